Source: an optimization exercise on an open RTL-to-GDS flow (aim: small area and a short achievable clock period). Production flows keep margins and buffers that such runs may drop. At most, simulation tests tie the RTL to the original design; equivalence was not proved. Order is by start time. A run may have started before the one above it ended, and the first run may already hold edits. Some runs may be left out. An edit can pass the tests and still lose a function that they never use. Function not checked in runs 1 to 6 and 9 to 12: the RTL went through the layout flow alone.

[flow/run.sh]
#!/bin/bash
# synth_recipe.tcl (not shown) runs the flow's synth.tcl, then flattens the netlist and writes it again
# the make line also repeats each setting of config.mk as NAME=value (left out here)
make -C /OpenROAD-flow-scripts/flow DESIGN_CONFIG=/design/flow/config.mk WORK_HOME=/design/flow/orfs CLKGATE_MAP_FILE= SYNTH_SCRIPT=/design/flow/synth_recipe.tcl finish
[flow/config.mk]
export PLATFORM = sky130hd
export DESIGN_NAME = ntt_block_radix2_pipelined
export DESIGN_NICKNAME = ntt_block_radix2_pipelined
export VERILOG_FILES = /design/flow/design.v
export SDC_FILE = /design/flow/constraint.sdc
export NUM_CORES = 4
export LEC_CHECK = 0
export CAP_MARGIN = 20
export CORE_MARGIN = 2
export CORE_UTILIZATION = 45
export SLEW_MARGIN = 20
[flow/constraint.sdc]
create_clock -name core_clock -period 65.0 [get_ports {clk}]
set_input_delay 13.0000 -clock core_clock [delete_from_list [all_inputs] [get_ports {clk}]]
set_output_delay 13.0000 -clock core_clock [all_outputs]
set_load 0.01 [all_outputs]
[flow/design.v]
module ntt_butterfly_2stage #(
    parameter W = 32,     
    parameter logic [2*W-1:0] Q = 64'd40961   
) (
    input  logic clk,
    input  logic reset,
    input  logic iNTT_mode,       
    input  logic [W-1:0] A_in,
    input  logic [W-1:0] B_in,
    input  logic [W-1:0] Wk_fwd,
    input  logic [W-1:0] Wk_inv,
    output logic [W-1:0] A_out,
    output logic [W-1:0] B_out
);
    logic [W-1:0]   Wk_selected;
    logic [2*W-1:0] pipe_mult_prod;    
    logic [W-1:0]   pipe_A_reg;        
    assign Wk_selected = iNTT_mode ? Wk_inv : Wk_fwd;
    always_ff @(posedge clk or posedge reset) begin
        if (reset) begin
            pipe_mult_prod <= '0;
            pipe_A_reg     <= '0;
        end else begin
            pipe_mult_prod <= B_in * Wk_selected;
            pipe_A_reg     <= A_in;
        end
    end
    logic [W-1:0] P_mod;   
    logic [W-1:0] B_term;  
    logic [W:0]   sum;     
    logic [W:0]   diff;    
    always_comb begin
        P_mod = pipe_mult_prod % Q;
    end
    assign B_term = P_mod;
    always_comb begin
        sum = pipe_A_reg + B_term;
        if (sum >= Q)
            A_out = sum - Q;
        else
            A_out = sum;
    end
    always_comb begin
        if (pipe_A_reg < B_term)
            diff = pipe_A_reg - B_term + Q;
        else
            diff = pipe_A_reg - B_term;
        B_out = diff[W-1:0];
    end
endmodule
module ntt_block_radix2_pipelined #(
    parameter W           = 32,
    parameter N           = 4,
    parameter logic [2*W-1:0] Modulus_Q   = 64'd2147483777,
    parameter OMEGA       = 1021707020,   
    parameter OMEGA_INV   = 1125776757    
) (
    input  logic clk,
    input  logic reset,
    input  logic data_valid_in,  
    input  logic iNTT_mode,      
    input  logic [N*W-1:0] Data_in,
    output logic [N*W-1:0] Data_out,
    output logic           data_valid_out,  
    output logic           mode_out         
);
    localparam LOG2_N = $clog2(N);
    logic [N*W-1:0] stage_regs [0:LOG2_N];
    logic [N*W-1:0] butterfly_out_wires [0:LOG2_N-1];
    logic [LOG2_N:0] valid_pipe;
    logic [LOG2_N:0] mode_pipe;
    function automatic [W-1:0] twiddle (
        input [2*W-1:0] base,
        input [2*W-1:0] mod,
        input integer   k
    );
        reg [2*W-1:0] twiddle_factor;
        integer i;
        begin
            twiddle_factor = 1;
            for (i = 0; i < k; i = i + 1)
                twiddle_factor = (twiddle_factor * base) % mod;
            twiddle = twiddle_factor[W-1:0];
        end
    endfunction
    function automatic integer bit_reverse_func (
        input integer addr_in
    );
        integer i;
        begin
            bit_reverse_func = 0;
            for (i = 0; i < LOG2_N; i = i + 1)
                if (addr_in & (1 << (LOG2_N - 1 - i)))
                    bit_reverse_func = bit_reverse_func | (1 << i);
        end
    endfunction
    always_ff @(posedge clk or posedge reset) begin
        if (reset) begin
            stage_regs[0] <= '0;
            valid_pipe[0] <= 1'b0;
            mode_pipe[0]  <= 1'b0;
        end else begin
            for (int i = 0; i < N; i++) begin
                stage_regs[0][i*W +: W] <= Data_in[bit_reverse_func(i)*W +: W];
            end
            valid_pipe[0] <= data_valid_in;
            mode_pipe[0]  <= iNTT_mode;
        end
    end
    genvar s, g, b;
    generate
        for (s = 0; s < LOG2_N; s = s + 1) begin : STAGE_LOOP
            localparam stride     = 1 << s;
            localparam num_groups = N / (stride * 2);
            for (g = 0; g < num_groups; g = g + 1) begin : GROUP_LOOP
                for (b = 0; b < stride; b = b + 1) begin : BFLY_LOOP
                    localparam top_idx     = (g * stride * 2) + b;
                    localparam bot_idx     = (g * stride * 2) + b + stride;
                    localparam twiddle_idx = b * num_groups;
                    localparam [W-1:0] WK_FWD = twiddle(OMEGA,     Modulus_Q, twiddle_idx);
                    localparam [W-1:0] WK_INV = twiddle(OMEGA_INV, Modulus_Q, twiddle_idx);
                    ntt_butterfly_2stage #(
                        .W(W),
                        .Q(Modulus_Q)
                    ) ntt_bfly_inst (
                        .clk(clk),
                        .reset(reset),
                        .iNTT_mode(mode_pipe[s]),
                        .A_in(stage_regs[s][top_idx*W +: W]),
                        .B_in(stage_regs[s][bot_idx*W +: W]),
                        .Wk_fwd(WK_FWD),
                        .Wk_inv(WK_INV),
                        .A_out(butterfly_out_wires[s][top_idx*W +: W]),
                        .B_out(butterfly_out_wires[s][bot_idx*W +: W])
                    );
                end
            end
            always_ff @(posedge clk or posedge reset) begin
                if (reset) begin
                    stage_regs[s+1] <= '0;
                end else begin
                    stage_regs[s+1] <= butterfly_out_wires[s];
                end
            end
            reg valid_mid_delay;
            reg mode_mid_delay;
            always_ff @(posedge clk or posedge reset) begin
                if (reset) begin
                    valid_mid_delay <= 1'b0;
                    valid_pipe[s+1] <= 1'b0;
                    mode_mid_delay  <= 1'b0;
                    mode_pipe[s+1]  <= 1'b0;
                end else begin
                    valid_mid_delay <= valid_pipe[s];
                    mode_mid_delay  <= mode_pipe[s];
                    valid_pipe[s+1] <= valid_mid_delay;
                    mode_pipe[s+1]  <= mode_mid_delay;
                end
            end
        end  
    endgenerate
    assign Data_out       = stage_regs[LOG2_N];
    assign data_valid_out = valid_pipe[LOG2_N];
    assign mode_out       = mode_pipe[LOG2_N];  
endmodule
==> results of run 1 <==
## final cells by class
class | count | area (µm²)
inverter | 1244 | 4705
clock inverter | 45 | 596.8
antenna | 2 | 5.005
tap | 3533 | 4420
timing repair buffer | 1616 | 13110
clock buffer | 95 | 2093
multi-input combinational | 11480 | 95850
fill | 25550 | 127500
sequential | 682 | 17070
## path summary, 6_finish.rpt
kind	startpoint	to	slack, ns	depth (start not counted)
setup reg to reg	flip-flop	stage_regs[2][62]	1.87	228
hold / removal	stage_regs[0][79]	flip-flop	0.34	0
min in group asynchronous	reset	async pin	12.85	2
setup / recovery	flip-flop	stage_regs[2][62]	1.87	228
hold reg to reg	stage_regs[0][79]	flip-flop	0.34	0
max in group asynchronous	reset	stage_regs[2][117]	49.00	5
## cell usage after synthesis (76+ instances only)
cell type  count  share of area
xor2_1       541          0.039
dfrtp_1      682           0.14
xnor2_1     1002          0.073
xnor2_2       76          0.010
o21bai_1     134         0.0084
o21ai_1       96         0.0040
o21a_1        84         0.0053
a21oi_1      502          0.021
or4_1         84         0.0053
inv_1       1231          0.039
nor4_1       189         0.0099
or2_2        101         0.0053
nand2b_1     153         0.0080
and3_1        92         0.0048
o211ai_1     100         0.0063
o31ai_1      127         0.0079
o21ai_0      387          0.016
nand4_1      203          0.011
nor2_1      1056          0.033
a31oi_1      161         0.0084
nor3_1       424          0.018
nand3_1      380          0.016
fa_1         749           0.12
buf_6        117          0.011
a211oi_1      88         0.0055
nand2_1     1039          0.032
and2_2        77         0.0048
and2_1       107         0.0056
or3_1        174         0.0091
ha_1         746          0.078
a21o_1       158         0.0099
clkbuf_1     152         0.0048
## routing by layer
| layer | global-route usage | part of all wire | up-vias |
|---|---|---|---|
| met5 | 0 | 0.000058 | - |
| met4 | 0.1439 | 0.051 | 4 |
| met3 | 0.05107 | 0.064 | 950 |
| met2 | 0.5526 | 0.47 | 4200 |
| met1 | 0.4275 | 0.42 | 54910 |
| li1 | - | - | 51990 |
## timing repair
| item | in CTS | in global routing |
|---|---|---|
| pin swaps | 3 | 62 |
| gates cloned | 0 | 7 |
| resized for setup | 25 | 213 |
| hold buffers | 0 | 0 |
| endpoints found under the setup margin | 62 | 64 |
| buffers inserted | 6 | 83 |
## stage by stage
stage	util	area (µm²)	hold WS, ns	worst slack (ns)
global placement	0.5006	132800	0.3312	-1.023
CTS	0.5115	135700	0.3301	0.03563
floorplan	-	120000	0.3312	3.200
finish	0.5195	137800	0.3355	1.872
detailed placement	0.5006	132800	0.3347	-1.061
global route	0.5195	137800	0.3468	-0.2358
## worst max-delay path: cells and delay by family (launching register included)
family                     cells  cell delay [ns]
AOI/OAI and AO/OA             99            25.36
xor gates and xnor gates      14             3.50
adders and majority gates      2             0.66
buffers and inverters         34             6.30
DFF                            1             0.48
muxes                          3             0.89
and+or+nand+nor               76            25.53
## kinds of logic after synthesis
kind of cell,share of synthesized area
and+or+nand+nor,0.2414
AOI/OAI and AO/OA,0.2017
buffers and inverters,0.07328
xor gates and xnor gates,0.1266
adders and majority gates,0.2045
DFF,0.1422
muxes,0.01032
other,0.00003125
==> metrics.md, run 1 <==
| Metric | Value |
|---|---|
| Worst skew pair latency | 0.74 ns |
| Max-slew violations | 0 |
| CTS root buffer | clkbuf_16 |
| MaxCap Viol Count | 0 |
| Post-Layout Cell Count | 18,700 |
| Setup TNS | 0 ns |
| GR Overflow Total | 0 |
| Total iterations of the first detailed-routing run | 6 |
| Max Fclk | 15.84 MHz |
| Sequential area share after synthesis | 0.1422 |
| Clk sink count | 682 |
| CTS clock-pin slew for the worst setup and hold paths | 0.07 ns |
| DRT antenna net count | 0 |
| Core area | 265,300 µm² |
| Critical Path Max Stage Delay | 0.62 ns |
| Final Hold Fails | 0 |
| Worst EP required | 65.55 ns |
| Port Buffers | 261 |
| CP Launch Type | flip-flop |
| Layout area overhead | 14.86% |
| Outcome | timing/DRC/antenna clean |
| Final Critical Period | 63.13 ns |
| Final setup fails | 0 |
| CP Max Fanout | 30 |
| Total CTS buffers | 76 |
| Largest register FFs | 384 |
| Die area | 270,800 µm² |
| Drt total wl | 464.3 mm |
| Vias | 112,100 |
| Post-Syn Area | 120,000 µm² |
| Core Rows | 189 |
| Die width | 520.4 µm |
| Yosys reg bits | 682 |
| DR WL/cell | 24.84 µm |
| Yosys cell types | 226 |
| GRT Total Usage | 0.3325 |
| Synth Instances | 13,860 |
| CP max stage cell | or4_4 |
| Vias in the first global route | 109,600 |
| Worst setup path category | flip-flop to flip-flop |
| IO Pins | 262 |
| CP Capture Type | flip-flop |
| Inst Count DP | 18,460 |
| Warnings from Yosys | 5 |
| Remaining routing DRC violations | 0 |
| CTS Buffer Depth | 3 |
| Most common cell after layout, fill and taps aside | buf_4 |
| Worst Hold Class | flip-flop to flip-flop |
| Synth Area per Inst | 8.659 µm² |
| Die Ht | 520.4 µm |
| Antenna violations before repair | 30 |
| Fin crit share | 0.9712 |
| Most frequent cells in the layout | buf_4 (1,327), inv_1 (1,230), nor2_1 (1,053) |
| Critical path arrival | 63.67 ns |
| Starting Density | 0.4523 |
| H-Tree Depth | 3 |
| Clk_skew | 0.08301 ns |
| Post-synth EDFFs | 0 |
| CP dominant cell by count | buf_4 |
| Starting DRT DRC Count | 10,420 |
| Nets | 16,730 |
| Share of layout cells above drive strength 1 | 0.2046 |
| Worst slew margin | 0.1721 |
| Final HPWL DP | 392.6 mm |
| Worst-margin pin slew | 1.233 ns |
| Asr flop ratio synth | 1.000 |
| Via-to-Cell Ratio | 5.994 |
| Gp weighted congestion | 1.028 |
| First-pass GRT wire length | 695.2 mm |
| Largest net degree at the start of global routing | 174 |
| CTS tree | yes |
| Main synth FF type | dfrtp_1 |
Power of run 1 is not shown: default switching activity piles up to over one toggle a cycle in this logic, so the estimate is an artifact.
--- run 2: outline of the changes from run 1 ---
flow/design.v: 165 -> 2976 lines; modules unchanged: 0
  ntt_block_radix2_pipelined: edited, 115 -> 2976 lines, shown in part
  removed: ntt_butterfly_2stage
==> module ntt_block_radix2_pipelined, changes in run 2, first 53 of 3088 lines <==
@@ -1,115 +1,2976 @@
-module ntt_block_radix2_pipelined #(
-    parameter W           = 32,
-    parameter N           = 4,
-    parameter logic [2*W-1:0] Modulus_Q   = 64'd2147483777,
-    parameter OMEGA       = 1021707020,   
-    parameter OMEGA_INV   = 1125776757    
-) (
-    input  logic clk,
-    input  logic reset,
-    input  logic data_valid_in,  
-    input  logic iNTT_mode,      
-    input  logic [N*W-1:0] Data_in,
-    output logic [N*W-1:0] Data_out,
-    output logic           data_valid_out,  
-    output logic           mode_out         
+module ntt_block_radix2_pipelined (
+    input  logic         clk,
+    input  logic         reset,
+    input  logic         data_valid_in,
+    input  logic         iNTT_mode,
+    input  logic [127:0] Data_in,
+    output logic [127:0] Data_out,
+    output logic         data_valid_out,
+    output logic         mode_out
 );
-    localparam LOG2_N = $clog2(N);
-    logic [N*W-1:0] stage_regs [0:LOG2_N];
-    logic [N*W-1:0] butterfly_out_wires [0:LOG2_N-1];
-    logic [LOG2_N:0] valid_pipe;
-    logic [LOG2_N:0] mode_pipe;
-    function automatic [W-1:0] twiddle (
-        input [2*W-1:0] base,
-        input [2*W-1:0] mod,
-        input integer   k
-    );
-        reg [2*W-1:0] twiddle_factor;
-        integer i;
-        begin
-            twiddle_factor = 1;
-            for (i = 0; i < k; i = i + 1)
-                twiddle_factor = (twiddle_factor * base) % mod;
-            twiddle = twiddle_factor[W-1:0];
-        end
-    endfunction
-    function automatic integer bit_reverse_func (
-        input integer addr_in
-    );
-        integer i;
-        begin
-            bit_reverse_func = 0;
-            for (i = 0; i < LOG2_N; i = i + 1)
-                if (addr_in & (1 << (LOG2_N - 1 - i)))
==> run 2 against run 1 <==
Worst hold slack got worse by 0.010 ns. Sequential share of layout area rose by 17 points. Count of clock-buffer cells in the layout fell by 19. Routed wire length fell by 83%. Critical path depth fell by 169. Critical path type unchanged. Maximum frequency rose to 4.2 times the previous value. Cell area fell by 74%. Critical endpoint is now r2489. Utilization rose by 0.68 points. Non-clock buffer count fell by 1340. Setup slack improved by 48 ns. Flip-flop and latch count fell by 145. Register-to-register slack improved by 48 ns.
==> metrics.md, run 2 <==
| Metric | Value |
|---|---|
| Pre-CTS WS | 49.85 ns |
| Final WS setup | 49.93 ns |
| Gp weighted congestion | 0.8881 |
| Post-CTS Setup Bufs | 0 |
| DRT antenna net count | 0 |
| Most common cell after layout, fill and taps aside | inv_1 |
| Worst slew margin | 0.3190 |
| CP Capture Type | flip-flop |
| Most frequent cells in the layout | inv_1 (757), fa_1 (644), dfxtp_1 (532) |
| Vias | 15,960 |
| Critical path arrival | 15.58 ns |
| Worst skew pair latency | 0.64 ns |
| Worst Hold Class | flip-flop to flip-flop |
| Drt total wl | 76.81 mm |
| Post-CTS Resized | 0 |
| Layout area overhead | 15.42% |
| Final Hold Fails | 0 |
| Yosys top cell area share | 0.4108 |
| Largest net degree at the start of global routing | 35 |
| R2R Setup Slk | 49.93 ns |
| Worst EP required | 65.51 ns |
| Area contributors post-synth | fa_1 (41%), dfxtp_1 (34%), inv_1 (9.1%) |
| Critical Path Max Stage Delay | 0.79 ns |
| Max-slew violations | 0 |
| Final Critical Period | 15.07 ns |
| Post-synth EDFFs | 0 |
| Worst setup path category | flip-flop to flip-flop |
| R2R cell count | 59 |
| Top-count cell post-synth | inv_1 |
| Total iterations of the first detailed-routing run | 5 |
| CTS tree | yes |
| Count of hold-fix buffers inserted at cts | 0 |
| Sequential area share after synthesis | 0.3432 |
| CP Max Fanout | 8 |
| Top cells by count, synth | inv_1 (757), fa_1 (644), dfxtp_1 (533), ha_1 (188), buf_4 (128) |
| Core Rows | 96 |
| RSZ-0062 raised after global routing | false |
| Antenna violations before repair | 2 |
| H-Tree Depth | 2 |
| CTS root buffer | clkbuf_16 |
| CP bufs+invs | 20 |
| Starting DRT DRC Count | 566 |
| Share of layout cells above drive strength 1 | 0.05385 |
| Synth Area per Inst | 12.65 µm² |
| Asr flop ratio synth | 0.007449 |
| Die Ht | 268.1 µm |
| Max Fclk | 66.37 MHz |
| Port Buffers | 261 |
| Setup TNS | 0 ns |
| Largest register FFs | 4 |
| CP max stage cell | dfxtp_1 |
| Final HPWL DP | 66.16 mm |
| Die area | 71,870 µm² |
| Kind of cell adding the most delay to the critical path | adder cells |
| Total CTS buffers | 58 |
| CTS Buffer Depth | 3 |
| Starting Density | 0.4560 |
| MaxCap Viol Count | 0 |
| GR Overflow Total | 0 |
| Nets | 3,629 |
| Layout Utilization | 0.5263 |
| Outcome | timing/DRC/antenna clean |
| First-pass GRT wire length | 116.9 mm |
| GRT Total Usage | 0.2268 |
| Main synth FF type | dfxtp_1 |
| Synth Instances | 2,481 |
| Post-Syn Area | 31,390 µm² |
| Remaining routing DRC violations | 0 |
| Fin crit share | 0.2318 |
| CTS clock-pin slew for the worst setup and hold paths | 0.07 ns |
| Clk_skew | 0.03828 ns |
| Worst path depth | 59 |
| CP Launch Type | flip-flop |
| DR WL/cell | 21.08 µm |
| Synth area leader | fa_1 |
| CP dominant cell by count | fa_1 |
| Biggest register | valid_pipe |
| Die width | 268.1 µm |
| Warnings from Yosys | 1 |
| Via-to-Cell Ratio | 4.382 |
| Yosys cell types | 33 |
| Core area | 68,830 µm² |
| Final setup fails | 0 |
| IO Pins | 262 |
| Yosys reg bits | 537 |
| Hold path depth | 0 |
| Vias in the first global route | 18,770 |
| Clk sink count | 537 |
| Worst-margin pin slew | 1.019 ns |
-- run 2: cell count changes in the layout (fill, tap and decap cells not counted), moves of 507 or more --
cell,before,now
buf_4,1327,15
xnor2_1,988,6
dfrtp_1,680,4
nand2_1,1038,16
nor2_1,1053,6
dfxtp_1,0,532
ha_1,746,188
xor2_1,539,32
-- run 2: final timing paths --
kind,to,startpoint
worst max-delay path,r2489,r509
worst min-delay path,r2780,r2779
worst max register to register,r2489,r509
worst min register to register,r2780,r2779
max in group asynchronous,valid_pipe[1],reset
min in group asynchronous,valid_pipe[3],reset
-- run 2: area by class of cell --
class	instances	area [µm²]
diodes	1	2.502
clock buffers	76	1629
clock inverters	30	382.9
fillers	5901	32600
inverters	758	2845
multi-input cells	1034	16700
flip-flops and latches	537	10770
well taps	931	1165
repair buffers	276	2725
-- run 2: per-stage QoR --
step | hold WS (ns) | cells | instance area, µm²
after floorplan | 0.3096 | 2481 | 31390
after global placement | 0.3360 | 3534 | 34200
after detailed placement | 0.3189 | 3535 | 34200
after CTS | 0.3273 | 3641 | 36210
after global routing | 0.3336 | 3642 | 36220
final | 0.3253 | 3643 | 36220
-- run 2: cells by family (layout without fill, tap and decap cells) --
kind of cell / Yosys count / in the layout / share of synthesized area
other: 0 / 1 / 0
AND/OR/NAND/NOR: 48 / 48 / 0.008332
buffers and inverters: 910 / 1140 / 0.1246
flip-flops: 537 / 537 / 0.3432
XOR/XNOR: 38 / 38 / 0.01060
AO/OA/AOI/OAI: 84 / 84 / 0.01635
adder cells (fa/ha/maj): 832 / 832 / 0.4857
multiplexers: 32 / 32 / 0.01120
-- run 2: routing by layer --
| layer | share of wire | global-route usage | vias up |
|---|---|---|---|
| li1 | - | - | 7265 |
| met1 | 0.45 | 0.3159 | 8321 |
| met2 | 0.48 | 0.3773 | 292 |
| met3 | 0.042 | 0.03656 | 85 |
| met4 | 0.019 | 0.04696 | 0 |
| met5 | 0 | 0 | - |
Power of run 2 is left out for the same reason.
## Run 3: large edit since run 2, in outline
flow/design.v: 2976 -> 2964 lines; modules unchanged: 0
  ntt_block_radix2_pipelined: edited, 2976 -> 2964 lines, shown in part
==> module ntt_block_radix2_pipelined as of run 3, first 23 of 2964 lines <==
module ntt_block_radix2_pipelined (
    input  logic         clk,
    input  logic         reset,
    input  logic         data_valid_in,
    input  logic         iNTT_mode,
    input  logic [127:0] Data_in,
    output logic [127:0] Data_out,
    output logic         data_valid_out,
    output logic         mode_out
);
    logic n130, n131, n132, n133, n134, n135, n136, n137, n138, n139, n140, n141, n142, n143, n144, n145;
    logic n146, n147, n148, n149, n150, n151, n152, n153, n154, n155, n156, n157, n158, n159, n160, n161;
    logic n162, n163, n164, n165, n166, n167, n168, n169, n170, n171, n172, n173, n174, n175, n176, n177;
    logic n178, n179, n180, n181, n182, n183, n184, n185, n186, n187, n188, n189, n190, n191, n192, n193;
    logic n194, n195, n196, n197, n198, n199, n200, n201, n202, n203, n204, n205, n206, n207, n208, n209;
    logic n210, n211, n212, n213, n214, n215, n216, n217, n218, n219, n220, n221, n222, n223, n224, n225;
    logic n226, n227, n228, n229, n230, n231, n232, n233, n234, n235, n236, n237, n238, n239, n240, n241;
    logic n242, n243, n244, n245, n246, n247, n248, n249, n250, n251, n252, n253, n254, n255, n256, n257;
    logic n258, n259, n260, n261, n262, n263, n264, n265, n266, n267, n268, n269, n270, n271, n272, n273;
    logic n274, n275, n276, n277, n278, n279, n280, n281, n282, n283, n284, n285, n286, n287, n288, n289;
    logic n290, n291, n292, n293, n294, n295, n296, n297, n298, n299, n300, n301, n302, n303, n304, n305;
    logic n306, n307, n308, n309, n310, n311, n312, n313, n314, n315, n316, n317, n318, n319, n320, n321;
    logic n322, n323, n324, n325, n326, n327, n328, n329, n330, n331, n332, n333, n334, n335, n336, n337;
removed: flow/run.sh
==> flow/flow/run.sh (new file) <==
#!/bin/bash
# Standard ORFS layout (standard synthesis unchanged); only the cell used to buffer the ports differs.
set -o pipefail
bash standard.sh "BUFFER_PORTS_ARGS=-buffer_cell sky130_fd_sc_hd__buf_2" finish > standard.log 2>&1
==> flow/standard.sh (new file) <==
#!/bin/bash
# synth_recipe.tcl (not shown) runs the flow's synth.tcl, then flattens the netlist and writes it again
# the make line also repeats each setting of config.mk as NAME=value (left out here)
make -C /OpenROAD-flow-scripts/flow DESIGN_CONFIG=/design/flow/config.mk WORK_HOME=/design/flow/orfs CLKGATE_MAP_FILE= SYNTH_SCRIPT=/design/flow/synth_recipe.tcl "${@:-finish}"
==> run 3 against run 2 <==
Still clean on timing, DRC and antenna. Global-route usage fell by 2.0 points. Routed wire length fell by 6.6%. Via count rose by 2.1%. Setup slack improved by 0.95 ns. Register-to-register slack improved by 1.3 ns. Critical endpoint is now data_valid_out.
==> metrics.md, run 3 <==
| Metric | Value |
|---|---|
| Main synth FF type | dfxtp_1 |
| Core area | 69,910 µm² |
| Clk sink count | 537 |
| Max-slew violations | 0 |
| R2R Setup Slk | 51.27 ns |
| Core Rows | 97 |
| Fin crit share | 0.2172 |
| DR WL/cell | 19.29 µm |
| Largest family of logic cells by synthesized area | adder cells |
| Layout Utilization | 0.5042 |
| CTS root buffer | clkbuf_16 |
| Final Hold Fails | 0 |
| H-Tree Depth | 2 |
| Post-Synth XOR/XNOR Area | 0.01325 |
| Critical path arrival | 1.12 ns |
| Final WS setup | 50.88 ns |
| Post-route cell area | 35,250 µm² |
| Starting DRT DRC Count | 841 |
| Die width | 269.5 µm |
| Setup TNS | 0 ns |
| Share of layout cells above drive strength 1 | 0.1418 |
| Hold Path End | r2767 |
| Gp weighted congestion | 0.9343 |
| Worst EP required | 52.00 ns |
| Grt met3 use | 0.04123 |
| Final HPWL DP | 61.29 mm |
| Warnings from Yosys | 1 |
| Post-CTS Resized | 0 |
| Worst setup path category | flip-flop to primary output |
| Crit-path cells | buf_2 |
| Vias in the first global route | 19,130 |
| Final Critical Period | 14.12 ns |
| Largest register FFs | 4 |
| First-pass GRT wire length | 111.9 mm |
| Synth Area per Inst | 12.44 µm² |
| Hold path depth | 0 |
| Compound-cell area share of the yosys netlist | 0.02201 |
| Worst path depth | 1 |
| Post-synthesis simple-gate area fraction | 0.01452 |
| Synth Instances | 2,550 |
| CP max stage cell | dfrtp_1 |
| Hold Startpoint | r2766 |
| Port Buffers | 261 |
| Post-synth EDFFs | 0 |
| Die Ht | 269.5 µm |
| M1 GR Usage | 0.2721 |
| Remaining routing DRC violations | 0 |
| Top-count cell post-synth | inv_1 |
| CP bufs+invs | 1 |
| Outcome | timing/DRC/antenna clean |
| Critical Path Max Stage Delay | 0.36 ns |
| Most frequent cells in the layout | inv_1 (749), fa_1 (633), dfxtp_1 (532) |
| GR Util met2 | 0.3487 |
| Kind of cell adding the most delay to the critical path | flip-flops |
| Area contributors post-synth | fa_1 (40%), dfxtp_1 (34%), inv_1 (8.9%) |
| Post-CTS Setup Bufs | 0 |
| Clk_skew | 0.02971 ns |
| DP Area | 33,220 µm² |
| Count of hold-fix buffers inserted at cts | 0 |
| Number of fill cells in the layout | 6,220 |
| Worst-margin pin slew | 0.9509 ns |
| Total iterations of the first detailed-routing run | 5 |
| Synth area leader | fa_1 |
| Ant diodes | 0 |
| Starting Density | 0.4538 |
| Worst skew pair latency | 0.63 ns |
| Die area | 72,630 µm² |
| CTS clock-pin slew for the worst setup and hold paths | 0.06 ns |
| RSZ-0062 raised after global routing | false |
| Post-Synth Adder-Cell Area | 0.4800 |
| Total CTS buffers | 57 |
| Mux cell area share after synthesis | 0.008244 |
| GRT Total Usage | 0.2072 |
| CP Capture Type | primary output |
| GR Overflow Total | 0 |
| Drt total wl | 71.72 mm |
| Layout area overhead | 11.11% |
| Yosys top cell area share | 0.3995 |
| CTS tree | yes |
| Top cells by count, synth | inv_1 (749), fa_1 (633), dfxtp_1 (533), ha_1 (204), buf_4 (130) |
| Vias | 16,300 |
| Largest net degree at the start of global routing | 37 |
| Post-Syn Area | 31,720 µm² |
| RR Endpoint | r2214 |
| Antenna violations before repair | 0 |
| Worst Hold Class | flip-flop to flip-flop |
| Pre-CTS WS | 51.11 ns |
| Nets | 3,699 |
| IO Pins | 262 |
| CTS Buffer Depth | 3 |
| CP Max Fanout | 1 |
| Asr flop ratio synth | 0.007449 |
| Max Fclk | 70.83 MHz |
| Yosys cell types | 45 |
| CP Launch Type | flip-flop |
| Worst slew margin | 0.3661 |
| Sequential area share after synthesis | 0.3395 |
| GRT busiest layer | met2 |
| MaxCap Viol Count | 0 |
| Via-to-Cell Ratio | 4.384 |
| Biggest register | valid_pipe |
| Final setup fails | 0 |
| R2R cell count | 35 |
| Most common cell after layout, fill and taps aside | inv_1 |
| DRT antenna net count | 0 |
| Yosys reg bits | 537 |
| Worst r2r src | r1174 |
run 3: kinds of logic (layout without fill, tap and decap cells):
kind of cell | count (synthesis) | count (layout)
simple gates | 89 | 89
flops | 537 | 537
mux | 24 | 24
xor+xnor | 48 | 48
compound gates | 114 | 114
buf+inv | 901 | 1129
fa+ha+maj | 837 | 837
run 3: metal layers:
metal	wire, µm	share of wire	vias up
li1	-	-	7517
met1	31000	0.43	8319
met2	34860	0.49	369
met3	3828	0.053	95
met4	2026	0.028	0
met5	0	0	-
run 3: final cells by class:
type	instances	area, µm²	share of cell area
Clock buffer	81	1657	0.04700
Clock inverter	26	371.6	0.01054
Inverter	750	2815	0.07987
Multi-Input combinational cell	1112	17070	0.4842
Sequential cell	537	10770	0.3056
Tap cell	940	1176	0.03337
Timing Repair Buffer	272	1389	0.03940
run 3: worst max-delay path by stage:
stage          slack (ns)        endpoint          start
2_1_floorplan       51.60     Data_out[0]          r2638
3_3_place_gp        51.22           r2214          r1174
3_5_place_dp        51.11           r2214          r1174
4_1_cts             50.84  data_valid_out  valid_pipe[3]
5_1_grt             50.72           r2214          r1174
6_report            50.88  data_valid_out  valid_pipe[3]
run 3: per-stage QoR:
step | hold WS [ns] | cells
floorplan | 0.3096 | 2550
global placement | 0.3355 | 3611
detailed placement | 0.3479 | 3611
CTS | 0.3522 | 3718
global route | 0.3643 | 3718
finish | 0.3496 | 3718
Power of run 3 is left out for the same reason.
==> run 4: changes to the inputs <==
==> flow/run.sh (new file) <==
#!/bin/bash
# synth_recipe.tcl (not shown) runs the flow's synth.tcl, then flattens the netlist and writes it again
# the make line also repeats each setting of config.mk as NAME=value (left out here)
make -C /OpenROAD-flow-scripts/flow DESIGN_CONFIG=/design/flow/config.mk WORK_HOME=/design/flow/orfs CLKGATE_MAP_FILE= SYNTH_SCRIPT=/design/flow/synth_recipe.tcl finish
--- a/flow/config.mk
+++ b/flow/config.mk
@@ -9,3 +9,4 @@
 export CORE_MARGIN = 2
 export CORE_UTILIZATION = 45
+export CTS_BUF_LIST = sky130_fd_sc_hd__clkbuf_4 sky130_fd_sc_hd__clkbuf_8
 export SLEW_MARGIN = 20
removed: flow/flow/run.sh
removed: flow/standard.sh
==> run 4 against run 3 <==
Clock skew up 0.022 ns. Setup slack worse by 0.46 ns. Cell area up 3.8%. Critical path type unchanged. Highest routed layer unchanged.
==> metrics.md, run 4 <==
| Metric | Value |
|---|---|
| Outcome | timing/DRC/antenna clean |
| Worst skew pair latency | 0.71 ns |
| Area contributors post-synth | fa_1 (40%), dfxtp_1 (34%), inv_1 (8.9%) |
| Die Ht | 269.5 µm |
| Clk sink count | 537 |
| Final setup fails | 0 |
| GR Overflow Total | 0 |
| Yosys reg bits | 537 |
| CTS clock-pin slew for the worst setup and hold paths | 0.07 ns |
| Via-to-Cell Ratio | 4.345 |
| CTS root buffer | clkbuf_8 |
| Nets | 3,734 |
| Synth Area per Inst | 12.44 µm² |
| Grt met3 use | 0.05504 |
| Largest register FFs | 4 |
| DRT antenna net count | 0 |
| M1 GR Usage | 0.2691 |
| RSZ-0062 raised after global routing | false |
| Starting Density | 0.4538 |
| Fin crit share | 0.2242 |
| Vias | 16,410 |
| Top-count cell post-synth | inv_1 |
| Core area | 69,910 µm² |
| Vias in the first global route | 19,230 |
| Yosys top cell area share | 0.3995 |
| Antenna violations before repair | 5 |
| CTS Buffer Depth | 3 |
| Kind of cell adding the most delay to the critical path | buffers and inverters |
| GRT Total Usage | 0.2114 |
| Final HPWL DP | 62.39 mm |
| Die area | 72,630 µm² |
| CP bufs+invs | 1 |
| MaxCap Viol Count | 0 |
| Critical Path Max Stage Delay | 0.54 ns |
| Post-CTS Setup Bufs | 0 |
| Top cells by count, synth | inv_1 (749), fa_1 (633), dfxtp_1 (533), ha_1 (204), buf_4 (130) |
| Max-slew violations | 0 |
| Worst setup path category | flip-flop to primary output |
| Area of the multi-input gates | 17,070 µm² |
| Most frequent cells in the layout | inv_1 (749), fa_1 (633), dfxtp_1 (532) |
| Count of hold-fix buffers inserted at cts | 0 |
| Max Fclk | 68.61 MHz |
| Most common cell after layout, fill and taps aside | inv_1 |
| Main synth FF type | dfxtp_1 |
| Biggest register | valid_pipe |
| Largest net degree at the start of global routing | 37 |
| Number of fill cells in the layout | 6,074 |
| Synth area leader | fa_1 |
| Crit-path cells | clkdlybuf4s50_1 |
| Starting DRT DRC Count | 764 |
| Layout Utilization | 0.5232 |
| Setup TNS | 0 ns |
| CP Capture Type | primary output |
| CP Max Fanout | 1 |
| CP Launch Type | flip-flop |
| Core Rows | 97 |
| Asr flop ratio synth | 0.007449 |
| Drt total wl | 73.63 mm |
| Remaining routing DRC violations | 0 |
| Total iterations of the first detailed-routing run | 4 |
| Pre-CTS WS | 51.15 ns |
| CP max stage cell | clkdlybuf4s50_1 |
| Share of layout cells above drive strength 1 | 0.07022 |
| Post-CTS Resized | 0 |
| Port Buffers | 261 |
| Gp weighted congestion | 0.9432 |
| Final Critical Period | 14.57 ns |
| Worst EP required | 52.00 ns |
| Critical path arrival | 1.57 ns |
| DR WL/cell | 19.50 µm |
| Synth Instances | 2,550 |
| Worst Hold Class | flip-flop to flip-flop |
| Total CTS buffers | 90 |
| GR Util met2 | 0.3521 |
| DP Area | 34,540 µm² |
| Die width | 269.5 µm |
| Warnings from Yosys | 1 |
| GRT busiest layer | met2 |
| Layout area overhead | 15.30% |
| Sequential area share after synthesis | 0.3395 |
| IO Pins | 262 |
| Post-route cell area | 36,570 µm² |
| H-Tree Depth | 3 |
| Final WS setup | 50.43 ns |
| Clk_skew | 0.05180 ns |
| First-pass GRT wire length | 113.0 mm |
| CTS tree | yes |
| Yosys cell types | 45 |
| Post-synth EDFFs | 0 |
| Post-Syn Area | 31,720 µm² |
| Sequential Area | 10,770 µm² |
| Worst-margin pin slew | 0.9760 ns |
| Worst slew margin | 0.3494 |
| Final Hold Fails | 0 |
## run 4: final timing paths
check                      cells after the start           from  slack (ns)            end
max                                            1          r2725       50.43   Data_out[87]
min                                            0  valid_pipe[0]        0.35  valid_pipe[1]
max reg2reg                                   55           r513       51.33          r2476
min reg2reg                                    0  valid_pipe[0]        0.35  valid_pipe[1]
max in group asynchronous                      2          reset       52.37  valid_pipe[3]
min in group asynchronous                      2          reset       12.49  valid_pipe[2]
## run 4: stage by stage
| stage | instances | hold slack, ns |
|---|---|---|
| after global routing | 3776 | 0.3672 |
| after detailed placement | 3613 | 0.3363 |
| after global placement | 3613 | 0.3351 |
| after floorplan | 2550 | 0.3096 |
| after CTS | 3774 | 0.3519 |
| final | 3776 | 0.3484 |
## run 4: final cells by class
cell class	instances	area share
Timing Repair Buffer	274	0.07410
Clock inverter	30	0.009613
Antenna cell	2	0.0001368
Inverter	750	0.07698
Sequential cell	537	0.2945
Multi-Input combinational cell	1112	0.4666
Clock buffer	131	0.04588
Tap cell	940	0.03216
## run 4: layer usage
metal / wire length (µm) / share of wire
met2: 35470 / 0.48
met4: 2240 / 0.030
met5: 0 / 0
met1: 30850 / 0.42
met3: 5070 / 0.069
## run 4: cell families (layout without fill, tap and decap cells)
family,after synthesis,in the layout,synth area share
muxes,24,24,0.008244
other,0,2,0
AOI/OAI and AO/OA,114,114,0.02201
buffers and inverters,901,1185,0.1225
adders and majority gates,837,837,0.4800
and+or+nand+nor,89,89,0.01452
DFF,537,537,0.3395
xor gates and xnor gates,48,48,0.01325
Power of run 4 is left out for the same reason.
==> run 5: changes to the inputs <==
--- a/flow/design.v
+++ b/flow/design.v
@@ -113,7 +113,7 @@
     logic n1931, n1932, n1933, n1934, n1935, n1936, n1937, n1938, n1939, n1940, n1941, n1942, n1943, n1944, n1945, n1946;
     logic n1947, n1948, n1949, n1950, n1951, n1952, n1953, n1954, n1955, n1956, n1957, n1958, n1959, n1960, n1961, n1962;
-    logic n2000, n2001, n2002, n2003, n2004, n2005, n2006, n2007, n2008, n2009, n2010, n2011, n2012, n2013, n2014, n2015;
-    logic n2016, n2017, n2018, n2019, n2020, n2021, n2022, n2023, n2024, n2025, n2026, n2027, n2028, n2029, n2030, n2031;
-    logic n2032, n2033, n2034, n2035, n2036, n2037, n2038, n2039, n2040, n2041, n2042, n2043, n2044, n2045, n2046, n2047;
+    logic n1963, n1964, n1965, n1966, n1967, n1968, n1969, n1970, n1971, n1972, n1973, n1974, n1975, n1976, n1977, n1978;
+    logic n1979, n1980, n1981, n1982, n1983, n1984, n1985, n1986, n1987, n1988, n1989, n1990, n1991, n1992, n1993, n1994;
+    logic n1995, n1996, n2034, n2035, n2036, n2037, n2038, n2039, n2040, n2041, n2042, n2043, n2044, n2045, n2046, n2047;
     logic n2048, n2049, n2050, n2051, n2052, n2053, n2054, n2055, n2056, n2057, n2058, n2059, n2060, n2061, n2062, n2063;
     logic n2064, n2065, n2066, n2067, n2068, n2069, n2070, n2071, n2072, n2073, n2074, n2075, n2076, n2077, n2078, n2079;
@@ -124,5 +124,5 @@
     logic n2144, n2145, n2146, n2147, n2148, n2149, n2150, n2151, n2152, n2153, n2154, n2155, n2156, n2157, n2158, n2159;
     logic n2160, n2161, n2162, n2163, n2164, n2165, n2166, n2167, n2168, n2169, n2170, n2171, n2172, n2173, n2174, n2175;
-    logic n2176, n2177, n2178, n2179, n2180, n2181, n2216, n2217, n2218, n2219, n2220, n2221, n2222, n2223, n2224, n2225;
+    logic n2176, n2177, n2178, n2179, n2180, n2181, n2182, n2183, n2184, n2185, n2186, n2187, n2188, n2189, n2190, n2191;
     logic n2226, n2227, n2228, n2229, n2230, n2231, n2232, n2233, n2234, n2235, n2236, n2237, n2238, n2239, n2240, n2241;
     logic n2242, n2243, n2244, n2245, n2246, n2247, n2248, n2249, n2250, n2251, n2252, n2253, n2254, n2255, n2256, n2257;
@@ -138,6 +138,6 @@
     logic n2402, n2403, n2404, n2405, n2406, n2407, n2408, n2409, n2410, n2411, n2412, n2413, n2414, n2415, n2416, n2417;
     logic n2418, n2419, n2420, n2421, n2422, n2423, n2424, n2425, n2426, n2427, n2428, n2429, n2430, n2431, n2432, n2433;
-    logic n2434, n2435, n2436, n2437, n2438, n2439, n2479, n2480, n2481, n2482, n2483, n2484, n2485, n2486, n2487, n2488;
-    logic n2489, n2490, n2491, n2492, n2493, n2494, n2495, n2496, n2497, n2498, n2499, n2500, n2501, n2502, n2503, n2504;
+    logic n2434, n2435, n2436, n2437, n2438, n2439, n2440, n2441, n2442, n2443, n2444, n2445, n2446, n2447, n2448, n2449;
+    logic n2450, n2490, n2491, n2492, n2493, n2494, n2495, n2496, n2497, n2498, n2499, n2500, n2501, n2502, n2503, n2504;
     logic n2505, n2506, n2507, n2508, n2509, n2510, n2511, n2512, n2513, n2514, n2515, n2516, n2517, n2518, n2519, n2520;
     logic n2521, n2522, n2523, n2524, n2525, n2526, n2527, n2528, n2529, n2530, n2531, n2532, n2533, n2534, n2535, n2536;
@@ -148,5 +148,7 @@
     logic n2601, n2602, n2603, n2604, n2605, n2606, n2607, n2608, n2609, n2610, n2611, n2612, n2613, n2614, n2615, n2616;
     logic n2617, n2618, n2619, n2620, n2621, n2622, n2623, n2624, n2625, n2626, n2627, n2628, n2629, n2630, n2631, n2632;
-    logic n2633, n2634, n2635, n2636, n2637;
+    logic n2633, n2634, n2635, n2636, n2637, n2638, n2639, n2640, n2641, n2642, n2643, n2644, n2645, n2646, n2647, n2648;
+    logic n2649, n2650, n2651, n2652, n2653, n2654, n2655, n2656, n2657, n2658, n2659, n2660, n2661, n2662, n2663, n2664;
+    logic n2665, n2666, n2667, n2668, n2669, n2670;
     logic r1, r2, r3, r4, r5, r6, r7, r8, r9, r10, r11, r12, r13, r14, r15, r16;
     logic r17, r18, r19, r20, r21, r22, r23, r24, r25, r26, r27, r28, r29, r30, r31, r32;
@@ -167,20 +169,20 @@
     logic r1609, r1610, r1611, r1612, r1613, r1614, r1781, r1782, r1783, r1784, r1785, r1786, r1787, r1788, r1789, r1790;
     logic r1791, r1792, r1793, r1794, r1795, r1796, r1797, r1798, r1799, r1800, r1801, r1802, r1803, r1804, r1805, r1806;
-    logic r1807, r1808, r1809, r1810, r1811, r1812, r1813, r1814, r1963, r1964, r1965, r1966, r1967, r1968, r1969, r1970;
-    logic r1971, r1972, r1973, r1974, r1975, r1976, r1977, r1978, r1979, r1980, r1981, r1982, r1983, r1984, r1985, r1986;
-    logic r1987, r1988, r1989, r1990, r1991, r1992, r1993, r1994, r1995, r1996, r1997, r1998, r1999, r2182, r2183, r2184;
-    logic r2185, r2186, r2187, r2188, r2189, r2190, r2191, r2192, r2193, r2194, r2195, r2196, r2197, r2198, r2199, r2200;
-    logic r2201, r2202, r2203, r2204, r2205, r2206, r2207, r2208, r2209, r2210, r2211, r2212, r2213, r2214, r2215, r2440;
-    logic r2441, r2442, r2443, r2444, r2445, r2446, r2447, r2448, r2449, r2450, r2451, r2452, r2453, r2454, r2455, r2456;
-    logic r2457, r2458, r2459, r2460, r2461, r2462, r2463, r2464, r2465, r2466, r2467, r2468, r2469, r2470, r2471, r2472;
-    logic r2473, r2474, r2475, r2476, r2477, r2478, r2638, r2639, r2640, r2641, r2642, r2643, r2644, r2645, r2646, r2647;
-    logic r2648, r2649, r2650, r2651, r2652, r2653, r2654, r2655, r2656, r2657, r2658, r2659, r2660, r2661, r2662, r2663;
-    logic r2664, r2665, r2666, r2667, r2668, r2669, r2670, r2671, r2672, r2673, r2674, r2675, r2676, r2677, r2678, r2679;
-    logic r2680, r2681, r2682, r2683, r2684, r2685, r2686, r2687, r2688, r2689, r2690, r2691, r2692, r2693, r2694, r2695;
-    logic r2696, r2697, r2698, r2699, r2700, r2701, r2702, r2703, r2704, r2705, r2706, r2707, r2708, r2709, r2710, r2711;
-    logic r2712, r2713, r2714, r2715, r2716, r2717, r2718, r2719, r2720, r2721, r2722, r2723, r2724, r2725, r2726, r2727;
-    logic r2728, r2729, r2730, r2731, r2732, r2733, r2734, r2735, r2736, r2737, r2738, r2739, r2740, r2741, r2742, r2743;
-    logic r2744, r2745, r2746, r2747, r2748, r2749, r2750, r2751, r2752, r2753, r2754, r2755, r2756, r2757, r2758, r2759;
-    logic r2760, r2761, r2762, r2763, r2764, r2765, r2766, r2767;
+    logic r1807, r1808, r1809, r1810, r1811, r1812, r1813, r1814, r1997, r1998, r1999, r2000, r2001, r2002, r2003, r2004;
+    logic r2005, r2006, r2007, r2008, r2009, r2010, r2011, r2012, r2013, r2014, r2015, r2016, r2017, r2018, r2019, r2020;
+    logic r2021, r2022, r2023, r2024, r2025, r2026, r2027, r2028, r2029, r2030, r2031, r2032, r2033, r2192, r2193, r2194;
+    logic r2195, r2196, r2197, r2198, r2199, r2200, r2201, r2202, r2203, r2204, r2205, r2206, r2207, r2208, r2209, r2210;
+    logic r2211, r2212, r2213, r2214, r2215, r2216, r2217, r2218, r2219, r2220, r2221, r2222, r2223, r2224, r2225, r2451;
+    logic r2452, r2453, r2454, r2455, r2456, r2457, r2458, r2459, r2460, r2461, r2462, r2463, r2464, r2465, r2466, r2467;
+    logic r2468, r2469, r2470, r2471, r2472, r2473, r2474, r2475, r2476, r2477, r2478, r2479, r2480, r2481, r2482, r2483;
+    logic r2484, r2485, r2486, r2487, r2488, r2489, r2671, r2672, r2673, r2674, r2675, r2676, r2677, r2678, r2679, r2680;
+    logic r2681, r2682, r2683, r2684, r2685, r2686, r2687, r2688, r2689, r2690, r2691, r2692, r2693, r2694, r2695, r2696;
+    logic r2697, r2698, r2699, r2700, r2701, r2702, r2703, r2704, r2705, r2706, r2707, r2708, r2709, r2710, r2711, r2712;
+    logic r2713, r2714, r2715, r2716, r2717, r2718, r2719, r2720, r2721, r2722, r2723, r2724, r2725, r2726, r2727, r2728;
+    logic r2729, r2730, r2731, r2732, r2733, r2734, r2735, r2736, r2737, r2738, r2739, r2740, r2741, r2742, r2743, r2744;
+    logic r2745, r2746, r2747, r2748, r2749, r2750, r2751, r2752, r2753, r2754, r2755, r2756, r2757, r2758, r2759, r2760;
+    logic r2761, r2762, r2763, r2764, r2765, r2766, r2767, r2768, r2769, r2770, r2771, r2772, r2773, r2774, r2775, r2776;
+    logic r2777, r2778, r2779, r2780, r2781, r2782, r2783, r2784, r2785, r2786, r2787, r2788, r2789, r2790, r2791, r2792;
+    logic r2793, r2794, r2795, r2796, r2797, r2798, r2799, r2800;
     logic [8:0] n1345;
     assign n1345 = {1'b0, n1173, n1289, n1287, n1285, n1283, n1281, n1279, n1277} + {1'b0, n1290, n1288, n1286, n1284, n1282, n1280, n1278, n1275} + n1344;
@@ -1734,686 +1736,719 @@
     assign n1844 = r1790 ^ n1820 ^ n1843;
     assign n1845 = (r1790 & n1820) | (n1843 & (r1790 ^ n1820));
-    assign n1846 = r1791 ^ n1845;
-    assign n1847 = ~n1846;
-    assign n1848 = r1791 | n1845;
-    assign n1849 = r1792 ^ n1848;
-    assign n1850 = ~n1849;
-    assign n1851 = r1792 | n1848;
-    assign n1852 = r1793 ^ n1851;
-    assign n1853 = ~n1852;
-    assign n1854 = r1793 | n1851;
-    assign n1855 = r1794 ^ n1854;
-    assign n1856 = ~n1855;
-    assign n1857 = r1794 | n1854;
-    assign n1858 = r1795 ^ n1857;
-    assign n1859 = ~n1858;
-    assign n1860 = r1795 | n1857;
-    assign n1861 = r1796 ^ n1860;
-    assign n1862 = ~n1861;
-    assign n1863 = r1796 | n1860;
-    assign n1864 = r1797 ^ n1863;
-    assign n1865 = ~n1864;
-    assign n1866 = r1797 | n1863;
-    assign n1867 = r1798 ^ n1866;
-    assign n1868 = ~n1867;
-    assign n1869 = r1798 | n1866;
-    assign n1870 = r1799 ^ n1869;
-    assign n1871 = ~n1870;
-    assign n1872 = r1799 | n1869;
-    assign n1873 = r1800 ^ n1872;
-    assign n1874 = ~n1873;
-    assign n1875 = r1800 | n1872;
-    assign n1876 = r1801 ^ n1875;
-    assign n1877 = ~n1876;
-    assign n1878 = r1801 | n1875;
-    assign n1879 = r1802 ^ n1878;
-    assign n1880 = ~n1879;
-    assign n1881 = r1802 | n1878;
-    assign n1882 = r1803 ^ n1881;
-    assign n1883 = ~n1882;
-    assign n1884 = r1803 | n1881;
-    assign n1885 = r1804 ^ n1884;
-    assign n1886 = ~n1885;
-    assign n1887 = r1804 | n1884;
-    assign n1888 = r1805 ^ n1887;
-    assign n1889 = ~n1888;
-    assign n1890 = r1805 | n1887;
-    assign n1891 = r1806 ^ n1890;
-    assign n1892 = ~n1891;
-    assign n1893 = r1806 | n1890;
-    assign n1894 = r1807 ^ n1893;
-    assign n1895 = ~n1894;
-    assign n1896 = r1807 | n1893;
-    assign n1897 = r1808 ^ n1896;
-    assign n1898 = ~n1897;
-    assign n1899 = r1808 | n1896;
-    assign n1900 = r1809 ^ n1899;
-    assign n1901 = ~n1900;
-    assign n1902 = r1809 | n1899;
-    assign n1903 = r1810 ^ n1902;
-    assign n1904 = ~n1903;
-    assign n1905 = r1810 | n1902;
-    assign n1906 = r1811 ^ n1905;
-    assign n1907 = ~n1906;
-    assign n1908 = r1811 | n1905;
-    assign n1909 = ~n1908;
-    assign n1910 = ~n1908;
-    assign n1911 = n1824 ^ n1822;
-    assign n1912 = n1824 & n1822;
-    assign n1913 = n1826 ^ n1912;
-    assign n1914 = n1826 & n1912;
-    assign n1915 = n1829 ^ n1914;
-    assign n1916 = n1829 & n1914;
-    assign n1917 = n1832 ^ n1916;
-    assign n1918 = n1832 & n1916;
-    assign n1919 = n1835 ^ n1918;
-    assign n1920 = n1835 & n1918;
-    assign n1921 = n1838 ^ n1920;
-    assign n1922 = n1838 & n1920;
-    assign n1923 = n1840 ^ n1922;
-    assign n1924 = ~n1923;
-    assign n1925 = n1840 | n1922;
-    assign n1926 = n1842 ^ n1925;
-    assign n1927 = n1842 & n1925;
-    assign n1928 = n1844 ^ n1927;
-    assign n1929 = n1844 & n1927;
-    assign n1930 = ~n1929;
-    assign n1931 = n1910 ? n1821 : n1822;
-    assign n1932 = n1910 ? n1911 : n1824;
-    assign n1933 = n1910 ? n1913 : n1826;
-    assign n1934 = n1910 ? n1915 : n1829;
-    assign n1935 = n1910 ? n1917 : n1832;
-    assign n1936 = n1910 ? n1919 : n1835;
-    assign n1937 = n1910 ? n1921 : n1838;
-    assign n1938 = n1910 ? n1924 : n1840;
-    assign n1939 = n1910 ? n1926 : n1842;
-    assign n1940 = n1910 ? n1928 : n1844;
-    assign n1941 = n1910 ? n1930 : n1847;
-    assign n1942 = n1910 ? n1930 : n1850;
-    assign n1943 = n1910 ? n1930 : n1853;
-    assign n1944 = n1910 ? n1930 : n1856;
-    assign n1945 = n1910 ? n1930 : n1859;
-    assign n1946 = n1910 ? n1930 : n1862;
-    assign n1947 = n1910 ? n1930 : n1865;
-    assign n1948 = n1910 ? n1930 : n1868;
-    assign n1949 = n1910 ? n1930 : n1871;
-    assign n1950 = n1910 ? n1930 : n1874;
-    assign n1951 = n1910 ? n1930 : n1877;
-    assign n1952 = n1910 ? n1930 : n1880;
-    assign n1953 = n1910 ? n1930 : n1883;
-    assign n1954 = n1910 ? n1930 : n1886;
-    assign n1955 = n1910 ? n1930 : n1889;
-    assign n1956 = n1910 ? n1930 : n1892;
-    assign n1957 = n1910 ? n1930 : n1895;
-    assign n1958 = n1910 ? n1930 : n1898;
-    assign n1959 = n1910 ? n1930 : n1901;
-    assign n1960 = n1910 ? n1930 : n1904;
-    assign n1961 = n1910 ? n1930 : n1907;
-    assign n1962 = n1910 ? n1929 : n1909;
-    assign n2000 = ~r1994;
-    assign n2001 = ~r1995;
-    assign n2002 = ~r1996;
-    assign n2003 = ~r1997;
-    assign n2004 = ~r1998;
-    assign n2005 = ~r1999;
-    assign n2006 = n2001 ^ n2000;
-    assign n2007 = n2001 & n2000;
-    assign n2008 = n2002 ^ n2007;
-    assign n2009 = ~n2008;
-    assign n2010 = n2002 | n2007;
-    assign n2011 = n2003 ^ n2010;
-    assign n2012 = n2003 & n2010;
-    assign n2013 = n2004 ^ n2012;
-    assign n2014 = n2004 & n2012;
-    assign n2015 = n2005 ^ n2014;
-    assign n2016 = n2005 & n2014;
-    assign n2017 = r1963 ^ r1994;
-    assign n2018 = r1963 & r1994;
-    assign n2019 = r1964 ^ n2006 ^ n2018;
-    assign n2020 = (r1964 & n2006) | (n2018 & (r1964 ^ n2006));
-    assign n2021 = r1965 ^ n2009 ^ n2020;
-    assign n2022 = (r1965 & n2009) | (n2020 & (r1965 ^ n2009));
-    assign n2023 = r1966 ^ n2011 ^ n2022;
-    assign n2024 = (r1966 & n2011) | (n2022 & (r1966 ^ n2011));
-    assign n2025 = r1967 ^ n2013 ^ n2024;
-    assign n2026 = (r1967 & n2013) | (n2024 & (r1967 ^ n2013));
-    assign n2027 = r1968 ^ n2015 ^ n2026;
-    assign n2028 = (r1968 & n2015) | (n2026 & (r1968 ^ n2015));
-    assign n2029 = r1969 ^ n2016 ^ n2028;
-    assign n2030 = (r1969 & n2016) | (n2028 & (r1969 ^ n2016));
-    assign n2031 = r1970 ^ r1994 ^ n2030;
-    assign n2032 = (r1970 & r1994) | (n2030 & (r1970 ^ r1994));
-    assign n2033 = r1971 ^ n2006 ^ n2032;
-    assign n2034 = (r1971 & n2006) | (n2032 & (r1971 ^ n2006));
-    assign n2035 = r1972 ^ n2009 ^ n2034;
-    assign n2036 = (r1972 & n2009) | (n2034 & (r1972 ^ n2009));
-    assign n2037 = r1973 ^ n2011 ^ n2036;
-    assign n2038 = (r1973 & n2011) | (n2036 & (r1973 ^ n2011));
-    assign n2039 = r1974 ^ n2013 ^ n2038;
-    assign n2040 = (r1974 & n2013) | (n2038 & (r1974 ^ n2013));
-    assign n2041 = r1975 ^ n2015 ^ n2040;
-    assign n2042 = (r1975 & n2015) | (n2040 & (r1975 ^ n2015));
-    assign n2043 = r1976 ^ n2016 ^ n2042;
-    assign n2044 = (r1976 & n2016) | (n2042 & (r1976 ^ n2016));
-    assign n2045 = r1977 ^ n2044;
-    assign n2046 = r1977 & n2044;
-    assign n2047 = r1978 ^ n2046;
-    assign n2048 = r1978 & n2046;
-    assign n2049 = r1979 ^ n2048;
-    assign n2050 = r1979 & n2048;
-    assign n2051 = r1980 ^ n2050;
-    assign n2052 = r1980 & n2050;
-    assign n2053 = r1981 ^ n2052;
-    assign n2054 = r1981 & n2052;
-    assign n2055 = r1982 ^ n2054;
-    assign n2056 = r1982 & n2054;
-    assign n2057 = r1983 ^ n2056;
-    assign n2058 = r1983 & n2056;
-    assign n2059 = r1984 ^ n2058;
-    assign n2060 = r1984 & n2058;
-    assign n2061 = r1985 ^ n2060;
-    assign n2062 = r1985 & n2060;
-    assign n2063 = r1986 ^ n2062;
-    assign n2064 = r1986 & n2062;
-    assign n2065 = r1987 ^ n2064;
-    assign n2066 = r1987 & n2064;
-    assign n2067 = r1988 ^ n2066;
-    assign n2068 = r1988 & n2066;
-    assign n2069 = r1989 ^ n2068;
-    assign n2070 = r1989 & n2068;
-    assign n2071 = r1990 ^ n2070;
-    assign n2072 = r1990 & n2070;
-    assign n2073 = r1991 ^ n2072;
-    assign n2074 = r1991 & n2072;
-    assign n2075 = r1992 ^ n2074;
-    assign n2076 = r1992 & n2074;
-    assign n2077 = r1993 ^ n2076;
-    assign n2078 = r1993 & n2076;
-    assign n2079 = n2033 | n2035;
-    assign n2080 = n2079 | n2037;
-    assign n2081 = n2080 | n2039;
-    assign n2082 = n2081 | n2041;
-    assign n2083 = n2082 | n2043;
-    assign n2084 = n2017 | n2019;
-    assign n2085 = n2084 | n2021;
-    assign n2086 = n2085 | n2023;
-    assign n2087 = n2086 | n2025;
-    assign n2088 = n2087 | n2027;
-    assign n2089 = n2088 | n2029;
-    assign n2090 = n2031 & n2089;
-    assign n2091 = n2083 | n2090;
-    assign n2092 = n2078 & n2091;
-    assign n2093 = ~n2017;
-    assign n2094 = n2019 ^ n2017;
-    assign n2095 = ~n2094;
-    assign n2096 = n2019 | n2017;
-    assign n2097 = n2021 ^ n2096;
-    assign n2098 = ~n2097;
-    assign n2099 = n2021 | n2096;
-    assign n2100 = n2023 ^ n2099;
-    assign n2101 = ~n2100;
-    assign n2102 = n2023 | n2099;
-    assign n2103 = n2025 ^ n2102;
-    assign n2104 = ~n2103;
-    assign n2105 = n2025 | n2102;
-    assign n2106 = n2027 ^ n2105;
-    assign n2107 = ~n2106;
-    assign n2108 = n2027 | n2105;
-    assign n2109 = n2029 ^ n2108;
-    assign n2110 = ~n2109;
-    assign n2111 = n2029 | n2108;
-    assign n2112 = n2031 ^ n2111;
-    assign n2113 = n2031 & n2111;
-    assign n2114 = n2033 ^ n2113;
-    assign n2115 = ~n2114;
-    assign n2116 = n2033 | n2113;
-    assign n2117 = n2035 ^ n2116;
-    assign n2118 = ~n2117;
-    assign n2119 = n2035 | n2116;
-    assign n2120 = n2037 ^ n2119;
-    assign n2121 = ~n2120;
-    assign n2122 = n2037 | n2119;
-    assign n2123 = n2039 ^ n2122;
-    assign n2124 = ~n2123;
-    assign n2125 = n2039 | n2122;
-    assign n2126 = n2041 ^ n2125;
-    assign n2127 = ~n2126;
-    assign n2128 = n2041 | n2125;
-    assign n2129 = n2043 ^ n2128;
-    assign n2130 = ~n2129;
-    assign n2131 = n2043 | n2128;
-    assign n2132 = n2092 ? n2093 : n2017;
-    assign n2133 = n2092 ? n2095 : n2019;
-    assign n2134 = n2092 ? n2098 : n2021;
-    assign n2135 = n2092 ? n2101 : n2023;
-    assign n2136 = n2092 ? n2104 : n2025;
-    assign n2137 = n2092 ? n2107 : n2027;
-    assign n2138 = n2092 ? n2110 : n2029;
-    assign n2139 = n2092 ? n2112 : n2031;
-    assign n2140 = n2092 ? n2115 : n2033;
-    assign n2141 = n2092 ? n2118 : n2035;
-    assign n2142 = n2092 ? n2121 : n2037;
-    assign n2143 = n2092 ? n2124 : n2039;
-    assign n2144 = n2092 ? n2127 : n2041;
-    assign n2145 = n2092 ? n2130 : n2043;
-    assign n2146 = ~n2092;
-    assign n2147 = n2146 & n2045;
-    assign n2148 = ~n2092;
-    assign n2149 = n2148 & n2047;
-    assign n2150 = ~n2092;
-    assign n2151 = n2150 & n2049;
-    assign n2152 = ~n2092;
-    assign n2153 = n2152 & n2051;
-    assign n2154 = ~n2092;
-    assign n2155 = n2154 & n2053;
-    assign n2156 = ~n2092;
-    assign n2157 = n2156 & n2055;
-    assign n2158 = ~n2092;
-    assign n2159 = n2158 & n2057;
-    assign n2160 = ~n2092;
-    assign n2161 = n2160 & n2059;
-    assign n2162 = ~n2092;
-    assign n2163 = n2162 & n2061;
-    assign n2164 = ~n2092;
-    assign n2165 = n2164 & n2063;
-    assign n2166 = ~n2092;
-    assign n2167 = n2166 & n2065;
-    assign n2168 = ~n2092;
-    assign n2169 = n2168 & n2067;
-    assign n2170 = ~n2092;
-    assign n2171 = n2170 & n2069;
-    assign n2172 = ~n2092;
-    assign n2173 = n2172 & n2071;
-    assign n2174 = ~n2092;
-    assign n2175 = n2174 & n2073;
-    assign n2176 = ~n2092;
-    assign n2177 = n2176 & n2075;
-    assign n2178 = ~n2092;
-    assign n2179 = n2178 & n2077;
-    assign n2180 = ~n2092;
-    assign n2181 = n2180 & n2078;
-    assign n2216 = ~r2213;
-    assign n2217 = ~r2214;
-    assign n2218 = ~r2215;
-    assign n2219 = n2217 ^ n2216;
-    assign n2220 = n2217 & n2216;
-    assign n2221 = n2218 ^ n2220;
-    assign n2222 = ~n2221;
-    assign n2223 = n2218 | n2220;
-    assign n2224 = ~n2223;
-    assign n2225 = n2222 ^ r2213;
-    assign n2226 = n2222 & r2213;
-    assign n2227 = n2222 ^ n2219 ^ n2226;
-    assign n2228 = (n2222 & n2219) | (n2226 & (n2222 ^ n2219));
-    assign n2229 = n2222 ^ n2222 ^ n2228;
-    assign n2230 = (n2222 & n2222) | (n2228 & (n2222 ^ n2222));
-    assign n2231 = n2222 ^ n2222 ^ n2230;
-    assign n2232 = (n2222 & n2222) | (n2230 & (n2222 ^ n2222));
-    assign n2233 = r2182 ^ r2213;
-    assign n2234 = r2182 & r2213;
-    assign n2235 = r2183 ^ n2219 ^ n2234;
-    assign n2236 = (r2183 & n2219) | (n2234 & (r2183 ^ n2219));
-    assign n2237 = r2184 ^ n2222 ^ n2236;
-    assign n2238 = (r2184 & n2222) | (n2236 & (r2184 ^ n2222));
-    assign n2239 = r2185 ^ n2222 ^ n2238;
-    assign n2240 = (r2185 & n2222) | (n2238 & (r2185 ^ n2222));
-    assign n2241 = r2186 ^ n2222 ^ n2240;
-    assign n2242 = (r2186 & n2222) | (n2240 & (r2186 ^ n2222));
-    assign n2243 = r2187 ^ n2222 ^ n2242;
-    assign n2244 = (r2187 & n2222) | (n2242 & (r2187 ^ n2222));
-    assign n2245 = r2188 ^ n2222 ^ n2244;
-    assign n2246 = (r2188 & n2222) | (n2244 & (r2188 ^ n2222));
-    assign n2247 = r2189 ^ n2225 ^ n2246;
-    assign n2248 = (r2189 & n2225) | (n2246 & (r2189 ^ n2225));
-    assign n2249 = r2190 ^ n2227 ^ n2248;
-    assign n2250 = (r2190 & n2227) | (n2248 & (r2190 ^ n2227));
-    assign n2251 = r2191 ^ n2229 ^ n2250;
-    assign n2252 = (r2191 & n2229) | (n2250 & (r2191 ^ n2229));
-    assign n2253 = r2192 ^ n2231 ^ n2252;
-    assign n2254 = (r2192 & n2231) | (n2252 & (r2192 ^ n2231));
-    assign n2255 = r2193 ^ n2231 ^ n2254;
-    assign n2256 = (r2193 & n2231) | (n2254 & (r2193 ^ n2231));
-    assign n2257 = r2194 ^ n2231 ^ n2256;
-    assign n2258 = (r2194 & n2231) | (n2256 & (r2194 ^ n2231));
-    assign n2259 = r2195 ^ n2231 ^ n2258;
-    assign n2260 = (r2195 & n2231) | (n2258 & (r2195 ^ n2231));
-    assign n2261 = r2196 ^ n2231 ^ n2260;
-    assign n2262 = (r2196 & n2231) | (n2260 & (r2196 ^ n2231));
-    assign n2263 = r2197 ^ n2231 ^ n2262;
-    assign n2264 = (r2197 & n2231) | (n2262 & (r2197 ^ n2231));
-    assign n2265 = r2198 ^ n2231 ^ n2264;
-    assign n2266 = (r2198 & n2231) | (n2264 & (r2198 ^ n2231));
-    assign n2267 = r2199 ^ n2231 ^ n2266;
-    assign n2268 = (r2199 & n2231) | (n2266 & (r2199 ^ n2231));
-    assign n2269 = r2200 ^ n2231 ^ n2268;
-    assign n2270 = (r2200 & n2231) | (n2268 & (r2200 ^ n2231));
-    assign n2271 = r2201 ^ n2231 ^ n2270;
-    assign n2272 = (r2201 & n2231) | (n2270 & (r2201 ^ n2231));
-    assign n2273 = r2202 ^ n2231 ^ n2272;
-    assign n2274 = (r2202 & n2231) | (n2272 & (r2202 ^ n2231));
-    assign n2275 = r2203 ^ n2231 ^ n2274;
-    assign n2276 = (r2203 & n2231) | (n2274 & (r2203 ^ n2231));
-    assign n2277 = r2204 ^ n2231 ^ n2276;
-    assign n2278 = (r2204 & n2231) | (n2276 & (r2204 ^ n2231));
-    assign n2279 = r2205 ^ n2231 ^ n2278;
-    assign n2280 = (r2205 & n2231) | (n2278 & (r2205 ^ n2231));
-    assign n2281 = r2206 ^ n2231 ^ n2280;
-    assign n2282 = (r2206 & n2231) | (n2280 & (r2206 ^ n2231));
-    assign n2283 = r2207 ^ n2231 ^ n2282;
-    assign n2284 = (r2207 & n2231) | (n2282 & (r2207 ^ n2231));
-    assign n2285 = r2208 ^ n2231 ^ n2284;
-    assign n2286 = (r2208 & n2231) | (n2284 & (r2208 ^ n2231));
-    assign n2287 = r2209 ^ n2231 ^ n2286;
-    assign n2288 = (r2209 & n2231) | (n2286 & (r2209 ^ n2231));
-    assign n2289 = r2210 ^ n2231 ^ n2288;
-    assign n2290 = (r2210 & n2231) | (n2288 & (r2210 ^ n2231));
-    assign n2291 = r2211 ^ n2231 ^ n2290;
-    assign n2292 = (r2211 & n2231) | (n2290 & (r2211 ^ n2231));
-    assign n2293 = r2212 ^ n2231 ^ n2292;
-    assign n2294 = (r2212 & n2231) | (n2292 & (r2212 ^ n2231));
-    assign n2295 = n2231 ^ n2294;
-    assign n2296 = n2231 & n2294;
-    assign n2297 = n2231 ^ n2296;
-    assign n2298 = n2231 & n2296;
-    assign n2299 = n2233 | n2235;
-    assign n2300 = n2299 | n2237;
-    assign n2301 = n2300 | n2239;
-    assign n2302 = n2301 | n2241;
-    assign n2303 = n2302 | n2243;
-    assign n2304 = n2303 | n2245;
-    assign n2305 = ~n2297;
-    assign n2306 = n2295 & n2305;
-    assign n2307 = n2247 & n2304;
-    assign n2308 = n2249 | n2307;
-    assign n2309 = n2306 & n2308;
-    assign n2310 = ~n2233;
-    assign n2311 = n2235 ^ n2233;
-    assign n2312 = n2235 & n2233;
-    assign n2313 = n2237 ^ n2312;
-    assign n2314 = n2237 & n2312;
-    assign n2315 = n2239 ^ n2314;
-    assign n2316 = n2239 & n2314;
-    assign n2317 = n2241 ^ n2316;
-    assign n2318 = n2241 & n2316;
-    assign n2319 = n2243 ^ n2318;
-    assign n2320 = n2243 & n2318;
-    assign n2321 = n2245 ^ n2320;
-    assign n2322 = n2245 & n2320;
-    assign n2323 = n2247 ^ n2322;
-    assign n2324 = ~n2323;
-    assign n2325 = n2247 | n2322;
-    assign n2326 = n2249 ^ n2325;
-    assign n2327 = n2249 & n2325;
-    assign n2328 = ~n2327;
-    assign n2329 = ~n2233;
-    assign n2330 = n2235 ^ n2233;
-    assign n2331 = ~n2330;
-    assign n2332 = n2235 | n2233;
-    assign n2333 = n2237 ^ n2332;
-    assign n2334 = ~n2333;
-    assign n2335 = n2237 | n2332;
-    assign n2336 = n2239 ^ n2335;
-    assign n2337 = ~n2336;
-    assign n2338 = n2239 | n2335;
-    assign n2339 = n2241 ^ n2338;
-    assign n2340 = ~n2339;
-    assign n2341 = n2241 | n2338;
-    assign n2342 = n2243 ^ n2341;
-    assign n2343 = ~n2342;
-    assign n2344 = n2243 | n2341;
-    assign n2345 = n2245 ^ n2344;
-    assign n2346 = ~n2345;
-    assign n2347 = n2245 | n2344;
-    assign n2348 = n2247 ^ n2347;
-    assign n2349 = n2247 & n2347;
-    assign n2350 = n2249 ^ n2349;
-    assign n2351 = ~n2350;
-    assign n2352 = n2249 | n2349;
-    assign n2353 = n2309 ? n2329 : n2233;
-    assign n2354 = n2297 ? n2310 : n2353;
-    assign n2355 = n2309 ? n2331 : n2235;
-    assign n2356 = n2297 ? n2311 : n2355;
-    assign n2357 = n2309 ? n2334 : n2237;
-    assign n2358 = n2297 ? n2313 : n2357;
-    assign n2359 = n2309 ? n2337 : n2239;
-    assign n2360 = n2297 ? n2315 : n2359;
-    assign n2361 = n2309 ? n2340 : n2241;
-    assign n2362 = n2297 ? n2317 : n2361;
-    assign n2363 = n2309 ? n2343 : n2243;
-    assign n2364 = n2297 ? n2319 : n2363;
-    assign n2365 = n2309 ? n2346 : n2245;
-    assign n2366 = n2297 ? n2321 : n2365;
-    assign n2367 = n2309 ? n2348 : n2247;
-    assign n2368 = n2297 ? n2324 : n2367;
-    assign n2369 = n2309 ? n2351 : n2249;
-    assign n2370 = n2297 ? n2326 : n2369;
-    assign n2371 = ~n2309;
-    assign n2372 = n2371 & n2251;
-    assign n2373 = n2297 ? n2328 : n2372;
-    assign n2374 = ~n2309;
-    assign n2375 = n2374 & n2253;
-    assign n2376 = n2297 ? n2328 : n2375;
-    assign n2377 = ~n2309;
-    assign n2378 = n2377 & n2255;
-    assign n2379 = n2297 ? n2328 : n2378;
-    assign n2380 = ~n2309;
-    assign n2381 = n2380 & n2257;
-    assign n2382 = n2297 ? n2328 : n2381;
-    assign n2383 = ~n2309;
-    assign n2384 = n2383 & n2259;
-    assign n2385 = n2297 ? n2328 : n2384;
-    assign n2386 = ~n2309;
-    assign n2387 = n2386 & n2261;
-    assign n2388 = n2297 ? n2328 : n2387;
-    assign n2389 = ~n2309;
-    assign n2390 = n2389 & n2263;
-    assign n2391 = n2297 ? n2328 : n2390;
-    assign n2392 = ~n2309;
-    assign n2393 = n2392 & n2265;
-    assign n2394 = n2297 ? n2328 : n2393;
-    assign n2395 = ~n2309;
-    assign n2396 = n2395 & n2267;
-    assign n2397 = n2297 ? n2328 : n2396;
-    assign n2398 = ~n2309;
-    assign n2399 = n2398 & n2269;
-    assign n2400 = n2297 ? n2328 : n2399;
-    assign n2401 = ~n2309;
-    assign n2402 = n2401 & n2271;
-    assign n2403 = n2297 ? n2328 : n2402;
-    assign n2404 = ~n2309;
-    assign n2405 = n2404 & n2273;
-    assign n2406 = n2297 ? n2328 : n2405;
-    assign n2407 = ~n2309;
-    assign n2408 = n2407 & n2275;
-    assign n2409 = n2297 ? n2328 : n2408;
-    assign n2410 = ~n2309;
-    assign n2411 = n2410 & n2277;
-    assign n2412 = n2297 ? n2328 : n2411;
-    assign n2413 = ~n2309;
-    assign n2414 = n2413 & n2279;
-    assign n2415 = n2297 ? n2328 : n2414;
-    assign n2416 = ~n2309;
-    assign n2417 = n2416 & n2281;
-    assign n2418 = n2297 ? n2328 : n2417;
-    assign n2419 = ~n2309;
-    assign n2420 = n2419 & n2283;
-    assign n2421 = n2297 ? n2328 : n2420;
-    assign n2422 = ~n2309;
-    assign n2423 = n2422 & n2285;
-    assign n2424 = n2297 ? n2328 : n2423;
-    assign n2425 = ~n2309;
-    assign n2426 = n2425 & n2287;
-    assign n2427 = n2297 ? n2328 : n2426;
-    assign n2428 = ~n2309;
-    assign n2429 = n2428 & n2289;
-    assign n2430 = n2297 ? n2328 : n2429;
-    assign n2431 = ~n2309;
-    assign n2432 = n2431 & n2291;
-    assign n2433 = n2297 ? n2328 : n2432;
-    assign n2434 = ~n2309;
-    assign n2435 = n2434 & n2293;
-    assign n2436 = n2297 ? n2328 : n2435;
-    assign n2437 = ~n2309;
-    assign n2438 = n2437 & n2295;
-    assign n2439 = n2297 ? n2327 : n2438;
-    assign n2479 = ~r2477;
-    assign n2480 = r2478 ^ r2477;
-    assign n2481 = ~n2480;
-    assign n2482 = r2478 | r2477;
-    assign n2483 = ~n2482;
-    assign n2484 = ~r2471;
-    assign n2485 = ~r2472;
-    assign n2486 = ~r2473;
-    assign n2487 = ~r2474;
-    assign n2488 = ~r2475;
-    assign n2489 = ~r2476;
-    assign n2490 = ~r2471;
-    assign n2491 = ~r2472;
-    assign n2492 = ~r2473;
-    assign n2493 = ~r2474;
-    assign n2494 = ~r2475;
-    assign n2495 = ~r2476;
-    assign n2496 = r2440 ^ n2484;
-    assign n2497 = ~n2496;
-    assign n2498 = r2440 | n2484;
-    assign n2499 = r2441 ^ n2485 ^ n2498;
-    assign n2500 = (r2441 & n2485) | (n2498 & (r2441 ^ n2485));
-    assign n2501 = r2442 ^ n2486 ^ n2500;
-    assign n2502 = (r2442 & n2486) | (n2500 & (r2442 ^ n2486));
-    assign n2503 = r2443 ^ n2487 ^ n2502;
-    assign n2504 = (r2443 & n2487) | (n2502 & (r2443 ^ n2487));
-    assign n2505 = r2444 ^ n2488 ^ n2504;
-    assign n2506 = (r2444 & n2488) | (n2504 & (r2444 ^ n2488));
-    assign n2507 = r2445 ^ n2489 ^ n2506;
-    assign n2508 = (r2445 & n2489) | (n2506 & (r2445 ^ n2489));
-    assign n2509 = r2446 ^ r2477 ^ n2508;
-    assign n2510 = (r2446 & r2477) | (n2508 & (r2446 ^ r2477));
-    assign n2511 = r2447 ^ n2490 ^ n2510;
-    assign n2512 = (r2447 & n2490) | (n2510 & (r2447 ^ n2490));
-    assign n2513 = r2448 ^ n2491 ^ n2512;
-    assign n2514 = (r2448 & n2491) | (n2512 & (r2448 ^ n2491));
-    assign n2515 = r2449 ^ n2492 ^ n2514;
-    assign n2516 = (r2449 & n2492) | (n2514 & (r2449 ^ n2492));
-    assign n2517 = r2450 ^ n2493 ^ n2516;
-    assign n2518 = (r2450 & n2493) | (n2516 & (r2450 ^ n2493));
-    assign n2519 = r2451 ^ n2494 ^ n2518;
-    assign n2520 = (r2451 & n2494) | (n2518 & (r2451 ^ n2494));
-    assign n2521 = r2452 ^ n2495 ^ n2520;
-    assign n2522 = (r2452 & n2495) | (n2520 & (r2452 ^ n2495));
-    assign n2523 = r2453 ^ r2477 ^ n2522;
-    assign n2524 = (r2453 & r2477) | (n2522 & (r2453 ^ r2477));
-    assign n2525 = r2454 ^ n2524;
-    assign n2526 = ~n2525;
-    assign n2527 = r2454 | n2524;
-    assign n2528 = r2455 ^ n2527;
-    assign n2529 = ~n2528;
-    assign n2530 = r2455 | n2527;
-    assign n2531 = r2456 ^ n2530;
-    assign n2532 = ~n2531;
-    assign n2533 = r2456 | n2530;
-    assign n2534 = r2457 ^ n2533;
-    assign n2535 = ~n2534;
-    assign n2536 = r2457 | n2533;
-    assign n2537 = r2458 ^ n2536;
-    assign n2538 = ~n2537;
-    assign n2539 = r2458 | n2536;
-    assign n2540 = r2459 ^ n2539;
-    assign n2541 = ~n2540;
-    assign n2542 = r2459 | n2539;
-    assign n2543 = r2460 ^ n2542;
-    assign n2544 = ~n2543;
-    assign n2545 = r2460 | n2542;
-    assign n2546 = r2461 ^ n2545;
-    assign n2547 = ~n2546;
-    assign n2548 = r2461 | n2545;
-    assign n2549 = r2462 ^ n2548;
-    assign n2550 = ~n2549;
-    assign n2551 = r2462 | n2548;
-    assign n2552 = r2463 ^ n2551;
-    assign n2553 = ~n2552;
-    assign n2554 = r2463 | n2551;
-    assign n2555 = r2464 ^ n2554;
-    assign n2556 = ~n2555;
-    assign n2557 = r2464 | n2554;
-    assign n2558 = r2465 ^ n2557;
-    assign n2559 = ~n2558;
-    assign n2560 = r2465 | n2557;
-    assign n2561 = r2466 ^ n2560;
-    assign n2562 = ~n2561;
-    assign n2563 = r2466 | n2560;
-    assign n2564 = r2467 ^ n2563;
-    assign n2565 = ~n2564;
-    assign n2566 = r2467 | n2563;
-    assign n2567 = r2468 ^ n2566;
-    assign n2568 = ~n2567;
-    assign n2569 = r2468 | n2566;
-    assign n2570 = r2469 ^ n2569;
-    assign n2571 = ~n2570;
-    assign n2572 = r2469 | n2569;
-    assign n2573 = r2470 ^ n2572;
-    assign n2574 = ~n2573;
-    assign n2575 = r2470 | n2572;
-    assign n2576 = ~n2575;
-    assign n2577 = ~n2575;
-    assign n2578 = n2499 ^ n2497;
-    assign n2579 = n2499 & n2497;
-    assign n2580 = n2501 ^ n2579;
-    assign n2581 = n2501 & n2579;
-    assign n2582 = n2503 ^ n2581;
-    assign n2583 = n2503 & n2581;
-    assign n2584 = n2505 ^ n2583;
-    assign n2585 = n2505 & n2583;
-    assign n2586 = n2507 ^ n2585;
-    assign n2587 = n2507 & n2585;
-    assign n2588 = n2509 ^ n2587;
-    assign n2589 = n2509 & n2587;
-    assign n2590 = n2511 ^ n2589;
-    assign n2591 = ~n2590;
-    assign n2592 = n2511 | n2589;
-    assign n2593 = n2513 ^ n2592;
-    assign n2594 = n2513 & n2592;
-    assign n2595 = n2515 ^ n2594;
-    assign n2596 = n2515 & n2594;
-    assign n2597 = n2517 ^ n2596;
-    assign n2598 = n2517 & n2596;
-    assign n2599 = n2519 ^ n2598;
-    assign n2600 = n2519 & n2598;
-    assign n2601 = n2521 ^ n2600;
-    assign n2602 = n2521 & n2600;
-    assign n2603 = n2523 ^ n2602;
-    assign n2604 = n2523 & n2602;
+    assign n1846 = ~n1845;
+    assign n1847 = r1791 ^ n1846;
+    assign n1848 = ~r1791;
+    assign n1849 = n1846 & n1848;
+    assign n1850 = r1792 ^ n1849;
+    assign n1851 = ~r1792;
+    assign n1852 = n1849 & n1851;
+    assign n1853 = r1793 ^ n1852;
+    assign n1854 = ~r1793;
+    assign n1855 = n1852 & n1854;
+    assign n1856 = r1794 ^ n1855;
+    assign n1857 = ~r1794;
+    assign n1858 = n1855 & n1857;
+    assign n1859 = r1795 ^ n1858;
+    assign n1860 = ~r1795;
+    assign n1861 = n1858 & n1860;
+    assign n1862 = r1796 ^ n1861;
+    assign n1863 = ~r1796;
+    assign n1864 = n1861 & n1863;
+    assign n1865 = r1797 ^ n1864;
+    assign n1866 = ~r1797;
+    assign n1867 = n1864 & n1866;
+    assign n1868 = r1798 ^ n1867;
+    assign n1869 = ~r1798;
+    assign n1870 = n1867 & n1869;
+    assign n1871 = r1799 ^ n1870;
+    assign n1872 = ~r1799;
+    assign n1873 = n1870 & n1872;
+    assign n1874 = r1800 ^ n1873;
+    assign n1875 = ~r1800;
+    assign n1876 = n1873 & n1875;
+    assign n1877 = r1801 ^ n1876;
+    assign n1878 = ~r1801;
+    assign n1879 = n1876 & n1878;
+    assign n1880 = r1802 ^ n1879;
+    assign n1881 = ~r1802;
+    assign n1882 = n1879 & n1881;
+    assign n1883 = r1803 ^ n1882;
+    assign n1884 = ~r1803;
+    assign n1885 = n1882 & n1884;
+    assign n1886 = r1804 ^ n1885;
+    assign n1887 = ~r1804;
+    assign n1888 = n1885 & n1887;
+    assign n1889 = r1805 ^ n1888;
+    assign n1890 = ~r1805;
+    assign n1891 = n1888 & n1890;
+    assign n1892 = r1806 ^ n1891;
+    assign n1893 = ~r1806;
+    assign n1894 = n1891 & n1893;
+    assign n1895 = r1807 ^ n1894;
+    assign n1896 = ~r1807;
+    assign n1897 = n1894 & n1896;
+    assign n1898 = r1808 ^ n1897;
+    assign n1899 = ~r1808;
+    assign n1900 = n1897 & n1899;
+    assign n1901 = r1809 ^ n1900;
+    assign n1902 = ~r1809;
+    assign n1903 = n1900 & n1902;
+    assign n1904 = r1810 ^ n1903;
+    assign n1905 = ~r1810;
+    assign n1906 = n1903 & n1905;
+    assign n1907 = r1811 ^ n1906;
+    assign n1908 = ~r1811;
+    assign n1909 = n1906 & n1908;
+    assign n1910 = ~n1845;
+    assign n1911 = r1791 | r1792;
+    assign n1912 = r1793 | r1794;
+    assign n1913 = r1795 | r1796;
+    assign n1914 = r1797 | r1798;
+    assign n1915 = r1799 | r1800;
+    assign n1916 = r1801 | r1802;
+    assign n1917 = r1803 | r1804;
+    assign n1918 = r1805 | r1806;
+    assign n1919 = r1807 | r1808;
+    assign n1920 = r1809 | r1810;
+    assign n1921 = n1911 | n1912;
+    assign n1922 = n1913 | n1914;
+    assign n1923 = n1915 | n1916;
+    assign n1924 = n1917 | n1918;
+    assign n1925 = n1919 | n1920;
+    assign n1926 = n1921 | n1922;
+    assign n1927 = n1923 | n1924;
+    assign n1928 = n1925 | r1811;
+    assign n1929 = n1926 | n1927;
+    assign n1930 = n1929 | n1928;
+    assign n1931 = ~n1930;
+    assign n1932 = n1910 & n1931;
+    assign n1933 = n1822 ^ n1932;
+    assign n1934 = n1822 & n1932;
+    assign n1935 = n1824 ^ n1934;
+    assign n1936 = n1824 & n1934;
+    assign n1937 = n1826 ^ n1936;
+    assign n1938 = n1826 & n1936;
+    assign n1939 = n1829 ^ n1938;
+    assign n1940 = n1829 & n1938;
+    assign n1941 = n1832 ^ n1940;
+    assign n1942 = n1832 & n1940;
+    assign n1943 = n1835 ^ n1942;
+    assign n1944 = n1835 & n1942;
+    assign n1945 = n1838 ^ n1944;
+    assign n1946 = n1838 & n1944;
+    assign n1947 = n1840 ^ n1932 ^ n1946;
+    assign n1948 = (n1840 & n1932) | (n1946 & (n1840 ^ n1932));
+    assign n1949 = n1842 ^ n1948;
+    assign n1950 = n1842 & n1948;
+    assign n1951 = n1844 ^ n1950;
+    assign n1952 = n1844 & n1950;
+    assign n1953 = n1932 & n1952;
+    assign n1954 = ~n1953;
+    assign n1955 = n1847 & n1954;
+    assign n1956 = ~n1953;
+    assign n1957 = n1850 & n1956;
+    assign n1958 = ~n1953;
+    assign n1959 = n1853 & n1958;
+    assign n1960 = ~n1953;
+    assign n1961 = n1856 & n1960;
+    assign n1962 = ~n1953;
+    assign n1963 = n1859 & n1962;
+    assign n1964 = ~n1953;
+    assign n1965 = n1862 & n1964;
+    assign n1966 = ~n1953;
+    assign n1967 = n1865 & n1966;
+    assign n1968 = ~n1953;
+    assign n1969 = n1868 & n1968;
+    assign n1970 = ~n1953;
+    assign n1971 = n1871 & n1970;
+    assign n1972 = ~n1953;
+    assign n1973 = n1874 & n1972;
+    assign n1974 = ~n1953;
+    assign n1975 = n1877 & n1974;
+    assign n1976 = ~n1953;
+    assign n1977 = n1880 & n1976;
+    assign n1978 = ~n1953;
+    assign n1979 = n1883 & n1978;
+    assign n1980 = ~n1953;
+    assign n1981 = n1886 & n1980;
+    assign n1982 = ~n1953;
+    assign n1983 = n1889 & n1982;
+    assign n1984 = ~n1953;
+    assign n1985 = n1892 & n1984;
+    assign n1986 = ~n1953;
+    assign n1987 = n1895 & n1986;
+    assign n1988 = ~n1953;
+    assign n1989 = n1898 & n1988;
+    assign n1990 = ~n1953;
+    assign n1991 = n1901 & n1990;
+    assign n1992 = ~n1953;
+    assign n1993 = n1904 & n1992;
+    assign n1994 = ~n1953;
+    assign n1995 = n1907 & n1994;
+    assign n1996 = n1932 & n1952;
+    assign n2034 = ~r2028;
+    assign n2035 = ~r2029;
+    assign n2036 = ~r2030;
+    assign n2037 = ~r2031;
+    assign n2038 = ~r2032;
+    assign n2039 = ~r2033;
+    assign n2040 = n2035 ^ n2034;
+    assign n2041 = n2035 & n2034;
+    assign n2042 = n2036 ^ n2041;
+    assign n2043 = ~n2042;
+    assign n2044 = n2036 | n2041;
+    assign n2045 = n2037 ^ n2044;
+    assign n2046 = n2037 & n2044;
+    assign n2047 = n2038 ^ n2046;
+    assign n2048 = n2038 & n2046;
+    assign n2049 = n2039 ^ n2048;
+    assign n2050 = n2039 & n2048;
+    assign n2051 = r1997 ^ r2028;
+    assign n2052 = r1997 & r2028;
+    assign n2053 = r1998 ^ n2040 ^ n2052;
+    assign n2054 = (r1998 & n2040) | (n2052 & (r1998 ^ n2040));
+    assign n2055 = r1999 ^ n2043 ^ n2054;
+    assign n2056 = (r1999 & n2043) | (n2054 & (r1999 ^ n2043));
+    assign n2057 = r2000 ^ n2045 ^ n2056;
+    assign n2058 = (r2000 & n2045) | (n2056 & (r2000 ^ n2045));
+    assign n2059 = r2001 ^ n2047 ^ n2058;
+    assign n2060 = (r2001 & n2047) | (n2058 & (r2001 ^ n2047));
+    assign n2061 = r2002 ^ n2049 ^ n2060;
+    assign n2062 = (r2002 & n2049) | (n2060 & (r2002 ^ n2049));
+    assign n2063 = r2003 ^ n2050 ^ n2062;
+    assign n2064 = (r2003 & n2050) | (n2062 & (r2003 ^ n2050));
+    assign n2065 = r2004 ^ r2028 ^ n2064;
+    assign n2066 = (r2004 & r2028) | (n2064 & (r2004 ^ r2028));
+    assign n2067 = r2005 ^ n2040 ^ n2066;
+    assign n2068 = (r2005 & n2040) | (n2066 & (r2005 ^ n2040));
+    assign n2069 = r2006 ^ n2043 ^ n2068;
+    assign n2070 = (r2006 & n2043) | (n2068 & (r2006 ^ n2043));
+    assign n2071 = r2007 ^ n2045 ^ n2070;
+    assign n2072 = (r2007 & n2045) | (n2070 & (r2007 ^ n2045));
+    assign n2073 = r2008 ^ n2047 ^ n2072;
+    assign n2074 = (r2008 & n2047) | (n2072 & (r2008 ^ n2047));
+    assign n2075 = r2009 ^ n2049 ^ n2074;
+    assign n2076 = (r2009 & n2049) | (n2074 & (r2009 ^ n2049));
+    assign n2077 = r2010 ^ n2050 ^ n2076;
+    assign n2078 = (r2010 & n2050) | (n2076 & (r2010 ^ n2050));
+    assign n2079 = r2011 ^ n2078;
+    assign n2080 = r2011 & n2078;
+    assign n2081 = r2012 ^ n2080;
+    assign n2082 = r2012 & n2080;
+    assign n2083 = r2013 ^ n2082;
+    assign n2084 = r2013 & n2082;
+    assign n2085 = r2014 ^ n2084;
+    assign n2086 = r2014 & n2084;
+    assign n2087 = r2015 ^ n2086;
+    assign n2088 = r2015 & n2086;
+    assign n2089 = r2016 ^ n2088;
+    assign n2090 = r2016 & n2088;
+    assign n2091 = r2017 ^ n2090;
+    assign n2092 = r2017 & n2090;
+    assign n2093 = r2018 ^ n2092;
+    assign n2094 = r2018 & n2092;
+    assign n2095 = r2019 ^ n2094;
+    assign n2096 = r2019 & n2094;
+    assign n2097 = r2020 ^ n2096;
+    assign n2098 = r2020 & n2096;
+    assign n2099 = r2021 ^ n2098;
+    assign n2100 = r2021 & n2098;
+    assign n2101 = r2022 ^ n2100;
+    assign n2102 = r2022 & n2100;
+    assign n2103 = r2023 ^ n2102;
+    assign n2104 = r2023 & n2102;
+    assign n2105 = r2024 ^ n2104;
+    assign n2106 = r2024 & n2104;
+    assign n2107 = r2025 ^ n2106;
+    assign n2108 = r2025 & n2106;
+    assign n2109 = r2026 ^ n2108;
+    assign n2110 = r2026 & n2108;
+    assign n2111 = r2027 ^ n2110;
+    assign n2112 = r2027 & n2110;
+    assign n2113 = ~r2011;
+    assign n2114 = ~r2012;
+    assign n2115 = ~r2013;
+    assign n2116 = ~r2014;
+    assign n2117 = ~r2015;
+    assign n2118 = ~r2016;
+    assign n2119 = ~r2017;
+    assign n2120 = ~r2018;
+    assign n2121 = ~r2019;
+    assign n2122 = ~r2020;
+    assign n2123 = ~r2021;
+    assign n2124 = ~r2022;
+    assign n2125 = ~r2023;
+    assign n2126 = ~r2024;
+    assign n2127 = ~r2025;
+    assign n2128 = ~r2026;
+    assign n2129 = ~r2027;
+    assign n2130 = n2113 | n2114;
+    assign n2131 = n2115 | n2116;
+    assign n2132 = n2117 | n2118;
+    assign n2133 = n2119 | n2120;
+    assign n2134 = n2121 | n2122;
+    assign n2135 = n2123 | n2124;
+    assign n2136 = n2125 | n2126;
+    assign n2137 = n2127 | n2128;
+    assign n2138 = n2130 | n2131;
+    assign n2139 = n2132 | n2133;
+    assign n2140 = n2134 | n2135;
+    assign n2141 = n2136 | n2137;
+    assign n2142 = n2138 | n2139;
+    assign n2143 = n2140 | n2141;
+    assign n2144 = n2142 | n2143;
+    assign n2145 = n2144 | n2129;
+    assign n2146 = ~n2145;
+    assign n2147 = n2078 & n2146;
+    assign n2148 = n2067 | n2069;
+    assign n2149 = n2071 | n2073;
+    assign n2150 = n2075 | n2077;
+    assign n2151 = n2148 | n2149;
+    assign n2152 = n2151 | n2150;
+    assign n2153 = n2051 | n2053;
+    assign n2154 = n2055 | n2057;
+    assign n2155 = n2059 | n2061;
+    assign n2156 = n2153 | n2154;
+    assign n2157 = n2155 | n2063;
+    assign n2158 = n2156 | n2157;
+    assign n2159 = n2065 & n2158;
+    assign n2160 = n2152 | n2159;
+    assign n2161 = n2147 & n2160;
+    assign n2162 = n2051 ^ n2161;
+    assign n2163 = n2051 & n2161;
+    assign n2164 = n2053 ^ n2161 ^ n2163;
+    assign n2165 = (n2053 & n2161) | (n2163 & (n2053 ^ n2161));
+    assign n2166 = n2055 ^ n2161 ^ n2165;
+    assign n2167 = (n2055 & n2161) | (n2165 & (n2055 ^ n2161));
+    assign n2168 = n2057 ^ n2161 ^ n2167;
+    assign n2169 = (n2057 & n2161) | (n2167 & (n2057 ^ n2161));
+    assign n2170 = n2059 ^ n2161 ^ n2169;
+    assign n2171 = (n2059 & n2161) | (n2169 & (n2059 ^ n2161));
+    assign n2172 = n2061 ^ n2161 ^ n2171;
+    assign n2173 = (n2061 & n2161) | (n2171 & (n2061 ^ n2161));
+    assign n2174 = n2063 ^ n2161 ^ n2173;
+    assign n2175 = (n2063 & n2161) | (n2173 & (n2063 ^ n2161));
+    assign n2176 = n2065 ^ n2175;
+    assign n2177 = n2065 & n2175;
+    assign n2178 = n2067 ^ n2161 ^ n2177;
+    assign n2179 = (n2067 & n2161) | (n2177 & (n2067 ^ n2161));
+    assign n2180 = n2069 ^ n2161 ^ n2179;
+    assign n2181 = (n2069 & n2161) | (n2179 & (n2069 ^ n2161));
+    assign n2182 = n2071 ^ n2161 ^ n2181;
+    assign n2183 = (n2071 & n2161) | (n2181 & (n2071 ^ n2161));
+    assign n2184 = n2073 ^ n2161 ^ n2183;
+    assign n2185 = (n2073 & n2161) | (n2183 & (n2073 ^ n2161));
+    assign n2186 = n2075 ^ n2161 ^ n2185;
+    assign n2187 = (n2075 & n2161) | (n2185 & (n2075 ^ n2161));
+    assign n2188 = n2077 ^ n2161 ^ n2187;
+    assign n2189 = (n2077 & n2161) | (n2187 & (n2077 ^ n2161));
+    assign n2190 = ~n2161;
+    assign n2191 = n2147 & n2190;
+    assign n2226 = ~r2223;
+    assign n2227 = ~r2224;
+    assign n2228 = ~r2225;
+    assign n2229 = n2227 ^ n2226;
+    assign n2230 = n2227 & n2226;
+    assign n2231 = n2228 ^ n2230;
+    assign n2232 = ~n2231;
+    assign n2233 = n2228 | n2230;
+    assign n2234 = ~n2233;
+    assign n2235 = n2232 ^ r2223;
+    assign n2236 = n2232 & r2223;
+    assign n2237 = n2232 ^ n2229 ^ n2236;
+    assign n2238 = (n2232 & n2229) | (n2236 & (n2232 ^ n2229));
+    assign n2239 = n2232 ^ n2232 ^ n2238;
+    assign n2240 = (n2232 & n2232) | (n2238 & (n2232 ^ n2232));
+    assign n2241 = n2232 ^ n2232 ^ n2240;
+    assign n2242 = (n2232 & n2232) | (n2240 & (n2232 ^ n2232));
+    assign n2243 = r2192 ^ r2223;
+    assign n2244 = r2192 & r2223;
+    assign n2245 = r2193 ^ n2229 ^ n2244;
+    assign n2246 = (r2193 & n2229) | (n2244 & (r2193 ^ n2229));
+    assign n2247 = r2194 ^ n2232 ^ n2246;
+    assign n2248 = (r2194 & n2232) | (n2246 & (r2194 ^ n2232));
+    assign n2249 = r2195 ^ n2232 ^ n2248;
+    assign n2250 = (r2195 & n2232) | (n2248 & (r2195 ^ n2232));
+    assign n2251 = r2196 ^ n2232 ^ n2250;
+    assign n2252 = (r2196 & n2232) | (n2250 & (r2196 ^ n2232));
+    assign n2253 = r2197 ^ n2232 ^ n2252;
+    assign n2254 = (r2197 & n2232) | (n2252 & (r2197 ^ n2232));
+    assign n2255 = r2198 ^ n2232 ^ n2254;
+    assign n2256 = (r2198 & n2232) | (n2254 & (r2198 ^ n2232));
+    assign n2257 = r2199 ^ n2235 ^ n2256;
+    assign n2258 = (r2199 & n2235) | (n2256 & (r2199 ^ n2235));
+    assign n2259 = r2200 ^ n2237 ^ n2258;
+    assign n2260 = (r2200 & n2237) | (n2258 & (r2200 ^ n2237));
+    assign n2261 = r2201 ^ n2239 ^ n2260;
+    assign n2262 = (r2201 & n2239) | (n2260 & (r2201 ^ n2239));
+    assign n2263 = r2202 ^ n2241 ^ n2262;
+    assign n2264 = (r2202 & n2241) | (n2262 & (r2202 ^ n2241));
+    assign n2265 = r2203 ^ n2241 ^ n2264;
+    assign n2266 = (r2203 & n2241) | (n2264 & (r2203 ^ n2241));
+    assign n2267 = r2204 ^ n2241 ^ n2266;
+    assign n2268 = (r2204 & n2241) | (n2266 & (r2204 ^ n2241));
+    assign n2269 = r2205 ^ n2241 ^ n2268;
+    assign n2270 = (r2205 & n2241) | (n2268 & (r2205 ^ n2241));
+    assign n2271 = r2206 ^ n2241 ^ n2270;
+    assign n2272 = (r2206 & n2241) | (n2270 & (r2206 ^ n2241));
+    assign n2273 = r2207 ^ n2241 ^ n2272;
+    assign n2274 = (r2207 & n2241) | (n2272 & (r2207 ^ n2241));
+    assign n2275 = r2208 ^ n2241 ^ n2274;
+    assign n2276 = (r2208 & n2241) | (n2274 & (r2208 ^ n2241));
+    assign n2277 = r2209 ^ n2241 ^ n2276;
+    assign n2278 = (r2209 & n2241) | (n2276 & (r2209 ^ n2241));
+    assign n2279 = r2210 ^ n2241 ^ n2278;
+    assign n2280 = (r2210 & n2241) | (n2278 & (r2210 ^ n2241));
+    assign n2281 = r2211 ^ n2241 ^ n2280;
+    assign n2282 = (r2211 & n2241) | (n2280 & (r2211 ^ n2241));
+    assign n2283 = r2212 ^ n2241 ^ n2282;
+    assign n2284 = (r2212 & n2241) | (n2282 & (r2212 ^ n2241));
+    assign n2285 = r2213 ^ n2241 ^ n2284;
+    assign n2286 = (r2213 & n2241) | (n2284 & (r2213 ^ n2241));
+    assign n2287 = r2214 ^ n2241 ^ n2286;
+    assign n2288 = (r2214 & n2241) | (n2286 & (r2214 ^ n2241));
+    assign n2289 = r2215 ^ n2241 ^ n2288;
+    assign n2290 = (r2215 & n2241) | (n2288 & (r2215 ^ n2241));
+    assign n2291 = r2216 ^ n2241 ^ n2290;
+    assign n2292 = (r2216 & n2241) | (n2290 & (r2216 ^ n2241));
+    assign n2293 = r2217 ^ n2241 ^ n2292;
+    assign n2294 = (r2217 & n2241) | (n2292 & (r2217 ^ n2241));
+    assign n2295 = r2218 ^ n2241 ^ n2294;
+    assign n2296 = (r2218 & n2241) | (n2294 & (r2218 ^ n2241));
+    assign n2297 = r2219 ^ n2241 ^ n2296;
+    assign n2298 = (r2219 & n2241) | (n2296 & (r2219 ^ n2241));
+    assign n2299 = r2220 ^ n2241 ^ n2298;
+    assign n2300 = (r2220 & n2241) | (n2298 & (r2220 ^ n2241));
+    assign n2301 = r2221 ^ n2241 ^ n2300;
+    assign n2302 = (r2221 & n2241) | (n2300 & (r2221 ^ n2241));
+    assign n2303 = r2222 ^ n2241 ^ n2302;
+    assign n2304 = (r2222 & n2241) | (n2302 & (r2222 ^ n2241));
+    assign n2305 = ~n2262;
+    assign n2306 = n2241 & n2305;
+    assign n2307 = r2202 | r2203;
+    assign n2308 = r2204 | r2205;
+    assign n2309 = r2206 | r2207;
+    assign n2310 = r2208 | r2209;
+    assign n2311 = r2210 | r2211;
+    assign n2312 = r2212 | r2213;
+    assign n2313 = r2214 | r2215;
+    assign n2314 = r2216 | r2217;
+    assign n2315 = r2218 | r2219;
+    assign n2316 = r2220 | r2221;
+    assign n2317 = n2307 | n2308;
+    assign n2318 = n2309 | n2310;
+    assign n2319 = n2311 | n2312;
+    assign n2320 = n2313 | n2314;
+    assign n2321 = n2315 | n2316;
+    assign n2322 = n2317 | n2318;
+    assign n2323 = n2319 | n2320;
+    assign n2324 = n2321 | r2222;
+    assign n2325 = n2322 | n2323;
+    assign n2326 = n2325 | n2324;
+    assign n2327 = ~n2326;
+    assign n2328 = n2306 & n2327;
+    assign n2329 = ~n2241;
+    assign n2330 = n2329 & n2262;
+    assign n2331 = ~r2202;
+    assign n2332 = ~r2203;
+    assign n2333 = ~r2204;
+    assign n2334 = ~r2205;
+    assign n2335 = ~r2206;
+    assign n2336 = ~r2207;
+    assign n2337 = ~r2208;
+    assign n2338 = ~r2209;
+    assign n2339 = ~r2210;
+    assign n2340 = ~r2211;
+    assign n2341 = ~r2212;
+    assign n2342 = ~r2213;
+    assign n2343 = ~r2214;
+    assign n2344 = ~r2215;
+    assign n2345 = ~r2216;
+    assign n2346 = ~r2217;
+    assign n2347 = ~r2218;
+    assign n2348 = ~r2219;
+    assign n2349 = ~r2220;
+    assign n2350 = ~r2221;
+    assign n2351 = ~r2222;
+    assign n2352 = n2331 | n2332;
+    assign n2353 = n2333 | n2334;
+    assign n2354 = n2335 | n2336;
+    assign n2355 = n2337 | n2338;
+    assign n2356 = n2339 | n2340;
+    assign n2357 = n2341 | n2342;
+    assign n2358 = n2343 | n2344;
+    assign n2359 = n2345 | n2346;
+    assign n2360 = n2347 | n2348;
+    assign n2361 = n2349 | n2350;
+    assign n2362 = n2352 | n2353;
+    assign n2363 = n2354 | n2355;
+    assign n2364 = n2356 | n2357;
+    assign n2365 = n2358 | n2359;
+    assign n2366 = n2360 | n2361;
+    assign n2367 = n2362 | n2363;
+    assign n2368 = n2364 | n2365;
+    assign n2369 = n2366 | n2351;
+    assign n2370 = n2367 | n2368;
+    assign n2371 = n2370 | n2369;
+    assign n2372 = ~n2371;
+    assign n2373 = n2330 & n2372;
+    assign n2374 = n2243 | n2245;
+    assign n2375 = n2247 | n2249;
+    assign n2376 = n2251 | n2253;
+    assign n2377 = n2374 | n2375;
+    assign n2378 = n2376 | n2255;
+    assign n2379 = n2377 | n2378;
+    assign n2380 = n2257 & n2379;
+    assign n2381 = n2259 | n2380;
+    assign n2382 = n2373 & n2381;
+    assign n2383 = n2328 | n2382;
+    assign n2384 = n2243 ^ n2383;
+    assign n2385 = n2243 & n2383;
+    assign n2386 = n2245 ^ n2382 ^ n2385;
+    assign n2387 = (n2245 & n2382) | (n2385 & (n2245 ^ n2382));
+    assign n2388 = n2247 ^ n2382 ^ n2387;
+    assign n2389 = (n2247 & n2382) | (n2387 & (n2247 ^ n2382));
+    assign n2390 = n2249 ^ n2382 ^ n2389;
+    assign n2391 = (n2249 & n2382) | (n2389 & (n2249 ^ n2382));
+    assign n2392 = n2251 ^ n2382 ^ n2391;
+    assign n2393 = (n2251 & n2382) | (n2391 & (n2251 ^ n2382));
+    assign n2394 = n2253 ^ n2382 ^ n2393;
+    assign n2395 = (n2253 & n2382) | (n2393 & (n2253 ^ n2382));
+    assign n2396 = n2255 ^ n2382 ^ n2395;
+    assign n2397 = (n2255 & n2382) | (n2395 & (n2255 ^ n2382));
+    assign n2398 = n2257 ^ n2328 ^ n2397;
+    assign n2399 = (n2257 & n2328) | (n2397 & (n2257 ^ n2328));
+    assign n2400 = n2259 ^ n2382 ^ n2399;
+    assign n2401 = (n2259 & n2382) | (n2399 & (n2259 ^ n2382));
+    assign n2402 = n2328 & n2401;
+    assign n2403 = ~n2402;
+    assign n2404 = n2261 & n2403;
+    assign n2405 = ~n2402;
+    assign n2406 = n2263 & n2405;
+    assign n2407 = ~n2402;
+    assign n2408 = n2265 & n2407;
+    assign n2409 = ~n2402;
+    assign n2410 = n2267 & n2409;
+    assign n2411 = ~n2402;
+    assign n2412 = n2269 & n2411;
+    assign n2413 = ~n2402;
+    assign n2414 = n2271 & n2413;
+    assign n2415 = ~n2402;
+    assign n2416 = n2273 & n2415;
+    assign n2417 = ~n2402;
+    assign n2418 = n2275 & n2417;
+    assign n2419 = ~n2402;
+    assign n2420 = n2277 & n2419;
+    assign n2421 = ~n2402;
+    assign n2422 = n2279 & n2421;
+    assign n2423 = ~n2402;
+    assign n2424 = n2281 & n2423;
+    assign n2425 = ~n2402;
+    assign n2426 = n2283 & n2425;
+    assign n2427 = ~n2402;
+    assign n2428 = n2285 & n2427;
+    assign n2429 = ~n2402;
+    assign n2430 = n2287 & n2429;
+    assign n2431 = ~n2402;
+    assign n2432 = n2289 & n2431;
+    assign n2433 = ~n2402;
+    assign n2434 = n2291 & n2433;
+    assign n2435 = ~n2402;
+    assign n2436 = n2293 & n2435;
+    assign n2437 = ~n2402;
+    assign n2438 = n2295 & n2437;
+    assign n2439 = ~n2402;
+    assign n2440 = n2297 & n2439;
+    assign n2441 = ~n2402;
+    assign n2442 = n2299 & n2441;
+    assign n2443 = ~n2402;
+    assign n2444 = n2301 & n2443;
+    assign n2445 = ~n2402;
+    assign n2446 = n2303 & n2445;
+    assign n2447 = ~n2382;
+    assign n2448 = n2373 & n2447;
+    assign n2449 = n2328 & n2401;
+    assign n2450 = n2448 | n2449;
+    assign n2490 = ~r2488;
+    assign n2491 = r2489 ^ r2488;
+    assign n2492 = ~n2491;
+    assign n2493 = r2489 | r2488;
+    assign n2494 = ~n2493;
+    assign n2495 = ~r2482;
+    assign n2496 = ~r2483;
+    assign n2497 = ~r2484;
+    assign n2498 = ~r2485;
+    assign n2499 = ~r2486;
+    assign n2500 = ~r2487;
+    assign n2501 = ~r2482;
+    assign n2502 = ~r2483;
+    assign n2503 = ~r2484;
+    assign n2504 = ~r2485;
+    assign n2505 = ~r2486;
+    assign n2506 = ~r2487;
+    assign n2507 = r2451 ^ n2495;
+    assign n2508 = ~n2507;
+    assign n2509 = r2451 | n2495;
+    assign n2510 = r2452 ^ n2496 ^ n2509;
+    assign n2511 = (r2452 & n2496) | (n2509 & (r2452 ^ n2496));
+    assign n2512 = r2453 ^ n2497 ^ n2511;
+    assign n2513 = (r2453 & n2497) | (n2511 & (r2453 ^ n2497));
+    assign n2514 = r2454 ^ n2498 ^ n2513;
+    assign n2515 = (r2454 & n2498) | (n2513 & (r2454 ^ n2498));
+    assign n2516 = r2455 ^ n2499 ^ n2515;
+    assign n2517 = (r2455 & n2499) | (n2515 & (r2455 ^ n2499));
+    assign n2518 = r2456 ^ n2500 ^ n2517;
+    assign n2519 = (r2456 & n2500) | (n2517 & (r2456 ^ n2500));
+    assign n2520 = r2457 ^ r2488 ^ n2519;
+    assign n2521 = (r2457 & r2488) | (n2519 & (r2457 ^ r2488));
+    assign n2522 = r2458 ^ n2501 ^ n2521;
+    assign n2523 = (r2458 & n2501) | (n2521 & (r2458 ^ n2501));
+    assign n2524 = r2459 ^ n2502 ^ n2523;
+    assign n2525 = (r2459 & n2502) | (n2523 & (r2459 ^ n2502));
+    assign n2526 = r2460 ^ n2503 ^ n2525;
+    assign n2527 = (r2460 & n2503) | (n2525 & (r2460 ^ n2503));
+    assign n2528 = r2461 ^ n2504 ^ n2527;
+    assign n2529 = (r2461 & n2504) | (n2527 & (r2461 ^ n2504));
+    assign n2530 = r2462 ^ n2505 ^ n2529;
+    assign n2531 = (r2462 & n2505) | (n2529 & (r2462 ^ n2505));
+    assign n2532 = r2463 ^ n2506 ^ n2531;
+    assign n2533 = (r2463 & n2506) | (n2531 & (r2463 ^ n2506));
+    assign n2534 = r2464 ^ r2488 ^ n2533;
+    assign n2535 = (r2464 & r2488) | (n2533 & (r2464 ^ r2488));
+    assign n2536 = ~n2535;
+    assign n2537 = r2465 ^ n2536;
+    assign n2538 = ~r2465;
+    assign n2539 = n2536 & n2538;
+    assign n2540 = r2466 ^ n2539;
+    assign n2541 = ~r2466;
+    assign n2542 = n2539 & n2541;
+    assign n2543 = r2467 ^ n2542;
+    assign n2544 = ~r2467;
+    assign n2545 = n2542 & n2544;
+    assign n2546 = r2468 ^ n2545;
+    assign n2547 = ~r2468;
+    assign n2548 = n2545 & n2547;
+    assign n2549 = r2469 ^ n2548;
+    assign n2550 = ~r2469;
+    assign n2551 = n2548 & n2550;
+    assign n2552 = r2470 ^ n2551;
+    assign n2553 = ~r2470;
+    assign n2554 = n2551 & n2553;
+    assign n2555 = r2471 ^ n2554;
+    assign n2556 = ~r2471;
+    assign n2557 = n2554 & n2556;
+    assign n2558 = r2472 ^ n2557;
+    assign n2559 = ~r2472;
+    assign n2560 = n2557 & n2559;
+    assign n2561 = r2473 ^ n2560;
+    assign n2562 = ~r2473;
+    assign n2563 = n2560 & n2562;
+    assign n2564 = r2474 ^ n2563;
+    assign n2565 = ~r2474;
+    assign n2566 = n2563 & n2565;
+    assign n2567 = r2475 ^ n2566;
+    assign n2568 = ~r2475;
+    assign n2569 = n2566 & n2568;
+    assign n2570 = r2476 ^ n2569;
+    assign n2571 = ~r2476;
+    assign n2572 = n2569 & n2571;
+    assign n2573 = r2477 ^ n2572;
+    assign n2574 = ~r2477;
+    assign n2575 = n2572 & n2574;
+    assign n2576 = r2478 ^ n2575;
+    assign n2577 = ~r2478;
+    assign n2578 = n2575 & n2577;
+    assign n2579 = r2479 ^ n2578;
+    assign n2580 = ~r2479;
+    assign n2581 = n2578 & n2580;
+    assign n2582 = r2480 ^ n2581;
+    assign n2583 = ~r2480;
+    assign n2584 = n2581 & n2583;
+    assign n2585 = r2481 ^ n2584;
+    assign n2586 = ~r2481;
+    assign n2587 = n2584 & n2586;
+    assign n2588 = ~n2535;
+    assign n2589 = r2465 | r2466;
+    assign n2590 = r2467 | r2468;
+    assign n2591 = r2469 | r2470;
+    assign n2592 = r2471 | r2472;
+    assign n2593 = r2473 | r2474;
+    assign n2594 = r2475 | r2476;
+    assign n2595 = r2477 | r2478;
+    assign n2596 = r2479 | r2480;
+    assign n2597 = n2589 | n2590;
+    assign n2598 = n2591 | n2592;
+    assign n2599 = n2593 | n2594;
+    assign n2600 = n2595 | n2596;
+    assign n2601 = n2597 | n2598;
+    assign n2602 = n2599 | n2600;
+    assign n2603 = n2601 | n2602;
+    assign n2604 = n2603 | r2481;
     assign n2605 = ~n2604;
-    assign n2606 = n2577 ? n2496 : n2497;
-    assign n2607 = n2577 ? n2578 : n2499;
-    assign n2608 = n2577 ? n2580 : n2501;
-    assign n2609 = n2577 ? n2582 : n2503;
-    assign n2610 = n2577 ? n2584 : n2505;
-    assign n2611 = n2577 ? n2586 : n2507;
-    assign n2612 = n2577 ? n2588 : n2509;
-    assign n2613 = n2577 ? n2591 : n2511;
-    assign n2614 = n2577 ? n2593 : n2513;
-    assign n2615 = n2577 ? n2595 : n2515;
-    assign n2616 = n2577 ? n2597 : n2517;
-    assign n2617 = n2577 ? n2599 : n2519;
-    assign n2618 = n2577 ? n2601 : n2521;
-    assign n2619 = n2577 ? n2603 : n2523;
-    assign n2620 = n2577 ? n2605 : n2526;
-    assign n2621 = n2577 ? n2605 : n2529;
-    assign n2622 = n2577 ? n2605 : n2532;
-    assign n2623 = n2577 ? n2605 : n2535;
-    assign n2624 = n2577 ? n2605 : n2538;
-    assign n2625 = n2577 ? n2605 : n2541;
-    assign n2626 = n2577 ? n2605 : n2544;
-    assign n2627 = n2577 ? n2605 : n2547;
-    assign n2628 = n2577 ? n2605 : n2550;
-    assign n2629 = n2577 ? n2605 : n2553;
-    assign n2630 = n2577 ? n2605 : n2556;
-    assign n2631 = n2577 ? n2605 : n2559;
-    assign n2632 = n2577 ? n2605 : n2562;
-    assign n2633 = n2577 ? n2605 : n2565;
-    assign n2634 = n2577 ? n2605 : n2568;
-    assign n2635 = n2577 ? n2605 : n2571;
-    assign n2636 = n2577 ? n2605 : n2574;
-    assign n2637 = n2577 ? n2604 : n2576;
+    assign n2606 = n2588 & n2605;
+    assign n2607 = n2508 ^ n2606;
+    assign n2608 = n2508 & n2606;
+    assign n2609 = n2510 ^ n2608;
+    assign n2610 = n2510 & n2608;
+    assign n2611 = n2512 ^ n2610;
+    assign n2612 = n2512 & n2610;
+    assign n2613 = n2514 ^ n2612;
+    assign n2614 = n2514 & n2612;
+    assign n2615 = n2516 ^ n2614;
+    assign n2616 = n2516 & n2614;
+    assign n2617 = n2518 ^ n2616;
+    assign n2618 = n2518 & n2616;
+    assign n2619 = n2520 ^ n2618;
+    assign n2620 = n2520 & n2618;
+    assign n2621 = n2522 ^ n2606 ^ n2620;
+    assign n2622 = (n2522 & n2606) | (n2620 & (n2522 ^ n2606));
+    assign n2623 = n2524 ^ n2622;
+    assign n2624 = n2524 & n2622;
+    assign n2625 = n2526 ^ n2624;
+    assign n2626 = n2526 & n2624;
+    assign n2627 = n2528 ^ n2626;
+    assign n2628 = n2528 & n2626;
+    assign n2629 = n2530 ^ n2628;
+    assign n2630 = n2530 & n2628;
+    assign n2631 = n2532 ^ n2630;
+    assign n2632 = n2532 & n2630;
+    assign n2633 = n2534 ^ n2632;
+    assign n2634 = n2534 & n2632;
+    assign n2635 = n2606 & n2634;
+    assign n2636 = ~n2635;
+    assign n2637 = n2537 & n2636;
+    assign n2638 = ~n2635;
+    assign n2639 = n2540 & n2638;
+    assign n2640 = ~n2635;
+    assign n2641 = n2543 & n2640;
+    assign n2642 = ~n2635;
+    assign n2643 = n2546 & n2642;
+    assign n2644 = ~n2635;
+    assign n2645 = n2549 & n2644;
+    assign n2646 = ~n2635;
+    assign n2647 = n2552 & n2646;
+    assign n2648 = ~n2635;
+    assign n2649 = n2555 & n2648;
+    assign n2650 = ~n2635;
+    assign n2651 = n2558 & n2650;
+    assign n2652 = ~n2635;
+    assign n2653 = n2561 & n2652;
+    assign n2654 = ~n2635;
+    assign n2655 = n2564 & n2654;
+    assign n2656 = ~n2635;
+    assign n2657 = n2567 & n2656;
+    assign n2658 = ~n2635;
+    assign n2659 = n2570 & n2658;
+    assign n2660 = ~n2635;
+    assign n2661 = n2573 & n2660;
+    assign n2662 = ~n2635;
+    assign n2663 = n2576 & n2662;
+    assign n2664 = ~n2635;
+    assign n2665 = n2579 & n2664;
+    assign n2666 = ~n2635;
+    assign n2667 = n2582 & n2666;
+    assign n2668 = ~n2635;
+    assign n2669 = n2585 & n2668;
+    assign n2670 = n2606 & n2634;
     always_ff @(posedge clk) begin
         r1 <= Data_in[0];
@@ -2713,244 +2748,244 @@
         r1813 <= n1679;
         r1814 <= n1680;
-        r1963 <= n1207;
-        r1964 <= n1291;
-        r1965 <= n1293;
-        r1966 <= n1295;
-        r1967 <= n1297;
-        r1968 <= n1299;
-        r1969 <= n1301;
-        r1970 <= n1303;
-        r1971 <= n1305;
-        r1972 <= n1307;
-        r1973 <= n1309;
-        r1974 <= n1311;
-        r1975 <= n1313;
-        r1976 <= n1315;
-        r1977 <= n1317;
-        r1978 <= n1319;
-        r1979 <= n1321;
-        r1980 <= n1323;
-        r1981 <= n1325;
-        r1982 <= n1327;
-        r1983 <= n1329;
-        r1984 <= n1331;
-        r1985 <= n1333;
-        r1986 <= n1335;
-        r1987 <= n1337;
-        r1988 <= n1339;
-        r1989 <= n1341;
-        r1990 <= n1343;
-        r1991 <= n1346;
-        r1992 <= n1347;
-        r1993 <= n1348;
-        r1994 <= n1349;
-        r1995 <= n1350;
-        r1996 <= n1351;
-        r1997 <= n1352;
-        r1998 <= n1353;
-        r1999 <= n1354;
-        r2182 <= n1715;
-        r2183 <= n1717;
-        r2184 <= n1719;
-        r2185 <= n1721;
-        r2186 <= n1723;
-        r2187 <= n1725;
-        r2188 <= n1727;
-        r2189 <= n1729;
-        r2190 <= n1731;
-        r2191 <= n1733;
-        r2192 <= n1735;
-        r2193 <= n1737;
-        r2194 <= n1739;
-        r2195 <= n1741;
-        r2196 <= n1743;
-        r2197 <= n1745;
-        r2198 <= n1747;
-        r2199 <= n1749;
-        r2200 <= n1751;
-        r2201 <= n1753;
-        r2202 <= n1755;
-        r2203 <= n1757;
-        r2204 <= n1759;
-        r2205 <= n1761;
-        r2206 <= n1763;
-        r2207 <= n1765;
-        r2208 <= n1767;
-        r2209 <= n1769;
-        r2210 <= n1771;
-        r2211 <= n1773;
-        r2212 <= n1775;
-        r2213 <= n1777;
-        r2214 <= n1779;
-        r2215 <= n1780;
-        r2440 <= n1357;
-        r2441 <= n1483;
-        r2442 <= n1485;
-        r2443 <= n1487;
-        r2444 <= n1489;
-        r2445 <= n1491;
-        r2446 <= n1493;
-        r2447 <= n1495;
-        r2448 <= n1497;
-        r2449 <= n1499;
-        r2450 <= n1501;
-        r2451 <= n1503;
-        r2452 <= n1505;
-        r2453 <= n1507;
-        r2454 <= n1509;
-        r2455 <= n1511;
-        r2456 <= n1513;
-        r2457 <= n1515;
-        r2458 <= n1517;
-        r2459 <= n1519;
-        r2460 <= n1521;
-        r2461 <= n1523;
-        r2462 <= n1525;
-        r2463 <= n1527;
-        r2464 <= n1529;
-        r2465 <= n1531;
-        r2466 <= n1533;
-        r2467 <= n1535;
-        r2468 <= n1538;
-        r2469 <= n1539;
-        r2470 <= n1540;
-        r2471 <= n1541;
-        r2472 <= n1542;
-        r2473 <= n1543;
-        r2474 <= n1544;
-        r2475 <= n1545;
-        r2476 <= n1546;
-        r2477 <= n1547;
-        r2478 <= n1548;
-        r2638 <= n1931;
-        r2639 <= n1932;
-        r2640 <= n1933;
-        r2641 <= n1934;
-        r2642 <= n1935;
-        r2643 <= n1936;
-        r2644 <= n1937;
-        r2645 <= n1938;
-        r2646 <= n1939;
-        r2647 <= n1940;
-        r2648 <= n1941;
-        r2649 <= n1942;
-        r2650 <= n1943;
-        r2651 <= n1944;
-        r2652 <= n1945;
-        r2653 <= n1946;
-        r2654 <= n1947;
-        r2655 <= n1948;
-        r2656 <= n1949;
-        r2657 <= n1950;
-        r2658 <= n1951;
-        r2659 <= n1952;
-        r2660 <= n1953;
-        r2661 <= n1954;
-        r2662 <= n1955;
-        r2663 <= n1956;
-        r2664 <= n1957;
-        r2665 <= n1958;
-        r2666 <= n1959;
-        r2667 <= n1960;
-        r2668 <= n1961;
-        r2669 <= n1962;
-        r2670 <= n2132;
-        r2671 <= n2133;
-        r2672 <= n2134;
-        r2673 <= n2135;
-        r2674 <= n2136;
-        r2675 <= n2137;
-        r2676 <= n2138;
-        r2677 <= n2139;
-        r2678 <= n2140;
-        r2679 <= n2141;
-        r2680 <= n2142;
-        r2681 <= n2143;
-        r2682 <= n2144;
-        r2683 <= n2145;
-        r2684 <= n2147;
-        r2685 <= n2149;
-        r2686 <= n2151;
-        r2687 <= n2153;
-        r2688 <= n2155;
-        r2689 <= n2157;
-        r2690 <= n2159;
-        r2691 <= n2161;
-        r2692 <= n2163;
-        r2693 <= n2165;
-        r2694 <= n2167;
-        r2695 <= n2169;
-        r2696 <= n2171;
-        r2697 <= n2173;
-        r2698 <= n2175;
-        r2699 <= n2177;
-        r2700 <= n2179;
-        r2701 <= n2181;
-        r2702 <= n2354;
-        r2703 <= n2356;
-        r2704 <= n2358;
-        r2705 <= n2360;
-        r2706 <= n2362;
-        r2707 <= n2364;
-        r2708 <= n2366;
-        r2709 <= n2368;
-        r2710 <= n2370;
-        r2711 <= n2373;
-        r2712 <= n2376;
-        r2713 <= n2379;
-        r2714 <= n2382;
-        r2715 <= n2385;
-        r2716 <= n2388;
-        r2717 <= n2391;
-        r2718 <= n2394;
-        r2719 <= n2397;
-        r2720 <= n2400;
-        r2721 <= n2403;
-        r2722 <= n2406;
-        r2723 <= n2409;
-        r2724 <= n2412;
-        r2725 <= n2415;
-        r2726 <= n2418;
-        r2727 <= n2421;
-        r2728 <= n2424;
-        r2729 <= n2427;
-        r2730 <= n2430;
-        r2731 <= n2433;
-        r2732 <= n2436;
-        r2733 <= n2439;
-        r2734 <= n2606;
-        r2735 <= n2607;
-        r2736 <= n2608;
-        r2737 <= n2609;
-        r2738 <= n2610;
-        r2739 <= n2611;
-        r2740 <= n2612;
-        r2741 <= n2613;
-        r2742 <= n2614;
-        r2743 <= n2615;
-        r2744 <= n2616;
-        r2745 <= n2617;
-        r2746 <= n2618;
-        r2747 <= n2619;
-        r2748 <= n2620;
-        r2749 <= n2621;
-        r2750 <= n2622;
-        r2751 <= n2623;
-        r2752 <= n2624;
-        r2753 <= n2625;
-        r2754 <= n2626;
-        r2755 <= n2627;
-        r2756 <= n2628;
-        r2757 <= n2629;
-        r2758 <= n2630;
-        r2759 <= n2631;
-        r2760 <= n2632;
-        r2761 <= n2633;
-        r2762 <= n2634;
-        r2763 <= n2635;
-        r2764 <= n2636;
-        r2765 <= n2637;
-        r2766 <= r517;
-        r2767 <= r2766;
+        r1997 <= n1207;
+        r1998 <= n1291;
+        r1999 <= n1293;
+        r2000 <= n1295;
+        r2001 <= n1297;
+        r2002 <= n1299;
+        r2003 <= n1301;
+        r2004 <= n1303;
+        r2005 <= n1305;
+        r2006 <= n1307;
+        r2007 <= n1309;
+        r2008 <= n1311;
+        r2009 <= n1313;
+        r2010 <= n1315;
+        r2011 <= n1317;
+        r2012 <= n1319;
+        r2013 <= n1321;
+        r2014 <= n1323;
+        r2015 <= n1325;
+        r2016 <= n1327;
+        r2017 <= n1329;
+        r2018 <= n1331;
+        r2019 <= n1333;
+        r2020 <= n1335;
+        r2021 <= n1337;
+        r2022 <= n1339;
+        r2023 <= n1341;
+        r2024 <= n1343;
+        r2025 <= n1346;
+        r2026 <= n1347;
+        r2027 <= n1348;
+        r2028 <= n1349;
+        r2029 <= n1350;
+        r2030 <= n1351;
+        r2031 <= n1352;
+        r2032 <= n1353;
+        r2033 <= n1354;
+        r2192 <= n1715;
+        r2193 <= n1717;
+        r2194 <= n1719;
+        r2195 <= n1721;
+        r2196 <= n1723;
+        r2197 <= n1725;
+        r2198 <= n1727;
+        r2199 <= n1729;
+        r2200 <= n1731;
+        r2201 <= n1733;
+        r2202 <= n1735;
+        r2203 <= n1737;
+        r2204 <= n1739;
+        r2205 <= n1741;
+        r2206 <= n1743;
+        r2207 <= n1745;
+        r2208 <= n1747;
+        r2209 <= n1749;
+        r2210 <= n1751;
+        r2211 <= n1753;
+        r2212 <= n1755;
+        r2213 <= n1757;
+        r2214 <= n1759;
+        r2215 <= n1761;
+        r2216 <= n1763;
+        r2217 <= n1765;
+        r2218 <= n1767;
+        r2219 <= n1769;
+        r2220 <= n1771;
+        r2221 <= n1773;
+        r2222 <= n1775;
+        r2223 <= n1777;
+        r2224 <= n1779;
+        r2225 <= n1780;
+        r2451 <= n1357;
+        r2452 <= n1483;
+        r2453 <= n1485;
+        r2454 <= n1487;
+        r2455 <= n1489;
+        r2456 <= n1491;
+        r2457 <= n1493;
+        r2458 <= n1495;
+        r2459 <= n1497;
+        r2460 <= n1499;
+        r2461 <= n1501;
+        r2462 <= n1503;
+        r2463 <= n1505;
+        r2464 <= n1507;
+        r2465 <= n1509;
+        r2466 <= n1511;
+        r2467 <= n1513;
+        r2468 <= n1515;
+        r2469 <= n1517;
+        r2470 <= n1519;
+        r2471 <= n1521;
+        r2472 <= n1523;
+        r2473 <= n1525;
+        r2474 <= n1527;
+        r2475 <= n1529;
+        r2476 <= n1531;
+        r2477 <= n1533;
+        r2478 <= n1535;
+        r2479 <= n1538;
+        r2480 <= n1539;
+        r2481 <= n1540;
+        r2482 <= n1541;
+        r2483 <= n1542;
+        r2484 <= n1543;
+        r2485 <= n1544;
+        r2486 <= n1545;
+        r2487 <= n1546;
+        r2488 <= n1547;
+        r2489 <= n1548;
+        r2671 <= n1933;
+        r2672 <= n1935;
+        r2673 <= n1937;
+        r2674 <= n1939;
+        r2675 <= n1941;
+        r2676 <= n1943;
+        r2677 <= n1945;
+        r2678 <= n1947;
+        r2679 <= n1949;
+        r2680 <= n1951;
+        r2681 <= n1955;
+        r2682 <= n1957;
+        r2683 <= n1959;
+        r2684 <= n1961;
+        r2685 <= n1963;
+        r2686 <= n1965;
+        r2687 <= n1967;
+        r2688 <= n1969;
+        r2689 <= n1971;
+        r2690 <= n1973;
+        r2691 <= n1975;
+        r2692 <= n1977;
+        r2693 <= n1979;
+        r2694 <= n1981;
+        r2695 <= n1983;
+        r2696 <= n1985;
+        r2697 <= n1987;
+        r2698 <= n1989;
+        r2699 <= n1991;
+        r2700 <= n1993;
+        r2701 <= n1995;
+        r2702 <= n1996;
+        r2703 <= n2162;
+        r2704 <= n2164;
+        r2705 <= n2166;
+        r2706 <= n2168;
+        r2707 <= n2170;
+        r2708 <= n2172;
+        r2709 <= n2174;
+        r2710 <= n2176;
+        r2711 <= n2178;
+        r2712 <= n2180;
+        r2713 <= n2182;
+        r2714 <= n2184;
+        r2715 <= n2186;
+        r2716 <= n2188;
+        r2717 <= n2079;
+        r2718 <= n2081;
+        r2719 <= n2083;
+        r2720 <= n2085;
+        r2721 <= n2087;
+        r2722 <= n2089;
+        r2723 <= n2091;
+        r2724 <= n2093;
+        r2725 <= n2095;
+        r2726 <= n2097;
+        r2727 <= n2099;
+        r2728 <= n2101;
+        r2729 <= n2103;
+        r2730 <= n2105;
+        r2731 <= n2107;
+        r2732 <= n2109;
+        r2733 <= n2111;
+        r2734 <= n2191;
+        r2735 <= n2384;
+        r2736 <= n2386;
+        r2737 <= n2388;
+        r2738 <= n2390;
+        r2739 <= n2392;
+        r2740 <= n2394;
+        r2741 <= n2396;
+        r2742 <= n2398;
+        r2743 <= n2400;
+        r2744 <= n2404;
+        r2745 <= n2406;
+        r2746 <= n2408;
+        r2747 <= n2410;
+        r2748 <= n2412;
+        r2749 <= n2414;
+        r2750 <= n2416;
+        r2751 <= n2418;
+        r2752 <= n2420;
+        r2753 <= n2422;
+        r2754 <= n2424;
+        r2755 <= n2426;
+        r2756 <= n2428;
+        r2757 <= n2430;
+        r2758 <= n2432;
+        r2759 <= n2434;
+        r2760 <= n2436;
+        r2761 <= n2438;
+        r2762 <= n2440;
+        r2763 <= n2442;
+        r2764 <= n2444;
+        r2765 <= n2446;
+        r2766 <= n2450;
+        r2767 <= n2607;
+        r2768 <= n2609;
+        r2769 <= n2611;
+        r2770 <= n2613;
+        r2771 <= n2615;
+        r2772 <= n2617;
+        r2773 <= n2619;
+        r2774 <= n2621;
+        r2775 <= n2623;
+        r2776 <= n2625;
+        r2777 <= n2627;
+        r2778 <= n2629;
+        r2779 <= n2631;
+        r2780 <= n2633;
+        r2781 <= n2637;
+        r2782 <= n2639;
+        r2783 <= n2641;
+        r2784 <= n2643;
+        r2785 <= n2645;
+        r2786 <= n2647;
+        r2787 <= n2649;
+        r2788 <= n2651;
+        r2789 <= n2653;
+        r2790 <= n2655;
+        r2791 <= n2657;
+        r2792 <= n2659;
+        r2793 <= n2661;
+        r2794 <= n2663;
+        r2795 <= n2665;
+        r2796 <= n2667;
+        r2797 <= n2669;
+        r2798 <= n2670;
+        r2799 <= r517;
+        r2800 <= r2799;
     end
     logic [3:0] valid_pipe;
@@ -2960,5 +2995,5 @@
     end
     assign data_valid_out = valid_pipe[3];
-    assign mode_out = r2767;
-    assign Data_out = {r2765, r2764, r2763, r2762, r2761, r2760, r2759, r2758, r2757, r2756, r2755, r2754, r2753, r2752, r2751, r2750, r2749, r2748, r2747, r2746, r2745, r2744, r2743, r2742, r2741, r2740, r2739, r2738, r2737, r2736, r2735, r2734, r2733, r2732, r2731, r2730, r2729, r2728, r2727, r2726, r2725, r2724, r2723, r2722, r2721, r2720, r2719, r2718, r2717, r2716, r2715, r2714, r2713, r2712, r2711, r2710, r2709, r2708, r2707, r2706, r2705, r2704, r2703, r2702, r2701, r2700, r2699, r2698, r2697, r2696, r2695, r2694, r2693, r2692, r2691, r2690, r2689, r2688, r2687, r2686, r2685, r2684, r2683, r2682, r2681, r2680, r2679, r2678, r2677, r2676, r2675, r2674, r2673, r2672, r2671, r2670, r2669, r2668, r2667, r2666, r2665, r2664, r2663, r2662, r2661, r2660, r2659, r2658, r2657, r2656, r2655, r2654, r2653, r2652, r2651, r2650, r2649, r2648, r2647, r2646, r2645, r2644, r2643, r2642, r2641, r2640, r2639, r2638};
+    assign mode_out = r2800;
+    assign Data_out = {r2798, r2797, r2796, r2795, r2794, r2793, r2792, r2791, r2790, r2789, r2788, r2787, r2786, r2785, r2784, r2783, r2782, r2781, r2780, r2779, r2778, r2777, r2776, r2775, r2774, r2773, r2772, r2771, r2770, r2769, r2768, r2767, r2766, r2765, r2764, r2763, r2762, r2761, r2760, r2759, r2758, r2757, r2756, r2755, r2754, r2753, r2752, r2751, r2750, r2749, r2748, r2747, r2746, r2745, r2744, r2743, r2742, r2741, r2740, r2739, r2738, r2737, r2736, r2735, r2734, r2733, r2732, r2731, r2730, r2729, r2728, r2727, r2726, r2725, r2724, r2723, r2722, r2721, r2720, r2719, r2718, r2717, r2716, r2715, r2714, r2713, r2712, r2711, r2710, r2709, r2708, r2707, r2706, r2705, r2704, r2703, r2702, r2701, r2700, r2699, r2698, r2697, r2696, r2695, r2694, r2693, r2692, r2691, r2690, r2689, r2688, r2687, r2686, r2685, r2684, r2683, r2682, r2681, r2680, r2679, r2678, r2677, r2676, r2675, r2674, r2673, r2672, r2671};
 endmodule
==> flow/flow/run.sh (new file) <==
#!/bin/bash
# Standard ORFS layout with the standard synthesis; only placement/CTS options differ.
set -o pipefail
bash standard.sh  "BUFFER_PORTS_ARGS=-buffer_cell sky130_fd_sc_hd__buf_2" "CTS_CLUSTER_SIZE=30" "CTS_CLUSTER_DIAMETER=150" finish > standard.log 2>&1
==> flow/standard.sh (new file) <==
#!/bin/bash
# synth_recipe.tcl (not shown) runs the flow's synth.tcl, then flattens the netlist and writes it again
# the make line also repeats each setting of config.mk as NAME=value (left out here)
make -C /OpenROAD-flow-scripts/flow DESIGN_CONFIG=/design/flow/config.mk WORK_HOME=/design/flow/orfs CLKGATE_MAP_FILE= SYNTH_SCRIPT=/design/flow/synth_recipe.tcl "${@:-finish}"
--- a/flow/config.mk
+++ b/flow/config.mk
@@ -9,4 +9,3 @@
 export CORE_MARGIN = 2
 export CORE_UTILIZATION = 45
-export CTS_BUF_LIST = sky130_fd_sc_hd__clkbuf_4 sky130_fd_sc_hd__clkbuf_8
 export SLEW_MARGIN = 20
removed: flow/run.sh
==> run 5 against run 4 <==
Critical path type unchanged. Cell area fell by 8.7%. Clock skew fell by 0.013 ns. Setup slack improved by 0.48 ns. Maximum frequency is 3.4% higher. Largest cell class unchanged. Still clean. Global-route usage shrank 0.18 points. Routed wire length fell by 2.4%. Synthesized cell count fell by 2.4%. Critical endpoint is now data_valid_out.
==> metrics.md, run 5 <==
| Metric | Value |
|---|---|
| Outcome | timing/DRC/antenna clean |
| Sequential area share after synthesis | 0.3444 |
| H-Tree Depth | 1 |
| RSZ-0062 raised after global routing | false |
| Worst path depth | 1 |
| Die area | 71,620 µm² |
| Post-CTS Setup Bufs | 0 |
| CTS tree | yes |
| MaxCap Viol Count | 0 |
| CTS Buffer Depth | 3 |
| Crit-path cells | buf_2 |
| Worst Hold Class | flip-flop to flip-flop |
| GRT busiest layer | met2 |
| Largest register FFs | 4 |
| Critical Path Max Stage Delay | 0.37 ns |
| Area contributors post-synth | fa_1 (42%), dfxtp_1 (34%), inv_1 (9.2%) |
| Synth area leader | fa_1 |
| DRT antenna net count | 0 |
| Main synth FF type | dfxtp_1 |
| Yosys cell types | 47 |
| Number of fill cells in the layout | 6,195 |
| Final Critical Period | 14.09 ns |
| Antenna violations before repair | 2 |
| Max Fclk | 70.95 MHz |
| Die Ht | 267.6 µm |
| Starting Density | 0.4552 |
| CP Capture Type | primary output |
| CTS root buffer | clkbuf_16 |
| Setup TNS | 0 ns |
| Clk_skew | 0.03926 ns |
| Worst setup path category | flip-flop to primary output |
| Drt total wl | 71.84 mm |
| Worst hold slack | 0.3484 ns |
| Inst Count DP | 3,548 |
| CP Max Fanout | 1 |
| Clk sink count | 537 |
| Die width | 267.6 µm |
| Largest net degree at the start of global routing | 35 |
| Yosys reg bits | 537 |
| Vias in the first global route | 18,410 |
| Post-Syn Area | 31,270 µm² |
| GR Overflow Total | 0 |
| GR Util met2 | 0.3512 |
| Layout area overhead | 6.782% |
| Vias | 15,980 |
| Share of layout cells above drive strength 1 | 0.1135 |
| Via-to-Cell Ratio | 4.469 |
| Total iterations of the first detailed-routing run | 4 |
| Top-count cell post-synth | inv_1 |
| CP Launch Type | flip-flop |
| Grt met3 use | 0.03071 |
| Worst skew pair latency | 0.60 ns |
| CTS clock-pin slew for the worst setup and hold paths | 0.11 ns |
| Gp weighted congestion | 0.9440 |
| First-pass GRT wire length | 109.6 mm |
| R2R cell count | 35 |
| Top cells by count, synth | inv_1 (764), fa_1 (652), dfxtp_1 (533), ha_1 (175), buf_4 (128) |
| Critical path arrival | 1.10 ns |
| Asr flop ratio synth | 0.007449 |
| Worst-margin pin slew | 1.037 ns |
| Synth Area per Inst | 12.57 µm² |
| Most common cell after layout, fill and taps aside | inv_1 |
| M1 GR Usage | 0.2909 |
| Post-route cell area | 33,390 µm² |
| DR WL/cell | 20.10 µm |
| Worst slew margin | 0.3082 |
| Yosys top cell area share | 0.4174 |
| CP max stage cell | dfrtp_1 |
| Fin crit share | 0.2168 |
| Remaining routing DRC violations | 0 |
| Kind of cell adding the most delay to the critical path | flip-flops |
| Biggest register | valid_pipe |
| Core Rows | 96 |
| Post-Layout Cell Count | 3,575 |
| Post-CTS Resized | 0 |
| Nets | 3,600 |
| Port Buffers | 261 |
| Final setup fails | 0 |
| Most frequent cells in the layout | inv_1 (764), fa_1 (652), dfxtp_1 (532) |
| Core area | 68,710 µm² |
| Hold path depth | 0 |
| Warnings from Yosys | 1 |
| Final Hold Fails | 0 |
| Starting DRT DRC Count | 792 |
| Count of hold-fix buffers inserted at cts | 0 |
| Final HPWL DP | 62.53 mm |
| Synth Instances | 2,488 |
| Post-synth EDFFs | 0 |
| GRT Total Usage | 0.2096 |
| DP Area | 32,770 µm² |
| Max-slew violations | 0 |
| CP bufs+invs | 1 |
| IO Pins | 262 |
| Total CTS buffers | 22 |
| Worst EP required | 52.00 ns |
| Ant diodes | 0 |
[run 5: cells by family after synthesis]
group / after synthesis / synth area share
multiplexers: 2 / 0.0007201
AND/OR/NAND/NOR: 139 / 0.02189
AO/OA/AOI/OAI: 29 / 0.006401
buffers and inverters: 902 / 0.1244
flip-flops: 537 / 0.3444
XOR/XNOR: 52 / 0.01480
adder cells (fa/ha/maj): 827 / 0.4874
[run 5: worst paths after layout]
check,startpoint,slack (ns),to
worst max register to register,r1174,51.26,r2224
worst max-delay path,valid_pipe[3],50.91,data_valid_out
max in group asynchronous,reset,52.60,valid_pipe[0]
min in group asynchronous,reset,12.26,valid_pipe[3]
worst min register to register,r2799,0.35,r2800
worst min-delay path,r2799,0.35,r2800
[run 5: stage by stage]
step | utilization | setup WS [ns]
finish | 0.4860 | 50.91
global route | 0.4860 | 50.76
CTS | 0.4859 | 50.87
detailed placement | 0.4770 | 51.14
global placement | 0.4770 | 51.42
floorplan | - | 51.60
[run 5: cell type report]
cell class                 instances  area, µm²  area share
clock buffer                      23      554.3     0.01660
clock inverter                     4      60.06    0.001798
inverter                         764       2868     0.08588
multi-input combinational       1049      16620      0.4978
sequential                       537      10770      0.3226
tap                              931       1165     0.03488
timing repair buffer             267       1351     0.04047
[run 5: layer usage]
metal	routed length, µm	vias to the layer above
met3	3434	63
met1	32220	8395
met2	34570	368
met5	0	-
li1	-	7151
met4	1610	0
Power of run 5 is left out for the same reason.
==> run 6: changes to the inputs <==
==> flow/flow/run.sh (replaced) <==
#!/bin/bash
# Standard ORFS layout with the standard synthesis; only placement/CTS options differ.
set -o pipefail
bash standard.sh  "BUFFER_PORTS_ARGS=-buffer_cell sky130_fd_sc_hd__buf_2" finish > standard.log 2>&1
==> run 6 against run 5 <==
Still clean. Maximum frequency shrank 0.17%. Utilization is 2.1 points higher. Flip-flop and latch count unchanged. Highest routed layer unchanged.
==> metrics.md, run 6 <==
| Metric | Value |
|---|---|
| Synth area leader | fa_1 |
| Total CTS buffers | 57 |
| CP bufs+invs | 1 |
| Drt total wl | 73.15 mm |
| Kind of cell adding the most delay to the critical path | flip-flops |
| Vias in the first global route | 18,940 |
| Largest net degree at the start of global routing | 35 |
| Worst Hold Class | flip-flop to flip-flop |
| Layout area overhead | 11.37% |
| CP Max Fanout | 1 |
| Share of layout cells above drive strength 1 | 0.1384 |
| Main synth FF type | dfxtp_1 |
| Max Fclk | 70.83 MHz |
| Remaining routing DRC violations | 0 |
| Warnings from Yosys | 1 |
| Yosys top cell area share | 0.4174 |
| Post-CTS Resized | 0 |
| Compound-cell area share of the yosys netlist | 0.006402 |
| Yosys reg bits | 537 |
| Most frequent cells in the layout | inv_1 (764), fa_1 (652), dfxtp_1 (532) |
| CTS tree | yes |
| Clk_skew | 0.03410 ns |
| Area contributors post-synth | fa_1 (42%), dfxtp_1 (34%), inv_1 (9.2%) |
| Final Critical Period | 14.12 ns |
| Top-count cell post-synth | inv_1 |
| Synth Area per Inst | 12.57 µm² |
| GR Overflow Total | 0 |
| Max-slew violations | 0 |
| Die Ht | 267.6 µm |
| Crit-path cells | buf_2 |
| Outcome | timing/DRC/antenna clean |
| Largest family of logic cells by synthesized area | adder cells |
| Count of hold-fix buffers inserted at cts | 0 |
| Post-Syn Area | 31,270 µm² |
| CTS clock-pin slew for the worst setup and hold paths | 0.06 ns |
| Post-Synth XOR/XNOR Area | 0.01480 |
| Hold path depth | 0 |
| Final Hold Fails | 0 |
| Post-synthesis simple-gate area fraction | 0.02189 |
| Die width | 267.6 µm |
| DRT antenna net count | 0 |
| IO Pins | 262 |
| Number of fill cells in the layout | 6,060 |
| Worst hold slack | 0.3391 ns |
| H-Tree Depth | 2 |
| Nets | 3,635 |
| First-pass GRT wire length | 111.9 mm |
| Starting Density | 0.4552 |
| CTS root buffer | clkbuf_16 |
| Yosys cell types | 47 |
| CP Launch Type | flip-flop |
| Post-Synth Adder-Cell Area | 0.4874 |
| GRT Total Usage | 0.2148 |
| Final setup fails | 0 |
| Antenna violations before repair | 2 |
| Critical Path Max Stage Delay | 0.35 ns |
| R2R cell count | 35 |
| Synth Instances | 2,488 |
| Total iterations of the first detailed-routing run | 6 |
| Largest register FFs | 4 |
| Gp weighted congestion | 0.9440 |
| Fin crit share | 0.2172 |
| Mux cell area share after synthesis | 0.0007202 |
| Post-route cell area | 34,830 µm² |
| MaxCap Viol Count | 0 |
| Worst slew margin | 0.3113 |
| Ant diodes | 0 |
| Core Rows | 96 |
| CTS Buffer Depth | 3 |
| Post-synth EDFFs | 0 |
| Top cells by count, synth | inv_1 (764), fa_1 (652), dfxtp_1 (533), ha_1 (175), buf_4 (128) |
| Critical path arrival | 1.12 ns |
| CP Capture Type | primary output |
| Core area | 68,710 µm² |
| DP Area | 32,770 µm² |
| Die area | 71,620 µm² |
| Worst path depth | 1 |
| Worst EP required | 52.00 ns |
| Worst setup path category | flip-flop to primary output |
| Most common cell after layout, fill and taps aside | inv_1 |
| RSZ-0062 raised after global routing | false |
| Sequential area share after synthesis | 0.3444 |
| DR WL/cell | 20.01 µm |
| Biggest register | valid_pipe |
| Worst skew pair latency | 0.65 ns |
| Vias | 16,290 |
| Final HPWL DP | 62.53 mm |
| Post-CTS Setup Bufs | 0 |
| Asr flop ratio synth | 0.007449 |
| Starting DRT DRC Count | 698 |
| Clk sink count | 537 |
| Setup TNS | 0 ns |
| Worst-margin pin slew | 1.032 ns |
| Port Buffers | 261 |
| CP max stage cell | dfrtp_1 |
| Via-to-Cell Ratio | 4.456 |
run 6: path summary, 6_finish.rpt:
| check | startpoint | end | slack, ns |
|---|---|---|---|
| setup / recovery | valid_pipe[3] | data_valid_out | 50.88 |
| hold / removal | r2799 | r2800 | 0.34 |
| setup reg to reg | r1174 | r2224 | 51.29 |
| hold reg to reg | r2799 | r2800 | 0.34 |
| max in group asynchronous | reset | valid_pipe[0] | 52.63 |
| min in group asynchronous | reset | valid_pipe[3] | 12.23 |
run 6: logic make-up after synthesis:
logic type | Yosys count
compound gates | 29
xor+xnor | 52
fa+ha+maj | 827
buf+inv | 902
flops | 537
mux | 2
simple gates | 139
run 6: layer usage:
layer | GRT usage | vias up | part of all wire
met5 | 0 | - | 0
met4 | 0.06281 | 0 | 0.029
met3 | 0.03549 | 105 | 0.050
met2 | 0.3541 | 395 | 0.48
met1 | 0.2933 | 8507 | 0.44
li1 | - | 7279 | -
run 6: per-stage QoR:
| stage | instances | utilization | setup slack [ns] |
|---|---|---|---|
| 6_report | 3655 | 0.5069 | 50.88 |
| 5_1_grt | 3655 | 0.5069 | 50.75 |
| 4_1_cts | 3655 | 0.5068 | 50.84 |
| 3_5_place_dp | 3548 | 0.4770 | 51.14 |
| 3_3_place_gp | 3548 | 0.4770 | 51.42 |
| 2_1_floorplan | 2488 | - | 51.60 |
run 6: final cells by class:
class | instances | area [µm²] | area share
Multi-Input combinational cell | 1049 | 16620 | 0.4773
Sequential cell | 537 | 10770 | 0.3093
Inverter | 764 | 2868 | 0.08234
Clock buffer | 68 | 1549 | 0.04448
Timing Repair Buffer | 267 | 1351 | 0.03880
Tap cell | 931 | 1165 | 0.03345
Clock inverter | 39 | 499.2 | 0.01433
Power of run 6 is left out for the same reason.
--- run 7: outline of the changes from run 6 ---
flow/design.v: 2999 -> 2365 lines; modules unchanged: 0
  ntt_fa: new, 10 lines
  ntt_ha: new, 9 lines
  ntt_block_radix2_pipelined: edited, 2999 -> 2346 lines, shown in part
==> module ntt_fa as of run 7 <==
module ntt_fa (
    input  logic a,
    input  logic b,
    input  logic c,
    output logic s,
    output logic co
);
    assign s  = a ^ b ^ c;
    assign co = (a & b) | (c & (a ^ b));
endmodule
==> module ntt_ha as of run 7 <==
module ntt_ha (
    input  logic a,
    input  logic b,
    output logic s,
    output logic co
);
    assign s  = a ^ b;
    assign co = a & b;
endmodule
==> module ntt_block_radix2_pipelined as of run 7, first 24 of 2346 lines <==
module ntt_block_radix2_pipelined (
    input  logic         clk,
    input  logic         reset,
    input  logic         data_valid_in,
    input  logic         iNTT_mode,
    input  logic [127:0] Data_in,
    output logic [127:0] Data_out,
    output logic         data_valid_out,
    output logic         mode_out
);
    logic n1, n2, n3, n4, n5, n6, n7, n8, n9, n10, n11, n12, n13, n14, n15, n16;
    logic n17, n18, n19, n20, n21, n22, n23, n24, n25, n26, n27, n28, n29, n30, n31, n32;
    logic n33, n34, n35, n36, n37, n38, n39, n40, n41, n42, n43, n44, n45, n46, n47, n48;
    logic n49, n50, n51, n52, n53, n54, n55, n56, n57, n58, n59, n60, n61, n62, n63, n64;
    logic n65, n66, n67, n68, n69, n70, n71, n72, n73, n74, n75, n76, n77, n78, n79, n80;
    logic n81, n82, n83, n84, n85, n86, n87, n88, n89, n90, n91, n92, n93, n94, n95, n96;
    logic n97, n98, n99, n100, n101, n102, n103, n104, n105, n106, n107, n108, n109, n110, n111, n112;
    logic n113, n114, n115, n116, n117, n118, n119, n120, n121, n122, n123, n124, n125, n126, n127, n128;
    logic n129, n130, n131, n132, n133, n134, n135, n136, n137, n138, n139, n140, n141, n142, n143, n144;
    logic n145, n146, n147, n148, n149, n150, n151, n152, n153, n154, n155, n156, n157, n158, n159, n160;
    logic n161, n162, n163, n164, n165, n166, n167, n168, n169, n170, n171, n172, n173, n174, n175, n176;
    logic n177, n178, n179, n180, n181, n182, n183, n184, n185, n186, n187, n188, n189, n190, n191, n192;
    logic n193, n194, n195, n196, n197, n198, n199, n200, n201, n202, n203, n204, n205, n206, n207, n208;
    logic n209, n210, n211, n212, n213, n214, n215, n216, n217, n218, n219, n220, n221, n222, n223, n224;
==> flow/flow/run.sh (replaced) <==
#!/bin/bash
# Standard ORFS layout with the standard synthesis; only placement/CTS options differ.
set -o pipefail
bash standard.sh  "BUFFER_PORTS_ARGS=-buffer_cell sky130_fd_sc_hd__buf_2" "CTS_CLUSTER_SIZE=24" "CTS_CLUSTER_DIAMETER=120" finish > standard.log 2>&1
--- a/flow/config.mk
+++ b/flow/config.mk
@@ -10,2 +10,4 @@
 export CORE_UTILIZATION = 45
 export SLEW_MARGIN = 20
+export SYNTH_HIERARCHICAL = 1
+export SYNTH_MINIMUM_KEEP_SIZE = 0
==> run 7 against run 6 <==
Sequential share of layout area rose by 2.4 points. Register-to-register slack improved by 0.29 ns. Critical path depth did not move. Via count fell by 7.8%. Area after synthesis fell by 3.7%. Final cell count fell by 13%. Count of clock-buffer cells in the layout fell by 40. Critical endpoint unchanged. Setup slack improved by 0.0055 ns. Critical path type unchanged. Maximum frequency barely moved. Synthesized cell count fell by 14%. Global-route usage fell by 0.065 points.
==> metrics.md, run 7 <==
| Metric | Value |
|---|---|
| Starting Density | 0.4564 |
| Sequential area share after synthesis | 0.3576 |
| Most frequent cells in the layout | fa_1 (641), dfxtp_1 (532), inv_1 (322) |
| CP Launch Type | flip-flop |
| RSZ-0062 raised after global routing | false |
| Core Rows | 94 |
| Top cells by count, synth | fa_1 (641), dfxtp_1 (533), inv_1 (322), ha_1 (186), buf_4 (128) |
| Final Hold Fails | 0 |
| Vias | 15,020 |
| DR WL/cell | 22.37 µm |
| Worst path depth | 1 |
| Final setup fails | 0 |
| Starting DRT DRC Count | 635 |
| Main synth FF type | dfxtp_1 |
| Worst Hold Class | flip-flop to flip-flop |
| Most common cell after layout, fill and taps aside | fa_1 |
| First-pass GRT wire length | 107.8 mm |
| Post-synth EDFFs | 0 |
| Kind of cell adding the most delay to the critical path | flip-flops |
| DRT antenna net count | 0 |
| R2R cell count | 33 |
| Post-CTS Resized | 0 |
| Area of the multi-input gates | 17,130 µm² |
| Die width | 262.7 µm |
| Worst slew margin | 0.3230 |
| Post-Syn Area | 30,120 µm² |
| MaxCap Viol Count | 0 |
| Port Buffers | 261 |
| CTS clock-pin slew for the worst setup and hold paths | 0.09 ns |
| CP max stage cell | dfrtp_1 |
| CP Capture Type | primary output |
| Crit-path cells | buf_2 |
| Clk_skew | 0.03140 ns |
| Final HPWL DP | 60.14 mm |
| IO Pins | 262 |
| Critical path arrival | 1.11 ns |
| CTS Buffer Depth | 3 |
| Final Critical Period | 14.11 ns |
| GR Overflow Total | 0 |
| Critical Path Max Stage Delay | 0.36 ns |
| Worst skew pair latency | 0.63 ns |
| Synth Instances | 2,135 |
| Yosys cell types | 59 |
| Vias in the first global route | 17,650 |
| Yosys top cell area share | 0.4261 |
| Post-CTS Setup Bufs | 0 |
| CP Max Fanout | 1 |
| Max-slew violations | 0 |
| Worst-margin pin slew | 1.016 ns |
| Warnings from Yosys | 7 |
| Top-count cell post-synth | fa_1 |
| Layout area overhead | 7.391% |
| CTS root buffer | clkbuf_16 |
| Nets | 3,253 |
| Share of layout cells above drive strength 1 | 0.1366 |
| Count of hold-fix buffers inserted at cts | 0 |
| Drt total wl | 70.75 mm |
| Setup TNS | 0 ns |
| Synth Area per Inst | 14.11 µm² |
| Synth area leader | fa_1 |
| H-Tree Depth | 1 |
| Worst setup path category | flip-flop to primary output |
| Total iterations of the first detailed-routing run | 5 |
| Layout Utilization | 0.4902 |
| GRT Total Usage | 0.2141 |
| Sequential Area | 10,770 µm² |
| Fin crit share | 0.2171 |
| Clk sink count | 537 |
| CP bufs+invs | 1 |
| Max Fclk | 70.86 MHz |
| Via-to-Cell Ratio | 4.749 |
| Number of fill cells in the layout | 5,728 |
| Total CTS buffers | 27 |
| Area contributors post-synth | fa_1 (43%), dfxtp_1 (35%), ha_1 (7.7%) |
| Worst EP required | 52.00 ns |
| Hold path depth | 0 |
| CTS tree | yes |
| Yosys reg bits | 537 |
| Largest register FFs | 4 |
| Asr flop ratio synth | 0.007449 |
| Gp weighted congestion | 0.9459 |
| Remaining routing DRC violations | 0 |
| Die Ht | 262.7 µm |
| Biggest register | valid_pipe |
| Outcome | timing/DRC/antenna clean |
| Core area | 65,980 µm² |
| Die area | 69,010 µm² |
| Antenna violations before repair | 1 |
| Largest net degree at the start of global routing | 35 |
-- run 7: cell types whose count changed after synthesis, sizes merged, moves of 5 or more --
cell,delta
ha,+11
nor2,-9
a21oi,+21
nor2b,+19
xnor2,+8
nand2,+5
a21o,+11
inv,-442
fa,-11
o21ai,+6
nand2b,+5
and3,+5
-- run 7: layout make-up --
| class | instances | area share |
|---|---|---|
| multi-input cells | 1136 | 0.5296 |
| flip-flops and latches | 537 | 0.3331 |
| repair buffers | 270 | 0.04248 |
| inverters | 322 | 0.03737 |
| well taps | 864 | 0.03343 |
| clock buffers | 28 | 0.02101 |
| clock inverters | 5 | 0.003018 |
| diodes | 1 | 0.00007738 |
-- run 7: cell families (layout without fill, tap and decap cells) --
family          count (synthesis)  count (layout)  share of synthesized area
simple gates                  162             162                    0.02792
compound gates                 83              83                    0.01849
other cells                     0               1                          0
flops                         537             537                     0.3576
fa+ha+maj                     827             827                     0.5034
xor+xnor                       64              64                    0.01861
buf+inv                       462             625                    0.07395
-- run 7: final timing paths --
path / start / end / slack, ns
min in group asynchronous: reset / valid_pipe[0] / 12.24
hold reg to reg: valid_pipe[0] / valid_pipe[1] / 0.35
setup reg to reg: q365 / q501 / 51.58
max in group asynchronous: reset / valid_pipe[2] / 52.61
hold / removal: valid_pipe[0] / valid_pipe[1] / 0.35
setup / recovery: valid_pipe[3] / data_valid_out / 50.89
-- run 7: per-module statistics from Yosys, one instance, submodules excluded --
module | flops+latches | cells inside | copies in the design | cell area [µm²]
ntt_block_radix2_pipelined | 537 | 1499 | 1 | 17380
ntt_fa | 0 | 1 | 636 | 20.02
-- run 7: worst reg2reg max path, delay by kind of cell (launching register included) --
| family | cells | cell delay [ns] |
|---|---|---|
| AND/OR/NAND/NOR | 1 | 0.15 |
| adder cells (fa/ha/maj) | 31 | 12.50 |
| buffers and inverters | 1 | 0.08 |
| flip-flops | 1 | 0.54 |
-- run 7: stage by stage --
step           hold slack (ns)  std cells  area [µm²]  setup WS (ns)
2_1_floorplan           0.3096       2135       30120          51.60
3_3_place_gp            0.3379       3129       31560          51.54
3_5_place_dp            0.3347       3129       31560          51.54
4_1_cts                 0.3571       3162       32330          50.83
5_1_grt                 0.3668       3162       32340          50.83
6_report                0.3540       3163       32340          50.89
-- run 7: layer usage --
metal  share of wire  GRT usage  vias to the layer above
li1                -          -                     6653
met1            0.42     0.2820                     7937
met2            0.50     0.3692                      346
met3           0.050    0.03430                       86
met4           0.027    0.05669                        0
met5               0          0                        -
Power of run 7 is left out for the same reason.
==> run 8: changes to the inputs <==
==> flow/flow/run.sh (replaced) <==
#!/bin/bash
# Standard ORFS layout with the standard synthesis; only placement/CTS options differ.
set -o pipefail
bash standard.sh  "BUFFER_PORTS_ARGS=-buffer_cell sky130_fd_sc_hd__buf_2" "CTS_CLUSTER_SIZE=30" "CTS_CLUSTER_DIAMETER=150" finish > standard.log 2>&1
==> run 8 against run 7 <==
Cell area shrank 0.52%. Clock skew grew 0.013 ns. Die area is the same. Critical path type unchanged. Critical endpoint unchanged. Largest cell class unchanged.
==> metrics.md, run 8 <==
| Metric | Value |
|---|---|
| Post-route cell area | 32,170 µm² |
| Vias in the first global route | 17,570 |
| Layout area overhead | 6.835% |
| Worst slew margin | 0.3160 |
| Post-synth EDFFs | 0 |
| Largest register FFs | 4 |
| Most common cell after layout, fill and taps aside | fa_1 |
| Synth Instances | 2,135 |
| Setup TNS | 0 ns |
| Fin crit share | 0.2169 |
| Final setup fails | 0 |
| Vias | 14,920 |
| Worst setup path category | flip-flop to primary output |
| Asr flop ratio synth | 0.007449 |
| Area contributors post-synth | fa_1 (43%), dfxtp_1 (35%), ha_1 (7.7%) |
| Die Ht | 262.7 µm |
| Worst-margin pin slew | 1.026 ns |
| Share of layout cells above drive strength 1 | 0.1340 |
| Sequential Area | 10,770 µm² |
| CP bufs+invs | 1 |
| Clk sink count | 537 |
| Most frequent cells in the layout | fa_1 (641), dfxtp_1 (532), inv_1 (322) |
| GRT Total Usage | 0.2133 |
| Yosys top cell area share | 0.4261 |
| Worst EP required | 52.00 ns |
| Top cells by count, synth | fa_1 (641), dfxtp_1 (533), inv_1 (322), ha_1 (186), buf_4 (128) |
| Clk_skew | 0.04458 ns |
| MaxCap Viol Count | 0 |
| Critical Path Max Stage Delay | 0.37 ns |
| Post-Syn Area | 30,120 µm² |
| Largest net degree at the start of global routing | 35 |
| GR Overflow Total | 0 |
| Main synth FF type | dfxtp_1 |
| Post-CTS Resized | 0 |
| First-pass GRT wire length | 107.5 mm |
| Total iterations of the first detailed-routing run | 5 |
| Area of the multi-input gates | 17,130 µm² |
| Number of fill cells in the layout | 5,737 |
| Outcome | timing/DRC/antenna clean |
| Starting Density | 0.4564 |
| DR WL/cell | 22.28 µm |
| CTS tree | yes |
| DRT antenna net count | 0 |
| H-Tree Depth | 1 |
| Synth Area per Inst | 14.11 µm² |
| Port Buffers | 261 |
| Crit-path cells | buf_2 |
| Yosys cell types | 59 |
| Max Fclk | 70.92 MHz |
| Ant diodes | 0 |
| Max-slew violations | 0 |
| RSZ-0062 raised after global routing | false |
| Nets | 3,248 |
| Final Critical Period | 14.10 ns |
| CTS clock-pin slew for the worst setup and hold paths | 0.11 ns |
| Top-count cell post-synth | fa_1 |
| DP Area | 31,560 µm² |
| CP max stage cell | dfrtp_1 |
| Remaining routing DRC violations | 0 |
| CP Max Fanout | 1 |
| Via-to-Cell Ratio | 4.728 |
| IO Pins | 262 |
| CTS Buffer Depth | 3 |
| Kind of cell adding the most delay to the critical path | flip-flops |
| CTS root buffer | clkbuf_16 |
| Count of hold-fix buffers inserted at cts | 0 |
| Warnings from Yosys | 7 |
| Post-CTS Setup Bufs | 0 |
| Starting DRT DRC Count | 721 |
| Worst Hold Class | flip-flop to flip-flop |
| Core Rows | 94 |
| Core area | 65,980 µm² |
| Gp weighted congestion | 0.9459 |
| CP Capture Type | primary output |
| Critical path arrival | 1.10 ns |
| Die area | 69,010 µm² |
| Final Hold Fails | 0 |
| Final HPWL DP | 60.14 mm |
| Die width | 262.7 µm |
| Sequential area share after synthesis | 0.3576 |
| Biggest register | valid_pipe |
| Drt total wl | 70.30 mm |
| Total CTS buffers | 22 |
| Worst skew pair latency | 0.61 ns |
| Antenna violations before repair | 1 |
| Synth area leader | fa_1 |
| CP Launch Type | flip-flop |
| Yosys reg bits | 537 |
## run 8: changes by cell type in the layout (fill, tap and decap cells not counted), sizes merged
| cell | before | now |
|---|---|---|
| inv | 325 | 323 |
| diode | 1 | 0 |
| clkinv | 1 | 2 |
| bufinv | 1 | 0 |
| clkbuf | 28 | 23 |
## run 8: path summary, 6_finish.rpt
path | startpoint | endpoint | slack (ns) | cells after the start
worst max-delay path | valid_pipe[3] | data_valid_out | 50.90 | 1
worst min-delay path | valid_pipe[0] | valid_pipe[1] | 0.36 | 0
worst max register to register | q365 | q501 | 51.59 | 33
worst min register to register | valid_pipe[0] | valid_pipe[1] | 0.36 | 0
max in group asynchronous | reset | valid_pipe[1] | 52.60 | 2
min in group asynchronous | reset | valid_pipe[3] | 12.25 | 2
## run 8: modules after synthesis (local to each module, per instance)
module	area [µm²]	cells inside	flops+latches	copies in the design
ntt_fa	20.02	1	0	636
ntt_block_radix2_pipelined	17380	1499	537	1
## run 8: cell families after synthesis
logic type,Yosys count,synth area share
adders and majority gates,827,0.5034
DFF,537,0.3576
buffers and inverters,462,0.07395
and+or+nand+nor,162,0.02792
AOI/OAI and AO/OA,83,0.01849
xor gates and xnor gates,64,0.01861
## run 8: metal layers
layer	track usage	share of wire	vias to the layer above
met2	0.3683	0.50	301
li1	-	-	6633
met1	0.2826	0.43	7912
met4	0.05157	0.025	0
met5	0	0	-
met3	0.03411	0.048	72
## run 8: layout make-up
type                            instances  share of cell area
Clock buffer                           23             0.01723
Clock inverter                          3            0.001789
Inverter                              322             0.03757
Multi-Input combinational cell       1136              0.5323
Sequential cell                       537              0.3348
Tap cell                              864             0.03360
Timing Repair Buffer                  270             0.04270
## run 8: per-stage QoR
step | util | std cells | setup slack, ns | hold slack (ns)
2_1_floorplan | - | 2135 | 51.60 | 0.3096
3_3_place_gp | 0.4782 | 3129 | 51.54 | 0.3379
3_5_place_dp | 0.4782 | 3129 | 51.54 | 0.3347
4_1_cts | 0.4875 | 3155 | 50.85 | 0.3609
5_1_grt | 0.4876 | 3155 | 50.86 | 0.3698
6_report | 0.4876 | 3155 | 50.90 | 0.3585
Power of run 8 is left out for the same reason.
==> run 9: too many edits to list; what changed since run 8 <==
flow/design.v: 2365 -> 2328 lines; modules unchanged: 2
  ntt_block_radix2_pipelined: edited, 2346 -> 2309 lines, shown in part
==> module ntt_block_radix2_pipelined as of run 9, first 24 of 2309 lines <==
module ntt_block_radix2_pipelined (
    input  logic         clk,
    input  logic         reset,
    input  logic         data_valid_in,
    input  logic         iNTT_mode,
    input  logic [127:0] Data_in,
    output logic [127:0] Data_out,
    output logic         data_valid_out,
    output logic         mode_out
);
    logic n1, n2, n3, n4, n5, n6, n7, n8, n9, n10, n11, n12, n13, n14, n15, n16;
    logic n17, n18, n19, n20, n21, n22, n23, n24, n25, n26, n27, n28, n29, n30, n31, n32;
    logic n33, n34, n35, n36, n37, n38, n39, n40, n41, n42, n43, n44, n45, n46, n47, n48;
    logic n49, n50, n51, n52, n53, n54, n55, n56, n57, n58, n59, n60, n61, n62, n63, n64;
    logic n65, n66, n67, n68, n69, n70, n71, n72, n73, n74, n75, n76, n77, n78, n79, n80;
    logic n81, n82, n83, n84, n85, n86, n87, n88, n89, n90, n91, n92, n93, n94, n95, n96;
    logic n97, n98, n99, n100, n101, n102, n103, n104, n105, n106, n107, n108, n109, n110, n111, n112;
    logic n113, n114, n115, n116, n117, n118, n119, n120, n121, n122, n123, n124, n125, n126, n127, n128;
    logic n129, n130, n131, n132, n133, n134, n135, n136, n137, n138, n139, n140, n141, n142, n143, n144;
    logic n145, n146, n147, n148, n149, n150, n151, n152, n153, n154, n155, n156, n157, n158, n159, n160;
    logic n161, n162, n163, n164, n165, n166, n167, n168, n169, n170, n171, n172, n173, n174, n175, n176;
    logic n177, n178, n179, n180, n181, n182, n183, n184, n185, n186, n187, n188, n189, n190, n191, n192;
    logic n193, n194, n195, n196, n197, n198, n199, n200, n201, n202, n203, n204, n205, n206, n207, n208;
    logic n209, n210, n211, n212, n213, n214, n215, n216, n217, n218, n219, n220, n221, n222, n223, n224;
==> run 9 against run 8 <==
Still clean on timing, DRC and antenna. Register-to-register slack lost 0.18 ns. Non-clock buffer count up 1. Worst hold slack worse by 0.021 ns. Sequential share of layout area grew 0.54 points. Clock skew fell by 0.026 ns. Routed wire length grew 1.2%. Highest routed layer unchanged.
==> metrics.md, run 9 <==
| Metric | Value |
|---|---|
| Yosys cell types | 62 |
| CP bufs+invs | 1 |
| Die Ht | 260.8 µm |
| Worst skew pair latency | 0.59 ns |
| Most common cell after layout, fill and taps aside | fa_1 |
| Yosys top cell area share | 0.4134 |
| Final Critical Period | 14.10 ns |
| CP Max Fanout | 1 |
| CTS clock-pin slew for the worst setup and hold paths | 0.11 ns |
| Die width | 260.8 µm |
| Clk_skew | 0.01837 ns |
| Synth Area per Inst | 13.90 µm² |
| Layout area overhead | 6.672% |
| Port Buffers | 261 |
| Synth Instances | 2,136 |
| Top-count cell post-synth | fa_1 |
| Critical path arrival | 1.10 ns |
| Via-to-Cell Ratio | 4.819 |
| Fin crit share | 0.2169 |
| Yosys reg bits | 537 |
| CTS root buffer | clkbuf_16 |
| MaxCap Viol Count | 0 |
| Final Hold Fails | 0 |
| Total iterations of the first detailed-routing run | 5 |
| Setup TNS | 0 ns |
| Worst-margin pin slew | 1.120 ns |
| Synth area leader | fa_1 |
| CP max stage cell | dfrtp_1 |
| Area contributors post-synth | fa_1 (41%), dfxtp_1 (36%), ha_1 (7.4%) |
| First-pass GRT wire length | 106.0 mm |
| RSZ-0062 raised after global routing | false |
| Max Fclk | 70.92 MHz |
| Post-synth EDFFs | 0 |
| DR WL/cell | 22.56 µm |
| Worst slew margin | 0.2465 |
| Biggest register | valid_pipe |
| Worst EP required | 52.00 ns |
| Core Rows | 94 |
| Share of layout cells above drive strength 1 | 0.1346 |
| Most frequent cells in the layout | fa_1 (613), dfxtp_1 (532), inv_1 (274) |
| Gp weighted congestion | 0.9321 |
| Post-CTS Setup Bufs | 0 |
| DRT antenna net count | 0 |
| Warnings from Yosys | 7 |
| Worst Hold Class | flip-flop to flip-flop |
| Max-slew violations | 0 |
| Worst path depth | 1 |
| Hold path depth | 0 |
| Count of hold-fix buffers inserted at cts | 0 |
| Largest register FFs | 4 |
| Final HPWL DP | 61.42 mm |
| CP Capture Type | primary output |
| IO Pins | 262 |
| Drt total wl | 71.12 mm |
| Total CTS buffers | 21 |
| GRT Total Usage | 0.2171 |
| Remaining routing DRC violations | 0 |
| Die area | 68,040 µm² |
| Sequential area share after synthesis | 0.3628 |
| DP Area | 31,120 µm² |
| CP Launch Type | flip-flop |
| Core area | 65,510 µm² |
| Vias in the first global route | 17,680 |
| H-Tree Depth | 1 |
| Pre-CTS WS | 51.50 ns |
| Starting Density | 0.4531 |
| Largest net degree at the start of global routing | 35 |
| CTS Buffer Depth | 3 |
| Vias | 15,190 |
| Crit-path cells | buf_2 |
| Worst setup path category | flip-flop to primary output |
| Nets | 3,208 |
| Clk sink count | 537 |
| Outcome | timing/DRC/antenna clean |
| Post-route cell area | 31,670 µm² |
| Final setup fails | 0 |
| Kind of cell adding the most delay to the critical path | flip-flops |
| Top cells by count, synth | fa_1 (613), dfxtp_1 (533), inv_1 (274), ha_1 (176), buf_4 (129) |
| Final WS setup | 50.90 ns |
| Post-Syn Area | 29,680 µm² |
| R2R cell count | 33 |
| Number of fill cells in the layout | 5,740 |
| Main synth FF type | dfxtp_1 |
| CTS tree | yes |
| Starting DRT DRC Count | 719 |
| GR Overflow Total | 0 |
| Asr flop ratio synth | 0.007449 |
| Antenna violations before repair | 2 |
| Critical Path Max Stage Delay | 0.38 ns |
| Post-CTS Resized | 0 |
run 9: cell count changes after synthesis, moves of 10 or more:
cell / previous run / this run
nand2_1: 14 / 48
o21ai_0: 11 / 39
nor3_1: 2 / 12
ha_1: 186 / 176
inv_1: 322 / 274
fa_1: 641 / 613
run 9: final cells by class:
| type | count | area (µm²) | area share |
|---|---|---|---|
| inverter | 274 | 1028 | 0.03248 |
| tap | 864 | 1081 | 0.03414 |
| multi-input combinational | 1182 | 16860 | 0.5324 |
| clock inverter | 2 | 13.76 | 0.0004346 |
| antenna | 1 | 2.502 | 0.00007903 |
| clock buffer | 22 | 529.3 | 0.01671 |
| sequential | 537 | 10770 | 0.3402 |
| timing repair buffer | 271 | 1381 | 0.04362 |
run 9: through the flow:
stage,cells,hold WS [ns],utilization
after detailed placement,3128,0.3157,0.4750
final,3153,0.3380,0.4834
after global routing,3152,0.3470,0.4833
after global placement,3128,0.3111,0.4750
after CTS,3152,0.3406,0.4833
after floorplan,2136,0.3096,-
run 9: cell families (layout without fill, tap and decap cells):
| logic type | after synthesis | count (layout) | synth area share |
|---|---|---|---|
| flip-flops | 537 | 537 | 0.3628 |
| AO/OA/AOI/OAI | 122 | 122 | 0.02774 |
| AND/OR/NAND/NOR | 211 | 211 | 0.03469 |
| multiplexers | 1 | 1 | 0.0003372 |
| other | 0 | 1 | 0 |
| adder cells (fa/ha/maj) | 790 | 790 | 0.4879 |
| XOR/XNOR | 58 | 58 | 0.01711 |
| buffers and inverters | 417 | 569 | 0.06938 |
run 9: worst paths after layout:
check / from / end / slack (ns)
max: valid_pipe[3] / data_valid_out / 50.90
min: q535 / q536 / 0.34
max reg2reg: q366 / q501 / 51.41
min reg2reg: q535 / q536 / 0.34
max in group asynchronous: reset / valid_pipe[0] / 52.59
min in group asynchronous: reset / valid_pipe[2] / 12.26
run 9: Yosys stat by module, one instance, submodules excluded:
module	area, µm²	copies in the design	flops+latches	cells inside
ntt_block_radix2_pipelined	17510	1	537	1528
ntt_fa	20.02	608	0	1
run 9: routing by layer:
metal	track usage	vias up	wire length (µm)
met5	0	-	0
met4	0.06270	0	2351
met3	0.02642	83	3014
met2	0.3757	337	36160
met1	0.2876	8029	29600
li1	-	6745	-
Power of run 9 is left out for the same reason.
==> run 10: changes to the inputs <==
==> flow/flow/run.sh (replaced) <==
#!/bin/bash
# Standard ORFS layout with the standard synthesis; only port-buffer cells and CTS clustering differ.
set -o pipefail
bash standard.sh "PRE_GLOBAL_PLACE_TCL=$PWD/flow/pre_gpl.tcl" "BUFFER_PORTS_ARGS=-inputs -buffer_cell sky130_fd_sc_hd__buf_1" "CTS_CLUSTER_SIZE=30" "CTS_CLUSTER_DIAMETER=150" finish > standard.log 2>&1
==> flow/flow/pre_gpl.tcl (new file) <==
# Buffer the outputs with buf_2 before the standard flow buffers the (remaining) input ports.
buffer_ports -outputs -buffer_cell sky130_fd_sc_hd__buf_2
==> run 10 against run 9 <==
Critical path type unchanged. Clock skew is 0.0090 ns higher. Sequential share of layout area grew 0.81 points. Via count shrank 3.4%. Maximum frequency grew 0.59%. Area after synthesis unchanged. Routed wire length is 1.6% lower. Critical endpoint unchanged. Global-route usage shrank 0.47 points. Count of clock-buffer cells in the layout rose by 1. Utilization fell by 1.1 points. Cell area fell by 2.3%. Synthesized cell count stayed put. Register-to-register slack hardly changed.
==> metrics.md, run 10 <==
| Metric | Value |
|---|---|
| Via-to-Cell Ratio | 4.846 |
| Met2 WL | 35.45 mm |
| Final setup fails | 0 |
| Sequential area share after synthesis | 0.3628 |
| Largest family of logic cells by synthesized area | adder cells |
| IO Pins | 262 |
| Largest register FFs | 4 |
| DRT antenna net count | 0 |
| RSZ-0062 raised after global routing | false |
| Die width | 260.8 µm |
| H-Tree Depth | 1 |
| Warnings from Yosys | 7 |
| Share of layout cells above drive strength 1 | 0.02404 |
| Met3 wire length | 2.567 mm |
| Outcome | timing/DRC/antenna clean |
| Post-Synth Adder-Cell Area | 0.4879 |
| Nets | 3,081 |
| Final HPWL DP | 60.07 mm |
| Final Hold Fails | 0 |
| Worst setup path category | flip-flop to primary output |
| Synth area leader | fa_1 |
| Top cells by count, synth | fa_1 (613), dfxtp_1 (533), inv_1 (274), ha_1 (176), buf_4 (129) |
| Antenna violations before repair | 2 |
| Post-Syn Area | 29,680 µm² |
| Critical path arrival | 1.02 ns |
| Post-synthesis simple-gate area fraction | 0.03469 |
| DR WL/cell | 23.12 µm |
| CTS root buffer | clkbuf_16 |
| Area contributors post-synth | fa_1 (41%), dfxtp_1 (36%), ha_1 (7.4%) |
| CP Capture Type | primary output |
| Worst skew pair latency | 0.62 ns |
| Biggest register | valid_pipe |
| Hold path depth | 0 |
| Worst r2r src | q366 |
| Setup TNS | 0 ns |
| Mux cell area share after synthesis | 0.0003372 |
| Top layer reached by signal wires | met4 |
| Asr flop ratio synth | 0.007449 |
| Hold Path End | q535 |
| Fin crit share | 0.2157 |
| Synth Instances | 2,136 |
| Count of hold-fix buffers inserted at cts | 0 |
| Gp weighted congestion | 0.9240 |
| Core area | 65,510 µm² |
| Layout area overhead | 4.202% |
| Hold Startpoint | q164 |
| CTS tree | yes |
| Remaining routing DRC violations | 0 |
| Worst Hold Class | flip-flop to flip-flop |
| Post-Synth XOR/XNOR Area | 0.01711 |
| CTS clock-pin slew for the worst setup and hold paths | 0.11 ns |
| Die Ht | 260.8 µm |
| Most frequent cells in the layout | fa_1 (613), dfxtp_1 (532), inv_1 (274) |
| Synth Area per Inst | 13.90 µm² |
| Worst EP required | 52.00 ns |
| GRT Total Usage | 0.2124 |
| Post-CTS Setup Bufs | 0 |
| Top-count cell post-synth | fa_1 |
| Worst slew margin | 0.2924 |
| Met1 Routed Length | 30.16 mm |
| Pre-CTS WS | 51.45 ns |
| DP Area | 30,320 µm² |
| RR Endpoint | q501 |
| MaxCap Viol Count | 0 |
| Final Critical Period | 14.02 ns |
| Worst-margin pin slew | 1.052 ns |
| Ant diodes | 0 |
| Vias | 14,670 |
| Drt total wl | 69.99 mm |
| Total iterations of the first detailed-routing run | 5 |
| GR Overflow Total | 0 |
| Total CTS buffers | 22 |
| Largest net degree at the start of global routing | 35 |
| Clk sink count | 537 |
| Main synth FF type | dfxtp_1 |
| R2R cell count | 33 |
| Yosys reg bits | 537 |
| Die area | 68,040 µm² |
| CP Max Fanout | 1 |
| Yosys cell types | 62 |
| Max Fclk | 71.34 MHz |
| Port Buffers | 261 |
| Clk_skew | 0.02741 ns |
| Post-CTS Resized | 0 |
| Post-route cell area | 30,930 µm² |
| Yosys top cell area share | 0.4134 |
| Most common cell after layout, fill and taps aside | fa_1 |
| Vias in the first global route | 16,850 |
| R2R Setup Slk | 51.42 ns |
| CTS Buffer Depth | 3 |
| CP Launch Type | flip-flop |
| First-pass GRT wire length | 103.6 mm |
| Final WS setup | 50.98 ns |
| Core Rows | 94 |
| Max-slew violations | 0 |
| Starting Density | 0.4531 |
| Compound-cell area share of the yosys netlist | 0.02773 |
| Starting DRT DRC Count | 721 |
| Post-synth EDFFs | 0 |
==> run 10: cell counts after synthesis <==
Identical to the previous run, type by type.
==> run 10: kinds of logic (layout without fill, tap and decap cells) <==
| group | after synthesis | count (layout) |
|---|---|---|
| adder cells (fa/ha/maj) | 790 | 790 |
| AND/OR/NAND/NOR | 211 | 211 |
| AO/OA/AOI/OAI | 122 | 122 |
| multiplexers | 1 | 1 |
| flip-flops | 537 | 537 |
| buffers and inverters | 417 | 444 |
| XOR/XNOR | 58 | 58 |
==> run 10: area by class of cell <==
cell class	count	area, µm²
clock buffers	23	554.3
clock inverters	4	57.56
fillers	5798	34580
inverters	274	1028
multi-input cells	1182	16860
flip-flops and latches	537	10770
well taps	864	1081
repair buffers	143	581.8
==> run 10: how the worst max path moves through the flow <==
stage	from	end	slack [ns]	depth (start not counted)
2_1_floorplan	q407	Data_out[0]	51.60	1
3_3_place_gp	valid_pipe[3]	data_valid_out	51.62	0
3_5_place_dp	q366	q501	51.45	33
4_1_cts	valid_pipe[3]	data_valid_out	50.94	0
5_1_grt	valid_pipe[3]	data_valid_out	50.94	0
6_report	valid_pipe[3]	data_valid_out	50.98	0
==> run 10: per-module statistics from Yosys, one instance, submodules excluded <==
module,cells,flops+latches
ntt_block_radix2_pipelined,1528,537
ntt_fa,1,0
==> run 10: through the flow <==
step	utilization	cells	hold WS (ns)
after global placement	0.4628	3000	0.3123
after global routing	0.4722	3027	0.3466
after floorplan	-	2136	0.3096
after CTS	0.4722	3027	0.3381
final	0.4722	3027	0.3353
after detailed placement	0.4628	3000	0.3132
==> run 10: routing by layer <==
layer  vias to the layer above  global-route usage
li1                       6495                   -
met1                      7782              0.2881
met2                       322              0.3644
met3                        71             0.02137
met4                         0             0.05873
met5                         -                   0
Power of run 10 is left out for the same reason.
==> run 11: changes to the inputs <==
==> flow/flow/run.sh (replaced) <==
#!/bin/bash
# Standard ORFS layout with the standard synthesis; only placement/CTS options differ.
set -o pipefail
bash standard.sh  "BUFFER_PORTS_ARGS=-buffer_cell sky130_fd_sc_hd__buf_1" "CTS_CLUSTER_SIZE=30" "CTS_CLUSTER_DIAMETER=150" finish > standard.log 2>&1
--- a/flow/config.mk
+++ b/flow/config.mk
@@ -10,4 +10,2 @@
 export CORE_UTILIZATION = 45
 export SLEW_MARGIN = 20
-export SYNTH_HIERARCHICAL = 1
-export SYNTH_MINIMUM_KEEP_SIZE = 0
removed: flow/flow/pre_gpl.tcl
==> run 11 against run 10 <==
Still clean on timing, DRC and antenna. Routed wire length up 3.8%. Non-clock buffer count increased by 133. Clock skew is 0.0039 ns lower. Utilization is 0.96 points higher. First-iteration DRC count up 20%. Sequential share of layout area decreased by 2.9 points. Die area is 7.2% higher. Synthesized cell count increased by 25%. Area after synthesis increased by 7.3%. Largest cell class unchanged.
==> metrics.md, run 11 <==
| Metric | Value |
|---|---|
| Critical path arrival | 1.10 ns |
| R2R cell count | 35 |
| Synth Area per Inst | 11.95 µm² |
| H-Tree Depth | 1 |
| GRT Total Usage | 0.2093 |
| Core Rows | 97 |
| Die area | 72,940 µm² |
| Most frequent cells in the layout | inv_1 (840), fa_1 (629), dfxtp_1 (532) |
| Kind of cell adding the most delay to the critical path | flip-flops |
| Max Fclk | 70.91 MHz |
| GR Util met2 | 0.3688 |
| Largest net degree at the start of global routing | 35 |
| Asr flop ratio synth | 0.007449 |
| CP max stage cell | dfxtp_1 |
| Worst r2r src | q198 |
| Most common cell after layout, fill and taps aside | inv_1 |
| Main synth FF type | dfxtp_1 |
| Area contributors post-synth | fa_1 (40%), dfxtp_1 (33%), inv_1 (9.9%) |
| Count of hold-fix buffers inserted at cts | 0 |
| Worst EP required | 52.00 ns |
| First-pass GRT wire length | 114.3 mm |
| Warnings from Yosys | 1 |
| Final Critical Period | 14.10 ns |
| CTS tree | yes |
| Via-to-Cell Ratio | 4.475 |
| Starting DRT DRC Count | 867 |
| Antenna violations before repair | 2 |
| Remaining routing DRC violations | 0 |
| Outcome | timing/DRC/antenna clean |
| Top-count cell post-synth | inv_1 |
| Worst skew pair latency | 0.62 ns |
| Critical Path Max Stage Delay | 0.34 ns |
| Total iterations of the first detailed-routing run | 5 |
| RR Endpoint | q367 |
| CP bufs+invs | 1 |
| CP Max Fanout | 1 |
| Die width | 270.1 µm |
| Sequential area share after synthesis | 0.3381 |
| DRT antenna net count | 0 |
| Total CTS buffers | 22 |
| Hold Startpoint | q164 |
| Top cells by count, synth | inv_1 (840), fa_1 (629), dfxtp_1 (533), ha_1 (179), buf_4 (131) |
| Starting Density | 0.4549 |
| Final HPWL DP | 63.12 mm |
| Yosys top cell area share | 0.3952 |
| Hold Path End | q535 |
| DR WL/cell | 19.29 µm |
| IO Pins | 262 |
| Setup TNS | 0 ns |
| Die Ht | 270.1 µm |
| Number of fill cells in the layout | 6,479 |
| Largest register FFs | 4 |
| MaxCap Viol Count | 0 |
| Fin crit share | 0.2170 |
| M1 GR Usage | 0.2739 |
| Vias | 16,860 |
| Crit-path cells | buf_1 |
| CTS Buffer Depth | 3 |
| CP Capture Type | primary output |
| Post-synth EDFFs | 0 |
| Post-Syn Area | 31,860 µm² |
| Drt total wl | 72.69 mm |
| R2R Setup Slk | 51.45 ns |
| Grt met3 use | 0.02827 |
| Worst hold slack | 0.3377 ns |
| Final Hold Fails | 0 |
| Hold path depth | 0 |
| Post-CTS Resized | 0 |
| Biggest register | valid_pipe |
| Synth area leader | fa_1 |
| Final setup fails | 0 |
| Layout area overhead | 5.891% |
| Yosys cell types | 55 |
| Post-CTS Setup Bufs | 0 |
| CTS clock-pin slew for the worst setup and hold paths | 0.11 ns |
| Nets | 3,764 |
| CTS root buffer | clkbuf_16 |
| Core area | 70,030 µm² |
| RSZ-0062 raised after global routing | false |
| CP Launch Type | flip-flop |
| Worst slew margin | 0.2753 |
| Gp weighted congestion | 0.9149 |
| Port Buffers | 261 |
| Worst setup path category | flip-flop to primary output |
| Synth Instances | 2,665 |
| Worst Hold Class | flip-flop to flip-flop |
| Share of layout cells above drive strength 1 | 0.01910 |
| Yosys reg bits | 537 |
| Vias in the first global route | 19,700 |
| GR Overflow Total | 0 |
| Max-slew violations | 0 |
| Worst path depth | 1 |
| Worst-margin pin slew | 1.078 ns |
| GRT busiest layer | met2 |
| Clk_skew | 0.02351 ns |
| Clk sink count | 537 |
## run 11: cell count changes in the layout (fill, tap and decap cells not counted), sizes merged, moves of 9 or more
| cell | delta |
|---|---|
| inv | +568 |
| buf | +133 |
| nand2 | -32 |
| o21ai | -25 |
| nor2 | +21 |
| fa | +16 |
| nor2b | -14 |
| and2b | -10 |
| xnor2 | +9 |
## run 11: area by class of cell
cell class | instances | area [µm²] | area share
diodes | 1 | 2.502 | 0.00007418
clock buffers | 23 | 554.3 | 0.01643
clock inverters | 4 | 66.31 | 0.001966
inverters | 841 | 3157 | 0.09357
multi-input cells | 1146 | 16920 | 0.5014
flip-flops and latches | 537 | 10770 | 0.3193
well taps | 940 | 1176 | 0.03486
repair buffers | 276 | 1092 | 0.03238
## run 11: worst max path at each step
| stage | from | endpoint |
|---|---|---|
| 4_1_cts | valid_pipe[3] | data_valid_out |
| 5_1_grt | valid_pipe[3] | data_valid_out |
| 3_5_place_dp | q198 | q367 |
| 2_1_floorplan | q407 | Data_out[0] |
| 6_report | q411 | Data_out[4] |
| 3_3_place_gp | valid_pipe[3] | data_valid_out |
## run 11: metrics by stage
stage | worst slack, ns | util | area [µm²] | std cells
after floorplan | 51.60 | - | 31860 | 2665
after global placement | 51.53 | 0.4729 | 33110 | 3740
after detailed placement | 51.35 | 0.4729 | 33110 | 3740
after CTS | 50.85 | 0.4817 | 33730 | 3767
after global routing | 50.81 | 0.4817 | 33740 | 3768
final | 50.90 | 0.4817 | 33740 | 3768
## run 11: metal layers
metal  part of all wire  wire [µm]
met1               0.42      30720
met2               0.51      36780
met5                  0          0
met4              0.022       1600
met3              0.049       3578
## run 11: kinds of logic after synthesis
group / count (synthesis) / synth area share
xor+xnor: 61 / 0.01701
mux: 1 / 0.0003534
compound gates: 102 / 0.02125
simple gates: 174 / 0.02639
buf+inv: 982 / 0.1314
fa+ha+maj: 808 / 0.4655
flops: 537 / 0.3381
Power of run 11 is left out for the same reason.
==> run 12: changes to the inputs <==
==> flow/flow/run.sh (replaced) <==
#!/bin/bash
# Standard ORFS layout with the standard synthesis; only port-buffer cells and CTS clustering differ.
set -o pipefail
bash standard.sh "POST_GLOBAL_PLACE_TCL=$PWD/flow/post_gpl.tcl" "BUFFER_PORTS_ARGS=-buffer_cell sky130_fd_sc_hd__buf_1" "CTS_CLUSTER_SIZE=30" "CTS_CLUSTER_DIAMETER=150" finish > standard.log 2>&1
==> flow/flow/post_gpl.tcl (new file) <==
# The standard port buffering used buf_1 on every port; give the output ports a buf_2 instead.
foreach port [get_ports -quiet *] {
  if {[get_property $port direction] ne "output"} { continue }
  set net [get_nets -quiet -of_objects $port]
  if {$net eq ""} { continue }
  foreach pin [get_pins -quiet -of_objects $net -filter "direction==output"] {
    set inst [get_cells -of_objects $pin]
    if {[get_property $inst ref_name] eq "sky130_fd_sc_hd__buf_1"} {
      replace_cell $inst sky130_fd_sc_hd__buf_2
    }
  }
}
==> run 12 against run 11 <==
The flow now stops in global placement (3_3_place_gp). Synthesized cell count unchanged. Area after synthesis is the same.
==> metrics.md, run 12 <==
| Metric | Value |
|---|---|
| Outcome | did not finish |
| Failing step | global placement (3_3_place_gp) |
| Error msg | [ERROR STA-0100] unsupported object type Port. |
| Post-Syn Area | 31,860 µm² |
| Main synth FF type | dfxtp_1 |
| Mux cell area share after synthesis | 0.0003535 |
| Asr flop ratio synth | 0.007449 |
| Post-Synth Adder-Cell Area | 0.4655 |
| Synth Area per Inst | 11.95 µm² |
| Post-Synth XOR/XNOR Area | 0.01701 |
| Compound-cell area share of the yosys netlist | 0.02125 |
| Die width | 270.1 µm |
| Starting Density | 0.4549 |
| Core Rows | 97 |
| Yosys reg bits | 537 |
| Post-synthesis simple-gate area fraction | 0.02639 |
| Sequential area share after synthesis | 0.3381 |
| Largest family of logic cells by synthesized area | adder cells |
| Area contributors post-synth | fa_1 (40%), dfxtp_1 (33%), inv_1 (9.9%) |
| Post-synth EDFFs | 0 |
| Yosys top cell area share | 0.3952 |
| Die Ht | 270.1 µm |
| Top-count cell post-synth | inv_1 |
| Warnings from Yosys | 1 |
| Top cells by count, synth | inv_1 (840), fa_1 (629), dfxtp_1 (533), ha_1 (179), buf_4 (131) |
| Port Buffers | 261 |
| Synth Instances | 2,665 |
| Yosys cell types | 55 |
| Synth area leader | fa_1 |
| IO Pins | 262 |
[run 12: cell counts after synthesis]
No cell type changed its count.
[run 12: logic make-up after synthesis]
logic type,after synthesis
multiplexers,1
AO/OA/AOI/OAI,102
XOR/XNOR,61
flip-flops,537
adder cells (fa/ha/maj),808
buffers and inverters,982
AND/OR/NAND/NOR,174
## Run 13: large edit since run 12, in outline
flow/design.v: 2328 -> 2333 lines; modules unchanged: 2
  ntt_block_radix2_pipelined: edited, 2309 -> 2314 lines, shown in part
==> module ntt_block_radix2_pipelined, changes in run 13, first 16 of 3167 lines <==
@@ -77,6 +77,6 @@
     logic n1057, n1058, n1059, n1060, n1061, n1062, n1063, n1064, n1065, n1066, n1067, n1068, n1069, n1070, n1071, n1072;
     logic n1073, n1074, n1075, n1076, n1077, n1078, n1079, n1080, n1081, n1082, n1083, n1084, n1085, n1086, n1087, n1088;
-    logic n1089, n1090, n1091, n1092, n1093, n1094, n1096, n1097, n1098, n1099, n1100, n1101, n1102, n1103, n1104, n1105;
-    logic n1106, n1107, n1108, n1109, n1110, n1111, n1112, n1113, n1114, n1115, n1116, n1117, n1118, n1119, n1120, n1121;
+    logic n1089, n1090, n1091, n1092, n1093, n1094, n1095, n1096, n1097, n1098, n1099, n1100, n1101, n1102, n1103, n1104;
+    logic n1105, n1106, n1108, n1109, n1110, n1111, n1112, n1113, n1114, n1115, n1116, n1117, n1118, n1119, n1120, n1121;
     logic n1122, n1123, n1124, n1125, n1126, n1127, n1128, n1129, n1130, n1131, n1132, n1133, n1134, n1135, n1136, n1137;
     logic n1138, n1139, n1140, n1141, n1142, n1143, n1144, n1145, n1146, n1147, n1148, n1149, n1150, n1151, n1152, n1153;
@@ -86,6 +86,6 @@
     logic n1202, n1203, n1204, n1205, n1206, n1207, n1208, n1209, n1210, n1211, n1212, n1213, n1214, n1215, n1216, n1217;
     logic n1218, n1219, n1220, n1221, n1222, n1223, n1224, n1225, n1226, n1227, n1228, n1229, n1230, n1231, n1232, n1233;
-    logic n1234, n1235, n1236, n1237, n1238, n1239, n1240, n1241, n1242, n1243, n1244, n1245, n1246, n1247, n1248, n1250;
-    logic n1251, n1252, n1253, n1254, n1255, n1256, n1257, n1258, n1259, n1260, n1261, n1262, n1263, n1264, n1265, n1266;
+    logic n1234, n1235, n1236, n1237, n1238, n1239, n1240, n1241, n1242, n1243, n1244, n1245, n1246, n1247, n1248, n1249;
+    logic n1250, n1251, n1252, n1253, n1254, n1255, n1256, n1258, n1259, n1260, n1261, n1262, n1263, n1264, n1265, n1266;
removed: flow/flow/post_gpl.tcl
==> flow/flow/run.sh (replaced) <==
#!/bin/bash
# Standard ORFS layout with the standard synthesis; only placement/CTS options differ.
set -o pipefail
bash standard.sh  "BUFFER_PORTS_ARGS=-buffer_cell sky130_fd_sc_hd__buf_2" "CTS_CLUSTER_SIZE=30" "CTS_CLUSTER_DIAMETER=150" finish > standard.log 2>&1
--- a/flow/config.mk
+++ b/flow/config.mk
@@ -10,2 +10,4 @@
 export CORE_UTILIZATION = 45
 export SLEW_MARGIN = 20
+export SYNTH_HIERARCHICAL = 1
+export SYNTH_MINIMUM_KEEP_SIZE = 0
==> run 13 against run 12 <==
Now clean on timing, DRC and antenna. Area after synthesis decreased by 7.6%. Synthesized cell count decreased by 21%.
==> metrics.md, run 13 <==
| Metric | Value |
|---|---|
| Post-Syn Area | 29,440 µm² |
| Die width | 259.8 µm |
| Via-to-Cell Ratio | 4.748 |
| GR Overflow Total | 0 |
| Yosys top cell area share | 0.4134 |
| Outcome | timing/DRC/antenna clean |
| DRT antenna net count | 0 |
| Worst skew pair latency | 0.59 ns |
| Worst setup path category | flip-flop to primary output |
| Top cells by count, synth | fa_1 (608), dfxtp_1 (533), inv_1 (289), ha_1 (182), buf_4 (128) |
| Vias in the first global route | 17,120 |
| Critical Path Max Stage Delay | 0.34 ns |
| Most common cell after layout, fill and taps aside | fa_1 |
| Worst slew margin | 0.2315 |
| RSZ-0062 raised after global routing | false |
| CP max stage cell | dfxtp_1 |
| DR WL/cell | 22.20 µm |
| CTS clock-pin slew for the worst setup and hold paths | 0.11 ns |
| Final HPWL DP | 59.42 mm |
| CTS Buffer Depth | 3 |
| Worst EP required | 52.00 ns |
| CP Max Fanout | 1 |
| IO Pins | 262 |
| Top-count cell post-synth | fa_1 |
| Post-CTS Resized | 0 |
| Synth Area per Inst | 13.99 µm² |
| Most frequent cells in the layout | fa_1 (608), dfxtp_1 (532), inv_1 (289) |
| CP bufs+invs | 1 |
| Core area | 64,580 µm² |
| Starting DRT DRC Count | 752 |
| Core Rows | 93 |
| Yosys cell types | 54 |
| Nets | 3,183 |
| Remaining routing DRC violations | 0 |
| Main synth FF type | dfxtp_1 |
| Area contributors post-synth | fa_1 (41%), dfxtp_1 (36%), ha_1 (7.7%) |
| Die Ht | 259.8 µm |
| Kind of cell adding the most delay to the critical path | flip-flops |
| Number of fill cells in the layout | 5,633 |
| MaxCap Viol Count | 0 |
| Clk sink count | 536 |
| Starting Density | 0.4559 |
| Critical path arrival | 1.05 ns |
| Total iterations of the first detailed-routing run | 5 |
| Worst r2r src | q198 |
| CP Capture Type | primary output |
| Gp weighted congestion | 0.9170 |
| Vias | 14,800 |
| Post-CTS Setup Bufs | 0 |
| Worst-margin pin slew | 1.142 ns |
| CTS tree | yes |
| Layout area overhead | 6.799% |
| First-pass GRT wire length | 104.5 mm |
| GRT Total Usage | 0.2143 |
| Crit-path cells | buf_2 |
| Drt total wl | 69.23 mm |
| Port Buffers | 261 |
| Max-slew violations | 0 |
| Total CTS buffers | 21 |
| Fin crit share | 0.2162 |
| Biggest register | valid_pipe |
| Setup TNS | 0 ns |
| Die area | 67,490 µm² |
| Yosys reg bits | 536 |
| Largest register FFs | 3 |
| Asr flop ratio synth | 0.005597 |
| Worst Hold Class | flip-flop to flip-flop |
| Antenna violations before repair | 0 |
| Final Critical Period | 14.05 ns |
| Synth Instances | 2,104 |
| Sequential area share after synthesis | 0.3649 |
| Largest net degree at the start of global routing | 35 |
| CP Launch Type | flip-flop |
| Hold Startpoint | q164 |
| Synth area leader | fa_1 |
| Crit. Startpoint | q507 |
| Post-synth EDFFs | 0 |
| Share of layout cells above drive strength 1 | 0.1353 |
| CTS root buffer | clkbuf_16 |
| Warnings from Yosys | 7 |
| Count of hold-fix buffers inserted at cts | 0 |
| Max Fclk | 71.17 MHz |
| Final setup fails | 0 |
| Final Hold Fails | 0 |
| Clk_skew | 0.03091 ns |
| H-Tree Depth | 1 |
==> run 13: worst paths after layout <==
kind,endpoint,slack (ns),cells after the start
min in group asynchronous,valid_pipe[2],12.26,2
setup reg to reg,q367,51.56,35
max in group asynchronous,valid_pipe[0],52.61,2
hold reg to reg,q535,0.34,0
hold / removal,q535,0.34,0
setup / recovery,Data_out[100],50.95,1
==> run 13: final cells by class <==
| type | count | area [µm²] | share of cell area |
|---|---|---|---|
| diodes | 1 | 2.502 | 0.00007958 |
| clock buffers | 23 | 533.0 | 0.01695 |
| clock inverters | 1 | 5.005 | 0.0001592 |
| inverters | 289 | 1085 | 0.03450 |
| multi-input cells | 1140 | 16610 | 0.5281 |
| flip-flops and latches | 536 | 10750 | 0.3417 |
| well taps | 855 | 1070 | 0.03402 |
| repair buffers | 273 | 1396 | 0.04440 |
==> run 13: metrics by stage <==
step                      instance area [µm²]  setup slack [ns]  instances    util  hold slack, ns
after floorplan                         29440             51.60       2104       -          0.3096
after global placement                  30910             51.57       3093  0.4786          0.3109
after detailed placement                30910             51.50       3093  0.4786          0.3143
after CTS                               31440             50.90       3117  0.4869          0.3404
after global routing                    31440             50.89       3117  0.4869          0.3507
final                                   31450             50.95       3118  0.4869          0.3370
==> run 13: modules after synthesis, one instance, submodules excluded <==
module                      flip-flops and latches  copies in the design  area, µm²
ntt_fa                                           0                   603      20.02
ntt_block_radix2_pipelined                     536                     1      17370
==> run 13: logic make-up after synthesis <==
kind of cell / count (synthesis) / share of synthesized area
fa+ha+maj: 790 / 0.4907
flops: 536 / 0.3649
buf+inv: 428 / 0.07101
simple gates: 178 / 0.03081
compound gates: 110 / 0.02409
xor+xnor: 62 / 0.01844
==> run 13: layer usage <==
layer / GRT usage / part of all wire / up-vias
li1: - / - / 6625
met1: 0.2918 / 0.43 / 7713
met2: 0.3557 / 0.49 / 398
met3: 0.04211 / 0.063 / 68
met4: 0.04885 / 0.025 / 0
met5: 0 / 0 / -
Power of run 13 is left out for the same reason.
==> run 14: changes to the inputs <==
==> flow/flow/run.sh (replaced) <==
#!/bin/bash
# Standard ORFS layout with the standard synthesis; only port-buffer cells and CTS clustering differ.
set -o pipefail
bash standard.sh "POST_GLOBAL_PLACE_TCL=$PWD/flow/post_gpl.tcl" "BUFFER_PORTS_ARGS=-buffer_cell sky130_fd_sc_hd__buf_1" "CTS_CLUSTER_SIZE=30" "CTS_CLUSTER_DIAMETER=150" finish > standard.log 2>&1
==> flow/flow/post_gpl.tcl (new file) <==
# The standard port buffering used buf_1 on every port; give the output ports a buf_2 instead.
set block [ord::get_db_block]
foreach bterm [$block getBTerms] {
  if {[$bterm getIoType] ne "OUTPUT"} { continue }
  set net [$bterm getNet]
  if {$net eq "NULL"} { continue }
  foreach iterm [$net getITerms] {
    if {![$iterm isOutputSignal]} { continue }
    set inst [$iterm getInst]
    if {[[$inst getMaster] getName] eq "sky130_fd_sc_hd__buf_1"} {
      replace_cell [get_cells [$inst getName]] sky130_fd_sc_hd__buf_2
    }
  }
}
==> run 14 against run 13 <==
Clock skew down 0.010 ns. Die area unchanged. Routed wire length up 2.1%. Global-route usage up 0.25 points. Via count up 0.63%. Area after synthesis unchanged. Synthesized cell count unchanged. Cell area down 0.37%.
==> metrics.md, run 14 <==
| Metric | Value |
|---|---|
| Outcome | timing/DRC/antenna clean |
| Max Fclk | 71.19 MHz |
| Fin crit share | 0.2161 |
| Count of hold-fix buffers inserted at cts | 0 |
| CP bufs+invs | 1 |
| CTS tree | yes |
| Crit-path cells | buf_2 |
| Die Ht | 259.8 µm |
| GRT Total Usage | 0.2168 |
| Post-CTS Setup Bufs | 0 |
| Worst EP required | 52.00 ns |
| Final Hold Fails | 0 |
| Final Critical Period | 14.05 ns |
| Asr flop ratio synth | 0.005597 |
| Total iterations of the first detailed-routing run | 5 |
| Largest register FFs | 3 |
| Starting Density | 0.4559 |
| Remaining routing DRC violations | 0 |
| Critical Path Max Stage Delay | 0.35 ns |
| Setup TNS | 0 ns |
| Core area | 64,580 µm² |
| Synth Instances | 2,104 |
| H-Tree Depth | 1 |
| Warnings from Yosys | 7 |
| First-pass GRT wire length | 106.0 mm |
| CTS Buffer Depth | 3 |
| Post-synth EDFFs | 0 |
| Most common cell after layout, fill and taps aside | fa_1 |
| Share of layout cells above drive strength 1 | 0.07947 |
| Drt total wl | 70.66 mm |
| Most frequent cells in the layout | fa_1 (608), dfxtp_1 (532), inv_1 (289) |
| CP Capture Type | primary output |
| DRT antenna net count | 0 |
| Max-slew violations | 0 |
| DR WL/cell | 22.64 µm |
| Die width | 259.8 µm |
| Top cells by count, synth | fa_1 (608), dfxtp_1 (533), inv_1 (289), ha_1 (182), buf_4 (128) |
| IO Pins | 262 |
| Yosys top cell area share | 0.4134 |
| Clk sink count | 536 |
| Worst skew pair latency | 0.58 ns |
| Area contributors post-synth | fa_1 (41%), dfxtp_1 (36%), ha_1 (7.7%) |
| Synth Area per Inst | 13.99 µm² |
| CTS root buffer | clkbuf_16 |
| Vias in the first global route | 17,220 |
| Critical path arrival | 1.05 ns |
| Yosys cell types | 54 |
| Sequential area share after synthesis | 0.3649 |
| MaxCap Viol Count | 0 |
| Die area | 67,490 µm² |
| Port Buffers | 261 |
| Via-to-Cell Ratio | 4.773 |
| Largest net degree at the start of global routing | 35 |
| Biggest register | valid_pipe |
| Worst slew margin | 0.3243 |
| Kind of cell adding the most delay to the critical path | flip-flops |
| Worst Hold Class | flip-flop to flip-flop |
| RSZ-0062 raised after global routing | false |
| Worst-margin pin slew | 1.014 ns |
| Total CTS buffers | 21 |
| CP Launch Type | flip-flop |
| Clk_skew | 0.02061 ns |
| CP max stage cell | dfxtp_1 |
| Top-count cell post-synth | fa_1 |
| Starting DRT DRC Count | 700 |
| GR Overflow Total | 0 |
| Nets | 3,186 |
| Final setup fails | 0 |
| Synth area leader | fa_1 |
| Worst setup path category | flip-flop to primary output |
| Core Rows | 93 |
| Main synth FF type | dfxtp_1 |
| CP Max Fanout | 1 |
| Post-Syn Area | 29,440 µm² |
| Antenna violations before repair | 1 |
| Final HPWL DP | 60.09 mm |
| Layout area overhead | 6.404% |
| CTS clock-pin slew for the worst setup and hold paths | 0.11 ns |
| Post-CTS Resized | 0 |
| Yosys reg bits | 536 |
| Vias | 14,900 |
==> run 14: cell count changes in the layout (fill, tap and decap cells not counted) <==
cell,delta
buf_1,+131
clkinv_2,-1
buf_4,+3
buf_2,-131
nor4_2,+1
clkbuf_1,-1
clkbuf_8,+2
nor4_1,-1
==> run 14: worst paths after layout <==
path / startpoint / to / slack (ns) / depth (start not counted)
worst max-delay path: q422 / Data_out[15] / 50.95 / 1
worst min-delay path: q535 / q536 / 0.34 / 0
worst max register to register: q146 / q402 / 51.47 / 32
worst min register to register: q535 / q536 / 0.34 / 0
max in group asynchronous: reset / valid_pipe[0] / 52.60 / 2
min in group asynchronous: reset / valid_pipe[1] / 12.27 / 2
==> run 14: per-layer routing <==
layer	vias to the layer above	part of all wire	global-route usage
li1	6634	-	-
met1	7792	0.43	0.2913
met2	394	0.49	0.3627
met3	78	0.055	0.04405
met4	0	0.026	0.05093
met5	-	0	0
==> run 14: area by class of cell <==
type / instances / area (µm²)
clock buffer: 24 / 556.8
sequential: 536 / 10750
multi-input combinational: 1140 / 16610
inverter: 289 / 1085
fill: 5743 / 33250
antenna: 1 / 2.502
timing repair buffer: 276 / 1255
tap: 855 / 1070
==> run 14: per-stage QoR <==
| step | area [µm²] | worst slack [ns] | hold WS, ns | std cells | utilization |
|---|---|---|---|---|---|
| floorplan | 29440 | 51.60 | 0.3096 | 2104 | - |
| global placement | 30600 | 51.53 | 0.3112 | 3096 | 0.4739 |
| detailed placement | 30760 | 51.49 | 0.3181 | 3096 | 0.4764 |
| CTS | 31320 | 50.91 | 0.3446 | 3120 | 0.4850 |
| global route | 31330 | 50.89 | 0.3465 | 3120 | 0.4851 |
| finish | 31330 | 50.95 | 0.3403 | 3121 | 0.4851 |
==> run 14: cells by family after synthesis <==
| logic type | count (synthesis) | synth area share |
|---|---|---|
| XOR/XNOR | 62 | 0.01844 |
| buffers and inverters | 428 | 0.07101 |
| flip-flops | 536 | 0.3649 |
| AND/OR/NAND/NOR | 178 | 0.03081 |
| AO/OA/AOI/OAI | 110 | 0.02409 |
| adder cells (fa/ha/maj) | 790 | 0.4907 |
==> run 14: Yosys stat by module, one instance, submodules excluded <==
module                      flip-flops and latches  cells inside  cell area, µm²
ntt_block_radix2_pipelined                     536          1501           17370
ntt_fa                                           0             1           20.02
Power of run 14 is left out for the same reason.
==> run 15: changes to the inputs <==
==> flow/flow/run.sh (replaced) <==
#!/bin/bash
# Standard ORFS layout of the standard synthesis. Differences from the default flow:
# ports are buffered with buf_1 and the output-port buffers are then resized to buf_2
# (flow/post_gpl.tcl), and the CTS sink clustering is set explicitly.
set -o pipefail
bash standard.sh "POST_GLOBAL_PLACE_TCL=$PWD/flow/post_gpl.tcl" "BUFFER_PORTS_ARGS=-buffer_cell sky130_fd_sc_hd__buf_1"  "CTS_CLUSTER_SIZE=20" "CTS_CLUSTER_DIAMETER=100" finish > standard.log 2>&1
==> run 15 against run 14 <==
Still clean on timing, DRC and antenna. Synthesized cell count is the same. First-iteration DRC count grew 11%. Routed wire length grew 0.53%. Sequential share of layout area shrank 0.46 points. Global-route usage grew 0.29 points. Via count grew 0.42%. Cell area grew 1.4%. Register-to-register slack is essentially flat. Utilization grew 0.66 points. Flip-flop and latch count is the same. Final cell count grew 0.61%.
==> metrics.md, run 15 <==
| Metric | Value |
|---|---|
| Outcome | timing/DRC/antenna clean |
| Post-CTS Resized | 0 |
| CP Capture Type | primary output |
| Final HPWL DP | 60.09 mm |
| Largest register FFs | 3 |
| CTS root buffer | clkbuf_16 |
| Crit-path cells | buf_2 |
| Post-Syn Area | 29,440 µm² |
| Top cells by count, synth | fa_1 (608), dfxtp_1 (533), inv_1 (289), ha_1 (182), buf_4 (128) |
| CTS clock-pin slew for the worst setup and hold paths | 0.08 ns |
| Main synth FF type | dfxtp_1 |
| CP bufs+invs | 1 |
| Critical Path Max Stage Delay | 0.34 ns |
| Ant diodes | 0 |
| Antenna violations before repair | 0 |
| Worst-margin pin slew | 1.022 ns |
| Synth area leader | fa_1 |
| Port Buffers | 261 |
| CP max stage cell | dfxtp_1 |
| Most frequent cells in the layout | fa_1 (608), dfxtp_1 (532), inv_1 (289) |
| Synth Area per Inst | 13.99 µm² |
| Worst skew pair latency | 0.57 ns |
| Critical path arrival | 1.04 ns |
| Largest family of logic cells by synthesized area | adder cells |
| Core area | 64,580 µm² |
| CTS tree | yes |
| Post-CTS Setup Bufs | 0 |
| Post-synthesis simple-gate area fraction | 0.03081 |
| Number of fill cells in the layout | 5,698 |
| Starting DRT DRC Count | 778 |
| Vias | 14,960 |
| Biggest register | valid_pipe |
| Clk sink count | 536 |
| Yosys reg bits | 536 |
| Post-synth EDFFs | 0 |
| Via-to-Cell Ratio | 4.765 |
| Count of hold-fix buffers inserted at cts | 0 |
| First-pass GRT wire length | 106.8 mm |
| DR WL/cell | 22.62 µm |
| Warnings from Yosys | 7 |
| Kind of cell adding the most delay to the critical path | flip-flops |
| Clk_skew | 0.01870 ns |
| Worst slew margin | 0.3186 |
| Sequential area share after synthesis | 0.3649 |
| Starting Density | 0.4559 |
| Max Fclk | 71.24 MHz |
| Remaining routing DRC violations | 0 |
| Compound-cell area share of the yosys netlist | 0.02409 |
| Drt total wl | 71.03 mm |
| DRT antenna net count | 0 |
| Yosys top cell area share | 0.4134 |
| Mux cell area share after synthesis | 0 |
| Post-Synth XOR/XNOR Area | 0.01844 |
| Layout area overhead | 7.849% |
| Largest net degree at the start of global routing | 35 |
| Top-count cell post-synth | fa_1 |
| Asr flop ratio synth | 0.005597 |
| Post-Synth Adder-Cell Area | 0.4907 |
| Total CTS buffers | 34 |
| CP Launch Type | flip-flop |
| Vias in the first global route | 17,390 |
| Worst setup path category | flip-flop to primary output |
| Final setup fails | 0 |
| Die width | 259.8 µm |
| Fin crit share | 0.2159 |
| Yosys cell types | 54 |
| Max-slew violations | 0 |
| Die area | 67,490 µm² |
| H-Tree Depth | 2 |
| Core Rows | 93 |
| IO Pins | 262 |
| GR Overflow Total | 0 |
| Die Ht | 259.8 µm |
| Setup TNS | 0 ns |
| Final Critical Period | 14.04 ns |
| Most common cell after layout, fill and taps aside | fa_1 |
| CP Max Fanout | 1 |
| CTS Buffer Depth | 3 |
| Share of layout cells above drive strength 1 | 0.08753 |
| GRT Total Usage | 0.2197 |
| Area contributors post-synth | fa_1 (41%), dfxtp_1 (36%), ha_1 (7.7%) |
| Worst Hold Class | flip-flop to flip-flop |
| MaxCap Viol Count | 0 |
| Final Hold Fails | 0 |
| Worst EP required | 52.00 ns |
| Nets | 3,199 |
| Synth Instances | 2,104 |
| RSZ-0062 raised after global routing | false |
| Total iterations of the first detailed-routing run | 6 |
[run 15: kinds of logic (layout without fill, tap and decap cells)]
family                     count (synthesis)  in the layout
buffers and inverters                    428            609
AOI/OAI and AO/OA                        110            110
adders and majority gates                790            790
DFF                                      536            536
and+or+nand+nor                          178            178
xor gates and xnor gates                  62             62
[run 15: final cells by class]
type,count,area (µm²),area share
well taps,855,1070,0.03369
clock inverters,6,77.57,0.002443
repair buffers,276,1255,0.03952
clock buffers,38,907.1,0.02857
inverters,289,1085,0.03416
multi-input cells,1140,16610,0.5232
flip-flops and latches,536,10750,0.3384
[run 15: path summary, 6_finish.rpt]
| check | start | end | slack [ns] | cells past startpoint |
|---|---|---|---|---|
| min in group asynchronous | reset | valid_pipe[1] | 12.28 | 2 |
| min | q535 | q536 | 0.33 | 0 |
| min reg2reg | q535 | q536 | 0.33 | 0 |
| max reg2reg | q146 | q402 | 51.46 | 32 |
| max | q422 | Data_out[15] | 50.96 | 1 |
| max in group asynchronous | reset | valid_pipe[0] | 52.60 | 2 |
[run 15: routing by layer]
layer  GRT usage  vias to the layer above  part of all wire
met1      0.2924                     7810              0.42
li1            -                     6673                 -
met5           0                        -                 0
met4     0.05699                        0             0.025
met2      0.3644                      402              0.49
met3     0.04951                       76             0.059
[run 15: stage by stage]
step / cell area, µm² / utilization / setup slack (ns) / cells / hold slack [ns]
finish: 31760 / 0.4917 / 50.96 / 3140 / 0.3332
global route: 31760 / 0.4917 / 50.89 / 3140 / 0.3392
CTS: 31750 / 0.4916 / 50.92 / 3140 / 0.3377
detailed placement: 30760 / 0.4764 / 51.49 / 3096 / 0.3181
global placement: 30600 / 0.4739 / 51.53 / 3096 / 0.3112
floorplan: 29440 / - / 51.60 / 2104 / 0.3096
[run 15: modules after synthesis (local to each module, per instance)]
module / cells inside / cell area [µm²]
ntt_block_radix2_pipelined: 1501 / 17370
ntt_fa: 1 / 20.02
Power of run 15 is left out for the same reason.
==> run 16: changes to the inputs <==
==> flow/flow/run.sh (replaced) <==
#!/bin/bash
# Standard ORFS layout of the standard synthesis. Differences from the default flow:
# ports are buffered with buf_1 and the output-port buffers are then resized to buf_2
# (flow/post_gpl.tcl), and the CTS sink clustering is set explicitly.
set -o pipefail
bash standard.sh "POST_GLOBAL_PLACE_TCL=$PWD/flow/post_gpl.tcl" "BUFFER_PORTS_ARGS=-buffer_cell sky130_fd_sc_hd__buf_1"  "CTS_CLUSTER_SIZE=30" "CTS_CLUSTER_DIAMETER=150" finish > standard.log 2>&1
--- a/flow/config.mk
+++ b/flow/config.mk
@@ -8,5 +8,5 @@
 export CAP_MARGIN = 20
 export CORE_MARGIN = 2
-export CORE_UTILIZATION = 45
+export CORE_UTILIZATION = 60
 export SLEW_MARGIN = 20
 export SYNTH_HIERARCHICAL = 1
==> run 16 against run 15 <==
First-iteration DRC count grew 9.6%. Non-clock buffer count fell by 7. Register-to-register slack is essentially flat. Utilization grew 15 points. Area after synthesis unchanged. Clock skew increased by 0.028 ns. Synthesized cell count unchanged. Critical path type unchanged.
==> metrics.md, run 16 <==
| Metric | Value |
|---|---|
| Outcome | timing/DRC/antenna clean |
| CP bufs+invs | 1 |
| Starting Density | 0.6053 |
| IO Pins | 262 |
| Sequential Area | 10,750 µm² |
| Synth area leader | fa_1 |
| Worst slew margin | 0.3385 |
| Biggest register | valid_pipe |
| First-pass GRT wire length | 98.53 mm |
| Worst-margin pin slew | 0.9922 ns |
| Final HPWL DP | 55.27 mm |
| Top-count cell post-synth | fa_1 |
| Yosys cell types | 54 |
| Area of the multi-input gates | 16,610 µm² |
| Clk_skew | 0.04627 ns |
| Post-CTS Setup Bufs | 0 |
| Layout Utilization | 0.6370 |
| Worst skew pair latency | 0.60 ns |
| Total iterations of the first detailed-routing run | 7 |
| Vias | 14,820 |
| CTS tree | yes |
| Antenna violations before repair | 0 |
| Max-slew violations | 0 |
| Die area | 50,860 µm² |
| Most common cell after layout, fill and taps aside | fa_1 |
| Worst EP required | 52.00 ns |
| Layout area overhead | 5.244% |
| Asr flop ratio synth | 0.005597 |
| Sequential area share after synthesis | 0.3649 |
| Hold Startpoint | q164 |
| Largest net degree at the start of global routing | 35 |
| Main synth FF type | dfxtp_1 |
| Core Rows | 81 |
| Number of fill cells in the layout | 3,717 |
| Total CTS buffers | 21 |
| Drt total wl | 65.06 mm |
| Crit. Startpoint | q530 |
| Fin crit share | 0.2161 |
| Final Hold Fails | 0 |
| Setup TNS | 0 ns |
| Critical path arrival | 1.05 ns |
| Worst setup path category | flip-flop to primary output |
| Largest register FFs | 3 |
| DR WL/cell | 22.59 µm |
| CP Max Fanout | 1 |
| Synth Area per Inst | 13.99 µm² |
| Worst r2r src | q198 |
| Die width | 225.5 µm |
| Post-Syn Area | 29,440 µm² |
| CP Capture Type | primary output |
| Yosys reg bits | 536 |
| GRT Total Usage | 0.2706 |
| Remaining routing DRC violations | 0 |
| Area contributors post-synth | fa_1 (41%), dfxtp_1 (36%), ha_1 (7.7%) |
| Top cells by count, synth | fa_1 (608), dfxtp_1 (533), inv_1 (289), ha_1 (182), buf_4 (128) |
| Worst Hold Class | flip-flop to flip-flop |
| CTS clock-pin slew for the worst setup and hold paths | 0.12 ns |
| Final Critical Period | 14.05 ns |
| CTS root buffer | clkbuf_16 |
| Yosys top cell area share | 0.4134 |
| Core area | 48,650 µm² |
| Ant diodes | 0 |
| Post-CTS Resized | 0 |
| CTS Buffer Depth | 3 |
| Port Buffers | 261 |
| DRT antenna net count | 0 |
| Nets | 3,179 |
| Warnings from Yosys | 7 |
| Count of hold-fix buffers inserted at cts | 0 |
| Synth Instances | 2,104 |
| RSZ-0062 raised after global routing | false |
| CP Launch Type | flip-flop |
| Critical Path Max Stage Delay | 0.33 ns |
| Clk sink count | 536 |
| Crit-path cells | buf_2 |
| Via-to-Cell Ratio | 5.146 |
| Inst Count DP | 2,856 |
| Kind of cell adding the most delay to the critical path | flip-flops |
| Starting DRT DRC Count | 853 |
| Vias in the first global route | 16,650 |
| Final setup fails | 0 |
| MaxCap Viol Count | 0 |
| Most frequent cells in the layout | fa_1 (608), dfxtp_1 (532), inv_1 (289) |
| H-Tree Depth | 1 |
| Share of layout cells above drive strength 1 | 0.07617 |
| GR Overflow Total | 0 |
| Die Ht | 225.5 µm |
| Max Fclk | 71.18 MHz |
| Post-synth EDFFs | 0 |
| Post-Layout Cell Count | 2,880 |
| CP max stage cell | dfxtp_1 |
run 16: path summary, 6_finish.rpt:
kind	slack, ns	cells past startpoint	end
min	0.34	0	q535
max reg2reg	51.47	33	q296
min in group asynchronous	12.28	2	valid_pipe[0]
min reg2reg	0.34	0	q535
max in group asynchronous	52.59	2	valid_pipe[1]
max	50.95	1	Data_out[123]
run 16: kinds of logic (layout without fill, tap and decap cells):
| logic type | count (synthesis) | after routing | share of synthesized area |
|---|---|---|---|
| fa+ha+maj | 790 | 790 | 0.4907 |
| flops | 536 | 536 | 0.3649 |
| buf+inv | 428 | 582 | 0.07101 |
| simple gates | 178 | 178 | 0.03081 |
| compound gates | 110 | 110 | 0.02409 |
| xor+xnor | 62 | 62 | 0.01844 |
run 16: area by class of cell:
cell class | instances | area share
Sequential cell | 536 | 0.3468
Clock inverter | 2 | 0.001252
Clock buffer | 22 | 0.01708
Timing Repair Buffer | 269 | 0.03880
Inverter | 289 | 0.03501
Tap cell | 622 | 0.02511
Multi-Input combinational cell | 1140 | 0.5360
run 16: modules after synthesis, one instance, submodules excluded:
module	cell area (µm²)	copies in the design	flip-flops and latches
ntt_block_radix2_pipelined	17370	1	536
ntt_fa	20.02	603	0
run 16: through the flow:
stage          worst slack [ns]  cell area (µm²)  hold slack, ns
3_5_place_dp              51.46            30420          0.3132
5_1_grt                   50.90            30990          0.3550
4_1_cts                   50.91            30990          0.3378
2_1_floorplan             51.60            29440          0.3096
6_report                  50.95            30990          0.3399
3_3_place_gp              51.53            30260          0.3125
run 16: metal layers:
metal | global-route usage | part of all wire | wire length, µm
met1 | 0.3811 | 0.43 | 28230
met2 | 0.4362 | 0.48 | 31120
met3 | 0.05189 | 0.057 | 3712
met4 | 0.07199 | 0.031 | 1988
met5 | 0 | 0 | 0
Power of run 16 is left out for the same reason.
==> run 17: changes to the inputs <==
--- a/flow/config.mk
+++ b/flow/config.mk
@@ -8,5 +8,5 @@
 export CAP_MARGIN = 20
 export CORE_MARGIN = 2
-export CORE_UTILIZATION = 60
+export CORE_UTILIZATION = 55
 export SLEW_MARGIN = 20
 export SYNTH_HIERARCHICAL = 1
==> run 17 against run 16 <==
Worst hold slack got worse by 0.00066 ns. Still clean. First-iteration DRC count decreased by 17%. Utilization down 4.8 points. Sequential share of layout area decreased by 0.094 points. Maximum frequency hardly changed. Flip-flop and latch count did not move.
==> metrics.md, run 17 <==
| Metric | Value |
|---|---|
| Outcome | timing/DRC/antenna clean |
| Kind of cell adding the most delay to the critical path | flip-flops |
| Worst EP required | 52.00 ns |
| Worst slew margin | 0.3312 |
| Max-slew violations | 0 |
| Worst-margin pin slew | 1.003 ns |
| Synth Instances | 2,104 |
| H-Tree Depth | 1 |
| GR Overflow Total | 0 |
| Die area | 55,400 µm² |
| Top-count cell post-synth | fa_1 |
| DR WL/cell | 22.68 µm |
| Post-CTS Resized | 0 |
| Synth area leader | fa_1 |
| Post-Syn Area | 29,440 µm² |
| Most frequent cells in the layout | fa_1 (608), dfxtp_1 (532), inv_1 (289) |
| Total CTS buffers | 21 |
| Max Fclk | 71.22 MHz |
| Total iterations of the first detailed-routing run | 4 |
| MaxCap Viol Count | 0 |
| Clk_skew | 0.01397 ns |
| GRT Total Usage | 0.2523 |
| CTS Buffer Depth | 3 |
| CP Launch Type | flip-flop |
| Critical path arrival | 1.04 ns |
| Die width | 235.4 µm |
| CTS tree | yes |
| Clk sink count | 536 |
| Port Buffers | 261 |
| Count of hold-fix buffers inserted at cts | 0 |
| Fin crit share | 0.2160 |
| Largest register FFs | 3 |
| Area contributors post-synth | fa_1 (41%), dfxtp_1 (36%), ha_1 (7.7%) |
| Nets | 3,180 |
| Final HPWL DP | 57.20 mm |
| Sequential area share after synthesis | 0.3649 |
| Largest family of logic cells by synthesized area | adder cells |
| CP max stage cell | dfxtp_1 |
| Most common cell after layout, fill and taps aside | fa_1 |
| DRT antenna net count | 0 |
| Worst skew pair latency | 0.57 ns |
| Crit-path cells | buf_2 |
| Compound-cell area share of the yosys netlist | 0.02409 |
| Setup TNS | 0 ns |
| Vias | 14,770 |
| Yosys reg bits | 536 |
| Top cells by count, synth | fa_1 (608), dfxtp_1 (533), inv_1 (289), ha_1 (182), buf_4 (128) |
| CP bufs+invs | 1 |
| Asr flop ratio synth | 0.005597 |
| Worst Hold Class | flip-flop to flip-flop |
| Remaining routing DRC violations | 0 |
| Post-synthesis simple-gate area fraction | 0.03081 |
| DP Area | 30,510 µm² |
| Post-Synth Adder-Cell Area | 0.4907 |
| Post-synth EDFFs | 0 |
| First-pass GRT wire length | 102.0 mm |
| Critical Path Max Stage Delay | 0.34 ns |
| Share of layout cells above drive strength 1 | 0.07617 |
| RSZ-0062 raised after global routing | false |
| Synth Area per Inst | 13.99 µm² |
| CP Max Fanout | 1 |
| Mux cell area share after synthesis | 0 |
| Largest net degree at the start of global routing | 35 |
| Final setup fails | 0 |
| CP Capture Type | primary output |
| CTS root buffer | clkbuf_16 |
| Post-CTS Setup Bufs | 0 |
| Main synth FF type | dfxtp_1 |
| Post-Synth XOR/XNOR Area | 0.01844 |
| Drt total wl | 66.84 mm |
| Via-to-Cell Ratio | 5.011 |
| Core area | 52,760 µm² |
| Warnings from Yosys | 7 |
| Final Hold Fails | 0 |
| Starting Density | 0.5581 |
| Core Rows | 84 |
| Layout Utilization | 0.5889 |
| Die Ht | 235.4 µm |
| Biggest register | valid_pipe |
| Vias in the first global route | 16,720 |
| Yosys top cell area share | 0.4134 |
| Yosys cell types | 54 |
| Starting DRT DRC Count | 704 |
| Post-route cell area | 31,070 µm² |
| Antenna violations before repair | 1 |
| Worst setup path category | flip-flop to primary output |
| CTS clock-pin slew for the worst setup and hold paths | 0.11 ns |
| Layout area overhead | 5.528% |
| IO Pins | 262 |
| Final Critical Period | 14.04 ns |
-- run 17: Yosys stat by module (local to each module, per instance) --
module / cells / flops+latches / copies in the design
ntt_block_radix2_pipelined: 1501 / 536 / 1
ntt_fa: 1 / 0 / 603
-- run 17: final cells by class --
cell class / instances / area, µm²
tap: 688 / 860.8
fill: 4233 / 21690
clock inverter: 1 / 30.03
inverter: 289 / 1085
antenna: 1 / 2.502
clock buffer: 22 / 529.3
multi-input combinational: 1140 / 16610
timing repair buffer: 270 / 1210
sequential: 536 / 10750
-- run 17: cell families after synthesis --
family | count (synthesis)
buffers and inverters | 428
adders and majority gates | 790
AOI/OAI and AO/OA | 110
xor gates and xnor gates | 62
and+or+nand+nor | 178
DFF | 536
-- run 17: metal layers --
metal	track usage	routed length (µm)	vias to the layer above
met5	0	0	-
met4	0.04767	1337	0
met3	0.04139	3634	55
li1	-	-	6622
met1	0.3584	29400	7720
met2	0.4168	32480	369
-- run 17: worst paths after layout --
path                       cells past startpoint  slack, ns       endpoint  start
max                                            1      50.96   Data_out[19]   q426
min                                            0       0.34           q535   q164
max reg2reg                                   33      51.40           q296   q198
min reg2reg                                    0       0.34           q535   q164
max in group asynchronous                      2      52.60  valid_pipe[1]  reset
min in group asynchronous                      2      12.27  valid_pipe[0]  reset
-- run 17: metrics by stage --
stage               worst slack [ns]  hold WS (ns)  instances
floorplan                      51.60        0.3096       2104
global placement               51.54        0.3105       2923
detailed placement             51.40        0.3121       2923
CTS                            50.93        0.3387       2946
global route                   50.91        0.3462       2946
finish                         50.96        0.3393       2947
Power of run 17 is left out for the same reason.
==> run 18: changes to the inputs <==
==> flow/flow/run.sh (replaced) <==
#!/bin/bash
# Standard ORFS layout of the standard synthesis. Differences from the default flow:
# ports are buffered with buf_1 and the output-port buffers are then resized to buf_2
# (flow/post_gpl.tcl), and the CTS sink clustering is set explicitly.
set -o pipefail
bash standard.sh "POST_GLOBAL_PLACE_TCL=$PWD/flow/post_gpl.tcl" "BUFFER_PORTS_ARGS=-buffer_cell sky130_fd_sc_hd__buf_1"  "CTS_CLUSTER_SIZE=30" "CTS_CLUSTER_DIAMETER=150" "CTS_BUF_DISTANCE=400" finish > standard.log 2>&1
==> run 18 against run 17 <==
Cell area did not move. Global-route usage did not move. Synthesized cell count did not move. Critical path depth did not move. Critical path type unchanged. Critical endpoint unchanged.
==> metrics.md, run 18 <==
| Metric | Value |
|---|---|
| Outcome | timing/DRC/antenna clean |
| CP Max Fanout | 1 |
| Max Fclk | 71.22 MHz |
| Clk sink count | 536 |
| Total CTS buffers | 21 |
| GR Overflow Total | 0 |
| CP Launch Type | flip-flop |
| Count of hold-fix buffers inserted at cts | 0 |
| Layout area overhead | 5.528% |
| Max-slew violations | 0 |
| Die Ht | 235.4 µm |
| Setup TNS | 0 ns |
| CP Capture Type | primary output |
| Most frequent cells in the layout | fa_1 (608), dfxtp_1 (532), inv_1 (289) |
| Remaining routing DRC violations | 0 |
| Largest net degree at the start of global routing | 35 |
| Crit-path cells | buf_2 |
| Top-count cell post-synth | fa_1 |
| Die area | 55,400 µm² |
| Critical Path Max Stage Delay | 0.34 ns |
| Synth area leader | fa_1 |
| Biggest register | valid_pipe |
| Post-synth EDFFs | 0 |
| DR WL/cell | 22.68 µm |
| Antenna violations before repair | 1 |
| Final Hold Fails | 0 |
| Post-CTS Resized | 0 |
| Area contributors post-synth | fa_1 (41%), dfxtp_1 (36%), ha_1 (7.7%) |
| Worst EP required | 52.00 ns |
| Yosys reg bits | 536 |
| Final setup fails | 0 |
| R2R Setup Slk | 51.40 ns |
| Vias in the first global route | 16,720 |
| Fin crit share | 0.2160 |
| Final HPWL DP | 57.20 mm |
| Asr flop ratio synth | 0.005597 |
| Most common cell after layout, fill and taps aside | fa_1 |
| Largest register FFs | 3 |
| MaxCap Viol Count | 0 |
| CTS Buffer Depth | 3 |
| Synth Area per Inst | 13.99 µm² |
| Main synth FF type | dfxtp_1 |
| Starting Density | 0.5581 |
| Worst setup path category | flip-flop to primary output |
| Post-route cell area | 31,070 µm² |
| CTS root buffer | clkbuf_16 |
| Vias | 14,770 |
| CTS tree | yes |
| Post-CTS Setup Bufs | 0 |
| GRT Total Usage | 0.2523 |
| Worst Hold Class | flip-flop to flip-flop |
| Post-Syn Area | 29,440 µm² |
| Critical path arrival | 1.04 ns |
| Yosys top cell area share | 0.4134 |
| Port Buffers | 261 |
| Total iterations of the first detailed-routing run | 4 |
| Yosys cell types | 54 |
| Starting DRT DRC Count | 704 |
| Final Critical Period | 14.04 ns |
| Die width | 235.4 µm |
| H-Tree Depth | 1 |
| CTS clock-pin slew for the worst setup and hold paths | 0.11 ns |
| Warnings from Yosys | 7 |
| First-pass GRT wire length | 102.0 mm |
| DRT antenna net count | 0 |
| Sequential area share after synthesis | 0.3649 |
| CP bufs+invs | 1 |
| IO Pins | 262 |
| Core area | 52,760 µm² |
| Clk_skew | 0.01397 ns |
| Synth Instances | 2,104 |
| Share of layout cells above drive strength 1 | 0.07617 |
| RSZ-0062 raised after global routing | false |
| Via-to-Cell Ratio | 5.011 |
| Worst skew pair latency | 0.57 ns |
| Kind of cell adding the most delay to the critical path | flip-flops |
| Top cells by count, synth | fa_1 (608), dfxtp_1 (533), inv_1 (289), ha_1 (182), buf_4 (128) |
| Nets | 3,180 |
| Worst slew margin | 0.3312 |
| Worst-margin pin slew | 1.003 ns |
| Drt total wl | 66.84 mm |
| CP max stage cell | dfxtp_1 |
| Core Rows | 84 |
| DP Area | 30,510 µm² |
## run 18: final cells by class
class,count,area (µm²)
inverter,289,1085
multi-input combinational,1140,16610
clock buffer,22,529.3
clock inverter,1,30.03
sequential,536,10750
antenna,1,2.502
timing repair buffer,270,1210
tap,688,860.8
fill,4233,21690
## run 18: final timing paths
path,start,to,cells after the start
worst min-delay path,q164,q535,0
min in group asynchronous,reset,valid_pipe[0],2
worst min register to register,q164,q535,0
worst max-delay path,q426,Data_out[19],1
worst max register to register,q198,q296,33
max in group asynchronous,reset,valid_pipe[1],2
## run 18: through the flow
step | worst slack, ns | hold WS [ns] | cells | util
detailed placement | 51.40 | 0.3121 | 2923 | 0.5783
floorplan | 51.60 | 0.3096 | 2104 | -
global placement | 51.54 | 0.3105 | 2923 | 0.5752
global route | 50.91 | 0.3462 | 2946 | 0.5889
finish | 50.96 | 0.3393 | 2947 | 0.5889
CTS | 50.93 | 0.3387 | 2946 | 0.5889
## run 18: logic make-up after synthesis
group                      after synthesis  synth area share
xor gates and xnor gates                62           0.01844
and+or+nand+nor                        178           0.03081
adders and majority gates              790            0.4907
AOI/OAI and AO/OA                      110           0.02409
buffers and inverters                  428           0.07101
DFF                                    536            0.3649
## run 18: per-layer routing
metal | vias to the layer above | part of all wire | global-route usage
met3 | 55 | 0.054 | 0.04139
met4 | 0 | 0.020 | 0.04767
met5 | - | 0 | 0
li1 | 6622 | - | -
met2 | 369 | 0.49 | 0.4168
met1 | 7720 | 0.44 | 0.3584
## run 18: modules after synthesis, one instance, submodules excluded
module | cells inside | times used | flip-flops and latches
ntt_block_radix2_pipelined | 1501 | 1 | 536
ntt_fa | 1 | 603 | 0
Power of run 18 is left out for the same reason.
==> run 19: changes to the inputs <==
==> flow/flow/run.sh (replaced) <==
#!/bin/bash
# Standard ORFS layout of the standard synthesis. Differences from the default flow:
# ports are buffered with buf_1
# and the CTS sink clustering is set explicitly.
set -o pipefail
bash standard.sh "BUFFER_PORTS_ARGS=-buffer_cell sky130_fd_sc_hd__buf_1"  "CTS_CLUSTER_SIZE=30" "CTS_CLUSTER_DIAMETER=150" finish > standard.log 2>&1
removed: flow/flow/post_gpl.tcl
==> run 19 against run 18 <==
Die area unchanged. Area after synthesis unchanged. Critical path depth unchanged. Clock skew up 0.0052 ns. Flip-flop and latch count unchanged. Worst hold slack worse by 0.00087 ns. First-iteration DRC count up 9.2%. Non-clock buffer count unchanged. Critical path type unchanged.
==> metrics.md, run 19 <==
| Metric | Value |
|---|---|
| Layout area overhead | 4.976% |
| Vias in the first global route | 16,690 |
| Hold path depth | 0 |
| Starting Density | 0.5581 |
| Final HPWL DP | 57.11 mm |
| Area of the multi-input gates | 16,610 µm² |
| Worst-margin pin slew | 1.010 ns |
| Final Hold Fails | 0 |
| Core Rows | 84 |
| CP Capture Type | primary output |
| DP Area | 30,350 µm² |
| Post-route cell area | 30,910 µm² |
| Yosys cell types | 54 |
| Critical Path Max Stage Delay | 0.35 ns |
| Final Critical Period | 14.09 ns |
| MaxCap Viol Count | 0 |
| Crit-path cells | buf_1 |
| CTS root buffer | clkbuf_16 |
| Critical path arrival | 1.09 ns |
| H-Tree Depth | 1 |
| Vias | 14,780 |
| Synth area leader | fa_1 |
| Largest net degree at the start of global routing | 35 |
| Top-count cell post-synth | fa_1 |
| CTS tree | yes |
| Worst Hold Class | flip-flop to flip-flop |
| Worst skew pair latency | 0.57 ns |
| Yosys reg bits | 536 |
| Total CTS buffers | 21 |
| Area contributors post-synth | fa_1 (41%), dfxtp_1 (36%), ha_1 (7.7%) |
| GRT Total Usage | 0.2530 |
| Max-slew violations | 0 |
| Die width | 235.4 µm |
| Die Ht | 235.4 µm |
| Die area | 55,400 µm² |
| IO Pins | 262 |
| Clk_skew | 0.01919 ns |
| CTS Buffer Depth | 3 |
| First-pass GRT wire length | 102.2 mm |
| Count of hold-fix buffers inserted at cts | 0 |
| Antenna violations before repair | 1 |
| Final setup fails | 0 |
| Most common cell after layout, fill and taps aside | fa_1 |
| Number of fill cells in the layout | 4,304 |
| Kind of cell adding the most delay to the critical path | flip-flops |
| CP max stage cell | dfxtp_1 |
| Remaining routing DRC violations | 0 |
| DRT antenna net count | 0 |
| Fin crit share | 0.2167 |
| Outcome | timing/DRC/antenna clean |
| Worst EP required | 52.00 ns |
| Biggest register | valid_pipe |
| RSZ-0062 raised after global routing | false |
| Post-synth EDFFs | 0 |
| Worst setup path category | flip-flop to primary output |
| Synth Instances | 2,104 |
| Worst slew margin | 0.3267 |
| Post-Syn Area | 29,440 µm² |
| Port Buffers | 261 |
| Share of layout cells above drive strength 1 | 0.01860 |
| Warnings from Yosys | 7 |
| R2R cell count | 33 |
| Most frequent cells in the layout | fa_1 (608), dfxtp_1 (532), inv_1 (289) |
| Pre-CTS WS | 51.42 ns |
| Gp weighted congestion | 0.9302 |
| CTS clock-pin slew for the worst setup and hold paths | 0.11 ns |
| DR WL/cell | 22.68 µm |
| Worst path depth | 1 |
| Max Fclk | 70.99 MHz |
| Nets | 3,180 |
| Core area | 52,760 µm² |
| Clk sink count | 536 |
| GR Overflow Total | 0 |
| CP Max Fanout | 1 |
| Yosys top cell area share | 0.4134 |
| Drt total wl | 66.82 mm |
| CP Launch Type | flip-flop |
| Main synth FF type | dfxtp_1 |
| Post-CTS Resized | 0 |
| Starting DRT DRC Count | 769 |
| Post-CTS Setup Bufs | 0 |
| CP bufs+invs | 1 |
| Total iterations of the first detailed-routing run | 5 |
| Sequential area share after synthesis | 0.3649 |
| Via-to-Cell Ratio | 5.015 |
| Sequential Area | 10,750 µm² |
| Asr flop ratio synth | 0.005597 |
| Final WS setup | 50.91 ns |
| Synth Area per Inst | 13.99 µm² |
| Setup TNS | 0 ns |
| Top cells by count, synth | fa_1 (608), dfxtp_1 (533), inv_1 (289), ha_1 (182), buf_4 (128) |
| Largest register FFs | 3 |
[run 19: cell counts after synthesis]
No cell type changed its count.
[run 19: final timing paths]
path / start / endpoint / slack, ns
setup reg to reg: q198 / q296 / 51.40
max in group asynchronous: reset / valid_pipe[2] / 52.60
min in group asynchronous: reset / valid_pipe[0] / 12.27
setup / recovery: q426 / Data_out[19] / 50.91
hold / removal: q164 / q535 / 0.34
hold reg to reg: q164 / q535 / 0.34
[run 19: per-layer routing]
layer | routed length, µm | global-route usage
met5 | 0 | 0
met4 | 1580 | 0.05617
met2 | 32500 | 0.4142
met1 | 29900 | 0.3608
met3 | 2837 | 0.03928
[run 19: layout make-up]
type | count | share of cell area
clock buffers | 22 | 0.01712
well taps | 688 | 0.02785
repair buffers | 270 | 0.03388
flip-flops and latches | 536 | 0.3477
clock inverters | 1 | 0.0009715
inverters | 289 | 0.03510
multi-input cells | 1140 | 0.5373
diodes | 1 | 0.00008096
[run 19: through the flow]
stage | hold slack (ns) | utilization | instances
2_1_floorplan | 0.3096 | - | 2104
3_3_place_gp | 0.3105 | 0.5752 | 2923
3_5_place_dp | 0.3121 | 0.5752 | 2923
4_1_cts | 0.3389 | 0.5858 | 2946
5_1_grt | 0.3454 | 0.5858 | 2946
6_report | 0.3384 | 0.5858 | 2947
[run 19: kinds of logic (layout without fill, tap and decap cells)]
group,count (synthesis),after routing,share of synthesized area
other,0,1,0
buffers and inverters,428,582,0.07101
adder cells (fa/ha/maj),790,790,0.4907
flip-flops,536,536,0.3649
AND/OR/NAND/NOR,178,178,0.03081
XOR/XNOR,62,62,0.01844
AO/OA/AOI/OAI,110,110,0.02409
[run 19: modules after synthesis (local to each module, per instance)]
module	copies in the design	flip-flops and latches
ntt_block_radix2_pipelined	1	536
ntt_fa	603	0
Power of run 19 is left out for the same reason.
==> run 20: changes to the inputs <==
==> flow/flow/run.sh (replaced) <==
#!/bin/bash
# Standard ORFS layout of the standard synthesis. Differences from the default flow:
# ports are buffered with buf_1 and the output-port buffers are then resized to buf_2
# (flow/post_gpl.tcl), and the CTS sink clustering is set explicitly.
set -o pipefail
bash standard.sh "POST_GLOBAL_PLACE_TCL=$PWD/flow/post_gpl.tcl" "BUFFER_PORTS_ARGS=-buffer_cell sky130_fd_sc_hd__buf_1"  "CTS_ARGS=-sink_clustering_enable -repair_clock_nets -sink_clustering_size 30 -sink_clustering_max_diameter 150 -balance_levels" finish > standard.log 2>&1
==> flow/flow/post_gpl.tcl (new file) <==
# The standard port buffering used buf_1 on every port; give the output ports a buf_2 instead.
set block [ord::get_db_block]
foreach bterm [$block getBTerms] {
  if {[$bterm getIoType] ne "OUTPUT"} { continue }
  set net [$bterm getNet]
  if {$net eq "NULL"} { continue }
  foreach iterm [$net getITerms] {
    if {![$iterm isOutputSignal]} { continue }
    set inst [$iterm getInst]
    if {[[$inst getMaster] getName] eq "sky130_fd_sc_hd__buf_1"} {
      replace_cell [get_cells [$inst getName]] sky130_fd_sc_hd__buf_2
    }
  }
}
==> run 20 against run 19 <==
Still clean. Cell area is 0.53% higher. Worst hold slack better by 0.00087 ns. Critical path depth stayed put. Final cell count unchanged. Flip-flop and latch count stayed put. Non-clock buffer count unchanged. Register-to-register slack about the same.
==> metrics.md, run 20 <==
| Metric | Value |
|---|---|
| Outcome | timing/DRC/antenna clean |
| Starting DRT DRC Count | 704 |
| Number of fill cells in the layout | 4,233 |
| Via-to-Cell Ratio | 5.011 |
| Critical Path Max Stage Delay | 0.34 ns |
| Total iterations of the first detailed-routing run | 4 |
| Starting Density | 0.5581 |
| Die area | 55,400 µm² |
| Yosys cell types | 54 |
| Final HPWL DP | 57.20 mm |
| Total CTS buffers | 21 |
| Post-Synth Adder-Cell Area | 0.4907 |
| Mux cell area share after synthesis | 0 |
| GR Overflow Total | 0 |
| Post-CTS Resized | 0 |
| MaxCap Viol Count | 0 |
| Post-synth EDFFs | 0 |
| RSZ-0062 raised after global routing | false |
| Clk_skew | 0.01397 ns |
| Asr flop ratio synth | 0.005597 |
| Worst EP required | 52.00 ns |
| Synth Instances | 2,104 |
| Post-Synth XOR/XNOR Area | 0.01844 |
| H-Tree Depth | 1 |
| Max Fclk | 71.22 MHz |
| First-pass GRT wire length | 102.0 mm |
| Compound-cell area share of the yosys netlist | 0.02409 |
| Worst-margin pin slew | 1.003 ns |
| Largest register FFs | 3 |
| Drt total wl | 66.84 mm |
| CP bufs+invs | 1 |
| Layout area overhead | 5.528% |
| IO Pins | 262 |
| Post-synthesis simple-gate area fraction | 0.03081 |
| Max-slew violations | 0 |
| Setup TNS | 0 ns |
| Largest net degree at the start of global routing | 35 |
| DR WL/cell | 22.68 µm |
| DRT antenna net count | 0 |
| Yosys reg bits | 536 |
| Port Buffers | 261 |
| Synth Area per Inst | 13.99 µm² |
| CTS root buffer | clkbuf_16 |
| Sequential area share after synthesis | 0.3649 |
| Nets | 3,180 |
| Crit-path cells | buf_2 |
| Critical path arrival | 1.04 ns |
| Clk sink count | 536 |
| Top cells by count, synth | fa_1 (608), dfxtp_1 (533), inv_1 (289), ha_1 (182), buf_4 (128) |
| Yosys top cell area share | 0.4134 |
| CP max stage cell | dfxtp_1 |
| Die Ht | 235.4 µm |
| Core Rows | 84 |
| Final Critical Period | 14.04 ns |
| Fin crit share | 0.2160 |
| CP Capture Type | primary output |
| Most common cell after layout, fill and taps aside | fa_1 |
| CTS tree | yes |
| Die width | 235.4 µm |
| CTS Buffer Depth | 3 |
| Post-Syn Area | 29,440 µm² |
| Largest family of logic cells by synthesized area | adder cells |
| GRT Total Usage | 0.2523 |
| Antenna violations before repair | 1 |
| Count of hold-fix buffers inserted at cts | 0 |
| Biggest register | valid_pipe |
| Kind of cell adding the most delay to the critical path | flip-flops |
| CP Max Fanout | 1 |
| Area contributors post-synth | fa_1 (41%), dfxtp_1 (36%), ha_1 (7.7%) |
| Core area | 52,760 µm² |
| Share of layout cells above drive strength 1 | 0.07617 |
| Vias in the first global route | 16,720 |
| Worst skew pair latency | 0.57 ns |
| Most frequent cells in the layout | fa_1 (608), dfxtp_1 (532), inv_1 (289) |
| Vias | 14,770 |
| Worst setup path category | flip-flop to primary output |
| Synth area leader | fa_1 |
| Final Hold Fails | 0 |
| Worst Hold Class | flip-flop to flip-flop |
| Remaining routing DRC violations | 0 |
| Main synth FF type | dfxtp_1 |
| CP Launch Type | flip-flop |
| Warnings from Yosys | 7 |
| Post-CTS Setup Bufs | 0 |
| Top-count cell post-synth | fa_1 |
| Worst slew margin | 0.3312 |
| Final setup fails | 0 |
| CTS clock-pin slew for the worst setup and hold paths | 0.11 ns |
## run 20: kinds of logic (layout without fill, tap and decap cells)
kind of cell,Yosys count,in the layout
buffers and inverters,428,582
XOR/XNOR,62,62
flip-flops,536,536
AND/OR/NAND/NOR,178,178
AO/OA/AOI/OAI,110,110
adder cells (fa/ha/maj),790,790
other,0,1
## run 20: per-layer routing
metal	global-route usage	wire length, µm
met2	0.4168	32480
met1	0.3584	29400
met3	0.04139	3634
met4	0.04767	1337
met5	0	0
## run 20: layout make-up
type                       instances  area, µm²  area share
multi-input combinational       1140      16610      0.5345
inverter                         289       1085     0.03491
clock inverter                     1      30.03   0.0009664
clock buffer                      22      529.3     0.01703
sequential                       536      10750      0.3459
antenna                            1      2.502  0.00008053
timing repair buffer             270       1210     0.03894
tap                              688      860.8     0.02770
## run 20: path summary, 6_finish.rpt
path                       start  slack [ns]            end  cells past startpoint
max                         q426       50.96   Data_out[19]                      1
min                         q164        0.34           q535                      0
max reg2reg                 q198       51.40           q296                     33
min reg2reg                 q164        0.34           q535                      0
max in group asynchronous  reset       52.60  valid_pipe[1]                      2
min in group asynchronous  reset       12.27  valid_pipe[0]                      2
## run 20: worst register-to-register path, delay by kind of cell, from the launching register on
kind,cells,cell delay (ns)
flip-flops,1,0.34
adder cells (fa/ha/maj),33,13.17
## run 20: metrics by stage
| step | util | cells | hold WS (ns) | cell area (µm²) | setup slack (ns) |
|---|---|---|---|---|---|
| after floorplan | - | 2104 | 0.3096 | 29440 | 51.60 |
| after global placement | 0.5752 | 2923 | 0.3105 | 30350 | 51.54 |
| after detailed placement | 0.5783 | 2923 | 0.3121 | 30510 | 51.40 |
| after CTS | 0.5889 | 2946 | 0.3387 | 31070 | 50.93 |
| after global routing | 0.5889 | 2946 | 0.3462 | 31070 | 50.91 |
| final | 0.5889 | 2947 | 0.3393 | 31070 | 50.96 |
## run 20: modules after synthesis, one instance, submodules excluded
module / times used / cells inside / flip-flops and latches / cell area [µm²]
ntt_fa: 603 / 1 / 0 / 20.02
ntt_block_radix2_pipelined: 1 / 1501 / 536 / 17370
Power of run 20 is left out for the same reason.
==> run 21: changes to the inputs <==
==> flow/flow/run.sh (replaced) <==
#!/bin/bash
# Standard ORFS layout of the standard synthesis. Differences from the default flow:
# ports are buffered with buf_1 and the output-port buffers are then resized to buf_2
# (flow/post_gpl.tcl), and the CTS sink clustering is set explicitly.
set -o pipefail
bash standard.sh "POST_GLOBAL_PLACE_TCL=$PWD/flow/post_gpl.tcl" "BUFFER_PORTS_ARGS=-buffer_cell sky130_fd_sc_hd__buf_1"  "CTS_ARGS=-sink_clustering_enable -repair_clock_nets -sink_clustering_size 30 -sink_clustering_max_diameter 150 -sink_clustering_levels 1" finish > standard.log 2>&1
==> run 21 against run 20 <==
Routed wire length stayed put. Register-to-register slack hardly changed. Critical path depth stayed put. Global-route usage stayed put. Count of clock-buffer cells in the layout stayed put. Via count stayed put. Final cell count stayed put. Clock skew stayed put.
==> metrics.md, run 21 <==
| Metric | Value |
|---|---|
| Sequential area share after synthesis | 0.3649 |
| Die width | 235.4 µm |
| Fin crit share | 0.2160 |
| DRT antenna net count | 0 |
| Critical Path Max Stage Delay | 0.34 ns |
| Total CTS buffers | 21 |
| Crit-path cells | buf_2 |
| Top cells by count, synth | fa_1 (608), dfxtp_1 (533), inv_1 (289), ha_1 (182), buf_4 (128) |
| Worst-margin pin slew | 1.003 ns |
| CTS root buffer | clkbuf_16 |
| GRT Total Usage | 0.2523 |
| Core Rows | 84 |
| Biggest register | valid_pipe |
| Die area | 55,400 µm² |
| CTS clock-pin slew for the worst setup and hold paths | 0.11 ns |
| First-pass GRT wire length | 102.0 mm |
| Antenna violations before repair | 1 |
| Post-Syn Area | 29,440 µm² |
| Final setup fails | 0 |
| Final HPWL DP | 57.20 mm |
| GR Overflow Total | 0 |
| Remaining routing DRC violations | 0 |
| Count of hold-fix buffers inserted at cts | 0 |
| H-Tree Depth | 1 |
| CTS Buffer Depth | 3 |
| Clk_skew | 0.01397 ns |
| CP Launch Type | flip-flop |
| Synth Instances | 2,104 |
| Vias in the first global route | 16,720 |
| Area contributors post-synth | fa_1 (41%), dfxtp_1 (36%), ha_1 (7.7%) |
| Main synth FF type | dfxtp_1 |
| CP Capture Type | primary output |
| Worst EP required | 52.00 ns |
| Outcome | timing/DRC/antenna clean |
| Number of fill cells in the layout | 4,233 |
| Largest register FFs | 3 |
| Yosys top cell area share | 0.4134 |
| Worst hold slack | 0.3393 ns |
| Synth area leader | fa_1 |
| Warnings from Yosys | 7 |
| Asr flop ratio synth | 0.005597 |
| Post-CTS Setup Bufs | 0 |
| Top-count cell post-synth | fa_1 |
| Worst setup path category | flip-flop to primary output |
| Port Buffers | 261 |
| Most common cell after layout, fill and taps aside | fa_1 |
| Layout area overhead | 5.528% |
| Starting DRT DRC Count | 704 |
| Synth Area per Inst | 13.99 µm² |
| Starting Density | 0.5581 |
| IO Pins | 262 |
| Drt total wl | 66.84 mm |
| Setup TNS | 0 ns |
| Yosys reg bits | 536 |
| Clk sink count | 536 |
| Final Critical Period | 14.04 ns |
| Share of layout cells above drive strength 1 | 0.07617 |
| RSZ-0062 raised after global routing | false |
| Core area | 52,760 µm² |
| MaxCap Viol Count | 0 |
| CP bufs+invs | 1 |
| Final Hold Fails | 0 |
| CP max stage cell | dfxtp_1 |
| Kind of cell adding the most delay to the critical path | flip-flops |
| Critical path arrival | 1.04 ns |
| CP Max Fanout | 1 |
| Worst Hold Class | flip-flop to flip-flop |
| Yosys cell types | 54 |
| Most frequent cells in the layout | fa_1 (608), dfxtp_1 (532), inv_1 (289) |
| Post-synth EDFFs | 0 |
| Die Ht | 235.4 µm |
| DR WL/cell | 22.68 µm |
| Via-to-Cell Ratio | 5.011 |
| Nets | 3,180 |
| CTS tree | yes |
| Max Fclk | 71.22 MHz |
| Worst slew margin | 0.3312 |
| Post-CTS Resized | 0 |
| Worst skew pair latency | 0.57 ns |
| Max-slew violations | 0 |
| Total iterations of the first detailed-routing run | 4 |
| Largest net degree at the start of global routing | 35 |
| Vias | 14,770 |
-- run 21: kinds of logic after synthesis --
logic type | synth area share
adder cells (fa/ha/maj) | 0.4907
flip-flops | 0.3649
buffers and inverters | 0.07101
AND/OR/NAND/NOR | 0.03081
AO/OA/AOI/OAI | 0.02409
XOR/XNOR | 0.01844
-- run 21: through the flow --
| step | setup slack [ns] | cell area [µm²] | util | cells |
|---|---|---|---|---|
| after floorplan | 51.60 | 29440 | - | 2104 |
| after detailed placement | 51.40 | 30510 | 0.5783 | 2923 |
| after global routing | 50.91 | 31070 | 0.5889 | 2946 |
| after CTS | 50.93 | 31070 | 0.5889 | 2946 |
| after global placement | 51.54 | 30350 | 0.5752 | 2923 |
| final | 50.96 | 31070 | 0.5889 | 2947 |
-- run 21: final timing paths --
kind                       start            end  slack (ns)  cells past startpoint
max                         q426   Data_out[19]       50.96                      1
min                         q164           q535        0.34                      0
max reg2reg                 q198           q296       51.40                     33
min reg2reg                 q164           q535        0.34                      0
max in group asynchronous  reset  valid_pipe[1]       52.60                      2
min in group asynchronous  reset  valid_pipe[0]       12.27                      2
-- run 21: cell type report --
cell class | instances | area (µm²) | area share
diodes | 1 | 2.502 | 0.00008053
clock buffers | 22 | 529.3 | 0.01703
clock inverters | 1 | 30.03 | 0.0009664
inverters | 289 | 1085 | 0.03491
multi-input cells | 1140 | 16610 | 0.5345
flip-flops and latches | 536 | 10750 | 0.3459
well taps | 688 | 860.8 | 0.02770
repair buffers | 270 | 1210 | 0.03894
-- run 21: Yosys stat by module (local to each module, per instance) --
| module | copies in the design | flops+latches | cells inside | cell area, µm² |
|---|---|---|---|---|
| ntt_block_radix2_pipelined | 1 | 536 | 1501 | 17370 |
| ntt_fa | 603 | 0 | 1 | 20.02 |
-- run 21: per-layer routing --
metal,GRT usage,up-vias,part of all wire
met4,0.04767,0,0.020
met2,0.4168,369,0.49
met1,0.3584,7720,0.44
met3,0.04139,55,0.054
li1,-,6622,-
met5,0,-,0
Power of run 21 is left out for the same reason.
==> run 22: too many edits to list; what changed since run 21 <==
flow/design.v: 2333 -> 2333 lines; modules unchanged: 2
  ntt_block_radix2_pipelined: edited, 2314 -> 2314 lines, shown in part
==> module ntt_block_radix2_pipelined as of run 22, first 24 of 2314 lines <==
module ntt_block_radix2_pipelined (
    input  logic         clk,
    input  logic         reset,
    input  logic         data_valid_in,
    input  logic         iNTT_mode,
    input  logic [127:0] Data_in,
    output logic [127:0] Data_out,
    output logic         data_valid_out,
    output logic         mode_out
);
    logic n1, n2, n3, n4, n5, n6, n7, n8, n9, n10, n11, n12, n13, n14, n15, n16;
    logic n17, n18, n19, n20, n21, n22, n23, n24, n25, n26, n27, n28, n29, n30, n31, n32;
    logic n33, n34, n35, n36, n37, n38, n39, n40, n41, n42, n43, n44, n45, n46, n47, n48;
    logic n49, n50, n51, n52, n53, n54, n55, n56, n57, n58, n59, n60, n61, n62, n63, n64;
    logic n65, n66, n67, n68, n69, n70, n71, n72, n73, n74, n75, n76, n77, n78, n79, n80;
    logic n81, n82, n83, n84, n85, n86, n87, n88, n89, n90, n91, n92, n93, n94, n95, n96;
    logic n97, n98, n99, n100, n101, n102, n103, n104, n105, n106, n107, n108, n109, n110, n111, n112;
    logic n113, n114, n115, n116, n117, n118, n119, n120, n121, n122, n123, n124, n125, n126, n127, n128;
    logic n129, n130, n131, n132, n133, n134, n135, n136, n137, n138, n139, n140, n141, n142, n143, n144;
    logic n145, n146, n147, n148, n149, n150, n151, n152, n153, n154, n155, n156, n157, n158, n159, n160;
    logic n161, n162, n163, n164, n165, n166, n167, n168, n169, n170, n171, n172, n173, n174, n175, n176;
    logic n177, n178, n179, n180, n181, n182, n183, n184, n185, n186, n187, n188, n189, n190, n191, n192;
    logic n193, n194, n195, n196, n197, n198, n199, n200, n201, n202, n203, n204, n205, n206, n207, n208;
    logic n209, n210, n211, n212, n213, n214, n215, n216, n217, n218, n219, n220, n221, n222, n223, n224;
==> flow/flow/run.sh (replaced) <==
#!/bin/bash
# Standard ORFS layout of the standard synthesis. Differences from the default flow:
# ports are buffered with buf_1 and the output-port buffers are then resized to buf_2
# (flow/post_gpl.tcl), and the CTS sink clustering is set explicitly.
set -o pipefail
bash standard.sh "POST_GLOBAL_PLACE_TCL=$PWD/flow/post_gpl.tcl" "BUFFER_PORTS_ARGS=-buffer_cell sky130_fd_sc_hd__buf_1"  "CTS_CLUSTER_SIZE=30" "CTS_CLUSTER_DIAMETER=150" finish > standard.log 2>&1
==> run 22 against run 21 <==
Register-to-register slack improved by 0.02 ns. Worst hold slack about the same. Setup slack got worse by 0.015 ns. Count of clock-buffer cells in the layout unchanged. Largest cell class unchanged. Routed wire length increased by 0.84%. Area after synthesis decreased by 0.28%. Still clean. Final cell count decreased by 0.61%. Utilization about the same. Highest routed layer unchanged. Cell area decreased by 0.24%.
==> metrics.md, run 22 <==
| Metric | Value |
|---|---|
| Outcome | timing/DRC/antenna clean |
| RSZ-0062 raised after global routing | false |
| Post-Syn Area | 29,360 µm² |
| Total iterations of the first detailed-routing run | 5 |
| First-pass GRT wire length | 101.8 mm |
| Worst EP required | 52.00 ns |
| R2R Setup Slk | 51.42 ns |
| Warnings from Yosys | 7 |
| Pre-CTS WS | 51.23 ns |
| Synth Area per Inst | 14.10 µm² |
| Synth Instances | 2,082 |
| GR Overflow Total | 0 |
| Post-synth EDFFs | 0 |
| Worst skew pair latency | 0.57 ns |
| Synth area leader | fa_1 |
| Starting DRT DRC Count | 636 |
| IO Pins | 262 |
| Nets | 3,163 |
| Max Fclk | 71.14 MHz |
| CP Capture Type | primary output |
| Layout Utilization | 0.5887 |
| Final Critical Period | 14.06 ns |
| Port Buffers | 261 |
| Worst hold slack | 0.3394 ns |
| Top cells by count, synth | fa_1 (612), dfxtp_1 (533), inv_1 (288), ha_1 (178), buf_4 (132) |
| Top-count cell post-synth | fa_1 |
| Largest register FFs | 3 |
| Starting Density | 0.5576 |
| Ant diodes | 0 |
| CTS Buffer Depth | 3 |
| DR WL/cell | 23.01 µm |
| Asr flop ratio synth | 0.005597 |
| Setup TNS | 0 ns |
| Most frequent cells in the layout | fa_1 (612), dfxtp_1 (532), inv_1 (288) |
| CP Launch Type | flip-flop |
| CTS clock-pin slew for the worst setup and hold paths | 0.11 ns |
| Fin crit share | 0.2162 |
| Final setup fails | 0 |
| CP bufs+invs | 1 |
| Most common cell after layout, fill and taps aside | fa_1 |
| Count of hold-fix buffers inserted at cts | 0 |
| Worst setup path category | flip-flop to primary output |
| Core area | 52,660 µm² |
| CP Max Fanout | 1 |
| CTS tree | yes |
| Yosys reg bits | 536 |
| Yosys cell types | 46 |
| Worst Hold Class | flip-flop to flip-flop |
| Final HPWL DP | 57.93 mm |
| Sequential area share after synthesis | 0.3660 |
| DRT antenna net count | 0 |
| Biggest register | valid_pipe |
| Clk_skew | 0.01236 ns |
| GRT Total Usage | 0.2540 |
| Total CTS buffers | 21 |
| Worst slew margin | 0.2961 |
| Via-to-Cell Ratio | 4.955 |
| H-Tree Depth | 1 |
| Worst-margin pin slew | 1.056 ns |
| Vias in the first global route | 16,520 |
| Share of layout cells above drive strength 1 | 0.07943 |
| Remaining routing DRC violations | 0 |
| Die width | 235.1 µm |
| Post-CTS Setup Bufs | 0 |
| Main synth FF type | dfxtp_1 |
| Crit-path cells | buf_2 |
| Critical path arrival | 1.06 ns |
| Post-CTS Resized | 0 |
| Layout area overhead | 5.569% |
| Yosys top cell area share | 0.4173 |
| Final Hold Fails | 0 |
| Kind of cell adding the most delay to the critical path | flip-flops |
| Largest net degree at the start of global routing | 35 |
| Final WS setup | 50.94 ns |
| Vias | 14,510 |
| Core Rows | 84 |
| Critical Path Max Stage Delay | 0.34 ns |
| Max-slew violations | 0 |
| CP max stage cell | dfxtp_1 |
| CTS root buffer | clkbuf_16 |
| Area contributors post-synth | fa_1 (42%), dfxtp_1 (36%), ha_1 (7.6%) |
| Clk sink count | 536 |
| MaxCap Viol Count | 0 |
| Drt total wl | 67.41 mm |
| Die Ht | 235.1 µm |
| Antenna violations before repair | 3 |
| Die area | 55,250 µm² |
run 22: cell families after synthesis:
family / share of synthesized area
multiplexers: 0.0003409
adder cells (fa/ha/maj): 0.4931
flip-flops: 0.3660
XOR/XNOR: 0.01760
AO/OA/AOI/OAI: 0.02011
AND/OR/NAND/NOR: 0.03111
buffers and inverters: 0.07176
run 22: worst paths after layout:
check / from / end / cells past startpoint
worst max-delay path: q418 / Data_out[11] / 1
worst min-delay path: q535 / q536 / 0
worst max register to register: q198 / q296 / 33
worst min register to register: q535 / q536 / 0
max in group asynchronous: reset / valid_pipe[0] / 2
min in group asynchronous: reset / valid_pipe[2] / 2
run 22: layer usage:
layer | up-vias | global-route usage | wire, µm
li1 | 6523 | - | -
met4 | 0 | 0.04373 | 1280
met2 | 296 | 0.4185 | 32880
met3 | 49 | 0.04993 | 3449
met5 | - | 0 | 0
met1 | 7644 | 0.3576 | 29790
run 22: Yosys stat by module (local to each module, per instance):
module / cells inside / copies in the design
ntt_block_radix2_pipelined: 1475 / 1
ntt_fa: 1 / 607
run 22: stage by stage:
stage	cell area, µm²	std cells
floorplan	29360	2082
global placement	30280	2906
detailed placement	30440	2906
CTS	31000	2929
global route	31000	2929
finish	31000	2929
run 22: layout make-up:
class	instances	area, µm²
Clock buffer	22	529.3
Clock inverter	1	30.03
Fill cell	4328	21660
Inverter	288	1081
Multi-Input combinational cell	1120	16510
Sequential cell	536	10750
Tap cell	688	860.8
Timing Repair Buffer	274	1240
Power of run 22 is left out for the same reason.
==> run 23: changes to the inputs <==
==> flow/flow/run.sh (replaced) <==
#!/bin/bash
# Standard ORFS layout of the standard synthesis. Differences from the default flow:
# ports are buffered with buf_1
# and the CTS sink clustering is set explicitly.
set -o pipefail
bash standard.sh "BUFFER_PORTS_ARGS=-buffer_cell sky130_fd_sc_hd__buf_1"  "CTS_CLUSTER_SIZE=30" "CTS_CLUSTER_DIAMETER=150" finish > standard.log 2>&1
removed: flow/flow/post_gpl.tcl
==> run 23 against run 22 <==
Critical path depth stayed put. Area after synthesis stayed put. Largest cell class unchanged. Via count is 0.66% higher. Synthesized cell count stayed put. Critical path type unchanged. Still clean. First-iteration DRC count is 11% lower. Cell area is 0.50% lower. Routed wire length is 0.29% lower.
==> metrics.md, run 23 <==
| Metric | Value |
|---|---|
| CTS clock-pin slew for the worst setup and hold paths | 0.11 ns |
| CP bufs+invs | 1 |
| Biggest register | valid_pipe |
| Post-route cell area | 30,840 µm² |
| Most frequent cells in the layout | fa_1 (612), dfxtp_1 (532), inv_1 (288) |
| Vias in the first global route | 16,660 |
| Critical Path Max Stage Delay | 0.33 ns |
| Post-CTS Resized | 0 |
| Core area | 52,660 µm² |
| Synth Area per Inst | 14.10 µm² |
| CTS root buffer | clkbuf_16 |
| Share of layout cells above drive strength 1 | 0.02141 |
| Fin crit share | 0.2168 |
| Sequential Area | 10,750 µm² |
| R2R Setup Slk | 51.43 ns |
| Asr flop ratio synth | 0.005597 |
| Starting DRT DRC Count | 565 |
| Worst skew pair latency | 0.58 ns |
| Main synth FF type | dfxtp_1 |
| H-Tree Depth | 1 |
| Count of hold-fix buffers inserted at cts | 0 |
| Final Hold Fails | 0 |
| Worst setup path category | flip-flop to primary output |
| Vias | 14,610 |
| Nets | 3,163 |
| Area contributors post-synth | fa_1 (42%), dfxtp_1 (36%), ha_1 (7.6%) |
| Worst path depth | 1 |
| Die width | 235.1 µm |
| Remaining routing DRC violations | 0 |
| Top-count cell post-synth | fa_1 |
| GR Overflow Total | 0 |
| Layout Utilization | 0.5857 |
| Clk_skew | 0.02279 ns |
| Most common cell after layout, fill and taps aside | fa_1 |
| Layout area overhead | 5.037% |
| Synth area leader | fa_1 |
| Final HPWL DP | 58.01 mm |
| Final setup fails | 0 |
| Starting Density | 0.5576 |
| Die area | 55,250 µm² |
| Crit. Startpoint | q418 |
| First-pass GRT wire length | 101.7 mm |
| Total CTS buffers | 21 |
| Sequential area share after synthesis | 0.3660 |
| Post-CTS Setup Bufs | 0 |
| IO Pins | 262 |
| Clk sink count | 536 |
| Via-to-Cell Ratio | 4.984 |
| DR WL/cell | 22.93 µm |
| Area of the multi-input gates | 16,510 µm² |
| Largest register FFs | 3 |
| Total iterations of the first detailed-routing run | 5 |
| DRT antenna net count | 0 |
| MaxCap Viol Count | 0 |
| Final Critical Period | 14.09 ns |
| Max-slew violations | 0 |
| Crit-path cells | buf_1 |
| Worst hold slack | 0.3382 ns |
| Worst-margin pin slew | 1.050 ns |
| CP max stage cell | dfxtp_1 |
| Die Ht | 235.1 µm |
| Yosys reg bits | 536 |
| Largest net degree at the start of global routing | 35 |
| CTS tree | yes |
| Worst slew margin | 0.3001 |
| RSZ-0062 raised after global routing | false |
| CP Launch Type | flip-flop |
| Worst Hold Class | flip-flop to flip-flop |
| GRT Total Usage | 0.2536 |
| Worst r2r src | q198 |
| CP Capture Type | primary output |
| RR Endpoint | q296 |
| Max Fclk | 70.98 MHz |
| Gp weighted congestion | 0.9907 |
| Top cells by count, synth | fa_1 (612), dfxtp_1 (533), inv_1 (288), ha_1 (178), buf_4 (132) |
| Setup TNS | 0 ns |
| Kind of cell adding the most delay to the critical path | flip-flops |
| Critical path arrival | 1.09 ns |
| Warnings from Yosys | 7 |
| DP Area | 30,280 µm² |
| Outcome | timing/DRC/antenna clean |
| Antenna violations before repair | 2 |
| Critical path destination | Data_out[11] |
| Yosys top cell area share | 0.4173 |
| CP Max Fanout | 1 |
| Drt total wl | 67.21 mm |
| R2R cell count | 33 |
| Yosys cell types | 46 |
| Core Rows | 84 |
| CTS Buffer Depth | 3 |
| Post-Syn Area | 29,360 µm² |
| Synth Instances | 2,082 |
| Port Buffers | 261 |
| Number of fill cells in the layout | 4,285 |
| Post-synth EDFFs | 0 |
| Worst EP required | 52.00 ns |
## run 23: cell types whose count changed in the layout (fill, tap and decap cells not counted)
cell	change
clkbuf_1	+1
diode_2	+1
buf_1	+130
buf_2	-130
## run 23: worst min-delay path by stage
stage	from	depth (start not counted)	slack, ns	endpoint
after floorplan	q164	0	0.31	q535
after global placement	q535	0	0.31	q536
after detailed placement	q535	0	0.31	q536
after CTS	q535	0	0.34	q536
after global routing	q535	0	0.36	q536
final	q164	0	0.34	q535
## run 23: final cells by class
type	instances	share of cell area
Tap cell	688	0.02791
Timing Repair Buffer	274	0.03493
Clock buffer	23	0.01728
Sequential cell	536	0.3485
Inverter	288	0.03505
Multi-Input combinational cell	1120	0.5353
Antenna cell	1	0.00008114
Clock inverter	1	0.0009737
## run 23: cell families after synthesis
logic type / count (synthesis) / synth area share
fa+ha+maj: 790 / 0.4931
flops: 536 / 0.3660
buf+inv: 426 / 0.07176
simple gates: 182 / 0.03111
compound gates: 88 / 0.02011
xor+xnor: 59 / 0.01760
mux: 1 / 0.0003409
## run 23: metrics by stage
| stage | cells | setup WS, ns |
|---|---|---|
| after global placement | 2906 | 51.50 |
| after floorplan | 2082 | 51.60 |
| final | 2931 | 50.91 |
| after CTS | 2930 | 50.87 |
| after global routing | 2930 | 50.84 |
| after detailed placement | 2906 | 51.25 |
## run 23: routing by layer
metal | share of wire | track usage | vias up | routed length (µm)
met3 | 0.048 | 0.04218 | 57 | 3228
li1 | - | - | 6517 | -
met5 | 0 | 0 | - | 0
met1 | 0.44 | 0.3630 | 7726 | 29800
met4 | 0.025 | 0.05351 | 0 | 1663
met2 | 0.48 | 0.4125 | 308 | 32520
## run 23: modules after synthesis (local to each module, per instance)
module,flip-flops and latches,cells
ntt_block_radix2_pipelined,536,1475
ntt_fa,0,1
Power of run 23 is left out for the same reason.
==> run 24: changes to the inputs <==
--- a/flow/config.mk
+++ b/flow/config.mk
@@ -8,5 +8,5 @@
 export CAP_MARGIN = 20
 export CORE_MARGIN = 2
-export CORE_UTILIZATION = 55
+export CORE_UTILIZATION = 70
 export SLEW_MARGIN = 20
 export SYNTH_HIERARCHICAL = 1
==> run 24 against run 23 <==
Die area down 21%. Clock skew up 0.0016 ns. Setup slack worse by 0.035 ns. Register-to-register slack worse by 0.15 ns. Cell area down 0.66%. Maximum frequency down 0.25%. Via count up 4.2%. Global-route usage up 8.0 points. Final cell count down 5.2%. Synthesized cell count unchanged. Critical path depth unchanged. Flip-flop and latch count unchanged.
==> metrics.md, run 24 <==
| Metric | Value |
|---|---|
| Max Fclk | 70.80 MHz |
| Via-to-Cell Ratio | 5.478 |
| Post-CTS Resized | 0 |
| First-pass GRT wire length | 103.5 mm |
| Worst setup path category | flip-flop to primary output |
| Critical Path Max Stage Delay | 0.35 ns |
| Top cells by count, synth | fa_1 (612), dfxtp_1 (533), inv_1 (288), ha_1 (178), buf_4 (132) |
| Setup TNS | 0 ns |
| Main synth FF type | dfxtp_1 |
| Yosys cell types | 46 |
| Crit-path cells | buf_1 |
| Synth Instances | 2,082 |
| Worst skew pair latency | 0.60 ns |
| GR Overflow Total | 0 |
| Worst r2r src | q97 |
| Final HPWL DP | 58.60 mm |
| Synth area leader | fa_1 |
| Warnings from Yosys | 7 |
| Worst-margin pin slew | 1.078 ns |
| Inst Count DP | 2,754 |
| Count of hold-fix buffers inserted at cts | 0 |
| GRT Total Usage | 0.3338 |
| Clk_skew | 0.02440 ns |
| IO Pins | 262 |
| MaxCap Viol Count | 0 |
| CTS tree | yes |
| H-Tree Depth | 1 |
| Post-Syn Area | 29,360 µm² |
| Area contributors post-synth | fa_1 (42%), dfxtp_1 (36%), ha_1 (7.6%) |
| Remaining routing DRC violations | 0 |
| Worst slew margin | 0.2813 |
| Yosys reg bits | 536 |
| Asr flop ratio synth | 0.005597 |
| Most frequent cells in the layout | fa_1 (612), dfxtp_1 (532), inv_1 (288) |
| Final Critical Period | 14.12 ns |
| Most common cell after layout, fill and taps aside | fa_1 |
| Clk sink count | 536 |
| Final Hold Fails | 0 |
| Vias | 15,220 |
| Core area | 41,670 µm² |
| Starting Density | 0.7047 |
| CP Launch Type | flip-flop |
| Hold Startpoint | q164 |
| Nets | 3,160 |
| CP Max Fanout | 1 |
| Largest net degree at the start of global routing | 35 |
| Die Ht | 208.8 µm |
| CTS Buffer Depth | 3 |
| Critical path arrival | 1.12 ns |
| RSZ-0062 raised after global routing | false |
| Worst EP required | 52.00 ns |
| Total CTS buffers | 21 |
| Post-CTS Setup Bufs | 0 |
| Die width | 208.8 µm |
| Sequential area share after synthesis | 0.3660 |
| Kind of cell adding the most delay to the critical path | flip-flops |
| Largest register FFs | 3 |
| Gp weighted congestion | 0.9949 |
| CTS clock-pin slew for the worst setup and hold paths | 0.10 ns |
| Vias in the first global route | 17,690 |
| Share of layout cells above drive strength 1 | 0.02054 |
| Layout area overhead | 4.342% |
| Outcome | timing/DRC/antenna clean |
| Final setup fails | 0 |
| Fin crit share | 0.2173 |
| Core Rows | 75 |
| Post-Layout Cell Count | 2,779 |
| Biggest register | valid_pipe |
| Top-count cell post-synth | fa_1 |
| Yosys top cell area share | 0.4173 |
| CTS root buffer | clkbuf_16 |
| Drt total wl | 68.91 mm |
| Crit. Startpoint | q435 |
| DRT antenna net count | 0 |
| Port Buffers | 261 |
| Worst Hold Class | flip-flop to flip-flop |
| Starting DRT DRC Count | 1,063 |
| CP Capture Type | primary output |
| Antenna violations before repair | 2 |
| CP max stage cell | dfxtp_1 |
| DR WL/cell | 24.80 µm |
| Die area | 43,600 µm² |
| Total iterations of the first detailed-routing run | 5 |
| Post-synth EDFFs | 0 |
| CP bufs+invs | 1 |
| Max-slew violations | 0 |
| Synth Area per Inst | 14.10 µm² |
-- run 24: final cells by class --
cell class	instances	area, µm²
diodes	1	2.502
clock buffers	22	529.3
multi-input cells	1120	16510
inverters	288	1081
clock inverters	2	38.79
repair buffers	271	1055
well taps	539	674.4
fillers	2613	11030
flip-flops and latches	536	10750
-- run 24: final timing paths --
kind                       depth (start not counted)            end  slack, ns
setup / recovery                                   1   Data_out[28]      50.88
hold / removal                                     0           q535       0.34
setup reg to reg                                  34           q162      51.28
hold reg to reg                                    0           q535       0.34
max in group asynchronous                          2  valid_pipe[0]      52.62
min in group asynchronous                          2  valid_pipe[1]      12.26
-- run 24: per-module statistics from Yosys (local to each module, per instance) --
module	area, µm²	cells	times used
ntt_fa	20.02	1	607
ntt_block_radix2_pipelined	17210	1475	1
-- run 24: per-layer routing --
metal	part of all wire	global-route usage	vias to the layer above	wire length [µm]
li1	-	-	6519	-
met1	0.39	0.4385	8058	26980
met2	0.50	0.5578	517	34490
met3	0.065	0.06372	128	4482
met4	0.043	0.1320	0	2964
met5	0	0	-	0
-- run 24: metrics by stage --
step	util	hold slack (ns)	setup slack, ns	area (µm²)
global route	0.7353	0.3429	50.85	30630
detailed placement	0.7216	0.3147	51.21	30070
finish	0.7353	0.3394	50.88	30640
CTS	0.7353	0.3391	50.84	30630
floorplan	-	0.3096	51.60	29360
global placement	0.7216	0.3113	51.54	30070
-- run 24: logic make-up after synthesis --
logic type,count (synthesis),share of synthesized area
flip-flops,536,0.3660
adder cells (fa/ha/maj),790,0.4931
buffers and inverters,426,0.07176
AND/OR/NAND/NOR,182,0.03111
XOR/XNOR,59,0.01760
AO/OA/AOI/OAI,88,0.02011
multiplexers,1,0.0003409
Power of run 24 is left out for the same reason.
==> run 25: changes to the inputs <==
--- a/flow/config.mk
+++ b/flow/config.mk
@@ -8,5 +8,5 @@
 export CAP_MARGIN = 20
 export CORE_MARGIN = 2
-export CORE_UTILIZATION = 70
+export CORE_UTILIZATION = 80
 export SLEW_MARGIN = 20
 export SYNTH_HIERARCHICAL = 1
==> run 25 against run 24 <==
Non-clock buffer count is the same. Cell area shrank 0.29%. Largest cell class unchanged. Clock skew shrank 0.0043 ns. Global-route usage grew 10 points. Critical path type is now flip-flop to flip-flop.
==> metrics.md, run 25 <==
| Metric | Value |
|---|---|
| Outcome | timing/DRC/antenna clean |
| Ant diodes | 0 |
| Most frequent cells in the layout | fa_1 (612), dfxtp_1 (532), inv_1 (288) |
| DRT antenna net count | 0 |
| Vias in the first global route | 19,230 |
| Main synth FF type | dfxtp_1 |
| Asr flop ratio synth | 0.005597 |
| DR WL/cell | 29.19 µm |
| H-Tree Depth | 1 |
| Yosys reg bits | 536 |
| CTS tree | yes |
| Vias | 16,540 |
| Count of hold-fix buffers inserted at cts | 0 |
| Worst EP required | 65.42 ns |
| CP Capture Type | flip-flop |
| CP Max Fanout | 2 |
| Antenna violations before repair | 4 |
| Via-to-Cell Ratio | 6.108 |
| Total CTS buffers | 21 |
| Largest register FFs | 3 |
| Top cells by count, synth | fa_1 (612), dfxtp_1 (533), inv_1 (288), ha_1 (178), buf_4 (132) |
| Die area | 38,250 µm² |
| CTS clock-pin slew for the worst setup and hold paths | 0.11 ns |
| Max Fclk | 70.13 MHz |
| Worst-margin pin slew | 1.081 ns |
| Synth Area per Inst | 14.10 µm² |
| Post-CTS Setup Bufs | 0 |
| Sequential area share after synthesis | 0.3660 |
| RSZ-0062 raised after global routing | false |
| MaxCap Viol Count | 0 |
| Port Buffers | 261 |
| Share of layout cells above drive strength 1 | 0.02054 |
| Post-CTS Resized | 0 |
| CP bufs+invs | 1 |
| Number of fill cells in the layout | 1,576 |
| CTS Buffer Depth | 3 |
| Yosys top cell area share | 0.4173 |
| Starting DRT DRC Count | 1,256 |
| Nets | 3,160 |
| Worst path depth | 34 |
| Remaining routing DRC violations | 0 |
| Worst slew margin | 0.2791 |
| CP dominant cell by count | fa_1 |
| GR Overflow Total | 0 |
| Clk_skew | 0.02008 ns |
| Total iterations of the first detailed-routing run | 5 |
| Worst setup path category | flip-flop to flip-flop |
| Worst Hold Class | flip-flop to flip-flop |
| Kind of cell adding the most delay to the critical path | adder cells |
| Crit. Startpoint | q97 |
| Critical path destination | q162 |
| CP Launch Type | flip-flop |
| Synth Instances | 2,082 |
| Die width | 195.6 µm |
| Final HPWL DP | 62.45 mm |
| Final setup fails | 0 |
| First-pass GRT wire length | 117.1 mm |
| Die Ht | 195.6 µm |
| Max-slew violations | 0 |
| Top-count cell post-synth | fa_1 |
| RR Endpoint | q162 |
| Biggest register | valid_pipe |
| Setup TNS | 0 ns |
| Post-synth EDFFs | 0 |
| Post-Syn Area | 29,360 µm² |
| R2R Setup Slk | 50.74 ns |
| Fin crit share | 0.2194 |
| Yosys cell types | 46 |
| Drt total wl | 79.04 mm |
| Worst skew pair latency | 0.58 ns |
| Most common cell after layout, fill and taps aside | fa_1 |
| Area contributors post-synth | fa_1 (42%), dfxtp_1 (36%), ha_1 (7.6%) |
| Core area | 36,350 µm² |
| Critical Path Max Stage Delay | 0.49 ns |
| Gp weighted congestion | 1.050 |
| R2R cell count | 34 |
| Core Rows | 70 |
| Final Hold Fails | 0 |
| Worst r2r src | q97 |
| CTS root buffer | clkbuf_16 |
| Layout area overhead | 4.044% |
| Clk sink count | 536 |
| Critical path arrival | 14.68 ns |
| Warnings from Yosys | 7 |
| Final Critical Period | 14.26 ns |
| GRT Total Usage | 0.4378 |
| Largest net degree at the start of global routing | 35 |
| IO Pins | 262 |
| Starting Density | 0.8078 |
| Synth area leader | fa_1 |
| CP max stage cell | fa_1 |
run 25: cell families after synthesis:
| family | synth area share |
|---|---|
| compound gates | 0.02011 |
| xor+xnor | 0.01760 |
| fa+ha+maj | 0.4931 |
| simple gates | 0.03111 |
| mux | 0.0003409 |
| flops | 0.3660 |
| buf+inv | 0.07176 |
run 25: per-layer routing:
layer | up-vias | global-route usage | part of all wire
met3 | 362 | 0.09896 | 0.085
met5 | - | 0 | 0.00054
li1 | 6524 | - | -
met4 | 6 | 0.2774 | 0.076
met1 | 8626 | 0.5244 | 0.34
met2 | 1023 | 0.7279 | 0.50
run 25: layout make-up:
type | count | area (µm²) | share of cell area
clock buffer | 23 | 533.0 | 0.01745
clock inverter | 2 | 38.79 | 0.001270
inverter | 288 | 1081 | 0.03539
multi-input combinational | 1120 | 16510 | 0.5404
sequential | 536 | 10750 | 0.3518
tap | 468 | 585.6 | 0.01917
timing repair buffer | 271 | 1055 | 0.03453
run 25: how the worst min path moves through the flow:
stage,depth (start not counted),startpoint,end
finish,0,q164,q535
global route,0,q164,q535
CTS,0,q164,q535
detailed placement,0,q164,q535
global placement,0,q535,q536
floorplan,0,q164,q535
run 25: per-module statistics from Yosys, one instance, submodules excluded:
| module | area, µm² | copies in the design |
|---|---|---|
| ntt_fa | 20.02 | 607 |
| ntt_block_radix2_pipelined | 17210 | 1 |
run 25: metrics by stage:
step / worst slack (ns) / hold slack (ns) / util / area, µm² / cells
floorplan: 51.60 / 0.3096 / - / 29360 / 2082
global placement: 51.56 / 0.3120 / 0.8248 / 29980 / 2683
detailed placement: 51.05 / 0.3121 / 0.8248 / 29980 / 2683
CTS: 50.73 / 0.3371 / 0.8405 / 30550 / 2708
global route: 50.52 / 0.3478 / 0.8405 / 30550 / 2708
finish: 50.74 / 0.3380 / 0.8405 / 30550 / 2708
Power of run 25 is left out for the same reason.
==> run 26: changes to the inputs <==
--- a/flow/design.v
+++ b/flow/design.v
@@ -162,7 +162,5 @@
     logic n2115, n2116, n2117, n2118, n2119, n2120, n2121, n2122, n2123, n2124, n2125, n2126, n2127, n2128, n2129, n2130;
     logic n2131, n2132, n2133, n2134, n2135, n2136, n2137, n2138, n2139, n2140, n2141, n2142, n2143, n2144, n2145, n2146;
-    logic n2147, n2148, n2149, n2150, n2151, n2152, n2153, n2154, n2155, n2156, n2157, n2158, n2159, n2160, n2161, n2162;
-    logic n2163, n2164, n2165, n2166, n2167, n2168, n2169, n2170, n2171, n2172, n2173, n2174, n2175, n2176, n2177, n2178;
-    logic n2179, n2180, n2181, n2182, n2183, n2184, n2185, n2186, n2187, n2188, n2189;
+    logic n2147, n2148, n2149, n2150;
     logic q1, q2, q3, q4, q5, q6, q7, q8, q9, q10, q11, q12, q13, q14, q15, q16;
     logic q17, q18, q19, q20, q21, q22, q23, q24, q25, q26, q27, q28, q29, q30, q31, q32;
@@ -1147,640 +1145,601 @@
     ntt_fa u_fa530 (.a(q272), .b(n1451), .c(n1473), .s(n1474), .co(n1475));
     ntt_fa u_fa531 (.a(q273), .b(n1452), .c(n1475), .s(n1476), .co(n1477));
-    assign n1478 = ~n1477;
-    assign n1479 = q274 ^ n1478;
-    assign n1480 = ~q274;
-    assign n1481 = n1478 & n1480;
-    assign n1482 = q275 ^ n1481;
-    assign n1483 = ~q275;
-    assign n1484 = n1481 & n1483;
-    assign n1485 = q276 ^ n1484;
-    assign n1486 = ~q276;
-    assign n1487 = n1484 & n1486;
-    assign n1488 = q277 ^ n1487;
-    assign n1489 = ~q277;
-    assign n1490 = n1487 & n1489;
-    assign n1491 = q278 ^ n1490;
-    assign n1492 = ~q278;
-    assign n1493 = n1490 & n1492;
-    assign n1494 = q279 ^ n1493;
-    assign n1495 = ~q279;
-    assign n1496 = n1493 & n1495;
-    assign n1497 = q280 ^ n1496;
-    assign n1498 = ~q280;
-    assign n1499 = n1496 & n1498;
-    assign n1500 = q281 ^ n1499;
-    assign n1501 = ~q281;
-    assign n1502 = n1499 & n1501;
-    assign n1503 = q282 ^ n1502;
-    assign n1504 = ~q282;
-    assign n1505 = n1502 & n1504;
-    assign n1506 = q283 ^ n1505;
-    assign n1507 = ~q283;
-    assign n1508 = n1505 & n1507;
-    assign n1509 = q284 ^ n1508;
-    assign n1510 = ~q284;
-    assign n1511 = n1508 & n1510;
-    assign n1512 = q285 ^ n1511;
-    assign n1513 = ~q285;
-    assign n1514 = n1511 & n1513;
-    assign n1515 = q286 ^ n1514;
-    assign n1516 = ~q286;
-    assign n1517 = n1514 & n1516;
-    assign n1518 = q287 ^ n1517;
-    assign n1519 = ~q287;
-    assign n1520 = n1517 & n1519;
-    assign n1521 = q288 ^ n1520;
-    assign n1522 = ~q288;
-    assign n1523 = n1520 & n1522;
-    assign n1524 = q289 ^ n1523;
-    assign n1525 = ~q289;
-    assign n1526 = n1523 & n1525;
-    assign n1527 = q290 ^ n1526;
-    assign n1528 = ~q290;
-    assign n1529 = n1526 & n1528;
-    assign n1530 = q291 ^ n1529;
-    assign n1531 = ~q291;
-    assign n1532 = n1529 & n1531;
-    assign n1533 = q292 ^ n1532;
-    assign n1534 = ~q292;
-    assign n1535 = n1532 & n1534;
-    assign n1536 = q293 ^ n1535;
-    assign n1537 = ~q293;
-    assign n1538 = n1535 & n1537;
-    assign n1539 = q294 ^ n1538;
-    assign n1540 = ~q294;
-    assign n1541 = n1538 & n1540;
-    assign n1542 = ~n1477;
-    assign n1543 = q274 | q275;
-    assign n1544 = q276 | q277;
-    assign n1545 = q278 | q279;
-    assign n1546 = q280 | q281;
-    assign n1547 = q282 | q283;
-    assign n1548 = q284 | q285;
-    assign n1549 = q286 | q287;
-    assign n1550 = q288 | q289;
-    assign n1551 = q290 | q291;
-    assign n1552 = q292 | q293;
-    assign n1553 = n1543 | n1544;
-    assign n1554 = n1545 | n1546;
-    assign n1555 = n1547 | n1548;
-    assign n1556 = n1549 | n1550;
-    assign n1557 = n1551 | n1552;
-    assign n1558 = n1553 | n1554;
-    assign n1559 = n1555 | n1556;
-    assign n1560 = n1557 | q294;
-    assign n1561 = n1558 | n1559;
-    assign n1562 = n1561 | n1560;
-    assign n1563 = ~n1562;
-    assign n1564 = n1542 & n1563;
-    assign n1565 = n1454 ^ n1564;
-    assign n1566 = n1454 & n1564;
-    assign n1567 = n1456 ^ n1566;
-    assign n1568 = n1456 & n1566;
-    assign n1569 = n1458 ^ n1568;
-    assign n1570 = n1458 & n1568;
-    assign n1571 = n1461 ^ n1570;
-    assign n1572 = n1461 & n1570;
-    assign n1573 = n1464 ^ n1572;
-    assign n1574 = n1464 & n1572;
-    assign n1575 = n1467 ^ n1574;
-    assign n1576 = n1467 & n1574;
-    assign n1577 = n1470 ^ n1576;
-    assign n1578 = n1470 & n1576;
-    ntt_fa u_fa532 (.a(n1472), .b(n1564), .c(n1578), .s(n1579), .co(n1580));
-    assign n1581 = n1474 ^ n1580;
-    assign n1582 = n1474 & n1580;
-    assign n1583 = n1476 ^ n1582;
-    assign n1584 = n1476 & n1582;
-    assign n1585 = n1564 & n1584;
-    assign n1586 = ~n1585;
-    assign n1587 = n1479 & n1586;
-    assign n1588 = ~n1585;
-    assign n1589 = n1482 & n1588;
-    assign n1590 = ~n1585;
-    assign n1591 = n1485 & n1590;
-    assign n1592 = ~n1585;
-    assign n1593 = n1488 & n1592;
-    assign n1594 = ~n1585;
-    assign n1595 = n1491 & n1594;
-    assign n1596 = ~n1585;
-    assign n1597 = n1494 & n1596;
-    assign n1598 = ~n1585;
-    assign n1599 = n1497 & n1598;
-    assign n1600 = ~n1585;
-    assign n1601 = n1500 & n1600;
-    assign n1602 = ~n1585;
-    assign n1603 = n1503 & n1602;
-    assign n1604 = ~n1585;
-    assign n1605 = n1506 & n1604;
-    assign n1606 = ~n1585;
-    assign n1607 = n1509 & n1606;
-    assign n1608 = ~n1585;
-    assign n1609 = n1512 & n1608;
-    assign n1610 = ~n1585;
-    assign n1611 = n1515 & n1610;
-    assign n1612 = ~n1585;
-    assign n1613 = n1518 & n1612;
-    assign n1614 = ~n1585;
-    assign n1615 = n1521 & n1614;
-    assign n1616 = ~n1585;
-    assign n1617 = n1524 & n1616;
-    assign n1618 = ~n1585;
-    assign n1619 = n1527 & n1618;
-    assign n1620 = ~n1585;
-    assign n1621 = n1530 & n1620;
-    assign n1622 = ~n1585;
-    assign n1623 = n1533 & n1622;
-    assign n1624 = ~n1585;
-    assign n1625 = n1536 & n1624;
-    assign n1626 = ~n1585;
-    assign n1627 = n1539 & n1626;
-    assign n1628 = n1564 & n1584;
-    assign n1629 = ~q329;
-    assign n1630 = ~q330;
-    assign n1631 = ~q331;
-    assign n1632 = ~q332;
-    assign n1633 = ~q333;
-    assign n1634 = ~q334;
-    assign n1635 = q298 ^ n1629;
-    assign n1636 = q298 & n1629;
-    ntt_fa u_fa533 (.a(q299), .b(n1630), .c(n1636), .s(n1637), .co(n1638));
-    ntt_fa u_fa534 (.a(q300), .b(n1631), .c(n1638), .s(n1639), .co(n1640));
-    ntt_fa u_fa535 (.a(q301), .b(n1632), .c(n1640), .s(n1641), .co(n1642));
-    ntt_fa u_fa536 (.a(q302), .b(n1633), .c(n1642), .s(n1643), .co(n1644));
-    ntt_fa u_fa537 (.a(q303), .b(n1634), .c(n1644), .s(n1645), .co(n1646));
-    assign n1647 = q304 ^ n1646;
-    assign n1648 = q304 & n1646;
-    ntt_fa u_fa538 (.a(q305), .b(n1629), .c(n1648), .s(n1649), .co(n1650));
-    ntt_fa u_fa539 (.a(q306), .b(n1630), .c(n1650), .s(n1651), .co(n1652));
-    ntt_fa u_fa540 (.a(q307), .b(n1631), .c(n1652), .s(n1653), .co(n1654));
-    ntt_fa u_fa541 (.a(q308), .b(n1632), .c(n1654), .s(n1655), .co(n1656));
-    ntt_fa u_fa542 (.a(q309), .b(n1633), .c(n1656), .s(n1657), .co(n1658));
-    ntt_fa u_fa543 (.a(q310), .b(n1634), .c(n1658), .s(n1659), .co(n1660));
-    assign n1661 = q311 ^ n1660;
-    assign n1662 = q311 & n1660;
-    assign n1663 = q312 ^ n1662;
-    assign n1664 = q312 & n1662;
-    assign n1665 = q313 ^ n1664;
-    assign n1666 = q313 & n1664;
-    assign n1667 = q314 ^ n1666;
-    assign n1668 = q314 & n1666;
-    assign n1669 = q315 ^ n1668;
-    assign n1670 = q315 & n1668;
-    assign n1671 = q316 ^ n1670;
-    assign n1672 = q316 & n1670;
-    assign n1673 = q317 ^ n1672;
-    assign n1674 = q317 & n1672;
-    assign n1675 = q318 ^ n1674;
-    assign n1676 = q318 & n1674;
-    assign n1677 = q319 ^ n1676;
-    assign n1678 = q319 & n1676;
-    assign n1679 = q320 ^ n1678;
-    assign n1680 = q320 & n1678;
-    assign n1681 = q321 ^ n1680;
-    assign n1682 = q321 & n1680;
-    assign n1683 = q322 ^ n1682;
-    assign n1684 = q322 & n1682;
-    assign n1685 = q323 ^ n1684;
-    assign n1686 = q323 & n1684;
-    assign n1687 = q324 ^ n1686;
-    assign n1688 = q324 & n1686;
-    assign n1689 = q325 ^ n1688;
-    assign n1690 = q325 & n1688;
-    assign n1691 = q326 ^ n1690;
-    assign n1692 = q326 & n1690;
-    assign n1693 = q327 ^ n1692;
-    assign n1694 = q327 & n1692;
-    assign n1695 = q328 ^ n1694;
-    assign n1696 = q328 & n1694;
-    assign n1697 = ~q311;
-    assign n1698 = ~q312;
-    assign n1699 = ~q313;
-    assign n1700 = ~q314;
-    assign n1701 = ~q315;
-    assign n1702 = ~q316;
-    assign n1703 = ~q317;
-    assign n1704 = ~q318;
-    assign n1705 = ~q319;
-    assign n1706 = ~q320;
-    assign n1707 = ~q321;
-    assign n1708 = ~q322;
-    assign n1709 = ~q323;
-    assign n1710 = ~q324;
-    assign n1711 = ~q325;
-    assign n1712 = ~q326;
-    assign n1713 = ~q327;
-    assign n1714 = ~q328;
-    assign n1715 = n1697 | n1698;
-    assign n1716 = n1699 | n1700;
-    assign n1717 = n1701 | n1702;
-    assign n1718 = n1703 | n1704;
-    assign n1719 = n1705 | n1706;
-    assign n1720 = n1707 | n1708;
-    assign n1721 = n1709 | n1710;
-    assign n1722 = n1711 | n1712;
-    assign n1723 = n1713 | n1714;
-    assign n1724 = n1715 | n1716;
-    assign n1725 = n1717 | n1718;
-    assign n1726 = n1719 | n1720;
-    assign n1727 = n1721 | n1722;
-    assign n1728 = n1724 | n1725;
-    assign n1729 = n1726 | n1727;
-    assign n1730 = n1728 | n1729;
-    assign n1731 = n1730 | n1723;
-    assign n1732 = ~n1731;
-    assign n1733 = n1660 & n1732;
-    assign n1734 = n1651 | n1653;
-    assign n1735 = n1655 | n1657;
-    assign n1736 = n1734 | n1735;
-    assign n1737 = n1736 | n1659;
-    assign n1738 = n1635 | n1637;
-    assign n1739 = n1639 | n1641;
-    assign n1740 = n1643 | n1645;
-    assign n1741 = n1738 | n1739;
-    assign n1742 = n1740 | n1647;
-    assign n1743 = n1741 | n1742;
-    assign n1744 = n1649 & n1743;
-    assign n1745 = n1737 | n1744;
-    assign n1746 = n1733 & n1745;
-    assign n1747 = n1635 ^ n1746;
-    assign n1748 = n1635 & n1746;
-    ntt_fa u_fa544 (.a(n1637), .b(n1746), .c(n1748), .s(n1749), .co(n1750));
-    ntt_fa u_fa545 (.a(n1639), .b(n1746), .c(n1750), .s(n1751), .co(n1752));
-    ntt_fa u_fa546 (.a(n1641), .b(n1746), .c(n1752), .s(n1753), .co(n1754));
-    ntt_fa u_fa547 (.a(n1643), .b(n1746), .c(n1754), .s(n1755), .co(n1756));
-    ntt_fa u_fa548 (.a(n1645), .b(n1746), .c(n1756), .s(n1757), .co(n1758));
-    ntt_fa u_fa549 (.a(n1647), .b(n1746), .c(n1758), .s(n1759), .co(n1760));
-    assign n1761 = n1649 ^ n1760;
-    assign n1762 = n1649 & n1760;
-    ntt_fa u_fa550 (.a(n1651), .b(n1746), .c(n1762), .s(n1763), .co(n1764));
-    ntt_fa u_fa551 (.a(n1653), .b(n1746), .c(n1764), .s(n1765), .co(n1766));
-    ntt_fa u_fa552 (.a(n1655), .b(n1746), .c(n1766), .s(n1767), .co(n1768));
-    ntt_fa u_fa553 (.a(n1657), .b(n1746), .c(n1768), .s(n1769), .co(n1770));
-    ntt_fa u_fa554 (.a(n1659), .b(n1746), .c(n1770), .s(n1771), .co(n1772));
-    assign n1773 = ~n1746;
-    assign n1774 = n1733 & n1773;
-    assign n1775 = ~q366;
-    assign n1776 = ~q367;
-    assign n1777 = ~q368;
-    assign n1778 = n1776 ^ n1775;
-    assign n1779 = n1776 & n1775;
-    assign n1780 = n1777 ^ n1779;
-    assign n1781 = ~n1780;
-    assign n1782 = n1777 | n1779;
-    assign n1783 = ~n1782;
-    assign n1784 = n1781 ^ q366;
-    assign n1785 = n1781 & q366;
-    ntt_fa u_fa555 (.a(n1781), .b(n1778), .c(n1785), .s(n1786), .co(n1787));
-    ntt_fa u_fa556 (.a(n1781), .b(n1781), .c(n1787), .s(n1788), .co(n1789));
-    ntt_fa u_fa557 (.a(n1781), .b(n1781), .c(n1789), .s(n1790), .co(n1791));
-    assign n1792 = q335 ^ q366;
-    assign n1793 = q335 & q366;
-    ntt_fa u_fa558 (.a(q336), .b(n1778), .c(n1793), .s(n1794), .co(n1795));
-    ntt_fa u_fa559 (.a(q337), .b(n1781), .c(n1795), .s(n1796), .co(n1797));
-    ntt_fa u_fa560 (.a(q338), .b(n1781), .c(n1797), .s(n1798), .co(n1799));
-    ntt_fa u_fa561 (.a(q339), .b(n1781), .c(n1799), .s(n1800), .co(n1801));
-    ntt_fa u_fa562 (.a(q340), .b(n1781), .c(n1801), .s(n1802), .co(n1803));
-    ntt_fa u_fa563 (.a(q341), .b(n1781), .c(n1803), .s(n1804), .co(n1805));
-    ntt_fa u_fa564 (.a(q342), .b(n1784), .c(n1805), .s(n1806), .co(n1807));
-    ntt_fa u_fa565 (.a(q343), .b(n1786), .c(n1807), .s(n1808), .co(n1809));
-    ntt_fa u_fa566 (.a(q344), .b(n1788), .c(n1809), .s(n1810), .co(n1811));
-    ntt_fa u_fa567 (.a(q345), .b(n1790), .c(n1811), .s(n1812), .co(n1813));
-    ntt_fa u_fa568 (.a(q346), .b(n1790), .c(n1813), .s(n1814), .co(n1815));
-    ntt_fa u_fa569 (.a(q347), .b(n1790), .c(n1815), .s(n1816), .co(n1817));
-    ntt_fa u_fa570 (.a(q348), .b(n1790), .c(n1817), .s(n1818), .co(n1819));
-    ntt_fa u_fa571 (.a(q349), .b(n1790), .c(n1819), .s(n1820), .co(n1821));
-    ntt_fa u_fa572 (.a(q350), .b(n1790), .c(n1821), .s(n1822), .co(n1823));
-    ntt_fa u_fa573 (.a(q351), .b(n1790), .c(n1823), .s(n1824), .co(n1825));
-    ntt_fa u_fa574 (.a(q352), .b(n1790), .c(n1825), .s(n1826), .co(n1827));
-    ntt_fa u_fa575 (.a(q353), .b(n1790), .c(n1827), .s(n1828), .co(n1829));
-    ntt_fa u_fa576 (.a(q354), .b(n1790), .c(n1829), .s(n1830), .co(n1831));
-    ntt_fa u_fa577 (.a(q355), .b(n1790), .c(n1831), .s(n1832), .co(n1833));
-    ntt_fa u_fa578 (.a(q356), .b(n1790), .c(n1833), .s(n1834), .co(n1835));
-    ntt_fa u_fa579 (.a(q357), .b(n1790), .c(n1835), .s(n1836), .co(n1837));
-    ntt_fa u_fa580 (.a(q358), .b(n1790), .c(n1837), .s(n1838), .co(n1839));
-    ntt_fa u_fa581 (.a(q359), .b(n1790), .c(n1839), .s(n1840), .co(n1841));
-    ntt_fa u_fa582 (.a(q360), .b(n1790), .c(n1841), .s(n1842), .co(n1843));
-    ntt_fa u_fa583 (.a(q361), .b(n1790), .c(n1843), .s(n1844), .co(n1845));
-    ntt_fa u_fa584 (.a(q362), .b(n1790), .c(n1845), .s(n1846), .co(n1847));
-    ntt_fa u_fa585 (.a(q363), .b(n1790), .c(n1847), .s(n1848), .co(n1849));
-    ntt_fa u_fa586 (.a(q364), .b(n1790), .c(n1849), .s(n1850), .co(n1851));
-    ntt_fa u_fa587 (.a(q365), .b(n1790), .c(n1851), .s(n1852), .co(n1853));
-    assign n1854 = ~n1811;
-    assign n1855 = n1790 & n1854;
-    assign n1856 = q345 | q346;
-    assign n1857 = q347 | q348;
-    assign n1858 = q349 | q350;
-    assign n1859 = q351 | q352;
-    assign n1860 = q353 | q354;
-    assign n1861 = q355 | q356;
-    assign n1862 = q357 | q358;
-    assign n1863 = q359 | q360;
-    assign n1864 = q361 | q362;
-    assign n1865 = q363 | q364;
-    assign n1866 = n1856 | n1857;
-    assign n1867 = n1858 | n1859;
-    assign n1868 = n1860 | n1861;
-    assign n1869 = n1862 | n1863;
-    assign n1870 = n1864 | n1865;
-    assign n1871 = n1866 | n1867;
-    assign n1872 = n1868 | n1869;
-    assign n1873 = n1870 | q365;
-    assign n1874 = n1871 | n1872;
-    assign n1875 = n1874 | n1873;
-    assign n1876 = ~n1875;
-    assign n1877 = n1855 & n1876;
-    assign n1878 = ~n1790;
-    assign n1879 = n1878 & n1811;
-    assign n1880 = ~q345;
-    assign n1881 = ~q346;
-    assign n1882 = ~q347;
-    assign n1883 = ~q348;
-    assign n1884 = ~q349;
-    assign n1885 = ~q350;
-    assign n1886 = ~q351;
-    assign n1887 = ~q352;
-    assign n1888 = ~q353;
-    assign n1889 = ~q354;
-    assign n1890 = ~q355;
-    assign n1891 = ~q356;
-    assign n1892 = ~q357;
-    assign n1893 = ~q358;
-    assign n1894 = ~q359;
-    assign n1895 = ~q360;
-    assign n1896 = ~q361;
-    assign n1897 = ~q362;
-    assign n1898 = ~q363;
-    assign n1899 = ~q364;
-    assign n1900 = ~q365;
-    assign n1901 = n1880 | n1881;
-    assign n1902 = n1882 | n1883;
-    assign n1903 = n1884 | n1885;
-    assign n1904 = n1886 | n1887;
-    assign n1905 = n1888 | n1889;
-    assign n1906 = n1890 | n1891;
-    assign n1907 = n1892 | n1893;
-    assign n1908 = n1894 | n1895;
-    assign n1909 = n1896 | n1897;
-    assign n1910 = n1898 | n1899;
-    assign n1911 = n1901 | n1902;
-    assign n1912 = n1903 | n1904;
-    assign n1913 = n1905 | n1906;
-    assign n1914 = n1907 | n1908;
-    assign n1915 = n1909 | n1910;
-    assign n1916 = n1911 | n1912;
-    assign n1917 = n1913 | n1914;
-    assign n1918 = n1915 | n1900;
-    assign n1919 = n1916 | n1917;
-    assign n1920 = n1919 | n1918;
-    assign n1921 = ~n1920;
-    assign n1922 = n1879 & n1921;
-    assign n1923 = n1792 | n1794;
-    assign n1924 = n1796 | n1798;
-    assign n1925 = n1800 | n1802;
-    assign n1926 = n1923 | n1924;
-    assign n1927 = n1925 | n1804;
-    assign n1928 = n1926 | n1927;
-    assign n1929 = n1806 & n1928;
-    assign n1930 = n1808 | n1929;
-    assign n1931 = n1922 & n1930;
-    assign n1932 = n1877 | n1931;
-    assign n1933 = n1792 ^ n1932;
-    assign n1934 = n1792 & n1932;
-    ntt_fa u_fa588 (.a(n1794), .b(n1931), .c(n1934), .s(n1935), .co(n1936));
-    ntt_fa u_fa589 (.a(n1796), .b(n1931), .c(n1936), .s(n1937), .co(n1938));
-    ntt_fa u_fa590 (.a(n1798), .b(n1931), .c(n1938), .s(n1939), .co(n1940));
-    ntt_fa u_fa591 (.a(n1800), .b(n1931), .c(n1940), .s(n1941), .co(n1942));
-    ntt_fa u_fa592 (.a(n1802), .b(n1931), .c(n1942), .s(n1943), .co(n1944));
-    ntt_fa u_fa593 (.a(n1804), .b(n1931), .c(n1944), .s(n1945), .co(n1946));
-    ntt_fa u_fa594 (.a(n1806), .b(n1877), .c(n1946), .s(n1947), .co(n1948));
-    ntt_fa u_fa595 (.a(n1808), .b(n1931), .c(n1948), .s(n1949), .co(n1950));
-    assign n1951 = n1877 & n1950;
-    assign n1952 = ~n1951;
-    assign n1953 = n1810 & n1952;
-    assign n1954 = ~n1951;
-    assign n1955 = n1812 & n1954;
-    assign n1956 = ~n1951;
-    assign n1957 = n1814 & n1956;
-    assign n1958 = ~n1951;
-    assign n1959 = n1816 & n1958;
-    assign n1960 = ~n1951;
-    assign n1961 = n1818 & n1960;
-    assign n1962 = ~n1951;
-    assign n1963 = n1820 & n1962;
-    assign n1964 = ~n1951;
-    assign n1965 = n1822 & n1964;
-    assign n1966 = ~n1951;
-    assign n1967 = n1824 & n1966;
-    assign n1968 = ~n1951;
-    assign n1969 = n1826 & n1968;
-    assign n1970 = ~n1951;
-    assign n1971 = n1828 & n1970;
-    assign n1972 = ~n1951;
-    assign n1973 = n1830 & n1972;
-    assign n1974 = ~n1951;
-    assign n1975 = n1832 & n1974;
-    assign n1976 = ~n1951;
-    assign n1977 = n1834 & n1976;
-    assign n1978 = ~n1951;
-    assign n1979 = n1836 & n1978;
-    assign n1980 = ~n1951;
-    assign n1981 = n1838 & n1980;
-    assign n1982 = ~n1951;
-    assign n1983 = n1840 & n1982;
-    assign n1984 = ~n1951;
-    assign n1985 = n1842 & n1984;
-    assign n1986 = ~n1951;
-    assign n1987 = n1844 & n1986;
-    assign n1988 = ~n1951;
-    assign n1989 = n1846 & n1988;
-    assign n1990 = ~n1951;
-    assign n1991 = n1848 & n1990;
-    assign n1992 = ~n1951;
-    assign n1993 = n1850 & n1992;
-    assign n1994 = ~n1951;
-    assign n1995 = n1852 & n1994;
-    assign n1996 = ~n1931;
-    assign n1997 = n1922 & n1996;
-    assign n1998 = n1877 & n1950;
-    assign n1999 = n1997 | n1998;
-    assign n2000 = ~q399;
-    assign n2001 = q400 ^ q399;
-    assign n2002 = ~n2001;
-    assign n2003 = q400 | q399;
-    assign n2004 = q401 ^ n2003;
-    assign n2005 = q401 & n2003;
-    assign n2006 = q402 ^ n2005;
-    assign n2007 = ~n2006;
-    assign n2008 = q402 | n2005;
-    assign n2009 = q403 ^ n2008;
-    assign n2010 = ~n2009;
-    assign n2011 = q403 | n2008;
-    assign n2012 = q404 ^ n2011;
-    assign n2013 = ~n2012;
-    assign n2014 = q404 | n2011;
-    assign n2015 = q405 ^ n2014;
-    assign n2016 = q405 & n2014;
-    assign n2017 = q406 ^ n2016;
-    assign n2018 = ~n2017;
-    assign n2019 = q406 | n2016;
-    assign n2020 = ~n2019;
-    assign n2021 = ~n2004;
-    assign n2022 = ~n2004;
-    assign n2023 = q298 ^ q399;
-    assign n2024 = ~n2023;
-    assign n2025 = q298 | q399;
-    ntt_fa u_fa596 (.a(q369), .b(n2001), .c(n2025), .s(n2026), .co(n2027));
-    ntt_fa u_fa597 (.a(q370), .b(n2021), .c(n2027), .s(n2028), .co(n2029));
-    ntt_fa u_fa598 (.a(q371), .b(n2006), .c(n2029), .s(n2030), .co(n2031));
-    ntt_fa u_fa599 (.a(q372), .b(n2009), .c(n2031), .s(n2032), .co(n2033));
-    ntt_fa u_fa600 (.a(q373), .b(n2012), .c(n2033), .s(n2034), .co(n2035));
-    assign n2036 = q374 ^ n2035;
-    assign n2037 = ~n2036;
-    assign n2038 = q374 | n2035;
-    ntt_fa u_fa601 (.a(q375), .b(q399), .c(n2038), .s(n2039), .co(n2040));
-    ntt_fa u_fa602 (.a(q376), .b(n2001), .c(n2040), .s(n2041), .co(n2042));
-    ntt_fa u_fa603 (.a(q377), .b(n2022), .c(n2042), .s(n2043), .co(n2044));
-    ntt_fa u_fa604 (.a(q378), .b(n2006), .c(n2044), .s(n2045), .co(n2046));
-    ntt_fa u_fa605 (.a(q379), .b(n2009), .c(n2046), .s(n2047), .co(n2048));
-    ntt_fa u_fa606 (.a(q380), .b(n2012), .c(n2048), .s(n2049), .co(n2050));
-    assign n2051 = ~n2050;
-    assign n2052 = q381 ^ n2051;
-    assign n2053 = ~q381;
-    assign n2054 = n2051 & n2053;
-    assign n2055 = q382 ^ n2054;
-    assign n2056 = ~q382;
-    assign n2057 = n2054 & n2056;
-    assign n2058 = q383 ^ n2057;
-    assign n2059 = ~q383;
-    assign n2060 = n2057 & n2059;
-    assign n2061 = q384 ^ n2060;
-    assign n2062 = ~q384;
-    assign n2063 = n2060 & n2062;
-    assign n2064 = q385 ^ n2063;
-    assign n2065 = ~q385;
-    assign n2066 = n2063 & n2065;
-    assign n2067 = q386 ^ n2066;
-    assign n2068 = ~q386;
-    assign n2069 = n2066 & n2068;
-    assign n2070 = q387 ^ n2069;
-    assign n2071 = ~q387;
-    assign n2072 = n2069 & n2071;
-    assign n2073 = q388 ^ n2072;
-    assign n2074 = ~q388;
-    assign n2075 = n2072 & n2074;
-    assign n2076 = q389 ^ n2075;
-    assign n2077 = ~q389;
-    assign n2078 = n2075 & n2077;
-    assign n2079 = q390 ^ n2078;
-    assign n2080 = ~q390;
-    assign n2081 = n2078 & n2080;
-    assign n2082 = q391 ^ n2081;
-    assign n2083 = ~q391;
-    assign n2084 = n2081 & n2083;
-    assign n2085 = q392 ^ n2084;
-    assign n2086 = ~q392;
-    assign n2087 = n2084 & n2086;
-    assign n2088 = q393 ^ n2087;
-    assign n2089 = ~q393;
-    assign n2090 = n2087 & n2089;
-    assign n2091 = q394 ^ n2090;
-    assign n2092 = ~q394;
-    assign n2093 = n2090 & n2092;
-    assign n2094 = q395 ^ n2093;
-    assign n2095 = ~q395;
-    assign n2096 = n2093 & n2095;
-    assign n2097 = q396 ^ n2096;
-    assign n2098 = ~q396;
-    assign n2099 = n2096 & n2098;
-    assign n2100 = q397 ^ n2099;
-    assign n2101 = ~q397;
-    assign n2102 = n2099 & n2101;
-    assign n2103 = q398 ^ n2102;
-    assign n2104 = ~q398;
-    assign n2105 = n2102 & n2104;
-    assign n2106 = ~n2050;
-    assign n2107 = q381 | q382;
-    assign n2108 = q383 | q384;
-    assign n2109 = q385 | q386;
-    assign n2110 = q387 | q388;
-    assign n2111 = q389 | q390;
-    assign n2112 = q391 | q392;
-    assign n2113 = q393 | q394;
-    assign n2114 = q395 | q396;
-    assign n2115 = q397 | q398;
-    assign n2116 = n2107 | n2108;
-    assign n2117 = n2109 | n2110;
-    assign n2118 = n2111 | n2112;
-    assign n2119 = n2113 | n2114;
-    assign n2120 = n2116 | n2117;
-    assign n2121 = n2118 | n2119;
-    assign n2122 = n2120 | n2121;
-    assign n2123 = n2122 | n2115;
-    assign n2124 = ~n2123;
-    assign n2125 = n2106 & n2124;
-    assign n2126 = n2024 ^ n2125;
-    assign n2127 = n2024 & n2125;
-    assign n2128 = n2026 ^ n2127;
-    assign n2129 = n2026 & n2127;
-    assign n2130 = n2028 ^ n2129;
-    assign n2131 = n2028 & n2129;
-    assign n2132 = n2030 ^ n2131;
-    assign n2133 = n2030 & n2131;
-    assign n2134 = n2032 ^ n2133;
-    assign n2135 = n2032 & n2133;
-    assign n2136 = n2034 ^ n2135;
-    assign n2137 = n2034 & n2135;
-    assign n2138 = n2037 ^ n2137;
-    assign n2139 = n2037 & n2137;
-    ntt_fa u_fa607 (.a(n2039), .b(n2125), .c(n2139), .s(n2140), .co(n2141));
-    assign n2142 = n2041 ^ n2141;
-    assign n2143 = n2041 & n2141;
-    assign n2144 = n2043 ^ n2143;
-    assign n2145 = n2043 & n2143;
-    assign n2146 = n2045 ^ n2145;
-    assign n2147 = n2045 & n2145;
-    assign n2148 = n2047 ^ n2147;
-    assign n2149 = n2047 & n2147;
-    assign n2150 = n2049 ^ n2149;
-    assign n2151 = n2049 & n2149;
-    assign n2152 = n2125 & n2151;
-    assign n2153 = ~n2152;
-    assign n2154 = n2052 & n2153;
-    assign n2155 = ~n2152;
-    assign n2156 = n2055 & n2155;
-    assign n2157 = ~n2152;
-    assign n2158 = n2058 & n2157;
-    assign n2159 = ~n2152;
-    assign n2160 = n2061 & n2159;
-    assign n2161 = ~n2152;
-    assign n2162 = n2064 & n2161;
-    assign n2163 = ~n2152;
-    assign n2164 = n2067 & n2163;
-    assign n2165 = ~n2152;
-    assign n2166 = n2070 & n2165;
-    assign n2167 = ~n2152;
-    assign n2168 = n2073 & n2167;
-    assign n2169 = ~n2152;
-    assign n2170 = n2076 & n2169;
-    assign n2171 = ~n2152;
-    assign n2172 = n2079 & n2171;
-    assign n2173 = ~n2152;
-    assign n2174 = n2082 & n2173;
-    assign n2175 = ~n2152;
-    assign n2176 = n2085 & n2175;
-    assign n2177 = ~n2152;
-    assign n2178 = n2088 & n2177;
-    assign n2179 = ~n2152;
-    assign n2180 = n2091 & n2179;
-    assign n2181 = ~n2152;
-    assign n2182 = n2094 & n2181;
-    assign n2183 = ~n2152;
-    assign n2184 = n2097 & n2183;
-    assign n2185 = ~n2152;
-    assign n2186 = n2100 & n2185;
-    assign n2187 = ~n2152;
-    assign n2188 = n2103 & n2187;
-    assign n2189 = n2125 & n2151;
+    assign n1478 = ~q274;
+    assign n1479 = ~q275;
+    assign n1480 = n1478 & n1479;
+    assign n1481 = ~q276;
+    assign n1482 = n1480 & n1481;
+    assign n1483 = ~q277;
+    assign n1484 = n1482 & n1483;
+    assign n1485 = ~q278;
+    assign n1486 = n1484 & n1485;
+    assign n1487 = ~q279;
+    assign n1488 = n1486 & n1487;
+    assign n1489 = ~q280;
+    assign n1490 = n1488 & n1489;
+    assign n1491 = ~q281;
+    assign n1492 = n1490 & n1491;
+    assign n1493 = ~q282;
+    assign n1494 = n1492 & n1493;
+    assign n1495 = ~q283;
+    assign n1496 = n1494 & n1495;
+    assign n1497 = ~q284;
+    assign n1498 = n1496 & n1497;
+    assign n1499 = ~q285;
+    assign n1500 = n1498 & n1499;
+    assign n1501 = ~q286;
+    assign n1502 = n1500 & n1501;
+    assign n1503 = ~q287;
+    assign n1504 = n1502 & n1503;
+    assign n1505 = ~q288;
+    assign n1506 = n1504 & n1505;
+    assign n1507 = ~q289;
+    assign n1508 = n1506 & n1507;
+    assign n1509 = ~q290;
+    assign n1510 = n1508 & n1509;
+    assign n1511 = ~q291;
+    assign n1512 = n1510 & n1511;
+    assign n1513 = ~q292;
+    assign n1514 = n1512 & n1513;
+    assign n1515 = ~q293;
+    assign n1516 = n1514 & n1515;
+    assign n1517 = ~q294;
+    assign n1518 = n1516 & n1517;
+    assign n1519 = ~n1477;
+    assign n1520 = q274 | q275;
+    assign n1521 = q276 | q277;
+    assign n1522 = q278 | q279;
+    assign n1523 = q280 | q281;
+    assign n1524 = q282 | q283;
+    assign n1525 = q284 | q285;
+    assign n1526 = q286 | q287;
+    assign n1527 = q288 | q289;
+    assign n1528 = q290 | q291;
+    assign n1529 = q292 | q293;
+    assign n1530 = n1520 | n1521;
+    assign n1531 = n1522 | n1523;
+    assign n1532 = n1524 | n1525;
+    assign n1533 = n1526 | n1527;
+    assign n1534 = n1528 | n1529;
+    assign n1535 = n1530 | n1531;
+    assign n1536 = n1532 | n1533;
+    assign n1537 = n1534 | q294;
+    assign n1538 = n1535 | n1536;
+    assign n1539 = n1538 | n1537;
+    assign n1540 = ~n1539;
+    assign n1541 = n1519 & n1540;
+    assign n1542 = n1454 ^ n1541;
+    assign n1543 = n1454 & n1541;
+    assign n1544 = n1456 ^ n1543;
+    assign n1545 = n1456 & n1543;
+    assign n1546 = n1458 ^ n1545;
+    assign n1547 = n1458 & n1545;
+    assign n1548 = n1461 ^ n1547;
+    assign n1549 = n1461 & n1547;
+    assign n1550 = n1464 ^ n1549;
+    assign n1551 = n1464 & n1549;
+    assign n1552 = n1467 ^ n1551;
+    assign n1553 = n1467 & n1551;
+    assign n1554 = n1470 ^ n1553;
+    assign n1555 = n1470 & n1553;
+    ntt_fa u_fa532 (.a(n1472), .b(n1541), .c(n1555), .s(n1556), .co(n1557));
+    assign n1558 = n1474 ^ n1557;
+    assign n1559 = n1474 & n1557;
+    assign n1560 = n1476 ^ n1559;
+    assign n1561 = n1476 & n1559;
+    assign n1562 = n1541 & n1561;
+    assign n1563 = ~n1477;
+    assign n1564 = ~n1562;
+    assign n1565 = n1563 & n1564;
+    assign n1566 = q274 ^ n1565;
+    assign n1567 = n1478 & n1565;
+    assign n1568 = q275 ^ n1567;
+    assign n1569 = n1480 & n1565;
+    assign n1570 = q276 ^ n1569;
+    assign n1571 = n1482 & n1565;
+    assign n1572 = q277 ^ n1571;
+    assign n1573 = n1484 & n1565;
+    assign n1574 = q278 ^ n1573;
+    assign n1575 = n1486 & n1565;
+    assign n1576 = q279 ^ n1575;
+    assign n1577 = n1488 & n1565;
+    assign n1578 = q280 ^ n1577;
+    assign n1579 = n1490 & n1565;
+    assign n1580 = q281 ^ n1579;
+    assign n1581 = n1492 & n1565;
+    assign n1582 = q282 ^ n1581;
+    assign n1583 = n1494 & n1565;
+    assign n1584 = q283 ^ n1583;
+    assign n1585 = n1496 & n1565;
+    assign n1586 = q284 ^ n1585;
+    assign n1587 = n1498 & n1565;
+    assign n1588 = q285 ^ n1587;
+    assign n1589 = n1500 & n1565;
+    assign n1590 = q286 ^ n1589;
+    assign n1591 = n1502 & n1565;
+    assign n1592 = q287 ^ n1591;
+    assign n1593 = n1504 & n1565;
+    assign n1594 = q288 ^ n1593;
+    assign n1595 = n1506 & n1565;
+    assign n1596 = q289 ^ n1595;
+    assign n1597 = n1508 & n1565;
+    assign n1598 = q290 ^ n1597;
+    assign n1599 = n1510 & n1565;
+    assign n1600 = q291 ^ n1599;
+    assign n1601 = n1512 & n1565;
+    assign n1602 = q292 ^ n1601;
+    assign n1603 = n1514 & n1565;
+    assign n1604 = q293 ^ n1603;
+    assign n1605 = n1516 & n1565;
+    assign n1606 = q294 ^ n1605;
+    assign n1607 = n1541 & n1561;
+    assign n1608 = ~q329;
+    assign n1609 = ~q330;
+    assign n1610 = ~q331;
+    assign n1611 = ~q332;
+    assign n1612 = ~q333;
+    assign n1613 = ~q334;
+    assign n1614 = q298 ^ n1608;
+    assign n1615 = q298 & n1608;
+    ntt_fa u_fa533 (.a(q299), .b(n1609), .c(n1615), .s(n1616), .co(n1617));
+    ntt_fa u_fa534 (.a(q300), .b(n1610), .c(n1617), .s(n1618), .co(n1619));
+    ntt_fa u_fa535 (.a(q301), .b(n1611), .c(n1619), .s(n1620), .co(n1621));
+    ntt_fa u_fa536 (.a(q302), .b(n1612), .c(n1621), .s(n1622), .co(n1623));
+    ntt_fa u_fa537 (.a(q303), .b(n1613), .c(n1623), .s(n1624), .co(n1625));
+    assign n1626 = q304 ^ n1625;
+    assign n1627 = q304 & n1625;
+    ntt_fa u_fa538 (.a(q305), .b(n1608), .c(n1627), .s(n1628), .co(n1629));
+    ntt_fa u_fa539 (.a(q306), .b(n1609), .c(n1629), .s(n1630), .co(n1631));
+    ntt_fa u_fa540 (.a(q307), .b(n1610), .c(n1631), .s(n1632), .co(n1633));
+    ntt_fa u_fa541 (.a(q308), .b(n1611), .c(n1633), .s(n1634), .co(n1635));
+    ntt_fa u_fa542 (.a(q309), .b(n1612), .c(n1635), .s(n1636), .co(n1637));
+    ntt_fa u_fa543 (.a(q310), .b(n1613), .c(n1637), .s(n1638), .co(n1639));
+    assign n1640 = q311 ^ n1639;
+    assign n1641 = q311 & n1639;
+    assign n1642 = q312 ^ n1641;
+    assign n1643 = q312 & n1641;
+    assign n1644 = q313 ^ n1643;
+    assign n1645 = q313 & n1643;
+    assign n1646 = q314 ^ n1645;
+    assign n1647 = q314 & n1645;
+    assign n1648 = q315 ^ n1647;
+    assign n1649 = q315 & n1647;
+    assign n1650 = q316 ^ n1649;
+    assign n1651 = q316 & n1649;
+    assign n1652 = q317 ^ n1651;
+    assign n1653 = q317 & n1651;
+    assign n1654 = q318 ^ n1653;
+    assign n1655 = q318 & n1653;
+    assign n1656 = q319 ^ n1655;
+    assign n1657 = q319 & n1655;
+    assign n1658 = q320 ^ n1657;
+    assign n1659 = q320 & n1657;
+    assign n1660 = q321 ^ n1659;
+    assign n1661 = q321 & n1659;
+    assign n1662 = q322 ^ n1661;
+    assign n1663 = q322 & n1661;
+    assign n1664 = q323 ^ n1663;
+    assign n1665 = q323 & n1663;
+    assign n1666 = q324 ^ n1665;
+    assign n1667 = q324 & n1665;
+    assign n1668 = q325 ^ n1667;
+    assign n1669 = q325 & n1667;
+    assign n1670 = q326 ^ n1669;
+    assign n1671 = q326 & n1669;
+    assign n1672 = q327 ^ n1671;
+    assign n1673 = q327 & n1671;
+    assign n1674 = q328 ^ n1673;
+    assign n1675 = q328 & n1673;
+    assign n1676 = ~q311;
+    assign n1677 = ~q312;
+    assign n1678 = ~q313;
+    assign n1679 = ~q314;
+    assign n1680 = ~q315;
+    assign n1681 = ~q316;
+    assign n1682 = ~q317;
+    assign n1683 = ~q318;
+    assign n1684 = ~q319;
+    assign n1685 = ~q320;
+    assign n1686 = ~q321;
+    assign n1687 = ~q322;
+    assign n1688 = ~q323;
+    assign n1689 = ~q324;
+    assign n1690 = ~q325;
+    assign n1691 = ~q326;
+    assign n1692 = ~q327;
+    assign n1693 = ~q328;
+    assign n1694 = n1676 | n1677;
+    assign n1695 = n1678 | n1679;
+    assign n1696 = n1680 | n1681;
+    assign n1697 = n1682 | n1683;
+    assign n1698 = n1684 | n1685;
+    assign n1699 = n1686 | n1687;
+    assign n1700 = n1688 | n1689;
+    assign n1701 = n1690 | n1691;
+    assign n1702 = n1692 | n1693;
+    assign n1703 = n1694 | n1695;
+    assign n1704 = n1696 | n1697;
+    assign n1705 = n1698 | n1699;
+    assign n1706 = n1700 | n1701;
+    assign n1707 = n1703 | n1704;
+    assign n1708 = n1705 | n1706;
+    assign n1709 = n1707 | n1708;
+    assign n1710 = n1709 | n1702;
+    assign n1711 = ~n1710;
+    assign n1712 = n1639 & n1711;
+    assign n1713 = n1630 | n1632;
+    assign n1714 = n1634 | n1636;
+    assign n1715 = n1713 | n1714;
+    assign n1716 = n1715 | n1638;
+    assign n1717 = n1614 | n1616;
+    assign n1718 = n1618 | n1620;
+    assign n1719 = n1622 | n1624;
+    assign n1720 = n1717 | n1718;
+    assign n1721 = n1719 | n1626;
+    assign n1722 = n1720 | n1721;
+    assign n1723 = n1628 & n1722;
+    assign n1724 = n1716 | n1723;
+    assign n1725 = n1712 & n1724;
+    assign n1726 = n1614 ^ n1725;
+    assign n1727 = n1614 & n1725;
+    ntt_fa u_fa544 (.a(n1616), .b(n1725), .c(n1727), .s(n1728), .co(n1729));
+    ntt_fa u_fa545 (.a(n1618), .b(n1725), .c(n1729), .s(n1730), .co(n1731));
+    ntt_fa u_fa546 (.a(n1620), .b(n1725), .c(n1731), .s(n1732), .co(n1733));
+    ntt_fa u_fa547 (.a(n1622), .b(n1725), .c(n1733), .s(n1734), .co(n1735));
+    ntt_fa u_fa548 (.a(n1624), .b(n1725), .c(n1735), .s(n1736), .co(n1737));
+    ntt_fa u_fa549 (.a(n1626), .b(n1725), .c(n1737), .s(n1738), .co(n1739));
+    assign n1740 = n1628 ^ n1739;
+    assign n1741 = n1628 & n1739;
+    ntt_fa u_fa550 (.a(n1630), .b(n1725), .c(n1741), .s(n1742), .co(n1743));
+    ntt_fa u_fa551 (.a(n1632), .b(n1725), .c(n1743), .s(n1744), .co(n1745));
+    ntt_fa u_fa552 (.a(n1634), .b(n1725), .c(n1745), .s(n1746), .co(n1747));
+    ntt_fa u_fa553 (.a(n1636), .b(n1725), .c(n1747), .s(n1748), .co(n1749));
+    ntt_fa u_fa554 (.a(n1638), .b(n1725), .c(n1749), .s(n1750), .co(n1751));
+    assign n1752 = ~n1725;
+    assign n1753 = n1712 & n1752;
+    assign n1754 = ~q366;
+    assign n1755 = ~q367;
+    assign n1756 = ~q368;
+    assign n1757 = n1755 ^ n1754;
+    assign n1758 = n1755 & n1754;
+    assign n1759 = n1756 ^ n1758;
+    assign n1760 = ~n1759;
+    assign n1761 = n1756 | n1758;
+    assign n1762 = ~n1761;
+    assign n1763 = n1760 ^ q366;
+    assign n1764 = n1760 & q366;
+    ntt_fa u_fa555 (.a(n1760), .b(n1757), .c(n1764), .s(n1765), .co(n1766));
+    ntt_fa u_fa556 (.a(n1760), .b(n1760), .c(n1766), .s(n1767), .co(n1768));
+    ntt_fa u_fa557 (.a(n1760), .b(n1760), .c(n1768), .s(n1769), .co(n1770));
+    assign n1771 = q335 ^ q366;
+    assign n1772 = q335 & q366;
+    ntt_fa u_fa558 (.a(q336), .b(n1757), .c(n1772), .s(n1773), .co(n1774));
+    ntt_fa u_fa559 (.a(q337), .b(n1760), .c(n1774), .s(n1775), .co(n1776));
+    ntt_fa u_fa560 (.a(q338), .b(n1760), .c(n1776), .s(n1777), .co(n1778));
+    ntt_fa u_fa561 (.a(q339), .b(n1760), .c(n1778), .s(n1779), .co(n1780));
+    ntt_fa u_fa562 (.a(q340), .b(n1760), .c(n1780), .s(n1781), .co(n1782));
+    ntt_fa u_fa563 (.a(q341), .b(n1760), .c(n1782), .s(n1783), .co(n1784));
+    ntt_fa u_fa564 (.a(q342), .b(n1763), .c(n1784), .s(n1785), .co(n1786));
+    ntt_fa u_fa565 (.a(q343), .b(n1765), .c(n1786), .s(n1787), .co(n1788));
+    ntt_fa u_fa566 (.a(q344), .b(n1767), .c(n1788), .s(n1789), .co(n1790));
+    ntt_fa u_fa567 (.a(q345), .b(n1769), .c(n1790), .s(n1791), .co(n1792));
+    ntt_fa u_fa568 (.a(q346), .b(n1769), .c(n1792), .s(n1793), .co(n1794));
+    ntt_fa u_fa569 (.a(q347), .b(n1769), .c(n1794), .s(n1795), .co(n1796));
+    ntt_fa u_fa570 (.a(q348), .b(n1769), .c(n1796), .s(n1797), .co(n1798));
+    ntt_fa u_fa571 (.a(q349), .b(n1769), .c(n1798), .s(n1799), .co(n1800));
+    ntt_fa u_fa572 (.a(q350), .b(n1769), .c(n1800), .s(n1801), .co(n1802));
+    ntt_fa u_fa573 (.a(q351), .b(n1769), .c(n1802), .s(n1803), .co(n1804));
+    ntt_fa u_fa574 (.a(q352), .b(n1769), .c(n1804), .s(n1805), .co(n1806));
+    ntt_fa u_fa575 (.a(q353), .b(n1769), .c(n1806), .s(n1807), .co(n1808));
+    ntt_fa u_fa576 (.a(q354), .b(n1769), .c(n1808), .s(n1809), .co(n1810));
+    ntt_fa u_fa577 (.a(q355), .b(n1769), .c(n1810), .s(n1811), .co(n1812));
+    ntt_fa u_fa578 (.a(q356), .b(n1769), .c(n1812), .s(n1813), .co(n1814));
+    ntt_fa u_fa579 (.a(q357), .b(n1769), .c(n1814), .s(n1815), .co(n1816));
+    ntt_fa u_fa580 (.a(q358), .b(n1769), .c(n1816), .s(n1817), .co(n1818));
+    ntt_fa u_fa581 (.a(q359), .b(n1769), .c(n1818), .s(n1819), .co(n1820));
+    ntt_fa u_fa582 (.a(q360), .b(n1769), .c(n1820), .s(n1821), .co(n1822));
+    ntt_fa u_fa583 (.a(q361), .b(n1769), .c(n1822), .s(n1823), .co(n1824));
+    ntt_fa u_fa584 (.a(q362), .b(n1769), .c(n1824), .s(n1825), .co(n1826));
+    ntt_fa u_fa585 (.a(q363), .b(n1769), .c(n1826), .s(n1827), .co(n1828));
+    ntt_fa u_fa586 (.a(q364), .b(n1769), .c(n1828), .s(n1829), .co(n1830));
+    ntt_fa u_fa587 (.a(q365), .b(n1769), .c(n1830), .s(n1831), .co(n1832));
+    assign n1833 = ~n1790;
+    assign n1834 = n1769 & n1833;
+    assign n1835 = q345 | q346;
+    assign n1836 = q347 | q348;
+    assign n1837 = q349 | q350;
+    assign n1838 = q351 | q352;
+    assign n1839 = q353 | q354;
+    assign n1840 = q355 | q356;
+    assign n1841 = q357 | q358;
+    assign n1842 = q359 | q360;
+    assign n1843 = q361 | q362;
+    assign n1844 = q363 | q364;
+    assign n1845 = n1835 | n1836;
+    assign n1846 = n1837 | n1838;
+    assign n1847 = n1839 | n1840;
+    assign n1848 = n1841 | n1842;
+    assign n1849 = n1843 | n1844;
+    assign n1850 = n1845 | n1846;
+    assign n1851 = n1847 | n1848;
+    assign n1852 = n1849 | q365;
+    assign n1853 = n1850 | n1851;
+    assign n1854 = n1853 | n1852;
+    assign n1855 = ~n1854;
+    assign n1856 = n1834 & n1855;
+    assign n1857 = ~n1769;
+    assign n1858 = n1857 & n1790;
+    assign n1859 = ~q345;
+    assign n1860 = ~q346;
+    assign n1861 = ~q347;
+    assign n1862 = ~q348;
+    assign n1863 = ~q349;
+    assign n1864 = ~q350;
+    assign n1865 = ~q351;
+    assign n1866 = ~q352;
+    assign n1867 = ~q353;
+    assign n1868 = ~q354;
+    assign n1869 = ~q355;
+    assign n1870 = ~q356;
+    assign n1871 = ~q357;
+    assign n1872 = ~q358;
+    assign n1873 = ~q359;
+    assign n1874 = ~q360;
+    assign n1875 = ~q361;
+    assign n1876 = ~q362;
+    assign n1877 = ~q363;
+    assign n1878 = ~q364;
+    assign n1879 = ~q365;
+    assign n1880 = n1859 | n1860;
+    assign n1881 = n1861 | n1862;
+    assign n1882 = n1863 | n1864;
+    assign n1883 = n1865 | n1866;
+    assign n1884 = n1867 | n1868;
+    assign n1885 = n1869 | n1870;
+    assign n1886 = n1871 | n1872;
+    assign n1887 = n1873 | n1874;
+    assign n1888 = n1875 | n1876;
+    assign n1889 = n1877 | n1878;
+    assign n1890 = n1880 | n1881;
+    assign n1891 = n1882 | n1883;
+    assign n1892 = n1884 | n1885;
+    assign n1893 = n1886 | n1887;
+    assign n1894 = n1888 | n1889;
+    assign n1895 = n1890 | n1891;
+    assign n1896 = n1892 | n1893;
+    assign n1897 = n1894 | n1879;
+    assign n1898 = n1895 | n1896;
+    assign n1899 = n1898 | n1897;
+    assign n1900 = ~n1899;
+    assign n1901 = n1858 & n1900;
+    assign n1902 = n1771 | n1773;
+    assign n1903 = n1775 | n1777;
+    assign n1904 = n1779 | n1781;
+    assign n1905 = n1902 | n1903;
+    assign n1906 = n1904 | n1783;
+    assign n1907 = n1905 | n1906;
+    assign n1908 = n1785 & n1907;
+    assign n1909 = n1787 | n1908;
+    assign n1910 = n1901 & n1909;
+    assign n1911 = n1856 | n1910;
+    assign n1912 = n1771 ^ n1911;
+    assign n1913 = n1771 & n1911;
+    ntt_fa u_fa588 (.a(n1773), .b(n1910), .c(n1913), .s(n1914), .co(n1915));
+    ntt_fa u_fa589 (.a(n1775), .b(n1910), .c(n1915), .s(n1916), .co(n1917));
+    ntt_fa u_fa590 (.a(n1777), .b(n1910), .c(n1917), .s(n1918), .co(n1919));
+    ntt_fa u_fa591 (.a(n1779), .b(n1910), .c(n1919), .s(n1920), .co(n1921));
+    ntt_fa u_fa592 (.a(n1781), .b(n1910), .c(n1921), .s(n1922), .co(n1923));
+    ntt_fa u_fa593 (.a(n1783), .b(n1910), .c(n1923), .s(n1924), .co(n1925));
+    ntt_fa u_fa594 (.a(n1785), .b(n1856), .c(n1925), .s(n1926), .co(n1927));
+    ntt_fa u_fa595 (.a(n1787), .b(n1910), .c(n1927), .s(n1928), .co(n1929));
+    assign n1930 = n1856 & n1929;
+    assign n1931 = ~n1930;
+    assign n1932 = n1789 & n1931;
+    assign n1933 = ~n1930;
+    assign n1934 = n1791 & n1933;
+    assign n1935 = ~n1930;
+    assign n1936 = n1793 & n1935;
+    assign n1937 = ~n1930;
+    assign n1938 = n1795 & n1937;
+    assign n1939 = ~n1930;
+    assign n1940 = n1797 & n1939;
+    assign n1941 = ~n1930;
+    assign n1942 = n1799 & n1941;
+    assign n1943 = ~n1930;
+    assign n1944 = n1801 & n1943;
+    assign n1945 = ~n1930;
+    assign n1946 = n1803 & n1945;
+    assign n1947 = ~n1930;
+    assign n1948 = n1805 & n1947;
+    assign n1949 = ~n1930;
+    assign n1950 = n1807 & n1949;
+    assign n1951 = ~n1930;
+    assign n1952 = n1809 & n1951;
+    assign n1953 = ~n1930;
+    assign n1954 = n1811 & n1953;
+    assign n1955 = ~n1930;
+    assign n1956 = n1813 & n1955;
+    assign n1957 = ~n1930;
+    assign n1958 = n1815 & n1957;
+    assign n1959 = ~n1930;
+    assign n1960 = n1817 & n1959;
+    assign n1961 = ~n1930;
+    assign n1962 = n1819 & n1961;
+    assign n1963 = ~n1930;
+    assign n1964 = n1821 & n1963;
+    assign n1965 = ~n1930;
+    assign n1966 = n1823 & n1965;
+    assign n1967 = ~n1930;
+    assign n1968 = n1825 & n1967;
+    assign n1969 = ~n1930;
+    assign n1970 = n1827 & n1969;
+    assign n1971 = ~n1930;
+    assign n1972 = n1829 & n1971;
+    assign n1973 = ~n1930;
+    assign n1974 = n1831 & n1973;
+    assign n1975 = ~n1910;
+    assign n1976 = n1901 & n1975;
+    assign n1977 = n1856 & n1929;
+    assign n1978 = n1976 | n1977;
+    assign n1979 = ~q399;
+    assign n1980 = q400 ^ q399;
+    assign n1981 = ~n1980;
+    assign n1982 = q400 | q399;
+    assign n1983 = q401 ^ n1982;
+    assign n1984 = q401 & n1982;
+    assign n1985 = q402 ^ n1984;
+    assign n1986 = ~n1985;
+    assign n1987 = q402 | n1984;
+    assign n1988 = q403 ^ n1987;
+    assign n1989 = ~n1988;
+    assign n1990 = q403 | n1987;
+    assign n1991 = q404 ^ n1990;
+    assign n1992 = ~n1991;
+    assign n1993 = q404 | n1990;
+    assign n1994 = q405 ^ n1993;
+    assign n1995 = q405 & n1993;
+    assign n1996 = q406 ^ n1995;
+    assign n1997 = ~n1996;
+    assign n1998 = q406 | n1995;
+    assign n1999 = ~n1998;
+    assign n2000 = ~n1983;
+    assign n2001 = ~n1983;
+    assign n2002 = q298 ^ q399;
+    assign n2003 = ~n2002;
+    assign n2004 = q298 | q399;
+    ntt_fa u_fa596 (.a(q369), .b(n1980), .c(n2004), .s(n2005), .co(n2006));
+    ntt_fa u_fa597 (.a(q370), .b(n2000), .c(n2006), .s(n2007), .co(n2008));
+    ntt_fa u_fa598 (.a(q371), .b(n1985), .c(n2008), .s(n2009), .co(n2010));
+    ntt_fa u_fa599 (.a(q372), .b(n1988), .c(n2010), .s(n2011), .co(n2012));
+    ntt_fa u_fa600 (.a(q373), .b(n1991), .c(n2012), .s(n2013), .co(n2014));
+    assign n2015 = q374 ^ n2014;
+    assign n2016 = ~n2015;
+    assign n2017 = q374 | n2014;
+    ntt_fa u_fa601 (.a(q375), .b(q399), .c(n2017), .s(n2018), .co(n2019));
+    ntt_fa u_fa602 (.a(q376), .b(n1980), .c(n2019), .s(n2020), .co(n2021));
+    ntt_fa u_fa603 (.a(q377), .b(n2001), .c(n2021), .s(n2022), .co(n2023));
+    ntt_fa u_fa604 (.a(q378), .b(n1985), .c(n2023), .s(n2024), .co(n2025));
+    ntt_fa u_fa605 (.a(q379), .b(n1988), .c(n2025), .s(n2026), .co(n2027));
+    ntt_fa u_fa606 (.a(q380), .b(n1991), .c(n2027), .s(n2028), .co(n2029));
+    assign n2030 = ~q381;
+    assign n2031 = ~q382;
+    assign n2032 = n2030 & n2031;
+    assign n2033 = ~q383;
+    assign n2034 = n2032 & n2033;
+    assign n2035 = ~q384;
+    assign n2036 = n2034 & n2035;
+    assign n2037 = ~q385;
+    assign n2038 = n2036 & n2037;
+    assign n2039 = ~q386;
+    assign n2040 = n2038 & n2039;
+    assign n2041 = ~q387;
+    assign n2042 = n2040 & n2041;
+    assign n2043 = ~q388;
+    assign n2044 = n2042 & n2043;
+    assign n2045 = ~q389;
+    assign n2046 = n2044 & n2045;
+    assign n2047 = ~q390;
+    assign n2048 = n2046 & n2047;
+    assign n2049 = ~q391;
+    assign n2050 = n2048 & n2049;
+    assign n2051 = ~q392;
+    assign n2052 = n2050 & n2051;
+    assign n2053 = ~q393;
+    assign n2054 = n2052 & n2053;
+    assign n2055 = ~q394;
+    assign n2056 = n2054 & n2055;
+    assign n2057 = ~q395;
+    assign n2058 = n2056 & n2057;
+    assign n2059 = ~q396;
+    assign n2060 = n2058 & n2059;
+    assign n2061 = ~q397;
+    assign n2062 = n2060 & n2061;
+    assign n2063 = ~q398;
+    assign n2064 = n2062 & n2063;
+    assign n2065 = ~n2029;
+    assign n2066 = q381 | q382;
+    assign n2067 = q383 | q384;
+    assign n2068 = q385 | q386;
+    assign n2069 = q387 | q388;
+    assign n2070 = q389 | q390;
+    assign n2071 = q391 | q392;
+    assign n2072 = q393 | q394;
+    assign n2073 = q395 | q396;
+    assign n2074 = q397 | q398;
+    assign n2075 = n2066 | n2067;
+    assign n2076 = n2068 | n2069;
+    assign n2077 = n2070 | n2071;
+    assign n2078 = n2072 | n2073;
+    assign n2079 = n2075 | n2076;
+    assign n2080 = n2077 | n2078;
+    assign n2081 = n2079 | n2080;
+    assign n2082 = n2081 | n2074;
+    assign n2083 = ~n2082;
+    assign n2084 = n2065 & n2083;
+    assign n2085 = n2003 ^ n2084;
+    assign n2086 = n2003 & n2084;
+    assign n2087 = n2005 ^ n2086;
+    assign n2088 = n2005 & n2086;
+    assign n2089 = n2007 ^ n2088;
+    assign n2090 = n2007 & n2088;
+    assign n2091 = n2009 ^ n2090;
+    assign n2092 = n2009 & n2090;
+    assign n2093 = n2011 ^ n2092;
+    assign n2094 = n2011 & n2092;
+    assign n2095 = n2013 ^ n2094;
+    assign n2096 = n2013 & n2094;
+    assign n2097 = n2016 ^ n2096;
+    assign n2098 = n2016 & n2096;
+    ntt_fa u_fa607 (.a(n2018), .b(n2084), .c(n2098), .s(n2099), .co(n2100));
+    assign n2101 = n2020 ^ n2100;
+    assign n2102 = n2020 & n2100;
+    assign n2103 = n2022 ^ n2102;
+    assign n2104 = n2022 & n2102;
+    assign n2105 = n2024 ^ n2104;
+    assign n2106 = n2024 & n2104;
+    assign n2107 = n2026 ^ n2106;
+    assign n2108 = n2026 & n2106;
+    assign n2109 = n2028 ^ n2108;
+    assign n2110 = n2028 & n2108;
+    assign n2111 = n2084 & n2110;
+    assign n2112 = ~n2029;
+    assign n2113 = ~n2111;
+    assign n2114 = n2112 & n2113;
+    assign n2115 = q381 ^ n2114;
+    assign n2116 = n2030 & n2114;
+    assign n2117 = q382 ^ n2116;
+    assign n2118 = n2032 & n2114;
+    assign n2119 = q383 ^ n2118;
+    assign n2120 = n2034 & n2114;
+    assign n2121 = q384 ^ n2120;
+    assign n2122 = n2036 & n2114;
+    assign n2123 = q385 ^ n2122;
+    assign n2124 = n2038 & n2114;
+    assign n2125 = q386 ^ n2124;
+    assign n2126 = n2040 & n2114;
+    assign n2127 = q387 ^ n2126;
+    assign n2128 = n2042 & n2114;
+    assign n2129 = q388 ^ n2128;
+    assign n2130 = n2044 & n2114;
+    assign n2131 = q389 ^ n2130;
+    assign n2132 = n2046 & n2114;
+    assign n2133 = q390 ^ n2132;
+    assign n2134 = n2048 & n2114;
+    assign n2135 = q391 ^ n2134;
+    assign n2136 = n2050 & n2114;
+    assign n2137 = q392 ^ n2136;
+    assign n2138 = n2052 & n2114;
+    assign n2139 = q393 ^ n2138;
+    assign n2140 = n2054 & n2114;
+    assign n2141 = q394 ^ n2140;
+    assign n2142 = n2056 & n2114;
+    assign n2143 = q395 ^ n2142;
+    assign n2144 = n2058 & n2114;
+    assign n2145 = q396 ^ n2144;
+    assign n2146 = n2060 & n2114;
+    assign n2147 = q397 ^ n2146;
+    assign n2148 = n2062 & n2114;
+    assign n2149 = q398 ^ n2148;
+    assign n2150 = n2084 & n2110;
     always_ff @(posedge clk) begin
         q1 <= Data_in[0];
@@ -2190,132 +2149,132 @@
         q405 <= n1279;
         q406 <= n1280;
-        q407 <= n1565;
-        q408 <= n1567;
-        q409 <= n1569;
-        q410 <= n1571;
-        q411 <= n1573;
-        q412 <= n1575;
-        q413 <= n1577;
-        q414 <= n1579;
-        q415 <= n1581;
-        q416 <= n1583;
-        q417 <= n1587;
-        q418 <= n1589;
-        q419 <= n1591;
-        q420 <= n1593;
-        q421 <= n1595;
-        q422 <= n1597;
-        q423 <= n1599;
-        q424 <= n1601;
-        q425 <= n1603;
-        q426 <= n1605;
-        q427 <= n1607;
-        q428 <= n1609;
-        q429 <= n1611;
-        q430 <= n1613;
-        q431 <= n1615;
-        q432 <= n1617;
-        q433 <= n1619;
-        q434 <= n1621;
-        q435 <= n1623;
-        q436 <= n1625;
-        q437 <= n1627;
-        q438 <= n1628;
-        q439 <= n1747;
-        q440 <= n1749;
-        q441 <= n1751;
-        q442 <= n1753;
-        q443 <= n1755;
-        q444 <= n1757;
-        q445 <= n1759;
-        q446 <= n1761;
-        q447 <= n1763;
-        q448 <= n1765;
-        q449 <= n1767;
-        q450 <= n1769;
-        q451 <= n1771;
-        q452 <= n1661;
-        q453 <= n1663;
-        q454 <= n1665;
-        q455 <= n1667;
-        q456 <= n1669;
-        q457 <= n1671;
-        q458 <= n1673;
-        q459 <= n1675;
-        q460 <= n1677;
-        q461 <= n1679;
-        q462 <= n1681;
-        q463 <= n1683;
-        q464 <= n1685;
-        q465 <= n1687;
-        q466 <= n1689;
-        q467 <= n1691;
-        q468 <= n1693;
-        q469 <= n1695;
-        q470 <= n1774;
-        q471 <= n1933;
-        q472 <= n1935;
-        q473 <= n1937;
-        q474 <= n1939;
-        q475 <= n1941;
-        q476 <= n1943;
-        q477 <= n1945;
-        q478 <= n1947;
-        q479 <= n1949;
-        q480 <= n1953;
-        q481 <= n1955;
-        q482 <= n1957;
-        q483 <= n1959;
-        q484 <= n1961;
-        q485 <= n1963;
-        q486 <= n1965;
-        q487 <= n1967;
-        q488 <= n1969;
-        q489 <= n1971;
-        q490 <= n1973;
-        q491 <= n1975;
-        q492 <= n1977;
-        q493 <= n1979;
-        q494 <= n1981;
-        q495 <= n1983;
-        q496 <= n1985;
-        q497 <= n1987;
-        q498 <= n1989;
-        q499 <= n1991;
-        q500 <= n1993;
-        q501 <= n1995;
-        q502 <= n1999;
-        q503 <= n2126;
-        q504 <= n2128;
-        q505 <= n2130;
-        q506 <= n2132;
-        q507 <= n2134;
-        q508 <= n2136;
-        q509 <= n2138;
-        q510 <= n2140;
-        q511 <= n2142;
-        q512 <= n2144;
-        q513 <= n2146;
-        q514 <= n2148;
-        q515 <= n2150;
-        q516 <= n2154;
-        q517 <= n2156;
-        q518 <= n2158;
-        q519 <= n2160;
-        q520 <= n2162;
-        q521 <= n2164;
-        q522 <= n2166;
-        q523 <= n2168;
-        q524 <= n2170;
-        q525 <= n2172;
-        q526 <= n2174;
-        q527 <= n2176;
-        q528 <= n2178;
-        q529 <= n2180;
-        q530 <= n2182;
-        q531 <= n2184;
-        q532 <= n2186;
-        q533 <= n2188;
-        q534 <= n2189;
+        q407 <= n1542;
+        q408 <= n1544;
+        q409 <= n1546;
+        q410 <= n1548;
+        q411 <= n1550;
+        q412 <= n1552;
+        q413 <= n1554;
+        q414 <= n1556;
+        q415 <= n1558;
+        q416 <= n1560;
+        q417 <= n1566;
+        q418 <= n1568;
+        q419 <= n1570;
+        q420 <= n1572;
+        q421 <= n1574;
+        q422 <= n1576;
+        q423 <= n1578;
+        q424 <= n1580;
+        q425 <= n1582;
+        q426 <= n1584;
+        q427 <= n1586;
+        q428 <= n1588;
+        q429 <= n1590;
+        q430 <= n1592;
+        q431 <= n1594;
+        q432 <= n1596;
+        q433 <= n1598;
+        q434 <= n1600;
+        q435 <= n1602;
+        q436 <= n1604;
+        q437 <= n1606;
+        q438 <= n1607;
+        q439 <= n1726;
+        q440 <= n1728;
+        q441 <= n1730;
+        q442 <= n1732;
+        q443 <= n1734;
+        q444 <= n1736;
+        q445 <= n1738;
+        q446 <= n1740;
+        q447 <= n1742;
+        q448 <= n1744;
+        q449 <= n1746;
+        q450 <= n1748;
+        q451 <= n1750;
+        q452 <= n1640;
+        q453 <= n1642;
+        q454 <= n1644;
+        q455 <= n1646;
+        q456 <= n1648;
+        q457 <= n1650;
+        q458 <= n1652;
+        q459 <= n1654;
+        q460 <= n1656;
+        q461 <= n1658;
+        q462 <= n1660;
+        q463 <= n1662;
+        q464 <= n1664;
+        q465 <= n1666;
+        q466 <= n1668;
+        q467 <= n1670;
+        q468 <= n1672;
+        q469 <= n1674;
+        q470 <= n1753;
+        q471 <= n1912;
+        q472 <= n1914;
+        q473 <= n1916;
+        q474 <= n1918;
+        q475 <= n1920;
+        q476 <= n1922;
+        q477 <= n1924;
+        q478 <= n1926;
+        q479 <= n1928;
+        q480 <= n1932;
+        q481 <= n1934;
+        q482 <= n1936;
+        q483 <= n1938;
+        q484 <= n1940;
+        q485 <= n1942;
+        q486 <= n1944;
+        q487 <= n1946;
+        q488 <= n1948;
+        q489 <= n1950;
+        q490 <= n1952;
+        q491 <= n1954;
+        q492 <= n1956;
+        q493 <= n1958;
+        q494 <= n1960;
+        q495 <= n1962;
+        q496 <= n1964;
+        q497 <= n1966;
+        q498 <= n1968;
+        q499 <= n1970;
+        q500 <= n1972;
+        q501 <= n1974;
+        q502 <= n1978;
+        q503 <= n2085;
+        q504 <= n2087;
+        q505 <= n2089;
+        q506 <= n2091;
+        q507 <= n2093;
+        q508 <= n2095;
+        q509 <= n2097;
+        q510 <= n2099;
+        q511 <= n2101;
+        q512 <= n2103;
+        q513 <= n2105;
+        q514 <= n2107;
+        q515 <= n2109;
+        q516 <= n2115;
+        q517 <= n2117;
+        q518 <= n2119;
+        q519 <= n2121;
+        q520 <= n2123;
+        q521 <= n2125;
+        q522 <= n2127;
+        q523 <= n2129;
+        q524 <= n2131;
+        q525 <= n2133;
+        q526 <= n2135;
+        q527 <= n2137;
+        q528 <= n2139;
+        q529 <= n2141;
+        q530 <= n2143;
+        q531 <= n2145;
+        q532 <= n2147;
+        q533 <= n2149;
+        q534 <= n2150;
         q535 <= q164;
         q536 <= q535;
--- a/flow/config.mk
+++ b/flow/config.mk
@@ -8,5 +8,5 @@
 export CAP_MARGIN = 20
 export CORE_MARGIN = 2
-export CORE_UTILIZATION = 80
+export CORE_UTILIZATION = 55
 export SLEW_MARGIN = 20
 export SYNTH_HIERARCHICAL = 1
==> run 26 against run 25 <==
Count of clock-buffer cells in the layout fell by 1. First-iteration DRC count fell by 40%. Highest routed layer is now met4. Clock skew rose by 0.020 ns. Flip-flop and latch count did not move. Utilization fell by 26 points. Cell area rose by 0.36%. Area after synthesis fell by 0.61%. Worst hold slack improved by 0.0020 ns. Synthesized cell count fell by 0.96%. Critical endpoint is now Data_out[112]. Largest cell class unchanged. Critical path type is now flip-flop to primary output.
==> metrics.md, run 26 <==
| Metric | Value |
|---|---|
| Clk_skew | 0.04010 ns |
| Outcome | timing/DRC/antenna clean |
| Synth Area per Inst | 14.15 µm² |
| Max Fclk | 70.86 MHz |
| Antenna violations before repair | 1 |
| Post-Layout Cell Count | 2,908 |
| Largest register FFs | 3 |
| Max-slew violations | 0 |
| RSZ-0062 raised after global routing | false |
| DRT antenna net count | 0 |
| Total iterations of the first detailed-routing run | 5 |
| DP Area | 30,090 µm² |
| Share of layout cells above drive strength 1 | 0.01982 |
| Setup TNS | 0 ns |
| CTS root buffer | clkbuf_16 |
| Crit-path cells | buf_1 |
| Worst path depth | 1 |
| Most common cell after layout, fill and taps aside | fa_1 |
| Critical Path Max Stage Delay | 0.35 ns |
| Post-CTS Resized | 0 |
| Synth area leader | fa_1 |
| GRT Total Usage | 0.2524 |
| Remaining routing DRC violations | 0 |
| R2R Setup Slk | 51.30 ns |
| Sequential area share after synthesis | 0.3682 |
| CTS tree | yes |
| CP max stage cell | dfxtp_1 |
| Final Critical Period | 14.11 ns |
| Via-to-Cell Ratio | 5.051 |
| CP Launch Type | flip-flop |
| Worst skew pair latency | 0.62 ns |
| Post-Syn Area | 29,180 µm² |
| Largest net degree at the start of global routing | 35 |
| Worst r2r src | q145 |
| Hold path depth | 0 |
| Post-route cell area | 30,660 µm² |
| R2R cell count | 34 |
| Main synth FF type | dfxtp_1 |
| Post-CTS Setup Bufs | 0 |
| Warnings from Yosys | 7 |
| Drt total wl | 65.59 mm |
| Starting DRT DRC Count | 754 |
| Biggest register | valid_pipe |
| Kind of cell adding the most delay to the critical path | flip-flops |
| Die area | 54,920 µm² |
| Worst slew margin | 0.2939 |
| Sequential Area | 10,750 µm² |
| Core Rows | 84 |
| Worst EP required | 52.00 ns |
| Area contributors post-synth | fa_1 (42%), dfxtp_1 (37%), ha_1 (6.1%) |
| Count of hold-fix buffers inserted at cts | 0 |
| Die Ht | 234.4 µm |
| Post-synth EDFFs | 0 |
| CTS Buffer Depth | 3 |
| Final Hold Fails | 0 |
| MaxCap Viol Count | 0 |
| Synth Instances | 2,062 |
| Worst setup path category | flip-flop to primary output |
| Die width | 234.4 µm |
| Port Buffers | 261 |
| Core area | 52,550 µm² |
| H-Tree Depth | 1 |
| Top cells by count, synth | fa_1 (612), dfxtp_1 (533), inv_1 (253), ha_1 (143), buf_4 (128) |
| Number of fill cells in the layout | 4,289 |
| IO Pins | 262 |
| Worst Hold Class | flip-flop to flip-flop |
| Layout area overhead | 5.055% |
| Yosys reg bits | 536 |
| Vias in the first global route | 16,460 |
| CP Capture Type | primary output |
| Worst-margin pin slew | 1.049 ns |
| Vias | 14,690 |
| Total CTS buffers | 21 |
| Ant diodes | 0 |
| CTS clock-pin slew for the worst setup and hold paths | 0.12 ns |
| Starting Density | 0.5554 |
| Top-count cell post-synth | fa_1 |
| Final setup fails | 0 |
| CP Max Fanout | 1 |
| First-pass GRT wire length | 99.10 mm |
| Nets | 3,106 |
| Hold Startpoint | q535 |
| DR WL/cell | 22.56 µm |
| Final HPWL DP | 56.20 mm |
| Asr flop ratio synth | 0.005597 |
| Most frequent cells in the layout | fa_1 (612), dfxtp_1 (532), buf_1 (261) |
| Area of the multi-input gates | 16,490 µm² |
| Critical path arrival | 1.11 ns |
| RR Endpoint | q334 |
| Inst Count DP | 2,884 |
| GR Overflow Total | 0 |
| Yosys cell types | 55 |
| Fin crit share | 0.2171 |
| CP bufs+invs | 1 |
| Gp weighted congestion | 0.9982 |
| Clk sink count | 536 |
| Yosys top cell area share | 0.4198 |
| Hold Path End | q536 |
==> run 26: cell count changes in the layout (fill, tap and decap cells not counted), moves of 15 or more <==
cell     previous run  this run
ha_1              178       143
inv_1             288       253
nor2_1             59        33
o21ai_0            27        42
xor2_1             43        58
==> run 26: cell type report <==
class | instances | share of cell area
Multi-Input combinational cell | 1138 | 0.5380
Sequential cell | 536 | 0.3505
Timing Repair Buffer | 269 | 0.03391
Clock inverter | 2 | 0.001265
Inverter | 253 | 0.03097
Tap cell | 688 | 0.02808
Clock buffer | 22 | 0.01726
==> run 26: worst max-delay path by stage <==
stage | start | endpoint | slack [ns]
2_1_floorplan | q407 | Data_out[0] | 51.60
3_3_place_gp | q198 | q367 | 51.40
3_5_place_dp | q198 | q367 | 51.21
4_1_cts | q519 | Data_out[112] | 50.85
5_1_grt | q144 | q334 | 50.72
6_report | q519 | Data_out[112] | 50.89
==> run 26: modules after synthesis, one instance, submodules excluded <==
module                      cell area [µm²]  copies in the design  flip-flops and latches  cells
ntt_fa                                20.02                   607                       0      1
ntt_block_radix2_pipelined            17030                     1                     536   1455
==> run 26: metrics by stage <==
stage,util,setup slack (ns),hold slack (ns)
2_1_floorplan,-,51.60,0.3096
4_1_cts,0.5834,50.85,0.3406
6_report,0.5834,50.89,0.3400
3_5_place_dp,0.5726,51.21,0.3143
5_1_grt,0.5834,50.72,0.3484
3_3_place_gp,0.5726,51.40,0.3114
==> run 26: cells by family after synthesis <==
logic type	synth area share
fa+ha+maj	0.4811
flops	0.3682
buf+inv	0.06662
simple gates	0.03280
compound gates	0.02637
xor+xnor	0.02491
==> run 26: routing by layer <==
metal  GRT usage  part of all wire  vias up
li1            -                 -     6527
met1      0.3561              0.43     7661
met2      0.4042              0.48      409
met3     0.04560             0.056       91
met4     0.07252             0.030        0
met5           0                 0        -
Power of run 26 is left out for the same reason.
==> run 27: changes to the inputs <==
==> flow/flow/run.sh (replaced) <==
#!/bin/bash
# Standard ORFS layout of the standard synthesis. Differences from the default flow:
# ports are buffered with buf_1 and the output-port buffers are then resized to buf_2
# (flow/post_gpl.tcl), and the CTS sink clustering is set explicitly.
set -o pipefail
bash standard.sh "POST_GLOBAL_PLACE_TCL=$PWD/flow/post_gpl.tcl" "BUFFER_PORTS_ARGS=-buffer_cell sky130_fd_sc_hd__buf_1"  "CTS_CLUSTER_SIZE=30" "CTS_CLUSTER_DIAMETER=150" finish > standard.log 2>&1
==> flow/flow/post_gpl.tcl (new file) <==
# The standard port buffering used buf_1 on every port; give the output ports a buf_2 instead.
set block [ord::get_db_block]
foreach bterm [$block getBTerms] {
  if {[$bterm getIoType] ne "OUTPUT"} { continue }
  set net [$bterm getNet]
  if {$net eq "NULL"} { continue }
  foreach iterm [$net getITerms] {
    if {![$iterm isOutputSignal]} { continue }
    set inst [$iterm getInst]
    if {[[$inst getMaster] getName] eq "sky130_fd_sc_hd__buf_1"} {
      replace_cell [get_cells [$inst getName]] sky130_fd_sc_hd__buf_2
    }
  }
}
==> run 27 against run 26 <==
Still clean on timing, DRC and antenna. Setup slack better by 0.041 ns. Flip-flop and latch count is the same. First-iteration DRC count decreased by 9.8%. Clock skew is 0.0069 ns lower. Via count decreased by 0.20%. Global-route usage about the same. Non-clock buffer count stayed put. Final cell count unchanged. Critical path depth unchanged. Die area unchanged. Register-to-register slack better by 0.04 ns. Utilization is 0.31 points higher. Highest routed layer unchanged.
==> metrics.md, run 27 <==
| Metric | Value |
|---|---|
| Layout area overhead | 5.612% |
| Yosys cell types | 55 |
| Vias in the first global route | 16,560 |
| Worst setup path category | flip-flop to primary output |
| Starting DRT DRC Count | 680 |
| CP Max Fanout | 1 |
| IO Pins | 262 |
| Final HPWL DP | 56.27 mm |
| Post-synth EDFFs | 0 |
| Count of hold-fix buffers inserted at cts | 0 |
| Max-slew violations | 0 |
| Nets | 3,106 |
| RSZ-0062 raised after global routing | false |
| Final Hold Fails | 0 |
| Kind of cell adding the most delay to the critical path | flip-flops |
| Crit-path cells | buf_2 |
| CTS Buffer Depth | 3 |
| Ant diodes | 0 |
| Clk_skew | 0.03323 ns |
| Main synth FF type | dfxtp_1 |
| Drt total wl | 65.39 mm |
| Die width | 234.4 µm |
| Worst-margin pin slew | 1.016 ns |
| Synth Instances | 2,062 |
| GRT Total Usage | 0.2523 |
| Total iterations of the first detailed-routing run | 5 |
| Worst Hold Class | flip-flop to flip-flop |
| Fin crit share | 0.2165 |
| Total CTS buffers | 21 |
| CP max stage cell | dfxtp_1 |
| Port Buffers | 261 |
| DP Area | 30,250 µm² |
| Post-CTS Setup Bufs | 0 |
| CP bufs+invs | 1 |
| Post-route cell area | 30,820 µm² |
| Layout Utilization | 0.5865 |
| CTS root buffer | clkbuf_16 |
| Yosys top cell area share | 0.4198 |
| R2R cell count | 32 |
| Worst EP required | 52.00 ns |
| Vias | 14,660 |
| First-pass GRT wire length | 99.79 mm |
| Yosys reg bits | 536 |
| Sequential area share after synthesis | 0.3682 |
| Via-to-Cell Ratio | 5.041 |
| Most frequent cells in the layout | fa_1 (612), dfxtp_1 (532), inv_1 (253) |
| Clk sink count | 536 |
| Most common cell after layout, fill and taps aside | fa_1 |
| Asr flop ratio synth | 0.005597 |
| CTS tree | yes |
| Critical path arrival | 1.07 ns |
| DR WL/cell | 22.49 µm |
| CTS clock-pin slew for the worst setup and hold paths | 0.12 ns |
| DRT antenna net count | 0 |
| Hold path depth | 0 |
| Pre-CTS WS | 51.23 ns |
| Critical Path Max Stage Delay | 0.34 ns |
| Post-CTS Resized | 0 |
| Starting Density | 0.5554 |
| Max Fclk | 71.07 MHz |
| Die area | 54,920 µm² |
| Final WS setup | 50.93 ns |
| Synth Area per Inst | 14.15 µm² |
| Largest register FFs | 3 |
| GR Overflow Total | 0 |
| Synth area leader | fa_1 |
| Setup TNS | 0 ns |
| H-Tree Depth | 1 |
| Core Rows | 84 |
| Top-count cell post-synth | fa_1 |
| Worst slew margin | 0.3163 |
| Worst skew pair latency | 0.61 ns |
| Area contributors post-synth | fa_1 (42%), dfxtp_1 (37%), ha_1 (6.1%) |
| Top cells by count, synth | fa_1 (612), dfxtp_1 (533), inv_1 (253), ha_1 (143), buf_4 (128) |
| Antenna violations before repair | 0 |
| MaxCap Viol Count | 0 |
| Die Ht | 234.4 µm |
| Biggest register | valid_pipe |
| R2R Setup Slk | 51.34 ns |
| Core area | 52,550 µm² |
| CP Launch Type | flip-flop |
| CP Capture Type | primary output |
| Post-Syn Area | 29,180 µm² |
| Remaining routing DRC violations | 0 |
| Final Critical Period | 14.07 ns |
| Outcome | timing/DRC/antenna clean |
| Final setup fails | 0 |
| Share of layout cells above drive strength 1 | 0.07838 |
| Warnings from Yosys | 7 |
| Largest net degree at the start of global routing | 35 |
| Worst path depth | 1 |
[run 27: per-module statistics from Yosys, one instance, submodules excluded]
module                      flip-flops and latches  cells
ntt_fa                                           0      1
ntt_block_radix2_pipelined                     536   1455
[run 27: cells by family (layout without fill, tap and decap cells)]
| kind of cell | after synthesis | count (layout) | synth area share |
|---|---|---|---|
| adders and majority gates | 755 | 755 | 0.4811 |
| DFF | 536 | 536 | 0.3682 |
| xor gates and xnor gates | 83 | 83 | 0.02491 |
| AOI/OAI and AO/OA | 120 | 120 | 0.02637 |
| buffers and inverters | 388 | 546 | 0.06662 |
| and+or+nand+nor | 180 | 180 | 0.03280 |
[run 27: path summary, 6_finish.rpt]
| path | from | end |
|---|---|---|
| setup / recovery | q519 | Data_out[112] |
| hold / removal | q535 | q536 |
| setup reg to reg | q144 | q403 |
| hold reg to reg | q535 | q536 |
| max in group asynchronous | reset | valid_pipe[1] |
| min in group asynchronous | reset | valid_pipe[0] |
[run 27: layout make-up]
| type | count | area (µm²) |
|---|---|---|
| clock buffers | 22 | 529.3 |
| fillers | 4273 | 21730 |
| repair buffers | 269 | 1202 |
| flip-flops and latches | 536 | 10750 |
| multi-input cells | 1138 | 16490 |
| inverters | 253 | 949.7 |
| well taps | 688 | 860.8 |
| clock inverters | 2 | 38.79 |
[run 27: layer usage]
metal / up-vias / part of all wire / GRT usage
met5: - / 0 / 0
met4: 0 / 0.027 / 0.06466
met3: 78 / 0.050 / 0.03575
met2: 376 / 0.49 / 0.4139
met1: 7691 / 0.44 / 0.3573
li1: 6514 / - / -
[run 27: per-stage QoR]
step	hold slack, ns	instances
6_report	0.3412	2908
3_5_place_dp	0.3157	2884
2_1_floorplan	0.3096	2062
3_3_place_gp	0.3114	2884
4_1_cts	0.3420	2908
5_1_grt	0.3485	2908
Power of run 27 is left out for the same reason.
==> run 28: changes to the inputs <==
==> flow/flow/run.sh (replaced) <==
#!/bin/bash
# Standard ORFS layout of the standard synthesis. Differences from the default flow:
# ports are buffered with buf_1
# and the CTS sink clustering is set explicitly.
set -o pipefail
bash standard.sh "BUFFER_PORTS_ARGS=-buffer_cell sky130_fd_sc_hd__buf_1"  "CTS_CLUSTER_SIZE=30" "CTS_CLUSTER_DIAMETER=130" finish > standard.log 2>&1
removed: flow/flow/post_gpl.tcl
==> run 28 against run 27 <==
Still clean on timing, DRC and antenna. Cell area shrank 0.53%. Worst hold slack got worse by 0.0013 ns. Area after synthesis unchanged. Sequential share of layout area is 0.19 points higher. Clock skew increased by 0.0069 ns. Via count grew 0.20%. Global-route usage hardly changed. Routed wire length is 0.30% higher. Non-clock buffer count stayed put. Flip-flop and latch count unchanged. Setup slack lost 0.041 ns. Utilization is 0.31 points lower. Critical endpoint unchanged.
==> metrics.md, run 28 <==
| Metric | Value |
|---|---|
| Outcome | timing/DRC/antenna clean |
| CP Capture Type | primary output |
| Yosys top cell area share | 0.4198 |
| Final setup fails | 0 |
| Nets | 3,106 |
| Worst EP required | 52.00 ns |
| DR WL/cell | 22.56 µm |
| MaxCap Viol Count | 0 |
| Synth Instances | 2,062 |
| Fin crit share | 0.2171 |
| Top cells by count, synth | fa_1 (612), dfxtp_1 (533), inv_1 (253), ha_1 (143), buf_4 (128) |
| Number of fill cells in the layout | 4,289 |
| Final Hold Fails | 0 |
| Total CTS buffers | 21 |
| Biggest register | valid_pipe |
| GR Overflow Total | 0 |
| DP Area | 30,090 µm² |
| Final Critical Period | 14.11 ns |
| Synth area leader | fa_1 |
| RR Endpoint | q334 |
| Vias | 14,690 |
| R2R Setup Slk | 51.30 ns |
| Most frequent cells in the layout | fa_1 (612), dfxtp_1 (532), buf_1 (261) |
| Clk_skew | 0.04010 ns |
| CP Launch Type | flip-flop |
| Max Fclk | 70.86 MHz |
| Ant diodes | 0 |
| Share of layout cells above drive strength 1 | 0.01982 |
| Die width | 234.4 µm |
| Setup TNS | 0 ns |
| Worst slew margin | 0.2939 |
| First-pass GRT wire length | 99.10 mm |
| Max-slew violations | 0 |
| CTS tree | yes |
| Count of hold-fix buffers inserted at cts | 0 |
| CP Max Fanout | 1 |
| Asr flop ratio synth | 0.005597 |
| Largest net degree at the start of global routing | 35 |
| CP bufs+invs | 1 |
| Yosys reg bits | 536 |
| Starting Density | 0.5554 |
| Post-Syn Area | 29,180 µm² |
| Worst r2r src | q145 |
| CTS clock-pin slew for the worst setup and hold paths | 0.12 ns |
| Hold Path End | q536 |
| Warnings from Yosys | 7 |
| Via-to-Cell Ratio | 5.051 |
| CTS root buffer | clkbuf_16 |
| Post-CTS Resized | 0 |
| Vias in the first global route | 16,460 |
| Starting DRT DRC Count | 754 |
| Main synth FF type | dfxtp_1 |
| Post-CTS Setup Bufs | 0 |
| Port Buffers | 261 |
| GRT Total Usage | 0.2524 |
| Core Rows | 84 |
| Area contributors post-synth | fa_1 (42%), dfxtp_1 (37%), ha_1 (6.1%) |
| CTS Buffer Depth | 3 |
| Worst Hold Class | flip-flop to flip-flop |
| Largest register FFs | 3 |
| Post-synth EDFFs | 0 |
| Hold Startpoint | q535 |
| Clk sink count | 536 |
| RSZ-0062 raised after global routing | false |
| Final HPWL DP | 56.20 mm |
| Critical Path Max Stage Delay | 0.35 ns |
| Worst hold slack | 0.3400 ns |
| Antenna violations before repair | 1 |
| Worst skew pair latency | 0.62 ns |
| Most common cell after layout, fill and taps aside | fa_1 |
| Yosys cell types | 55 |
| Post-route cell area | 30,660 µm² |
| R2R cell count | 34 |
| Remaining routing DRC violations | 0 |
| Critical path arrival | 1.11 ns |
| Top-count cell post-synth | fa_1 |
| Crit-path cells | buf_1 |
| Worst-margin pin slew | 1.049 ns |
| Gp weighted congestion | 0.9982 |
| Synth Area per Inst | 14.15 µm² |
| Pre-CTS WS | 51.21 ns |
| Drt total wl | 65.59 mm |
| H-Tree Depth | 1 |
| Hold path depth | 0 |
| IO Pins | 262 |
| CP max stage cell | dfxtp_1 |
| Core area | 52,550 µm² |
| Final WS setup | 50.89 ns |
| Die Ht | 234.4 µm |
| Die area | 54,920 µm² |
| Total iterations of the first detailed-routing run | 5 |
| Sequential area share after synthesis | 0.3682 |
| Worst setup path category | flip-flop to primary output |
| Kind of cell adding the most delay to the critical path | flip-flops |
| DRT antenna net count | 0 |
| Layout area overhead | 5.055% |
## run 28: kinds of logic (layout without fill, tap and decap cells)
| kind of cell | Yosys count | count (layout) | share of synthesized area |
|---|---|---|---|
| adders and majority gates | 755 | 755 | 0.4811 |
| buffers and inverters | 388 | 546 | 0.06662 |
| xor gates and xnor gates | 83 | 83 | 0.02491 |
| and+or+nand+nor | 180 | 180 | 0.03280 |
| DFF | 536 | 536 | 0.3682 |
| AOI/OAI and AO/OA | 120 | 120 | 0.02637 |
## run 28: worst max path at each step
| stage | from | to | cells past startpoint |
|---|---|---|---|
| 2_1_floorplan | q407 | Data_out[0] | 1 |
| 4_1_cts | q519 | Data_out[112] | 1 |
| 6_report | q519 | Data_out[112] | 1 |
| 3_5_place_dp | q198 | q367 | 35 |
| 5_1_grt | q144 | q334 | 34 |
| 3_3_place_gp | q198 | q367 | 35 |
## run 28: routing by layer
layer | wire length [µm] | GRT usage
met5 | 0 | 0
met4 | 1996 | 0.07252
met3 | 3676 | 0.04560
met2 | 31550 | 0.4042
met1 | 28370 | 0.3561
## run 28: metrics by stage
stage                     utilization  instances
after CTS                      0.5834       2908
after floorplan                     -       2062
after global routing           0.5834       2908
final                          0.5834       2908
after global placement         0.5726       2884
after detailed placement       0.5726       2884
## run 28: final cells by class
type | count | area, µm² | share of cell area
clock buffers | 22 | 529.3 | 0.01726
clock inverters | 2 | 38.79 | 0.001265
inverters | 253 | 949.7 | 0.03097
multi-input cells | 1138 | 16490 | 0.5380
flip-flops and latches | 536 | 10750 | 0.3505
well taps | 688 | 860.8 | 0.02808
repair buffers | 269 | 1040 | 0.03391
## run 28: Yosys stat by module (local to each module, per instance)
| module | area (µm²) | copies in the design | flops+latches | cells |
|---|---|---|---|---|
| ntt_block_radix2_pipelined | 17030 | 1 | 536 | 1455 |
| ntt_fa | 20.02 | 607 | 0 | 1 |
Power of run 28 is left out for the same reason.
==> run 29: changes to the inputs <==
==> flow/flow/run.sh (replaced) <==
#!/bin/bash
# Standard ORFS layout of the standard synthesis. Differences from the default flow:
# ports are buffered with buf_1
# and the CTS sink clustering is set explicitly.
set -o pipefail
bash standard.sh "BUFFER_PORTS_ARGS=-buffer_cell sky130_fd_sc_hd__buf_1"  "CTS_CLUSTER_SIZE=28" "CTS_CLUSTER_DIAMETER=140" finish > standard.log 2>&1
==> run 29 against run 28 <==
Via count increased by 0.18%. Flip-flop and latch count unchanged. Still clean. Synthesized cell count stayed put. Setup slack improved by 0.017 ns. Clock skew shrank 0.0069 ns. Die area unchanged. Maximum frequency increased by 0.12%. Non-clock buffer count did not move.
==> metrics.md, run 29 <==
| Metric | Value |
|---|---|
| Final Hold Fails | 0 |
| Clk sink count | 536 |
| Number of fill cells in the layout | 4,265 |
| Synth Area per Inst | 14.15 µm² |
| Max Fclk | 70.95 MHz |
| Post-Syn Area | 29,180 µm² |
| GR Overflow Total | 0 |
| Setup TNS | 0 ns |
| CTS Buffer Depth | 3 |
| Worst setup path category | flip-flop to primary output |
| Core area | 52,550 µm² |
| Worst-margin pin slew | 0.9674 ns |
| Outcome | timing/DRC/antenna clean |
| Max-slew violations | 0 |
| Yosys reg bits | 536 |
| Area contributors post-synth | fa_1 (42%), dfxtp_1 (37%), ha_1 (6.1%) |
| GRT Total Usage | 0.2515 |
| Starting Density | 0.5554 |
| Die Ht | 234.4 µm |
| Warnings from Yosys | 7 |
| H-Tree Depth | 1 |
| Top-count cell post-synth | fa_1 |
| MaxCap Viol Count | 0 |
| Drt total wl | 65.36 mm |
| Most frequent cells in the layout | fa_1 (612), dfxtp_1 (532), buf_1 (261) |
| CP Capture Type | primary output |
| CTS tree | yes |
| Layout area overhead | 5.226% |
| Final setup fails | 0 |
| CP Max Fanout | 1 |
| Post-Layout Cell Count | 2,910 |
| Sequential Area | 10,750 µm² |
| Via-to-Cell Ratio | 5.057 |
| CP bufs+invs | 1 |
| Worst EP required | 52.00 ns |
| Main synth FF type | dfxtp_1 |
| Post-synth EDFFs | 0 |
| Biggest register | valid_pipe |
| Core Rows | 84 |
| Post-CTS Resized | 0 |
| First-pass GRT wire length | 98.81 mm |
| Port Buffers | 261 |
| CP Launch Type | flip-flop |
| Final Critical Period | 14.09 ns |
| Largest net degree at the start of global routing | 35 |
| Ant diodes | 0 |
| Total CTS buffers | 23 |
| DR WL/cell | 22.46 µm |
| CTS root buffer | clkbuf_16 |
| Critical Path Max Stage Delay | 0.34 ns |
| Clk_skew | 0.03315 ns |
| Yosys cell types | 55 |
| Antenna violations before repair | 1 |
| Total iterations of the first detailed-routing run | 5 |
| IO Pins | 262 |
| Final HPWL DP | 56.20 mm |
| RSZ-0062 raised after global routing | false |
| Fin crit share | 0.2168 |
| Synth Instances | 2,062 |
| Yosys top cell area share | 0.4198 |
| Final WS setup | 50.91 ns |
| Die area | 54,920 µm² |
| Largest register FFs | 3 |
| Kind of cell adding the most delay to the critical path | flip-flops |
| Worst slew margin | 0.3551 |
| Vias in the first global route | 16,510 |
| Nets | 3,108 |
| Worst skew pair latency | 0.60 ns |
| Count of hold-fix buffers inserted at cts | 0 |
| CP max stage cell | dfxtp_1 |
| Share of layout cells above drive strength 1 | 0.02070 |
| Area of the multi-input gates | 16,490 µm² |
| Sequential area share after synthesis | 0.3682 |
| Gp weighted congestion | 0.9982 |
| Vias | 14,720 |
| Synth area leader | fa_1 |
| Crit-path cells | buf_1 |
| Top cells by count, synth | fa_1 (612), dfxtp_1 (533), inv_1 (253), ha_1 (143), buf_4 (128) |
| Die width | 234.4 µm |
| Post-CTS Setup Bufs | 0 |
| Worst Hold Class | flip-flop to flip-flop |
| Starting DRT DRC Count | 672 |
| Critical path arrival | 1.09 ns |
| Pre-CTS WS | 51.21 ns |
| Remaining routing DRC violations | 0 |
| DRT antenna net count | 0 |
| CTS clock-pin slew for the worst setup and hold paths | 0.12 ns |
| Asr flop ratio synth | 0.005597 |
| Most common cell after layout, fill and taps aside | fa_1 |
| Inst Count DP | 2,884 |
## run 29: cell counts after synthesis
No cell type changed its count.
## run 29: worst reg2reg max path, delay by kind of cell (launching register included)
family	cells	cell delay, ns
adder cells (fa/ha/maj)	26	10.63
AND/OR/NAND/NOR	1	0.07
buffers and inverters	2	0.41
AO/OA/AOI/OAI	5	1.80
flip-flops	1	0.69
## run 29: routing by layer
| layer | wire, µm | vias up | global-route usage | part of all wire |
|---|---|---|---|---|
| met4 | 2445 | 0 | 0.08058 | 0.037 |
| li1 | - | 6522 | - | - |
| met1 | 27850 | 7651 | 0.3509 | 0.43 |
| met3 | 3753 | 102 | 0.04633 | 0.057 |
| met2 | 31310 | 440 | 0.4027 | 0.48 |
| met5 | 0 | - | 0 | 0 |
## run 29: per-module statistics from Yosys (local to each module, per instance)
module / area, µm² / flops+latches / cells
ntt_block_radix2_pipelined: 17030 / 536 / 1455
ntt_fa: 20.02 / 0 / 1
## run 29: worst paths after layout
kind / from / to / slack, ns / cells after the start
setup / recovery: q519 / Data_out[112] / 50.91 / 1
hold / removal: q535 / q536 / 0.34 / 0
setup reg to reg: q145 / q334 / 51.27 / 34
hold reg to reg: q535 / q536 / 0.34 / 0
max in group asynchronous: reset / valid_pipe[0] / 52.61 / 2
min in group asynchronous: reset / valid_pipe[2] / 12.26 / 2
## run 29: per-stage QoR
stage,utilization,hold WS [ns],area (µm²)
4_1_cts,0.5844,0.3385,30710
5_1_grt,0.5844,0.3468,30710
6_report,0.5844,0.3377,30710
2_1_floorplan,-,0.3096,29180
3_5_place_dp,0.5726,0.3143,30090
3_3_place_gp,0.5726,0.3114,30090
## run 29: final cells by class
type,instances,share of cell area
multi-input cells,1138,0.5371
flip-flops and latches,536,0.3499
inverters,253,0.03092
repair buffers,269,0.03386
well taps,688,0.02803
clock buffers,24,0.01886
clock inverters,2,0.001263
## run 29: logic make-up after synthesis
| group | share of synthesized area |
|---|---|
| flip-flops | 0.3682 |
| buffers and inverters | 0.06662 |
| AO/OA/AOI/OAI | 0.02637 |
| AND/OR/NAND/NOR | 0.03280 |
| adder cells (fa/ha/maj) | 0.4811 |
| XOR/XNOR | 0.02491 |
Power of run 29 is left out for the same reason.

afterwards: timing with drivers on the ports:
No port has a modelled driver above. Below, the same layouts with a new extraction and two added sets of constraints.
Step 1 (the two cells are an assumption about what drives the block):
set clk [get_ports {clk}]
set_driving_cell -lib_cell sky130_fd_sc_hd__clkbuf_16 $clk
set_driving_cell -lib_cell sky130_fd_sc_hd__buf_2 [delete_from_list [all_inputs] $clk]
Step 2 also shifts input and output timing later by t, the mid clock arrival at the registers, as if the neighbouring blocks saw the same clock.
Three values: ideal ports, drivers, drivers and shift; two values: the first two.
| run | t, ns | slack for setup (ns) | hold WS [ns] | slew at the worst register clock pin (ns) | pins driven straight from the clock port |
|---|---|---|---|---|---|
| run 1 | 0.798 | 1.872 / 1.871 / 1.871 | 0.335 / 0.335 / 0.335 | 0.07 / 0.07 | 1 |
| run 2 | 0.686 | 49.932 / 49.932 / 49.932 | 0.325 / 0.325 / 0.325 | 0.07 / 0.07 | 1 |
| run 3 | 0.682 | 50.882 / 50.818 / 51.266 | 0.350 / 0.350 / 0.350 | 0.06 / 0.06 | 1 |
| run 4 | 0.748 | 50.425 / 50.365 / 51.114 | 0.348 / 0.348 / 0.348 | 0.07 / 0.07 | 1 |
| run 5 | 0.645 | 50.905 / 50.845 / 51.263 | 0.348 / 0.348 / 0.348 | 0.12 / 0.12 | 1 |
| run 6 | 0.692 | 50.881 / 50.821 / 51.290 | 0.339 / 0.339 / 0.339 | 0.07 / 0.07 | 1 |
| run 7 | 0.678 | 50.887 / 50.828 / 51.506 | 0.354 / 0.354 / 0.354 | 0.10 / 0.10 | 1 |
| run 8 | 0.651 | 50.900 / 50.841 / 51.491 | 0.359 / 0.359 / 0.359 | 0.11 / 0.11 | 1 |
| run 9 | 0.647 | 50.899 / 50.835 / 51.414 | 0.338 / 0.338 / 0.338 | 0.12 / 0.12 | 1 |
| run 10 | 0.668 | 50.982 / 50.916 / 51.419 | 0.335 / 0.335 / 0.335 | 0.11 / 0.11 | 1 |
| run 11 | 0.664 | 50.897 / 50.838 / 51.453 | 0.338 / 0.338 / 0.338 | 0.11 / 0.11 | 1 |
| run 13 | 0.634 | 50.949 / 50.893 / 51.527 | 0.337 / 0.337 / 0.337 | 0.12 / 0.12 | 1 |
| run 14 | 0.623 | 50.953 / 50.896 / 51.472 | 0.340 / 0.340 / 0.340 | 0.12 / 0.12 | 1 |
| run 15 | 0.621 | 50.963 / 50.906 / 51.462 | 0.333 / 0.333 / 0.333 | 0.08 / 0.08 | 1 |
| run 16 | 0.633 | 50.951 / 50.890 / 51.471 | 0.340 / 0.340 / 0.340 | 0.12 / 0.12 | 1 |
| run 17 | 0.621 | 50.959 / 50.900 / 51.402 | 0.339 / 0.339 / 0.339 | 0.11 / 0.11 | 1 |
| run 18 | 0.621 | 50.959 / 50.900 / 51.402 | 0.339 / 0.339 / 0.339 | 0.11 / 0.11 | 1 |
| run 19 | 0.628 | 50.914 / 50.852 / 51.405 | 0.338 / 0.338 / 0.338 | 0.12 / 0.12 | 1 |
| run 20 | 0.621 | 50.959 / 50.900 / 51.402 | 0.339 / 0.339 / 0.339 | 0.11 / 0.11 | 1 |
| run 21 | 0.621 | 50.959 / 50.900 / 51.402 | 0.339 / 0.339 / 0.339 | 0.11 / 0.11 | 1 |
| run 22 | 0.631 | 50.944 / 50.882 / 51.419 | 0.339 / 0.339 / 0.339 | 0.11 / 0.11 | 1 |
| run 23 | 0.631 | 50.911 / 50.850 / 51.425 | 0.338 / 0.338 / 0.338 | 0.12 / 0.12 | 1 |
| run 24 | 0.641 | 50.876 / 50.818 / 51.276 | 0.339 / 0.339 / 0.339 | 0.11 / 0.11 | 1 |
| run 25 | 0.625 | 50.741 / 50.741 / 50.741 | 0.338 / 0.338 / 0.338 | 0.11 / 0.11 | 1 |
| run 26 | 0.659 | 50.888 / 50.829 / 51.299 | 0.340 / 0.340 / 0.340 | 0.12 / 0.12 | 1 |
| run 27 | 0.651 | 50.929 / 50.868 / 51.339 | 0.341 / 0.341 / 0.341 | 0.12 / 0.12 | 1 |
| run 28 | 0.659 | 50.888 / 50.829 / 51.299 | 0.340 / 0.340 / 0.340 | 0.12 / 0.12 | 1 |
| run 29 | 0.649 | 50.906 / 50.842 / 51.270 | 0.338 / 0.338 / 0.338 | 0.12 / 0.12 | 1 |
After both steps every run listed still meets setup and hold. For run 1, which loses most, drivers alone change the setup slack by -0.001 ns; drivers and shift together by -0.001 ns.
